This is an optimization exercise on Yosys and OpenROAD, whose aim is small area, not a production implementation.
RTL that was checked went through simulation tests only; none was proved equivalent to the original.
The runs stand in the order in which they began. Some may have run side by side, so a run need not build on the results above it, and the first need not be the original design.
Not every run is shown, and edits may drop behaviour that the tests do not exercise.
Function not checked in runs 1, 4 to 8 and 12: the RTL went through the layout flow alone.

[run.sh]
#!/bin/bash
# synth_recipe.tcl (not shown) runs the flow's synth.tcl, then flattens the netlist and writes it again
# the make line also repeats each setting of config.mk as NAME=value (left out here)
make -C /OpenROAD-flow-scripts/flow DESIGN_CONFIG=/design/flow/config.mk WORK_HOME=/design/flow/orfs CLKGATE_MAP_FILE= SYNTH_SCRIPT=/design/flow/synth_recipe.tcl finish
[config.mk]
export PLATFORM = sky130hd
export DESIGN_NAME = flash_bus
export DESIGN_NICKNAME = flash_bus
export VERILOG_FILES = /design/flow/design.v
export SDC_FILE = /design/flow/constraint.sdc
export NUM_CORES = 4
export LEC_CHECK = 0
export CAP_MARGIN = 20
export CORE_MARGIN = 2
export CORE_UTILIZATION = 40
export SLEW_MARGIN = 20
[constraint.sdc]
create_clock -name core_clock -period 8.0 [get_ports {i_clk}]
set_input_delay 1.6000 -clock core_clock [delete_from_list [all_inputs] [get_ports {i_clk}]]
set_output_delay 1.6000 -clock core_clock [all_outputs]
set_load 0.01 [all_outputs]
[design.v]
module flash_bus_controller #(
	parameter PERIOD			= 8,
	parameter NUM_OF_CHIPS 			= 4,
	parameter OP_WIDTH			= 5,
	parameter BUS_ADDR_WIDTH		= 40,
	parameter LENGTH_WIDTH			= 15
)
(
	input 	i_clk,
	input 	i_rst,
	output reg				o_busy,		 
	input 	[OP_WIDTH-1:0] 			i_operation,	 
	input 	[log2(NUM_OF_CHIPS)-1:0]	i_chip,		 
	input 	[BUS_ADDR_WIDTH-1:0] 		i_addr,		 
	input 	[LENGTH_WIDTH-1:0]		i_length,	 
	input 					i_start,	 
        output  [LENGTH_WIDTH-1:0]              o_sample_count,  
        output	[NUM_OF_CHIPS-1:0] 		o_chip_ready,	 
	output	[NUM_OF_CHIPS-1:0] 		o_chip_result,	 
	output	[NUM_OF_CHIPS-1:0] 		o_chip_exists,	 
        input [15:0] i_adc_sample_fifo_data,
        input        i_adc_sample_fifo_almost_empty,
        input        i_adc_sample_fifo_empty,
        output       o_adc_sample_fifo_re,
        input        i_adc_sample_fifo_valid,
	output [12:0] o_wr_buffer_addr,
	input  [15:0] i_wr_buffer_data,
	output [12:0] o_rd_buffer_addr,
	output [15:0] o_rd_buffer_data,
	output	      o_rd_buffer_we,
	input 	[7:0] 		  i_bus_data,
	output	[7:0]	 	  o_bus_data,
	output		 	  o_bus_data_tri_n,
	output			  o_bus_we_n,
	output			  o_bus_re_n,
	output [NUM_OF_CHIPS-1:0] o_bus_ces_n,
	output			  o_bus_cle,
	output			  o_bus_ale
);
function integer log2;
	input integer value;
begin
	if (value <= 2) begin
		log2 = 1;
	end else begin
		for (log2 = 0; value > 1; log2 = log2 + 1)
			value = value >> 1;
	end
end
endfunction
function integer ceil_division;
	input [31:0] a, b;
	integer remainder;
begin
	remainder = a % b;
	if (remainder != 0)
		ceil_division = (a-remainder)/b + 1;
	else
		ceil_division = a/b;
end
endfunction
localparam NAND_MFR_TOSHIBA  =      8'h98;
localparam NAND_MFR_TOSHIBA2 = 		8'h94;
localparam NAND_MFR_TOSHIBA3 =      8'h84;
localparam NAND_MFR_SAMSUNG  =      8'hec;
localparam NAND_MFR_FUJITSU  =      8'h04;
localparam NAND_MFR_NATIONAL =      8'h8f;
localparam NAND_MFR_RENESAS  =      8'h07;
localparam NAND_MFR_STMICRO  =      8'h20;
localparam NAND_MFR_HYNIX    =      8'had;
localparam NAND_MFR_MICRON   =      8'h2c;
localparam	DELAY_tADL				= ceil_division(70,PERIOD);	 
localparam 	DELAY_tALS 				= ceil_division(10,PERIOD);	 
localparam	DELAY_tALH				= ceil_division(5,PERIOD);	 
localparam 	DELAY_tCLS 				= ceil_division(10,PERIOD);	 
localparam	DELAY_tCLH				= ceil_division(5,PERIOD);	 
localparam	DELAY_tCLR				= ceil_division(10,PERIOD);	 
localparam	DELAY_tWW				= ceil_division(10,PERIOD);	 
localparam	DELAY_tRR				= ceil_division(20,PERIOD);	 
localparam	DELAY_tWHR				= ceil_division(60,PERIOD);	 
localparam	DELAY_tRHW				= ceil_division(100,PERIOD);	 
localparam	DELAY_tWB				= ceil_division(100,PERIOD);	 
localparam	DELAY_tWH				= ceil_division(10,PERIOD);	 
localparam	DELAY_tWP				= ceil_division(16,PERIOD);	 
localparam	DELAY_tWC				= ceil_division(44,PERIOD);	 
localparam	DELAY_tRP				= ceil_division(16,PERIOD);	 
localparam	DELAY_tREH				= ceil_division(10,PERIOD);	 
localparam	DELAY_tRC				= ceil_division(44,PERIOD);	 
localparam	DELAY_CMD_WELOW			= 30;	
localparam	DELAY_CMD_WEHIGH		= 30;	
localparam	DELAY_ADDR_WELOW		= 30;	
localparam	DELAY_ADDR_WEHIGH		= 30;	
localparam	DELAY_CMD_CLELOW		= 20;	
localparam	DELAY_ADDR_ALELOW		= 20;	
localparam	DELAY_tDBSY				= 200; 	 
localparam	DELAY_tADL_minus_tWC	= DELAY_tADL-DELAY_tWH-DELAY_tWP;	 
localparam	CMD_READID						= 8'h90;
localparam	CMD_RESET						= 8'hFF;
localparam	CMD_BLOCKERASE0					= 8'h60;
localparam	CMD_BLOCKERASE1					= 8'hD0;
localparam	CMD_WRITEPAGE0					= 8'h80;
localparam	CMD_WRITEPAGE1					= 8'h10;
localparam  CMD_PROGRAM_PAGE_CACHE_SEQ		= 8'h15;
localparam 	CMD_PROGRAM_PAGE_CACHE_0		= 8'h80;
localparam 	CMD_PROGRAM_PAGE_CACHE_1		= 8'h15;
localparam	CMD_READ_MODE					= 8'h00;
localparam	CMD_READPAGE0					= 8'h00;
localparam	CMD_READPAGE1					= 8'h30;
localparam 	CMD_READ_PAGE_CACHE_SEQUENTIAL	= 8'h31;
localparam 	CMD_READ_PAGE_CACHE_RANDOM_0	= 8'h00;
localparam 	CMD_READ_PAGE_CACHE_RANDOM_1	= 8'h31;
localparam 	CMD_READ_PAGE_CACHE_LAST		= 8'h3F;
localparam 	CMD_READ_PARAMPAGE				= 8'hEC;
localparam 	CMD_TWOPLANEBLOCKERASE0			= 8'h60;
localparam	CMD_TWOPLANEBLOCKERASE1 		= 8'h60;
localparam 	CMD_TWOPLANEBLOCKERASE2 		= 8'hD0;
localparam 	CMD_TWOPLANEWRITEPAGE0			= 8'h80;
localparam 	CMD_TWOPLANEWRITEPAGE1			= 8'h11;
localparam	CMD_TWOPLANEWRITEPAGE2			= 8'h80;
localparam	CMD_TWOPLANEWRITEPAGE3			= 8'h10;
localparam	CMD_TWOPLANEREADPAGE0			= 8'h00;
localparam	CMD_TWOPLANEREADPAGE1			= 8'h00;
localparam	CMD_TWOPLANEREADPAGE2			= 8'h30;
localparam	CMD_TWOPLANEREADPAGE3			= 8'h06;
localparam	CMD_TWOPLANEREADPAGE4			= 8'hE0;
localparam 	CMD_STATUS						= 8'h70;
localparam 	CMD_STATUS_ENHANCED				= 8'h78;
localparam 	CMD_SETFEATURES					= 8'hEF;
localparam	CMD_READPAGE_TOSH0				= 8'h00;
localparam 	CMD_READPAGE_TOSH1				= 8'h01;
localparam OP_READSTATUS 			= 0;
localparam OP_JUSTREADSTATUS 			= 1;
localparam OP_RESET 				= 2;
localparam OP_SET_TIMING_MODE			= 3;
localparam OP_STARTREAD 			= 4;
localparam OP_COMPLETEREAD 			= 5;
localparam OP_PROGRAM 				= 6;
localparam OP_ERASE 				= 7;
localparam OP_READID 				= 8;
localparam OP_READPARAM 			= 9;
localparam OP_CHECK_EXISTS      		= 10;
localparam OP_READ_ADC_SAMPLES      		= 11;
	localparam DIR_OUT = 0;
	localparam DIR_IN  = 1;
	integer i;
	reg [NUM_OF_CHIPS-1:0] chip_ready_reg, chip_ready_next;
	reg [NUM_OF_CHIPS-1:0] chip_result_reg, chip_result_next;
	reg [NUM_OF_CHIPS-1:0] chip_exists_reg, chip_exists_next;
	reg [OP_WIDTH-1:0]	     op_reg, op_next;
	reg [LENGTH_WIDTH-1:0]	     length_reg, length_next;
	reg [log2(NUM_OF_CHIPS)-1:0] chip_reg, chip_next;
	reg [BUS_ADDR_WIDTH-1:0]     addr_reg, addr_next;
	reg              [7:0] bus_data_in_reg;
	reg	               bus_dir_reg, bus_dir_next;
	reg              [7:0] bus_data_out_reg, bus_data_out_next;
	reg	               bus_we_n_reg, bus_we_n_next;
	reg	               bus_re_n_reg, bus_re_n_next;
	reg [NUM_OF_CHIPS-1:0] bus_ces_n_reg, bus_ces_n_next;
	reg	               bus_cle_reg, bus_cle_next;
	reg	               bus_ale_reg, bus_ale_next;
        reg adc_sample_fifo_re_reg, adc_sample_fifo_re_next;
        reg [13:0] wr_buffer_addr_reg, wr_buffer_addr_next;  
        wire [7:0] wr_buffer_data_out_byte;  
        reg [12:0] rd_buffer_addr_reg, rd_buffer_addr_next;  
        reg [15:0] rd_buffer_data_reg, rd_buffer_data_next;
        reg        rd_buffer_we_reg, rd_buffer_we_next;  
        localparam STATE_RESET              = 0;
        localparam STATE_STARTUP_0          = 1;
        localparam STATE_STARTUP_1          = 2;
        localparam STATE_IDLE               = 3;
        localparam STATE_SEND_COMMAND_0     = 4;
        localparam STATE_SEND_ADDRESS       = 5;
        localparam STATE_SEND_COMMAND_1     = 6;
        localparam STATE_READ_STATUS        = 7;
        localparam STATE_DELAY_ADL          = 8;
        localparam STATE_DELAY_WHR          = 9;
        localparam STATE_DELAY_RHW          = 10;
        localparam STATE_DELAY_WB           = 11;
        localparam STATE_WRITE_DATA         = 12;
        localparam STATE_READ_DATA          = 13;
        localparam STATE_READ_ADC_SAMPLES_0 = 14;
        localparam STATE_READ_ADC_SAMPLES_1 = 15;
        reg [4:0] state_reg, state_next;
	localparam DELAY_STATE_CTRL_RESET   = ceil_division(1000000,PERIOD);
        localparam DELAY_STATE_SEND_COMMAND = DELAY_tWC;  
        localparam DELAY_STATE_SEND_ADDRESS = DELAY_tWC;  
        localparam DELAY_STATE_READ_DATA = DELAY_tRC;  
        localparam DELAY_STATE_WRITE_DATA = DELAY_tWC;  
        localparam DELAY_STATE_WHR = DELAY_tWHR; 
        localparam DELAY_STATE_ADL = DELAY_tADL;  
        localparam DELAY_STATE_RHW = DELAY_tRHW; 
        localparam DELAY_STATE_WB = DELAY_tWB; 
        reg [19:0]  state_delay_count_reg;
	reg [LENGTH_WIDTH-1:0]	byte_count_reg, byte_count_next;
	reg [LENGTH_WIDTH-1:0]	sample_count_reg, sample_count_next;
	reg [39:0]		addr_out_reg, addr_out_next;  
	reg [2:0]		addr_bytes_reg, addr_bytes_next;  
        reg [log2(NUM_OF_CHIPS)-1:0] chip_counter_reg, chip_counter_next;
        reg [1:0] startup_op_reg, startup_op_next;
        reg  reading_status_reg, reading_status_next;
        wire [NUM_OF_CHIPS-1:0] chip_decode = 4'h1 << chip_reg;
        wire [NUM_OF_CHIPS-1:0] chip_decode_n = ~chip_decode;
	always @(posedge i_clk or posedge i_rst) begin
		if (i_rst) begin
			state_reg <= STATE_RESET;
                        chip_ready_reg <= 0;
                        chip_result_reg <= 0;
                        chip_exists_reg <= 0;
			op_reg <= 0;
			length_reg <= 0;
			chip_reg <= 0;
			addr_reg <= 0;
			byte_count_reg <= 0;
			sample_count_reg <= 0;
			addr_out_reg <= 0;
			addr_bytes_reg <= 0;
			bus_data_in_reg <= 0;
			bus_dir_reg <= DIR_OUT;
			bus_data_out_reg <= 0;
			bus_we_n_reg <= 1;
			bus_re_n_reg <= 1;
			bus_ces_n_reg <= 0;
			bus_cle_reg <= 0;
			bus_ale_reg <= 0;
		        adc_sample_fifo_re_reg <= 0;
                        wr_buffer_addr_reg <= 0;
		        rd_buffer_addr_reg <= 0;
		        rd_buffer_data_reg <= 0;
		        rd_buffer_we_reg <= 0;
                        chip_counter_reg <= 0;
                        startup_op_reg <= 0;
                        reading_status_reg <= 0;
                end else begin
			state_reg <= state_next;
                        chip_ready_reg <= chip_ready_next;
                        chip_result_reg <= chip_result_next;
                        chip_exists_reg <= chip_exists_next;
			op_reg <= op_next;
			length_reg <= length_next;
			chip_reg <= chip_next;
			addr_reg <= addr_next;
			byte_count_reg <= byte_count_next;
			sample_count_reg <= sample_count_next;
			addr_out_reg <= addr_out_next;
			addr_bytes_reg <= addr_bytes_next;
			bus_data_in_reg <= i_bus_data;
			bus_data_out_reg <= bus_data_out_next;
			bus_dir_reg <= bus_dir_next;
			bus_we_n_reg <= bus_we_n_next;
			bus_re_n_reg <= bus_re_n_next;
			bus_ces_n_reg <= bus_ces_n_next;
			bus_cle_reg <= bus_cle_next;
			bus_ale_reg <= bus_ale_next;
		        adc_sample_fifo_re_reg <= adc_sample_fifo_re_next;
		        wr_buffer_addr_reg <= wr_buffer_addr_next;
		        rd_buffer_addr_reg <= rd_buffer_addr_next;
		        rd_buffer_data_reg <= rd_buffer_data_next;
		        rd_buffer_we_reg <= rd_buffer_we_next;
                        chip_counter_reg <= chip_counter_next;
                        startup_op_reg <= startup_op_next;
                        reading_status_reg <= reading_status_next;
                end
	end
	always @* begin
		state_next = state_reg;
                chip_ready_next = chip_ready_reg;
                chip_result_next = chip_result_reg;
                chip_exists_next = chip_exists_reg;
                op_next = op_reg;
		length_next = length_reg;
		chip_next = chip_reg;
		addr_next = addr_reg;
                byte_count_next = byte_count_reg;
                sample_count_next = sample_count_reg;
		addr_out_next = addr_out_reg;
		addr_bytes_next = addr_bytes_reg;
		o_busy = 1'b1;
                adc_sample_fifo_re_next = 1'b0;
                wr_buffer_addr_next = wr_buffer_addr_reg;
                rd_buffer_addr_next[2:0] = (rd_buffer_we_reg) ? rd_buffer_addr_reg[2:0] - 3'd1 : rd_buffer_addr_reg[2:0];
                rd_buffer_addr_next[12:3] = (rd_buffer_we_reg && (rd_buffer_addr_reg[2:0] == 3'd0)) ? rd_buffer_addr_reg[12:3] + 10'd1 : rd_buffer_addr_reg[12:3];
		rd_buffer_data_next[15:8] = (!byte_count_reg[0]) ? bus_data_in_reg : rd_buffer_data_reg[15:8];
		rd_buffer_data_next[7:0] = (byte_count_reg[0]) ? bus_data_in_reg : rd_buffer_data_reg[7:0];
		rd_buffer_we_next = 1'b0;
                chip_counter_next = chip_counter_reg;
                startup_op_next = startup_op_reg;
                reading_status_next = reading_status_reg;
		case(state_reg)
                        STATE_RESET: begin  
                            if (state_delay_count_reg == DELAY_STATE_CTRL_RESET-1) begin
                                chip_ready_next = {NUM_OF_CHIPS{1'b1}};
                                chip_exists_next = 0;
                                chip_counter_next = 0;
                                startup_op_next = 0;
                                state_next = STATE_STARTUP_0;
                            end
			end
                        STATE_STARTUP_0: begin
                            if (startup_op_reg == 2'd3) begin
                                state_next = STATE_IDLE;
                            end else if (chip_ready_reg[chip_counter_reg]) begin
                                reading_status_next = 0;
                                state_next = STATE_STARTUP_1;
                            end else begin
                                reading_status_next = 1;
                                chip_next = chip_counter_reg;
                                op_next = (reading_status_reg) ? OP_JUSTREADSTATUS : OP_READSTATUS;
                                state_next = (reading_status_reg) ? STATE_READ_STATUS : STATE_SEND_COMMAND_0;
                            end
                        end
                        STATE_STARTUP_1: begin
                            op_next = (startup_op_reg == 2'd0) ? OP_RESET           :
                                      (startup_op_reg == 2'd1) ? OP_SET_TIMING_MODE : OP_CHECK_EXISTS;
                            chip_next = chip_counter_reg;
                            chip_counter_next = chip_counter_reg + 1;
                            startup_op_next = (chip_counter_reg == NUM_OF_CHIPS-1) ? startup_op_reg + 2'd1 : startup_op_reg;
                            state_next = STATE_SEND_COMMAND_0;
                        end
			STATE_IDLE: begin
                            o_busy = 0;
                            op_next = i_operation;
                            chip_next = i_chip;
                            addr_next = i_addr;
                            length_next = i_length;
                            rd_buffer_addr_next = 13'd7;
                            wr_buffer_addr_next = 14'd15;
                            if (i_start) begin
                                state_next = (i_operation == OP_JUSTREADSTATUS)   ? STATE_READ_STATUS        : 
                                             (i_operation == OP_READ_ADC_SAMPLES) ? STATE_READ_ADC_SAMPLES_0 : STATE_SEND_COMMAND_0;
                            end
			end
                        STATE_SEND_COMMAND_0: begin
                            addr_bytes_next = (op_reg == OP_SET_TIMING_MODE) ? 3'd1 : 
                                              (op_reg == OP_READID)          ? 3'd1 : 
                                              (op_reg == OP_CHECK_EXISTS)    ? 3'd1 : 
                                              (op_reg == OP_ERASE)           ? 3'd3 : 
                                              (op_reg == OP_READPARAM)       ? 3'd1 : 3'd5;
                            addr_out_next = (op_reg == OP_SET_TIMING_MODE) ? {32'h0, 8'h01}           :
                                            (op_reg == OP_READID)          ? {32'h0, 8'h00}           :
                                            (op_reg == OP_CHECK_EXISTS)    ? {32'h0, 8'h00}           :
                                            (op_reg == OP_READPARAM)       ? {32'h0, 8'h00}           :
                                            (op_reg == OP_ERASE)           ? {16'h0, addr_reg[39:16]} : addr_reg;
                            chip_ready_next[chip_reg] = (op_reg == OP_RESET) ? 0 : chip_ready_reg[chip_reg];
                            if (state_delay_count_reg == DELAY_STATE_SEND_COMMAND-1) begin                      
                                state_next = (op_reg == OP_READSTATUS)   ? STATE_DELAY_WHR    : 
                                             (op_reg == OP_RESET)        ? STATE_DELAY_WB     :
                                             (op_reg == OP_COMPLETEREAD) ? STATE_DELAY_WHR    : STATE_SEND_ADDRESS;
                            end
                        end
                        STATE_SEND_ADDRESS: begin
                            chip_ready_next[chip_reg] = (op_reg == OP_READPARAM) ? 1'b0 : chip_ready_reg[chip_reg];
                            if (state_delay_count_reg == DELAY_STATE_SEND_ADDRESS-1) begin
				if (addr_bytes_reg == 1) begin
                                    state_next = (op_reg == OP_PROGRAM)         ? STATE_DELAY_ADL :
                                                 (op_reg == OP_SET_TIMING_MODE) ? STATE_DELAY_ADL :
                                                 (op_reg == OP_READPARAM)       ? STATE_DELAY_WB  :
                                                 (op_reg == OP_READID)          ? STATE_DELAY_WHR : 
                                                 (op_reg == OP_CHECK_EXISTS)    ? STATE_DELAY_WHR : STATE_SEND_COMMAND_1;
				end else begin
                                    addr_bytes_next = addr_bytes_reg - 1;
                                    addr_out_next = {8'h0, addr_out_reg[39:8]};
				end
                            end
			end
                        STATE_SEND_COMMAND_1: begin
                            chip_ready_next[chip_reg] = (op_reg == OP_ERASE)     ? 1'b0 : 
                                                        (op_reg == OP_STARTREAD) ? 1'b0 : chip_ready_reg[chip_reg];
                            if (state_delay_count_reg == DELAY_STATE_SEND_COMMAND-1) begin
                               state_next = (op_reg == OP_ERASE)     ? STATE_DELAY_WB : 
                                            (op_reg == OP_PROGRAM)   ? STATE_DELAY_WB : 
                                            (op_reg == OP_STARTREAD) ? STATE_DELAY_WB : STATE_IDLE;
                            end
                        end
                        STATE_DELAY_WHR: begin
                            byte_count_next = (op_reg == OP_READID)       ? 3'd6 :
			                      (op_reg == OP_CHECK_EXISTS) ? 3'd6 : length_reg;
                            if (state_delay_count_reg == DELAY_STATE_WHR-1) begin
                                state_next = (op_reg == OP_READSTATUS)   ? STATE_READ_STATUS : 
                                             (op_reg == OP_READID)       ? STATE_READ_DATA   :
                                             (op_reg == OP_CHECK_EXISTS) ? STATE_READ_DATA   :
                                             (op_reg == OP_COMPLETEREAD) ? STATE_READ_DATA   : STATE_IDLE;
                            end
                        end
			STATE_READ_STATUS: begin
                            if (state_delay_count_reg == DELAY_STATE_READ_DATA-1) begin
                                chip_ready_next[chip_reg] = bus_data_in_reg[6];
                                chip_result_next[chip_reg] = bus_data_in_reg[0];
                                state_next = STATE_DELAY_RHW;
                            end
			end		
                        STATE_DELAY_ADL: begin
                            if (state_delay_count_reg == DELAY_STATE_ADL-1) begin
                                wr_buffer_addr_next[3:0] = wr_buffer_addr_reg[3:0] - 4'd1;
                                wr_buffer_addr_next[13:4] = (wr_buffer_addr_reg[3:0] == 4'd0) ? wr_buffer_addr_reg[13:4] +10'd1 : wr_buffer_addr_reg[13:4];
                                state_next = STATE_WRITE_DATA;
                                byte_count_next = (op_reg == OP_SET_TIMING_MODE) ? 4 : length_reg;
                            end
                        end
                        STATE_DELAY_RHW: begin
                            if (state_delay_count_reg == DELAY_STATE_RHW-1) begin
                                state_next = (startup_op_reg != 2'd3) ? STATE_STARTUP_0 : STATE_IDLE;
                            end
                        end
                        STATE_DELAY_WB: begin
                            if (state_delay_count_reg == DELAY_STATE_WB-1) begin
                                state_next = (startup_op_reg != 2'd3) ? STATE_STARTUP_0 : STATE_IDLE;
                            end
                        end
                        STATE_WRITE_DATA: begin
                            chip_ready_next[chip_reg] = 0;
                            if (state_delay_count_reg == DELAY_STATE_WRITE_DATA-1) begin
                                wr_buffer_addr_next[3:0] = wr_buffer_addr_reg[3:0] - 4'd1;
                                wr_buffer_addr_next[13:4] = (wr_buffer_addr_reg[3:0] == 4'd0) ? wr_buffer_addr_reg[13:4] +10'd1 : wr_buffer_addr_reg[13:4];
                                byte_count_next = byte_count_reg - 1;
                                if (byte_count_reg == 1) begin
                                    state_next = (op_reg == OP_PROGRAM)         ? STATE_SEND_COMMAND_1 :
                                                 (op_reg == OP_SET_TIMING_MODE) ? STATE_DELAY_WB       : STATE_IDLE;
                                end
                            end
                        end
			STATE_READ_DATA: begin
                            if (state_delay_count_reg == DELAY_STATE_READ_DATA-1) begin
                                rd_buffer_we_next = (op_reg == OP_CHECK_EXISTS) ? 1'b0 : (byte_count_reg[0]) ? 1'b1 : 1'b0;
                                if (((op_reg == OP_READID) || (op_reg == OP_CHECK_EXISTS)) && (byte_count_reg == 5) && (bus_data_in_reg != 0)) begin 
                                    chip_exists_next[chip_reg] = 1;
                                end
                                byte_count_next = byte_count_reg - 1;
                                if (byte_count_reg == 1) begin
                                    state_next = STATE_DELAY_RHW;
                                end
                            end
                        end
			STATE_READ_ADC_SAMPLES_0: begin
                            if (i_adc_sample_fifo_empty) begin
                                sample_count_next = 0;
                                state_next = STATE_READ_ADC_SAMPLES_1;
                            end else if (adc_sample_fifo_re_reg && i_adc_sample_fifo_valid) begin
                                rd_buffer_data_next = i_adc_sample_fifo_data;
                                rd_buffer_we_next = 1'b1;
                                sample_count_next = sample_count_reg + 1;
                                if (i_adc_sample_fifo_almost_empty) begin
                                    state_next = STATE_READ_ADC_SAMPLES_1;
                                end else begin
                                    adc_sample_fifo_re_next = 1'b1;
                                end
                            end else begin
                                sample_count_next = 0;
                                adc_sample_fifo_re_next = 1'b1;
                            end
                        end
			STATE_READ_ADC_SAMPLES_1: begin
                            rd_buffer_data_next = 16'hFFFF;
                            rd_buffer_we_next = 1'b1;
                            sample_count_next = sample_count_reg + 1;
                            state_next = STATE_IDLE;
                        end
		endcase
	end
        assign wr_buffer_data_out_byte = (byte_count_reg[0]) ? i_wr_buffer_data[7:0] : i_wr_buffer_data[15:8];  
        always @* begin
	    case (state_reg)
                STATE_RESET, STATE_STARTUP_0, STATE_STARTUP_1, STATE_IDLE, STATE_DELAY_WB, STATE_DELAY_RHW, STATE_READ_ADC_SAMPLES_0, STATE_READ_ADC_SAMPLES_1: begin
                    bus_dir_next = DIR_IN;
                    bus_data_out_next = 8'h0;
                    bus_we_n_next = 1;
                    bus_re_n_next = 1;
                    bus_ces_n_next = {NUM_OF_CHIPS{1'b1}};
                    bus_cle_next = 0;
                    bus_ale_next = 0;
                end
                STATE_SEND_COMMAND_0: begin 
                    bus_dir_next = DIR_OUT;
                    bus_data_out_next = (op_reg == OP_READSTATUS)      ? CMD_STATUS         :
                                        (op_reg == OP_RESET)           ? CMD_RESET          : 
                                        (op_reg == OP_READID)          ? CMD_READID         : 
                                        (op_reg == OP_CHECK_EXISTS)    ? CMD_READID         : 
                                        (op_reg == OP_READPARAM)       ? CMD_READ_PARAMPAGE : 
                                        (op_reg == OP_PROGRAM)         ? CMD_WRITEPAGE0     : 
                                        (op_reg == OP_STARTREAD)       ? CMD_READPAGE0      : 
                                        (op_reg == OP_COMPLETEREAD)    ? CMD_READ_MODE      : 
                                        (op_reg == OP_ERASE)           ? CMD_BLOCKERASE0    : 
                                        (op_reg == OP_SET_TIMING_MODE) ? CMD_SETFEATURES    : 8'h00;
                    bus_we_n_next = (state_delay_count_reg < DELAY_tWP) ? 0 : 1;
                    bus_re_n_next = 1;
                    bus_ces_n_next = chip_decode_n;
                    bus_cle_next = 1;
                    bus_ale_next = 0;
                end
                STATE_SEND_COMMAND_1: begin 
                    bus_dir_next = DIR_OUT;
                    bus_data_out_next = (op_reg == OP_STARTREAD)    ? CMD_READPAGE1   :
                                        (op_reg == OP_PROGRAM)      ? CMD_WRITEPAGE1  : 
                                        (op_reg == OP_ERASE)        ? CMD_BLOCKERASE1 : 8'h00;
                    bus_we_n_next = (state_delay_count_reg < DELAY_tWP) ? 0 : 1;
                    bus_re_n_next = 1;
                    bus_ces_n_next = chip_decode_n;
                    bus_cle_next = 1;
                    bus_ale_next = 0;
                end
                STATE_SEND_ADDRESS: begin
                    bus_dir_next = DIR_OUT;
                    bus_data_out_next = addr_out_reg[7:0];
                    bus_we_n_next = (state_delay_count_reg < DELAY_tWP) ? 0 : 1;
                    bus_re_n_next = 1;
                    bus_ces_n_next = chip_decode_n;
                    bus_cle_next = 0;
                    bus_ale_next = 1;
                end
                STATE_READ_STATUS, STATE_READ_DATA: begin
                    bus_dir_next = DIR_IN;
                    bus_data_out_next = 8'h00;
                    bus_we_n_next = 1;
                    bus_re_n_next = (state_delay_count_reg < DELAY_tRP) ? 0 : 1;
                    bus_ces_n_next = chip_decode_n;
                    bus_cle_next = 0;
                    bus_ale_next = 0;
                end
                STATE_WRITE_DATA: begin
                    bus_dir_next = DIR_OUT;
                    bus_data_out_next = (op_reg == OP_SET_TIMING_MODE) ? ((byte_count_reg == 4) ? 8'h04 : 8'h00) : wr_buffer_data_out_byte;
                    bus_we_n_next = (state_delay_count_reg < DELAY_tWP) ? 0 : 1;
                    bus_re_n_next = 1;
                    bus_ces_n_next = chip_decode_n;
                    bus_cle_next = 0;
                    bus_ale_next = 0;
                end
                default: begin
                    bus_dir_next = DIR_IN;
                    bus_data_out_next = 8'h0;
                    bus_we_n_next = 1;
                    bus_re_n_next = 1;
                    bus_ces_n_next = chip_decode_n;
                    bus_cle_next = 0;
                    bus_ale_next = 0;
                end
            endcase
        end
        always @(posedge i_clk or posedge i_rst) begin
            if (i_rst) begin
                state_delay_count_reg <= 0;
            end else begin
                state_delay_count_reg <= state_delay_count_reg + 1;
                case (state_reg)
                    STATE_RESET: begin
                        if (state_delay_count_reg == DELAY_STATE_CTRL_RESET-1) begin
                            state_delay_count_reg <= 0;
                        end
                    end
                    STATE_SEND_COMMAND_0, STATE_SEND_COMMAND_1: begin
                        if (state_delay_count_reg == DELAY_STATE_SEND_COMMAND-1) begin
                            state_delay_count_reg <= 0;
                        end
                    end
                    STATE_SEND_ADDRESS: begin
                        if (state_delay_count_reg == DELAY_STATE_SEND_ADDRESS-1) begin
                            state_delay_count_reg <= 0;
                        end
                    end
                    STATE_READ_STATUS, STATE_READ_DATA: begin
                        if (state_delay_count_reg == DELAY_STATE_READ_DATA-1) begin
                            state_delay_count_reg <= 0;
                        end
                    end
                    STATE_DELAY_WHR: begin
                        if (state_delay_count_reg == DELAY_STATE_WHR-1) begin
                            state_delay_count_reg <= 0;
                        end
                    end
                    STATE_DELAY_ADL: begin
                        if (state_delay_count_reg == DELAY_STATE_ADL-1) begin
                            state_delay_count_reg <= 0;
                        end
                    end
                    STATE_DELAY_RHW: begin
                        if (state_delay_count_reg == DELAY_STATE_RHW-1) begin
                            state_delay_count_reg <= 0;
                        end
                    end
                    STATE_DELAY_WB: begin
                        if (state_delay_count_reg == DELAY_STATE_WB-1) begin
                            state_delay_count_reg <= 0;
                        end
                    end
                    STATE_WRITE_DATA: begin
                        if (state_delay_count_reg == DELAY_STATE_WRITE_DATA-1) begin
                            state_delay_count_reg <= 0;
                        end
                    end
                    default: begin
                        state_delay_count_reg <= 0;
                    end
                endcase
            end
        end
	assign o_sample_count = sample_count_reg;
        assign o_adc_sample_fifo_re = adc_sample_fifo_re_reg;
        assign o_bus_data 	= bus_data_out_reg;
	assign o_bus_data_tri_n = bus_dir_reg;
	assign o_bus_we_n 	= bus_we_n_reg;
	assign o_bus_re_n 	= bus_re_n_reg;
	assign o_bus_ces_n 	= bus_ces_n_reg;
	assign o_bus_cle 	= bus_cle_reg;
	assign o_bus_ale 	= bus_ale_reg;
        assign o_chip_ready = chip_ready_reg;
        assign o_chip_result = chip_result_reg;
        assign o_chip_exists = chip_exists_reg;
        assign o_wr_buffer_addr = wr_buffer_addr_reg[13:1];
        assign o_rd_buffer_addr = rd_buffer_addr_reg;
        assign o_rd_buffer_data = rd_buffer_data_reg;
        assign o_rd_buffer_we = rd_buffer_we_reg;
endmodule
module chip_scoreboard (
    input            clka,
    input            rsta,
    input  [0:0]     wea,
    input  [1:0]     addra,
    input  [113:0]   dina,
    output [113:0]   douta
);
    reg [113:0] mem0, mem1, mem2, mem3;
    reg [113:0] rd_s0, rd_s1, rd_s2;
    always @(posedge clka or posedge rsta) begin
        if (rsta) begin
            mem0  <= 114'd0;
            mem1  <= 114'd0;
            mem2  <= 114'd0;
            mem3  <= 114'd0;
            rd_s0 <= 114'd0;
            rd_s1 <= 114'd0;
            rd_s2 <= 114'd0;
        end else begin
            if (wea[0]) begin
                case (addra)
                    2'd0: mem0 <= dina;
                    2'd1: mem1 <= dina;
                    2'd2: mem2 <= dina;
                    2'd3: mem3 <= dina;
                endcase
            end
            case (addra)
                2'd0: rd_s0 <= mem0;
                2'd1: rd_s0 <= mem1;
                2'd2: rd_s0 <= mem2;
                2'd3: rd_s0 <= mem3;
            endcase
            rd_s1 <= rd_s0;
            rd_s2 <= rd_s1;
        end
    end
    assign douta = rd_s2;
endmodule
module flash_bus_sm #(
	parameter NUM_OF_CHIPS 		= 4,
	parameter CMD_FIFO_DATA_WIDTH	= 72,
	parameter RSLT_FIFO_DATA_WIDTH	= 26,
	parameter BUS_ADDR_WIDTH	= 40,
	parameter PAGE_SIZE_WIDTH	= 15
)
(
	input 	i_clk,
	input 	i_rst,
        input i_recording_en,
        output o_top_bus_active,
        input i_disp_cmd_req,
        output o_disp_cmd_ack,
        input [CMD_FIFO_DATA_WIDTH-1:0] i_disp_cmd_data,
        output o_disp_rsp_req,
        input i_disp_rsp_ack,
        input i_disp_rsp_listening,
        output [RSLT_FIFO_DATA_WIDTH-1:0] o_disp_rsp_data,
        output [NUM_OF_CHIPS-1:0] o_disp_chip_active,  
        output o_disp_wr_buffer_rsvd,
        output o_disp_rd_buffer_rsvd,
	output	[31:0]	o_cyclecount_sum,		
	input	    	i_cyclecount_reset,		
	input	[7:0]	i_cyclecount_start,		
	input	[7:0]	i_cyclecount_end,		
        output o_adc_master_record,
	input 			    			i_ctrl_busy,		
	output reg 	[0:4] 				o_ctrl_operation,	 
	output reg	[log2(NUM_OF_CHIPS)-1:0]	o_ctrl_chip,		
	output reg	[BUS_ADDR_WIDTH-1:0]		o_ctrl_addr,	        
	output reg	[PAGE_SIZE_WIDTH-1:0]		o_ctrl_length,		
	output reg			        	o_ctrl_start,	    	 
	input           [PAGE_SIZE_WIDTH-1:0]           i_sample_count,
        input [NUM_OF_CHIPS-1:0] i_ctrl_chip_ready,	 
	input [NUM_OF_CHIPS-1:0] i_ctrl_chip_result
);
function integer log2;
	input integer value;
begin
	if (value <= 2) begin
		log2 = 1;
	end else begin
		for (log2 = 0; value > 1; log2 = log2 + 1)
			value = value >> 1;
	end
end
endfunction
function integer ceil_division;
	input [31:0] a, b;
	integer remainder;
begin
	remainder = a % b;
	if (remainder != 0)
		ceil_division = (a-remainder)/b + 1;
	else
		ceil_division = a/b;
end
endfunction
localparam OP_READSTATUS 			= 0;
localparam OP_JUSTREADSTATUS 			= 1;
localparam OP_RESET 				= 2;
localparam OP_SET_TIMING_MODE			= 3;
localparam OP_STARTREAD 			= 4;
localparam OP_COMPLETEREAD 			= 5;
localparam OP_PROGRAM 				= 6;
localparam OP_ERASE 				= 7;
localparam OP_READID 				= 8;
localparam OP_READPARAM 			= 9;
localparam OP_CHECK_EXISTS      		= 10;
localparam OP_READ_ADC_SAMPLES      		= 11;
localparam HOP_PROGRAM	       = 0;
localparam HOP_READ 	       = 1;
localparam HOP_ERASE 	       = 2;
localparam HOP_READID 	       = 3;
localparam HOP_READPARAM       = 4;
localparam HOP_RESET 	       = 5;
localparam HOP_SET_TIMING_MODE = 6;
localparam HOP_GET_ADC_SAMPLES = 7;
	localparam CMD_BUS_ADDR_WIDTH 	= 46;
	localparam CMD_TAG_WIDTH	= 8;
	localparam CMD_SIZE_WIDTH 	= 10;
	localparam CMD_OP_WIDTH 	= 8;
	function [CMD_TAG_WIDTH-1:0] getTagFromCommand;
		input [CMD_FIFO_DATA_WIDTH-1:0] addr;
		getTagFromCommand = addr[CMD_FIFO_DATA_WIDTH-1 -: CMD_TAG_WIDTH];
	endfunction
	function [CMD_SIZE_WIDTH-1:0] getSizeFromCommand;
		input [CMD_FIFO_DATA_WIDTH-1:0] addr;
		getSizeFromCommand = addr[CMD_FIFO_DATA_WIDTH-CMD_TAG_WIDTH-1 -: CMD_SIZE_WIDTH];
	endfunction
	function [CMD_OP_WIDTH-1:0] getOpFromCommand;
		input [CMD_FIFO_DATA_WIDTH-1:0] addr;
		getOpFromCommand = addr[CMD_FIFO_DATA_WIDTH-CMD_TAG_WIDTH-CMD_SIZE_WIDTH-1 -: CMD_OP_WIDTH];
	endfunction
	function [CMD_BUS_ADDR_WIDTH-1:0] getBusAddrFromCommand;
		input [CMD_FIFO_DATA_WIDTH-1:0] addr;
		getBusAddrFromCommand = addr[CMD_BUS_ADDR_WIDTH-1 : 0];
	endfunction
	function [1:0] getChipNum;
		input [CMD_BUS_ADDR_WIDTH-1:0] addr;
		getChipNum = addr[CMD_BUS_ADDR_WIDTH-2-2-1 : CMD_BUS_ADDR_WIDTH-2-2-2];
	endfunction
	function [39:0] getRemainingAddress;
		input [CMD_BUS_ADDR_WIDTH-1:0] addr;
		getRemainingAddress = addr[CMD_BUS_ADDR_WIDTH-2-4-1 : 0];
	endfunction
	reg [CMD_TAG_WIDTH-1:0]		cmd_tag_reg, cmd_tag_next;
	reg [CMD_SIZE_WIDTH-1:0]	cmd_size_reg, cmd_size_next;
	reg [CMD_OP_WIDTH-1:0]		cmd_op_reg, cmd_op_next;
	reg [CMD_BUS_ADDR_WIDTH-1:0]	cmd_addr_reg, cmd_addr_next;
	localparam CHIP_STATE_WIDTH	= 5;
	localparam CYCLE_COUNT_WIDTH	= 36;
	localparam TOTAL_SB_WIDTH	= CMD_TAG_WIDTH+CMD_OP_WIDTH+CHIP_STATE_WIDTH+CMD_SIZE_WIDTH+1+CMD_BUS_ADDR_WIDTH+CYCLE_COUNT_WIDTH;  
	wire [CMD_TAG_WIDTH-1:0]	sb_tag_rd;
	wire [CMD_OP_WIDTH-1:0] 	sb_op_rd;
	wire [CHIP_STATE_WIDTH-1:0]	sb_chip_state_rd;
	wire [CMD_SIZE_WIDTH-1:0]	sb_length_rd;
	wire [CMD_BUS_ADDR_WIDTH-1:0]	sb_bus_addr_rd;
	wire [CYCLE_COUNT_WIDTH-1:0]	sb_cycle_count_rd;	 
	wire	                        sb_sent_read_status_rd;
	reg [CMD_TAG_WIDTH-1:0]	        sb_tag_wr;
	reg [CMD_OP_WIDTH-1:0]	        sb_op_wr;
	reg [CHIP_STATE_WIDTH-1:0]	sb_chip_state_wr;
	reg [CMD_SIZE_WIDTH-1:0]	sb_length_wr;
	reg [CMD_BUS_ADDR_WIDTH-1:0]	sb_bus_addr_wr;
	reg [CYCLE_COUNT_WIDTH-1:0]	sb_cycle_count_wr;
	reg	                        sb_sent_read_status_wr;
	reg sb_fifo_we;
        reg [1:0] sb_addr;
	reg [35:0]	sys_cycle_count_reg, sys_cycle_count_next; 	 
	reg [0:31]	op_cycle_count_reg, op_cycle_count_next; 	 
        reg recording_reg, recording_next;
        reg new_cmd_ack_reg, new_cmd_ack_next;
        reg new_rsp_req_reg, new_rsp_req_next;
        reg [RSLT_FIFO_DATA_WIDTH-1:0] new_rsp_data_reg, new_rsp_data_next;
        reg [NUM_OF_CHIPS-1:0] chip_active_reg, chip_active_next;
        reg wr_buffer_rsvd_reg, wr_buffer_rsvd_next;
        reg rd_buffer_rsvd_reg, rd_buffer_rsvd_next;
        reg [log2(NUM_OF_CHIPS)-1:0] curr_chip_reg, curr_chip_next;
        wire [NUM_OF_CHIPS-1:0] new_cmd_chip_decode = {{NUM_OF_CHIPS-1{1'b0}},1'b1} << getChipNum(cmd_addr_reg);
	localparam CS_IDLE 		 = 0;  
        localparam CS_READ_START_PENDING = 1;  
	localparam CS_READ_DATA_PENDING  = 2;  
	localparam CS_READ_DATA_DONE	 = 3;  
	localparam CS_WRITE_DATA_PENDING = 4;  
	localparam CS_WRITE_DATA_ONBUS   = 5;  
	localparam CS_WRITE_DATA_DONE    = 6;  
	localparam CS_ERASE_PENDING      = 7;
	localparam CS_ERASE_ONBUS        = 8;
	localparam CS_ERASE_DONE         = 9;
	localparam CS_READID_0           = 10;
	localparam CS_READID_1           = 11;
	localparam CS_READPARAM_0        = 12;
	localparam CS_READPARAM_1        = 13;
	localparam CS_READPARAM_2        = 14;
	localparam CS_SETTIMINGMODE_0    = 15;
	localparam CS_SETTIMINGMODE_1    = 16;
	localparam CS_RESET_0            = 17;
	localparam CS_RESET_1            = 18;
        localparam CS_GET_ADC_SAMPLES_0  = 19;
        localparam CS_GET_ADC_SAMPLES_1  = 20;
        localparam CS_UNKNOWN            = 21;	
	localparam STATE_IDLE 		      = 0;
	localparam STATE_NEW_RQST_0	      = 1;
	localparam STATE_GET_NEXT_OP_0 	      = 2;
	localparam STATE_GET_NEXT_OP_1 	      = 3;
	localparam STATE_GET_NEXT_OP_2 	      = 4;
        localparam STATE_WAIT_FOR_CONTROLLER  = 5;
        localparam STATE_CHECK_FOR_CHIP_READY = 6;
	localparam STATE_DO_BUS_OP	      = 7;
	localparam STATE_NEW_RSLT_0	      = 8;
	localparam STATE_NEW_RSLT_1	      = 9;
	localparam STATE_SWITCH_CHIPS	      = 10;
	reg [3:0] state_reg, state_next;
	always @(posedge i_clk or posedge i_rst) begin
            if (i_rst) begin
                state_reg <= STATE_IDLE;
                sys_cycle_count_reg <= 0;
                op_cycle_count_reg <= 0;
                recording_reg <= 0;
                cmd_tag_reg <= 0;
                cmd_size_reg <= 0;
                cmd_op_reg <= 0;
                cmd_addr_reg <= 0;
                new_cmd_ack_reg <= 0;
                new_rsp_req_reg <= 0;
                new_rsp_data_reg <= 0;
                chip_active_reg <= 0;
                wr_buffer_rsvd_reg <= 0;
                rd_buffer_rsvd_reg <= 0;
                curr_chip_reg <= 0;
            end else begin
                state_reg <= state_next;
                sys_cycle_count_reg <= sys_cycle_count_next;
                op_cycle_count_reg <= op_cycle_count_next;
                recording_reg <= recording_next;
                cmd_tag_reg <= cmd_tag_next;
                cmd_size_reg <= cmd_size_next;
                cmd_op_reg <= cmd_op_next;
                cmd_addr_reg <= cmd_addr_next;
                new_cmd_ack_reg <= new_cmd_ack_next;
                new_rsp_req_reg <= new_rsp_req_next;
                new_rsp_data_reg <= new_rsp_data_next;
                chip_active_reg <= chip_active_next;
                wr_buffer_rsvd_reg <= wr_buffer_rsvd_next;
                rd_buffer_rsvd_reg <= rd_buffer_rsvd_next;
                curr_chip_reg <= curr_chip_next;
            end
	end
	always @* begin
            state_next = state_reg;
            sys_cycle_count_next = sys_cycle_count_reg + 1;
            op_cycle_count_next = i_cyclecount_reset ? 0 : op_cycle_count_reg;
            cmd_tag_next = cmd_tag_reg;
            cmd_size_next = cmd_size_reg;
            cmd_op_next = cmd_op_reg;
            cmd_addr_next = cmd_addr_reg;
            new_cmd_ack_next = 0;
            new_rsp_req_next = new_rsp_req_reg;
            new_rsp_data_next = new_rsp_data_reg;
            chip_active_next = chip_active_reg;
            wr_buffer_rsvd_next = wr_buffer_rsvd_reg;
            rd_buffer_rsvd_next = rd_buffer_rsvd_reg;
            curr_chip_next = curr_chip_reg;
            sb_tag_wr = sb_tag_rd;
            sb_op_wr = sb_op_rd;
            sb_chip_state_wr = sb_chip_state_rd;
            sb_length_wr = sb_length_rd;
            sb_bus_addr_wr = sb_bus_addr_rd;
            sb_cycle_count_wr = sb_cycle_count_rd;
            sb_sent_read_status_wr = sb_sent_read_status_rd;
            sb_addr = curr_chip_reg;
            sb_fifo_we = 0;
            recording_next = (!i_recording_en) ? 0 : recording_reg;
            o_ctrl_operation = 0;
            o_ctrl_chip = getChipNum(sb_bus_addr_rd);
            o_ctrl_addr = getRemainingAddress(sb_bus_addr_rd);
            o_ctrl_length = {sb_length_rd,5'd0};
            o_ctrl_start = 0;
            case(state_reg)
                STATE_IDLE: begin
                    cmd_tag_next = getTagFromCommand(i_disp_cmd_data);
                    cmd_size_next = getSizeFromCommand(i_disp_cmd_data);
                    cmd_op_next = getOpFromCommand(i_disp_cmd_data);
                    cmd_addr_next = getBusAddrFromCommand(i_disp_cmd_data);
                    if (i_disp_cmd_req) begin
                        new_cmd_ack_next = 1;
                        state_next = STATE_NEW_RQST_0;
                    end else if (chip_active_reg[curr_chip_reg]) begin
                        state_next = STATE_GET_NEXT_OP_0;
                    end else begin
                        curr_chip_next = curr_chip_reg + 1;
                    end
                end
                STATE_NEW_RQST_0: begin  
                    sb_tag_wr = cmd_tag_reg;
                    sb_op_wr = cmd_op_reg;
                    sb_length_wr = cmd_size_reg;  
                    sb_bus_addr_wr = cmd_addr_reg;
                    sb_sent_read_status_wr = 0;
                    sb_addr = getChipNum(cmd_addr_reg);
                    sb_fifo_we = 1;
                    chip_active_next = chip_active_reg | new_cmd_chip_decode;
                    if (cmd_op_reg == HOP_READ) begin
                        sb_chip_state_wr = CS_READ_START_PENDING;
                        rd_buffer_rsvd_next = 1;
                    end else if (cmd_op_reg == HOP_PROGRAM) begin
                        sb_chip_state_wr = CS_WRITE_DATA_PENDING;
                        wr_buffer_rsvd_next = 1;
                    end else if (cmd_op_reg == HOP_ERASE) begin
                        sb_chip_state_wr = CS_ERASE_PENDING;					
                    end else if (cmd_op_reg == HOP_READID) begin
                        sb_chip_state_wr = CS_READID_0;
                        rd_buffer_rsvd_next = 1;
                    end else if (cmd_op_reg == HOP_READPARAM) begin
                        sb_chip_state_wr = CS_READPARAM_0;
                        rd_buffer_rsvd_next = 1;
                    end else if (cmd_op_reg == HOP_SET_TIMING_MODE) begin
                        sb_chip_state_wr = CS_SETTIMINGMODE_0;
                    end else if (cmd_op_reg == HOP_RESET) begin
                        sb_chip_state_wr = CS_RESET_0;
                    end else if (cmd_op_reg == HOP_GET_ADC_SAMPLES) begin
                        sb_chip_state_wr = CS_GET_ADC_SAMPLES_0;
                        rd_buffer_rsvd_next = 1;
                    end
                    state_next = STATE_IDLE;
                end
                STATE_GET_NEXT_OP_0: begin  
                    state_next = STATE_GET_NEXT_OP_1;
                end
                STATE_GET_NEXT_OP_1: begin  
                    state_next = STATE_WAIT_FOR_CONTROLLER;
                end
                STATE_WAIT_FOR_CONTROLLER: begin
                    if (!i_ctrl_busy) begin
                        if (sb_op_rd == HOP_GET_ADC_SAMPLES) begin
                            state_next = STATE_DO_BUS_OP;
                        end else begin
                            state_next = STATE_CHECK_FOR_CHIP_READY;
                        end
                    end
                end
                STATE_CHECK_FOR_CHIP_READY: begin
                    if (!i_ctrl_chip_ready[getChipNum(sb_bus_addr_rd)]) begin        
                        o_ctrl_operation = (sb_sent_read_status_rd) ? OP_JUSTREADSTATUS : OP_READSTATUS;
                        o_ctrl_start = 1;
                        sb_sent_read_status_wr = 1;
                        sb_fifo_we = 1;
                        state_next = STATE_SWITCH_CHIPS;
                    end else begin
                        state_next = STATE_DO_BUS_OP;
                    end
                end
                STATE_DO_BUS_OP: begin
                    if (i_cyclecount_start[CHIP_STATE_WIDTH-1:0] == CS_IDLE) begin
                        recording_next = 0;
                    end else if (i_cyclecount_start[CHIP_STATE_WIDTH-1:0] == sb_chip_state_rd) begin
                        sb_cycle_count_wr = sys_cycle_count_reg; 
                        if (i_recording_en) begin
                            recording_next = 1;
                        end
                    end 
                    if (i_cyclecount_end[CHIP_STATE_WIDTH-1:0] == CS_IDLE) begin
                        recording_next = 0;
                    end else if (i_cyclecount_end[CHIP_STATE_WIDTH-1:0] == sb_chip_state_rd) begin
                        op_cycle_count_next = op_cycle_count_reg + (sys_cycle_count_reg - sb_cycle_count_rd);
                        recording_next = 0;
                    end
                    case (sb_chip_state_rd)
                        CS_READ_START_PENDING, CS_READ_DATA_PENDING,
                        CS_WRITE_DATA_PENDING,
                        CS_ERASE_PENDING,
                        CS_READID_0,
                        CS_READPARAM_0, CS_READPARAM_1,
                        CS_SETTIMINGMODE_0,
                        CS_RESET_0,
                        CS_GET_ADC_SAMPLES_0: begin
                            case (sb_chip_state_rd)
                                CS_READ_START_PENDING: o_ctrl_operation = OP_STARTREAD;
                                CS_READ_DATA_PENDING:  o_ctrl_operation = OP_COMPLETEREAD;
                                CS_WRITE_DATA_PENDING: o_ctrl_operation = OP_PROGRAM;
                                CS_ERASE_PENDING:      o_ctrl_operation = OP_ERASE;
                                CS_READID_0:           o_ctrl_operation = OP_READID;
                                CS_READPARAM_0:        o_ctrl_operation = OP_READPARAM;
                                CS_READPARAM_1:        o_ctrl_operation = OP_COMPLETEREAD;
                                CS_SETTIMINGMODE_0:    o_ctrl_operation = OP_SET_TIMING_MODE;
                                CS_RESET_0:            o_ctrl_operation = OP_RESET;
                                CS_GET_ADC_SAMPLES_0:  o_ctrl_operation = OP_READ_ADC_SAMPLES;
                            endcase
                            o_ctrl_start = 1;
                            case (sb_chip_state_rd)
                                CS_READ_START_PENDING: sb_chip_state_wr = CS_READ_DATA_PENDING;
                                CS_READ_DATA_PENDING:  sb_chip_state_wr = CS_READ_DATA_DONE;
                                CS_WRITE_DATA_PENDING: sb_chip_state_wr = CS_WRITE_DATA_ONBUS;
                                CS_ERASE_PENDING:      sb_chip_state_wr = CS_ERASE_ONBUS;
                                CS_READID_0:           sb_chip_state_wr = CS_READID_1;
                                CS_READPARAM_0:        sb_chip_state_wr = CS_READPARAM_1;
                                CS_READPARAM_1:        sb_chip_state_wr = CS_READPARAM_2;
                                CS_SETTIMINGMODE_0:    sb_chip_state_wr = CS_SETTIMINGMODE_1;
                                CS_RESET_0:            sb_chip_state_wr = CS_RESET_1;
                                CS_GET_ADC_SAMPLES_0:  sb_chip_state_wr = CS_GET_ADC_SAMPLES_1;
                            endcase
                            sb_fifo_we = 1;
                            state_next = STATE_SWITCH_CHIPS;
                        end
                        CS_WRITE_DATA_ONBUS, CS_ERASE_ONBUS: begin
                            case (sb_chip_state_rd)
                                CS_WRITE_DATA_ONBUS: sb_chip_state_wr = CS_WRITE_DATA_DONE;
                                CS_ERASE_ONBUS:      sb_chip_state_wr = CS_ERASE_DONE;
                            endcase
                            sb_fifo_we = 1;
                            state_next = STATE_SWITCH_CHIPS;
                        end
                        CS_READ_DATA_DONE,
                        CS_WRITE_DATA_DONE,
                        CS_ERASE_DONE,
                        CS_READID_1,
                        CS_READPARAM_2,
                        CS_SETTIMINGMODE_1,
                        CS_RESET_1,
                        CS_GET_ADC_SAMPLES_1: begin 
                            state_next = STATE_NEW_RSLT_0;
                        end
                    endcase
                end
                STATE_SWITCH_CHIPS: begin
                    curr_chip_next = curr_chip_reg + 1;
                    state_next = STATE_IDLE;
                end
                STATE_NEW_RSLT_0: begin
                    new_rsp_req_next = 1;
                    if (sb_op_rd == HOP_GET_ADC_SAMPLES) begin
                        if (i_sample_count[3:0] == 0) begin
                            new_rsp_data_next = {sb_tag_rd,i_sample_count[4+CMD_SIZE_WIDTH-1:4],8'd0};
                        end else begin
                            new_rsp_data_next = {sb_tag_rd,i_sample_count[4+CMD_SIZE_WIDTH-1:4] + {{CMD_SIZE_WIDTH-1{1'b0}},1'b1},8'd0};
                        end
                    end else begin
                        new_rsp_data_next = {sb_tag_rd,sb_length_rd,8'd0};
                    end
                    state_next = STATE_NEW_RSLT_1;
                end
                STATE_NEW_RSLT_1: begin
                    if (i_disp_rsp_ack) begin
                        chip_active_next[curr_chip_reg] = 0;
                        rd_buffer_rsvd_next = ((sb_op_rd == HOP_READ) || (sb_op_rd == HOP_READID) || (sb_op_rd == HOP_READPARAM) || (sb_op_rd == HOP_GET_ADC_SAMPLES)) ? 0 : rd_buffer_rsvd_reg;
                        wr_buffer_rsvd_next = (sb_op_rd == HOP_PROGRAM) ? 0 : wr_buffer_rsvd_reg;
                        new_rsp_req_next = 0;
                        state_next = STATE_SWITCH_CHIPS;
                    end
                end
            endcase
	end
	assign o_cyclecount_sum = op_cycle_count_reg;
        assign o_disp_cmd_ack = new_cmd_ack_reg;
        assign o_disp_rsp_req = new_rsp_req_reg;
        assign o_disp_rsp_data = (i_disp_rsp_listening) ? new_rsp_data_reg : {RSLT_FIFO_DATA_WIDTH{1'b0}};
        assign o_disp_chip_active = chip_active_reg;
        assign o_disp_wr_buffer_rsvd = wr_buffer_rsvd_reg;
        assign o_disp_rd_buffer_rsvd = rd_buffer_rsvd_reg;
        assign o_top_bus_active = |chip_active_reg;
        assign o_adc_master_record = recording_reg;
	chip_scoreboard chip_scoreboard_inst (
            .clka(i_clk),
            .rsta(i_rst),
            .addra(sb_addr),
            .dina({sb_tag_wr,sb_op_wr,sb_chip_state_wr,sb_length_wr,sb_bus_addr_wr,sb_sent_read_status_wr,sb_cycle_count_wr}),
            .wea(sb_fifo_we),
            .douta({sb_tag_rd,sb_op_rd,sb_chip_state_rd,sb_length_rd,sb_bus_addr_rd,sb_sent_read_status_rd,sb_cycle_count_rd}) 
	);
endmodule
 module flash_bus #(
	parameter NUM_OF_CHIPS 			= 4,
	parameter CMD_FIFO_DATA_WIDTH 	= 72,
	parameter WR_FIFO_DATA_WIDTH 	= 128,
	parameter RD_FIFO_DATA_WIDTH 	= 136,
	parameter RSLT_FIFO_DATA_WIDTH 	= 26,
	parameter PERIOD 				= 8,
	parameter PAGE_SIZE_WIDTH		= 15
 )
 (
	input 	i_clk,		 
	input 	i_rst,	 
        output o_top_bus_active,
        input i_recording_en,
        input i_disp_cmd_req,
        output o_disp_cmd_ack,
        input [CMD_FIFO_DATA_WIDTH-1:0] i_disp_cmd_data,
        output o_disp_rsp_req,
        input i_disp_rsp_ack,
        input i_disp_rsp_listening,
        output [RSLT_FIFO_DATA_WIDTH-1:0] o_disp_rsp_data,
        output [NUM_OF_CHIPS-1:0] o_disp_chip_active,  
        output o_disp_wr_buffer_rsvd,
        output o_disp_rd_buffer_rsvd,
        input [15:0] i_adc_sample_fifo_data,
        input        i_adc_sample_fifo_almost_empty,
        input        i_adc_sample_fifo_empty,
        output       o_adc_sample_fifo_re,
        input        i_adc_sample_fifo_valid,
        output [12:0] o_wr_buffer_addr,
        input  [15:0] i_wr_buffer_data,
        output [12:0] o_rd_buffer_addr,
        output [15:0] o_rd_buffer_data,
        output        o_rd_buffer_we,
	output	[0:31]						o_cyclecount_sum,		
	input								i_cyclecount_reset,		
	input	[0:7]						i_cyclecount_start,		
	input	[0:7]						i_cyclecount_end,		
        output o_adc_master_record,
	input 	[7:0] 						i_bus_data,			 
	output 	[7:0]	 					o_bus_data,			 
	output		 						o_bus_data_tri_n,	 
	output 								o_bus_we_n,			 
	output 								o_bus_re_n,			 
	output [NUM_OF_CHIPS-1:0] 					o_bus_ces_n,			 
	output 								o_bus_cle,			 
	output 								o_bus_ale,			 
        output [NUM_OF_CHIPS-1:0] o_chip_exists
 );
function integer log2;
	input integer value;
begin
	if (value <= 2) begin
		log2 = 1;
	end else begin
		for (log2 = 0; value > 1; log2 = log2 + 1)
			value = value >> 1;
	end
end
endfunction
function integer ceil_division;
	input [31:0] a, b;
	integer remainder;
begin
	remainder = a % b;
	if (remainder != 0)
		ceil_division = (a-remainder)/b + 1;
	else
		ceil_division = a/b;
end
endfunction
	localparam BUS_ADDR_WIDTH = 40;
	wire					ctrl_busy; 		 
	wire 	[4:0] 				ctrl_operation;	
	wire 	[log2(NUM_OF_CHIPS)-1:0]	ctrl_chip;		
	wire 	[BUS_ADDR_WIDTH-1:0] 		ctrl_addr;		
	wire	[PAGE_SIZE_WIDTH-1:0]		ctrl_length;	
	wire 					ctrl_start;		
        wire    [PAGE_SIZE_WIDTH-1:0]           ctrl_sample_count;
	wire [NUM_OF_CHIPS-1:0] 	chip_ready;			 
	wire [NUM_OF_CHIPS-1:0] 	chip_result;			 
	flash_bus_sm #(
		.NUM_OF_CHIPS(NUM_OF_CHIPS),
		.CMD_FIFO_DATA_WIDTH(CMD_FIFO_DATA_WIDTH),
		.RSLT_FIFO_DATA_WIDTH(RSLT_FIFO_DATA_WIDTH),
		.BUS_ADDR_WIDTH(BUS_ADDR_WIDTH)
	) busSM (
		.i_clk(i_clk),
		.i_rst(i_rst),
                .o_top_bus_active(o_top_bus_active),
                .i_recording_en(i_recording_en),
                .i_disp_cmd_req(i_disp_cmd_req),
                .o_disp_cmd_ack(o_disp_cmd_ack),
                .i_disp_cmd_data(i_disp_cmd_data),
                .o_disp_rsp_req(o_disp_rsp_req),
                .i_disp_rsp_ack(i_disp_rsp_ack),
                .i_disp_rsp_listening(i_disp_rsp_listening),
                .o_disp_rsp_data(o_disp_rsp_data),
                .o_disp_chip_active(o_disp_chip_active),  
                .o_disp_wr_buffer_rsvd(o_disp_wr_buffer_rsvd),
                .o_disp_rd_buffer_rsvd(o_disp_rd_buffer_rsvd),
		.o_cyclecount_sum(o_cyclecount_sum),
		.i_cyclecount_reset(i_cyclecount_reset),
		.i_cyclecount_start(i_cyclecount_start),
		.i_cyclecount_end(i_cyclecount_end),
                .o_adc_master_record(o_adc_master_record),
		.i_ctrl_busy(ctrl_busy),
		.o_ctrl_operation(ctrl_operation),
		.o_ctrl_chip(ctrl_chip),
		.o_ctrl_addr(ctrl_addr),
		.o_ctrl_length(ctrl_length),
		.o_ctrl_start(ctrl_start),
                .i_sample_count(ctrl_sample_count),
		.i_ctrl_chip_ready(chip_ready),
		.i_ctrl_chip_result(chip_result)
	);
	flash_bus_controller #(
		.PERIOD(PERIOD),
		.NUM_OF_CHIPS(NUM_OF_CHIPS),
		.OP_WIDTH(5),
		.BUS_ADDR_WIDTH(BUS_ADDR_WIDTH),
		.LENGTH_WIDTH(PAGE_SIZE_WIDTH)
	) busController (
		.i_clk(i_clk),
		.i_rst(i_rst),
		.o_busy(ctrl_busy),
		.i_operation(ctrl_operation),
		.i_chip(ctrl_chip),
		.i_addr(ctrl_addr),
		.i_length(ctrl_length),
		.i_start(ctrl_start),
		.o_sample_count(ctrl_sample_count),
		.o_chip_ready(chip_ready),
		.o_chip_result(chip_result),
		.o_chip_exists(o_chip_exists),
                .i_adc_sample_fifo_data(i_adc_sample_fifo_data),
                .i_adc_sample_fifo_almost_empty(i_adc_sample_fifo_almost_empty),
                .i_adc_sample_fifo_empty(i_adc_sample_fifo_empty),
                .o_adc_sample_fifo_re(o_adc_sample_fifo_re),
                .i_adc_sample_fifo_valid(i_adc_sample_fifo_valid),
		.o_wr_buffer_addr(o_wr_buffer_addr),
		.i_wr_buffer_data(i_wr_buffer_data),
		.o_rd_buffer_addr(o_rd_buffer_addr),
		.o_rd_buffer_data(o_rd_buffer_data),
		.o_rd_buffer_we(o_rd_buffer_we),
		.i_bus_data(i_bus_data),
		.o_bus_data(o_bus_data),
		.o_bus_data_tri_n(o_bus_data_tri_n),
		.o_bus_we_n(o_bus_we_n),
		.o_bus_re_n(o_bus_re_n),
		.o_bus_ces_n(o_bus_ces_n),
		.o_bus_cle(o_bus_cle),
		.o_bus_ale(o_bus_ale)
	);
endmodule
==> run summary, run 1 <==
Seq/Total Area, Yosys 0.579; post-synthesis mux area share 0.0472; cell taking the most area after synthesis dfrtp_1; clk_skew roughly 0.026 ns; GRT Overall Usage 0.188; Initial Util 0.404; pin count of the biggest net entering global routing between 150 and 200; layout cell share with drive strength beyond 1 0.0787; vias post-DR 34,736; number of synthesized register bits 1,142; DR pass1 iterations 8; first-pass GRT wire length 191 mm; DR iter-0 viols 2,609; RSZ-0062 raised after global routing no; worst path required time 6.40 ns; Synth Area in Simple Gates 0.145; Unique masters post-synth 94; ANT nets after route 0; post-DR wirelength/cell 17.8 um; die height 355 um; period utilisation layout 0.633; # IOs 271; XOR/XNOR share of the synthesized area 0.0215; CTS Buf Count 120; Synth async-reset ratio 1.00; fin crit period 5.06 ns; vias in the first global route roughly 33,000; Mapped Avg Cell Area 10.2 um2; GR Overflow Total 0; dpl hpwl 75.9 mm; drc violations 0; FP Rows 128; Crit Path Category input port to output pin; crit path DAT 3.46 ns; GPL Wtd Cong between 0.8 and 0.9; CTS hold repair buffers 0; clock root cell clkbuf_16; Final WS setup 2.94 ns; DP Worst Slack 2.90 ns; largest family of logic cells by synthesized area simple AND/OR/NAND/NOR gates; number of antenna violations at the first check in global routing 1; Warnings, synthesis 3; Slew Viols, Final 0; Critical Path Fanout Max 18; predominant post-synthesis flop cell dfrtp_1; Chip Width ~360 um; worst rel slew slack 0.284; Post-synth EDFFs 0; Nets 5,197; area share of fa/ha/maj cells after synthesis 0.0303; vias per cell ~5.2; endpoints failing hold 0; max cap viols 0; Fill cells 11,332; CTS clk-pin slew, worst paths 0.06 ns; Worst-Margin Slew 1.07 ns; CP startpoint kind input port; Min-Delay Path Class flop to flop; H-tree depth 3; TritonCTS clock tree built; Setup TNS Final 0 ns; Area contributors post-synth dfrtp_1 (58%), nand2_1 (5.4%), a21oi_1 (4.3%); final setup vio count 0; Synth Area in Compound Gates 0.135; Post-Syn Area slightly below 0.05 mm2; core area 0.122 mm2; status complete, no violations; Die Area around 0.13 mm2; post-CTS sizing 0; Synth Instances 4,834; Post CTS Setup Buffer Count 0; IO buf count about 250; P&R area growth vs syn 16.0%; CTS Sinks around 1,100; post-synth top area share 0.577; clock tree buffer depth 3; smallest hold slack 0.331 ns; final wirelength 119 mm; CP Capture Type output pin; clock latency (worst-skew pair) roughly 0.73 ns; f_max 198 MHz
Yosys cell counts (12+ instances only):
master	count
dfrtp_1	1140
nand2_1	709
nor2_1	476
a21oi_1	424
o21ai_0	285
inv_1	179
clkbuf_1	145
and2_1	133
mux2i_1	126
a31oi_1	123
buf_2	118
a211oi_1	113
nand3_1	90
mux2_2	85
xnor2_1	75
ha_1	70
xor2_1	46
nor3_1	45
o21ai_1	33
and3_1	32
fa_1	31
nand4_1	27
buf_1	25
o211ai_1	24
buf_4	22
a21o_1	18
nor4_1	16
nand2b_1	15
nor2b_1	14
a221o_1	12
path summary, 6_finish.rpt:
check,start,endpoint,slack [ns],cells past startpoint
setup / recovery,i_disp_rsp_listening,o_disp_rsp_data[22],2.94,3
hold / removal,busSM.chip_scoreboard_inst.rd_s0[31],busSM.chip_scoreboard_inst.rd_s1[31],0.33,0
setup reg to reg,busSM.state_reg[1],busSM.chip_scoreboard_inst.rd_s0[68],3.16,9
hold reg to reg,busSM.chip_scoreboard_inst.rd_s0[31],busSM.chip_scoreboard_inst.rd_s1[31],0.33,0
max in group asynchronous,i_rst,busSM.cmd_addr_reg[35],5.07,4
min in group asynchronous,i_rst,busSM.chip_scoreboard_inst.mem3[30],1.31,2
metal layers:
metal / vias to the layer above / track usage / part of all wire
met5: - / 0 / 0
met4: 0 / 0.0507 / 0.020
met3: 139 / 0.0282 / 0.045
met2: 728 / 0.290 / 0.45
met1: 17161 / 0.277 / 0.48
li1: 16708 / - / -
per-stage QoR:
stage / utilization / instances / instance area (um2)
floorplan: - / 4841 / 49400
detailed placement: 0.436 / 6460 / 53200
global route: 0.469 / 6681 / 57300
finish: 0.469 / 6682 / 57300
global placement: 0.435 / 6458 / 53200
CTS: 0.469 / 6680 / 57300
cells by family after synthesis:
kind of cell	Yosys count
AO/OA/AOI/OAI	1138
XOR/XNOR	121
adder cells (fa/ha/maj)	101
buffers and inverters	493
flip-flops	1142
multiplexers	217
other	1
AND/OR/NAND/NOR	1621
cell usage in the layout (no fill, tap or decap), types with 25 or more instances in the layout:
cell type        instances
a211oi_1               113
a21oi_1                423
a31oi_1                123
and2_1                 133
and3_1                  31
buf_4                   43
clkbuf_16              121
clkbuf_8                31
clkdlybuf4s50_1        252
clkinv_2                25
dfrtp_1               1140
fa_1                    31
ha_1                    70
inv_1                  178
mux2_2                  85
mux2i_1                126
nand2_1                705
nand3_1                 89
nand4_1                 27
nor2_1                 473
nor3_1                  45
o21ai_0                285
o21ai_1                 32
xnor2_1                 75
xor2_1                  46
worst max-delay path, stage by stage:
cell and delay, ns:
clkdlybuf4s50_1 1.06, and2_1 0.24, clkdlybuf4s50_1 0.54
cell type report:
type | count | area (um2) | share of cell area
clock inverter | 47 | 522 | 0.00910
sequential | 1142 | 28600 | 0.499
inverter | 180 | 679 | 0.0119
multi-input combinational | 3206 | 18900 | 0.329
clock buffer | 173 | 3530 | 0.0616
antenna | 1 | 2.50 | 0.0000437
tap | 1625 | 2030 | 0.0355
timing repair buffer | 308 | 3110 | 0.0543
Power of run 1 is not shown: the default activity estimate is doubtful for this run.
==> run 2, diff against run 1 <==
==> design.v (replaced) <==
module flash_bus_controller (
	input 	i_clk,
	input 	i_rst,
	output 			o_busy,
	input 	[3:0] 		i_operation,
	input 	[1:0]		i_chip,
	input 	[14:0]		i_length,
	input 			i_start,
	input 	[159:0]		i_sb_addr,
	input 			i_startup_done,
        output  [13:0]          o_sample_count,
        output	[3:0] 		o_chip_ready,
	output	[3:0] 		o_chip_exists,
        input [15:0] i_adc_sample_fifo_data,
        input        i_adc_sample_fifo_almost_empty,
        input        i_adc_sample_fifo_empty,
        output       o_adc_sample_fifo_re,
        input        i_adc_sample_fifo_valid,
	output [12:0] o_wr_buffer_addr,
	input  [15:0] i_wr_buffer_data,
	output [12:0] o_rd_buffer_addr,
	output [15:0] o_rd_buffer_data,
	output	      o_rd_buffer_we,
	input 	[7:0] 		  i_bus_data,
	output	[7:0]	 	  o_bus_data,
	output		 	  o_bus_data_tri_n,
	output			  o_bus_we_n,
	output			  o_bus_re_n,
	output [3:0]		  o_bus_ces_n,
	output			  o_bus_cle,
	output			  o_bus_ale
);
	localparam	CMD_READID		= 8'h90;
	localparam	CMD_RESET		= 8'hFF;
	localparam	CMD_BLOCKERASE0		= 8'h60;
	localparam	CMD_BLOCKERASE1		= 8'hD0;
	localparam	CMD_WRITEPAGE0		= 8'h80;
	localparam	CMD_WRITEPAGE1		= 8'h10;
	localparam	CMD_READ_MODE		= 8'h00;
	localparam	CMD_READPAGE0		= 8'h00;
	localparam	CMD_READPAGE1		= 8'h30;
	localparam 	CMD_READ_PARAMPAGE	= 8'hEC;
	localparam 	CMD_STATUS		= 8'h70;
	localparam 	CMD_SETFEATURES		= 8'hEF;
	localparam OP_READSTATUS 		= 0;
	localparam OP_JUSTREADSTATUS 		= 1;
	localparam OP_RESET 			= 2;
	localparam OP_SET_TIMING_MODE		= 3;
	localparam OP_STARTREAD 		= 4;
	localparam OP_COMPLETEREAD 		= 5;
	localparam OP_PROGRAM 			= 6;
	localparam OP_ERASE 			= 7;
	localparam OP_READID 			= 8;
	localparam OP_READPARAM 		= 9;
	localparam OP_CHECK_EXISTS      	= 10;
	localparam OP_READ_ADC_SAMPLES      	= 11;
	localparam DELAY_tWP 			= 2;
	localparam DELAY_tRP 			= 2;
        localparam DELAY_STATE_SEND_COMMAND 	= 6;
        localparam DELAY_STATE_SEND_ADDRESS 	= 6;
        localparam DELAY_STATE_READ_DATA 	= 6;
        localparam DELAY_STATE_WRITE_DATA 	= 6;
        localparam DELAY_STATE_WHR 		= 8;
        localparam DELAY_STATE_ADL 		= 9;
        localparam DELAY_STATE_RHW 		= 13;
        localparam DELAY_STATE_WB 		= 13;
	localparam DIR_OUT = 0;
	localparam DIR_IN  = 1;
        localparam STATE_RESET              = 0;
        localparam STATE_STARTUP_0          = 1;
        localparam STATE_STARTUP_1          = 2;
        localparam STATE_IDLE               = 3;
        localparam STATE_SEND_COMMAND_0     = 4;
        localparam STATE_SEND_ADDRESS       = 5;
        localparam STATE_SEND_COMMAND_1     = 6;
        localparam STATE_READ_STATUS        = 7;
        localparam STATE_DELAY_ADL          = 8;
        localparam STATE_DELAY_WHR          = 9;
        localparam STATE_DELAY_RHW          = 10;
        localparam STATE_DELAY_WB           = 11;
        localparam STATE_WRITE_DATA         = 12;
        localparam STATE_READ_DATA          = 13;
        localparam STATE_READ_ADC_SAMPLES_0 = 14;
        localparam STATE_READ_ADC_SAMPLES_1 = 15;
	reg [3:0] state_reg, state_next;
	reg [3:0] delay_reg;
	reg [3:0] chip_ready_reg, chip_ready_next;
	reg [3:0] chip_exists_reg, chip_exists_next;
	reg [3:0] op_reg, op_next;
	reg [1:0] chip_reg, chip_next;
	reg [7:0] bus_data_in_reg;
	reg	  bus_dir_reg, bus_dir_next;
	reg [7:0] bus_data_out_reg, bus_data_out_next;
	reg	  bus_we_n_reg, bus_we_n_next;
	reg	  bus_re_n_reg, bus_re_n_next;
	reg [3:0] bus_ces_n_reg, bus_ces_n_next;
	reg	  bus_cle_reg, bus_cle_next;
	reg	  bus_ale_reg, bus_ale_next;
        reg adc_sample_fifo_re_reg, adc_sample_fifo_re_next;
        reg [13:0] wr_buffer_addr_reg, wr_buffer_addr_next;
        reg [12:0] rd_buffer_addr_reg, rd_buffer_addr_next;
        reg [15:0] rd_buffer_data_reg, rd_buffer_data_next;
        reg        rd_buffer_we_reg, rd_buffer_we_next;
	reg [14:0] byte_count_reg, byte_count_next;
	reg [13:0] sample_count_reg, sample_count_next;
	reg [2:0]  addr_bytes_reg, addr_bytes_next;
        reg [1:0] chip_counter_reg, chip_counter_next;
        reg [1:0] startup_op_reg, startup_op_next;
        reg       reading_status_reg, reading_status_next;
        wire [3:0] chip_decode_n = ~(4'h1 << chip_reg);
	reg delay_done;
	always @* begin
		case (state_reg)
			STATE_SEND_COMMAND_0, STATE_SEND_COMMAND_1: delay_done = (delay_reg == DELAY_STATE_SEND_COMMAND-1);
			STATE_SEND_ADDRESS:                         delay_done = (delay_reg == DELAY_STATE_SEND_ADDRESS-1);
			STATE_READ_STATUS, STATE_READ_DATA:         delay_done = (delay_reg == DELAY_STATE_READ_DATA-1);
			STATE_DELAY_WHR:                            delay_done = (delay_reg == DELAY_STATE_WHR-1);
			STATE_DELAY_ADL:                            delay_done = (delay_reg == DELAY_STATE_ADL-1);
			STATE_DELAY_RHW:                            delay_done = (delay_reg == DELAY_STATE_RHW-1);
			STATE_DELAY_WB:                             delay_done = (delay_reg == DELAY_STATE_WB-1);
			STATE_WRITE_DATA:                           delay_done = (delay_reg == DELAY_STATE_WRITE_DATA-1);
			default:                                    delay_done = 1'b1;
		endcase
	end
	wire [39:0] op_addr = i_sb_addr[40*chip_reg +: 40];
	reg  [7:0]  addr_byte;
	always @* begin
		case (addr_bytes_reg)
			3'd5:    addr_byte = op_addr[7:0];
			3'd4:    addr_byte = op_addr[15:8];
			3'd3:    addr_byte = op_addr[23:16];
			3'd2:    addr_byte = op_addr[31:24];
			default: addr_byte = op_addr[39:32];
		endcase
	end
	always @(posedge i_clk or posedge i_rst) begin
		if (i_rst) begin
			state_reg <= STATE_RESET;
			delay_reg <= 0;
                        chip_ready_reg <= 0;
                        chip_exists_reg <= 0;
			op_reg <= 0;
			chip_reg <= 0;
			byte_count_reg <= 0;
			sample_count_reg <= 0;
			addr_bytes_reg <= 0;
			bus_data_in_reg <= 0;
			bus_dir_reg <= DIR_OUT;
			bus_data_out_reg <= 0;
			bus_we_n_reg <= 1;
			bus_re_n_reg <= 1;
			bus_ces_n_reg <= 0;
			bus_cle_reg <= 0;
			bus_ale_reg <= 0;
		        adc_sample_fifo_re_reg <= 0;
                        wr_buffer_addr_reg <= 0;
		        rd_buffer_addr_reg <= 0;
		        rd_buffer_data_reg <= 0;
		        rd_buffer_we_reg <= 0;
                        chip_counter_reg <= 0;
                        startup_op_reg <= 0;
                        reading_status_reg <= 0;
                end else begin
			state_reg <= state_next;
			delay_reg <= (state_reg == STATE_RESET || state_reg == STATE_STARTUP_0 || state_reg == STATE_STARTUP_1 ||
			              state_reg == STATE_IDLE || state_reg == STATE_READ_ADC_SAMPLES_0 ||
			              state_reg == STATE_READ_ADC_SAMPLES_1 || delay_done) ? 4'd0 : delay_reg + 4'd1;
                        chip_ready_reg <= chip_ready_next;
                        chip_exists_reg <= chip_exists_next;
			op_reg <= op_next;
			chip_reg <= chip_next;
			byte_count_reg <= byte_count_next;
			sample_count_reg <= sample_count_next;
			addr_bytes_reg <= addr_bytes_next;
			bus_data_in_reg <= i_bus_data;
			bus_data_out_reg <= bus_data_out_next;
			bus_dir_reg <= bus_dir_next;
			bus_we_n_reg <= bus_we_n_next;
			bus_re_n_reg <= bus_re_n_next;
			bus_ces_n_reg <= bus_ces_n_next;
			bus_cle_reg <= bus_cle_next;
			bus_ale_reg <= bus_ale_next;
		        adc_sample_fifo_re_reg <= adc_sample_fifo_re_next;
		        wr_buffer_addr_reg <= wr_buffer_addr_next;
		        rd_buffer_addr_reg <= rd_buffer_addr_next;
		        rd_buffer_data_reg <= rd_buffer_data_next;
		        rd_buffer_we_reg <= rd_buffer_we_next;
                        chip_counter_reg <= chip_counter_next;
                        startup_op_reg <= startup_op_next;
                        reading_status_reg <= reading_status_next;
                end
	end
	assign o_busy = (state_reg != STATE_IDLE);
	always @* begin
		state_next = state_reg;
                chip_ready_next = chip_ready_reg;
                chip_exists_next = chip_exists_reg;
                op_next = op_reg;
		chip_next = chip_reg;
                byte_count_next = byte_count_reg;
                sample_count_next = sample_count_reg;
		addr_bytes_next = addr_bytes_reg;
                adc_sample_fifo_re_next = 1'b0;
                wr_buffer_addr_next = wr_buffer_addr_reg;
                rd_buffer_addr_next[2:0] = (rd_buffer_we_reg) ? rd_buffer_addr_reg[2:0] - 3'd1 : rd_buffer_addr_reg[2:0];
                rd_buffer_addr_next[12:3] = (rd_buffer_we_reg && (rd_buffer_addr_reg[2:0] == 3'd0)) ? rd_buffer_addr_reg[12:3] + 10'd1 : rd_buffer_addr_reg[12:3];
		rd_buffer_data_next[15:8] = (!byte_count_reg[0]) ? bus_data_in_reg : rd_buffer_data_reg[15:8];
		rd_buffer_data_next[7:0] = (byte_count_reg[0]) ? bus_data_in_reg : rd_buffer_data_reg[7:0];
		rd_buffer_we_next = 1'b0;
                chip_counter_next = chip_counter_reg;
                startup_op_next = startup_op_reg;
                reading_status_next = reading_status_reg;
		case (state_reg)
                        STATE_RESET: begin
                            if (i_startup_done) begin
                                chip_ready_next = 4'hF;
                                chip_exists_next = 0;
                                chip_counter_next = 0;
                                startup_op_next = 0;
                                state_next = STATE_STARTUP_0;
                            end
			end
                        STATE_STARTUP_0: begin
                            if (startup_op_reg == 2'd3) begin
                                state_next = STATE_IDLE;
                            end else if (chip_ready_reg[chip_counter_reg]) begin
                                reading_status_next = 0;
                                state_next = STATE_STARTUP_1;
                            end else begin
                                reading_status_next = 1;
                                chip_next = chip_counter_reg;
                                op_next = (reading_status_reg) ? OP_JUSTREADSTATUS : OP_READSTATUS;
                                state_next = (reading_status_reg) ? STATE_READ_STATUS : STATE_SEND_COMMAND_0;
                            end
                        end
                        STATE_STARTUP_1: begin
                            op_next = (startup_op_reg == 2'd0) ? OP_RESET           :
                                      (startup_op_reg == 2'd1) ? OP_SET_TIMING_MODE : OP_CHECK_EXISTS;
                            chip_next = chip_counter_reg;
                            chip_counter_next = chip_counter_reg + 1;
                            startup_op_next = (chip_counter_reg == 2'd3) ? startup_op_reg + 2'd1 : startup_op_reg;
                            state_next = STATE_SEND_COMMAND_0;
                        end
			STATE_IDLE: begin
                            op_next = i_operation;
                            chip_next = i_chip;
                            rd_buffer_addr_next = 13'd7;
                            wr_buffer_addr_next = 14'd15;
                            if (i_start) begin
                                byte_count_next = i_length;
                                state_next = (i_operation == OP_JUSTREADSTATUS)   ? STATE_READ_STATUS        :
                                             (i_operation == OP_READ_ADC_SAMPLES) ? STATE_READ_ADC_SAMPLES_0 : STATE_SEND_COMMAND_0;
                            end
			end
                        STATE_SEND_COMMAND_0: begin
                            addr_bytes_next = (op_reg == OP_SET_TIMING_MODE) ? 3'd1 :
                                              (op_reg == OP_READID)          ? 3'd1 :
                                              (op_reg == OP_CHECK_EXISTS)    ? 3'd1 :
                                              (op_reg == OP_ERASE)           ? 3'd3 :
                                              (op_reg == OP_READPARAM)       ? 3'd1 : 3'd5;
                            if (op_reg == OP_RESET)
                                chip_ready_next[chip_reg] = 1'b0;
                            if (delay_done) begin
                                state_next = (op_reg == OP_READSTATUS)   ? STATE_DELAY_WHR    :
                                             (op_reg == OP_RESET)        ? STATE_DELAY_WB     :
                                             (op_reg == OP_COMPLETEREAD) ? STATE_DELAY_WHR    : STATE_SEND_ADDRESS;
                            end
                        end
                        STATE_SEND_ADDRESS: begin
                            if (op_reg == OP_READPARAM)
                                chip_ready_next[chip_reg] = 1'b0;
                            if (delay_done) begin
				if (addr_bytes_reg == 3'd1) begin
                                    state_next = (op_reg == OP_PROGRAM)         ? STATE_DELAY_ADL :
                                                 (op_reg == OP_SET_TIMING_MODE) ? STATE_DELAY_ADL :
                                                 (op_reg == OP_READPARAM)       ? STATE_DELAY_WB  :
                                                 (op_reg == OP_READID)          ? STATE_DELAY_WHR :
                                                 (op_reg == OP_CHECK_EXISTS)    ? STATE_DELAY_WHR : STATE_SEND_COMMAND_1;
				end else begin
                                    addr_bytes_next = addr_bytes_reg - 3'd1;
				end
                            end
			end
                        STATE_SEND_COMMAND_1: begin
                            if ((op_reg == OP_ERASE) || (op_reg == OP_STARTREAD))
                                chip_ready_next[chip_reg] = 1'b0;
                            if (delay_done) begin
                               state_next = (op_reg == OP_ERASE)     ? STATE_DELAY_WB :
                                            (op_reg == OP_PROGRAM)   ? STATE_DELAY_WB :
                                            (op_reg == OP_STARTREAD) ? STATE_DELAY_WB : STATE_IDLE;
                            end
                        end
                        STATE_DELAY_WHR: begin
                            if ((op_reg == OP_READID) || (op_reg == OP_CHECK_EXISTS))
                                byte_count_next = 15'd6;
                            if (delay_done) begin
                                state_next = (op_reg == OP_READSTATUS)   ? STATE_READ_STATUS :
                                             (op_reg == OP_READID)       ? STATE_READ_DATA   :
                                             (op_reg == OP_CHECK_EXISTS) ? STATE_READ_DATA   :
                                             (op_reg == OP_COMPLETEREAD) ? STATE_READ_DATA   : STATE_IDLE;
                            end
                        end
			STATE_READ_STATUS: begin
                            if (delay_done) begin
                                chip_ready_next[chip_reg] = bus_data_in_reg[6];
                                state_next = STATE_DELAY_RHW;
                            end
			end
                        STATE_DELAY_ADL: begin
                            if (delay_done) begin
                                wr_buffer_addr_next[3:0] = wr_buffer_addr_reg[3:0] - 4'd1;
                                wr_buffer_addr_next[13:4] = (wr_buffer_addr_reg[3:0] == 4'd0) ? wr_buffer_addr_reg[13:4] + 10'd1 : wr_buffer_addr_reg[13:4];
                                state_next = STATE_WRITE_DATA;
                                if (op_reg == OP_SET_TIMING_MODE)
                                    byte_count_next = 15'd4;
                            end
                        end
                        STATE_DELAY_RHW, STATE_DELAY_WB: begin
                            if (delay_done)
                                state_next = (startup_op_reg != 2'd3) ? STATE_STARTUP_0 : STATE_IDLE;
                        end
                        STATE_WRITE_DATA: begin
                            chip_ready_next[chip_reg] = 1'b0;
                            if (delay_done) begin
                                wr_buffer_addr_next[3:0] = wr_buffer_addr_reg[3:0] - 4'd1;
                                wr_buffer_addr_next[13:4] = (wr_buffer_addr_reg[3:0] == 4'd0) ? wr_buffer_addr_reg[13:4] + 10'd1 : wr_buffer_addr_reg[13:4];
                                byte_count_next = byte_count_reg - 15'd1;
                                if (byte_count_reg == 15'd1) begin
                                    state_next = (op_reg == OP_PROGRAM)         ? STATE_SEND_COMMAND_1 :
                                                 (op_reg == OP_SET_TIMING_MODE) ? STATE_DELAY_WB       : STATE_IDLE;
                                end
                            end
                        end
			STATE_READ_DATA: begin
                            if (delay_done) begin
                                rd_buffer_we_next = (op_reg == OP_CHECK_EXISTS) ? 1'b0 : byte_count_reg[0];
                                if (((op_reg == OP_READID) || (op_reg == OP_CHECK_EXISTS)) && (byte_count_reg == 15'd5) && (bus_data_in_reg != 8'd0))
                                    chip_exists_next[chip_reg] = 1'b1;
                                byte_count_next = byte_count_reg - 15'd1;
                                if (byte_count_reg == 15'd1)
                                    state_next = STATE_DELAY_RHW;
                            end
                        end
			STATE_READ_ADC_SAMPLES_0: begin
                            if (i_adc_sample_fifo_empty) begin
                                sample_count_next = 0;
                                state_next = STATE_READ_ADC_SAMPLES_1;
                            end else if (adc_sample_fifo_re_reg && i_adc_sample_fifo_valid) begin
                                rd_buffer_data_next = i_adc_sample_fifo_data;
                                rd_buffer_we_next = 1'b1;
                                sample_count_next = sample_count_reg + 14'd1;
                                if (i_adc_sample_fifo_almost_empty)
                                    state_next = STATE_READ_ADC_SAMPLES_1;
                                else
                                    adc_sample_fifo_re_next = 1'b1;
                            end else begin
                                sample_count_next = 0;
                                adc_sample_fifo_re_next = 1'b1;
                            end
                        end
			STATE_READ_ADC_SAMPLES_1: begin
                            rd_buffer_data_next = 16'hFFFF;
                            rd_buffer_we_next = 1'b1;
                            sample_count_next = sample_count_reg + 14'd1;
                            state_next = STATE_IDLE;
                        end
			default: ;
		endcase
	end
        wire [7:0] wr_buffer_data_out_byte = (byte_count_reg[0]) ? i_wr_buffer_data[7:0] : i_wr_buffer_data[15:8];
        always @* begin
	    case (state_reg)
                STATE_RESET, STATE_STARTUP_0, STATE_STARTUP_1, STATE_IDLE, STATE_DELAY_WB, STATE_DELAY_RHW, STATE_READ_ADC_SAMPLES_0, STATE_READ_ADC_SAMPLES_1: begin
                    bus_dir_next = DIR_IN;
                    bus_data_out_next = 8'h0;
                    bus_we_n_next = 1;
                    bus_re_n_next = 1;
                    bus_ces_n_next = 4'hF;
                    bus_cle_next = 0;
                    bus_ale_next = 0;
                end
                STATE_SEND_COMMAND_0: begin
                    bus_dir_next = DIR_OUT;
                    bus_data_out_next = (op_reg == OP_READSTATUS)      ? CMD_STATUS         :
                                        (op_reg == OP_RESET)           ? CMD_RESET          :
                                        (op_reg == OP_READID)          ? CMD_READID         :
                                        (op_reg == OP_CHECK_EXISTS)    ? CMD_READID         :
                                        (op_reg == OP_READPARAM)       ? CMD_READ_PARAMPAGE :
                                        (op_reg == OP_PROGRAM)         ? CMD_WRITEPAGE0     :
                                        (op_reg == OP_STARTREAD)       ? CMD_READPAGE0      :
                                        (op_reg == OP_COMPLETEREAD)    ? CMD_READ_MODE      :
                                        (op_reg == OP_ERASE)           ? CMD_BLOCKERASE0    :
                                        (op_reg == OP_SET_TIMING_MODE) ? CMD_SETFEATURES    : 8'h00;
                    bus_we_n_next = (delay_reg < DELAY_tWP) ? 0 : 1;
                    bus_re_n_next = 1;
                    bus_ces_n_next = chip_decode_n;
                    bus_cle_next = 1;
                    bus_ale_next = 0;
                end
                STATE_SEND_COMMAND_1: begin
                    bus_dir_next = DIR_OUT;
                    bus_data_out_next = (op_reg == OP_STARTREAD)    ? CMD_READPAGE1   :
                                        (op_reg == OP_PROGRAM)      ? CMD_WRITEPAGE1  :
                                        (op_reg == OP_ERASE)        ? CMD_BLOCKERASE1 : 8'h00;
                    bus_we_n_next = (delay_reg < DELAY_tWP) ? 0 : 1;
                    bus_re_n_next = 1;
                    bus_ces_n_next = chip_decode_n;
                    bus_cle_next = 1;
                    bus_ale_next = 0;
                end
                STATE_SEND_ADDRESS: begin
                    bus_dir_next = DIR_OUT;
                    bus_data_out_next = (op_reg == OP_SET_TIMING_MODE) ? 8'h01 :
                                        ((op_reg == OP_READID) || (op_reg == OP_CHECK_EXISTS) || (op_reg == OP_READPARAM)) ? 8'h00 :
                                        addr_byte;
                    bus_we_n_next = (delay_reg < DELAY_tWP) ? 0 : 1;
                    bus_re_n_next = 1;
                    bus_ces_n_next = chip_decode_n;
                    bus_cle_next = 0;
                    bus_ale_next = 1;
                end
                STATE_READ_STATUS, STATE_READ_DATA: begin
                    bus_dir_next = DIR_IN;
                    bus_data_out_next = 8'h00;
                    bus_we_n_next = 1;
                    bus_re_n_next = (delay_reg < DELAY_tRP) ? 0 : 1;
                    bus_ces_n_next = chip_decode_n;
                    bus_cle_next = 0;
                    bus_ale_next = 0;
                end
                STATE_WRITE_DATA: begin
                    bus_dir_next = DIR_OUT;
                    bus_data_out_next = (op_reg == OP_SET_TIMING_MODE) ? ((byte_count_reg == 15'd4) ? 8'h04 : 8'h00) : wr_buffer_data_out_byte;
                    bus_we_n_next = (delay_reg < DELAY_tWP) ? 0 : 1;
                    bus_re_n_next = 1;
                    bus_ces_n_next = chip_decode_n;
                    bus_cle_next = 0;
                    bus_ale_next = 0;
                end
                default: begin
                    bus_dir_next = DIR_IN;
                    bus_data_out_next = 8'h0;
                    bus_we_n_next = 1;
                    bus_re_n_next = 1;
                    bus_ces_n_next = chip_decode_n;
                    bus_cle_next = 0;
                    bus_ale_next = 0;
                end
            endcase
        end
	assign o_sample_count = sample_count_reg;
        assign o_adc_sample_fifo_re = adc_sample_fifo_re_reg;
        assign o_bus_data 	= bus_data_out_reg;
	assign o_bus_data_tri_n = bus_dir_reg;
	assign o_bus_we_n 	= bus_we_n_reg;
	assign o_bus_re_n 	= bus_re_n_reg;
	assign o_bus_ces_n 	= bus_ces_n_reg;
	assign o_bus_cle 	= bus_cle_reg;
	assign o_bus_ale 	= bus_ale_reg;
        assign o_chip_ready = chip_ready_reg;
        assign o_chip_exists = chip_exists_reg;
        assign o_wr_buffer_addr = wr_buffer_addr_reg[13:1];
        assign o_rd_buffer_addr = rd_buffer_addr_reg;
        assign o_rd_buffer_data = rd_buffer_data_reg;
        assign o_rd_buffer_we = rd_buffer_we_reg;
endmodule
module flash_bus_sm (
	input 	i_clk,
	input 	i_rst,
        input i_recording_en,
        output o_top_bus_active,
        input i_disp_cmd_req,
        output o_disp_cmd_ack,
        input [71:0] i_disp_cmd_data,
        output o_disp_rsp_req,
        input i_disp_rsp_ack,
        input i_disp_rsp_listening,
        output [25:0] o_disp_rsp_data,
        output [3:0] o_disp_chip_active,
        output o_disp_wr_buffer_rsvd,
        output o_disp_rd_buffer_rsvd,
	output	[31:0]	o_cyclecount_sum,
	input	    	i_cyclecount_reset,
	input	[7:0]	i_cyclecount_start,
	input	[7:0]	i_cyclecount_end,
        output o_adc_master_record,
	input 			i_ctrl_busy,
	output reg [3:0]	o_ctrl_operation,
	output     [1:0]	o_ctrl_chip,
	output     [14:0]	o_ctrl_length,
	output reg		o_ctrl_start,
	output     [159:0]	o_sb_addr,
	output			o_startup_done,
	input      [13:0]	i_sample_count,
	input      [3:0]	i_ctrl_chip_ready
);
	localparam OP_READSTATUS 		= 0;
	localparam OP_JUSTREADSTATUS 		= 1;
	localparam OP_RESET 			= 2;
	localparam OP_SET_TIMING_MODE		= 3;
	localparam OP_STARTREAD 		= 4;
	localparam OP_COMPLETEREAD 		= 5;
	localparam OP_PROGRAM 			= 6;
	localparam OP_ERASE 			= 7;
	localparam OP_READID 			= 8;
	localparam OP_READPARAM 		= 9;
	localparam OP_READ_ADC_SAMPLES		= 11;
	localparam CS_READ_START_PENDING = 1;
	localparam CS_READ_DATA_PENDING  = 2;
	localparam CS_READ_DATA_DONE	 = 3;
	localparam CS_WRITE_DATA_PENDING = 4;
	localparam CS_WRITE_DATA_ONBUS   = 5;
	localparam CS_WRITE_DATA_DONE    = 6;
	localparam CS_ERASE_PENDING      = 7;
	localparam CS_ERASE_ONBUS        = 8;
	localparam CS_ERASE_DONE         = 9;
	localparam CS_READID_0           = 10;
	localparam CS_READID_1           = 11;
	localparam CS_READPARAM_0        = 12;
	localparam CS_READPARAM_1        = 13;
	localparam CS_READPARAM_2        = 14;
	localparam CS_SETTIMINGMODE_0    = 15;
	localparam CS_SETTIMINGMODE_1    = 16;
	localparam CS_RESET_0            = 17;
	localparam CS_RESET_1            = 18;
	localparam CS_GET_ADC_SAMPLES_0  = 19;
	localparam CS_GET_ADC_SAMPLES_1  = 20;
	localparam STATE_IDLE 		      = 0;
	localparam STATE_NEW_RQST_0	      = 1;
	localparam STATE_GET_NEXT_OP_0 	      = 2;
	localparam STATE_GET_NEXT_OP_1 	      = 3;
        localparam STATE_WAIT_FOR_CONTROLLER  = 5;
        localparam STATE_CHECK_FOR_CHIP_READY = 6;
	localparam STATE_DO_BUS_OP	      = 7;
	localparam STATE_NEW_RSLT_0	      = 8;
	localparam STATE_NEW_RSLT_1	      = 9;
	localparam STATE_SWITCH_CHIPS	      = 10;
	reg [3:0]  state_reg;
	reg [31:0] sys_cycle_count_reg;
	reg [31:0] op_cycle_count_reg;
	reg        recording_reg;
	reg        new_cmd_ack_reg;
	reg        new_rsp_req_reg;
	reg [17:0] new_rsp_data_reg;
	reg [3:0]  chip_active_reg;
	reg        wr_buffer_rsvd_reg;
	reg        rd_buffer_rsvd_reg;
	reg [1:0]  curr_chip_reg;
	reg [1:0]  new_chip_reg;
	reg        new_rd_reg, new_wr_reg;
	reg [39:0] sb_addr  [0:3];
	reg [7:0]  sb_tag   [0:3];
	reg [9:0]  sb_len   [0:3];
	reg [4:0]  sb_state [0:3];
	reg [3:0]  sb_srs;
	reg [31:0] sb_cc    [0:3];
	reg [3:0]  sb_cc_valid;		 
	reg [31:0] cc_s0, cc_s1, cc_s2;
	reg [2:0]  cc_zero;			 
	wire [1:0] c = curr_chip_reg;
	wire [7:0] rd_tag   = sb_tag[c];
	wire [9:0] rd_len   = sb_len[c];
	wire [4:0] rd_state = sb_state[c];
	wire       rd_srs   = sb_srs[c];
	wire [1:0]  cc_addr = (state_reg == STATE_NEW_RQST_0) ? new_chip_reg : c;
	wire [31:0] cc_rd   = sb_cc_valid[cc_addr] ? sb_cc[cc_addr] : 32'd0;
	wire [31:0] cc_new  = cc_zero[2] ? 32'd0 : cc_s2;
	wire [2:0] new_op   = i_disp_cmd_data[48:46];
	wire [1:0] new_chip = i_disp_cmd_data[41:40];
	reg  [4:0] new_state;
	always @* begin
		case (new_op)
			3'd0: new_state = CS_WRITE_DATA_PENDING;
			3'd1: new_state = CS_READ_START_PENDING;
			3'd2: new_state = CS_ERASE_PENDING;
			3'd3: new_state = CS_READID_0;
			3'd4: new_state = CS_READPARAM_0;
			3'd5: new_state = CS_RESET_0;
			3'd6: new_state = CS_SETTIMINGMODE_0;
			default: new_state = CS_GET_ADC_SAMPLES_0;
		endcase
	end
	wire st_adc   = (rd_state == CS_GET_ADC_SAMPLES_0) || (rd_state == CS_GET_ADC_SAMPLES_1);
	wire st_prog  = (rd_state == CS_WRITE_DATA_PENDING) || (rd_state == CS_WRITE_DATA_ONBUS) || (rd_state == CS_WRITE_DATA_DONE);
	wire st_rdbuf = (rd_state == CS_READ_START_PENDING) || (rd_state == CS_READ_DATA_PENDING) || (rd_state == CS_READ_DATA_DONE) ||
	                (rd_state == CS_READID_0) || (rd_state == CS_READID_1) ||
	                (rd_state == CS_READPARAM_0) || (rd_state == CS_READPARAM_1) || (rd_state == CS_READPARAM_2) || st_adc;
	reg st_send, st_onbus, st_done;
	reg [3:0] st_op;
	always @* begin
		st_send = 1'b0; st_onbus = 1'b0; st_done = 1'b0; st_op = 4'd0;
		case (rd_state)
			CS_READ_START_PENDING: begin st_send = 1'b1; st_op = OP_STARTREAD; end
			CS_READ_DATA_PENDING:  begin st_send = 1'b1; st_op = OP_COMPLETEREAD; end
			CS_WRITE_DATA_PENDING: begin st_send = 1'b1; st_op = OP_PROGRAM; end
			CS_ERASE_PENDING:      begin st_send = 1'b1; st_op = OP_ERASE; end
			CS_READID_0:           begin st_send = 1'b1; st_op = OP_READID; end
			CS_READPARAM_0:        begin st_send = 1'b1; st_op = OP_READPARAM; end
			CS_READPARAM_1:        begin st_send = 1'b1; st_op = OP_COMPLETEREAD; end
			CS_SETTIMINGMODE_0:    begin st_send = 1'b1; st_op = OP_SET_TIMING_MODE; end
			CS_RESET_0:            begin st_send = 1'b1; st_op = OP_RESET; end
			CS_GET_ADC_SAMPLES_0:  begin st_send = 1'b1; st_op = OP_READ_ADC_SAMPLES; end
			CS_WRITE_DATA_ONBUS, CS_ERASE_ONBUS: st_onbus = 1'b1;
			CS_READ_DATA_DONE, CS_WRITE_DATA_DONE, CS_ERASE_DONE, CS_READID_1, CS_READPARAM_2,
			CS_SETTIMINGMODE_1, CS_RESET_1, CS_GET_ADC_SAMPLES_1: st_done = 1'b1;
			default: ;
		endcase
	end
	wire in_idle  = (state_reg == STATE_IDLE);
	wire in_nq    = (state_reg == STATE_NEW_RQST_0);
	wire in_do    = (state_reg == STATE_DO_BUS_OP);
	wire in_check = (state_reg == STATE_CHECK_FOR_CHIP_READY);
	wire chip_rdy = i_ctrl_chip_ready[c];
	wire cs_match = (i_cyclecount_start[4:0] != 5'd0) && (i_cyclecount_start[4:0] == rd_state);
	wire ce_match = (i_cyclecount_end[4:0] != 5'd0) && (i_cyclecount_end[4:0] == rd_state);
	wire we_new   = in_idle && i_disp_cmd_req;
	wire we_state = in_do && (st_send || st_onbus);
	wire we_srs   = in_check && !chip_rdy;
	wire we_cc_do = we_state && cs_match;
	integer k;
	always @(posedge i_clk) begin
		for (k = 0; k < 4; k = k + 1) begin
			if (we_new && new_chip == k) begin
				sb_addr[k] <= i_disp_cmd_data[39:0];
				sb_tag[k]  <= i_disp_cmd_data[71:64];
				sb_len[k]  <= i_disp_cmd_data[63:54];
			end
			if (we_new && new_chip == k)
				sb_state[k] <= new_state;
			else if (we_state && c == k)
				sb_state[k] <= rd_state + 5'd1;
			if (we_new && new_chip == k)
				sb_srs[k] <= 1'b0;
			else if (we_srs && c == k)
				sb_srs[k] <= 1'b1;
			if (in_nq && new_chip_reg == k)
				sb_cc[k] <= cc_new;
			else if (we_cc_do && c == k)
				sb_cc[k] <= sys_cycle_count_reg;
		end
		cc_s0 <= cc_rd;
		cc_s1 <= cc_s0;
		cc_s2 <= cc_s1;
	end
	always @(posedge i_clk or posedge i_rst) begin
		if (i_rst) begin
			sb_cc_valid <= 4'd0;
			cc_zero <= 3'b111;
		end else begin
			cc_zero <= {cc_zero[1:0], 1'b0};
			for (k = 0; k < 4; k = k + 1)
				if ((in_nq && new_chip_reg == k) || (we_cc_do && c == k))
					sb_cc_valid[k] <= 1'b1;
		end
	end
	always @(posedge i_clk or posedge i_rst) begin
		if (i_rst) begin
			state_reg <= STATE_IDLE;
			sys_cycle_count_reg <= 0;
			op_cycle_count_reg <= 0;
			recording_reg <= 0;
			new_cmd_ack_reg <= 0;
			new_rsp_req_reg <= 0;
			new_rsp_data_reg <= 0;
			chip_active_reg <= 0;
			wr_buffer_rsvd_reg <= 0;
			rd_buffer_rsvd_reg <= 0;
			curr_chip_reg <= 0;
			new_chip_reg <= 0;
			new_rd_reg <= 0;
			new_wr_reg <= 0;
		end else begin
			sys_cycle_count_reg <= sys_cycle_count_reg + 32'd1;
			new_cmd_ack_reg <= 1'b0;
			if (!i_recording_en)
				recording_reg <= 1'b0;
			if (i_cyclecount_reset)
				op_cycle_count_reg <= 0;
			case (state_reg)
				STATE_IDLE: begin
					new_chip_reg <= new_chip;
					new_rd_reg <= (new_op == 3'd1) || (new_op == 3'd3) || (new_op == 3'd4) || (new_op == 3'd7);
					new_wr_reg <= (new_op == 3'd0);
					if (i_disp_cmd_req) begin
						new_cmd_ack_reg <= 1'b1;
						state_reg <= STATE_NEW_RQST_0;
					end else if (chip_active_reg[c]) begin
						state_reg <= STATE_GET_NEXT_OP_0;
					end else begin
						curr_chip_reg <= c + 2'd1;
					end
				end
				STATE_NEW_RQST_0: begin
					chip_active_reg[new_chip_reg] <= 1'b1;
					if (new_rd_reg) rd_buffer_rsvd_reg <= 1'b1;
					if (new_wr_reg) wr_buffer_rsvd_reg <= 1'b1;
					state_reg <= STATE_IDLE;
				end
				STATE_GET_NEXT_OP_0: state_reg <= STATE_GET_NEXT_OP_1;
				STATE_GET_NEXT_OP_1: state_reg <= STATE_WAIT_FOR_CONTROLLER;
				STATE_WAIT_FOR_CONTROLLER: begin
					if (!i_ctrl_busy)
						state_reg <= st_adc ? STATE_DO_BUS_OP : STATE_CHECK_FOR_CHIP_READY;
				end
				STATE_CHECK_FOR_CHIP_READY: begin
					state_reg <= chip_rdy ? STATE_DO_BUS_OP : STATE_SWITCH_CHIPS;
				end
				STATE_DO_BUS_OP: begin
					if (i_cyclecount_start[4:0] == 5'd0)
						recording_reg <= 1'b0;
					else if (cs_match && i_recording_en)
						recording_reg <= 1'b1;
					if (i_cyclecount_end[4:0] == 5'd0)
						recording_reg <= 1'b0;
					else if (ce_match) begin
						op_cycle_count_reg <= op_cycle_count_reg + (sys_cycle_count_reg - cc_rd);
						recording_reg <= 1'b0;
					end
					if (st_send || st_onbus)
						state_reg <= STATE_SWITCH_CHIPS;
					else if (st_done)
						state_reg <= STATE_NEW_RSLT_0;
				end
				STATE_SWITCH_CHIPS: begin
					curr_chip_reg <= c + 2'd1;
					state_reg <= STATE_IDLE;
				end
				STATE_NEW_RSLT_0: begin
					new_rsp_req_reg <= 1'b1;
					if (st_adc)
						new_rsp_data_reg <= {rd_tag, i_sample_count[13:4] + {9'd0, (i_sample_count[3:0] != 4'd0)}};
					else
						new_rsp_data_reg <= {rd_tag, rd_len};
					state_reg <= STATE_NEW_RSLT_1;
				end
				STATE_NEW_RSLT_1: begin
					if (i_disp_rsp_ack) begin
						chip_active_reg[c] <= 1'b0;
						if (st_rdbuf) rd_buffer_rsvd_reg <= 1'b0;
						if (st_prog) wr_buffer_rsvd_reg <= 1'b0;
						new_rsp_req_reg <= 1'b0;
						state_reg <= STATE_SWITCH_CHIPS;
					end
				end
				default: ;
			endcase
		end
	end
	always @* begin
		o_ctrl_operation = 4'd0;
		o_ctrl_start = 1'b0;
		if (in_check && !chip_rdy) begin
			o_ctrl_operation = rd_srs ? OP_JUSTREADSTATUS : OP_READSTATUS;
			o_ctrl_start = 1'b1;
		end else if (in_do && st_send) begin
			o_ctrl_operation = st_op;
			o_ctrl_start = 1'b1;
		end
	end
	assign o_ctrl_chip = c;
	assign o_ctrl_length = {rd_len, 5'd0};
	assign o_sb_addr = {sb_addr[3], sb_addr[2], sb_addr[1], sb_addr[0]};
	assign o_startup_done = (sys_cycle_count_reg == 32'd124999);
	assign o_cyclecount_sum = op_cycle_count_reg;
        assign o_disp_cmd_ack = new_cmd_ack_reg;
        assign o_disp_rsp_req = new_rsp_req_reg;
        assign o_disp_rsp_data = i_disp_rsp_listening ? {new_rsp_data_reg, 8'd0} : 26'd0;
        assign o_disp_chip_active = chip_active_reg;
        assign o_disp_wr_buffer_rsvd = wr_buffer_rsvd_reg;
        assign o_disp_rd_buffer_rsvd = rd_buffer_rsvd_reg;
        assign o_top_bus_active = |chip_active_reg;
        assign o_adc_master_record = recording_reg;
endmodule
module flash_bus #(
	parameter NUM_OF_CHIPS 			= 4,
	parameter CMD_FIFO_DATA_WIDTH 	= 72,
	parameter WR_FIFO_DATA_WIDTH 	= 128,
	parameter RD_FIFO_DATA_WIDTH 	= 136,
	parameter RSLT_FIFO_DATA_WIDTH 	= 26,
	parameter PERIOD 				= 8,
	parameter PAGE_SIZE_WIDTH		= 15
 )
 (
	input 	i_clk,
	input 	i_rst,
        output o_top_bus_active,
        input i_recording_en,
        input i_disp_cmd_req,
        output o_disp_cmd_ack,
        input [CMD_FIFO_DATA_WIDTH-1:0] i_disp_cmd_data,
        output o_disp_rsp_req,
        input i_disp_rsp_ack,
        input i_disp_rsp_listening,
        output [RSLT_FIFO_DATA_WIDTH-1:0] o_disp_rsp_data,
        output [NUM_OF_CHIPS-1:0] o_disp_chip_active,
        output o_disp_wr_buffer_rsvd,
        output o_disp_rd_buffer_rsvd,
        input [15:0] i_adc_sample_fifo_data,
        input        i_adc_sample_fifo_almost_empty,
        input        i_adc_sample_fifo_empty,
        output       o_adc_sample_fifo_re,
        input        i_adc_sample_fifo_valid,
        output [12:0] o_wr_buffer_addr,
        input  [15:0] i_wr_buffer_data,
        output [12:0] o_rd_buffer_addr,
        output [15:0] o_rd_buffer_data,
        output        o_rd_buffer_we,
	output	[0:31]						o_cyclecount_sum,
	input								i_cyclecount_reset,
	input	[0:7]						i_cyclecount_start,
	input	[0:7]						i_cyclecount_end,
        output o_adc_master_record,
	input 	[7:0] 						i_bus_data,
	output 	[7:0]	 					o_bus_data,
	output		 						o_bus_data_tri_n,
	output 								o_bus_we_n,
	output 								o_bus_re_n,
	output [NUM_OF_CHIPS-1:0] 					o_bus_ces_n,
	output 								o_bus_cle,
	output 								o_bus_ale,
        output [NUM_OF_CHIPS-1:0] o_chip_exists
 );
	wire		ctrl_busy;
	wire [3:0]	ctrl_operation;
	wire [1:0]	ctrl_chip;
	wire [14:0]	ctrl_length;
	wire		ctrl_start;
	wire [13:0]	ctrl_sample_count;
	wire [159:0]	sb_addr;
	wire		startup_done;
	wire [3:0]	chip_ready;
	flash_bus_sm busSM (
		.i_clk(i_clk),
		.i_rst(i_rst),
                .o_top_bus_active(o_top_bus_active),
                .i_recording_en(i_recording_en),
                .i_disp_cmd_req(i_disp_cmd_req),
                .o_disp_cmd_ack(o_disp_cmd_ack),
                .i_disp_cmd_data(i_disp_cmd_data),
                .o_disp_rsp_req(o_disp_rsp_req),
                .i_disp_rsp_ack(i_disp_rsp_ack),
                .i_disp_rsp_listening(i_disp_rsp_listening),
                .o_disp_rsp_data(o_disp_rsp_data),
                .o_disp_chip_active(o_disp_chip_active),
                .o_disp_wr_buffer_rsvd(o_disp_wr_buffer_rsvd),
                .o_disp_rd_buffer_rsvd(o_disp_rd_buffer_rsvd),
		.o_cyclecount_sum(o_cyclecount_sum),
		.i_cyclecount_reset(i_cyclecount_reset),
		.i_cyclecount_start(i_cyclecount_start),
		.i_cyclecount_end(i_cyclecount_end),
                .o_adc_master_record(o_adc_master_record),
		.i_ctrl_busy(ctrl_busy),
		.o_ctrl_operation(ctrl_operation),
		.o_ctrl_chip(ctrl_chip),
		.o_ctrl_length(ctrl_length),
		.o_ctrl_start(ctrl_start),
		.o_sb_addr(sb_addr),
		.o_startup_done(startup_done),
                .i_sample_count(ctrl_sample_count),
		.i_ctrl_chip_ready(chip_ready)
	);
	flash_bus_controller busController (
		.i_clk(i_clk),
		.i_rst(i_rst),
		.o_busy(ctrl_busy),
		.i_operation(ctrl_operation),
		.i_chip(ctrl_chip),
		.i_length(ctrl_length),
		.i_start(ctrl_start),
		.i_sb_addr(sb_addr),
		.i_startup_done(startup_done),
		.o_sample_count(ctrl_sample_count),
		.o_chip_ready(chip_ready),
		.o_chip_exists(o_chip_exists),
                .i_adc_sample_fifo_data(i_adc_sample_fifo_data),
                .i_adc_sample_fifo_almost_empty(i_adc_sample_fifo_almost_empty),
                .i_adc_sample_fifo_empty(i_adc_sample_fifo_empty),
                .o_adc_sample_fifo_re(o_adc_sample_fifo_re),
                .i_adc_sample_fifo_valid(i_adc_sample_fifo_valid),
		.o_wr_buffer_addr(o_wr_buffer_addr),
		.i_wr_buffer_data(i_wr_buffer_data),
		.o_rd_buffer_addr(o_rd_buffer_addr),
		.o_rd_buffer_data(o_rd_buffer_data),
		.o_rd_buffer_we(o_rd_buffer_we),
		.i_bus_data(i_bus_data),
		.o_bus_data(o_bus_data),
		.o_bus_data_tri_n(o_bus_data_tri_n),
		.o_bus_we_n(o_bus_we_n),
		.o_bus_re_n(o_bus_re_n),
		.o_bus_ces_n(o_bus_ces_n),
		.o_bus_cle(o_bus_cle),
		.o_bus_ale(o_bus_ale)
	);
endmodule
==> run 2 against run 1 <==
Against the previous run:
- cell area shrank 31%
- highest routed layer is now met5
- synthesized area fell by 32%
- cell count down 36%
- count of clock-buffer cells in the layout decreased by 71
- critical path type is now flop to flop
- via count decreased by 33%
- setup slack got worse by 1.5 ns
- maximum frequency fell by 23%
- still clean on timing, DRC and antenna
==> run summary, run 2 <==
Synth Instances 2,953; cell taking the most area after synthesis edfxtp_1; worst rel slew slack 0.283; Post-synth EDFFs 380; DR iter-0 viols about 1,800; Area contributors post-synth edfxtp_1 (34%), dfrtp_1 (17%), dfxtp_1 (6.0%); Crit Path Category flop to flop; TritonCTS clock tree built; Unique masters post-synth 90; H-tree depth 3; Post CTS Setup Buffer Count 0; Critical Path Fanout Max 36; Die Area 0.0862 mm2; CTS Sinks 717; f_max 152 MHz; clock tree buffer depth 3; Mapped Avg Cell Area 11.4 um2; FP Rows 106; endpoints failing hold 0; final wirelength 88.0 mm; Chip Width 294 um; CTS hold repair buffers 0; vias in the first global route 23,377; hold path start busSM.cc_s1[30]; RSZ-0062 raised after global routing no; DR pass1 iterations 6; GRT Overall Usage 0.202; R2R Setup Slk 1.42 ns; Initial Util 0.403; Hold EP busSM.cc_s2[30]; vias post-DR approximately 23,000; drc violations 0; post-DR wirelength/cell around 20 um; Synth async-reset ratio 0.331; predominant post-synthesis flop cell edfxtp_1; max FFs per register 160; number of synthesized register bits 717; reg2reg start busSM.state_reg[0]; IO buf count 247; final setup vio count 0; post-CTS sizing 0; Nets 3,388; P&R area growth vs syn 18.6%; core area 0.0833 mm2; status complete, no violations; crit path DAT around 7.1 ns; Worst R2R End busSM.op_cycle_count_reg[28]; CTS Buf Count ~80; Seq/Total Area, Yosys 0.577; GR Overflow Total 0; crit path launch busSM.state_reg[0]; hold depth 0; die height 294 um; R2R cell count 18; dpl hpwl 57.6 mm; Post-Syn Area 0.0335 mm2; fin cells between 4,000 and 5,000; fin crit period 6.58 ns; most common cell in the synthesized netlist edfxtp_1; number of antenna violations at the first check in global routing 6; CTS clk-pin slew, worst paths 0.06 ns; pin count of the biggest net entering global routing about 150; Top reg by flops busSM.sb_addr; Fill cells 7,460; max cap viols 0; post-route cell area 0.0398 mm2; first-pass GRT wire length 136 mm; ANT nets after route 0; post-synth top area share 0.340; GPL Wtd Cong slightly below 0.9; cell area after placement 0.0369 mm2; CP Capture Type flop; CP startpoint kind flop; clk_skew 0.0508 ns; vias per cell 5.44; Post-synth top cells edfxtp_1 (380), nand2_1 (362), o21ai_0 (269); layout cell share with drive strength beyond 1 0.0969; commonest non-fill, non-tap cell in the layout edfxtp_1; largest registers busSM.sb_addr x160, busSM.sb_cc x128, busSM.sb_len x40; period utilisation layout 0.822; most frequent cells in the layout edfxtp_1 (380), nand2_1 (356), o21ai_0 (269); Cells after DPL 4,137; Setup TNS Final 0 ns; Warnings, synthesis 7; Slew Viols, Final 0; clock root cell clkbuf_16; # IOs between 200 and 300; smallest hold slack 0.298 ns; clock latency (worst-skew pair) between 0.6 and 0.7 ns; worst path required time 8.51 ns; Worst-Margin Slew 1.07 ns; Min-Delay Path Class flop to flop
==> run 2: routing by layer <==
metal  vias to the layer above  global-route usage  routed length, um
met2                       769               0.335              42400
met4                         8              0.0623               2450
met3                       165              0.0350               5270
met5                         -                   0                 55
li1                      10870                   -                  -
met1                     11532               0.272              37800
==> run 2: worst max-delay path by stage <==
stage | to | slack, ns | cells past startpoint
after floorplan | busSM.op_cycle_count_reg[28] | 2.68 | 20
after global placement | busSM.op_cycle_count_reg[28] | 1.46 | 18
after detailed placement | busSM.op_cycle_count_reg[28] | 1.45 | 18
after CTS | busSM.op_cycle_count_reg[28] | 1.41 | 18
after global routing | busSM.op_cycle_count_reg[28] | 0.93 | 18
final | busSM.op_cycle_count_reg[28] | 1.42 | 18
==> run 2: logic make-up (layout without fill, tap and decap cells) <==
family          count (synthesis)  in the layout  synth area share
simple gates                  910            910             0.127
flops                         717            717             0.577
compound gates                618            618             0.111
buf+inv                       362            611            0.0438
mux                           122            122            0.0642
xor+xnor                      115            115            0.0300
fa+ha+maj                     108            108            0.0472
other cells                     1             10          0.000112
==> run 2: worst max-delay path, cell delays in order, from the launching register on <==
cell and delay (ns):
dfrtp_1 0.68, nor4b_4 0.62, nor2_1 0.15, a21oi_4 0.17, buf_4 0.55, mux4_2 0.40, nor2b_1 0.17, fa_1 0.53
inv_1 0.06, fa_1 0.49, a211oi_1 0.24, o21ai_0 0.25, o2111ai_1 0.44, a211oi_1 0.24, o21ai_0 0.50, o21ai_0 0.30
a211oi_1 0.35, mux2i_1 0.25, nand2_1 0.06
==> run 2: per-stage QoR <==
stage,utilization,setup WS (ns)
CTS,0.477,1.41
detailed placement,0.443,1.45
global placement,0.443,1.46
finish,0.478,1.42
global route,0.478,0.932
floorplan,-,2.68
==> run 2: final cells by class <==
class	count	area (um2)	area share
Antenna cell	1	2.50	0.0000629
Inverter	174	658	0.0165
Multi-Input combinational cell	1882	12800	0.322
Sequential cell	717	19400	0.487
Clock buffer	102	2200	0.0552
Tap cell	1080	1350	0.0340
Clock inverter	49	579	0.0146
Timing Repair Buffer	286	2810	0.0707
Power of run 2 is not shown: the default activity estimate is doubtful for this run.
==> run 3, diff against run 2 <==
--- a/config.mk
+++ b/config.mk
@@ -9,3 +9,5 @@
 export CORE_MARGIN = 2
 export CORE_UTILIZATION = 40
+export CTS_BUF_LIST = sky130_fd_sc_hd__clkbuf_4
+export CTS_CLUSTER_SIZE = 30
 export SLEW_MARGIN = 20
==> run 3 against run 2 <==
Against the previous run:
- clock skew grew 0.026 ns
- routed wire length grew 1.0%
- maximum frequency shrank 0.70%
- largest cell class unchanged
==> run summary, run 3 <==
Synth Area in Compound Gates 0.111; Mapped Avg Cell Area 11.4 um2; largest family of logic cells by synthesized area simple AND/OR/NAND/NOR gates; IO buf count about 250; crit path buf inv count 2; DR pass1 iterations 7; Post-synth EDFFs 380; area of the multi-input gates 0.0128 mm2; CP Capture Type flop; f_max 151 MHz; GRT Overall Usage 0.206; Chip Width 294 um; area share of fa/ha/maj cells after synthesis 0.0472; Post CTS Setup Buffer Count 0; CP max stage cell dfrtp_1; final setup vio count 0; Fill cells approximately 7,600; Critical Path Fanout Max 36; endpoints failing hold 0; commonest non-fill, non-tap cell in the layout edfxtp_1; # IOs 271; post-synthesis mux area share 0.0642; post-DR wirelength/cell about 20 um; CP startpoint kind flop; first-pass GRT wire length 138 mm; max cap viols 0; vias per cell 5.34; Seq/Total Area, Yosys 0.577; number of antenna violations at the first check in global routing 7; dpl hpwl between 50 and 60 mm; cell taking the most area after synthesis edfxtp_1; vias post-DR around 24,000; CP cell instances nor4b_4 -> nor2_1 -> a21oi_4 -> buf_4 -> mux4_2 -> nor2b_1 -> fa_1 -> inv_1 -> fa_1 -> a211oi_1 -> o21ai_0 -> o2111ai_1 -> a211oi_1 -> o21ai_0 -> o21ai_0 -> a211oi_1 -> mux2i_1 -> nand2_1; largest registers busSM.sb_addr x160, busSM.sb_cc x128, busSM.sb_len x40; CTS Sinks 717; RSZ-0062 raised after global routing no; Top reg by flops busSM.sb_addr; CTS hold repair buffers 0; Nets between 3,000 and 4,000; fin crit period 6.62 ns; H-tree depth 4; DR iter-0 viols ~1,900; Crit Path Category flop to flop; worst path required time roughly 8.9 ns; Min-Delay Path Class flop to flop; XOR/XNOR share of the synthesized area 0.0300; P&R area growth vs syn 18.1%; Unique masters post-synth 90; Warnings, synthesis 7; Setup TNS Final 0 ns; Post-synth top cells edfxtp_1 (380), nand2_1 (362), o21ai_0 (269); clock latency (worst-skew pair) 1.06 ns; most common cell in the synthesized netlist edfxtp_1; Die Area 0.0862 mm2; period utilisation layout 0.828; clk_skew approximately 0.077 ns; Reg area roughly 0.019 mm2; Slew Viols, Final 0; CTS clk-pin slew, worst paths 0.07 ns; CTS Buf Count 187; crit path DAT 7.51 ns; worst rel slew slack 0.282; Synth Instances 2,953; Synth Area in Simple Gates 0.127; Initial Util 0.403; FP Rows 106; pin count of the biggest net entering global routing ~150; post-synth top area share 0.340; die height 294 um; most frequent cells in the layout edfxtp_1 (380), nand2_1 (356), clkbuf_4 (292); Synth async-reset ratio 0.331; final wirelength 88.9 mm; Post-Syn Area 0.0335 mm2; Top delay family on crit path compound AO/OA/AOI/OAI gates; TritonCTS clock tree built; core area 0.0833 mm2; post-CTS sizing 0; GPL Wtd Cong 0.864; drc violations 0; clock tree buffer depth 3; ANT nets after route 0; Max stage delay on crit path 0.68 ns; GR Overflow Total 0; clock root cell clkbuf_4; max FFs per register 160; layout cell share with drive strength beyond 1 0.145; status complete, no violations; Area contributors post-synth edfxtp_1 (34%), dfrtp_1 (17%), dfxtp_1 (6.0%); number of synthesized register bits 717; predominant post-synthesis flop cell edfxtp_1; Worst-Margin Slew 1.07 ns; vias in the first global route between 20,000 and 25,000
## run 3: changes by cell type in the layout (fill, tap and decap cells not counted), sizes merged
cell	delta
diode	+3
clkinv	+20
clkbuf	+190
bufinv	-3
inv	-2
clkinvlp	-4
## run 3: worst paths after layout
check | cells after the start | slack [ns] | startpoint | end
max | 18 | 1.38 | busSM.state_reg[0] | busSM.op_cycle_count_reg[28]
min | 0 | 0.31 | busSM.cc_s0[10] | busSM.cc_s1[10]
max reg2reg | 18 | 1.38 | busSM.state_reg[0] | busSM.op_cycle_count_reg[28]
min reg2reg | 0 | 0.31 | busSM.cc_s0[10] | busSM.cc_s1[10]
max in group asynchronous | 3 | 5.49 | i_rst | busSM.op_cycle_count_reg[27]
min in group asynchronous | 2 | 1.06 | i_rst | busSM.op_cycle_count_reg[15]
## run 3: cell families after synthesis
kind of cell,Yosys count
flops,717
xor+xnor,115
compound gates,618
buf+inv,362
mux,122
simple gates,910
other cells,1
fa+ha+maj,108
## run 3: cell type report
cell class              instances  share of cell area
repair buffers                286              0.0708
clock inverters                60              0.0105
clock buffers                 292              0.0554
diodes                          4            0.000253
flip-flops and latches        717               0.489
inverters                     174              0.0166
multi-input cells            1882               0.324
well taps                    1080              0.0341
## run 3: routing by layer
layer / wire (um) / vias up / track usage
met2: 43200 / 867 / 0.337
met4: 2150 / 8 / 0.0789
met5: 57 / - / 0
met1: 37500 / 11736 / 0.268
met3: 5950 / 160 / 0.0453
li1: - / 11228 / -
## run 3: stage by stage
step,utilization,area (um2),setup WS (ns),hold slack (ns),std cells
5_1_grt,0.475,39600,0.939,0.296,4495
4_1_cts,0.475,39500,1.41,0.290,4489
3_5_place_dp,0.443,36900,1.45,0.312,4137
2_1_floorplan,-,33600,2.68,0.310,2961
6_report,0.475,39600,1.38,0.309,4495
3_3_place_gp,0.443,36900,1.46,0.311,4137
Power of run 3 is not shown: the default activity estimate is doubtful for this run.
==> run 4, diff against run 3 <==
--- a/design.v
+++ b/design.v
@@ -556,6 +556,10 @@
 	reg [31:0] sb_cc    [0:3];
 	reg [3:0]  sb_cc_valid;		 
-	reg [31:0] cc_s0, cc_s1, cc_s2;
-	reg [2:0]  cc_zero;			 
+	reg [31:0] cc_pend;		 
+	reg [1:0]  cc_pend_chip;
+	reg [2:0]  nq_age;		 
+	reg [2:0]  do_age;		 
+	reg [1:0]  do_chip;
+	reg [1:0]  rd_a0, rd_a1, rd_a2;	 
 	wire [1:0] c = curr_chip_reg;
 	wire [7:0] rd_tag   = sb_tag[c];
@@ -563,7 +567,9 @@
 	wire [4:0] rd_state = sb_state[c];
 	wire       rd_srs   = sb_srs[c];
-	wire [1:0]  cc_addr = (state_reg == STATE_NEW_RQST_0) ? new_chip_reg : c;
-	wire [31:0] cc_rd   = sb_cc_valid[cc_addr] ? sb_cc[cc_addr] : 32'd0;
-	wire [31:0] cc_new  = cc_zero[2] ? 32'd0 : cc_s2;
+	wire        nq_state  = (state_reg == STATE_NEW_RQST_0);
+	wire [1:0]  cc_addr   = nq_state ? rd_a2 : c;
+	wire [31:0] cc_rd     = sb_cc_valid[cc_addr] ? sb_cc[cc_addr] : 32'd0;
+	wire        nq_commit = nq_age[2] | (nq_age[1] & nq_state);
+	wire        do_commit = do_age[2];
 	wire [2:0] new_op   = i_disp_cmd_data[48:46];
 	wire [1:0] new_chip = i_disp_cmd_data[41:40];
@@ -634,21 +640,29 @@
 			else if (we_srs && c == k)
 				sb_srs[k] <= 1'b1;
-			if (in_nq && new_chip_reg == k)
-				sb_cc[k] <= cc_new;
-			else if (we_cc_do && c == k)
-				sb_cc[k] <= sys_cycle_count_reg;
+			if (nq_commit && cc_pend_chip == k)
+				sb_cc[k] <= cc_pend;
+			else if (do_commit && do_chip == k)
+				sb_cc[k] <= sys_cycle_count_reg - 32'd3;
 		end
-		cc_s0 <= cc_rd;
-		cc_s1 <= cc_s0;
-		cc_s2 <= cc_s1;
+		if (in_nq) begin
+			cc_pend <= cc_rd;
+			cc_pend_chip <= new_chip_reg;
+		end
+		if (we_cc_do)
+			do_chip <= c;
+		rd_a0 <= in_nq ? new_chip_reg : c;
+		rd_a1 <= rd_a0;
+		rd_a2 <= rd_a1;
 	end
 	always @(posedge i_clk or posedge i_rst) begin
 		if (i_rst) begin
 			sb_cc_valid <= 4'd0;
-			cc_zero <= 3'b111;
+			nq_age <= 3'd0;
+			do_age <= 3'd0;
 		end else begin
-			cc_zero <= {cc_zero[1:0], 1'b0};
+			nq_age <= {nq_age[1] & ~in_nq, nq_age[0] & ~in_nq, in_nq};
+			do_age <= {do_age[1:0], we_cc_do};
 			for (k = 0; k < 4; k = k + 1)
-				if ((in_nq && new_chip_reg == k) || (we_cc_do && c == k))
+				if ((nq_commit && cc_pend_chip == k) || (do_commit && do_chip == k))
 					sb_cc_valid[k] <= 1'b1;
 		end
==> flow/run.sh (new file) <==
#!/bin/bash
# Layout flow: the standard flow (standard synthesis, floorplan, power grid,
# placement, CTS, routing) with two changes that only affect buffering:
#  - the input and output ports get sky130_fd_sc_hd__buf_1 port buffers instead
#    of the default clkdlybuf4s50_1;
#  - clock tree synthesis uses clkbuf_4/clkbuf_8 and inserts no dummy loads.
# The full make output goes to flow_make.log in the work folder; each ORFS
# step also keeps its own log under orfs/logs/.
set -euo pipefail
bash standard.sh \
  "BUFFER_PORTS_ARGS=-buffer_cell sky130_fd_sc_hd__buf_1" \
  "CTS_ARGS=-sink_clustering_enable -repair_clock_nets -dont_use_dummy_load -buf_list {sky130_fd_sc_hd__clkbuf_4 sky130_fd_sc_hd__clkbuf_8}" \
  finish > flow_make.log 2>&1
==> standard.sh (new file) <==
#!/bin/bash
# synth_recipe.tcl (not shown) runs the flow's synth.tcl, then flattens the netlist and writes it again
# the make line also repeats each setting of config.mk as NAME=value (left out here)
make -C /OpenROAD-flow-scripts/flow DESIGN_CONFIG=/design/flow/config.mk WORK_HOME=/design/flow/orfs CLKGATE_MAP_FILE= SYNTH_SCRIPT=/design/flow/synth_recipe.tcl "${@:-finish}"
--- a/config.mk
+++ b/config.mk
@@ -9,5 +9,3 @@
 export CORE_MARGIN = 2
 export CORE_UTILIZATION = 40
-export CTS_BUF_LIST = sky130_fd_sc_hd__clkbuf_4
-export CTS_CLUSTER_SIZE = 30
 export SLEW_MARGIN = 20
removed: run.sh
==> run 4 against run 3 <==
Against the previous run:
- critical path depth grew 1
- die area shrank 1.4%
- cell count shrank 6.6%
- synthesized cell count shrank 2.4%
- sequential share of layout area grew 2.2 points
- first-iteration DRC count shrank 9.0%
- count of clock-buffer cells in the layout shrank 178
- synthesized area shrank 1.4%
- utilization shrank 2.9 points
- register-to-register slack gained 0.08 ns
- sequential cell count shrank 51
- maximum frequency grew 1.2%
- critical endpoint is now busSM.op_cycle_count_reg[31]
==> run summary, run 4 <==
status complete, no violations; smallest hold slack roughly 0.32 ns; # IOs 271; f_max 153 MHz; most frequent cells in the layout edfxtp_1 (416), nor2_1 (329), buf_1 (247); DR iter-0 viols between 1,500 and 2,000; final setup vio count 0; CTS clk-pin slew, worst paths 0.05 ns; GPL Wtd Cong 0.856; post-DR wirelength/cell 20.3 um; worst path required time 8.49 ns; ANT nets after route 0; clock root cell clkbuf_8; number of synthesized register bits 666; DR pass1 iterations 5; Top reg by flops busSM.sb_addr; clock tree buffer depth 3; Crit Path Category flop to flop; post-CTS sizing 0; vias in the first global route approximately 23,000; Finished Core Util 0.447; Seq/Total Area, Yosys 0.565; crit path DAT approximately 7 ns; commonest non-fill, non-tap cell in the layout edfxtp_1; post-synth top area share 0.378; CTS Buf Count between 100 and 150; GRT Overall Usage 0.200; CP Capture Type flop; period utilisation layout 0.818; Most Crowded Layer GR met2; endpoints failing hold 0; CTS hold repair buffers 0; met1 Use GR 0.267; clock latency (worst-skew pair) approximately 0.76 ns; fin crit period 6.55 ns; clk_skew about 0.13 ns; TritonCTS clock tree built; crit path buf inv count 2; RSZ-0062 raised after global routing no; predominant post-synthesis flop cell edfxtp_1; drc violations 0; CP max stage cell mux4_2; Synth async-reset ratio 0.360; number of antenna violations at the first check in global routing 2; FP Rows 105; worst rel slew slack 0.224; CP cell instances nor2_1 -> nand2_1 -> inv_2 -> buf_4 -> a21oi_4 -> mux4_2 -> nand3_1 -> fa_1 -> ha_1 -> a21oi_1 -> o21ai_0 -> a21oi_1 -> a21o_1 -> a31oi_1 -> a211oi_1 -> o31ai_1 -> xor2_1 -> o211ai_1 -> o31ai_1; Post CTS Setup Buffer Count 0; GRT met2 Usage 0.340; M3 GR Usage 0.0291; vias post-DR 22,703; Min-Delay Path Class flop to flop; Unique masters post-synth 88; Worst-Margin Slew 1.16 ns; dpl hpwl 55.5 mm; layout cell share with drive strength beyond 1 0.0995; first-pass GRT wire length 132 mm; CTS Sinks approximately 670; Slew Viols, Final 0; most common cell in the synthesized netlist edfxtp_1; Area contributors post-synth edfxtp_1 (38%), dfrtp_1 (18%), mux4_2 (5.0%); R2R Setup Slk 1.45 ns; Nets ~3,400; Post-synth top cells edfxtp_1 (416), nor2_1 (329), dfrtp_1 (238); Post-synth EDFFs approximately 420; die height 292 um; vias per cell about 5.4; pin count of the biggest net entering global routing 154; H-tree depth 3; largest registers busSM.sb_addr x160, busSM.sb_cc x128, busSM.sb_len x40; CP startpoint kind flop; Max stage delay on crit path 0.78 ns; Setup TNS Final 0 ns; core area 0.0820 mm2; Warnings, synthesis 7; Top delay family on crit path compound AO/OA/AOI/OAI gates; Synth Instances a little under 3,000; Chip Width about 290 um; P&R area growth vs syn 10.7%; Post-Syn Area around 0.033 mm2; max FFs per register 160; IO buf count 247; Initial Util 0.403; max cap viols 0; final wirelength 85.2 mm; Critical Path Fanout Max 32; cell taking the most area after synthesis edfxtp_1; Mapped Avg Cell Area approximately 11 um2; GR Overflow Total 0; Die Area 0.0850 mm2
[run 4: cell types whose count changed after synthesis, moves of 28 or more]
cell,change
nand2b_1,-38
dfxtp_1,-90
nor2b_1,-28
and2_1,+31
clkbuf_1,-31
edfxtp_1,+36
a21oi_1,+97
nand3b_1,+34
nor2_1,+151
nand3_1,-41
nand2_1,-147
o21ai_0,-123
[run 4: area by class of cell]
| cell class | count | area (um2) |
|---|---|---|
| Multi-Input combinational cell | 1885 | 13100 |
| Sequential cell | 666 | 18700 |
| Antenna cell | 1 | 2.50 |
| Inverter | 176 | 669 |
| Clock buffer | 114 | 1570 |
| Tap cell | 1070 | 1340 |
| Timing Repair Buffer | 286 | 1230 |
| Fill cell | 7764 | 45400 |
[run 4: per-stage QoR]
stage          instance area (um2)  instances  setup slack (ns)
2_1_floorplan                33100       2890              2.79
6_report                     36600       4198              1.45
5_1_grt                      36600       4198              1.02
3_5_place_dp                 35100       4083              1.44
3_3_place_gp                 35100       4083              1.50
4_1_cts                      36600       4197              1.35
[run 4: worst register-to-register path, delay by kind of cell, from the launching register on]
family | cells | cell delay, ns
AOI/OAI and AO/OA | 10 | 2.16
xor gates and xnor gates | 1 | 0.18
adders and majority gates | 2 | 0.94
buffers and inverters | 2 | 0.92
DFF | 1 | 0.49
muxes | 1 | 0.78
and+or+nand+nor | 3 | 0.88
[run 4: logic make-up after synthesis]
group,after synthesis,synth area share
AO/OA/AOI/OAI,594,0.107
XOR/XNOR,142,0.0376
AND/OR/NAND/NOR,889,0.127
flip-flops,666,0.565
adder cells (fa/ha/maj),108,0.0479
multiplexers,144,0.0732
buffers and inverters,339,0.0419
other,1,0.000113
[run 4: worst paths after layout]
path                                     from                                    to  depth (start not counted)
max                        busSM.state_reg[1]          busSM.op_cycle_count_reg[31]                         19
min                            busSM.rd_a0[1]                        busSM.rd_a1[1]                          0
max reg2reg                busSM.state_reg[1]          busSM.op_cycle_count_reg[31]                         19
min reg2reg                    busSM.rd_a0[1]                        busSM.rd_a1[1]                          0
max in group asynchronous               i_rst        busController.bus_ces_n_reg[1]                          3
min in group asynchronous               i_rst  busController.wr_buffer_addr_reg[11]                          2
[run 4: per-layer routing]
layer,vias to the layer above,wire [um]
met5,-,0
met4,0,2000
met3,146,4620
met2,602,42200
met1,11195,36400
li1,10760,-
Power of run 4 is not shown: the default activity estimate is doubtful for this run.
==> run 5, diff against run 4 <==
==> run.sh (new file) <==
#!/bin/bash
# synth_recipe.tcl (not shown) runs the flow's synth.tcl, then flattens the netlist and writes it again
# the make line also repeats each setting of config.mk as NAME=value (left out here)
make -C /OpenROAD-flow-scripts/flow DESIGN_CONFIG=/design/flow/config.mk WORK_HOME=/design/flow/orfs CLKGATE_MAP_FILE= SYNTH_SCRIPT=/design/flow/synth_recipe.tcl finish
removed: flow/run.sh
removed: standard.sh
==> run 5 against run 4 <==
Against the previous run:
- largest cell class unchanged
- clock skew is 0.089 ns lower
- via count grew 2.1%
- critical path type unchanged
- critical path depth grew 2
- still clean on timing, DRC and antenna
==> run summary, run 5 <==
GR Overflow Total 0; Warnings, synthesis 7; crit path launch busSM.state_reg[1]; RSZ-0062 raised after global routing no; dpl hpwl 58.8 mm; Finished Core Util 0.476; Top reg by flops busSM.sb_addr; number of antenna violations at the first check in global routing 2; pin count of the biggest net entering global routing 66; worst path required time between 8 and 9 ns; drc violations 0; vias per cell approximately 5.5; Chip Width 292 um; # IOs 271; fin crit period 6.43 ns; clk_skew between 0.04 and 0.05 ns; crit path DAT 6.93 ns; CP Capture Type flop; Mapped Avg Cell Area between 10 and 15 um2; clock root cell clkbuf_16; Synth async-reset ratio 0.360; f_max 156 MHz; Critical Path Fanout Max 44; DR pass1 iterations 6; period utilisation layout 0.803; Post CTS Setup Buffer Count 0; vias in the first global route 23,615; Post-synth top cells edfxtp_1 (416), nor2_1 (329), dfrtp_1 (238); CTS Buf Count 75; GPL Wtd Cong approximately 0.90; clock latency (worst-skew pair) 0.64 ns; Slew Viols, Final 0; first-pass GRT wire length between 100 and 150 mm; number of synthesized register bits 666; CTS clk-pin slew, worst paths approximately 0.060 ns; hold path start busSM.rd_a0[1]; post-route cell area 0.0390 mm2; clock tree buffer depth 3; CTS hold repair buffers 0; post-CTS sizing 0; TritonCTS clock tree built; largest registers busSM.sb_addr x160, busSM.sb_cc x128, busSM.sb_len x40; CTS Sinks 666; final wirelength around 88 mm; post-synth top area share 0.378; Post-synth EDFFs around 420; layout cell share with drive strength beyond 1 0.0960; Synth Instances about 2,900; ANT nets after route 0; DR iter-0 viols about 1,800; Seq/Total Area, Yosys 0.565; status complete, no violations; GRT Overall Usage 0.204; die height 292 um; max cap viols 0; worst rel slew slack 0.256; endpoints failing hold 0; commonest non-fill, non-tap cell in the layout edfxtp_1; Crit Path Category flop to flop; FP Rows 105; CP startpoint kind flop; final setup vio count 0; P&R area growth vs syn 17.9%; Setup TNS Final 0 ns; vias post-DR 23,176; most common cell in the synthesized netlist edfxtp_1; Unique masters post-synth slightly below 90; max FFs per register 160; Initial Util 0.403; most frequent cells in the layout edfxtp_1 (416), nor2_1 (329), clkdlybuf4s50_1 (246); H-tree depth 3; predominant post-synthesis flop cell edfxtp_1; cell area after placement between 0.03 and 0.04 mm2; Cells after DPL 4,087; IO buf count about 250; Area contributors post-synth edfxtp_1 (38%), dfrtp_1 (18%), mux4_2 (5.0%); fin cells 4,227; post-DR wirelength/cell 20.8 um; Die Area 0.0850 mm2; core area a little over 0.08 mm2; Worst-Margin Slew 1.11 ns; Min-Delay Path Class flop to flop; Post-Syn Area 0.0331 mm2; Nets 3,340; reg2reg start busSM.state_reg[1]; cell taking the most area after synthesis edfxtp_1
run 5: cell counts after synthesis:
No cell type changed its count.
run 5: final cells by class:
cell class | count | area (um2)
diodes | 1 | 2.50
clock buffers | 103 | 2050
clock inverters | 36 | 370
fillers | 7355 | 43000
inverters | 176 | 669
multi-input cells | 1885 | 13100
flip-flops and latches | 666 | 18700
well taps | 1070 | 1340
repair buffers | 290 | 2790
run 5: worst max-delay path, stage by stage, from the launching register on:
cell	delay [ns]
dfrtp_1	0.50
nor2_1	0.29
nand2_1	0.19
inv_2	0.14
buf_4	0.63
a21oi_4	0.12
buf_4	0.35
mux4_2	0.35
and2_1	0.21
fa_1	0.51
inv_1	0.07
ha_1	0.32
a211oi_1	0.28
o21ai_0	0.20
a21oi_1	0.50
a21o_1	0.24
a31oi_1	0.23
a211oi_1	0.42
o31ai_1	0.14
xor2_1	0.38
o211ai_1	0.13
o31ai_1	0.09
run 5: cell families after synthesis:
| family | Yosys count | synth area share |
|---|---|---|
| AOI/OAI and AO/OA | 594 | 0.107 |
| DFF | 666 | 0.565 |
| buffers and inverters | 339 | 0.0419 |
| muxes | 144 | 0.0732 |
| other | 1 | 0.000113 |
| and+or+nand+nor | 889 | 0.127 |
| xor gates and xnor gates | 142 | 0.0376 |
| adders and majority gates | 108 | 0.0479 |
run 5: metrics by stage:
step,hold slack [ns],setup slack (ns)
after floorplan,0.310,2.79
after global placement,0.312,1.67
after detailed placement,0.312,1.62
after CTS,0.325,1.55
after global routing,0.331,0.981
final,0.324,1.57
run 5: per-layer routing:
metal	vias to the layer above	track usage	wire length, um
met5	-	0	0
met4	0	0.0585	2240
met3	142	0.0330	4520
met2	662	0.360	44600
met1	11616	0.260	36400
li1	10756	-	-
run 5: worst paths after layout:
check | to | slack, ns | depth (start not counted)
worst max-delay path | busSM.op_cycle_count_reg[31] | 1.57 | 21
worst min-delay path | busSM.rd_a1[1] | 0.32 | 0
worst max register to register | busSM.op_cycle_count_reg[31] | 1.57 | 21
worst min register to register | busSM.rd_a1[1] | 0.32 | 0
max in group asynchronous | busController.bus_ale_reg | 5.34 | 3
min in group asynchronous | busController.wr_buffer_addr_reg[3] | 1.44 | 2
Power of run 5 is not shown: the default activity estimate is doubtful for this run.
==> run 6, diff against run 5 <==
--- a/design.v
+++ b/design.v
@@ -123,15 +123,23 @@
 		endcase
 	end
-	wire [39:0] op_addr = i_sb_addr[40*chip_reg +: 40];
-	reg  [7:0]  addr_byte;
+	wire [3:0] addr_chip_sel = 4'h1 << chip_reg;
+	reg  [4:0] addr_byte_sel;
 	always @* begin
 		case (addr_bytes_reg)
-			3'd5:    addr_byte = op_addr[7:0];
-			3'd4:    addr_byte = op_addr[15:8];
-			3'd3:    addr_byte = op_addr[23:16];
-			3'd2:    addr_byte = op_addr[31:24];
-			default: addr_byte = op_addr[39:32];
+			3'd5:    addr_byte_sel = 5'b00001;
+			3'd4:    addr_byte_sel = 5'b00010;
+			3'd3:    addr_byte_sel = 5'b00100;
+			3'd2:    addr_byte_sel = 5'b01000;
+			default: addr_byte_sel = 5'b10000;
 		endcase
 	end
+	reg  [7:0] addr_byte;
+	integer ci, bi;
+	always @* begin
+		addr_byte = 8'd0;
+		for (ci = 0; ci < 4; ci = ci + 1)
+			for (bi = 0; bi < 5; bi = bi + 1)
+				addr_byte = addr_byte | ({8{addr_chip_sel[ci] & addr_byte_sel[bi]}} & i_sb_addr[40*ci + 8*bi +: 8]);
+	end
 	always @(posedge i_clk or posedge i_rst) begin
 		if (i_rst) begin
@@ -558,7 +566,5 @@
 	reg [31:0] cc_pend;		 
 	reg [1:0]  cc_pend_chip;
-	reg [2:0]  nq_age;		 
-	reg [2:0]  do_age;		 
-	reg [1:0]  do_chip;
+	reg [2:0]  cc_age;		 
 	reg [1:0]  rd_a0, rd_a1, rd_a2;	 
 	wire [1:0] c = curr_chip_reg;
@@ -570,6 +576,4 @@
 	wire [1:0]  cc_addr   = nq_state ? rd_a2 : c;
 	wire [31:0] cc_rd     = sb_cc_valid[cc_addr] ? sb_cc[cc_addr] : 32'd0;
-	wire        nq_commit = nq_age[2] | (nq_age[1] & nq_state);
-	wire        do_commit = do_age[2];
 	wire [2:0] new_op   = i_disp_cmd_data[48:46];
 	wire [1:0] new_chip = i_disp_cmd_data[41:40];
@@ -624,4 +628,6 @@
 	wire we_srs   = in_check && !chip_rdy;
 	wire we_cc_do = we_state && cs_match;
+	wire cc_load   = in_nq | we_cc_do;	 
+	wire cc_commit = cc_age[2] | (cc_age[1] & cc_load);
 	integer k;
 	always @(posedge i_clk) begin
@@ -640,15 +646,11 @@
 			else if (we_srs && c == k)
 				sb_srs[k] <= 1'b1;
-			if (nq_commit && cc_pend_chip == k)
+			if (cc_commit && cc_pend_chip == k)
 				sb_cc[k] <= cc_pend;
-			else if (do_commit && do_chip == k)
-				sb_cc[k] <= sys_cycle_count_reg - 32'd3;
 		end
-		if (in_nq) begin
-			cc_pend <= cc_rd;
-			cc_pend_chip <= new_chip_reg;
+		if (cc_load) begin
+			cc_pend <= in_nq ? cc_rd : sys_cycle_count_reg;
+			cc_pend_chip <= in_nq ? new_chip_reg : c;
 		end
-		if (we_cc_do)
-			do_chip <= c;
 		rd_a0 <= in_nq ? new_chip_reg : c;
 		rd_a1 <= rd_a0;
@@ -658,11 +660,9 @@
 		if (i_rst) begin
 			sb_cc_valid <= 4'd0;
-			nq_age <= 3'd0;
-			do_age <= 3'd0;
+			cc_age <= 3'd0;
 		end else begin
-			nq_age <= {nq_age[1] & ~in_nq, nq_age[0] & ~in_nq, in_nq};
-			do_age <= {do_age[1:0], we_cc_do};
+			cc_age <= {cc_age[1] & ~cc_load, cc_age[0] & ~cc_load, cc_load};
 			for (k = 0; k < 4; k = k + 1)
-				if ((nq_commit && cc_pend_chip == k) || (do_commit && do_chip == k))
+				if (cc_commit && cc_pend_chip == k)
 					sb_cc_valid[k] <= 1'b1;
 		end
==> flow/run.sh (new file) <==
#!/bin/bash
# Layout flow: the standard flow (standard synthesis netlist structure and
# registers, floorplan, power grid, placement, CTS, routing) with changes that
# only affect how the combinational logic is mapped and buffered:
#  - ABC maps the combinational logic with an area-oriented script
#    (flow/abc_area.script) instead of ORFS's delay-oriented one; the
#    registers Yosys creates are the same;
#  - the input and output ports get sky130_fd_sc_hd__buf_1 port buffers
#    instead of the default clkdlybuf4s50_1;
#  - clock tree synthesis uses smaller clock buffers and no dummy loads.
# The full make output goes to flow_make.log in the work folder; each ORFS step
# also keeps its own log under orfs/logs/.
set -euo pipefail
WORK=$(pwd)
SCRIPTS="$WORK/orfs_scripts"
rm -rf "$SCRIPTS"
cp -r "$FLOW_HOME/scripts" "$SCRIPTS"
if [[ -f flow/abc_area.script ]]; then
  cp flow/abc_area.script "$SCRIPTS/abc_speed.script"
fi
bash standard.sh \
  "SCRIPTS_DIR=$SCRIPTS" \
  "BUFFER_PORTS_ARGS=-buffer_cell sky130_fd_sc_hd__buf_1" \
  "CTS_ARGS=-sink_clustering_enable -repair_clock_nets -dont_use_dummy_load -buf_list sky130_fd_sc_hd__clkbuf_4" \
  finish > flow_make.log 2>&1
==> flow/abc_area.script (new file) <==
&get -n
&st
&dch
&nf
&st
&syn2
&if -g -K 6
&synch2
&nf
&st
&syn2
&if -g -K 6
&synch2
&nf
&st
&dch -f
&nf -p -a
&put
topo
dnsize -c
==> standard.sh (new file) <==
#!/bin/bash
# synth_recipe.tcl (not shown) runs the flow's synth.tcl, then flattens the netlist and writes it again
# the make line also repeats each setting of config.mk as NAME=value (left out here)
make -C /OpenROAD-flow-scripts/flow DESIGN_CONFIG=/design/flow/config.mk WORK_HOME=/design/flow/orfs CLKGATE_MAP_FILE= SYNTH_SCRIPT=/design/flow/synth_recipe.tcl "${@:-finish}"
removed: run.sh
==> run 6 against run 5 <==
Against the previous run:
- maximum frequency shrank 10%
- critical path type unchanged
- still clean on timing, DRC and antenna
- non-clock buffer count down 2
- global-route usage increased by 0.75 points
==> run summary, run 6 <==
dpl hpwl 54.6 mm; drc violations 0; worst rel slew slack 0.269; first-pass GRT wire length 127 mm; Highest Signal Layer met5; final wirelength 81.9 mm; Nets 3,300; Post-Syn Area about 0.030 mm2; Post CTS Setup Buffer Count 0; final setup vio count 0; fin cells 4,027; GR Overflow Total 0; met2 routed WL 39.8 mm; vias post-DR 22,528; Area contributors post-synth edfxtp_1 (41%), dfrtp_1 (19%), a21oi_1 (3.9%); Max stage delay on crit path 0.75 ns; most frequent cells in the layout edfxtp_1 (414), nor2_1 (263), nand2_1 (258); post-CTS sizing 0; # IOs 271; largest registers busSM.sb_addr x160, busSM.sb_cc x128, busSM.sb_len x40; WL met3 6.01 mm; GPL Wtd Cong 0.905; core area around 0.075 mm2; CTS Buf Count approximately 180; pin count of the biggest net entering global routing 127; Mapped Avg Cell Area 11.6 um2; H-tree depth 4; predominant post-synthesis flop cell edfxtp_1; TritonCTS clock tree built; P&R area growth vs syn 12.5%; clock tree buffer depth 3; crit path DAT 8.04 ns; Slew Viols, Final 0; post-synth top area share 0.411; fin crit period 7.16 ns; Finished Core Util 0.456; CTS clk-pin slew, worst paths 0.06 ns; f_max 140 MHz; Initial Util 0.405; GRT Overall Usage 0.212; Seq/Total Area, Yosys 0.614; CP Capture Type flop; WL met1 between 30 and 40 mm; CTS Sinks 661; post-DR wirelength/cell a little over 20 um; Min-Delay Path Class flop to flop; period utilisation layout 0.895; crit path launch busSM.state_reg[1]; worst path required time 8.89 ns; CP cell instances or2_0 -> nor3b_2 -> nand2_1 -> nand2_1 -> buf_4 -> o21ai_0 -> nor2_1 -> o21a_1 -> fa_1 -> clkinv_1 -> ha_1 -> a21o_1 -> o211ai_1 -> a32oi_1 -> a31o_1 -> a211o_1 -> a221o_1 -> a21bo_1 -> a41oi_1 -> nor3b_1 -> or4_1 -> nand4_1 -> and2_0; hold path start busSM.rd_a0[1]; cell taking the most area after synthesis edfxtp_1; ANT nets after route 0; FP Rows 100; CP startpoint kind flop; die height 279 um; Cells after DPL 3,844; vias per cell 5.59; Post-synth top cells edfxtp_1 (414), nor2_1 (267), nand2_1 (259); Synth async-reset ratio 0.359; max FFs per register 160; Top reg by flops busSM.sb_addr; Warnings, synthesis 7; Top delay family on crit path compound AO/OA/AOI/OAI gates; Crit path top cell by count nand2_1; Die Area 0.0778 mm2; Unique masters post-synth 65; commonest non-fill, non-tap cell in the layout edfxtp_1; DR iter-0 viols 1,714; most common cell in the synthesized netlist edfxtp_1; layout cell share with drive strength beyond 1 0.0806; clock latency (worst-skew pair) 1.09 ns; crit path buf inv count 2; Synth Instances 2,602; IO buf count 247; vias in the first global route 22,822; max cap viols 0; Crit Path Category flop to flop; clock root cell clkbuf_4; reg2reg start busSM.state_reg[1]; CP max stage cell nor3b_2; RSZ-0062 raised after global routing no; DR pass1 iterations 6; number of antenna violations at the first check in global routing 11; status complete, no violations; number of synthesized register bits 661; Worst-Margin Slew 1.10 ns; Post-synth EDFFs a little over 400; CTS hold repair buffers 0; Critical Path Fanout Max 64; Chip Width approximately 280 um; clk_skew 0.153 ns; endpoints failing hold 0
==> run 6: area by class of cell <==
| cell class | count | area (um2) |
|---|---|---|
| fillers | 6999 | 40600 |
| flip-flops and latches | 661 | 18600 |
| multi-input cells | 1762 | 11000 |
| clock buffers | 178 | 1340 |
| repair buffers | 288 | 1240 |
| well taps | 969 | 1210 |
| inverters | 165 | 628 |
| diodes | 4 | 10.0 |
==> run 6: metal layers <==
| metal | global-route usage | vias to the layer above |
|---|---|---|
| met2 | 0.352 | 855 |
| li1 | - | 10527 |
| met1 | 0.267 | 10965 |
| met3 | 0.0481 | 173 |
| met4 | 0.0885 | 8 |
| met5 | 0 | - |
==> run 6: worst paths after layout <==
kind,to,slack [ns],cells after the start
worst max-delay path,busSM.op_cycle_count_reg[30],0.84,23
worst min-delay path,busSM.rd_a1[1],0.32,0
worst max register to register,busSM.op_cycle_count_reg[30],0.84,23
worst min register to register,busSM.rd_a1[1],0.32,0
max in group asynchronous,busController.wr_buffer_addr_reg[5],5.60,3
min in group asynchronous,busSM.new_chip_reg[0],0.80,2
==> run 6: cell families after synthesis <==
logic type      after synthesis  synth area share
other cells                   1          0.000124
buf+inv                     186            0.0257
mux                          39            0.0151
simple gates                848             0.128
xor+xnor                     91            0.0264
flops                       661             0.614
fa+ha+maj                   106            0.0516
compound gates              670             0.139
==> run 6: per-stage QoR <==
stage | hold WS (ns) | cell area (um2) | setup slack (ns) | TNS (ns)
final | 0.321 | 34000 | 0.841 | 0
after global routing | 0.347 | 34000 | 0.334 | 0
after CTS | 0.331 | 34000 | 0.903 | 0
after detailed placement | 0.315 | 32600 | 0.940 | 0
after global placement | 0.313 | 32600 | 1.08 | 0
after floorplan | 0.310 | 30300 | -0.0519 | -3.32
Power of run 6 is not shown: the default activity estimate is doubtful for this run.
==> run 7, diff against run 6 <==
--- a/design.v
+++ b/design.v
@@ -142,15 +142,23 @@
 				addr_byte = addr_byte | ({8{addr_chip_sel[ci] & addr_byte_sel[bi]}} & i_sb_addr[40*ci + 8*bi +: 8]);
 	end
+	always @(posedge i_clk) begin
+		delay_reg <= (state_reg == STATE_RESET || state_reg == STATE_STARTUP_0 || state_reg == STATE_STARTUP_1 ||
+		              state_reg == STATE_IDLE || state_reg == STATE_READ_ADC_SAMPLES_0 ||
+		              state_reg == STATE_READ_ADC_SAMPLES_1 || delay_done) ? 4'd0 : delay_reg + 4'd1;
+		chip_ready_reg <= chip_ready_next;
+		op_reg <= op_next;
+		chip_reg <= chip_next;
+		byte_count_reg[14:1] <= byte_count_next[14:1];
+		sample_count_reg <= sample_count_next;
+		addr_bytes_reg <= addr_bytes_next;
+		chip_counter_reg <= chip_counter_next;
+		startup_op_reg <= startup_op_next;
+		reading_status_reg <= reading_status_next;
+	end
 	always @(posedge i_clk or posedge i_rst) begin
 		if (i_rst) begin
 			state_reg <= STATE_RESET;
-			delay_reg <= 0;
-                        chip_ready_reg <= 0;
-                        chip_exists_reg <= 0;
-			op_reg <= 0;
-			chip_reg <= 0;
-			byte_count_reg <= 0;
-			sample_count_reg <= 0;
-			addr_bytes_reg <= 0;
+			chip_exists_reg <= 0;
+			byte_count_reg[0] <= 1'b0;
 			bus_data_in_reg <= 0;
 			bus_dir_reg <= DIR_OUT;
@@ -161,24 +169,13 @@
 			bus_cle_reg <= 0;
 			bus_ale_reg <= 0;
-		        adc_sample_fifo_re_reg <= 0;
-                        wr_buffer_addr_reg <= 0;
-		        rd_buffer_addr_reg <= 0;
-		        rd_buffer_data_reg <= 0;
-		        rd_buffer_we_reg <= 0;
-                        chip_counter_reg <= 0;
-                        startup_op_reg <= 0;
-                        reading_status_reg <= 0;
-                end else begin
+			adc_sample_fifo_re_reg <= 0;
+			wr_buffer_addr_reg <= 0;
+			rd_buffer_addr_reg <= 0;
+			rd_buffer_data_reg <= 0;
+			rd_buffer_we_reg <= 0;
+		end else begin
 			state_reg <= state_next;
-			delay_reg <= (state_reg == STATE_RESET || state_reg == STATE_STARTUP_0 || state_reg == STATE_STARTUP_1 ||
-			              state_reg == STATE_IDLE || state_reg == STATE_READ_ADC_SAMPLES_0 ||
-			              state_reg == STATE_READ_ADC_SAMPLES_1 || delay_done) ? 4'd0 : delay_reg + 4'd1;
-                        chip_ready_reg <= chip_ready_next;
-                        chip_exists_reg <= chip_exists_next;
-			op_reg <= op_next;
-			chip_reg <= chip_next;
-			byte_count_reg <= byte_count_next;
-			sample_count_reg <= sample_count_next;
-			addr_bytes_reg <= addr_bytes_next;
+			chip_exists_reg <= chip_exists_next;
+			byte_count_reg[0] <= byte_count_next[0];
 			bus_data_in_reg <= i_bus_data;
 			bus_data_out_reg <= bus_data_out_next;
@@ -189,13 +186,10 @@
 			bus_cle_reg <= bus_cle_next;
 			bus_ale_reg <= bus_ale_next;
-		        adc_sample_fifo_re_reg <= adc_sample_fifo_re_next;
-		        wr_buffer_addr_reg <= wr_buffer_addr_next;
-		        rd_buffer_addr_reg <= rd_buffer_addr_next;
-		        rd_buffer_data_reg <= rd_buffer_data_next;
-		        rd_buffer_we_reg <= rd_buffer_we_next;
-                        chip_counter_reg <= chip_counter_next;
-                        startup_op_reg <= startup_op_next;
-                        reading_status_reg <= reading_status_next;
-                end
+			adc_sample_fifo_re_reg <= adc_sample_fifo_re_next;
+			wr_buffer_addr_reg <= wr_buffer_addr_next;
+			rd_buffer_addr_reg <= rd_buffer_addr_next;
+			rd_buffer_data_reg <= rd_buffer_data_next;
+			rd_buffer_we_reg <= rd_buffer_we_next;
+		end
 	end
 	assign o_busy = (state_reg != STATE_IDLE);
@@ -653,4 +647,9 @@
 			cc_pend_chip <= in_nq ? new_chip_reg : c;
 		end
+		if (in_idle) begin
+			new_chip_reg <= new_chip;
+			new_rd_reg <= (new_op == 3'd1) || (new_op == 3'd3) || (new_op == 3'd4) || (new_op == 3'd7);
+			new_wr_reg <= (new_op == 3'd0);
+		end
 		rd_a0 <= in_nq ? new_chip_reg : c;
 		rd_a1 <= rd_a0;
@@ -681,7 +680,4 @@
 			rd_buffer_rsvd_reg <= 0;
 			curr_chip_reg <= 0;
-			new_chip_reg <= 0;
-			new_rd_reg <= 0;
-			new_wr_reg <= 0;
 		end else begin
 			sys_cycle_count_reg <= sys_cycle_count_reg + 32'd1;
@@ -693,7 +689,4 @@
 			case (state_reg)
 				STATE_IDLE: begin
-					new_chip_reg <= new_chip;
-					new_rd_reg <= (new_op == 3'd1) || (new_op == 3'd3) || (new_op == 3'd4) || (new_op == 3'd7);
-					new_wr_reg <= (new_op == 3'd0);
 					if (i_disp_cmd_req) begin
 						new_cmd_ack_reg <= 1'b1;
--- a/flow/run.sh
+++ b/flow/run.sh
@@ -22,4 +22,4 @@
   "SCRIPTS_DIR=$SCRIPTS" \
   "BUFFER_PORTS_ARGS=-buffer_cell sky130_fd_sc_hd__buf_1" \
-  "CTS_ARGS=-sink_clustering_enable -repair_clock_nets -dont_use_dummy_load -buf_list sky130_fd_sc_hd__clkbuf_4" \
+  "CTS_ARGS=-sink_clustering_enable -repair_clock_nets -dont_use_dummy_load -sink_clustering_size 18 -sink_clustering_max_diameter 45 -buf_list sky130_fd_sc_hd__clkbuf_8" \
   finish > flow_make.log 2>&1
==> flow/abc_area.script (replaced) <==
strash
&get -n
&deepsyn -T 20
&put
dch -f
amap
==> run 7 against run 6 <==
Against the previous run:
- the layout now fails its checks (setup timing)
- critical path depth is 36 higher
- synthesized cell count is 6.1% lower
- maximum frequency is 14% lower
- global-route usage is 0.26 points lower
- count of clock-buffer cells in the layout is 83 lower
- first-iteration DRC count is 9.7% lower
- critical path type unchanged
- highest routed layer unchanged
==> run summary, run 7 <==
status complete, but fails checks; SO Faults setup timing; Worst-Margin Slew approximately 1 ns; CP startpoint kind flop; vias in the first global route 21,379; Warnings, synthesis 7; FP Rows slightly below 100; core area 0.0727 mm2; Die Area between 0.07 and 0.08 mm2; most common cell in the synthesized netlist edfxtp_1; CTS clk-pin slew, worst paths ~0.07 ns; Min-Delay Path Class flop to flop; most frequent cells in the layout edfxtp_1 (464), clkinv_1 (378), buf_1 (247); Post-Syn Area 0.0292 mm2; number of antenna violations at the first check in global routing 4; CP max stage cell fa_1; GRT Overall Usage 0.209; CTS hold repair buffers 0; post-synth top area share 0.477; crit path DAT 8.82 ns; vias post-DR 21,187; crit path buf inv count 4; final wirelength 79.9 mm; ANT nets after route 0; Chip Width 274 um; Top reg by flops busSM.sb_addr; Critical Path Fanout Max 4; H-tree depth 3; period utilisation layout 1.04; endpoints failing hold 0; Top delay family on crit path simple AND/OR/NAND/NOR gates; Unique masters post-synth 58; CTS Sinks 661; clock latency (worst-skew pair) 0.73 ns; final setup vio count 1; Initial Util 0.402; cell area after placement 0.0321 mm2; clock root cell clkbuf_8; Mapped Avg Cell Area 12.0 um2; Slew Viols, Final 0; commonest non-fill, non-tap cell in the layout edfxtp_1; fin crit period 8.33 ns; clk_skew ~0.12 ns; drc violations 0; post-DR wirelength/cell 20.7 um; die height 274 um; largest registers busSM.sb_addr x160, busSM.sb_cc x128, busSM.sb_len x40; Crit Path Category flop to flop; Synth Instances about 2,400; GPL Wtd Cong 0.891; GR Overflow Total 0; Nets 3,146; number of synthesized register bits approximately 660; IO buf count 247; layout cell share with drive strength beyond 1 0.107; Synth async-reset ratio 0.277; f_max 120 MHz; RSZ-0062 raised after global routing yes; pin count of the biggest net entering global routing about 80; worst rel slew slack 0.342; Final WS setup -0.332 ns; DR pass1 iterations 6; max FFs per register 160; Seq/Total Area, Yosys 0.643; predominant post-synthesis flop cell edfxtp_1; clock tree buffer depth 3; CTS Buf Count 95; first-pass GRT wire length 121 mm; max cap viols 0; DR iter-0 viols 1,547; cell count along the critical path 59; CP Capture Type flop; Crit path top cell by count nor2_2; Max stage delay on crit path roughly 0.58 ns; Post-synth top cells edfxtp_1 (464), clkinv_1 (388), nor2_1 (268); P&R area growth vs syn 15.9%; cell taking the most area after synthesis edfxtp_1; # IOs 271; vias per cell roughly 5.5; hold depth 0; R2R cell count ~60; post-route cell area 0.0339 mm2; dpl hpwl 55.1 mm; worst path required time roughly 8.5 ns; Post-synth EDFFs 464; Area contributors post-synth edfxtp_1 (48%), dfrtp_1 (15%), clkinv_1 (5.0%); TritonCTS clock tree built
## run 7: changes by cell type after synthesis, moves of 50 or more
cell | before | now
clkinv_1 | 165 | 388
a21oi_1 | 238 | 124
nand2_1 | 259 | 158
o21ai_0 | 182 | 101
a22oi_1 | 16 | 83
xnor2_1 | 61 | 0
dfrtp_1 | 235 | 181
edfxtp_1 | 414 | 464
## run 7: worst reg2reg max path, delay by kind of cell (launching register included)
kind	cells	cell delay, ns
flops	1	0.39
fa+ha+maj	2	0.79
simple gates	33	3.45
buf+inv	4	0.38
compound gates	20	3.17
## run 7: metrics by stage
| step | std cells | setup WS, ns | setup TNS, ns | utilization | hold WS [ns] |
|---|---|---|---|---|---|
| finish | 3860 | -0.332 | -0.332 | 0.466 | 0.313 |
| CTS | 3838 | -0.491 | -0.491 | 0.461 | 0.309 |
| floorplan | 2451 | -0.460 | -0.460 | - | 0.310 |
| detailed placement | 3738 | -0.793 | -1.66 | 0.441 | 0.322 |
| global placement | 3738 | -0.683 | -1.15 | 0.441 | 0.313 |
| global route | 3860 | -0.843 | -1.34 | 0.466 | 0.320 |
## run 7: final timing paths
check,from,end,slack (ns)
worst max-delay path,busSM.state_reg[2],busSM.op_cycle_count_reg[31],-0.33
worst min-delay path,busSM.rd_a0[1],busSM.rd_a1[1],0.31
worst max register to register,busSM.state_reg[2],busSM.op_cycle_count_reg[31],-0.33
worst min register to register,busSM.rd_a0[1],busSM.rd_a1[1],0.31
max in group asynchronous,i_rst,busSM.op_cycle_count_reg[21],5.63
min in group asynchronous,i_rst,busController.bus_data_out_reg[0],0.98
## run 7: kinds of logic after synthesis
kind of cell | synth area share
other | 0.000128
flip-flops | 0.643
adder cells (fa/ha/maj) | 0.0538
buffers and inverters | 0.0552
AO/OA/AOI/OAI | 0.155
AND/OR/NAND/NOR | 0.0925
## run 7: repair_timing
| item | CTS | global route |
|---|---|---|
| gates resized for setup | 23 | 61 |
| setup endpoints to repair | 5 | 9 |
| endpoints found under the hold margin | 0 | 0 |
| pin swaps | 14 | 35 |
| setup buffers | 5 | 20 |
## run 7: layer usage
layer	track usage	vias to the layer above	part of all wire
met5	0	-	0.00038
met2	0.358	715	0.50
met1	0.262	10396	0.41
met3	0.0419	153	0.063
met4	0.0761	4	0.027
li1	-	9919	-
## run 7: cell type report
type                       count  area [um2]
fill                        6672       38800
timing repair buffer         374        1890
multi-input combinational   1381        9200
clock buffer                  95        1310
antenna                        2        5.00
sequential                   661       18800
inverter                     388        1470
tap                          959        1200
Power of run 7 is not shown: the default activity estimate is doubtful for this run.
==> run 8, diff against run 7 <==
--- a/flow/run.sh
+++ b/flow/run.sh
@@ -22,4 +22,4 @@
   "SCRIPTS_DIR=$SCRIPTS" \
   "BUFFER_PORTS_ARGS=-buffer_cell sky130_fd_sc_hd__buf_1" \
-  "CTS_ARGS=-sink_clustering_enable -repair_clock_nets -dont_use_dummy_load -sink_clustering_size 18 -sink_clustering_max_diameter 45 -buf_list sky130_fd_sc_hd__clkbuf_8" \
+  "CTS_ARGS=-sink_clustering_enable -repair_clock_nets -dont_use_dummy_load -sink_clustering_size 14 -sink_clustering_max_diameter 60 -buf_list sky130_fd_sc_hd__clkbuf_8" \
   finish > flow_make.log 2>&1
==> run 8 against run 7 <==
Against the previous run:
- the layout still fails its checks (setup timing)
- via count decreased by 0.38%
- hold slack better by 0.028 ns
- synthesized area stayed put
- first-iteration DRC count up 5.6%
- maximum frequency decreased by 0.19%
- global-route usage is 0.089 points lower
- register-to-register slack worse by 0.02 ns
- cell area shrank 1.2%
- sequential share of layout area rose by 0.65 points
- critical endpoint unchanged
- highest routed layer unchanged
==> run summary, run 8 <==
status complete, but fails checks; SO Faults setup timing; Critical Path Fanout Max 4; worst path required time 8.48 ns; layout cell share with drive strength beyond 1 0.0969; Warnings, synthesis 7; number of antenna violations at the first check in global routing 4; DR iter-0 viols 1,634; cell taking the most area after synthesis edfxtp_1; drc violations 0; Initial Util 0.402; ANT nets after route 0; Synth async-reset ratio 0.277; Area contributors post-synth edfxtp_1 (48%), dfrtp_1 (15%), clkinv_1 (5.0%); crit path DAT 8.83 ns; most common cell in the synthesized netlist edfxtp_1; first-pass GRT wire length 120 mm; reg2reg start busSM.state_reg[2]; predominant post-synthesis flop cell edfxtp_1; clock tree buffer depth 3; Slew Viols, Final 0; vias in the first global route ~21,000; vias post-DR 21,107; Crit path top cell by count nor2_2; core area between 0.07 and 0.08 mm2; Mapped Avg Cell Area 12.0 um2; H-tree depth 3; Die Area 0.0753 mm2; GR Overflow Total 0; CP Capture Type flop; CTS Sinks 661; final wirelength 79.8 mm; Worst-Margin Slew 0.962 ns; R2R cell count 59; number of synthesized register bits ~660; # IOs 271; Worst R2R End busSM.op_cycle_count_reg[31]; Top delay family on crit path simple AND/OR/NAND/NOR gates; Seq/Total Area, Yosys 0.643; Cells after DPL roughly 3,700; period utilisation layout 1.04; Crit Path Category flop to flop; worst rel slew slack 0.354; FP Rows roughly 100; endpoints failing hold 0; Setup TNS Final -0.348 ns; Unique masters post-synth 58; post-DR wirelength/cell 20.8 um; P&R area growth vs syn 14.5%; fin crit period 8.35 ns; TritonCTS clock tree built; Top reg by flops busSM.sb_addr; f_max 120 MHz; CP max stage cell fa_1; Chip Width 274 um; DP Worst Slack -0.793 ns; GRT Overall Usage 0.208; cell count along the critical path 59; clock latency (worst-skew pair) ~0.70 ns; Synth Instances 2,444; Final WS setup -0.348 ns; CTS Buf Count 66; RSZ-0062 raised after global routing yes; Post-synth EDFFs about 460; crit path buf inv count 3; R2R Setup Slk -0.35 ns; IO buf count 247; clock root cell clkbuf_8; commonest non-fill, non-tap cell in the layout edfxtp_1; worst setup path end busSM.op_cycle_count_reg[31]; Max stage delay on crit path 0.58 ns; Nets 3,117; clk_skew between 0.1 and 0.15 ns; crit path launch busSM.state_reg[2]; GPL Wtd Cong ~0.9; smallest hold slack 0.341 ns; dpl hpwl 55.1 mm; fin cells 3,831; final setup vio count 1; most frequent cells in the layout edfxtp_1 (464), clkinv_1 (378), buf_1 (247); CP startpoint kind flop; CTS hold repair buffers 0; die height about 270 um; max cap viols 0; DR pass1 iterations 6; post-synth top area share 0.477; vias per cell approximately 5.5; Post-Syn Area between 0.02 and 0.03 mm2; Post-synth top cells edfxtp_1 (464), clkinv_1 (388), nor2_1 (268); CTS clk-pin slew, worst paths 0.09 ns; max FFs per register 160; Min-Delay Path Class flop to flop; pin count of the biggest net entering global routing 78; largest registers busSM.sb_addr x160, busSM.sb_cc x128, busSM.sb_len x40
-- run 8: cell counts after synthesis --
Identical to the previous run, type by type.
-- run 8: what timing repair did --
item / CTS / global route
gates resized for setup: 23 / 62
endpoints found under the setup margin: 5 / 9
setup buffers: 5 / 20
pin swaps: 14 / 36
-- run 8: metrics by stage --
| step | util | cell area [um2] |
|---|---|---|
| floorplan | - | 29300 |
| global placement | 0.441 | 32100 |
| global route | 0.460 | 33500 |
| detailed placement | 0.441 | 32100 |
| finish | 0.460 | 33500 |
| CTS | 0.455 | 33100 |
-- run 8: cell type report --
cell class | instances | area [um2]
antenna | 2 | 5.00
multi-input combinational | 1381 | 9210
tap | 959 | 1200
inverter | 388 | 1470
fill | 6683 | 39200
clock buffer | 66 | 908
timing repair buffer | 374 | 1900
sequential | 661 | 18800
-- run 8: routing by layer --
layer | routed length (um) | part of all wire | vias to the layer above | track usage
li1 | - | - | 9855 | -
met1 | 32600 | 0.41 | 10465 | 0.264
met2 | 40200 | 0.50 | 636 | 0.357
met3 | 4660 | 0.058 | 147 | 0.0388
met4 | 2380 | 0.030 | 4 | 0.0727
met5 | 26 | 0.00033 | - | 0
-- run 8: logic make-up (layout without fill, tap and decap cells) --
family                   after synthesis  in the layout  synth area share
other                                  1             10          0.000128
flip-flops                           661            661             0.643
adder cells (fa/ha/maj)              107            107            0.0538
buffers and inverters                409            828            0.0552
AND/OR/NAND/NOR                      622            622            0.0925
AO/OA/AOI/OAI                        644            644             0.155
-- run 8: worst min-delay path by stage --
stage                               from        endpoint  slack (ns)  cells past startpoint
after global routing      busSM.rd_a0[1]  busSM.rd_a1[1]        0.35                      0
after floorplan           busSM.rd_a0[0]  busSM.rd_a1[0]        0.31                      0
after global placement    busSM.rd_a1[1]  busSM.rd_a2[1]        0.31                      0
after detailed placement  busSM.rd_a0[1]  busSM.rd_a1[1]        0.32                      0
final                     busSM.rd_a0[1]  busSM.rd_a1[1]        0.34                      0
after CTS                 busSM.rd_a0[1]  busSM.rd_a1[1]        0.34                      0
Power of run 8 is not shown: the default activity estimate is doubtful for this run.
==> run 9, diff against run 8 <==
--- a/design.v
+++ b/design.v
@@ -55,4 +55,30 @@
 	localparam OP_CHECK_EXISTS      	= 10;
 	localparam OP_READ_ADC_SAMPLES      	= 11;
+	function [31:0] rinc;
+		input [31:0] a;
+		input        cin;
+		integer i;
+		reg c;
+		begin
+			c = cin;
+			for (i = 0; i < 32; i = i + 1) begin
+				rinc[i] = a[i] ^ c;
+				c = c & a[i];
+			end
+		end
+	endfunction
+	function [31:0] rdec;
+		input [31:0] a;
+		input        bin;
+		integer i;
+		reg c;
+		begin
+			c = bin;
+			for (i = 0; i < 32; i = i + 1) begin
+				rdec[i] = a[i] ^ c;
+				c = c & ~a[i];
+			end
+		end
+	endfunction
 	localparam DELAY_tWP 			= 2;
 	localparam DELAY_tRP 			= 2;
@@ -194,4 +220,10 @@
 	end
 	assign o_busy = (state_reg != STATE_IDLE);
+	wire [31:0] rdec32_rd = rdec({29'd0, rd_buffer_addr_reg[2:0]}, 1'b1);
+	wire [31:0] rinc32_rd = rinc({22'd0, rd_buffer_addr_reg[12:3]}, 1'b1);
+	wire [31:0] rdec32_wr = rdec({28'd0, wr_buffer_addr_reg[3:0]}, 1'b1);
+	wire [31:0] rinc32_wr = rinc({22'd0, wr_buffer_addr_reg[13:4]}, 1'b1);
+	wire [31:0] rdec32_bc = rdec({17'd0, byte_count_reg}, 1'b1);
+	wire [31:0] rinc32_sc = rinc({18'd0, sample_count_reg}, 1'b1);
 	always @* begin
 		state_next = state_reg;
@@ -205,6 +237,6 @@
                 adc_sample_fifo_re_next = 1'b0;
                 wr_buffer_addr_next = wr_buffer_addr_reg;
-                rd_buffer_addr_next[2:0] = (rd_buffer_we_reg) ? rd_buffer_addr_reg[2:0] - 3'd1 : rd_buffer_addr_reg[2:0];
-                rd_buffer_addr_next[12:3] = (rd_buffer_we_reg && (rd_buffer_addr_reg[2:0] == 3'd0)) ? rd_buffer_addr_reg[12:3] + 10'd1 : rd_buffer_addr_reg[12:3];
+                rd_buffer_addr_next[2:0] = (rd_buffer_we_reg) ? rdec32_rd[2:0] : rd_buffer_addr_reg[2:0];
+                rd_buffer_addr_next[12:3] = (rd_buffer_we_reg && (rd_buffer_addr_reg[2:0] == 3'd0)) ? rinc32_rd[9:0] : rd_buffer_addr_reg[12:3];
 		rd_buffer_data_next[15:8] = (!byte_count_reg[0]) ? bus_data_in_reg : rd_buffer_data_reg[15:8];
 		rd_buffer_data_next[7:0] = (byte_count_reg[0]) ? bus_data_in_reg : rd_buffer_data_reg[7:0];
@@ -311,6 +343,6 @@
                         STATE_DELAY_ADL: begin
                             if (delay_done) begin
-                                wr_buffer_addr_next[3:0] = wr_buffer_addr_reg[3:0] - 4'd1;
-                                wr_buffer_addr_next[13:4] = (wr_buffer_addr_reg[3:0] == 4'd0) ? wr_buffer_addr_reg[13:4] + 10'd1 : wr_buffer_addr_reg[13:4];
+                                wr_buffer_addr_next[3:0] = rdec32_wr[3:0];
+                                wr_buffer_addr_next[13:4] = (wr_buffer_addr_reg[3:0] == 4'd0) ? rinc32_wr[9:0] : wr_buffer_addr_reg[13:4];
                                 state_next = STATE_WRITE_DATA;
                                 if (op_reg == OP_SET_TIMING_MODE)
@@ -325,7 +357,7 @@
                             chip_ready_next[chip_reg] = 1'b0;
                             if (delay_done) begin
-                                wr_buffer_addr_next[3:0] = wr_buffer_addr_reg[3:0] - 4'd1;
-                                wr_buffer_addr_next[13:4] = (wr_buffer_addr_reg[3:0] == 4'd0) ? wr_buffer_addr_reg[13:4] + 10'd1 : wr_buffer_addr_reg[13:4];
-                                byte_count_next = byte_count_reg - 15'd1;
+                                wr_buffer_addr_next[3:0] = rdec32_wr[3:0];
+                                wr_buffer_addr_next[13:4] = (wr_buffer_addr_reg[3:0] == 4'd0) ? rinc32_wr[9:0] : wr_buffer_addr_reg[13:4];
+                                byte_count_next = rdec32_bc[14:0];
                                 if (byte_count_reg == 15'd1) begin
                                     state_next = (op_reg == OP_PROGRAM)         ? STATE_SEND_COMMAND_1 :
@@ -339,5 +371,5 @@
                                 if (((op_reg == OP_READID) || (op_reg == OP_CHECK_EXISTS)) && (byte_count_reg == 15'd5) && (bus_data_in_reg != 8'd0))
                                     chip_exists_next[chip_reg] = 1'b1;
-                                byte_count_next = byte_count_reg - 15'd1;
+                                byte_count_next = rdec32_bc[14:0];
                                 if (byte_count_reg == 15'd1)
                                     state_next = STATE_DELAY_RHW;
@@ -351,5 +383,5 @@
                                 rd_buffer_data_next = i_adc_sample_fifo_data;
                                 rd_buffer_we_next = 1'b1;
-                                sample_count_next = sample_count_reg + 14'd1;
+                                sample_count_next = rinc32_sc[13:0];
                                 if (i_adc_sample_fifo_almost_empty)
                                     state_next = STATE_READ_ADC_SAMPLES_1;
@@ -364,5 +396,5 @@
                             rd_buffer_data_next = 16'hFFFF;
                             rd_buffer_we_next = 1'b1;
-                            sample_count_next = sample_count_reg + 14'd1;
+                            sample_count_next = rinc32_sc[13:0];
                             state_next = STATE_IDLE;
                         end
@@ -508,4 +540,30 @@
 	localparam OP_READPARAM 		= 9;
 	localparam OP_READ_ADC_SAMPLES		= 11;
+	function [31:0] rinc;
+		input [31:0] a;
+		input        cin;
+		integer i;
+		reg c;
+		begin
+			c = cin;
+			for (i = 0; i < 32; i = i + 1) begin
+				rinc[i] = a[i] ^ c;
+				c = c & a[i];
+			end
+		end
+	endfunction
+	function [31:0] rdec;
+		input [31:0] a;
+		input        bin;
+		integer i;
+		reg c;
+		begin
+			c = bin;
+			for (i = 0; i < 32; i = i + 1) begin
+				rdec[i] = a[i] ^ c;
+				c = c & ~a[i];
+			end
+		end
+	endfunction
 	localparam CS_READ_START_PENDING = 1;
 	localparam CS_READ_DATA_PENDING  = 2;
@@ -568,5 +626,5 @@
 	wire       rd_srs   = sb_srs[c];
 	wire        nq_state  = (state_reg == STATE_NEW_RQST_0);
-	wire [1:0]  cc_addr   = nq_state ? rd_a2 : c;
+	reg  [1:0]  cc_addr;		 
 	wire [31:0] cc_rd     = sb_cc_valid[cc_addr] ? sb_cc[cc_addr] : 32'd0;
 	wire [2:0] new_op   = i_disp_cmd_data[48:46];
@@ -652,4 +710,5 @@
 			new_wr_reg <= (new_op == 3'd0);
 		end
+		cc_addr <= we_new ? rd_a1 : c;
 		rd_a0 <= in_nq ? new_chip_reg : c;
 		rd_a1 <= rd_a0;
@@ -667,4 +726,6 @@
 		end
 	end
+	wire [31:0] adc_units_w = rinc({22'd0, i_sample_count[13:4]}, (i_sample_count[3:0] != 4'd0));
+	wire [9:0]  adc_units = adc_units_w[9:0];
 	always @(posedge i_clk or posedge i_rst) begin
 		if (i_rst) begin
@@ -681,5 +742,5 @@
 			curr_chip_reg <= 0;
 		end else begin
-			sys_cycle_count_reg <= sys_cycle_count_reg + 32'd1;
+			sys_cycle_count_reg <= rinc(sys_cycle_count_reg, 1'b1);
 			new_cmd_ack_reg <= 1'b0;
 			if (!i_recording_en)
@@ -736,5 +797,5 @@
 					new_rsp_req_reg <= 1'b1;
 					if (st_adc)
-						new_rsp_data_reg <= {rd_tag, i_sample_count[13:4] + {9'd0, (i_sample_count[3:0] != 4'd0)}};
+						new_rsp_data_reg <= {rd_tag, adc_units};
 					else
 						new_rsp_data_reg <= {rd_tag, rd_len};
--- a/flow/run.sh
+++ b/flow/run.sh
@@ -22,4 +22,4 @@
   "SCRIPTS_DIR=$SCRIPTS" \
   "BUFFER_PORTS_ARGS=-buffer_cell sky130_fd_sc_hd__buf_1" \
-  "CTS_ARGS=-sink_clustering_enable -repair_clock_nets -dont_use_dummy_load -sink_clustering_size 14 -sink_clustering_max_diameter 60 -buf_list sky130_fd_sc_hd__clkbuf_8" \
+  "CTS_ARGS=-sink_clustering_enable -repair_clock_nets -dont_use_dummy_load -sink_clustering_size 16 -sink_clustering_max_diameter 50 -buf_list sky130_fd_sc_hd__clkbuf_8" \
   finish > flow_make.log 2>&1
==> run 9 against run 8 <==
Against the previous run:
- now clean on timing, DRC and antenna
- routed wire length down 5.2%
- highest routed layer is now met4
- largest cell class unchanged
- sequential share of layout area up 1.2 points
- register-to-register slack better by 0.73 ns
- first-iteration DRC count up 1.2%
- global-route usage down 0.87 points
- critical path depth down 8
- utilization down 0.99 points
- critical endpoint unchanged
- hold slack worse by 0.029 ns
==> run summary, run 9 <==
status complete, no violations; Worst-Margin Slew between 1 and 1.5 ns; Post-synth top cells edfxtp_1 (464), clkinv_1 (394), nor2_1 (218); Nets 2,991; Top reg by flops busSM.sb_addr; TritonCTS clock tree built; cell taking the most area after synthesis edfxtp_1; worst rel slew slack 0.300; Post-synth EDFFs about 460; CTS clk-pin slew, worst paths ~0.080 ns; Synth async-reset ratio 0.277; Critical Path Fanout Max 4; post-DR wirelength/cell approximately 21 um; IO buf count 247; first-pass GRT wire length ~120 mm; Seq/Total Area, Yosys 0.642; predominant post-synthesis flop cell edfxtp_1; GR Overflow Total 0; Cells after DPL 3,549; worst path required time 8.54 ns; Slew Viols, Final 0; final setup vio count 0; dpl hpwl between 50 and 60 mm; clk_skew 0.0931 ns; pin count of the biggest net entering global routing 77; Final WS setup 0.384 ns; clock latency (worst-skew pair) approximately 0.68 ns; vias in the first global route 20,492; clock root cell clkbuf_8; Area contributors post-synth edfxtp_1 (48%), dfrtp_1 (15%), ha_1 (6.3%); post-synth top area share 0.476; H-tree depth 3; cell area after placement 0.0316 mm2; # IOs 271; largest registers busSM.sb_addr x160, busSM.sb_cc x128, busSM.sb_len x40; final wirelength approximately 76 mm; GRT Overall Usage 0.200; most frequent cells in the layout edfxtp_1 (464), clkinv_1 (392), buf_1 (247); Fill cells 6,631; CP startpoint kind flop; DP Worst Slack -0.185 ns; RSZ-0062 raised after global routing yes; Mapped Avg Cell Area ~13 um2; FP Rows 99; layout cell share with drive strength beyond 1 0.0565; Crit Path Category flop to flop; max FFs per register 160; Warnings, synthesis 7; CTS Buf Count 76; Initial Util 0.403; max cap viols 0; most common cell in the synthesized netlist edfxtp_1; Chip Width 275 um; vias post-DR 20,004; commonest non-fill, non-tap cell in the layout edfxtp_1; CTS hold repair buffers 0; Die Area 0.0754 mm2; vias per cell ~5.5; DR pass1 iterations 7; post-route cell area 0.0328 mm2; Post-Syn Area 0.0293 mm2; CP max stage cell fa_1; GPL Wtd Cong 0.915; Setup TNS Final 0 ns; ANT nets after route 0; number of antenna violations at the first check in global routing 2; Unique masters post-synth 55; fin cells approximately 3,600; number of synthesized register bits 661; Min-Delay Path Class flop to flop; die height 275 um; drc violations 0; CTS Sinks between 600 and 700; Max stage delay on crit path 0.55 ns; period utilisation layout 0.952; endpoints failing hold 0; fin crit period about 7.6 ns; clock tree buffer depth 3; crit path DAT 8.15 ns; Synth Instances 2,324; CP Capture Type flop; DR iter-0 viols roughly 1,700; P&R area growth vs syn 11.9%; core area 0.0727 mm2; f_max 131 MHz
[run 9: stage by stage]
stage / hold WS, ns / utilization
CTS: 0.308 / 0.449
finish: 0.313 / 0.451
detailed placement: 0.312 / 0.434
global placement: 0.311 / 0.434
floorplan: 0.310 / -
global route: 0.318 / 0.450
[run 9: area by class of cell]
| type | count | area, um2 | area share |
|---|---|---|---|
| Multi-Input combinational cell | 1255 | 8990 | 0.274 |
| Antenna cell | 3 | 7.51 | 0.000229 |
| Timing Repair Buffer | 287 | 1230 | 0.0376 |
| Inverter | 394 | 1490 | 0.0454 |
| Sequential cell | 661 | 18800 | 0.574 |
| Tap cell | 959 | 1200 | 0.0366 |
| Clock buffer | 76 | 1050 | 0.0319 |
[run 9: final timing paths]
| kind | from | end | slack [ns] | depth (start not counted) |
|---|---|---|---|---|
| max | busSM.sb_cc_valid[3] | busSM.op_cycle_count_reg[31] | 0.38 | 51 |
| min | busSM.rd_a0[0] | busSM.rd_a1[0] | 0.31 | 0 |
| max reg2reg | busSM.sb_cc_valid[3] | busSM.op_cycle_count_reg[31] | 0.38 | 51 |
| min reg2reg | busSM.rd_a0[0] | busSM.rd_a1[0] | 0.31 | 0 |
| max in group asynchronous | i_rst | busController.wr_buffer_addr_reg[4] | 5.76 | 3 |
| min in group asynchronous | i_rst | busController.rd_buffer_addr_reg[8] | 1.00 | 2 |
[run 9: metal layers]
metal / wire length [um] / GRT usage / vias to the layer above / share of wire
met5: 0 / 0 / - / 0
met4: 2580 / 0.0731 / 0 / 0.034
met3: 4480 / 0.0329 / 163 / 0.059
met2: 37300 / 0.345 / 669 / 0.49
met1: 31400 / 0.253 / 9931 / 0.41
li1: - / - / 9241 / -
[run 9: what timing repair did]
action | 4_1_cts | 5_1_grt
buffers inserted | 1 | 6
setup endpoints to repair | 1 | 3
pin swaps | 1 | 7
hold endpoints to repair | 0 | 0
resized for setup | 2 | 21
[run 9: worst max-delay path, delay by kind of cell, from the launching register on]
family,cells,cell delay (ns)
adders and majority gates,2,0.86
and+or+nand+nor,28,2.57
buffers and inverters,2,0.14
AOI/OAI and AO/OA,19,3.54
DFF,1,0.37
[run 9: logic make-up after synthesis]
group | share of synthesized area
AOI/OAI and AO/OA | 0.141
and+or+nand+nor | 0.0771
buffers and inverters | 0.0559
DFF | 0.642
other | 0.000128
adders and majority gates | 0.0840
Power of run 9 is not shown: the default activity estimate is doubtful for this run.
==> run 10, diff against run 9 <==
--- a/flow/run.sh
+++ b/flow/run.sh
@@ -22,4 +22,4 @@
   "SCRIPTS_DIR=$SCRIPTS" \
   "BUFFER_PORTS_ARGS=-buffer_cell sky130_fd_sc_hd__buf_1" \
-  "CTS_ARGS=-sink_clustering_enable -repair_clock_nets -dont_use_dummy_load -sink_clustering_size 16 -sink_clustering_max_diameter 50 -buf_list sky130_fd_sc_hd__clkbuf_8" \
+  "CTS_ARGS=-sink_clustering_enable -repair_clock_nets -dont_use_dummy_load -sink_clustering_size 14 -sink_clustering_max_diameter 60 -buf_list sky130_fd_sc_hd__clkbuf_8" \
   finish > flow_make.log 2>&1
==> run 10 against run 9 <==
Against the previous run:
- cell count decreased by 0.50%
- global-route usage fell by 0.16 points
- still clean on timing, DRC and antenna
- synthesized area is the same
- largest cell class unchanged
- count of clock-buffer cells in the layout decreased by 18
- die area unchanged
- first-iteration DRC count barely moved
- utilization decreased by 0.34 points
- routed wire length fell by 0.35%
- hold slack gained 0.010 ns
- cell area down 0.75%
==> run summary, run 10 <==
fin crit period 7.68 ns; Synth Instances 2,324; Synth async-reset ratio 0.277; final setup vio count 0; Nets 2,974; number of antenna violations at the first check in global routing 2; DR pass1 iterations 9; crit path DAT approximately 8 ns; Die Area 0.0754 mm2; drc violations 0; status complete, no violations; CP Capture Type flop; R2R cell count 52; max cap viols 0; Worst R2R End busSM.op_cycle_count_reg[31]; f_max 130 MHz; period utilisation layout 0.960; Max stage delay on crit path 0.52 ns; CTS clk-pin slew, worst paths 0.09 ns; RSZ-0062 raised after global routing yes; P&R area growth vs syn 11.0%; CP max stage cell fa_1; GR Overflow Total 0; worst rel slew slack 0.297; die height 275 um; hold path start busSM.rd_a0[1]; Post-synth EDFFs around 460; max FFs per register 160; Unique masters post-synth 55; Warnings, synthesis 7; Area contributors post-synth edfxtp_1 (48%), dfrtp_1 (15%), ha_1 (6.3%); DR iter-0 viols 1,655; CTS Sinks 661; Min-Delay Path Class flop to flop; vias per cell approximately 5.5; # IOs 271; commonest non-fill, non-tap cell in the layout edfxtp_1; Mapped Avg Cell Area 12.6 um2; clock latency (worst-skew pair) 0.76 ns; clock root cell clkbuf_8; core area 0.0727 mm2; Initial Util 0.403; H-tree depth 2; Critical Path Fanout Max 4; vias in the first global route between 20,000 and 25,000; R2R Setup Slk 0.32 ns; Synth Area in Compound Gates 0.141; reg2reg start busSM.cc_addr[1]; post-DR wirelength/cell 20.9 um; CTS hold repair buffers 0; area share of fa/ha/maj cells after synthesis 0.0840; Crit Path Category flop to flop; worst path required time 8.51 ns; FP Rows 99; vias post-DR 19,872; clk_skew 0.143 ns; endpoints failing hold 0; cell taking the most area after synthesis edfxtp_1; Chip Width ~270 um; Setup TNS Final 0 ns; Hold EP busSM.rd_a1[1]; Slew Viols, Final 0; smallest hold slack 0.323 ns; hold depth 0; Post-synth top cells edfxtp_1 (464), clkinv_1 (394), nor2_1 (218); Post-Syn Area between 0.02 and 0.03 mm2; first-pass GRT wire length about 120 mm; post-synth top area share 0.476; dpl hpwl 51.9 mm; most common cell in the synthesized netlist edfxtp_1; predominant post-synthesis flop cell edfxtp_1; Final WS setup about 0.32 ns; TritonCTS clock tree built; CTS Buf Count 58; CP startpoint kind flop; post-synthesis mux area share 0; ANT nets after route 0; largest family of logic cells by synthesized area compound AO/OA/AOI/OAI gates; cell area after placement 0.0316 mm2; layout cell share with drive strength beyond 1 0.0505; post-route cell area about 0.033 mm2; final wirelength roughly 75 mm; Synth Area in Simple Gates 0.0771; XOR/XNOR share of the synthesized area 0; Worst-Margin Slew 1.05 ns; DP Worst Slack -0.185 ns; number of synthesized register bits 661; most frequent cells in the layout edfxtp_1 (464), clkinv_1 (392), buf_1 (247); clock tree buffer depth 3; Seq/Total Area, Yosys 0.642; GRT Overall Usage 0.198; largest registers busSM.sb_addr x160, busSM.sb_cc x128, busSM.sb_len x40; pin count of the biggest net entering global routing 77; Top reg by flops busSM.sb_addr; IO buf count about 250; GPL Wtd Cong 0.915
[run 10: per-layer routing]
metal | routed length, um | track usage | share of wire
met5 | 0 | 0 | 0
met4 | 2550 | 0.0689 | 0.034
met2 | 37200 | 0.343 | 0.49
met3 | 4170 | 0.0282 | 0.055
met1 | 31500 | 0.254 | 0.42
[run 10: final cells by class]
class / count / area [um2]
Inverter: 394 / 1490
Fill cell: 6638 / 40200
Timing Repair Buffer: 288 / 1240
Antenna cell: 2 / 5.00
Sequential cell: 661 / 18800
Tap cell: 959 / 1200
Multi-Input combinational cell: 1255 / 8990
Clock buffer: 58 / 798
[run 10: stage by stage]
step,utilization,cells
final,0.447,3617
after global routing,0.447,3616
after CTS,0.446,3608
after detailed placement,0.434,3549
after global placement,0.434,3549
after floorplan,-,2331
[run 10: what timing repair did]
item                                   CTS  global route
endpoints found under the hold margin    0             0
gates resized for setup                  2            20
setup endpoints to repair                1             3
pin swaps                                1             6
setup buffers                            1             7
[run 10: kinds of logic after synthesis]
group,after synthesis
flops,661
compound gates,577
simple gates,492
buf+inv,415
fa+ha+maj,178
other cells,1
[run 10: critical path: cells and delay by family, from the launching register on]
| family | cells | cell delay [ns] |
|---|---|---|
| compound gates | 19 | 3.48 |
| fa+ha+maj | 2 | 0.83 |
| buf+inv | 3 | 0.21 |
| simple gates | 28 | 2.69 |
| flops | 1 | 0.36 |
[run 10: worst max path at each step]
stage	from	endpoint	slack (ns)	cells after the start
after floorplan	i_disp_cmd_req	busSM.sb_state[3][0]	-0.13	4
after global placement	busSM.cc_addr[1]	busSM.op_cycle_count_reg[31]	0.14	52
after detailed placement	busSM.cc_addr[1]	busSM.op_cycle_count_reg[31]	-0.19	52
after CTS	busSM.cc_addr[1]	busSM.op_cycle_count_reg[31]	0.01	54
after global routing	busSM.cc_addr[1]	busSM.op_cycle_count_reg[31]	-0.09	52
final	busSM.cc_addr[1]	busSM.op_cycle_count_reg[31]	0.32	52
Power of run 10 is not shown: the default activity estimate is doubtful for this run.
==> run 11, diff against run 10 <==
--- a/flow/run.sh
+++ b/flow/run.sh
@@ -22,4 +22,4 @@
   "SCRIPTS_DIR=$SCRIPTS" \
   "BUFFER_PORTS_ARGS=-buffer_cell sky130_fd_sc_hd__buf_1" \
-  "CTS_ARGS=-sink_clustering_enable -repair_clock_nets -dont_use_dummy_load -sink_clustering_size 14 -sink_clustering_max_diameter 60 -buf_list sky130_fd_sc_hd__clkbuf_8" \
+  "CTS_ARGS=-sink_clustering_enable -repair_clock_nets -dont_use_dummy_load -sink_clustering_size 18 -sink_clustering_max_diameter 70 -buf_list sky130_fd_sc_hd__clkbuf_8" \
   finish > flow_make.log 2>&1
==> run 11 against run 10 <==
Against the previous run:
- still clean on timing, DRC and antenna
- non-clock buffer count stayed put
- count of clock-buffer cells in the layout shrank 10
- die area is the same
- hold slack better by 0.0077 ns
- cell count down 0.30%
- synthesized area unchanged
- first-iteration DRC count rose by 2.3%
- sequential share of layout area grew 0.24 points
- critical path depth grew 1
- setup slack improved by 0.022 ns
- critical endpoint unchanged
==> run summary, run 11 <==
status complete, no violations; die height around 270 um; Post-synth EDFFs 464; Chip Width 275 um; CTS hold repair buffers 0; fin crit period 7.66 ns; clock latency (worst-skew pair) 0.71 ns; period utilisation layout 0.957; smallest hold slack 0.331 ns; ANT nets after route 0; worst rel slew slack 0.306; vias in the first global route 20,291; Final WS setup 0.341 ns; predominant post-synthesis flop cell edfxtp_1; final setup vio count 0; Warnings, synthesis 7; CTS clk-pin slew, worst paths 0.11 ns; endpoints failing hold 0; Synth Instances approximately 2,300; Post-synth top cells edfxtp_1 (464), clkinv_1 (394), nor2_1 (218); Nets 2,964; first-pass GRT wire length 115 mm; DR iter-0 viols approximately 1,700; most common cell in the synthesized netlist edfxtp_1; CTS Buf Count 48; Unique masters post-synth 55; DR pass1 iterations 9; Area contributors post-synth edfxtp_1 (48%), dfrtp_1 (15%), ha_1 (6.3%); Max stage delay on crit path 0.54 ns; IO buf count between 200 and 250; Min-Delay Path Class flop to flop; Setup TNS Final 0 ns; Synth async-reset ratio 0.277; P&R area growth vs syn 10.6%; DP Worst Slack -0.185 ns; largest registers busSM.sb_addr x160, busSM.sb_cc x128, busSM.sb_len x40; cell taking the most area after synthesis edfxtp_1; f_max 131 MHz; vias post-DR slightly below 20,000; core area 0.0727 mm2; Mapped Avg Cell Area 12.6 um2; CTS Sinks 661; number of antenna violations at the first check in global routing 1; GR Overflow Total 0; CP max stage cell fa_1; CP Capture Type flop; post-synth top area share 0.476; H-tree depth 2; vias per cell 5.52; max cap viols 0; post-DR wirelength/cell 20.9 um; most frequent cells in the layout edfxtp_1 (464), clkinv_1 (392), buf_1 (247); Slew Viols, Final 0; R2R Setup Slk 0.34 ns; FP Rows 99; RSZ-0062 raised after global routing yes; worst path required time 8.53 ns; Initial Util 0.403; clock root cell clkbuf_8; GRT Overall Usage 0.197; Crit Path Category flop to flop; CP startpoint kind flop; # IOs 271; commonest non-fill, non-tap cell in the layout edfxtp_1; clk_skew 0.0980 ns; Worst-Margin Slew 1.04 ns; drc violations 0; pin count of the biggest net entering global routing 77; clock tree buffer depth 3; Critical Path Fanout Max 3; number of synthesized register bits approximately 660; max FFs per register 160; final wirelength 75.3 mm; GPL Wtd Cong just over 0.9; layout cell share with drive strength beyond 1 0.0469; TritonCTS clock tree built; Die Area ~0.075 mm2; Post-Syn Area 0.0293 mm2; dpl hpwl 51.9 mm; crit path DAT ~8.2 ns; Top reg by flops busSM.sb_addr; Seq/Total Area, Yosys 0.642
-- run 11: repair_timing --
action | 4_1_cts | 5_1_grt
gates resized for setup | 2 | 21
gates cloned | 0 | 0
setup buffers | 1 | 7
setup endpoints to repair | 1 | 4
pin swaps | 1 | 7
-- run 11: area by class of cell --
| cell class | count | area [um2] |
|---|---|---|
| diodes | 1 | 2.50 |
| multi-input cells | 1255 | 8990 |
| clock buffers | 48 | 661 |
| well taps | 959 | 1200 |
| flip-flops and latches | 661 | 18800 |
| inverters | 394 | 1490 |
| repair buffers | 288 | 1240 |
| fillers | 6649 | 40300 |
-- run 11: per-stage QoR --
stage / instances / instance area [um2] / utilization
6_report: 3606 / 32400 / 0.445
4_1_cts: 3598 / 32300 / 0.444
3_5_place_dp: 3549 / 31600 / 0.434
5_1_grt: 3605 / 32400 / 0.445
2_1_floorplan: 2331 / 29300 / -
3_3_place_gp: 3549 / 31600 / 0.434
-- run 11: worst paths after layout --
| kind | startpoint | end | cells past startpoint |
|---|---|---|---|
| max in group asynchronous | i_rst | busController.rd_buffer_data_reg[2] | 3 |
| min in group asynchronous | i_rst | busController.rd_buffer_addr_reg[8] | 2 |
| setup / recovery | busSM.cc_addr[1] | busSM.op_cycle_count_reg[31] | 53 |
| setup reg to reg | busSM.cc_addr[1] | busSM.op_cycle_count_reg[31] | 53 |
| hold / removal | busSM.rd_a0[0] | busSM.rd_a1[0] | 0 |
| hold reg to reg | busSM.rd_a0[0] | busSM.rd_a1[0] | 0 |
-- run 11: per-layer routing --
layer  routed length (um)  track usage
met1                31400        0.253
met2                37500        0.346
met3                 4180       0.0268
met4                 2220       0.0621
met5                    0            0
-- run 11: kinds of logic after synthesis --
group	after synthesis	share of synthesized area
simple gates	492	0.0771
flops	661	0.642
compound gates	577	0.141
other cells	1	0.000128
buf+inv	415	0.0559
fa+ha+maj	178	0.0840
-- run 11: worst max-delay path, delay by kind of cell, from the launching register on --
family	cells	cell delay, ns
adders and majority gates	2	0.85
AOI/OAI and AO/OA	20	3.53
buffers and inverters	3	0.22
and+or+nand+nor	28	2.56
DFF	1	0.37
Power of run 11 is not shown: the default activity estimate is doubtful for this run.
==> run 12, diff against run 11 <==
--- a/design.v
+++ b/design.v
@@ -627,4 +627,5 @@
 	wire        nq_state  = (state_reg == STATE_NEW_RQST_0);
 	reg  [1:0]  cc_addr;		 
+	reg  [31:0] cc_diff;
 	wire [31:0] cc_rd     = sb_cc_valid[cc_addr] ? sb_cc[cc_addr] : 32'd0;
 	wire [2:0] new_op   = i_disp_cmd_data[48:46];
@@ -711,4 +712,5 @@
 		end
 		cc_addr <= we_new ? rd_a1 : c;
+		cc_diff <= sys_next - cc_rd;
 		rd_a0 <= in_nq ? new_chip_reg : c;
 		rd_a1 <= rd_a0;
@@ -728,4 +730,5 @@
 	wire [31:0] adc_units_w = rinc({22'd0, i_sample_count[13:4]}, (i_sample_count[3:0] != 4'd0));
 	wire [9:0]  adc_units = adc_units_w[9:0];
+	wire [31:0] sys_next = rinc(sys_cycle_count_reg, 1'b1);
 	always @(posedge i_clk or posedge i_rst) begin
 		if (i_rst) begin
@@ -742,5 +745,5 @@
 			curr_chip_reg <= 0;
 		end else begin
-			sys_cycle_count_reg <= rinc(sys_cycle_count_reg, 1'b1);
+			sys_cycle_count_reg <= sys_next;
 			new_cmd_ack_reg <= 1'b0;
 			if (!i_recording_en)
@@ -782,5 +785,5 @@
 						recording_reg <= 1'b0;
 					else if (ce_match) begin
-						op_cycle_count_reg <= op_cycle_count_reg + (sys_cycle_count_reg - cc_rd);
+						op_cycle_count_reg <= op_cycle_count_reg + cc_diff;
 						recording_reg <= 1'b0;
 					end
--- a/flow/run.sh
+++ b/flow/run.sh
@@ -22,4 +22,4 @@
   "SCRIPTS_DIR=$SCRIPTS" \
   "BUFFER_PORTS_ARGS=-buffer_cell sky130_fd_sc_hd__buf_1" \
-  "CTS_ARGS=-sink_clustering_enable -repair_clock_nets -dont_use_dummy_load -sink_clustering_size 18 -sink_clustering_max_diameter 70 -buf_list sky130_fd_sc_hd__clkbuf_8" \
+  "CTS_ARGS=-sink_clustering_enable -repair_clock_nets -dont_use_dummy_load -sink_clustering_size 14 -sink_clustering_max_diameter 60 -buf_list sky130_fd_sc_hd__clkbuf_8" \
   finish > flow_make.log 2>&1
==> run 12 against run 11 <==
Against the previous run:
- still clean on timing, DRC and antenna
- non-clock buffer count decreased by 3
- synthesized area increased by 2.7%
- critical path depth decreased by 17
- critical endpoint is now busSM.cc_diff[31]
==> run summary, run 12 <==
Post-Syn Area 0.0301 mm2; max FFs per register between 150 and 200; max cap viols 0; GPL Wtd Cong 0.877; crit path buf inv count 0; vias in the first global route 20,819; number of antenna violations at the first check in global routing 5; layout cell share with drive strength beyond 1 0.0491; post-route cell area between 0.03 and 0.04 mm2; crit path DAT 8.10 ns; GRT Overall Usage 0.201; Max stage delay on crit path 0.41 ns; clk_skew 0.0758 ns; Chip Width about 280 um; Top reg by flops busSM.sb_addr; clock latency (worst-skew pair) 0.68 ns; Initial Util 0.404; Warnings, synthesis 7; largest registers busSM.sb_addr x160, busSM.sb_cc x128, busSM.sb_len x40; post-synth top area share 0.463; smallest hold slack 0.297 ns; crit path launch busSM.sys_cycle_count_reg[0]; R2R Setup Slk just under 0.5 ns; cell count along the critical path 36; CP max stage cell dfrtp_1; IO buf count 247; vias post-DR between 20,000 and 25,000; most frequent cells in the layout edfxtp_1 (464), clkinv_1 (331), buf_1 (247); Crit Path Category flop to flop; vias per cell roughly 5.5; fin crit period 7.52 ns; CP Capture Type flop; # IOs 271; cell taking the most area after synthesis edfxtp_1; Post-synth EDFFs between 400 and 500; Unique masters post-synth 54; Nets 3,066; Synth async-reset ratio 0.264; f_max 133 MHz; pin count of the biggest net entering global routing 108; core area 0.0744 mm2; endpoints failing hold 0; die height 278 um; hold depth 0; Crit path top cell by count ha_1; Area contributors post-synth edfxtp_1 (46%), dfrtp_1 (15%), ha_1 (7.4%); Fill cells 6,737; Seq/Total Area, Yosys 0.646; number of synthesized register bits 693; final wirelength 78.6 mm; Die Area 0.0774 mm2; CTS Buf Count between 60 and 70; Top delay family on crit path adder cells; cell area after placement 0.0325 mm2; post-CTS sizing 0; most common cell in the synthesized netlist edfxtp_1; Post-synth top cells edfxtp_1 (464), clkinv_1 (332), nor2_1 (256); status complete, no violations; reg2reg start busSM.sys_cycle_count_reg[0]; DR iter-0 viols 1,562; CTS hold repair buffers 0; period utilisation layout 0.940; worst rel slew slack 0.298; drc violations 0; RSZ-0062 raised after global routing no; CP startpoint kind flop; CTS clk-pin slew, worst paths 0.09 ns; Hold EP busSM.rd_a1[0]; clock root cell clkbuf_8; first-pass GRT wire length 120 mm; FP Rows 100; ANT nets after route 0; Worst R2R End busSM.cc_diff[31]; Min-Delay Path Class flop to flop; final setup vio count 0; H-tree depth 3; worst path required time approximately 8.6 ns; post-DR wirelength/cell 21.1 um; Worst-Margin Slew 1.05 ns; TritonCTS clock tree built; Mapped Avg Cell Area 12.5 um2; hold path start busSM.rd_a0[0]; commonest non-fill, non-tap cell in the layout edfxtp_1; GR Overflow Total 0; P&R area growth vs syn 11.3%; CTS Sinks slightly below 700; R2R cell count 36; predominant post-synthesis flop cell edfxtp_1; DR pass1 iterations 5; Slew Viols, Final 0; Critical Path Fanout Max 3; Post CTS Setup Buffer Count 0; dpl hpwl 53.8 mm; Synth Instances roughly 2,400; clock tree buffer depth 3
-- run 12: cell count changes after synthesis, sizes merged, moves of 26 or more --
cell    previous run  this run
ha               147       177
o21a              24        51
a21oi             95       121
a221oi            12        43
clkinv           394       332
nor2             218       256
fa                31         2
dfxtp             14        46
-- run 12: per-stage QoR --
stage | setup slack [ns] | instances | utilization | setup TNS [ns]
2_1_floorplan | -0.0875 | 2416 | - | -1.71
3_3_place_gp | 0.515 | 3649 | 0.437 | 0
3_5_place_dp | 0.493 | 3649 | 0.437 | 0
4_1_cts | 0.443 | 3716 | 0.449 | 0
5_1_grt | 0.000898 | 3717 | 0.450 | 0
6_report | 0.482 | 3717 | 0.450 | 0
-- run 12: cells by family (layout without fill, tap and decap cells) --
family,Yosys count,in the layout,share of synthesized area
AOI/OAI and AO/OA,634,634,0.149
adders and majority gates,179,179,0.0750
buffers and inverters,353,684,0.0467
DFF,693,693,0.646
other,1,9,0.000125
and+or+nand+nor,549,549,0.0829
-- run 12: worst reg2reg max path, delay by kind of cell (launching register included) --
kind / cells / cell delay (ns)
AND/OR/NAND/NOR: 5 / 0.61
flip-flops: 1 / 0.41
AO/OA/AOI/OAI: 3 / 0.46
adder cells (fa/ha/maj): 28 / 5.97
-- run 12: cell type report --
class	count	area [um2]	area share
timing repair buffer	285	1260	0.0377
sequential	693	19400	0.581
antenna	1	2.50	0.0000747
clock buffer	67	922	0.0275
multi-input combinational	1370	9390	0.280
tap	969	1210	0.0362
inverter	332	1250	0.0374
-- run 12: worst max-delay path by stage --
stage,end
2_1_floorplan,busSM.sb_state[2][0]
3_3_place_gp,busSM.cc_diff[31]
5_1_grt,busSM.cc_diff[30]
6_report,busSM.cc_diff[31]
3_5_place_dp,busSM.cc_diff[31]
4_1_cts,busSM.cc_diff[31]
-- run 12: routing by layer --
layer	wire (um)	vias to the layer above	global-route usage
met2	39000	625	0.349
met3	4610	158	0.0357
met4	2730	6	0.0719
li1	-	9649	-
met5	44	-	0
met1	32300	10120	0.253
Power of run 12 is not shown: the default activity estimate is doubtful for this run.
==> run 13, diff against run 12 <==
--- a/design.v
+++ b/design.v
@@ -627,5 +627,4 @@
 	wire        nq_state  = (state_reg == STATE_NEW_RQST_0);
 	reg  [1:0]  cc_addr;		 
-	reg  [31:0] cc_diff;
 	wire [31:0] cc_rd     = sb_cc_valid[cc_addr] ? sb_cc[cc_addr] : 32'd0;
 	wire [2:0] new_op   = i_disp_cmd_data[48:46];
@@ -712,5 +711,4 @@
 		end
 		cc_addr <= we_new ? rd_a1 : c;
-		cc_diff <= sys_next - cc_rd;
 		rd_a0 <= in_nq ? new_chip_reg : c;
 		rd_a1 <= rd_a0;
@@ -730,5 +728,4 @@
 	wire [31:0] adc_units_w = rinc({22'd0, i_sample_count[13:4]}, (i_sample_count[3:0] != 4'd0));
 	wire [9:0]  adc_units = adc_units_w[9:0];
-	wire [31:0] sys_next = rinc(sys_cycle_count_reg, 1'b1);
 	always @(posedge i_clk or posedge i_rst) begin
 		if (i_rst) begin
@@ -745,5 +742,5 @@
 			curr_chip_reg <= 0;
 		end else begin
-			sys_cycle_count_reg <= sys_next;
+			sys_cycle_count_reg <= rinc(sys_cycle_count_reg, 1'b1);
 			new_cmd_ack_reg <= 1'b0;
 			if (!i_recording_en)
@@ -785,5 +782,5 @@
 						recording_reg <= 1'b0;
 					else if (ce_match) begin
-						op_cycle_count_reg <= op_cycle_count_reg + cc_diff;
+						op_cycle_count_reg <= op_cycle_count_reg + (sys_cycle_count_reg - cc_rd);
 						recording_reg <= 1'b0;
 					end
--- a/config.mk
+++ b/config.mk
@@ -9,3 +9,4 @@
 export CORE_MARGIN = 2
 export CORE_UTILIZATION = 40
+export SETUP_SLACK_MARGIN = 0.4
 export SLEW_MARGIN = 20
==> run 13 against run 12 <==
Against the previous run:
- still clean
- first-iteration DRC count grew 4.9%
- synthesized area shrank 2.6%
- cell area shrank 1.8%
- maximum frequency shrank 1.6%
- sequential share of layout area shrank 0.87 points
- sequential cell count shrank 32
- register-to-register slack lost 0.12 ns
- clock skew grew 0.070 ns
- critical path type unchanged
- largest cell class unchanged
==> run summary, run 13 <==
Mapped Avg Cell Area 12.6 um2; largest registers busSM.sb_addr x160, busSM.sb_cc x128, busSM.sb_len x40; Reg area 0.0188 mm2; Critical Path Fanout Max 4; area share of fa/ha/maj cells after synthesis 0.0840; final wirelength 76.0 mm; vias post-DR ~20,000; Fill cells 6,616; Area contributors post-synth edfxtp_1 (48%), dfrtp_1 (15%), ha_1 (6.3%); Worst-Margin Slew 1.04 ns; H-tree depth 2; Slew Viols, Final 0; core area around 0.073 mm2; die height 275 um; Min-Delay Path Class flop to flop; post-DR wirelength/cell 20.9 um; drc violations 0; CP max stage cell fa_1; Top reg by flops busSM.sb_addr; worst path required time roughly 8.5 ns; f_max 131 MHz; Post-Syn Area ~0.029 mm2; Synth Area in Simple Gates 0.0771; worst rel slew slack 0.305; number of synthesized register bits 661; first-pass GRT wire length between 100 and 150 mm; clock tree buffer depth 3; layout cell share with drive strength beyond 1 0.0686; # IOs 271; Synth async-reset ratio 0.277; GR Overflow Total 0; CTS clk-pin slew, worst paths around 0.090 ns; CP startpoint kind flop; post-synthesis mux area share 0; Warnings, synthesis 7; final setup vio count 0; DR iter-0 viols 1,638; largest family of logic cells by synthesized area compound AO/OA/AOI/OAI gates; Initial Util 0.403; clk_skew 0.146 ns; max cap viols 0; cell taking the most area after synthesis edfxtp_1; DR pass1 iterations 7; fin crit period 7.64 ns; Max stage delay on crit path around 0.56 ns; smallest hold slack 0.325 ns; Unique masters post-synth 55; dpl hpwl 51.9 mm; GPL Wtd Cong 0.915; predominant post-synthesis flop cell edfxtp_1; Crit Path Category flop to flop; vias in the first global route 20,474; XOR/XNOR share of the synthesized area 0; crit path DAT just over 8 ns; vias per cell 5.48; Synth Area in Compound Gates 0.141; clock root cell clkbuf_8; Chip Width 275 um; GRT Overall Usage 0.199; most frequent cells in the layout edfxtp_1 (464), clkinv_1 (385), buf_1 (247); Synth Instances 2,324; Nets ~3,000; number of antenna violations at the first check in global routing 2; CTS Sinks about 660; area of the multi-input gates around 0.009 mm2; Crit path top cell by count nor2_2; status complete, no violations; endpoints failing hold 0; post-synth top area share 0.476; CP Capture Type flop; CTS Buf Count 58; pin count of the biggest net entering global routing a little under 80; RSZ-0062 raised after global routing yes; most common cell in the synthesized netlist edfxtp_1; Post-synth EDFFs between 400 and 500; clock latency (worst-skew pair) 0.76 ns; period utilisation layout 0.955; commonest non-fill, non-tap cell in the layout edfxtp_1; ANT nets after route 0; TritonCTS clock tree built; FP Rows roughly 100; max FFs per register 160; P&R area growth vs syn 12.2%; Seq/Total Area, Yosys 0.642; Post-synth top cells edfxtp_1 (464), clkinv_1 (394), nor2_1 (218); Die Area 0.0754 mm2; IO buf count 247
## run 13: worst paths after layout
kind / startpoint / to / slack [ns] / cells past startpoint
setup / recovery: busSM.cc_addr[1] / busSM.op_cycle_count_reg[31] / 0.36 / 53
hold / removal: busSM.rd_a0[1] / busSM.rd_a1[1] / 0.32 / 0
setup reg to reg: busSM.cc_addr[1] / busSM.op_cycle_count_reg[31] / 0.36 / 53
hold reg to reg: busSM.rd_a0[1] / busSM.rd_a1[1] / 0.32 / 0
max in group asynchronous: i_rst / busController.rd_buffer_addr_reg[3] / 5.76 / 3
min in group asynchronous: i_rst / busController.state_reg[0] / 0.96 / 2
## run 13: area by class of cell
type	count	share of cell area
Sequential cell	661	0.572
Multi-Input combinational cell	1255	0.277
Antenna cell	2	0.000152
Inverter	394	0.0452
Timing Repair Buffer	315	0.0450
Clock buffer	58	0.0243
Tap cell	959	0.0365
## run 13: logic make-up (layout without fill, tap and decap cells)
kind of cell / after synthesis / count (layout)
adder cells (fa/ha/maj): 178 / 178
buffers and inverters: 415 / 767
other: 1 / 10
AO/OA/AOI/OAI: 577 / 577
AND/OR/NAND/NOR: 492 / 492
flip-flops: 661 / 661
## run 13: per-layer routing
metal	wire, um	track usage	vias to the layer above	share of wire
met5	0	0	-	0
met4	2740	0.0709	0	0.036
met3	4230	0.0282	162	0.056
met2	37400	0.344	639	0.49
met1	31600	0.255	9902	0.42
li1	-	-	9282	-
## run 13: worst max-delay path: cells and delay by family, from the launching register on
family	cells	cell delay, ns
AOI/OAI and AO/OA	18	3.17
and+or+nand+nor	29	2.89
adders and majority gates	2	0.78
DFF	1	0.36
buffers and inverters	4	0.28
## run 13: what timing repair did
item | 4_1_cts | 5_1_grt
gates resized for setup | 19 | 43
setup endpoints to repair | 2 | 5
hold buffers | 0 | 0
setup buffers | 21 | 14
endpoints found under the hold margin | 0 | 0
pin swaps | 8 | 25
## run 13: through the flow
stage | setup TNS, ns | cells | utilization | area, um2 | setup slack [ns]
CTS | 0 | 3628 | 0.448 | 32600 | 0.396
global route | 0 | 3643 | 0.452 | 32900 | 0.0624
floorplan | -2.55 | 2331 | - | 29300 | -0.131
global placement | 0 | 3549 | 0.434 | 31600 | 0.138
finish | 0 | 3644 | 0.452 | 32900 | 0.364
detailed placement | -0.185 | 3549 | 0.434 | 31600 | -0.185
Power of run 13 is not shown: the default activity estimate is doubtful for this run.
==> run 14, diff against run 13 <==
==> flow/abc_area.script (replaced) <==
strash
dc2
dch -f
amap
strash
dc2
dch -f
amap
topo
dnsize -c
--- a/config.mk
+++ b/config.mk
@@ -9,4 +9,3 @@
 export CORE_MARGIN = 2
 export CORE_UTILIZATION = 40
-export SETUP_SLACK_MARGIN = 0.4
 export SLEW_MARGIN = 20
==> run 14 against run 13 <==
Against the previous run:
- still clean on timing, DRC and antenna
- count of clock-buffer cells in the layout fell by 1
- clock skew fell by 0.033 ns
- die area rose by 0.53%
- cell area rose by 0.60%
- critical path type unchanged
- critical endpoint unchanged
- largest cell class unchanged
==> run summary, run 14 <==
area of the multi-input gates ~0.0096 mm2; Crit Path Category flop to flop; predominant post-synthesis flop cell edfxtp_1; commonest non-fill, non-tap cell in the layout edfxtp_1; worst rel slew slack 0.286; Seq/Total Area, Yosys 0.638; period utilisation layout 0.961; clock root cell clkbuf_8; status complete, no violations; most common cell in the synthesized netlist edfxtp_1; ANT nets after route 0; crit path buf inv count 5; Post-Syn Area 0.0294 mm2; post-DR wirelength/cell between 20 and 25 um; CTS Sinks 661; GR Overflow Total 0; Top reg by flops busSM.sb_addr; clock latency (worst-skew pair) 0.70 ns; core area 0.0730 mm2; layout cell share with drive strength beyond 1 0.0698; IO buf count roughly 250; Min-Delay Path Class flop to flop; fin cells roughly 3,700; Slew Viols, Final 0; Cells after DPL 3,651; TritonCTS clock tree built; Max stage delay on crit path 0.49 ns; CTS hold repair buffers 0; Critical Path Fanout Max 4; Die Area 0.0758 mm2; fin crit period 7.69 ns; Synth Instances 2,390; final wirelength approximately 76 mm; P&R area growth vs syn 12.3%; crit path DAT 8.25 ns; CP startpoint kind flop; Reg area 0.0188 mm2; Chip Width 275 um; CTS Buf Count 57; Nets about 3,100; CTS clk-pin slew, worst paths ~0.090 ns; worst path required time 8.56 ns; CP Capture Type flop; DR pass1 iterations 5; dpl hpwl 52.0 mm; Worst-Margin Slew 1.04 ns; Top delay family on crit path compound AO/OA/AOI/OAI gates; final setup vio count 0; vias in the first global route 20,566; Synth async-reset ratio 0.277; RSZ-0062 raised after global routing yes; vias per cell between 5 and 6; first-pass GRT wire length between 100 and 150 mm; endpoints failing hold 0; largest registers busSM.sb_addr x160, busSM.sb_cc x128, busSM.sb_len x40; Warnings, synthesis 7; drc violations 0; Initial Util 0.404; max FFs per register 160; Post-synth top cells edfxtp_1 (464), clkinv_1 (309), nor2_1 (264); number of antenna violations at the first check in global routing 1; most frequent cells in the layout edfxtp_1 (464), clkinv_1 (302), buf_1 (247); cell taking the most area after synthesis edfxtp_1; vias post-DR 20,403; clock tree buffer depth 3; Crit path top cell by count nor2_2; GPL Wtd Cong between 0.8 and 0.9; max cap viols 0; die height roughly 280 um; post-synth top area share 0.473; f_max approximately 130 MHz; Fill cells 6,704; DR iter-0 viols 1,599; Post-synth EDFFs roughly 460; Unique masters post-synth 55; CP max stage cell fa_1; number of synthesized register bits 661; pin count of the biggest net entering global routing 123; FP Rows 99; clk_skew 0.113 ns; Mapped Avg Cell Area 12.3 um2; GRT Overall Usage 0.199; # IOs 271; Area contributors post-synth edfxtp_1 (47%), dfrtp_1 (15%), ha_1 (6.2%); H-tree depth 2
==> run 14: changes by cell type in the layout (fill, tap and decap cells not counted), sizes merged, moves of 9 or more <==
cell / previous run / this run
nand2: 81 / 189
clkinv: 385 / 303
nor2: 218 / 264
o21ai: 90 / 133
a221o: 34 / 3
nand3: 45 / 20
o22ai: 74 / 55
a22o: 25 / 8
a311oi: 3 / 20
a21oi: 95 / 81
nor2b: 29 / 41
nor3: 30 / 41
a221oi: 12 / 22
o32a: 0 / 9
==> run 14: logic make-up (layout without fill, tap and decap cells) <==
group                      Yosys count  after routing  synth area share
adders and majority gates          178            178            0.0835
AOI/OAI and AO/OA                  579            579             0.137
DFF                                661            661             0.638
other                                1              9          0.000127
and+or+nand+nor                    641            641            0.0960
buffers and inverters              330            685            0.0447
==> run 14: metal layers <==
layer,global-route usage,up-vias,share of wire
met2,0.344,584,0.50
met5,0,-,0
met3,0.0245,128,0.048
met4,0.0615,0,0.027
li1,-,9532,-
met1,0.261,10159,0.43
==> run 14: path summary, 6_finish.rpt <==
kind / startpoint / endpoint / slack (ns) / cells after the start
worst max register to register: busSM.cc_addr[0] / busSM.op_cycle_count_reg[31] / 0.31 / 55
worst max-delay path: busSM.cc_addr[0] / busSM.op_cycle_count_reg[31] / 0.31 / 55
worst min-delay path: busSM.rd_a0[1] / busSM.rd_a1[1] / 0.34 / 0
min in group asynchronous: i_rst / busSM.op_cycle_count_reg[11] / 1.11 / 2
max in group asynchronous: i_rst / busController.state_reg[2] / 5.31 / 3
worst min register to register: busSM.rd_a0[1] / busSM.rd_a1[1] / 0.34 / 0
==> run 14: area by class of cell <==
type / instances / area share
multi-input combinational: 1406 / 0.291
tap: 959 / 0.0363
clock buffer: 57 / 0.0237
inverter: 309 / 0.0357
sequential: 661 / 0.569
antenna: 1 / 0.0000757
timing repair buffer: 319 / 0.0450
==> run 14: per-stage QoR <==
step | setup slack [ns] | setup TNS, ns | instance area, um2 | util | hold WS (ns)
after global routing | -0.280 | -0.407 | 33100 | 0.453 | 0.346
after floorplan | -0.106 | -1.10 | 29500 | - | 0.310
after CTS | 0.000484 | 0 | 32900 | 0.451 | 0.344
after detailed placement | -0.268 | -0.360 | 32100 | 0.439 | 0.319
final | 0.313 | 0 | 33100 | 0.453 | 0.341
after global placement | -0.186 | -0.191 | 32000 | 0.439 | 0.316
==> run 14: what timing repair did <==
action	in CTS	in global routing
pin swaps	0	9
endpoints found under the setup margin	2	4
cloned	0	0
buffers inserted	0	4
resized for setup	12	45
Power of run 14 is not shown: the default activity estimate is doubtful for this run.
==> run 15, diff against run 14 <==
--- a/config.mk
+++ b/config.mk
@@ -9,3 +9,4 @@
 export CORE_MARGIN = 2
 export CORE_UTILIZATION = 40
+export SETUP_SLACK_MARGIN = 0.3
 export SLEW_MARGIN = 20
==> run 15 against run 14 <==
Against the previous run:
- still clean on timing, DRC and antenna
- cell area increased by 0.42%
- routed wire length increased by 2.2%
- clock skew increased by 0.023 ns
- sequential share of layout area decreased by 0.24 points
- first-iteration DRC count increased by 13%
- register-to-register slack improved by 0.12 ns
- utilization increased by 0.19 points
- synthesized area unchanged
- global-route usage increased by 0.39 points
- hold slack got worse by 0.0048 ns
- non-clock buffer count increased by 6
- count of clock-buffer cells in the layout increased by 1
- highest routed layer unchanged
==> run summary, run 15 <==
TritonCTS clock tree built; P&R area growth vs syn 12.8%; commonest non-fill, non-tap cell in the layout edfxtp_1; max FFs per register 160; Crit path top cell by count nor2_2; vias in the first global route 20,526; Critical Path Fanout Max 4; clock root cell clkbuf_8; Fill cells 6,646; Synth async-reset ratio 0.277; # IOs 271; core area 0.0730 mm2; Initial Util 0.404; CP Capture Type flop; pin count of the biggest net entering global routing 93; hold path start busSM.rd_a0[0]; drc violations 0; DR iter-0 viols about 1,800; R2R Setup Slk 0.44 ns; clock latency (worst-skew pair) 0.74 ns; number of synthesized register bits around 660; status complete, no violations; period utilisation layout 0.945; Top reg by flops busSM.sb_addr; Warnings, synthesis 7; R2R cell count 54; post-synth top area share 0.473; Post-synth EDFFs 464; Post-Syn Area 0.0294 mm2; Post-synth top cells edfxtp_1 (464), clkinv_1 (309), nor2_1 (264); predominant post-synthesis flop cell edfxtp_1; reg2reg start busSM.cc_addr[1]; CTS Sinks 661; CP max stage cell fa_1; fin crit period 7.56 ns; Unique masters post-synth 55; CTS Buf Count 58; Max stage delay on crit path 0.51 ns; vias post-DR ~21,000; cell taking the most area after synthesis edfxtp_1; most frequent cells in the layout edfxtp_1 (464), clkinv_1 (301), buf_1 (247); Worst-Margin Slew 1.19 ns; GR Overflow Total 0; vias per cell 5.51; Chip Width around 280 um; RSZ-0062 raised after global routing yes; clk_skew 0.135 ns; Worst R2R End busSM.op_cycle_count_reg[31]; Synth Instances ~2,400; endpoints failing hold 0; Area contributors post-synth edfxtp_1 (47%), dfrtp_1 (15%), ha_1 (6.2%); Finished Core Util 0.455; final setup vio count 0; Min-Delay Path Class flop to flop; final wirelength 78.2 mm; most common cell in the synthesized netlist edfxtp_1; layout cell share with drive strength beyond 1 0.0739; Nets 3,077; CP startpoint kind flop; hold depth 0; Slew Viols, Final 0; CTS clk-pin slew, worst paths 0.09 ns; Crit Path Category flop to flop; ANT nets after route 0; DR pass1 iterations 6; Seq/Total Area, Yosys 0.638; IO buf count roughly 250; GRT Overall Usage 0.203; largest registers busSM.sb_addr x160, busSM.sb_cc x128, busSM.sb_len x40; post-DR wirelength/cell 21.0 um; Mapped Avg Cell Area 12.3 um2; worst setup path end busSM.op_cycle_count_reg[31]; first-pass GRT wire length 119 mm; f_max about 130 MHz; Die Area ~0.076 mm2; die height 275 um; worst rel slew slack 0.201; crit path launch busSM.cc_addr[1]; GPL Wtd Cong approximately 0.86; worst path required time 8.58 ns; number of antenna violations at the first check in global routing 6; crit path DAT 8.14 ns; clock tree buffer depth 3; H-tree depth 2; FP Rows between 90 and 100; dpl hpwl between 50 and 60 mm; max cap viols 0
==> run 15: what timing repair did <==
action                                  CTS  global route
buffers inserted                          1             8
resized for setup                        25            45
endpoints found under the hold margin     0             0
hold buffers                              0             0
pin swaps                                 7            11
endpoints found under the setup margin    4             5
==> run 15: cell families (layout without fill, tap and decap cells) <==
kind of cell	after synthesis	after routing	share of synthesized area
buf+inv	330	692	0.0447
simple gates	641	641	0.0960
fa+ha+maj	178	178	0.0835
other cells	1	14	0.000127
compound gates	579	579	0.137
flops	661	661	0.638
==> run 15: how the worst min path moves through the flow <==
stage                                 to  slack, ns
final                     busSM.rd_a1[0]       0.34
after global routing      busSM.rd_a1[1]       0.35
after CTS                 busSM.rd_a1[0]       0.34
after detailed placement  busSM.rd_a1[0]       0.32
after global placement    busSM.rd_a1[0]       0.32
after floorplan           busSM.rd_a1[0]       0.31
==> run 15: critical path: cells and delay by family (launching register included) <==
family	cells	cell delay [ns]
flip-flops	1	0.39
buffers and inverters	4	0.31
AO/OA/AOI/OAI	20	3.61
AND/OR/NAND/NOR	28	2.40
adder cells (fa/ha/maj)	2	0.71
==> run 15: area by class of cell <==
| type | count | area [um2] | area share |
|---|---|---|---|
| diodes | 6 | 15.0 | 0.000452 |
| multi-input cells | 1406 | 9640 | 0.290 |
| repair buffers | 325 | 1560 | 0.0471 |
| inverters | 309 | 1180 | 0.0357 |
| flip-flops and latches | 661 | 18800 | 0.566 |
| well taps | 959 | 1200 | 0.0361 |
| clock buffers | 58 | 798 | 0.0240 |
==> run 15: metal layers <==
metal  part of all wire  wire, um  GRT usage  up-vias
met5                  0         0          0        -
met4              0.028      2180     0.0623        0
met3              0.058      4510     0.0322      127
met2               0.50     39000      0.345      670
met1               0.42     32500      0.266    10174
li1                   -         -          -     9539
==> run 15: through the flow <==
step | cells | cell area (um2) | hold WS [ns] | TNS (ns) | worst slack (ns)
floorplan | 2397 | 29500 | 0.310 | -0.998 | -0.101
global placement | 3650 | 32100 | 0.316 | -0.0740 | -0.0740
detailed placement | 3650 | 32100 | 0.316 | -0.152 | -0.152
CTS | 3709 | 33000 | 0.340 | 0 | 0.308
global route | 3722 | 33200 | 0.353 | -0.100 | -0.100
finish | 3724 | 33200 | 0.336 | 0 | 0.437
Power of run 15 is not shown: the default activity estimate is doubtful for this run.
==> run 16, diff against run 15 <==
--- a/flow/run.sh
+++ b/flow/run.sh
@@ -22,4 +22,4 @@
   "SCRIPTS_DIR=$SCRIPTS" \
   "BUFFER_PORTS_ARGS=-buffer_cell sky130_fd_sc_hd__buf_1" \
-  "CTS_ARGS=-sink_clustering_enable -repair_clock_nets -dont_use_dummy_load -sink_clustering_size 14 -sink_clustering_max_diameter 60 -buf_list sky130_fd_sc_hd__clkbuf_8" \
+  "CTS_ARGS=-sink_clustering_enable -repair_clock_nets -dont_use_dummy_load -sink_clustering_size 28 -sink_clustering_max_diameter 70 -buf_list sky130_fd_sc_hd__clkbuf_16" \
   finish > flow_make.log 2>&1
==> run 16 against run 15 <==
Against the previous run:
- still clean
- critical endpoint unchanged
- hold slack worse by 0.0015 ns
- critical path depth is 1 higher
- first-iteration DRC count is 5.7% higher
- register-to-register slack hardly changed
- die area stayed put
- highest routed layer unchanged
==> run summary, run 16 <==
CTS hold repair buffers 0; fin crit period 7.57 ns; ANT nets after route 0; Critical Path Fanout Max 4; Max stage delay on crit path 0.51 ns; TritonCTS clock tree built; core area approximately 0.073 mm2; Mapped Avg Cell Area between 10 and 15 um2; most frequent cells in the layout edfxtp_1 (464), clkinv_1 (300), buf_1 (247); GPL Wtd Cong 0.863; CTS Buf Count 41; post-DR wirelength/cell around 21 um; Seq/Total Area, Yosys 0.638; Reg area roughly 0.019 mm2; clock latency (worst-skew pair) 0.61 ns; pin count of the biggest net entering global routing 93; max FFs per register 160; endpoints failing hold 0; P&R area growth vs syn 13.7%; Worst-Margin Slew 1.16 ns; CTS Sinks 661; Crit path top cell by count nor2_2; commonest non-fill, non-tap cell in the layout edfxtp_1; vias per cell about 5.5; CTS clk-pin slew, worst paths 0.09 ns; post-synth top area share 0.473; GRT Overall Usage 0.201; Warnings, synthesis 7; dpl hpwl 52.4 mm; Slew Viols, Final 0; Initial Util 0.404; worst path required time 8.46 ns; # IOs 271; Post-Syn Area 0.0294 mm2; DR pass1 iterations 7; Post-synth top cells edfxtp_1 (464), clkinv_1 (309), nor2_1 (264); area of the multi-input gates 0.00965 mm2; period utilisation layout 0.947; Synth Instances 2,390; smallest hold slack ~0.33 ns; Fill cells 6,621; Die Area 0.0758 mm2; max cap viols 0; first-pass GRT wire length 118 mm; Post-synth EDFFs 464; Top reg by flops busSM.sb_addr; H-tree depth 2; vias post-DR 20,401; final wirelength 77.7 mm; fin cells 3,708; RSZ-0062 raised after global routing yes; Chip Width 275 um; die height 275 um; Final WS setup 0.428 ns; clk_skew 0.0887 ns; Synth async-reset ratio 0.277; Cells after DPL 3,650; CP max stage cell fa_1; vias in the first global route 20,375; number of antenna violations at the first check in global routing 4; largest registers busSM.sb_addr x160, busSM.sb_cc x128, busSM.sb_len x40; Nets a little over 3,000; cell taking the most area after synthesis edfxtp_1; f_max 132 MHz; clock tree buffer depth 3; GR Overflow Total 0; DR iter-0 viols 1,905; number of synthesized register bits 661; CP Capture Type flop; FP Rows 99; worst rel slew slack 0.216; clock root cell clkbuf_16; Crit Path Category flop to flop; predominant post-synthesis flop cell edfxtp_1; Area contributors post-synth edfxtp_1 (47%), dfrtp_1 (15%), ha_1 (6.2%); status complete, no violations; layout cell share with drive strength beyond 1 0.0703; drc violations 0; Min-Delay Path Class flop to flop; crit path DAT 8.03 ns; CP startpoint kind flop; final setup vio count 0; IO buf count 247; most common cell in the synthesized netlist edfxtp_1; DP Worst Slack -0.152 ns; Unique masters post-synth 55
-- run 16: through the flow --
stage               cell area [um2]  TNS, ns  utilization
floorplan                     29500   -0.998            -
global placement              32100  -0.0740        0.439
detailed placement            32100   -0.152        0.439
CTS                           33200        0        0.455
global route                  33500   -0.108        0.459
finish                        33500        0        0.459
-- run 16: critical path: cells and delay by family, from the launching register on --
| family | cells | cell delay (ns) |
|---|---|---|
| buffers and inverters | 5 | 0.33 |
| and+or+nand+nor | 28 | 2.41 |
| AOI/OAI and AO/OA | 20 | 3.53 |
| adders and majority gates | 2 | 0.72 |
| DFF | 1 | 0.40 |
-- run 16: path summary, 6_finish.rpt --
check                                  from                          endpoint  slack [ns]  depth (start not counted)
setup / recovery           busSM.cc_addr[0]      busSM.op_cycle_count_reg[31]        0.43                         55
hold / removal               busSM.rd_a0[0]                    busSM.rd_a1[0]        0.33                          0
setup reg to reg           busSM.cc_addr[0]      busSM.op_cycle_count_reg[31]        0.43                         55
hold reg to reg              busSM.rd_a0[0]                    busSM.rd_a1[0]        0.33                          0
max in group asynchronous             i_rst               busSM.recording_reg        5.50                          3
min in group asynchronous             i_rst  busController.bus_data_in_reg[3]        1.13                          2
-- run 16: area by class of cell --
| class | count | share of cell area |
|---|---|---|
| inverter | 309 | 0.0354 |
| multi-input combinational | 1406 | 0.288 |
| antenna | 4 | 0.000299 |
| sequential | 661 | 0.562 |
| timing repair buffer | 328 | 0.0475 |
| tap | 959 | 0.0359 |
| clock buffer | 41 | 0.0307 |
-- run 16: logic make-up after synthesis --
family	count (synthesis)	synth area share
AO/OA/AOI/OAI	579	0.137
adder cells (fa/ha/maj)	178	0.0835
buffers and inverters	330	0.0447
flip-flops	661	0.638
other	1	0.000127
AND/OR/NAND/NOR	641	0.0960
-- run 16: routing by layer --
metal | wire length (um) | GRT usage | up-vias
li1 | - | - | 9519
met1 | 32500 | 0.265 | 10170
met2 | 39200 | 0.347 | 600
met3 | 4000 | 0.0283 | 112
met4 | 1940 | 0.0576 | 0
met5 | 0 | 0 | -
-- run 16: what timing repair did --
item / in CTS / in global routing
hold endpoints to repair: 0 / 0
cloned: 0 / 0
setup buffers: 1 / 11
pin swaps: 8 / 12
setup endpoints to repair: 4 / 5
gates resized for setup: 27 / 48
Power of run 16 is not shown: the default activity estimate is doubtful for this run.
==> run 17, diff against run 16 <==
--- a/flow/run.sh
+++ b/flow/run.sh
@@ -22,4 +22,4 @@
   "SCRIPTS_DIR=$SCRIPTS" \
   "BUFFER_PORTS_ARGS=-buffer_cell sky130_fd_sc_hd__buf_1" \
-  "CTS_ARGS=-sink_clustering_enable -repair_clock_nets -dont_use_dummy_load -sink_clustering_size 28 -sink_clustering_max_diameter 70 -buf_list sky130_fd_sc_hd__clkbuf_16" \
+  "CTS_ARGS=-sink_clustering_enable -repair_clock_nets -dont_use_dummy_load -sink_clustering_size 14 -sink_clustering_max_diameter 60 -buf_list sky130_fd_sc_hd__clkbuf_8" \
   finish > flow_make.log 2>&1
--- a/config.mk
+++ b/config.mk
@@ -8,5 +8,6 @@
 export CAP_MARGIN = 20
 export CORE_MARGIN = 2
-export CORE_UTILIZATION = 40
+export CORE_UTILIZATION = 65
+export PLACE_DENSITY = 0.75
 export SETUP_SLACK_MARGIN = 0.3
 export SLEW_MARGIN = 20
==> run 17 against run 16 <==
Against the previous run:
- count of clock-buffer cells in the layout is 15 higher
- cell area is 2.6% lower
- critical path depth increased by 2
- first-iteration DRC count is 5.1% higher
- cell count shrank 9.7%
- maximum frequency down 2.4%
- hold slack got worse by 0.00084 ns
- largest cell class unchanged
- utilization is 27 points higher
- clock skew shrank 0.041 ns
- critical path type unchanged
- setup slack got worse by 0.19 ns
==> run summary, run 17 <==
Top reg by flops busSM.sb_addr; max cap viols 0; layout cell share with drive strength beyond 1 0.0683; number of antenna violations at the first check in global routing 0; CP Capture Type flop; post-route cell area roughly 0.033 mm2; crit path DAT 8.29 ns; CTS Buf Count 56; clock latency (worst-skew pair) 0.69 ns; largest registers busSM.sb_addr x160, busSM.sb_cc x128, busSM.sb_len x40; worst rel slew slack 0.289; endpoints failing hold 0; Crit Path Category flop to flop; clock tree buffer depth 3; worst path required time 8.53 ns; Area contributors post-synth edfxtp_1 (47%), dfrtp_1 (15%), ha_1 (6.2%); met1 Use GR 0.416; clk_skew 0.0479 ns; max FFs per register between 150 and 200; CTS clk-pin slew, worst paths 0.09 ns; Crit path top cell by count nor2_2; Setup TNS Final 0 ns; vias in the first global route 20,790; TritonCTS clock tree built; fin crit period 7.76 ns; cell area after placement 0.0316 mm2; Post-Syn Area 0.0294 mm2; commonest non-fill, non-tap cell in the layout edfxtp_1; Unique masters post-synth 55; GRT met2 Usage 0.537; Warnings, synthesis 7; predominant post-synthesis flop cell edfxtp_1; Seq/Total Area, Yosys 0.638; Synth async-reset ratio 0.277; final setup vio count 0; pin count of the biggest net entering global routing approximately 80; most common cell in the synthesized netlist edfxtp_1; CP startpoint kind flop; P&R area growth vs syn 10.7%; GPL Wtd Cong slightly below 1; first-pass GRT wire length about 110 mm; IO buf count 247; Final WS setup 0.239 ns; smallest hold slack 0.333 ns; H-tree depth 2; number of synthesized register bits 661; period utilisation layout 0.970; GRT Overall Usage 0.314; cell taking the most area after synthesis edfxtp_1; ANT nets after route 0; DR pass1 iterations 6; CTS Sinks 661; f_max 129 MHz; Initial Util 0.661; Min-Delay Path Class flop to flop; GR Overflow Total 0; Worst-Margin Slew 1.06 ns; Critical Path Fanout Max 4; CP max stage cell fa_1; clock root cell clkbuf_8; Post-synth EDFFs ~460; Synth Instances 2,390; RSZ-0062 raised after global routing yes; Most Crowded Layer GR met2; dpl hpwl 50.1 mm; Mapped Avg Cell Area 12.3 um2; Nets 3,072; Chip Width ~220 um; vias post-DR 20,807; FP Rows 77; status complete, no violations; vias per cell 6.21; Max stage delay on crit path roughly 0.42 ns; DR iter-0 viols 2,002; final wirelength around 73 mm; Slew Viols, Final 0; core area 0.0445 mm2; M3 GR Usage 0.0358; CTS hold repair buffers 0; # IOs around 270; DP Worst Slack -0.438 ns; Post-synth top cells edfxtp_1 (464), clkinv_1 (309), nor2_1 (264); post-synth top area share 0.473; post-DR wirelength/cell approximately 22 um; Die Area between 0.04 and 0.05 mm2; drc violations 0; die height ~220 um; most frequent cells in the layout edfxtp_1 (464), clkinv_1 (302), buf_1 (247)
run 17: cell types whose count changed in the layout (fill, tap and decap cells not counted), moves of 3 or more:
cell | before | now
buf_4 | 74 | 71
clkbuf_8 | 0 | 56
nand2_1 | 186 | 189
nand2_2 | 3 | 0
clkbuf_16 | 41 | 0
run 17: layout make-up:
type	instances	area, um2
Antenna cell	2	5.00
Fill cell	3040	11900
Timing Repair Buffer	322	1510
Inverter	309	1190
Tap cell	592	741
Sequential cell	661	18800
Multi-Input combinational cell	1406	9580
Clock buffer	56	771
run 17: logic make-up after synthesis:
group                    count (synthesis)  synth area share
flip-flops                             661             0.638
AND/OR/NAND/NOR                        641            0.0960
AO/OA/AOI/OAI                          579             0.137
buffers and inverters                  330            0.0447
adder cells (fa/ha/maj)                178            0.0835
other                                    1          0.000127
run 17: worst max-delay path, delay by kind of cell (launching register included):
kind            cells  cell delay [ns]
buf+inv             8             0.70
flops               1             0.40
fa+ha+maj           2             0.64
simple gates       28             2.54
compound gates     19             3.33
run 17: path summary, 6_finish.rpt:
check                                                       to  slack [ns]  cells past startpoint             start
hold reg to reg                                 busSM.rd_a1[1]        0.33                      0    busSM.rd_a0[1]
hold / removal                                  busSM.rd_a1[1]        0.33                      0    busSM.rd_a0[1]
max in group asynchronous             busSM.chip_active_reg[0]        5.66                      3             i_rst
setup / recovery                  busSM.op_cycle_count_reg[31]        0.24                     57  busSM.cc_addr[0]
setup reg to reg                  busSM.op_cycle_count_reg[31]        0.24                     57  busSM.cc_addr[0]
min in group asynchronous  busController.rd_buffer_addr_reg[9]        0.99                      2             i_rst
run 17: per-layer routing:
layer / wire, um / part of all wire / vias up
li1: - / - / 9533
met1: 28600 / 0.39 / 10182
met2: 36900 / 0.50 / 928
met3: 5070 / 0.069 / 164
met4: 2620 / 0.036 / 0
met5: 0 / 0 / -
run 17: metrics by stage:
step	std cells	utilization
global route	3346	0.732
global placement	3281	0.709
floorplan	2397	-
CTS	3341	0.730
finish	3348	0.732
detailed placement	3281	0.709
run 17: timing repair:
action | CTS | global route
hold endpoints to repair | 0 | 0
setup endpoints to repair | 4 | 4
pin swaps | 7 | 8
resized for setup | 28 | 26
buffers inserted | 4 | 5
Power of run 17 is not shown: the default activity estimate is doubtful for this run.
==> run 18, diff against run 17 <==
--- a/config.mk
+++ b/config.mk
@@ -8,6 +8,5 @@
 export CAP_MARGIN = 20
 export CORE_MARGIN = 2
-export CORE_UTILIZATION = 65
-export PLACE_DENSITY = 0.75
+export CORE_UTILIZATION = 55
 export SETUP_SLACK_MARGIN = 0.3
 export SLEW_MARGIN = 20
==> run 18 against run 17 <==
Against the previous run:
- synthesized cell count is the same
- cell area grew 0.82%
- clock skew is 0.023 ns higher
- maximum frequency rose by 0.91%
- critical path depth down 2
- synthesized area stayed put
==> run summary, run 18 <==
status complete, no violations; DR pass1 iterations 6; Area contributors post-synth edfxtp_1 (47%), dfrtp_1 (15%), ha_1 (6.2%); CP max stage cell fa_1; Final WS setup 0.310 ns; Slew Viols, Final 0; GRT Overall Usage 0.264; Warnings, synthesis 7; die height 235 um; Synth async-reset ratio 0.277; post-synth top area share 0.473; most common cell in the synthesized netlist edfxtp_1; core area 0.0528 mm2; H-tree depth 2; layout cell share with drive strength beyond 1 0.0752; Post-Syn Area 0.0294 mm2; Synth Instances between 2,000 and 2,500; cell taking the most area after synthesis edfxtp_1; P&R area growth vs syn 11.6%; pin count of the biggest net entering global routing 121; RSZ-0062 raised after global routing yes; Crit Path Category flop to flop; fin crit period 7.69 ns; drc violations 0; clk_skew 0.0707 ns; Mapped Avg Cell Area 12.3 um2; Seq/Total Area, Yosys 0.638; max cap viols 0; dpl hpwl 50.0 mm; clock root cell clkbuf_8; IO buf count approximately 250; Worst-Margin Slew 1.14 ns; post-DR wirelength/cell ~21 um; Min-Delay Path Class flop to flop; commonest non-fill, non-tap cell in the layout edfxtp_1; Max stage delay on crit path 0.50 ns; Top reg by flops busSM.sb_addr; worst path required time 8.55 ns; Crit path top cell by count nor2_2; TritonCTS clock tree built; vias post-DR around 20,000; final setup vio count 0; vias in the first global route 20,302; first-pass GRT wire length 115 mm; GR Overflow Total 0; Chip Width 235 um; Unique masters post-synth 55; clock tree buffer depth 3; ANT nets after route 0; Post-synth EDFFs about 460; Most Crowded Layer GR met2; f_max about 130 MHz; Nets 3,084; worst rel slew slack 0.239; largest registers busSM.sb_addr x160, busSM.sb_cc x128, busSM.sb_len x40; fin cells 3,455; period utilisation layout 0.961; CTS Sinks 661; predominant post-synthesis flop cell edfxtp_1; number of antenna violations at the first check in global routing 2; final wirelength 73.6 mm; CP Capture Type flop; clock latency (worst-skew pair) 0.68 ns; Top delay family on crit path compound AO/OA/AOI/OAI gates; crit path DAT 8.24 ns; crit path buf inv count 5; Die Area roughly 0.055 mm2; vias per cell around 5.9; Critical Path Fanout Max 4; max FFs per register 160; M3 GR Usage 0.0334; FP Rows 84; endpoints failing hold 0; Post-synth top cells edfxtp_1 (464), clkinv_1 (309), nor2_1 (264); most frequent cells in the layout edfxtp_1 (464), clkinv_1 (300), buf_1 (247); # IOs between 200 and 300; DP Worst Slack -0.363 ns; GPL Wtd Cong about 0.90; met1 Use GR 0.346; CTS Buf Count 57; Cells after DPL 3,383; CTS clk-pin slew, worst paths about 0.080 ns; GRT met2 Usage 0.465; DR iter-0 viols 1,641; CP startpoint kind flop; Initial Util 0.558; number of synthesized register bits 661
==> run 18: cell counts after synthesis <==
No cell type changed its count.
==> run 18: worst register-to-register path: cells and delay by family (launching register included) <==
kind,cells,cell delay [ns]
adders and majority gates,2,0.71
DFF,1,0.39
buffers and inverters,5,0.40
and+or+nand+nor,28,2.52
AOI/OAI and AO/OA,20,3.55
==> run 18: final cells by class <==
| class | instances | area [um2] |
|---|---|---|
| well taps | 688 | 861 |
| repair buffers | 333 | 1600 |
| inverters | 309 | 1190 |
| multi-input cells | 1406 | 9620 |
| fillers | 4231 | 19900 |
| flip-flops and latches | 661 | 18800 |
| diodes | 1 | 2.50 |
| clock buffers | 57 | 785 |
==> run 18: cells by family after synthesis <==
logic type / synth area share
DFF: 0.638
and+or+nand+nor: 0.0960
AOI/OAI and AO/OA: 0.137
buffers and inverters: 0.0447
adders and majority gates: 0.0835
other: 0.000127
==> run 18: final timing paths <==
path,start,to,slack (ns),depth (start not counted)
max in group asynchronous,i_rst,busController.bus_cle_reg,5.26,3
worst max-delay path,busSM.cc_addr[0],busSM.op_cycle_count_reg[31],0.31,55
min in group asynchronous,i_rst,busController.rd_buffer_addr_reg[7],1.12,2
worst min-delay path,busSM.rd_a0[1],busSM.rd_a1[1],0.33,0
worst max register to register,busSM.cc_addr[0],busSM.op_cycle_count_reg[31],0.31,55
worst min register to register,busSM.rd_a0[1],busSM.rd_a1[1],0.33,0
==> run 18: what timing repair did <==
item | CTS | global route
setup buffers | 2 | 12
endpoints found under the setup margin | 4 | 5
pin swaps | 6 | 15
gates resized for setup | 29 | 35
hold buffers | 0 | 0
==> run 18: per-layer routing <==
metal	vias up	routed length, um
met5	-	13
met4	2	1760
met3	115	3530
met2	556	37600
met1	10207	30800
li1	9550	-
==> run 18: per-stage QoR <==
step | TNS (ns) | hold slack (ns) | utilization | area (um2)
after floorplan | -0.998 | 0.310 | - | 29500
after detailed placement | -0.530 | 0.312 | 0.602 | 31700
after global routing | -0.284 | 0.345 | 0.623 | 32900
final | 0 | 0.332 | 0.623 | 32900
after CTS | 0 | 0.333 | 0.619 | 32600
after global placement | -0.0703 | 0.311 | 0.602 | 31700
Power of run 18 is not shown: the default activity estimate is doubtful for this run.
==> run 19, diff against run 18 <==
==> flow/abc_area.script (replaced) <==
strash
&get -n
&deepsyn -J 30 -T 300
&put
dch -f
amap
--- a/config.mk
+++ b/config.mk
@@ -8,5 +8,5 @@
 export CAP_MARGIN = 20
 export CORE_MARGIN = 2
-export CORE_UTILIZATION = 55
-export SETUP_SLACK_MARGIN = 0.3
+export CORE_UTILIZATION = 40
+export SETUP_SLACK_MARGIN = 0.4
 export SLEW_MARGIN = 20
==> run 19 against run 18 <==
Against the previous run:
- first-iteration DRC count increased by 0.98%
- synthesized cell count down 5.9%
- critical path depth decreased by 2
- maximum frequency decreased by 1.0%
- setup slack got worse by 0.079 ns
- sequential cell count is the same
- synthesized area fell by 1.3%
- cell count increased by 2.7%
- via count down 2.9%
- count of clock-buffer cells in the layout rose by 1
- routed wire length up 3.6%
- sequential share of layout area grew 0.52 points
- critical path type unchanged
==> run summary, run 19 <==
Synth Instances 2,249; cell taking the most area after synthesis edfxtp_1; H-tree depth 2; Worst-Margin Slew 1.12 ns; number of antenna violations at the first check in global routing 6; largest registers busSM.sb_addr x160, busSM.sb_cc x128, busSM.sb_len x40; die height between 200 and 300 um; crit path DAT 8.34 ns; Die Area roughly 0.075 mm2; Seq/Total Area, Yosys 0.647; CP Capture Type flop; GR Overflow Total 0; post-DR wirelength/cell 21.5 um; Crit Path Category flop to flop; Unique masters post-synth 60; smallest hold slack around 0.33 ns; Cells after DPL 3,473; FP Rows 98; final setup vio count 0; pin count of the biggest net entering global routing 80; Crit path top cell by count nor2_2; drc violations 0; final wirelength 76.3 mm; CP startpoint kind flop; vias in the first global route 20,017; P&R area growth vs syn 12.0%; f_max 129 MHz; commonest non-fill, non-tap cell in the layout edfxtp_1; GRT Overall Usage 0.201; clk_skew 0.0990 ns; number of synthesized register bits roughly 660; post-synth top area share 0.479; status complete, no violations; Slew Viols, Final 0; ANT nets after route 0; Mapped Avg Cell Area 12.9 um2; CP max stage cell fa_1; vias per cell 5.59; Critical Path Fanout Max 3; fin crit period 7.77 ns; Warnings, synthesis 7; clock latency (worst-skew pair) 0.69 ns; Chip Width 274 um; fin cells 3,550; Area contributors post-synth edfxtp_1 (48%), dfrtp_1 (16%), ha_1 (6.3%); DR pass1 iterations 17; period utilisation layout 0.971; worst path required time roughly 8.6 ns; post-route cell area 0.0325 mm2; most frequent cells in the layout edfxtp_1 (464), clkinv_1 (301), buf_1 (247); predominant post-synthesis flop cell edfxtp_1; Max stage delay on crit path 0.57 ns; cell area after placement 0.0314 mm2; Nets roughly 3,000; first-pass GRT wire length around 120 mm; clock tree buffer depth 3; CTS Buf Count a little under 60; worst rel slew slack 0.253; most common cell in the synthesized netlist edfxtp_1; dpl hpwl ~51 mm; # IOs 271; Post-synth EDFFs 464; Top reg by flops busSM.sb_addr; clock root cell clkbuf_8; IO buf count 247; TritonCTS clock tree built; CTS clk-pin slew, worst paths 0.08 ns; CTS Sinks 661; CTS hold repair buffers 0; endpoints failing hold 0; max FFs per register between 150 and 200; layout cell share with drive strength beyond 1 0.0689; Synth async-reset ratio 0.277; DR iter-0 viols 1,657; max cap viols 0; Post-Syn Area a little under 0.03 mm2; Initial Util 0.405; vias post-DR 19,831; core area about 0.072 mm2; Min-Delay Path Class flop to flop; Setup TNS Final 0 ns; GPL Wtd Cong 0.887; RSZ-0062 raised after global routing yes; Fill cells 6,559; Post-synth top cells edfxtp_1 (464), clkinv_1 (309), nor2_1 (217)
[run 19: worst paths after layout]
check	slack, ns	from	endpoint	cells past startpoint
setup / recovery	0.23	busSM.cc_addr[1]	busSM.op_cycle_count_reg[31]	53
hold / removal	0.33	busSM.rd_a0[0]	busSM.rd_a1[0]	0
setup reg to reg	0.23	busSM.cc_addr[1]	busSM.op_cycle_count_reg[31]	53
hold reg to reg	0.33	busSM.rd_a0[0]	busSM.rd_a1[0]	0
max in group asynchronous	5.61	i_rst	busController.rd_buffer_addr_reg[1]	3
min in group asynchronous	1.03	i_rst	busSM.op_cycle_count_reg[11]	2
[run 19: timing repair]
item	4_1_cts	5_1_grt
pin swaps	4	35
gates resized for setup	16	43
setup buffers	1	16
setup endpoints to repair	2	5
[run 19: per-layer routing]
metal / wire length, um / vias to the layer above / track usage
li1: - / 9078 / -
met1: 31200 / 9911 / 0.256
met2: 37900 / 689 / 0.348
met3: 4810 / 147 / 0.0376
met4: 2250 / 6 / 0.0610
met5: 35 / - / 0
[run 19: cell families after synthesis]
kind of cell             count (synthesis)  share of synthesized area
AO/OA/AOI/OAI                          561                      0.140
XOR/XNOR                                 1                   0.000301
adder cells (fa/ha/maj)                178                     0.0846
buffers and inverters                  330                     0.0453
flip-flops                             661                      0.647
other                                    1                   0.000129
AND/OR/NAND/NOR                        517                     0.0829
[run 19: cell type report]
type                    count  area (um2)  share of cell area
multi-input cells        1265        9190               0.282
clock buffers              58         798              0.0245
repair buffers            306        1400              0.0431
diodes                      1        2.50           0.0000769
flip-flops and latches    661       18800               0.578
inverters                 309        1170              0.0359
well taps                 950        1190              0.0365
[run 19: per-stage QoR]
step / setup slack [ns] / util
2_1_floorplan: -0.00164 / -
3_3_place_gp: 0.0132 / 0.438
3_5_place_dp: -0.0466 / 0.438
4_1_cts: 0.367 / 0.450
5_1_grt: -0.182 / 0.454
6_report: 0.230 / 0.454
[run 19: worst max-delay path, delay by kind of cell, from the launching register on]
kind	cells	cell delay (ns)
fa+ha+maj	2	0.78
flops	1	0.35
compound gates	20	3.72
buf+inv	3	0.13
simple gates	28	2.67
Power of run 19 is not shown: the default activity estimate is doubtful for this run.
==> run 20, diff against run 19 <==
--- a/config.mk
+++ b/config.mk
@@ -8,5 +8,6 @@
 export CAP_MARGIN = 20
 export CORE_MARGIN = 2
-export CORE_UTILIZATION = 40
+export CORE_UTILIZATION = 65
+export PLACE_DENSITY = 0.75
 export SETUP_SLACK_MARGIN = 0.4
 export SLEW_MARGIN = 20
==> run 20 against run 19 <==
Against the previous run:
- synthesized cell count did not move
- critical endpoint unchanged
- cell count fell by 10%
- utilization rose by 27 points
- critical path type unchanged
- still clean on timing, DRC and antenna
- maximum frequency fell by 0.36%
- global-route usage rose by 9.5 points
- routed wire length fell by 10%
- sequential cell count did not move
==> run summary, run 20 <==
clock latency (worst-skew pair) 0.67 ns; max FFs per register 160; GR Overflow Total 0; max cap viols 0; Mapped Avg Cell Area 12.9 um2; CTS Buf Count 55; commonest non-fill, non-tap cell in the layout edfxtp_1; status complete, no violations; TritonCTS clock tree built; Die Area 0.0464 mm2; IO buf count 247; layout cell share with drive strength beyond 1 0.0618; endpoints failing hold 0; Synth Area in Compound Gates 0.140; die height roughly 220 um; f_max approximately 130 MHz; Initial Util 0.657; FP Rows 77; P&R area growth vs syn 9.87%; DR iter-0 viols 1,846; period utilisation layout 0.975; DR pass1 iterations 6; Synth async-reset ratio 0.277; CP Capture Type flop; GPL Wtd Cong around 0.89; reg2reg start busSM.cc_addr[1]; largest registers busSM.sb_addr x160, busSM.sb_cc x128, busSM.sb_len x40; Worst-Margin Slew 1.14 ns; R2R cell count 53; area of the multi-input gates 0.00917 mm2; cell taking the most area after synthesis edfxtp_1; Top delay family on crit path compound AO/OA/AOI/OAI gates; Post-synth top cells edfxtp_1 (464), clkinv_1 (309), nor2_1 (217); Fill cells 3,046; Worst R2R End busSM.op_cycle_count_reg[31]; CTS Sinks 661; final setup vio count 0; pin count of the biggest net entering global routing 115; drc violations 0; Area contributors post-synth edfxtp_1 (48%), dfrtp_1 (16%), ha_1 (6.3%); worst path required time 8.54 ns; post-synth top area share 0.479; crit path buf inv count 3; post-synthesis mux area share 0; Finished Core Util 0.722; Warnings, synthesis 7; hold path start busSM.rd_a0[1]; Slew Viols, Final 0; Hold EP busSM.rd_a1[1]; area share of fa/ha/maj cells after synthesis 0.0846; H-tree depth 2; # IOs 271; Unique masters post-synth 60; # diodes 0; first-pass GRT wire length 108 mm; CTS clk-pin slew, worst paths 0.09 ns; hold depth 0; most frequent cells in the layout edfxtp_1 (464), clkinv_1 (302), buf_1 (247); vias post-DR 19,890; Max stage delay on crit path 0.55 ns; Crit Path Category flop to flop; CP max stage cell fa_1; fin crit period 7.80 ns; Final WS setup ~0.20 ns; R2R Setup Slk 0.20 ns; Crit path top cell by count nor2_2; Critical Path Fanout Max 3; number of antenna violations at the first check in global routing 0; Top reg by flops busSM.sb_addr; clock tree buffer depth 3; dpl hpwl 46.3 mm; worst rel slew slack 0.237; Synth Instances 2,249; DP Worst Slack -0.178 ns; number of synthesized register bits roughly 660; Post-synth EDFFs between 400 and 500; ANT nets after route 0; smallest hold slack roughly 0.34 ns; XOR/XNOR share of the synthesized area 0.000301; Setup TNS Final 0 ns; most common cell in the synthesized netlist edfxtp_1; vias per cell around 6.3; clk_skew 0.0458 ns; final wirelength between 60 and 70 mm; Min-Delay Path Class flop to flop; Chip Width approximately 220 um; predominant post-synthesis flop cell edfxtp_1; RSZ-0062 raised after global routing yes; largest family of logic cells by synthesized area compound AO/OA/AOI/OAI gates; crit path launch busSM.cc_addr[1]; Reg area 0.0188 mm2; crit path DAT roughly 8.3 ns; vias in the first global route 19,971; Synth Area in Simple Gates 0.0829; clock root cell clkbuf_8; Nets 2,905; CP startpoint kind flop; Post-Syn Area 0.0291 mm2; GRT Overall Usage 0.296; Seq/Total Area, Yosys 0.647; post-DR wirelength/cell roughly 22 um; core area ~0.044 mm2
## run 20: cell counts after synthesis
Identical to the previous run, type by type.
## run 20: kinds of logic (layout without fill, tap and decap cells)
| kind of cell | after synthesis | in the layout |
|---|---|---|
| xor gates and xnor gates | 1 | 1 |
| other | 1 | 8 |
| AOI/OAI and AO/OA | 561 | 561 |
| buffers and inverters | 330 | 661 |
| adders and majority gates | 178 | 178 |
| DFF | 661 | 661 |
| and+or+nand+nor | 517 | 517 |
## run 20: per-stage QoR
stage / area, um2 / instances
after floorplan: 29100 / 2256
after global placement: 30900 / 3107
after detailed placement: 30900 / 3107
after CTS: 31700 / 3165
after global routing: 31900 / 3179
final: 31900 / 3179
## run 20: worst max path at each step
stage / endpoint / slack, ns / cells after the start
detailed placement: busSM.op_cycle_count_reg[31] / -0.18 / 53
finish: busSM.op_cycle_count_reg[31] / 0.20 / 53
global placement: busSM.op_cycle_count_reg[31] / 0.05 / 53
global route: busSM.op_cycle_count_reg[31] / -0.27 / 53
floorplan: busSM.sb_state[0][0] / -0.002 / 4
CTS: busSM.op_cycle_count_reg[31] / 0.24 / 53
## run 20: per-layer routing
metal	share of wire	vias to the layer above	global-route usage
met3	0.071	152	0.0447
met1	0.40	9835	0.401
met2	0.49	870	0.499
met4	0.032	0	0.0972
li1	-	9033	-
met5	0	-	0
## run 20: timing repair
action,CTS,global route
resized for setup,13,35
cloned,0,0
pin swaps,4,26
setup buffers,3,14
setup endpoints to repair,3,5
hold buffers,0,0
## run 20: layout make-up
cell class	instances	share of cell area
clock buffer	55	0.0237
multi-input combinational	1265	0.287
tap	592	0.0232
timing repair buffer	297	0.0409
inverter	309	0.0366
sequential	661	0.589
Power of run 20 is not shown: the default activity estimate is doubtful for this run.
==> run 21, diff against run 20 <==
--- a/design.v
+++ b/design.v
@@ -9,5 +9,5 @@
 	input 	[159:0]		i_sb_addr,
 	input 			i_startup_done,
-        output  [13:0]          o_sample_count,
+        output  [13:0]          o_sample_count,  
         output	[3:0] 		o_chip_ready,
 	output	[3:0] 		o_chip_exists,
@@ -225,5 +225,7 @@
 	wire [31:0] rinc32_wr = rinc({22'd0, wr_buffer_addr_reg[13:4]}, 1'b1);
 	wire [31:0] rdec32_bc = rdec({17'd0, byte_count_reg}, 1'b1);
-	wire [31:0] rinc32_sc = rinc({18'd0, sample_count_reg}, 1'b1);
+	wire [31:0] rinc32_sl = rinc({28'd0, sample_count_reg[3:0]}, 1'b1);
+	wire [31:0] rinc32_su = rinc({22'd0, sample_count_reg[13:4]}, (sample_count_reg[3:0] == 4'd0));
+	wire [13:0] sample_count_inc = {rinc32_su[9:0], rinc32_sl[3:0]};
 	always @* begin
 		state_next = state_reg;
@@ -383,5 +385,5 @@
                                 rd_buffer_data_next = i_adc_sample_fifo_data;
                                 rd_buffer_we_next = 1'b1;
-                                sample_count_next = rinc32_sc[13:0];
+                                sample_count_next = sample_count_inc;
                                 if (i_adc_sample_fifo_almost_empty)
                                     state_next = STATE_READ_ADC_SAMPLES_1;
@@ -396,5 +398,5 @@
                             rd_buffer_data_next = 16'hFFFF;
                             rd_buffer_we_next = 1'b1;
-                            sample_count_next = rinc32_sc[13:0];
+                            sample_count_next = sample_count_inc;
                             state_next = STATE_IDLE;
                         end
@@ -726,6 +728,5 @@
 		end
 	end
-	wire [31:0] adc_units_w = rinc({22'd0, i_sample_count[13:4]}, (i_sample_count[3:0] != 4'd0));
-	wire [9:0]  adc_units = adc_units_w[9:0];
+	wire [9:0]  adc_units = i_sample_count[13:4];	 
 	always @(posedge i_clk or posedge i_rst) begin
 		if (i_rst) begin
==> run 21 against run 20 <==
Against the previous run:
- clock skew up 0.032 ns
- setup slack better by 0.12 ns
- global-route usage up 0.79 points
- still clean
- cell area down 0.49%
- routed wire length up 2.5%
- die area down 0.63%
- critical path depth down 1
- sequential share of layout area up 0.29 points
- critical path type unchanged
- largest cell class unchanged
- hold slack worse by 0.014 ns
- via count down 0.34%
- maximum frequency up 1.6%
- first-iteration DRC count up 1.4%
==> run summary, run 21 <==
hold depth 0; worst path required time 8.52 ns; drc violations 0; Warnings, synthesis 7; largest registers busSM.sb_addr x160, busSM.sb_cc x128, busSM.sb_len x40; Seq/Total Area, Yosys 0.651; Worst-Margin Slew roughly 1.1 ns; most frequent cells in the layout edfxtp_1 (464), clkinv_1 (318), buf_1 (247); Worst R2R End busSM.op_cycle_count_reg[31]; Post-Syn Area 0.0289 mm2; Synth Instances 2,236; Min-Delay Path Class flop to flop; # IOs 271; number of antenna violations at the first check in global routing 1; f_max 130 MHz; post-synth top area share 0.482; fin crit period roughly 7.7 ns; GRT Overall Usage 0.304; status complete, no violations; clock root cell clkbuf_8; Finished Core Util 0.722; Crit path top cell by count nor2_1; most common cell in the synthesized netlist edfxtp_1; vias post-DR 19,822; smallest hold slack 0.329 ns; CTS Buf Count 55; Synth async-reset ratio 0.277; post-DR wirelength/cell 22.1 um; GPL Wtd Cong ~0.95; clk_skew 0.0775 ns; Crit Path Category flop to flop; clock tree buffer depth 3; DR pass1 iterations 6; Setup TNS Final 0 ns; ANT nets after route 0; predominant post-synthesis flop cell edfxtp_1; Nets 2,884; number of synthesized register bits roughly 660; TritonCTS clock tree built; Die Area 0.0461 mm2; Hold EP busSM.rd_a1[1]; GR Overflow Total 0; commonest non-fill, non-tap cell in the layout edfxtp_1; vias in the first global route between 20,000 and 25,000; Mapped Avg Cell Area 12.9 um2; Critical Path Fanout Max 3; FP Rows 77; CP Capture Type flop; Chip Width 215 um; reg2reg start busSM.sb_cc_valid[3]; Unique masters post-synth 56; H-tree depth 2; Top reg by flops busSM.sb_addr; period utilisation layout 0.959; DR iter-0 viols 1,871; CP startpoint kind flop; IO buf count 247; core area 0.0440 mm2; die height 215 um; Area contributors post-synth edfxtp_1 (48%), dfrtp_1 (16%), ha_1 (5.9%); Slew Viols, Final 0; hold path start busSM.rd_a0[1]; Max stage delay on crit path 0.55 ns; worst rel slew slack 0.293; max cap viols 0; cell taking the most area after synthesis edfxtp_1; final wirelength 70.1 mm; Post-synth top cells edfxtp_1 (464), clkinv_1 (325), nor2_1 (241); CTS clk-pin slew, worst paths 0.09 ns; max FFs per register 160; dpl hpwl ~47 mm; R2R Setup Slk 0.33 ns; R2R cell count 52; CTS hold repair buffers 0; layout cell share with drive strength beyond 1 0.0575; P&R area growth vs syn 10.0%; RSZ-0062 raised after global routing yes; Post-synth EDFFs 464; clock latency (worst-skew pair) 0.70 ns; first-pass GRT wire length 109 mm; endpoints failing hold 0; Initial Util 0.656; vias per cell 6.25; CP max stage cell fa_1; crit path DAT 8.19 ns; CTS Sinks around 660; final setup vio count 0; Fill cells just over 3,000; pin count of the biggest net entering global routing 115
run 21: cell count changes after synthesis, sizes merged, moves of 9 or more:
| cell | delta |
|---|---|
| nor2 | +24 |
| nand2b | -12 |
| o311ai | +10 |
| a31oi | +10 |
| a211o | -13 |
| ha | -10 |
| o21ai | -15 |
| clkinv | +16 |
| nor2b | -26 |
| a22o | +14 |
| o32ai | +11 |
| o211ai | -9 |
| a221oi | +21 |
run 21: per-stage QoR:
| step | setup WS (ns) | instance area [um2] | std cells |
|---|---|---|---|
| floorplan | -0.130 | 28900 | 2243 |
| global placement | 0.449 | 30700 | 3093 |
| detailed placement | 0.231 | 30700 | 3094 |
| CTS | 0.405 | 31500 | 3150 |
| global route | -0.203 | 31800 | 3169 |
| finish | 0.325 | 31800 | 3170 |
run 21: what timing repair did:
| item | 4_1_cts | 5_1_grt |
|---|---|---|
| cloned | 0 | 2 |
| pin swaps | 2 | 21 |
| resized for setup | 11 | 30 |
| buffers inserted | 1 | 16 |
| setup endpoints to repair | 2 | 4 |
run 21: worst max-delay path by stage:
| stage | slack, ns | to | from | cells after the start |
|---|---|---|---|---|
| after floorplan | -0.13 | busSM.sb_state[0][0] | i_disp_cmd_req | 4 |
| after global placement | 0.45 | busSM.op_cycle_count_reg[31] | busSM.cc_addr[0] | 53 |
| after detailed placement | 0.23 | busSM.op_cycle_count_reg[31] | busSM.cc_addr[0] | 53 |
| after CTS | 0.41 | busSM.op_cycle_count_reg[31] | busSM.cc_addr[0] | 53 |
| after global routing | -0.20 | busSM.op_cycle_count_reg[31] | busSM.sb_cc_valid[3] | 52 |
| final | 0.33 | busSM.op_cycle_count_reg[31] | busSM.sb_cc_valid[3] | 52 |
run 21: cell type report:
cell class	count	area, um2	share of cell area
sequential	661	18800	0.591
multi-input combinational	1236	8870	0.279
timing repair buffer	299	1380	0.0433
inverter	325	1230	0.0387
clock buffer	55	757	0.0238
tap	592	741	0.0233
antenna	2	5.00	0.000157
run 21: logic make-up (layout without fill, tap and decap cells):
kind of cell	count (synthesis)	after routing	synth area share
buf+inv	346	679	0.0477
other cells	1	10	0.000130
fa+ha+maj	168	168	0.0808
flops	661	661	0.651
simple gates	494	494	0.0770
compound gates	566	566	0.144
run 21: per-layer routing:
layer,share of wire,global-route usage,up-vias
met4,0.030,0.0998,0
li1,-,-,9034
met2,0.51,0.527,812
met1,0.39,0.396,9836
met5,0,0,-
met3,0.067,0.0471,140
run 21: critical path: cells and delay by family, from the launching register on:
| kind | cells | cell delay [ns] |
|---|---|---|
| compound gates | 20 | 3.57 |
| simple gates | 29 | 2.69 |
| flops | 1 | 0.39 |
| buf+inv | 1 | 0.06 |
| fa+ha+maj | 2 | 0.78 |
Power of run 21 is not shown: the default activity estimate is doubtful for this run.
==> run 22, diff against run 21 <==
==> flow/abc_area.script (replaced) <==
strash
&get -n
&deepsyn -J 30 -T 300
&dch -f
&nf -p
&put
==> run 22 against run 21 <==
Against the previous run:
- still clean on timing, DRC and antenna
- synthesized cell count down 0.63%
- register-to-register slack better by 0.43 ns
- first-iteration DRC count up 28%
- clock skew down 0.032 ns
- setup slack better by 0.43 ns
- cell count down 0.38%
- die area down 0.40%
- critical endpoint unchanged
==> run summary, run 22 <==
Post-synth EDFFs ~460; Slew Viols, Final 0; fin crit period 7.24 ns; status complete, no violations; P&R area growth vs syn 9.72%; GPL Wtd Cong 0.938; pin count of the biggest net entering global routing 113; number of synthesized register bits 661; final setup vio count 0; IO buf count about 250; f_max 138 MHz; Nets 2,870; met1 Use GR 0.399; Post-synth top cells edfxtp_1 (464), nand2_1 (236), clkinv_1 (200); crit path DAT 7.81 ns; RSZ-0062 raised after global routing yes; Mapped Avg Cell Area 12.9 um2; Min-Delay Path Class flop to flop; DP Worst Slack -0.0455 ns; vias per cell between 6 and 7; CP Capture Type flop; CTS Sinks 661; Setup TNS Final 0 ns; Die Area 0.0460 mm2; vias in the first global route 19,381; vias post-DR 19,558; largest registers busSM.sb_addr x160, busSM.sb_cc x128, busSM.sb_len x40; cell area after placement 0.0307 mm2; cell taking the most area after synthesis edfxtp_1; number of antenna violations at the first check in global routing 2; most common cell in the synthesized netlist edfxtp_1; CTS Buf Count 54; # IOs 271; Fill cells 3,087; clock tree buffer depth 3; Chip Width 214 um; Synth Instances around 2,200; GRT Overall Usage 0.298; Reg area 0.0188 mm2; Unique masters post-synth 55; GRT met2 Usage 0.502; TritonCTS clock tree built; endpoints failing hold 0; post-DR wirelength/cell 21.7 um; H-tree depth 2; clock latency (worst-skew pair) 0.68 ns; Max stage delay on crit path 0.56 ns; CTS hold repair buffers 0; post-synth top area share 0.484; most frequent cells in the layout edfxtp_1 (464), buf_1 (247), nand2_1 (236); M3 GR Usage 0.0441; post-route cell area 0.0316 mm2; Post-Syn Area around 0.029 mm2; worst rel slew slack 0.322; Synth async-reset ratio 0.277; area of the multi-input gates 0.00919 mm2; first-pass GRT wire length 106 mm; FP Rows 77; CTS clk-pin slew, worst paths 0.09 ns; Warnings, synthesis 7; Final WS setup 0.756 ns; period utilisation layout 0.906; drc violations 0; Crit Path Category flop to flop; dpl hpwl 46.0 mm; commonest non-fill, non-tap cell in the layout edfxtp_1; Seq/Total Area, Yosys 0.653; die height 214 um; layout cell share with drive strength beyond 1 0.0543; predominant post-synthesis flop cell edfxtp_1; max FFs per register 160; core area 0.0439 mm2; Most Crowded Layer GR met2; Initial Util 0.655; Critical Path Fanout Max 5; worst path required time 8.57 ns; CP max stage cell fa_1; CP startpoint kind flop; Top reg by flops busSM.sb_addr; clk_skew approximately 0.046 ns; GR Overflow Total 0; ANT nets after route 0; DR pass1 iterations 9; Finished Core Util 0.718; DR iter-0 viols 2,396; Worst-Margin Slew 1.01 ns; Area contributors post-synth edfxtp_1 (48%), dfrtp_1 (16%), ha_1 (6.0%); max cap viols 0; clock root cell clkbuf_8; final wirelength 68.5 mm
==> run 22: cell type report <==
type,instances,area share
inverters,200,0.0240
multi-input cells,1347,0.291
repair buffers,300,0.0420
clock buffers,54,0.0235
flip-flops and latches,661,0.596
well taps,592,0.0235
diodes,4,0.000317
==> run 22: what timing repair did <==
item,4_1_cts,5_1_grt
gates cloned,0,0
gates resized for setup,10,27
buffers inserted,3,7
pin swaps,7,14
endpoints found under the setup margin,3,5
==> run 22: worst max-delay path, delay by kind of cell, from the launching register on <==
family                   cells  cell delay [ns]
AO/OA/AOI/OAI               32             5.24
buffers and inverters        1             0.08
adder cells (fa/ha/maj)      2             0.86
AND/OR/NAND/NOR              3             0.59
flip-flops                   1             0.38
==> run 22: final timing paths <==
check	startpoint	to	slack [ns]	cells after the start
max in group asynchronous	i_rst	busController.bus_ces_n_reg[3]	5.29	3
min reg2reg	busSM.rd_a0[1]	busSM.rd_a1[1]	0.34	0
min	busSM.rd_a0[1]	busSM.rd_a1[1]	0.34	0
min in group asynchronous	i_rst	busController.rd_buffer_addr_reg[12]	1.12	2
max reg2reg	busSM.sb_cc_valid[3]	busSM.op_cycle_count_reg[31]	0.76	38
max	busSM.sb_cc_valid[3]	busSM.op_cycle_count_reg[31]	0.76	38
==> run 22: routing by layer <==
metal  part of all wire  up-vias
met1               0.39     9577
met3              0.081      166
li1                   -     8952
met4              0.033        0
met2               0.49      863
met5                  0        -
==> run 22: per-stage QoR <==
step	instances	hold slack, ns
floorplan	2229	0.310
global placement	3090	0.313
detailed placement	3090	0.314
CTS	3147	0.336
global route	3154	0.343
finish	3158	0.337
==> run 22: kinds of logic after synthesis <==
logic type                 share of synthesized area
other                                       0.000130
xor gates and xnor gates                     0.00761
DFF                                            0.653
muxes                                        0.00570
adders and majority gates                     0.0812
and+or+nand+nor                                0.101
AOI/OAI and AO/OA                              0.120
buffers and inverters                         0.0316
Power of run 22 is not shown: the default activity estimate is doubtful for this run.
==> run 23, diff against run 22 <==
--- a/config.mk
+++ b/config.mk
@@ -10,4 +10,4 @@
 export CORE_UTILIZATION = 65
 export PLACE_DENSITY = 0.75
-export SETUP_SLACK_MARGIN = 0.4
+export SETUP_SLACK_MARGIN = 0.2
 export SLEW_MARGIN = 20
==> run 23 against run 22 <==
Against the previous run:
- still clean on timing, DRC and antenna
- sequential cell count unchanged
- die area unchanged
- cell area down 0.14%
- clock skew is 0.0084 ns higher
- synthesized area did not move
- critical endpoint unchanged
==> run summary, run 23 <==
status complete, no violations; worst rel slew slack 0.347; ANT nets after route 0; post-synth top area share 0.484; period utilisation layout 0.905; final wirelength 68.5 mm; core area 0.0439 mm2; Die Area 0.0460 mm2; Critical Path Fanout Max 6; DR pass1 iterations 9; FP Rows 77; Synth Instances ~2,200; vias in the first global route 19,469; # IOs 271; CP Capture Type flop; clock latency (worst-skew pair) a little under 0.7 ns; clock root cell clkbuf_8; post-DR wirelength/cell ~22 um; fin crit period 7.24 ns; first-pass GRT wire length about 110 mm; clk_skew 0.0539 ns; cell taking the most area after synthesis edfxtp_1; CTS hold repair buffers 0; layout cell share with drive strength beyond 1 0.0508; Crit Path Category flop to flop; Warnings, synthesis 7; CP max stage cell fa_1; most frequent cells in the layout edfxtp_1 (464), buf_1 (247), nand2_1 (236); CTS clk-pin slew, worst paths roughly 0.1 ns; CTS Sinks 661; Top reg by flops busSM.sb_addr; GRT Overall Usage 0.297; H-tree depth 2; max cap viols 0; dpl hpwl roughly 46 mm; CTS Buf Count 56; vias post-DR about 20,000; most common cell in the synthesized netlist edfxtp_1; RSZ-0062 raised after global routing no; endpoints failing hold 0; IO buf count between 200 and 250; Slew Viols, Final 0; pin count of the biggest net entering global routing 133; Post-synth EDFFs roughly 460; crit path DAT slightly below 8 ns; Unique masters post-synth between 50 and 60; final setup vio count 0; Min-Delay Path Class flop to flop; Post-synth top cells edfxtp_1 (464), nand2_1 (236), clkinv_1 (200); worst path required time 8.57 ns; Max stage delay on crit path ~0.56 ns; largest registers busSM.sb_addr x160, busSM.sb_cc x128, busSM.sb_len x40; P&R area growth vs syn 9.57%; Area contributors post-synth edfxtp_1 (48%), dfrtp_1 (16%), ha_1 (6.0%); GR Overflow Total 0; Initial Util 0.655; GPL Wtd Cong 0.946; CP startpoint kind flop; DR iter-0 viols 2,205; Seq/Total Area, Yosys 0.653; Crit path top cell by count o21ai_0; predominant post-synthesis flop cell edfxtp_1; number of antenna violations at the first check in global routing 1; drc violations 0; TritonCTS clock tree built; R2R Setup Slk 0.76 ns; f_max 138 MHz; Nets 2,865; number of synthesized register bits roughly 660; Post-Syn Area between 0.02 and 0.03 mm2; commonest non-fill, non-tap cell in the layout edfxtp_1; max FFs per register 160; Synth async-reset ratio 0.277; vias per cell slightly above 6; clock tree buffer depth 3; die height 214 um; Mapped Avg Cell Area 12.9 um2; Setup TNS Final 0 ns; Chip Width around 210 um; Worst-Margin Slew 0.970 ns
## run 23: repair_timing
action / CTS / global route
setup buffers: 2 / 5
pin swaps: 3 / 13
gates resized for setup: 4 / 27
gates cloned: 0 / 0
setup endpoints to repair: 2 / 6
## run 23: area by class of cell
class	instances	area (um2)
diodes	1	2.50
clock buffers	56	771
fillers	3108	12400
inverters	200	758
multi-input cells	1347	9180
flip-flops and latches	661	18800
well taps	592	741
repair buffers	293	1270
## run 23: worst paths after layout
| check | start | endpoint | cells after the start |
|---|---|---|---|
| hold reg to reg | busSM.rd_a0[0] | busSM.rd_a1[0] | 0 |
| setup / recovery | busSM.sb_cc_valid[2] | busSM.op_cycle_count_reg[31] | 39 |
| setup reg to reg | busSM.sb_cc_valid[2] | busSM.op_cycle_count_reg[31] | 39 |
| min in group asynchronous | i_rst | busController.rd_buffer_addr_reg[4] | 2 |
| hold / removal | busSM.rd_a0[0] | busSM.rd_a1[0] | 0 |
| max in group asynchronous | i_rst | busSM.op_cycle_count_reg[1] | 3 |
## run 23: critical path: cells and delay by family (launching register included)
family / cells / cell delay, ns
fa+ha+maj: 2 / 0.85
simple gates: 4 / 0.48
flops: 1 / 0.38
compound gates: 32 / 5.37
buf+inv: 1 / 0.08
## run 23: stage by stage
| step | setup slack (ns) | instance area (um2) | std cells | utilization | hold slack (ns) |
|---|---|---|---|---|---|
| after floorplan | 0.393 | 28800 | 2229 | - | 0.310 |
| after detailed placement | 0.00575 | 30700 | 3086 | 0.698 | 0.315 |
| after global placement | 0.167 | 30700 | 3086 | 0.698 | 0.313 |
| final | 0.761 | 31500 | 3150 | 0.717 | 0.335 |
| after global routing | 0.120 | 31500 | 3149 | 0.717 | 0.345 |
| after CTS | 0.159 | 31400 | 3144 | 0.716 | 0.336 |
## run 23: logic make-up (layout without fill, tap and decap cells)
kind of cell,after synthesis,count (layout),share of synthesized area
AND/OR/NAND/NOR,633,633,0.101
flip-flops,661,661,0.653
adder cells (fa/ha/maj),168,168,0.0812
XOR/XNOR,25,25,0.00761
buffers and inverters,221,549,0.0316
AO/OA/AOI/OAI,500,500,0.120
multiplexers,13,13,0.00570
other,1,9,0.000130
## run 23: per-layer routing
metal	up-vias	wire (um)	GRT usage
met1	9700	27000	0.394
li1	8930	-	-
met2	808	34400	0.507
met3	156	5070	0.0434
met4	0	2090	0.106
met5	-	0	0
Power of run 23 is not shown: the default activity estimate is doubtful for this run.
==> run 24, diff against run 23 <==
==> flow/abc_area.script (replaced) <==
strash
&get -n
&deepsyn -J 30 -T 300
&dch -f
&nf -p -R 1000
&put
==> run 24 against run 23 <==
Against the previous run:
- clock skew down 0.0032 ns
- critical path type unchanged
- sequential cell count unchanged
- sequential share of layout area decreased by 0.31 points
- still clean on timing, DRC and antenna
==> run summary, run 24 <==
IO buf count 247; CTS Buf Count 55; Seq/Total Area, Yosys 0.655; vias per cell 6.24; DR iter-0 viols 2,036; Crit Path Category flop to flop; Synth Instances 2,192; post-synth top area share 0.486; clock root cell clkbuf_8; commonest non-fill, non-tap cell in the layout edfxtp_1; f_max 132 MHz; period utilisation layout 0.944; CTS Sinks approximately 660; Synth async-reset ratio 0.277; clk_skew 0.0508 ns; final wirelength 69.2 mm; endpoints failing hold 0; Cells after DPL 3,064; max FFs per register 160; crit path DAT slightly above 8 ns; number of antenna violations at the first check in global routing 2; Top reg by flops busSM.sb_addr; Initial Util 0.662; worst path required time 8.61 ns; most common cell in the synthesized netlist edfxtp_1; Top delay family on crit path simple AND/OR/NAND/NOR gates; FP Rows 76; Post-synth top cells edfxtp_1 (464), nand2_1 (224), dfrtp_1 (181); RSZ-0062 raised after global routing yes; Nets 2,852; layout cell share with drive strength beyond 1 0.0692; Reg area about 0.019 mm2; most frequent cells in the layout edfxtp_1 (464), buf_1 (247), nand2_1 (221); hold path start busSM.rd_a0[0]; worst rel slew slack 0.295; Warnings, synthesis 7; R2R Setup Slk 0.45 ns; P&R area growth vs syn 10.4%; core area 0.0434 mm2; DR pass1 iterations 9; first-pass GRT wire length 107 mm; clock tree buffer depth 3; CTS clk-pin slew, worst paths around 0.090 ns; dpl hpwl between 40 and 50 mm; Min-Delay Path Class flop to flop; vias post-DR between 15,000 and 20,000; cell taking the most area after synthesis edfxtp_1; Finished Core Util 0.731; Critical Path Fanout Max 5; area of the multi-input gates 0.00931 mm2; GRT Overall Usage 0.299; H-tree depth 2; die height 214 um; predominant post-synthesis flop cell edfxtp_1; clock latency (worst-skew pair) between 0.6 and 0.7 ns; Die Area 0.0458 mm2; drc violations 0; CP Capture Type flop; cell area after placement 0.0307 mm2; CP startpoint kind flop; TritonCTS clock tree built; Max stage delay on crit path 0.53 ns; vias in the first global route 19,507; fin cells 3,131; number of synthesized register bits 661; Crit path top cell by count nand2b_1; Chip Width between 200 and 250 um; status complete, no violations; post-route cell area 0.0317 mm2; Hold EP busSM.rd_a1[0]; GR Overflow Total 0; # IOs 271; fin crit period 7.55 ns; largest registers busSM.sb_addr x160, busSM.sb_cc x128, busSM.sb_len x40; Fill cells between 3,000 and 4,000; Unique masters post-synth between 50 and 60; R2R cell count 49; Mapped Avg Cell Area 13.1 um2; pin count of the biggest net entering global routing 92; Post-synth EDFFs approximately 460; crit path buf inv count 3; reg2reg start busSM.sb_cc_valid[1]; CTS hold repair buffers 0; Worst R2R End busSM.op_cycle_count_reg[30]; ANT nets after route 0; GPL Wtd Cong 0.890; Slew Viols, Final 0; Post-Syn Area 0.0287 mm2; Area contributors post-synth edfxtp_1 (49%), dfrtp_1 (16%), ha_1 (6.0%); crit path launch busSM.sb_cc_valid[1]; final setup vio count 0; hold depth 0; CP max stage cell fa_1; post-DR wirelength/cell 22.1 um; max cap viols 0; Worst-Margin Slew between 1 and 1.5 ns
-- run 24: cell count changes in the layout (fill, tap and decap cells not counted), moves of 9 or more --
cell | before | now
clkinv_1 | 196 | 172
buf_4 | 46 | 64
o21ai_0 | 102 | 85
o21a_1 | 6 | 22
nand2_1 | 236 | 221
nand2b_1 | 12 | 26
a21boi_1 | 11 | 0
and2_0 | 55 | 44
and2_4 | 0 | 11
o21ai_2 | 0 | 11
nor2_1 | 161 | 152
-- run 24: logic make-up (layout without fill, tap and decap cells) --
logic type | after synthesis | in the layout | share of synthesized area
mux | 13 | 13 | 0.00571
fa+ha+maj | 168 | 168 | 0.0814
flops | 661 | 661 | 0.655
xor+xnor | 25 | 25 | 0.00763
simple gates | 640 | 640 | 0.104
compound gates | 485 | 485 | 0.117
buf+inv | 199 | 544 | 0.0288
other cells | 1 | 10 | 0.000131
-- run 24: timing repair --
item,4_1_cts,5_1_grt
gates resized for setup,12,59
setup buffers,3,7
endpoints found under the hold margin,0,0
pin swaps,8,26
endpoints found under the setup margin,3,5
-- run 24: cell type report --
cell class / count / share of cell area
Multi-Input combinational cell: 1339 / 0.294
Antenna cell: 2 / 0.000158
Inverter: 178 / 0.0214
Clock buffer: 55 / 0.0239
Timing Repair Buffer: 311 / 0.0444
Tap cell: 585 / 0.0231
Sequential cell: 661 / 0.593
-- run 24: worst register-to-register path: cells and delay by family, from the launching register on --
kind | cells | cell delay (ns)
AND/OR/NAND/NOR | 26 | 3.24
adder cells (fa/ha/maj) | 2 | 0.79
buffers and inverters | 3 | 0.40
flip-flops | 1 | 0.40
AO/OA/AOI/OAI | 18 | 2.66
-- run 24: metal layers --
layer / global-route usage / vias to the layer above / share of wire
li1: - / 8880 / -
met1: 0.413 / 9566 / 0.40
met2: 0.493 / 958 / 0.49
met3: 0.0487 / 141 / 0.090
met4: 0.0933 / 0 / 0.028
met5: 0 / - / 0
-- run 24: how the worst max path moves through the flow --
| stage | endpoint | slack [ns] | cells after the start |
|---|---|---|---|
| 6_report | busSM.op_cycle_count_reg[30] | 0.45 | 49 |
| 4_1_cts | busSM.op_cycle_count_reg[30] | 0.19 | 48 |
| 3_3_place_gp | busSM.op_cycle_count_reg[30] | -0.04 | 48 |
| 3_5_place_dp | busSM.op_cycle_count_reg[30] | -0.20 | 49 |
| 5_1_grt | busSM.op_cycle_count_reg[30] | -0.05 | 50 |
| 2_1_floorplan | busSM.op_cycle_count_reg[30] | 0.25 | 48 |
-- run 24: per-stage QoR --
| step | setup TNS (ns) | hold WS (ns) | worst slack, ns |
|---|---|---|---|
| final | 0 | 0.310 | 0.452 |
| after global routing | -0.0495 | 0.323 | -0.0495 |
| after CTS | 0 | 0.314 | 0.191 |
| after detailed placement | -0.259 | 0.316 | -0.197 |
| after global placement | -0.0429 | 0.312 | -0.0429 |
| after floorplan | 0 | 0.310 | 0.253 |
Power of run 24 is not shown: the default activity estimate is doubtful for this run.
==> run 25, diff against run 24 <==
--- a/flow/run.sh
+++ b/flow/run.sh
@@ -22,4 +22,4 @@
   "SCRIPTS_DIR=$SCRIPTS" \
   "BUFFER_PORTS_ARGS=-buffer_cell sky130_fd_sc_hd__buf_1" \
-  "CTS_ARGS=-sink_clustering_enable -repair_clock_nets -dont_use_dummy_load -sink_clustering_size 14 -sink_clustering_max_diameter 60 -buf_list sky130_fd_sc_hd__clkbuf_8" \
+  "CTS_ARGS=-sink_clustering_enable -repair_clock_nets -dont_use_dummy_load -sink_clustering_size 10 -sink_clustering_max_diameter 40 -buf_list sky130_fd_sc_hd__clkbuf_4" \
   finish > flow_make.log 2>&1
==> flow/abc_area.script (replaced) <==
strash
&get -n
&deepsyn -J 30 -T 300
&dch -f
&nf -p
&put
==> run 25 against run 24 <==
Against the previous run:
- still clean
- critical path depth down 10
- routed wire length down 0.94%
- count of clock-buffer cells in the layout up 35
- non-clock buffer count down 16
- clock skew up 0.039 ns
- hold slack better by 0.028 ns
- critical path type unchanged
==> run summary, run 25 <==
status complete, no violations; most common cell in the synthesized netlist edfxtp_1; final setup vio count 0; Post-synth top cells edfxtp_1 (464), nand2_1 (236), clkinv_1 (200); final wirelength 68.6 mm; CTS hold repair buffers 0; Nets 2,901; Crit path top cell by count o21ai_0; M3 GR Usage 0.0565; layout cell share with drive strength beyond 1 0.0636; CP Capture Type flop; number of synthesized register bits 661; Initial Util 0.655; die height 214 um; DR pass1 iterations 6; Slew Viols, Final 0; DR iter-0 viols 2,242; Worst-Margin Slew 1.02 ns; Post-Syn Area 0.0288 mm2; Synth async-reset ratio 0.277; Finished Core Util 0.716; met1 Use GR 0.396; fin crit period 7.30 ns; post-DR wirelength/cell 21.5 um; predominant post-synthesis flop cell edfxtp_1; CP max stage cell fa_1; GR Overflow Total 0; worst path required time 8.73 ns; TritonCTS clock tree built; Setup TNS Final 0 ns; most frequent cells in the layout edfxtp_1 (464), buf_1 (247), nand2_1 (236); Top reg by flops busSM.sb_addr; Max stage delay on crit path between 0.5 and 0.6 ns; cell taking the most area after synthesis edfxtp_1; f_max 137 MHz; Most Crowded Layer GR met2; drc violations 0; post-synth top area share 0.484; pin count of the biggest net entering global routing 133; ANT nets after route 0; clock root cell clkbuf_4; Post-synth EDFFs ~460; clk_skew 0.0902 ns; Die Area 0.0460 mm2; Warnings, synthesis 7; Area contributors post-synth edfxtp_1 (48%), dfrtp_1 (16%), ha_1 (6.0%); max FFs per register 160; Seq/Total Area, Yosys 0.653; vias per cell 6.17; FP Rows 77; largest registers busSM.sb_addr x160, busSM.sb_cc x128, busSM.sb_len x40; GPL Wtd Cong 0.946; # IOs 271; CP startpoint kind flop; endpoints failing hold 0; vias post-DR 19,691; CTS Sinks 661; GRT met2 Usage 0.504; number of antenna violations at the first check in global routing 3; worst rel slew slack 0.313; Unique masters post-synth 55; IO buf count approximately 250; RSZ-0062 raised after global routing yes; Synth Instances about 2,200; dpl hpwl 45.8 mm; first-pass GRT wire length 107 mm; GRT Overall Usage 0.300; H-tree depth 3; max cap viols 0; Min-Delay Path Class flop to flop; Chip Width 214 um; CTS Buf Count 90; clock tree buffer depth 3; clock latency (worst-skew pair) 0.86 ns; commonest non-fill, non-tap cell in the layout edfxtp_1; P&R area growth vs syn 9.33%; core area 0.0439 mm2; Critical Path Fanout Max 6; CTS clk-pin slew, worst paths ~0.1 ns; crit path DAT 8.04 ns; Crit Path Category flop to flop; Mapped Avg Cell Area 12.9 um2; period utilisation layout 0.913; vias in the first global route 19,734
## run 25: cell types whose count changed after synthesis, sizes merged, moves of 2 or more
cell    delta
clkinv    +22
o21a      -16
nand2b    -15
a21boi    +13
nand2     +12
nor2       +9
o21ai      +9
nor3       -8
a21oi      +7
nor2b      -2
## run 25: worst paths after layout
| kind | start | endpoint | slack [ns] | depth (start not counted) |
|---|---|---|---|---|
| worst max-delay path | busSM.sb_cc_valid[2] | busSM.op_cycle_count_reg[31] | 0.70 | 39 |
| worst min-delay path | busSM.rd_a0[0] | busSM.rd_a1[0] | 0.34 | 0 |
| worst max register to register | busSM.sb_cc_valid[2] | busSM.op_cycle_count_reg[31] | 0.70 | 39 |
| worst min register to register | busSM.rd_a0[0] | busSM.rd_a1[0] | 0.34 | 0 |
| max in group asynchronous | i_rst | busSM.rd_buffer_rsvd_reg | 5.59 | 3 |
| min in group asynchronous | i_rst | busController.rd_buffer_addr_reg[3] | 0.94 | 2 |
## run 25: cells by family (layout without fill, tap and decap cells)
group                    Yosys count  after routing  synth area share
AO/OA/AOI/OAI                    500            500             0.120
AND/OR/NAND/NOR                  633            633             0.101
buffers and inverters            221            585            0.0316
XOR/XNOR                          25             25           0.00761
adder cells (fa/ha/maj)          168            168            0.0812
other                              1             12          0.000130
multiplexers                      13             13           0.00570
flip-flops                       661            661             0.653
## run 25: critical path, delay by kind of cell (launching register included)
family	cells	cell delay, ns
adders and majority gates	2	0.85
AOI/OAI and AO/OA	32	5.38
DFF	1	0.39
and+or+nand+nor	4	0.50
buffers and inverters	1	0.08
## run 25: metrics by stage
stage / hold slack (ns) / instances / area (um2) / setup WS [ns]
after floorplan: 0.310 / 2229 / 28800 / 0.393
after global placement: 0.313 / 3086 / 30700 / 0.167
after detailed placement: 0.315 / 3086 / 30700 / 0.00575
after CTS: 0.339 / 3178 / 31400 / 0.128
after global routing: 0.348 / 3188 / 31400 / 0.0690
final: 0.338 / 3189 / 31400 / 0.699
## run 25: per-layer routing
metal  vias up  wire length, um
met3       154             5330
li1       9035                -
met2       849            34100
met4         0             2160
met5         -                0
met1      9653            27000
## run 25: what timing repair did
item	in CTS	in global routing
setup endpoints to repair	2	6
resized for setup	5	26
buffers inserted	2	7
pin swaps	3	13
hold endpoints to repair	0	0
## run 25: area by class of cell
cell class	count	area (um2)
tap	592	741
timing repair buffer	295	1290
multi-input combinational	1347	9180
fill	3145	12500
inverter	200	758
clock buffer	90	676
antenna	4	10.0
sequential	661	18800
Power of run 25 is not shown: the default activity estimate is doubtful for this run.
==> run 26, diff against run 25 <==
--- a/flow/run.sh
+++ b/flow/run.sh
@@ -22,4 +22,4 @@
   "SCRIPTS_DIR=$SCRIPTS" \
   "BUFFER_PORTS_ARGS=-buffer_cell sky130_fd_sc_hd__buf_1" \
-  "CTS_ARGS=-sink_clustering_enable -repair_clock_nets -dont_use_dummy_load -sink_clustering_size 10 -sink_clustering_max_diameter 40 -buf_list sky130_fd_sc_hd__clkbuf_4" \
+  "CTS_ARGS=-sink_clustering_enable -repair_clock_nets -dont_use_dummy_load -sink_clustering_size 16 -sink_clustering_max_diameter 60 -buf_list sky130_fd_sc_hd__clkbuf_8" \
   finish > flow_make.log 2>&1
==> run 26 against run 25 <==
Against the previous run:
- synthesized area unchanged
- via count down 1.0%
- die area unchanged
- still clean on timing, DRC and antenna
==> run summary, run 26 <==
Seq/Total Area, Yosys 0.653; die height 214 um; Setup TNS Final 0 ns; GPL Wtd Cong 0.946; Chip Width around 210 um; CP startpoint kind flop; dpl hpwl ~46 mm; max cap viols 0; pin count of the biggest net entering global routing 133; status complete, no violations; vias post-DR 19,495; predominant post-synthesis flop cell edfxtp_1; commonest non-fill, non-tap cell in the layout edfxtp_1; # IOs 271; CP max stage cell fa_1; post-route cell area 0.0314 mm2; Nets about 2,900; first-pass GRT wire length between 100 and 150 mm; Slew Viols, Final 0; Initial Util 0.655; period utilisation layout 0.913; FP Rows 77; clock tree buffer depth 3; Area contributors post-synth edfxtp_1 (48%), dfrtp_1 (16%), ha_1 (6.0%); Die Area approximately 0.046 mm2; number of antenna violations at the first check in global routing 1; Min-Delay Path Class flop to flop; RSZ-0062 raised after global routing no; Mapped Avg Cell Area around 13 um2; CP Capture Type flop; Crit path top cell by count o21ai_0; R2R Setup Slk roughly 0.7 ns; clock root cell clkbuf_8; worst path required time ~8.6 ns; Critical Path Fanout Max 6; core area about 0.044 mm2; Crit Path Category flop to flop; Warnings, synthesis 7; CTS hold repair buffers 0; most frequent cells in the layout edfxtp_1 (464), buf_1 (247), nand2_1 (236); cell taking the most area after synthesis edfxtp_1; crit path DAT 7.89 ns; CTS clk-pin slew, worst paths 0.10 ns; final wirelength 68.2 mm; clock latency (worst-skew pair) 0.68 ns; fin crit period 7.30 ns; Top reg by flops busSM.sb_addr; vias in the first global route 19,414; Synth async-reset ratio 0.277; GR Overflow Total 0; H-tree depth 2; CTS Buf Count 49; P&R area growth vs syn 9.22%; DR pass1 iterations 9; ANT nets after route 0; IO buf count around 250; Post-synth top cells edfxtp_1 (464), nand2_1 (236), clkinv_1 (200); CTS Sinks 661; max FFs per register 160; DR iter-0 viols approximately 2,100; endpoints failing hold 0; clk_skew 0.0545 ns; final setup vio count 0; Worst-Margin Slew 0.983 ns; cell area after placement 0.0307 mm2; Max stage delay on crit path between 0.5 and 0.6 ns; number of synthesized register bits 661; Unique masters post-synth 55; drc violations 0; vias per cell 6.20; post-synth top area share 0.484; Synth Instances roughly 2,200; most common cell in the synthesized netlist edfxtp_1; layout cell share with drive strength beyond 1 0.0483; GRT Overall Usage 0.296; Post-synth EDFFs about 460; Post-Syn Area 0.0288 mm2; worst rel slew slack 0.337; TritonCTS clock tree built; f_max 137 MHz; post-DR wirelength/cell 21.7 um; largest registers busSM.sb_addr x160, busSM.sb_cc x128, busSM.sb_len x40
run 26: cell types whose count changed in the layout (fill, tap and decap cells not counted), moves of 3 or more:
| cell | change |
|---|---|
| clkbuf_8 | +49 |
| clkbuf_4 | -90 |
| diode_2 | -3 |
| buf_4 | -3 |
run 26: per-stage QoR:
step                      hold WS [ns]  setup WS (ns)  utilization  std cells
after floorplan                  0.310          0.393            -       2229
after global placement           0.313          0.167        0.698       3086
after detailed placement         0.315        0.00575        0.698       3086
after CTS                        0.338          0.212        0.713       3136
after global routing             0.347          0.137        0.715       3141
final                            0.335          0.697        0.715       3142
run 26: what timing repair did:
action	4_1_cts	5_1_grt
setup endpoints to repair	2	6
endpoints found under the hold margin	0	0
gates resized for setup	5	26
pin swaps	2	12
setup buffers	1	5
run 26: routing by layer:
| metal | track usage | vias up | part of all wire |
|---|---|---|---|
| li1 | - | 8909 | - |
| met1 | 0.395 | 9597 | 0.40 |
| met2 | 0.505 | 828 | 0.50 |
| met3 | 0.0479 | 161 | 0.075 |
| met4 | 0.0968 | 0 | 0.032 |
| met5 | 0 | - | 0 |
run 26: logic make-up (layout without fill, tap and decap cells):
family | after synthesis | count (layout) | share of synthesized area
flip-flops | 661 | 661 | 0.653
AND/OR/NAND/NOR | 633 | 633 | 0.101
AO/OA/AOI/OAI | 500 | 500 | 0.120
buffers and inverters | 221 | 541 | 0.0316
adder cells (fa/ha/maj) | 168 | 168 | 0.0812
XOR/XNOR | 25 | 25 | 0.00761
multiplexers | 13 | 13 | 0.00570
other | 1 | 9 | 0.000130
run 26: area by class of cell:
class                      count  area [um2]
inverter                     200         758
timing repair buffer         292        1260
antenna                        1        2.50
sequential                   661       18800
fill                        3112       12500
multi-input combinational   1347        9180
tap                          592         741
clock buffer                  49         674
run 26: path summary, 6_finish.rpt:
kind | endpoint | startpoint | cells after the start
min in group asynchronous | busController.rd_buffer_addr_reg[0] | i_rst | 2
setup / recovery | busSM.op_cycle_count_reg[31] | busSM.sb_cc_valid[2] | 39
max in group asynchronous | busSM.rd_buffer_rsvd_reg | i_rst | 3
setup reg to reg | busSM.op_cycle_count_reg[31] | busSM.sb_cc_valid[2] | 39
hold / removal | busSM.rd_a1[0] | busSM.rd_a0[0] | 0
hold reg to reg | busSM.rd_a1[0] | busSM.rd_a0[0] | 0
run 26: critical path: cells and delay by family (launching register included):
kind / cells / cell delay [ns]
flip-flops: 1 / 0.39
adder cells (fa/ha/maj): 2 / 0.85
AO/OA/AOI/OAI: 32 / 5.47
buffers and inverters: 1 / 0.08
AND/OR/NAND/NOR: 4 / 0.47
Power of run 26 is not shown: the default activity estimate is doubtful for this run.
==> run 27, diff against run 26 <==
--- a/config.mk
+++ b/config.mk
@@ -8,6 +8,6 @@
 export CAP_MARGIN = 20
 export CORE_MARGIN = 2
-export CORE_UTILIZATION = 65
-export PLACE_DENSITY = 0.75
+export CORE_UTILIZATION = 75
+export PLACE_DENSITY = 0.85
 export SETUP_SLACK_MARGIN = 0.2
 export SLEW_MARGIN = 20
==> run 27 against run 26 <==
Against the previous run:
- still clean on timing, DRC and antenna
- die area decreased by 13%
- critical path depth decreased by 1
- setup slack worse by 0.16 ns
- hold slack about the same
- register-to-register slack worse by 0.16 ns
- utilization rose by 11 points
- critical endpoint unchanged
==> run summary, run 27 <==
max FFs per register 160; Min-Delay Path Class flop to flop; crit path buf inv count 1; fin crit period about 7.5 ns; GR Overflow Total 0; Synth async-reset ratio 0.277; FP Rows 71; cell taking the most area after synthesis edfxtp_1; clock latency (worst-skew pair) about 0.67 ns; DR iter-0 viols around 2,300; Max stage delay on crit path 0.57 ns; CP max stage cell fa_1; commonest non-fill, non-tap cell in the layout edfxtp_1; Post-Syn Area 0.0288 mm2; Synth Instances 2,222; post-DR wirelength/cell 22.9 um; met1 Use GR 0.465; predominant post-synthesis flop cell edfxtp_1; layout cell share with drive strength beyond 1 0.0483; drc violations 0; Area contributors post-synth edfxtp_1 (48%), dfrtp_1 (16%), ha_1 (6.0%); clock tree buffer depth 3; GRT Overall Usage 0.359; IO buf count 247; Most Crowded Layer GR met2; number of antenna violations at the first check in global routing 1; Crit path top cell by count o21ai_0; largest registers busSM.sb_addr x160, busSM.sb_cc x128, busSM.sb_len x40; dpl hpwl 47.2 mm; DR pass1 iterations 8; post-synth top area share 0.484; endpoints failing hold 0; core area 0.0378 mm2; max cap viols 0; CTS clk-pin slew, worst paths approximately 0.10 ns; GPL Wtd Cong 0.928; crit path launch busSM.sb_cc_valid[3]; # IOs around 270; ANT nets after route 0; M3 GR Usage 0.0722; Critical Path Fanout Max 5; Die Area between 0.03 and 0.04 mm2; DP Worst Slack -0.0642 ns; die height 200 um; TritonCTS clock tree built; Warnings, synthesis 7; RSZ-0062 raised after global routing no; vias post-DR roughly 20,000; number of synthesized register bits 661; H-tree depth 2; worst path required time 8.56 ns; CTS Buf Count 48; vias in the first global route 20,308; Worst-Margin Slew 1.05 ns; crit path DAT 8.02 ns; P&R area growth vs syn 8.81%; Finished Core Util 0.829; clk_skew 0.0504 ns; Top reg by flops busSM.sb_addr; final setup vio count 0; Mapped Avg Cell Area 12.9 um2; Initial Util 0.762; hold path start busSM.rd_a0[1]; Nets 2,854; Setup TNS Final 0 ns; GRT met2 Usage 0.601; # diodes 0; f_max 134 MHz; first-pass GRT wire length 108 mm; Post-synth EDFFs 464; Seq/Total Area, Yosys 0.653; most common cell in the synthesized netlist edfxtp_1; pin count of the biggest net entering global routing 122; CP Capture Type flop; Top delay family on crit path compound AO/OA/AOI/OAI gates; vias per cell 6.56; period utilisation layout 0.933; worst rel slew slack 0.293; Unique masters post-synth 55; Slew Viols, Final 0; Final WS setup 0.539 ns; clock root cell clkbuf_8; status complete, no violations; Chip Width 200 um; Post-synth top cells edfxtp_1 (464), nand2_1 (236), clkinv_1 (200); CP startpoint kind flop; CTS Sinks 661; final wirelength around 70 mm; reg2reg start busSM.sb_cc_valid[3]; most frequent cells in the layout edfxtp_1 (464), buf_1 (247), nand2_1 (236); Crit Path Category flop to flop
==> run 27: cell counts after synthesis <==
Identical to the previous run, type by type.
==> run 27: area by class of cell <==
class                           count  area [um2]
Sequential cell                   661       18800
Multi-Input combinational cell   1347        9190
Fill cell                        2071        6460
Timing Repair Buffer              290        1250
Inverter                          200         762
Clock buffer                       48         661
Tap cell                          511         639
==> run 27: kinds of logic (layout without fill, tap and decap cells) <==
kind of cell,count (synthesis),count (layout),share of synthesized area
flops,661,661,0.653
mux,13,13,0.00570
simple gates,633,633,0.101
xor+xnor,25,25,0.00761
other cells,1,8,0.000130
fa+ha+maj,168,168,0.0812
buf+inv,221,538,0.0316
compound gates,500,500,0.120
==> run 27: through the flow <==
step | cells | hold slack, ns | cell area, um2
after floorplan | 2229 | 0.310 | 28800
after global placement | 3002 | 0.312 | 30500
after detailed placement | 3002 | 0.320 | 30500
after CTS | 3051 | 0.341 | 31200
after global routing | 3057 | 0.348 | 31300
final | 3057 | 0.335 | 31300
==> run 27: what timing repair did <==
action / in CTS / in global routing
resized for setup: 7 / 28
hold buffers: 0 / 0
buffers inserted: 1 / 6
setup endpoints to repair: 3 / 5
gates cloned: 0 / 0
pin swaps: 4 / 13
==> run 27: path summary, 6_finish.rpt <==
check                                                 endpoint  slack (ns)  cells past startpoint
max                               busSM.op_cycle_count_reg[31]        0.54                     38
min                                             busSM.rd_a1[1]        0.33                      0
max reg2reg                       busSM.op_cycle_count_reg[31]        0.54                     38
min reg2reg                                     busSM.rd_a1[1]        0.33                      0
max in group asynchronous           busSM.new_rsp_data_reg[14]        5.39                      3
min in group asynchronous  busController.rd_buffer_addr_reg[8]        1.12                      2
==> run 27: per-layer routing <==
layer	routed length, um	up-vias
met5	13	-
met4	2850	2
met3	6810	237
met2	35200	1221
li1	-	8916
met1	25200	9692
==> run 27: worst register-to-register path, delay by kind of cell (launching register included) <==
| kind | cells | cell delay (ns) |
|---|---|---|
| AND/OR/NAND/NOR | 3 | 0.61 |
| adder cells (fa/ha/maj) | 2 | 0.86 |
| AO/OA/AOI/OAI | 32 | 5.46 |
| buffers and inverters | 1 | 0.08 |
| flip-flops | 1 | 0.39 |
Power of run 27 is not shown: the default activity estimate is doubtful for this run.

## re-timing with driven ports
The results above use ideal ports. As a check the final layouts listed here were re-extracted and re-timed, cells and wires unchanged.
Step 1: set_driving_cell puts a clkbuf_16 on i_clk and a buf_2 on each other input, an assumption about the parent block.
Step 2 also shifts input and output timing later by t, the mid clock arrival at the registers, as if the neighbouring blocks saw the same clock.
Slacks: ideal / step 1 / step 2; pairs: ideal / step 1.
run	t (ns)	setup slack, ns	cell pins on the clock port's net
run 1	0.788	2.939 / 2.915 / 2.915	1
run 2	0.693	1.422 / 1.422 / 1.422	1
run 3	1.083	1.375 / 1.375 / 1.375	1
run 4	0.760	1.453 / 1.453 / 1.453	1
run 5	0.682	1.573 / 1.573 / 1.573	1
run 6	1.066	0.841 / 0.841 / 0.841	1
run 7	0.731	-0.332 / -0.332 / -0.332	1
run 8	0.698	-0.348 / -0.348 / -0.348	1
run 9	0.693	0.384 / 0.384 / 0.384	1
run 10	0.748	0.319 / 0.319 / 0.319	1
run 11	0.706	0.341 / 0.341 / 0.341	1
run 12	0.688	0.482 / 0.482 / 0.482	1
run 13	0.746	0.364 / 0.364 / 0.364	1
run 14	0.712	0.313 / 0.313 / 0.313	1
run 15	0.733	0.437 / 0.437 / 0.437	1
run 16	0.627	0.428 / 0.428 / 0.428	1
run 17	0.722	0.239 / 0.239 / 0.239	1
run 18	0.709	0.310 / 0.310 / 0.310	1
run 19	0.717	0.230 / 0.230 / 0.230	1
run 20	0.703	0.202 / 0.202 / 0.202	1
run 21	0.720	0.325 / 0.325 / 0.325	1
run 22	0.720	0.756 / 0.756 / 0.756	1
run 23	0.715	0.761 / 0.761 / 0.761	1
run 24	0.716	0.452 / 0.452 / 0.452	1
run 25	0.865	0.699 / 0.699 / 0.699	1
run 26	0.706	0.697 / 0.697 / 0.697	1
run 27	0.695	0.539 / 0.539 / 0.539	1
The setup slack of run 1, which loses most, moves by -0.024 ns with the drivers and by -0.024 ns with both steps.
